Source: an optimization exercise on an open RTL-to-GDS flow (aim: small area, a short achievable clock period and few clock cycles). Production flows keep margins and buffers that such runs may drop. The RTL was checked by simulation tests, not by an equivalence proof against the original design. The runs stand in the order in which they began. Some may have run side by side, so a run need not build on the results above it, and the first need not be the original design. Some runs may be left out. An edit can pass the tests and still lose a function that they never use. No activity file was given, so power comes from the tool's default toggle rates.

==> design/flow/design.v <==
module Top(
    Clk,
    Reset,
    Data_in,
    Wr_En,
    Outputs,
    Re
    );
    input wire Clk;
    input wire Reset;
    input wire Wr_En;
    input wire [3:0] Data_in;
    output wire Outputs;
    output wire Re;
    reg       wr_q;
    reg [3:0] din_q;
    always @(posedge Clk or negedge Reset)
        if (~Reset) wr_q <= 1'b0;
        else        wr_q <= Wr_En;
    always @(posedge Clk) din_q <= Data_in;
    localparam ST_WR = 2'd0, ST_HUF = 2'd1, ST_OUT = 2'd2;
    reg [1:0] st;
    reg [8:0] wc;         
    reg [1:0] ph;         
    reg       gdone;      
    reg [2:0] hs;         
    wire wactive = wr_q | (wc[8] & ~gdone);
    wire ins     = wactive & ph[1];
    wire first   = wr_q & (wc == 9'd0);
    wire [2:0] hin = wr_q ? din_q[3:1] : 3'd0;
    wire       lin = din_q[0];
    reg  [6:0] acc;
    reg  [1:0] lsb;
    wire [6:0] acc5 = {acc[4:0], 2'b00} + acc + {4'd0, hin};
    wire [9:0] grp  = {lsb[0], lsb[1], lin, acc5};
    always @(posedge Clk) begin
        if (wactive) begin
            if (ph == 2'd0) begin acc <= {4'd0, hin}; lsb[0] <= lin; end
            else            begin acc <= acc5;        lsb[1] <= lin; end
        end
    end
    localparam NG = 86;
    reg  [NG*10-1:0] ring;
    wire [9:0] slot0 = ring[9:0];
    always @(posedge Clk)
        ring <= {(ins ? grp : slot0), ring[NG*10-1:10]};
    reg [7:0] cnt  [0:9];
    reg [3:0] node [0:9];
    reg [5:0] code [0:9];
    wire [7:0] cur = cnt[din_q];
    wire [7:0] inc = cur + 8'd1;
    reg  [9:0] cand;
    reg  [3:0] vhi;
    reg  [9:0] m1, m2;
    reg  [7:0] v1, v2;
    wire [9:0] cand0 = (hs == 3'd0) ? 10'h3ff : ~m1;
    reg  [9:0] ch, cl;
    reg  [3:0] vh, vl;
    integer i, b;
    always @* begin
        ch = cand0;
        for (b = 7; b >= 4; b = b - 1) begin : eh
            reg [9:0] z;
            for (i = 0; i < 10; i = i + 1) z[i] = ch[i] & ~cnt[i][b];
            vh[b-4] = ~|z;
            if (|z) ch = z;
        end
        cl = cand;
        for (b = 3; b >= 0; b = b - 1) begin : el
            reg [9:0] z;
            for (i = 0; i < 10; i = i + 1) z[i] = cl[i] & ~cnt[i][b];
            vl[b] = ~|z;
            if (|z) cl = z;
        end
    end
    wire [9:0] pick = cl & ~(cl - 10'd1);
    function [3:0] enc;
        input [9:0] oh;
        begin
            enc[0] = oh[1] | oh[3] | oh[5] | oh[7] | oh[9];
            enc[1] = oh[2] | oh[3] | oh[6] | oh[7];
            enc[2] = oh[4] | oh[5] | oh[6] | oh[7];
            enc[3] = oh[8] | oh[9];
        end
    endfunction
    wire [3:0] m1b = enc(m1);
    wire [3:0] m2b = enc(m2);
    wire [7:0] s   = v1 + v2;
    wire       upd = (st == ST_HUF) && (hs == 3'd4) && (v2 != 8'hff);
    always @(posedge Clk) begin
        for (i = 0; i < 10; i = i + 1) begin
            if (first) begin
                cnt[i]  <= 8'd0;
                node[i] <= i;
                code[i] <= 6'd1;
            end else if (st == ST_WR && wr_q && din_q == i) begin
                cnt[i] <= inc;
            end else if (upd) begin
                if (m1[i]) cnt[i] <= 8'hff;
                else if (m2[i]) cnt[i] <= s;
                if (node[i] == m1b) begin
                    node[i] <= m2b;
                    code[i] <= {code[i][4:0], 1'b0};
                end else if (node[i] == m2b) begin
                    code[i] <= {code[i][4:0], 1'b1};
                end
            end
        end
    end
    always @(posedge Clk) begin
        if (st == ST_HUF) begin
            case (hs)
                3'd0, 3'd2: begin cand <= ch; vhi <= vh; end
                3'd1: begin m1 <= pick; v1 <= {vhi, vl}; end
                3'd3: begin m2 <= pick; v2 <= {vhi, vl}; end
                default: ;
            endcase
        end
    end
    reg [6:0] P;         
    reg [6:0] ng;        
    reg [9:0] qh, qx;    
    reg       hv, xv, h85, x85;
    reg [1:0] hidx;
    wire       attap = (P[3:0] == 4'd0);
    reg  [9:0] tap;
    always @* begin
        case (P[6:4])
            3'd0: tap = ring[  0*10 +: 10];
            3'd1: tap = ring[ 16*10 +: 10];
            3'd2: tap = ring[ 32*10 +: 10];
            3'd3: tap = ring[ 48*10 +: 10];
            3'd4: tap = ring[ 64*10 +: 10];
            default: tap = ring[ 80*10 +: 10];
        endcase
    end
    reg [8:0] hdec;
    always @* begin
        case (qh[6:0])
            7'd0: hdec = 9'b000000000;
            7'd1: hdec = 9'b000000001;
            7'd2: hdec = 9'b000000010;
            7'd3: hdec = 9'b000000011;
            7'd4: hdec = 9'b000000100;
            7'd5: hdec = 9'b000001000;
            7'd6: hdec = 9'b000001001;
            7'd7: hdec = 9'b000001010;
            7'd8: hdec = 9'b000001011;
            7'd9: hdec = 9'b000001100;
            7'd10: hdec = 9'b000010000;
            7'd11: hdec = 9'b000010001;
            7'd12: hdec = 9'b000010010;
            7'd13: hdec = 9'b000010011;
            7'd14: hdec = 9'b000010100;
            7'd15: hdec = 9'b000011000;
            7'd16: hdec = 9'b000011001;
            7'd17: hdec = 9'b000011010;
            7'd18: hdec = 9'b000011011;
            7'd19: hdec = 9'b000011100;
            7'd20: hdec = 9'b000100000;
            7'd21: hdec = 9'b000100001;
            7'd22: hdec = 9'b000100010;
            7'd23: hdec = 9'b000100011;
            7'd24: hdec = 9'b000100100;
            7'd25: hdec = 9'b001000000;
            7'd26: hdec = 9'b001000001;
            7'd27: hdec = 9'b001000010;
            7'd28: hdec = 9'b001000011;
            7'd29: hdec = 9'b001000100;
            7'd30: hdec = 9'b001001000;
            7'd31: hdec = 9'b001001001;
            7'd32: hdec = 9'b001001010;
            7'd33: hdec = 9'b001001011;
            7'd34: hdec = 9'b001001100;
            7'd35: hdec = 9'b001010000;
            7'd36: hdec = 9'b001010001;
            7'd37: hdec = 9'b001010010;
            7'd38: hdec = 9'b001010011;
            7'd39: hdec = 9'b001010100;
            7'd40: hdec = 9'b001011000;
            7'd41: hdec = 9'b001011001;
            7'd42: hdec = 9'b001011010;
            7'd43: hdec = 9'b001011011;
            7'd44: hdec = 9'b001011100;
            7'd45: hdec = 9'b001100000;
            7'd46: hdec = 9'b001100001;
            7'd47: hdec = 9'b001100010;
            7'd48: hdec = 9'b001100011;
            7'd49: hdec = 9'b001100100;
            7'd50: hdec = 9'b010000000;
            7'd51: hdec = 9'b010000001;
            7'd52: hdec = 9'b010000010;
            7'd53: hdec = 9'b010000011;
            7'd54: hdec = 9'b010000100;
            7'd55: hdec = 9'b010001000;
            7'd56: hdec = 9'b010001001;
            7'd57: hdec = 9'b010001010;
            7'd58: hdec = 9'b010001011;
            7'd59: hdec = 9'b010001100;
            7'd60: hdec = 9'b010010000;
            7'd61: hdec = 9'b010010001;
            7'd62: hdec = 9'b010010010;
            7'd63: hdec = 9'b010010011;
            7'd64: hdec = 9'b010010100;
            7'd65: hdec = 9'b010011000;
            7'd66: hdec = 9'b010011001;
            7'd67: hdec = 9'b010011010;
            7'd68: hdec = 9'b010011011;
            7'd69: hdec = 9'b010011100;
            7'd70: hdec = 9'b010100000;
            7'd71: hdec = 9'b010100001;
            7'd72: hdec = 9'b010100010;
            7'd73: hdec = 9'b010100011;
            7'd74: hdec = 9'b010100100;
            7'd75: hdec = 9'b011000000;
            7'd76: hdec = 9'b011000001;
            7'd77: hdec = 9'b011000010;
            7'd78: hdec = 9'b011000011;
            7'd79: hdec = 9'b011000100;
            7'd80: hdec = 9'b011001000;
            7'd81: hdec = 9'b011001001;
            7'd82: hdec = 9'b011001010;
            7'd83: hdec = 9'b011001011;
            7'd84: hdec = 9'b011001100;
            7'd85: hdec = 9'b011010000;
            7'd86: hdec = 9'b011010001;
            7'd87: hdec = 9'b011010010;
            7'd88: hdec = 9'b011010011;
            7'd89: hdec = 9'b011010100;
            7'd90: hdec = 9'b011011000;
            7'd91: hdec = 9'b011011001;
            7'd92: hdec = 9'b011011010;
            7'd93: hdec = 9'b011011011;
            7'd94: hdec = 9'b011011100;
            7'd95: hdec = 9'b011100000;
            7'd96: hdec = 9'b011100001;
            7'd97: hdec = 9'b011100010;
            7'd98: hdec = 9'b011100011;
            7'd99: hdec = 9'b011100100;
            7'd100: hdec = 9'b100000000;
            7'd101: hdec = 9'b100000001;
            7'd102: hdec = 9'b100000010;
            7'd103: hdec = 9'b100000011;
            7'd104: hdec = 9'b100000100;
            7'd105: hdec = 9'b100001000;
            7'd106: hdec = 9'b100001001;
            7'd107: hdec = 9'b100001010;
            7'd108: hdec = 9'b100001011;
            7'd109: hdec = 9'b100001100;
            7'd110: hdec = 9'b100010000;
            7'd111: hdec = 9'b100010001;
            7'd112: hdec = 9'b100010010;
            7'd113: hdec = 9'b100010011;
            7'd114: hdec = 9'b100010100;
            7'd115: hdec = 9'b100011000;
            7'd116: hdec = 9'b100011001;
            7'd117: hdec = 9'b100011010;
            7'd118: hdec = 9'b100011011;
            7'd119: hdec = 9'b100011100;
            7'd120: hdec = 9'b100100000;
            7'd121: hdec = 9'b100100001;
            7'd122: hdec = 9'b100100010;
            7'd123: hdec = 9'b100100011;
            7'd124: hdec = 9'b100100100;
            default: hdec = 9'b000000000;
        endcase
    end
    wire [2:0] h0 = hdec[8:6];
    wire [2:0] h1 = hdec[5:3];
    wire [2:0] h2 = hdec[2:0];
    reg [3:0] hdig;
    always @* begin
        case (hidx)
            2'd0: hdig = {h0, qh[9]};
            2'd1: hdig = {h1, qh[8]};
            default: hdig = {h2, qh[7]};
        endcase
    end
    reg [3:0] nd;
    reg       ndv, nd8;
    reg [3:0] sc;        
    reg [5:0] S;
    reg       rep;
    reg       out_r, re_r;
    assign Outputs = out_r;
    assign Re      = re_r;
    wire       sempty = (S == 6'b100000);
    wire       take   = (st == ST_OUT) && sempty && !rep && ndv;
    wire       hpop   = hv && (!ndv || take) && (sc == 4'd9) && (hidx == 2'd2 || h85);
    wire       fetch  = gdone && attap && (!xv || hpop || !hv);
    wire [5:0] c  = code[nd];
    reg  [5:0] tf;
    always @* begin
        if      (c[5]) tf = {c[4:0], 1'b1};
        else if (c[4]) tf = {c[3:0], 2'b10};
        else if (c[3]) tf = {c[2:0], 3'b100};
        else if (c[2]) tf = {c[1:0], 4'b1000};
        else if (c[1]) tf = {c[0],   5'b10000};
        else           tf = 6'b100000;
    end
    always @(posedge Clk or negedge Reset) begin
        if (~Reset) begin
            st <= ST_WR; wc <= 9'd0; ph <= 2'd0; gdone <= 1'b0; hs <= 3'd0;
            P <= 7'd0; ng <= 7'd0; hv <= 1'b0; xv <= 1'b0; h85 <= 1'b0; x85 <= 1'b0;
            hidx <= 2'd0; ndv <= 1'b0; nd8 <= 1'b0; sc <= 4'd0;
            S <= 6'b100000; rep <= 1'b0; out_r <= 1'b0; re_r <= 1'b0;
        end else begin
            if (wr_q) wc <= wc + 9'd1;
            if (wactive) ph <= ph[1] ? 2'd0 : ph + 2'd1;
            if (ins && !wr_q) begin
                gdone <= 1'b1;
                P  <= 7'd11;
                ng <= 7'd3;
            end
            if (wr_q && wc == 9'd255) st <= ST_HUF;
            if (st == ST_HUF) begin
                if (hs == 3'd4) begin
                    hs <= 3'd0;
                    if (v2 == 8'hff) st <= ST_OUT;
                end else hs <= hs + 3'd1;
            end
            if (gdone) begin
                if (fetch) begin
                    P  <= (P >= 7'd84) ? P - 7'd84 : P + 7'd2;
                    ng <= (ng == 7'd85) ? 7'd0 : ng + 7'd1;
                end else
                    P  <= (P == 7'd0) ? 7'd85 : P - 7'd1;
            end
            if (hpop || !hv) begin
                if (xv) begin
                    hv <= 1'b1; h85 <= x85; hidx <= 2'd0;
                    xv <= fetch; x85 <= (ng == 7'd85);
                end else begin
                    hv <= fetch; h85 <= (ng == 7'd85); hidx <= 2'd0;
                end
            end else if (fetch) begin
                xv <= 1'b1; x85 <= (ng == 7'd85);
            end
            if (!ndv || take) begin
                if (sc != 4'd9) begin
                    ndv <= 1'b1; nd8 <= (sc == 4'd8); sc <= sc + 4'd1;
                end else if (hv) begin
                    ndv <= 1'b1; nd8 <= 1'b0;
                    if (!hpop) hidx <= hidx + 2'd1;
                end else
                    ndv <= 1'b0;
            end
            if (!sempty) begin
                out_r <= S[5]; re_r <= 1'b1; S <= {S[4:0], 1'b0};
            end else if (rep) begin
                re_r <= 1'b1; rep <= 1'b0;
            end else begin
                re_r <= 1'b0;
                if (take) begin
                    S   <= tf;
                    rep <= nd8 && (tf != 6'b100000);
                end
            end
        end
    end
    always @(posedge Clk) begin
        if (hpop || !hv) begin
            if (xv) qh <= qx; else qh <= tap;
            if (xv) qx <= tap;
        end else if (fetch) qx <= tap;
        if (!ndv || take) begin
            if (sc != 4'd9) nd <= sc;
            else            nd <= hdig;
        end
    end
endmodule
==> design/flow/run.sh <==
#!/bin/bash
# synth_recipe.tcl (not shown) runs the flow's synth.tcl, then flattens the netlist and writes it again
# the make line also repeats each setting of config.mk as NAME=value (left out here)
make -C /OpenROAD-flow-scripts/flow DESIGN_CONFIG=/design/flow/config.mk WORK_HOME=/design/flow/orfs CLKGATE_MAP_FILE= SYNTH_SCRIPT=/design/flow/synth_recipe.tcl finish
==> design/flow/config.mk <==
export PLATFORM = sky130hd
export DESIGN_NAME = Top
export DESIGN_NICKNAME = Top
export VERILOG_FILES = /design/flow/design.v
export SDC_FILE = /design/flow/constraint.sdc
export NUM_CORES = 4
export LEC_CHECK = 0
export CAP_MARGIN = 20
export CORE_MARGIN = 2
export CORE_UTILIZATION = 40
export SETUP_SLACK_MARGIN = 0.5
export SLEW_MARGIN = 20
==> design/flow/constraint.sdc <==
create_clock -name core_clock -period 7.0 [get_ports {Clk}]
set_input_delay 1.4000 -clock core_clock [delete_from_list [all_inputs] [get_ports {Clk}]]
set_output_delay 1.4000 -clock core_clock [all_outputs]
set_load 0.01 [all_outputs]
==> results_dict.tcl, run 1 <==
set metrics [dict create \
    whs_endpoint "ring[33]$_DFF_P_" \
    initial_core_util_pct 40.4 \
    synth.distinct_cells 93 \
    nNetsFinal 3263 \
    wire_per_inst_microns 17.8 \
    crit_path_end_kind "register" \
    antenna_cells 0 \
    ys_ff_latch 1189 \
    dr.pass1.iters 5 \
    syn_area_sq_um 37000 \
    clkTransAtPathRegs_ns 0.06 \
    synth_xor_area_share_pct 2.65 \
    antenna_found_initial 0 \
    r2r-start "hs[0]$_DFFE_PN0P_" \
    cts_resized 0 \
    cts_buffer_depth 3 \
    avgSynthCellArea_sq_um 11.7 \
    syn_inst 3170 \
    rows 111 \
    grt_max_degree 94 \
    wl_microns 80000 \
    async_reset_ff_share_pct 4.46 \
    clk_latency_ns 0.69 \
    io_pins 9 \
    area.growth.synth_to_final_pct 14.1 \
    drt_iter0_drc 1993 \
    skew_ns 0.0784 \
    start_kind "register" \
    yosys_warnings 4 \
    whs_ns 0.282 \
    core_area_sq_um 91700 \
    via_per_inst 5.15 \
    synth_fa_ha_area_share_pct 1.78 \
    die_y_microns 308 \
    cp.arrival_ns 5.71 \
    peakVddDrop_uv 296 \
    setup_tns_ns 0 \
    r2r_cells 14 \
    max_cap_violations 0 \
    hp-start "ring[43]$_DFF_P_" \
    synthTopCellsByArea "dfxtp_1 57%, edfxtp_1 6.7%, dfrtp_1 3.5%" \
    synth-main-ff-cell "dfxtp_1" \
    die_width_microns 308 \
    grt_pass1_wl_microns 126000 \
    post-route-period-util_pct 75.3 \
    clock-sinks 1189 \
    netlist_top_cells_count "1053 x dfxtp_1, 317 x nor2_1, 228 x nand2_1, 162 x a21oi_1, 137 x o21ai_0" \
    numCtsBuffers 109 \
    p_leak_nw 16.5 \
    synth_edf_count 83 \
    yosysMostFrequentCell "dfxtp_1" \
    post_cts_buffers 0 \
    cts_tree "done" \
    fmax_mhz 190 \
    synth_compound_area_share_pct 12.2 \
    cts.hold.buffers_added 0 \
    tightest_slew_ns 1.19 \
    gp_congestion 0.929 \
    synth_nets 3227 \
    htree_levels 3 \
    gr-total-overflow 0 \
    drive_gt1_share_pct 8.71 \
    power.density_nw_per_um2 387 \
    clockRootBuffer "clkbuf_16" \
    final-setup-viol-count 0 \
    fin_crit_ns 5.27 \
    synth_top_area_share_pct 57.0 \
    slew_violations 0 \
    worstPathMaxFanout 31 \
    io_buffer_count 8 \
    dr_total_vias 23100 \
    drc 0 \
    min_delay_path_depth 0 \
    rrSetupSlack_ns 1.73 \
    muxShareOfSynthArea_pct 4.10 \
    synth_top_family_by_area "compound AO/OA/AOI/OAI gates" \
    slew_headroom_pct 20.5 \
    dp_hpwl_microns 52100 \
    die_area_sq_um 94900 \
    ys_seq_area_share_pct 67.3 \
    synth_top_cell_by_area "dfxtp_1" \
    hp-class "reg2reg" \
    rsz0062_at_grt "no" \
    grt_pass1_vias 21900 \
    hold_viol 0 \
    grt_use_total_pct 16.8 \
    path_class "reg2reg" \
    dp_slack_ns 1.49 \
    postRouteAntennaNets 0 \
    outcome "finished clean" \
    r2r_end "cand[0]$_DFFE_PP_" \
    setup_ws_ns 1.73 \
    synthSimpleGateAreaFrac_pct 9.78 \
    finalPower_mw 16.3 \
    crit_required_ns 7.43 \
]
## layout make-up
class	count	area (sq um)
Sequential cell	1189	24900
Clock inverter	29	429
Clock buffer	172	3350
Multi-Input combinational cell	1781	11400
Tap cell	1186	1480
Timing Repair Buffer	46	360
Inverter	79	298
Fill cell	8382	49500
## logic make-up (layout without fill, tap and decap cells)
kind of cell | after synthesis | in the layout
DFF | 1189 | 1189
and+or+nand+nor | 806 | 806
AOI/OAI and AO/OA | 677 | 677
buffers and inverters | 200 | 326
muxes | 135 | 135
xor gates and xnor gates | 112 | 112
adders and majority gates | 51 | 51
## state kept, by name (all words and copies together) (netlist names), 9 cells and up
name and count:
qx 10, code 60, cand 10, hdec 9
qh 10, node 40, wc 9, cnt 80
ring 860, m2 10, m1 10
## worst max-delay path by stage
stage | start | end | slack (ns) | cells past startpoint
2_1_floorplan | S[0]$_DFFE_PN0P_ | hdec[1]$_DFF_P_ | 2.92 | 16
3_3_place_gp | hs[0]$_DFFE_PN0P_ | cand[0]$_DFFE_PP_ | 1.48 | 14
3_5_place_dp | hs[0]$_DFFE_PN0P_ | cand[0]$_DFFE_PP_ | 1.49 | 14
4_1_cts | hs[0]$_DFFE_PN0P_ | cand[0]$_DFFE_PP_ | 1.38 | 14
5_1_grt | hs[0]$_DFFE_PN0P_ | cand[0]$_DFFE_PP_ | 1.25 | 14
6_report | hs[0]$_DFFE_PN0P_ | cand[0]$_DFFE_PP_ | 1.73 | 14
## power by group
group	total [mW]	switching [mW]	internal (mW)	leakage, nW
Clock	6.02	2.50	3.53	1.84
Combinational	1.67	0.929	0.740	4.72
Sequential	8.65	0.685	7.97	9.98
Total	16.3	4.11	12.2	16.5
## worst max-delay path, cell delays in order, from the launching register on
cell and delay [ns]:
dfrtp_1 0.41, inv_1 0.08, ha_1 0.26, nand2b_2 0.45, a21oi_1 0.18, or4_1 0.56
nor4_1 0.31, o21a_1 0.19, o221ai_2 0.26, o21ai_2 0.55, inv_2 0.14, o211a_1 0.23
or4b_1 0.52, nand4b_1 0.50, a221oi_1 0.37
## stage by stage
| stage | util [%] | instance area, sq um | instances |
|---|---|---|---|
| after CTS | 46.0 | 42200 | 4482 |
| after floorplan | - | 37000 | 3170 |
| after detailed placement | 41.9 | 38400 | 4281 |
| after global routing | 46.0 | 42200 | 4482 |
| final | 46.0 | 42200 | 4482 |
| after global placement | 41.9 | 38400 | 4281 |
## layout by cell type (no fill, tap or decap), drive strengths merged, types with 11 or more instances in the layout
cell,netlist,routed
a2111oi,14,14
a211oi,37,37
a21boi,11,11
a21o,23,23
a21oi,163,163
a221oi,16,16
a22o,11,11
a22oi,14,14
a31oi,47,47
and2,12,12
and3,12,12
buf,31,39
clkbuf,90,172
clkinv,4,23
dfrtp,52,52
dfxtp,1053,1053
edfxtp,83,83
ha,47,47
inv,75,76
mux2,31,31
mux2i,94,94
nand2,230,230
nand2b,28,28
nand3,45,45
nor2,317,317
nor2b,30,30
nor3,55,55
nor4,20,20
o211ai,31,31
o21ai,143,143
o221ai,28,28
o22ai,26,26
o31ai,11,11
or3,12,12
xnor2,88,88
xor2,24,24
## per-layer routing
layer	up-vias	track usage, %	share of wire, %
met2	771	25.4	43
met5	-	0	0
met1	11000	24.2	47
met3	184	2.65	6.3
li1	11200	-	-
met4	0	6.23	3.2
Testbench counts, summed over its fixed seeds: cycles 11,177.
==> run 2, diff against run 1 <==
--- a/design/flow/design.v
+++ b/design/flow/design.v
@@ -52,7 +52,9 @@
     reg  [9:0] cand;
     reg  [3:0] vhi;
-    reg  [9:0] m1, m2;
-    reg  [7:0] v1, v2;
-    wire [9:0] cand0 = (hs == 3'd0) ? 10'h3ff : ~m1;
+    reg  [9:0] C1, C2;    
+    reg  [7:0] v1, v2;    
+    reg  [9:0] m1r, m2r;  
+    reg        multi;     
+    wire [9:0] cand0 = (hs == 3'd0) ? 10'h3ff : ~C1;
     reg  [9:0] ch, cl;
     reg  [3:0] vh, vl;
@@ -74,5 +76,16 @@
         end
     end
-    wire [9:0] pick = cl & ~(cl - 10'd1);
+    function [9:0] lowest;
+        input [9:0] x;
+        integer k;
+        reg seen;
+        begin
+            seen = 1'b0;
+            for (k = 0; k < 10; k = k + 1) begin
+                lowest[k] = x[k] & ~seen;
+                seen = seen | x[k];
+            end
+        end
+    endfunction
     function [3:0] enc;
         input [9:0] oh;
@@ -84,8 +97,14 @@
         end
     endfunction
+    wire [9:0] c1lo  = lowest(C1);
+    wire [9:0] c1rest = C1 & ~c1lo;
+    wire [9:0] m1  = m1r;
+    wire [9:0] m2  = multi ? m2r : lowest(C2);
+    wire [7:0] v2e = multi ? v1 : v2;
     wire [3:0] m1b = enc(m1);
     wire [3:0] m2b = enc(m2);
-    wire [7:0] s   = v1 + v2;
-    wire       upd = (st == ST_HUF) && (hs == 3'd4) && (v2 != 8'hff);
+    wire [7:0] s   = v1 + v2e;
+    wire       hufu = (st == ST_HUF) && (hs == 3'd4);
+    wire       upd  = hufu && (v2e != 8'hff);
     always @(posedge Clk) begin
         for (i = 0; i < 10; i = i + 1) begin
@@ -112,8 +131,13 @@
             case (hs)
                 3'd0, 3'd2: begin cand <= ch; vhi <= vh; end
-                3'd1: begin m1 <= pick; v1 <= {vhi, vl}; end
-                3'd3: begin m2 <= pick; v2 <= {vhi, vl}; end
+                3'd1: begin C1 <= cl; v1 <= {vhi, vl}; end
+                3'd3: begin C2 <= cl; v2 <= {vhi, vl}; end
                 default: ;
             endcase
+            if (hs == 3'd2) begin
+                m1r   <= c1lo;
+                m2r   <= lowest(c1rest);
+                multi <= |c1rest;
+            end
         end
     end
@@ -317,6 +341,8 @@
                 if (hs == 3'd4) begin
                     hs <= 3'd0;
-                    if (v2 == 8'hff) st <= ST_OUT;
-                end else hs <= hs + 3'd1;
+                    if (v2e == 8'hff) st <= ST_OUT;
+                end else if (hs == 3'd2 && (|c1rest))
+                    hs <= 3'd4;
+                else hs <= hs + 3'd1;
             end
             if (gdone) begin
--- a/design/flow/config.mk
+++ b/design/flow/config.mk
@@ -6,7 +6,8 @@
 export NUM_CORES = 4
 export LEC_CHECK = 0
+export ABC_CLOCK_PERIOD_IN_PS = 3000
 export CAP_MARGIN = 20
 export CORE_MARGIN = 2
 export CORE_UTILIZATION = 40
-export SETUP_SLACK_MARGIN = 0.5
+export SETUP_SLACK_MARGIN = 4.0
 export SLEW_MARGIN = 20
==> results_dict.tcl, run 2 <==
set metrics [dict create \
    io_pins 9 \
    rrSetupSlack_ns 2.90 \
    async_reset_ff_share_pct 4.38 \
    clockRootBuffer "clkbuf_16" \
    antenna_cells 0 \
    syn_area_sq_um 38100 \
    hp-class "reg2reg" \
    crit_path_end_kind "register" \
    r2r-start "C1[9]$_DFFE_PP_" \
    netlist_top_cells_count "1053 x dfxtp_1, 308 x nor2_1, 234 x nand2_1, 154 x o21ai_0, 142 x a21oi_1" \
    final_util_pct 50.6 \
    path_common_cell "or4_4" \
    worstPathMaxFanout 8 \
    clock-sinks 1209 \
    r2r_end "cand[9]$_DFFE_PP_" \
    final_cell_mix "1045 x dfxtp_1, 260 x nor2_1, 225 x nand2_1, 195 x buf_4, 126 x o21ai_0" \
    finalPower_mw 16.8 \
    setup_tns_ns 0 \
    syn_inst 3253 \
    clkTransAtPathRegs_ns 0.07 \
    postRouteAntennaNets 0 \
    cp.depth 11 \
    yosysMostFrequentCell "dfxtp_1" \
    path_class "reg2reg" \
    gr-total-overflow 0 \
    cp_cell_sequence "a21oi_1 > or4_4 > or3_4 > a221o_1 > o211ai_4 > a311oi_4 > o211ai_1 > o32ai_2 > or4_4 > buf_4 > o22ai_4" \
    ys_ff_latch 1209 \
    nNetsFinal 3563 \
    fmax_mhz 244 \
    die_area_sq_um 97700 \
    avgSynthCellArea_sq_um 11.7 \
    synthTopCellsByArea "dfxtp_1 55%, edfxtp_1 8.1%, dfrtp_1 3.4%" \
    dp_hpwl_microns 56700 \
    wl_microns 96700 \
    slowest_stage "edfxtp_1" \
    reg_top3 "ring x860, cnt x80, code x60" \
    cts_tree "done" \
    power.density_nw_per_um2 351 \
    skew_ns 0.0646 \
    die_width_microns 313 \
    io_buffer_count 8 \
    antenna_found_initial 3 \
    synth_nets 3310 \
    top_register "ring" \
    clk_latency_ns 0.72 \
    rows 113 \
    slew_headroom_pct 25.9 \
    max_cap_violations 0 \
    dp_cells 4429 \
    final_area_sq_um 47900 \
    start_kind "register" \
    wire_per_inst_microns 19.9 \
    fin_crit_ns 4.10 \
    crit_end "cand[9]$_DFFE_PP_" \
    crit_start "C1[9]$_DFFE_PP_" \
    tightest_slew_ns 1.11 \
    p_leak_nw 19.3 \
    synth-main-ff-cell "dfxtp_1" \
    r2r_cells 11 \
    drc 0 \
    crit_buf_inv 1 \
    initial_core_util_pct 40.2 \
    final-setup-viol-count 0 \
    gp_congestion 0.942 \
    cts_buffer_depth 3 \
    critPathMaxStageDelay_ns 0.66 \
    core_area_sq_um 94700 \
    numCtsBuffers 111 \
    ys_seq_area_share_pct 67.0 \
    synth_top_area_share_pct 55.4 \
    nFillCells 8214 \
    crit_required_ns 7.55 \
    largest_reg_flops 860 \
    cp_top_family "simple AND/OR/NAND/NOR gates" \
    placed_area_sq_um 39900 \
    die_y_microns 313 \
    dr_total_vias 25800 \
    final_common_cell "dfxtp_1" \
    outcome "finished clean" \
    grt_use_total_pct 19.1 \
    yosys_warnings 4 \
    rsz0062_at_grt "yes" \
    synth_top_cell_by_area "dfxtp_1" \
    drive_gt1_share_pct 23.2 \
    hold_viol 0 \
    peakVddDrop_uv 287 \
    slew_violations 0 \
    post-route-period-util_pct 58.6 \
    area.growth.synth_to_final_pct 25.8 \
    grt_pass1_wl_microns 146000 \
    stdcell_count 4868 \
    synth_edf_count 103 \
    via_per_inst 5.30 \
    htree_levels 3 \
    drt_iter0_drc 2282 \
    dr.pass1.iters 6 \
    cp.arrival_ns 4.66 \
    grt_max_degree 83 \
    synth.distinct_cells 91 \
    grt_pass1_vias 24800 \
]
run 2: kinds of logic (layout without fill, tap and decap cells):
| group | count (synthesis) | in the layout | share of synthesized area (%) |
|---|---|---|---|
| AOI/OAI and AO/OA | 682 | 684 | 11.9 |
| muxes | 167 | 170 | 4.78 |
| and+or+nand+nor | 834 | 840 | 10.1 |
| buffers and inverters | 202 | 541 | 2.05 |
| DFF | 1209 | 1209 | 67.0 |
| xor gates and xnor gates | 108 | 108 | 2.48 |
| adders and majority gates | 51 | 51 | 1.73 |
run 2: cell type report:
class                   count  area, sq um  share of cell area (%)
multi-input cells        1853        14100                    29.5
clock inverters            55          682                    1.42
clock buffers             155         3270                    6.82
inverters                  71          298                   0.622
well taps                1265         1580                    3.30
repair buffers            260         2400                    5.00
flip-flops and latches   1209        25500                    53.3
run 2: layer usage:
metal / part of all wire [%] / track usage, % / vias up
li1: - / - / 12100
met3: 7.5 / 3.75 / 332
met4: 4.5 / 8.56 / 4
met5: 0.028 / 0 / -
met2: 44 / 28.9 / 1002
met1: 44 / 26.6 / 12400
run 2: where the power goes:
group	internal [mW]	switching, mW	total [mW]
Clock	3.66	2.65	6.32
Combinational	0.873	1.12	2.00
Sequential	7.90	0.591	8.49
Total	12.4	4.37	16.8
run 2: worst min-delay path by stage:
stage,from,endpoint,slack (ns),cells after the start
3_5_place_dp,ring[143]$_DFF_P_,ring[133]$_DFF_P_,0.31,0
2_1_floorplan,ring[10]$_DFF_P_,ring[0]$_DFF_P_,0.31,0
5_1_grt,ring[187]$_DFF_P_,ring[177]$_DFF_P_,0.30,0
6_report,ring[820]$_DFF_P_,ring[810]$_DFF_P_,0.30,0
4_1_cts,ring[820]$_DFF_P_,ring[810]$_DFF_P_,0.29,0
3_3_place_gp,ring[653]$_DFF_P_,ring[643]$_DFF_P_,0.31,0
run 2: timing repair:
action / in CTS / in global routing
cloned: 11 / 7
endpoints found under the setup margin: 264 / 191
setup buffers: 130 / 81
pin swaps: 95 / 104
hold buffers: 0 / 0
gates resized for setup: 267 / 182
run 2: stage by stage:
stage          worst slack (ns)  hold WS [ns]
2_1_floorplan              3.08         0.310
3_3_place_gp               2.13         0.310
3_5_place_dp               2.10         0.312
4_1_cts                    2.89         0.293
5_1_grt                    2.81         0.303
6_report                   2.90         0.301
Testbench counts for the RTL of run 2, summed over its fixed seeds: cycles 11,169.
==> run 3, diff against run 2 <==
--- a/design/flow/config.mk
+++ b/design/flow/config.mk
@@ -6,8 +6,7 @@
 export NUM_CORES = 4
 export LEC_CHECK = 0
-export ABC_CLOCK_PERIOD_IN_PS = 3000
 export CAP_MARGIN = 20
 export CORE_MARGIN = 2
 export CORE_UTILIZATION = 40
-export SETUP_SLACK_MARGIN = 4.0
+export SETUP_SLACK_MARGIN = 3.5
 export SLEW_MARGIN = 20
==> results_dict.tcl, run 3 <==
set metrics [dict create \
    post-route-period-util_pct 60.4 \
    final_common_cell "dfxtp_1" \
    core_area_sq_um 94700 \
    postRouteAntennaNets 0 \
    p_switching_mw 4.24 \
    rrSetupSlack_ns 2.77 \
    dr.pass1.iters 6 \
    grt_max_degree 92 \
    rows 113 \
    synth_top_area_share_pct 55.4 \
    drc 0 \
    ys_ff_latch 1209 \
    clkPwrFrac_pct 37.4 \
    cts.hold.buffers_added 0 \
    tightest_slew_ns 1.17 \
    gp_congestion 0.976 \
    area.growth.synth_to_final_pct 19.6 \
    hold_viol 0 \
    grtUsageMet3_pct 3.90 \
    crit_buf_inv 3 \
    avgSynthCellArea_sq_um 11.7 \
    setup_tns_ns 0 \
    p_leak_nw 18.3 \
    grt_pass1_vias 23800 \
    gr-total-overflow 0 \
    yosysMostFrequentCell "dfxtp_1" \
    clkTransAtPathRegs_ns 0.07 \
    path_common_cell "or4_4" \
    clk_latency_ns 0.70 \
    drive_gt1_share_pct 16.1 \
    die_y_microns 313 \
    clock-sinks 1209 \
    yosys_warnings 4 \
    die_area_sq_um 97700 \
    dr_total_vias 25100 \
    io_buffer_count 8 \
    grt_use_total_pct 18.4 \
    initial_core_util_pct 40.2 \
    reg_top3 "ring x860, cnt x80, code x60" \
    dp_hpwl_microns 57400 \
    crit_required_ns 7.50 \
    netlist_top_cells_count "1053 x dfxtp_1, 308 x nor2_1, 234 x nand2_1, 154 x o21ai_0, 142 x a21oi_1" \
    start_kind "register" \
    numCtsBuffers 108 \
    largest_reg_flops 860 \
    via_per_inst 5.28 \
    cts_buffer_depth 3 \
    synth-main-ff-cell "dfxtp_1" \
    met1_usage_pct 25.9 \
    nFillCells 8534 \
    skew_ns 0.0475 \
    combPwrFrac_pct 11.3 \
    outcome "finished clean" \
    io_pins 9 \
    grtUsageMet2_pct 27.5 \
    slowest_stage "or4_4" \
    synth_top_cell_by_area "dfxtp_1" \
    nNetsFinal 3460 \
    swShare_pct 25.6 \
    cts_tree "done" \
    cp_cell_sequence "inv_2 > ha_4 > nand2b_4 > a21oi_2 > or4_4 > or3_4 > a221o_1 > o211ai_2 > a311oi_4 > buf_6 > o211ai_1 > o32ai_2 > or4_4 > buf_4 > o22ai_4" \
    slew_headroom_pct 22.1 \
    critPathMaxStageDelay_ns 0.64 \
    fin_crit_ns 4.23 \
    internal-power_mw 12.3 \
    sequentialPowerShare_pct 51.3 \
    synthTopCellsByArea "dfxtp_1 55%, edfxtp_1 8.1%, dfrtp_1 3.4%" \
    crit_path_end_kind "register" \
    cp.depth 15 \
    path_class "reg2reg" \
    cp.arrival_ns 4.73 \
    die_width_microns 313 \
    min_delay_path_depth 0 \
    rsz0062_at_grt "yes" \
    grt_pass1_wl_microns 141000 \
    cp_top_family "simple AND/OR/NAND/NOR gates" \
    r2r_cells 15 \
    synth_nets 3310 \
    setup_ws_ns 2.77 \
    drt_iter0_drc 2265 \
    ys_seq_area_share_pct 67.0 \
    grt_busiest_layer "met2" \
    slew_violations 0 \
    final_cell_mix "1044 x dfxtp_1, 289 x nor2_1, 231 x nand2_1, 147 x o21ai_0, 140 x buf_4" \
    syn_area_sq_um 38100 \
    wire_per_inst_microns 19.4 \
    wl_microns 92600 \
    worstPathMaxFanout 6 \
    peakVddDrop_uv 297 \
    async_reset_ff_share_pct 4.38 \
    hp-class "reg2reg" \
    fmax_mhz 236 \
    syn_inst 3253 \
    max_cap_violations 0 \
    final-setup-viol-count 0 \
    synth.distinct_cells 91 \
    top_register "ring" \
    synth_edf_count 103 \
    htree_levels 3 \
    dp_slack_ns 2.02 \
    clockRootBuffer "clkbuf_16" \
    antenna_found_initial 1 \
    power.density_nw_per_um2 363 \
]
==> run 3: cell counts after synthesis <==
No cell type changed its count.
==> run 3: what timing repair did <==
item	4_1_cts	5_1_grt
pin swaps	33	36
resized for setup	109	105
setup buffers	46	69
gates cloned	8	1
endpoints found under the setup margin	181	145
==> run 3: routing by layer <==
| metal | up-vias | wire, microns |
|---|---|---|
| met1 | 12000 | 41600 |
| met2 | 1034 | 39600 |
| met3 | 307 | 7160 |
| met4 | 0 | 4210 |
| met5 | - | 0 |
| li1 | 11800 | - |
==> run 3: worst paths after layout <==
path | from | to
worst min register to register | ring[811]$_DFF_P_ | ring[801]$_DFF_P_
worst max-delay path | hs[0]$_DFFE_PN0P_ | cand[5]$_DFFE_PP_
worst min-delay path | ring[811]$_DFF_P_ | ring[801]$_DFF_P_
worst max register to register | hs[0]$_DFFE_PN0P_ | cand[5]$_DFFE_PP_
max in group asynchronous | Reset | P[5]$_DFFE_PN0P_
min in group asynchronous | Reset | ph[1]$_DFFE_PN0N_
==> run 3: cell type report <==
class	instances	area, sq um	share of cell area, %
inverter	71	282	0.618
clock buffer	167	3350	7.36
multi-input combinational	1849	12900	28.4
tap	1265	1580	3.47
antenna	1	2.50	0.00549
timing repair buffer	164	1370	3.01
sequential	1209	25500	56.0
clock inverter	34	497	1.09
==> run 3: kinds of logic (layout without fill, tap and decap cells) <==
kind of cell | count (synthesis) | after routing | share of synthesized area (%)
AOI/OAI and AO/OA | 682 | 683 | 11.9
xor gates and xnor gates | 108 | 108 | 2.48
adders and majority gates | 51 | 51 | 1.73
buffers and inverters | 202 | 436 | 2.05
DFF | 1209 | 1209 | 67.0
muxes | 167 | 168 | 4.78
other | 0 | 1 | 0
and+or+nand+nor | 834 | 839 | 10.1
==> run 3: metrics by stage <==
step	instances	utilization, %	power [mW]	cell area (sq um)	hold WS (ns)
2_1_floorplan	3253	-	9.51	38200	0.310
4_1_cts	4689	46.9	16.5	44500	0.309
6_report	4760	48.1	16.5	45600	0.307
3_5_place_dp	4434	41.9	10.2	39700	0.312
3_3_place_gp	4434	41.9	10.2	39700	0.310
5_1_grt	4759	48.1	17.2	45600	0.324
==> run 3: power by group through the flow <==
stage / Clock (mW) / Combinational, mW / Sequential [mW]
global route: 6.60 / 2.04 / 8.56
global placement: 0 / 1.57 / 8.60
floorplan: 0 / 1.19 / 8.32
CTS: 6.33 / 1.71 / 8.48
detailed placement: 0 / 1.58 / 8.60
finish: 6.19 / 1.86 / 8.49
==> run 4, diff against run 3 <==
--- a/design/flow/design.v
+++ b/design/flow/design.v
@@ -24,5 +24,5 @@
     reg [1:0] ph;         
     reg       gdone;      
-    reg [2:0] hs;         
+    reg [3:0] hs;         
     wire wactive = wr_q | (wc[8] & ~gdone);
     wire ins     = wactive & ph[1];
@@ -51,29 +51,33 @@
     wire [7:0] inc = cur + 8'd1;
     reg  [9:0] cand;
-    reg  [3:0] vhi;
     reg  [9:0] C1, C2;    
     reg  [7:0] v1, v2;    
     reg  [9:0] m1r, m2r;  
     reg        multi;     
-    wire [9:0] cand0 = (hs == 3'd0) ? 10'h3ff : ~C1;
-    reg  [9:0] ch, cl;
-    reg  [3:0] vh, vl;
-    integer i, b;
+    wire [9:0] cand0 = hs[2] ? ~C1 : 10'h3ff;
+    wire [9:0] cin   = (hs[1:0] == 2'd0) ? cand0 : cand;
+    reg  [9:0] ce;
+    reg  [1:0] ve;
+    reg  [5:0] vacc;
+    reg  [9:0] bh, bl;    
+    integer i;
     always @* begin
-        ch = cand0;
-        for (b = 7; b >= 4; b = b - 1) begin : eh
-            reg [9:0] z;
-            for (i = 0; i < 10; i = i + 1) z[i] = ch[i] & ~cnt[i][b];
-            vh[b-4] = ~|z;
-            if (|z) ch = z;
-        end
-        cl = cand;
-        for (b = 3; b >= 0; b = b - 1) begin : el
-            reg [9:0] z;
-            for (i = 0; i < 10; i = i + 1) z[i] = cl[i] & ~cnt[i][b];
-            vl[b] = ~|z;
-            if (|z) cl = z;
+        for (i = 0; i < 10; i = i + 1) begin
+            case (hs[1:0])
+                2'd0: begin bh[i] = cnt[i][7]; bl[i] = cnt[i][6]; end
+                2'd1: begin bh[i] = cnt[i][5]; bl[i] = cnt[i][4]; end
+                2'd2: begin bh[i] = cnt[i][3]; bl[i] = cnt[i][2]; end
+                default: begin bh[i] = cnt[i][1]; bl[i] = cnt[i][0]; end
+            endcase
         end
     end
+    wire [9:0] zh  = cin & ~bh;
+    wire [9:0] c1s = (|zh) ? zh : cin;
+    wire [9:0] zl  = c1s & ~bl;
+    always @* begin
+        ve[1] = ~|zh;
+        ve[0] = ~|zl;
+        ce    = (|zl) ? zl : c1s;
+    end
     function [9:0] lowest;
         input [9:0] x;
@@ -105,5 +109,5 @@
     wire [3:0] m2b = enc(m2);
     wire [7:0] s   = v1 + v2e;
-    wire       hufu = (st == ST_HUF) && (hs == 3'd4);
+    wire       hufu = (st == ST_HUF) && (hs == 4'd8);
     wire       upd  = hufu && (v2e != 8'hff);
     always @(posedge Clk) begin
@@ -129,11 +133,9 @@
     always @(posedge Clk) begin
         if (st == ST_HUF) begin
-            case (hs)
-                3'd0, 3'd2: begin cand <= ch; vhi <= vh; end
-                3'd1: begin C1 <= cl; v1 <= {vhi, vl}; end
-                3'd3: begin C2 <= cl; v2 <= {vhi, vl}; end
-                default: ;
-            endcase
-            if (hs == 3'd2) begin
+            cand <= ce;
+            vacc <= {vacc[3:0], ve};
+            if (hs == 4'd3) begin C1 <= ce; v1 <= {vacc, ve}; end
+            if (hs == 4'd7) begin C2 <= ce; v2 <= {vacc, ve}; end
+            if (hs == 4'd4) begin
                 m1r   <= c1lo;
                 m2r   <= lowest(c1rest);
@@ -325,5 +327,5 @@
     always @(posedge Clk or negedge Reset) begin
         if (~Reset) begin
-            st <= ST_WR; wc <= 9'd0; ph <= 2'd0; gdone <= 1'b0; hs <= 3'd0;
+            st <= ST_WR; wc <= 9'd0; ph <= 2'd0; gdone <= 1'b0; hs <= 4'd0;
             P <= 7'd0; ng <= 7'd0; hv <= 1'b0; xv <= 1'b0; h85 <= 1'b0; x85 <= 1'b0;
             hidx <= 2'd0; ndv <= 1'b0; nd8 <= 1'b0; sc <= 4'd0;
@@ -339,10 +341,10 @@
             if (wr_q && wc == 9'd255) st <= ST_HUF;
             if (st == ST_HUF) begin
-                if (hs == 3'd4) begin
-                    hs <= 3'd0;
+                if (hs == 4'd8) begin
+                    hs <= 4'd0;
                     if (v2e == 8'hff) st <= ST_OUT;
-                end else if (hs == 3'd2 && (|c1rest))
-                    hs <= 3'd4;
-                else hs <= hs + 3'd1;
+                end else if (hs == 4'd4 && (|c1rest))
+                    hs <= 4'd8;
+                else hs <= hs + 4'd1;
             end
             if (gdone) begin
--- a/design/flow/config.mk
+++ b/design/flow/config.mk
@@ -6,7 +6,8 @@
 export NUM_CORES = 4
 export LEC_CHECK = 0
+export ABC_CLOCK_PERIOD_IN_PS = 3000
 export CAP_MARGIN = 20
 export CORE_MARGIN = 2
 export CORE_UTILIZATION = 40
-export SETUP_SLACK_MARGIN = 3.5
+export SETUP_SLACK_MARGIN = 4.0
 export SLEW_MARGIN = 20
==> results_dict.tcl, run 4 <==
set metrics [dict create \
    outcome "finished clean" \
    io_pins 9 \
    synth_nets 3298 \
    postRouteAntennaNets 0 \
    synth_top_area_share_pct 55.2 \
    rrSetupSlack_ns 3.63 \
    synth.distinct_cells 91 \
    yosys_warnings 4 \
    gp_congestion 0.910 \
    setup_ws_ns 3.63 \
    stdcell_count 4806 \
    grt_busiest_layer "met2" \
    gr-total-overflow 0 \
    synth_top_cell_by_area "dfxtp_1" \
    clock-sinks 1212 \
    r2r_end "C2[0]$_DFFE_PP_" \
    area.growth.synth_to_final_pct 22.2 \
    numCtsBuffers 108 \
    avgSynthCellArea_sq_um 11.8 \
    min_delay_path_depth 0 \
    cp_cell_sequence "buf_4 > ha_4 > a222oi_1 > nand2b_1 > o311ai_0 > or4_4 > a311o_1 > nand4_4 > a221oi_4" \
    multiInputGateArea_sq_um 13000 \
    grt_max_degree 85 \
    post-route-period-util_pct 48.2 \
    htree_levels 3 \
    synth_edf_count 105 \
    crit_path_end_kind "register" \
    fin_crit_ns 3.37 \
    clockRootBuffer "clkbuf_16" \
    top_register "ring" \
    async_reset_ff_share_pct 4.46 \
    peakVddDrop_uv 322 \
    largest_reg_flops 860 \
    netlist_top_cells_count "1053 x dfxtp_1, 297 x nand2_1, 176 x nor2_1, 155 x o21ai_0, 130 x a21oi_1" \
    grt_pass1_wl_microns 135000 \
    grt_pass1_vias 23400 \
    cts.hold.buffers_added 0 \
    drt_iter0_drc 2599 \
    power.density_nw_per_um2 359 \
    clkTransAtPathRegs_ns 0.07 \
    ys_ff_latch 1212 \
    die_width_microns 313 \
    setup_tns_ns 0 \
    r2r_cells 9 \
    r2r-start "hs[1]$_DFFE_PN0P_" \
    hp-start "ring[141]$_DFF_P_" \
    rsz0062_at_grt "yes" \
    dp_hpwl_microns 52000 \
    synthTopCellsByArea "dfxtp_1 55%, edfxtp_1 8.3%, dfrtp_1 3.5%" \
    final_cell_mix "1049 x dfxtp_1, 290 x nand2_1, 180 x buf_4, 160 x nor2_1, 130 x o21ai_0" \
    cts_buffer_depth 3 \
    nFillCells 8217 \
    hp-class "reg2reg" \
    slowest_stage "a222oi_1" \
    start_kind "register" \
    dp_slack_ns 2.36 \
    crit_required_ns 7.49 \
    synth-main-ff-cell "dfxtp_1" \
    cp_top_family "compound AO/OA/AOI/OAI gates" \
    tightest_slew_ns 1.00 \
    wire_per_inst_microns 18.4 \
    hold_viol 0 \
    reg_top3 "ring x860, cnt x80, code x60" \
    initial_core_util_pct 40.3 \
    dr_total_vias 24900 \
    fmax_mhz 296 \
    syn_area_sq_um 38200 \
    synth_xor_area_share_pct 2.59 \
    die_area_sq_um 98000 \
    whs_ns 0.314 \
    dr.pass1.iters 9 \
    antenna_cells 0 \
    rows 113 \
    muxShareOfSynthArea_pct 4.72 \
    p_leak_nw 18.4 \
    die_y_microns 313 \
    drive_gt1_share_pct 20.0 \
    synth_compound_area_share_pct 11.8 \
    syn_inst 3241 \
    path_class "reg2reg" \
    synthSimpleGateAreaFrac_pct 9.46 \
    antenna_found_initial 1 \
    synth_fa_ha_area_share_pct 1.80 \
    worstPathMaxFanout 20 \
    ys_seq_area_share_pct 67.0 \
    met1_usage_pct 24.3 \
    io_buffer_count 8 \
    dp_cells 4392 \
    synth_top_family_by_area "compound AO/OA/AOI/OAI gates" \
    drc 0 \
    cp.arrival_ns 3.86 \
    yosysMostFrequentCell "dfxtp_1" \
    register_area_sq_um 25600 \
    slew_headroom_pct 33.0 \
    final-setup-viol-count 0 \
    skew_ns 0.0513 \
    critPathMaxStageDelay_ns 0.72 \
    crit_buf_inv 1 \
    grtUsageMet3_pct 2.97 \
    whs_endpoint "ring[131]$_DFF_P_" \
    core_area_sq_um 94900 \
    nNetsFinal 3503 \
    final_common_cell "dfxtp_1" \
    clk_latency_ns 0.69 \
    grt_use_total_pct 17.2 \
    final_util_pct 49.2 \
    wl_microns 88400 \
    grtUsageMet2_pct 26.4 \
    max_cap_violations 0 \
    via_per_inst 5.17 \
    slew_violations 0 \
    cts_tree "done" \
]
## run 4: cells by family after synthesis
| logic type | Yosys count |
|---|---|
| DFF | 1212 |
| AOI/OAI and AO/OA | 681 |
| buffers and inverters | 243 |
| muxes | 165 |
| adders and majority gates | 54 |
| and+or+nand+nor | 773 |
| xor gates and xnor gates | 113 |
## run 4: repair_timing
item,CTS,global route
pin swaps,38,75
setup endpoints to repair,255,188
resized for setup,160,190
buffers inserted,106,87
cloned,7,9
## run 4: report_power, final
part           switching (mW)  internal (mW)  leakage (nW)  total (mW)
Combinational            1.11          0.895          6.38        2.00
Sequential              0.606           8.18          10.2        8.79
Clock                    2.59           3.39          1.83        5.98
Total                    4.31           12.5          18.4        16.8
## run 4: per-layer routing
layer  vias to the layer above  routed length [microns]
li1                      11800                        -
met4                         0                     3320
met5                         -                        0
met3                       246                     5570
met1                     11900                    40700
met2                       917                    38800
## run 4: worst max path at each step
stage / from / endpoint / slack, ns / depth (start not counted)
floorplan: P[4]$_DFFE_PN0P_ / hdec[2]$_DFF_P_ / 4.00 / 16
global placement: P[4]$_DFFE_PN0P_ / hdec[0]$_DFF_P_ / 2.39 / 10
detailed placement: P[4]$_DFFE_PN0P_ / hdec[1]$_DFF_P_ / 2.36 / 9
CTS: hs[0]$_DFFE_PN0P_ / C2[6]$_DFFE_PP_ / 3.70 / 12
global route: hs[1]$_DFFE_PN0P_ / C1[0]$_DFFE_PP_ / 3.62 / 9
finish: hs[1]$_DFFE_PN0P_ / C2[0]$_DFFE_PP_ / 3.63 / 9
## run 4: area by class of cell
cell class,instances,area share (%)
Sequential cell,1212,54.8
Clock buffer,158,6.76
Tap cell,1265,3.39
Timing Repair Buffer,254,5.21
Multi-Input combinational cell,1789,27.9
Inverter,78,0.713
Timing Repair inverter,3,0.0456
Clock inverter,47,1.15
## run 4: metrics by stage
stage	cell area [sq um]	power, mW
2_1_floorplan	38400	9.94
3_3_place_gp	39600	10.5
3_5_place_dp	39600	10.6
4_1_cts	45100	16.8
5_1_grt	46700	17.5
6_report	46700	16.8
Testbench counts for the RTL of run 4, summed over its fixed seeds: cycles 11,455.
==> run 5, diff against run 4 <==
--- a/design/flow/design.v
+++ b/design/flow/design.v
@@ -24,5 +24,5 @@
     reg [1:0] ph;         
     reg       gdone;      
-    reg [3:0] hs;         
+    reg [2:0] hs;         
     wire wactive = wr_q | (wc[8] & ~gdone);
     wire ins     = wactive & ph[1];
@@ -46,18 +46,8 @@
         ring <= {(ins ? grp : slot0), ring[NG*10-1:10]};
     reg [7:0] cnt  [0:9];
-    reg [3:0] node [0:9];
-    reg [5:0] code [0:9];
     wire [7:0] cur = cnt[din_q];
     wire [7:0] inc = cur + 8'd1;
-    reg  [9:0] cand;
-    reg  [9:0] C1, C2;    
+    reg  [9:0] A, W, B;
     reg  [7:0] v1, v2;    
-    reg  [9:0] m1r, m2r;  
-    reg        multi;     
-    wire [9:0] cand0 = hs[2] ? ~C1 : 10'h3ff;
-    wire [9:0] cin   = (hs[1:0] == 2'd0) ? cand0 : cand;
-    reg  [9:0] ce;
-    reg  [1:0] ve;
-    reg  [5:0] vacc;
     reg  [9:0] bh, bl;    
     integer i;
@@ -72,11 +62,49 @@
         end
     end
-    wire [9:0] zh  = cin & ~bh;
-    wire [9:0] c1s = (|zh) ? zh : cin;
-    wire [9:0] zl  = c1s & ~bl;
-    always @* begin
-        ve[1] = ~|zh;
-        ve[0] = ~|zl;
-        ce    = (|zl) ? zl : c1s;
+    function two;    
+        input [9:0] x;
+        integer k;
+        reg seen;
+        begin
+            two = 1'b0; seen = 1'b0;
+            for (k = 0; k < 10; k = k + 1) begin
+                two = two | (x[k] & seen);
+                seen = seen | x[k];
+            end
+        end
+    endfunction
+    function [31:0] step;
+        input [9:0] a, w, bb, x;
+        reg [9:0] z, zb, an, wn, bn;
+        reg b1, b2;
+        begin
+            an = a; wn = w; bn = bb;
+            if (w == 10'd0) begin
+                z = a & ~x;
+                if (two(z)) begin an = z; b1 = 1'b0; b2 = 1'b0; end
+                else if (|z) begin wn = z; bn = a & x; b1 = 1'b0; b2 = 1'b1; end
+                else begin b1 = 1'b1; b2 = 1'b1; end
+            end else begin
+                zb = bb & ~x;
+                if (|zb) bn = zb;
+                b1 = |(w & x);
+                b2 = ~|zb;
+            end
+            step = {an, wn, bn, b1, b2};
+        end
+    endfunction
+    wire        s0   = (hs[1:0] == 2'd0);
+    wire [9:0]  Ai   = s0 ? 10'h3ff : A;
+    wire [9:0]  Wi   = s0 ? 10'h000 : W;
+    wire [31:0] r1   = step(Ai, Wi, B, bh);
+    wire [31:0] r2   = step(r1[31:22], r1[21:12], r1[11:2], bl);
+    always @(posedge Clk) begin
+        if (st == ST_HUF && !hs[2]) begin
+            A  <= r2[31:22];
+            W  <= r2[21:12];
+            B  <= r2[11:2];
+            v1 <= {v1[5:0], r1[1], r2[1]};
+            v2 <= {v2[5:0], r1[0], r2[0]};
+        end
     end
     function [9:0] lowest;
@@ -101,20 +129,16 @@
         end
     endfunction
-    wire [9:0] c1lo  = lowest(C1);
-    wire [9:0] c1rest = C1 & ~c1lo;
-    wire [9:0] m1  = m1r;
-    wire [9:0] m2  = multi ? m2r : lowest(C2);
-    wire [7:0] v2e = multi ? v1 : v2;
-    wire [3:0] m1b = enc(m1);
+    wire       wz  = (W == 10'd0);
+    wire [9:0] alo = lowest(A);
+    wire [9:0] m1  = wz ? alo : W;
+    wire [9:0] m2  = lowest(wz ? (A & ~alo) : B);
     wire [3:0] m2b = enc(m2);
-    wire [7:0] s   = v1 + v2e;
-    wire       hufu = (st == ST_HUF) && (hs == 4'd8);
-    wire       upd  = hufu && (v2e != 8'hff);
+    wire [7:0] s   = v1 + v2;
+    wire       hufu = (st == ST_HUF) && hs[2];
+    wire       upd  = hufu && (v2 != 8'hff);
     always @(posedge Clk) begin
         for (i = 0; i < 10; i = i + 1) begin
             if (first) begin
                 cnt[i]  <= 8'd0;
-                node[i] <= i;
-                code[i] <= 6'd1;
             end else if (st == ST_WR && wr_q && din_q == i) begin
                 cnt[i] <= inc;
@@ -122,26 +146,54 @@
                 if (m1[i]) cnt[i] <= 8'hff;
                 else if (m2[i]) cnt[i] <= s;
-                if (node[i] == m1b) begin
-                    node[i] <= m2b;
-                    code[i] <= {code[i][4:0], 1'b0};
-                end else if (node[i] == m2b) begin
-                    code[i] <= {code[i][4:0], 1'b1};
-                end
             end
         end
     end
-    always @(posedge Clk) begin
-        if (st == ST_HUF) begin
-            cand <= ce;
-            vacc <= {vacc[3:0], ve};
-            if (hs == 4'd3) begin C1 <= ce; v1 <= {vacc, ve}; end
-            if (hs == 4'd7) begin C2 <= ce; v2 <= {vacc, ve}; end
-            if (hs == 4'd4) begin
-                m1r   <= c1lo;
-                m2r   <= lowest(c1rest);
-                multi <= |c1rest;
+    reg  [99:0] ncr;
+    reg  [3:0]  rot;
+    reg         pa_v, pb_v;
+    reg  [3:0]  pa_n, pb_n, pa_1, pa_2, pb_1, pb_2;
+    wire [3:0]  m1b = enc(m1);
+    function [9:0] apply;
+        input [9:0] e;
+        input [3:0] a1, a2;
+        begin
+            if (e[9:6] == a1)      apply = {a2, e[4:0], 1'b0};
+            else if (e[9:6] == a2) apply = {e[9:6], e[4:0], 1'b1};
+            else                   apply = e;
+        end
+    endfunction
+    wire [9:0] ea = pa_v ? apply(ncr[9:0], pa_1, pa_2) : ncr[9:0];
+    wire [9:0] eb = pb_v ? apply(ea, pb_1, pb_2) : ea;
+    wire       ncinit = wr_q && (wc < 9'd10);
+    always @(posedge Clk)
+        ncr <= {(ncinit ? {rot, 6'd1} : eb), ncr[99:10]};
+    wire pa_last = pa_v && (pa_n == 4'd1);
+    wire pb_last = pb_v && (pb_n == 4'd1);
+    always @(posedge Clk or negedge Reset) begin
+        if (~Reset) begin
+            rot <= 4'd0;
+            pa_v <= 1'b0; pb_v <= 1'b0;
+            pa_n <= 4'd0; pb_n <= 4'd0;
+            pa_1 <= 4'd0; pa_2 <= 4'd0; pb_1 <= 4'd0; pb_2 <= 4'd0;
+        end else begin
+            rot <= (rot == 4'd9) ? 4'd0 : rot + 4'd1;
+            if (!pa_v || pa_last) begin
+                if (pb_v && !pb_last) begin
+                    pa_v <= 1'b1; pa_n <= pb_n - 4'd1; pa_1 <= pb_1; pa_2 <= pb_2;
+                    pb_v <= upd; pb_n <= 4'd10; pb_1 <= m1b; pb_2 <= m2b;
+                end else begin
+                    pa_v <= upd; pa_n <= 4'd10; pa_1 <= m1b; pa_2 <= m2b;
+                    pb_v <= 1'b0;
+                end
+            end else begin
+                pa_n <= pa_n - 4'd1;
+                if (pb_v && !pb_last) pb_n <= pb_n - 4'd1;
+                else begin
+                    pb_v <= upd; pb_n <= 4'd10; pb_1 <= m1b; pb_2 <= m2b;
+                end
             end
         end
     end
+    wire ncbusy = pa_v | pb_v;
     reg [6:0] P;         
     reg [6:0] ng;        
@@ -312,8 +364,14 @@
     assign Re      = re_r;
     wire       sempty = (S == 6'b100000);
-    wire       take   = (st == ST_OUT) && sempty && !rep && ndv;
+    wire       take   = (st == ST_OUT) && !ncbusy && sempty && !rep && ndv;
     wire       hpop   = hv && (!ndv || take) && (sc == 4'd9) && (hidx == 2'd2 || h85);
     wire       fetch  = gdone && attap && (!xv || hpop || !hv);
-    wire [5:0] c  = code[nd];
+    wire [4:0] pd = {1'b0, nd} + 5'd10 - {1'b0, rot};
+    wire [3:0] pos = (pd >= 5'd10) ? pd - 5'd10 : pd[3:0];
+    reg  [5:0] c;
+    always @* begin
+        c = 6'd0;
+        for (i = 0; i < 10; i = i + 1) if (pos == i) c = ncr[10*i +: 6];
+    end
     reg  [5:0] tf;
     always @* begin
@@ -327,5 +385,5 @@
     always @(posedge Clk or negedge Reset) begin
         if (~Reset) begin
-            st <= ST_WR; wc <= 9'd0; ph <= 2'd0; gdone <= 1'b0; hs <= 4'd0;
+            st <= ST_WR; wc <= 9'd0; ph <= 2'd0; gdone <= 1'b0; hs <= 3'd0;
             P <= 7'd0; ng <= 7'd0; hv <= 1'b0; xv <= 1'b0; h85 <= 1'b0; x85 <= 1'b0;
             hidx <= 2'd0; ndv <= 1'b0; nd8 <= 1'b0; sc <= 4'd0;
@@ -341,10 +399,8 @@
             if (wr_q && wc == 9'd255) st <= ST_HUF;
             if (st == ST_HUF) begin
-                if (hs == 4'd8) begin
-                    hs <= 4'd0;
-                    if (v2e == 8'hff) st <= ST_OUT;
-                end else if (hs == 4'd4 && (|c1rest))
-                    hs <= 4'd8;
-                else hs <= hs + 4'd1;
+                if (hs[2]) begin
+                    hs <= 3'd0;
+                    if (v2 == 8'hff) st <= ST_OUT;
+                end else hs <= hs + 3'd1;
             end
             if (gdone) begin
==> results_dict.tcl, run 5 <==
set metrics [dict create \
    max_cap_violations 0 \
    yosys_warnings 2 \
    io_pins 9 \
    final_util_pct 50.7 \
    cts_buffer_depth 3 \
    combPwrFrac_pct 10.6 \
    largest_reg_flops 860 \
    antenna_found_initial 0 \
    start_kind "register" \
    p_switching_mw 4.25 \
    grtUsageMet3_pct 4.50 \
    die_area_sq_um 97500 \
    whs_endpoint "ring[223]$_DFF_P_" \
    fmax_mhz 235 \
    top_register "ring" \
    hp-start "ring[233]$_DFF_P_" \
    drive_gt1_share_pct 24.3 \
    ys_seq_area_share_pct 67.2 \
    antenna_cells 0 \
    synth-main-ff-cell "dfxtp_1" \
    netlist_top_cells_count "1053 x dfxtp_1, 244 x nor2_1, 242 x nand2_1, 191 x a21oi_1, 161 x o21ai_0" \
    nNetsFinal 3594 \
    avgSynthCellArea_sq_um 11.8 \
    initial_core_util_pct 40.2 \
    io_buffer_count 8 \
    grt_busiest_layer "met2" \
    path_class "reg2reg" \
    yosysMostFrequentCell "dfxtp_1" \
    post-route-period-util_pct 60.8 \
    outcome "finished clean" \
    dr.pass1.iters 9 \
    sequentialPowerShare_pct 52.2 \
    power.density_nw_per_um2 351 \
    clkPwrFrac_pct 37.1 \
    setup_tns_ns 0 \
    ys_ff_latch 1215 \
    clockRootBuffer "clkbuf_16" \
    crit_required_ns 7.53 \
    numCtsBuffers 113 \
    syn_area_sq_um 38000 \
    p_leak_nw 19.1 \
    finalPower_mw 16.8 \
    clkTransAtPathRegs_ns 0.06 \
    reg_top3 "ring x860, ncr x100, cnt x80" \
    drc 0 \
    fin_crit_ns 4.26 \
    final-setup-viol-count 0 \
    cp.arrival_ns 4.79 \
    die_y_microns 312 \
    grt_pass1_vias 24700 \
    cts.hold.buffers_added 0 \
    r2r_cells 16 \
    rrSetupSlack_ns 2.74 \
    internal-power_mw 12.6 \
    via_per_inst 5.34 \
    clk_latency_ns 0.69 \
    nFillCells 8144 \
    synth_edf_count 79 \
    wl_microns 98800 \
    peakVddDrop_uv 255 \
    synth_top_area_share_pct 55.5 \
    swShare_pct 25.3 \
    postRouteAntennaNets 0 \
    final_common_cell "dfxtp_1" \
    setup_ws_ns 2.74 \
    cts_tree "done" \
    async_reset_ff_share_pct 6.83 \
    area.growth.synth_to_final_pct 26.3 \
    slew_headroom_pct 15.4 \
    r2r_end "A[5]$_DFFE_PP_" \
    synth.distinct_cells 99 \
    synth_nets 3291 \
    hold_viol 0 \
    clock-sinks 1215 \
    met1_usage_pct 27.5 \
    rows 113 \
    core_area_sq_um 94600 \
    syn_inst 3221 \
    dp_slack_ns 1.32 \
    die_width_microns 312 \
    grtUsageMet2_pct 28.3 \
    dr_total_vias 26100 \
    final_cell_mix "1049 x dfxtp_1, 218 x nand2_1, 218 x buf_4, 213 x nor2_1, 158 x a21oi_1" \
    gr-total-overflow 0 \
    r2r-start "hs[0]$_DFFE_PN0N_" \
    crit_path_end_kind "register" \
    wire_per_inst_microns 20.2 \
    synth_top_cell_by_area "dfxtp_1" \
    drt_iter0_drc 2540 \
    grt_pass1_wl_microns 149000 \
    synthTopCellsByArea "dfxtp_1 55%, edfxtp_1 6.2%, dfrtp_1 5.4%" \
    htree_levels 3 \
    hp-class "reg2reg" \
    grt_use_total_pct 19.5 \
    slew_violations 0 \
    dp_hpwl_microns 61100 \
    worstPathMaxFanout 11 \
    gp_congestion 0.994 \
    skew_ns 0.0230 \
    rsz0062_at_grt "yes" \
    grt_max_degree 43 \
    min_delay_path_depth 0 \
    tightest_slew_ns 1.27 \
]
## run 5: cell count changes after synthesis, sizes merged, moves of 29 or more
cell	change
mux2i	-60
xnor2	-40
nand2	-54
dfrtp	+29
a21oi	+63
o22ai	-31
nor2	+64
## run 5: layout make-up
| class | count | area (sq um) | share of cell area, % |
|---|---|---|---|
| flip-flops and latches | 1215 | 25600 | 53.2 |
| multi-input cells | 1791 | 13700 | 28.6 |
| clock buffers | 167 | 3430 | 7.14 |
| repair buffers | 303 | 2770 | 5.77 |
| well taps | 1265 | 1580 | 3.30 |
| clock inverters | 47 | 494 | 1.03 |
| inverters | 98 | 428 | 0.891 |
| repair inverters | 2 | 13.8 | 0.0287 |
## run 5: repair_timing
item | 4_1_cts | 5_1_grt
setup buffers | 154 | 97
gates cloned | 9 | 2
gates resized for setup | 258 | 195
pin swaps | 71 | 74
endpoints found under the setup margin | 168 | 151
## run 5: stage by stage
step | std cells | hold slack [ns] | instance area, sq um
after floorplan | 3221 | 0.310 | 38500
after global placement | 4411 | 0.310 | 39900
after detailed placement | 4411 | 0.312 | 39900
after CTS | 4788 | 0.312 | 46300
after global routing | 4888 | 0.316 | 48000
final | 4888 | 0.313 | 48000
## run 5: routing by layer
layer	up-vias	wire length, microns
li1	12100	-
met1	12600	44400
met4	0	4620
met2	1157	41800
met5	-	0
met3	312	8000
## run 5: power by group through the flow
stage	Combinational [mW]	Clock [mW]	Sequential [mW]
2_1_floorplan	1.12	0	8.61
3_3_place_gp	1.48	0	8.89
3_5_place_dp	1.50	0	8.89
4_1_cts	1.69	6.41	8.77
5_1_grt	1.94	6.68	8.90
6_report	1.79	6.25	8.79
## run 5: worst max-delay path, cell delays in order (launching register included)
cell	delay, ns
dfrtp_2	0.46
buf_4	0.16
ha_4	0.18
clkinvlp_2	0.37
nor2_1	0.15
a21oi_2	0.28
nor2_1	0.15
or4_4	0.54
a211oi_4	0.29
nand2_4	0.10
or3_4	0.43
buf_6	0.13
buf_6	0.10
o21ai_4	0.22
a31oi_4	0.13
buf_6	0.17
a211oi_2	0.21
## run 5: how the worst max path moves through the flow
stage	start	endpoint	depth (start not counted)
2_1_floorplan	rot[1]$_DFF_PN0_	rep$_DFFE_PN0P_	16
3_3_place_gp	hs[1]$_DFFE_PN0N_	B[5]$_DFFE_PP_	13
3_5_place_dp	hs[1]$_DFFE_PN0N_	B[5]$_DFFE_PP_	13
4_1_cts	hs[1]$_DFFE_PN0N_	B[1]$_DFFE_PP_	17
5_1_grt	hs[0]$_DFFE_PN0N_	B[2]$_DFFE_PP_	18
6_report	hs[0]$_DFFE_PN0N_	A[5]$_DFFE_PP_	16
## run 5: logic make-up after synthesis
kind of cell	Yosys count	share of synthesized area, %
multiplexers	129	4.11
AO/OA/AOI/OAI	758	13.2
buffers and inverters	220	2.30
AND/OR/NAND/NOR	762	9.29
XOR/XNOR	67	1.56
adder cells (fa/ha/maj)	70	2.34
flip-flops	1215	67.2
Testbench counts for the RTL of run 5, summed over its fixed seeds: cycles 11,224.
==> run 6, diff against run 5 <==
--- a/design/flow/config.mk
+++ b/design/flow/config.mk
@@ -10,4 +10,7 @@
 export CORE_MARGIN = 2
 export CORE_UTILIZATION = 40
+export CTS_BUF_LIST = sky130_fd_sc_hd__clkbuf_8 sky130_fd_sc_hd__clkbuf_16
+export CTS_CLUSTER_DIAMETER = 50
+export CTS_CLUSTER_SIZE = 18
 export SETUP_SLACK_MARGIN = 4.0
 export SLEW_MARGIN = 20
==> results_dict.tcl, run 6 <==
set metrics [dict create \
    outcome "finished clean" \
    synth-main-ff-cell "dfxtp_1" \
    path_common_cell "buf_4" \
    io_buffer_count 8 \
    yosys_warnings 2 \
    grt_pass1_wl_microns 150000 \
    numCtsBuffers 106 \
    clkTransAtPathRegs_ns 0.07 \
    fmax_mhz 231 \
    die_area_sq_um 97500 \
    cts_tree "done" \
    hold_viol 0 \
    io_pins 9 \
    antenna_cells 0 \
    syn_area_sq_um 38000 \
    drc 0 \
    cp.arrival_ns 4.85 \
    post-route-period-util_pct 61.8 \
    slew_headroom_pct 20.5 \
    max_cap_violations 0 \
    rows 113 \
    path_class "reg2reg" \
    core_area_sq_um 94600 \
    skew_ns 0.0497 \
    drt_iter0_drc 2664 \
    htree_levels 3 \
    fin_crit_ns 4.33 \
    final_cell_mix "1049 x dfxtp_1, 228 x buf_4, 222 x nand2_1, 214 x nor2_1, 161 x a21oi_1" \
    largest_reg_flops 860 \
    synthTopCellsByArea "dfxtp_1 55%, edfxtp_1 6.2%, dfrtp_1 5.4%" \
    via_per_inst 5.41 \
    synth_edf_count 79 \
    dr.pass1.iters 9 \
    crit_required_ns 7.52 \
    reg_top3 "ring x860, ncr x100, cnt x80" \
    final_common_cell "dfxtp_1" \
    placed_area_sq_um 39900 \
    crit_path_end_kind "register" \
    finalPower_mw 16.4 \
    power.density_nw_per_um2 343 \
    tightest_slew_ns 1.19 \
    dr_total_vias 26300 \
    peakVddDrop_uv 206 \
    wire_per_inst_microns 20.3 \
    grt_max_degree 81 \
    synth_top_cell_by_area "dfxtp_1" \
    slowest_stage "a222oi_1" \
    critPathMaxStageDelay_ns 0.49 \
    cts.hold.buffers_added 0 \
    grt_use_total_pct 19.6 \
    dp_hpwl_microns 61100 \
    worstPathMaxFanout 7 \
    final-setup-viol-count 0 \
    netlist_top_cells_count "1053 x dfxtp_1, 244 x nor2_1, 242 x nand2_1, 191 x a21oi_1, 161 x o21ai_0" \
    drive_gt1_share_pct 24.5 \
    yosysMostFrequentCell "dfxtp_1" \
    die_width_microns 312 \
    hp-class "reg2reg" \
    crit_start "hs[1]$_DFFE_PN0N_" \
    clk_latency_ns 0.70 \
    slew_violations 0 \
    top_register "ring" \
    async_reset_ff_share_pct 6.83 \
    ys_seq_area_share_pct 67.2 \
    cp_top_family "compound AO/OA/AOI/OAI gates" \
    r2r-start "hs[1]$_DFFE_PN0N_" \
    ys_ff_latch 1215 \
    crit_buf_inv 6 \
    final_area_sq_um 47900 \
    cts_buffer_depth 3 \
    synth_top_area_share_pct 55.5 \
    grt_pass1_vias 24800 \
    rsz0062_at_grt "yes" \
    p_leak_nw 19.0 \
    synth.distinct_cells 99 \
    area.growth.synth_to_final_pct 26.1 \
    clockRootBuffer "clkbuf_16" \
    initial_core_util_pct 40.2 \
    avgSynthCellArea_sq_um 11.8 \
    start_kind "register" \
    setup_tns_ns 0 \
    wl_microns 98800 \
    gr-total-overflow 0 \
    gp_congestion 0.994 \
    hp-start "ring[390]$_DFF_P_" \
    antenna_found_initial 0 \
    cp_cell_sequence "inv_4 > ha_4 > buf_12 > buf_6 > a222oi_1 > buf_4 > mux2i_1 > buf_4 > o22ai_1 > nor3b_1 > nand4_1 > buf_4 > nand2_1 > a211oi_1 > a21oi_1 > o31a_4 > a22oi_1 > mux2_2" \
    clock-sinks 1215 \
    syn_inst 3221 \
    die_y_microns 312 \
    nNetsFinal 3608 \
    synth_nets 3291 \
    postRouteAntennaNets 0 \
    nFillCells 8130 \
]
run 6: final cells by class:
type / instances / area [sq um] / area share [%]
Tap cell: 1265 / 1580 / 3.30
Timing Repair Buffer: 322 / 3080 / 6.43
Inverter: 98 / 434 / 0.906
Timing Repair inverter: 3 / 22.5 / 0.0470
Clock inverter: 61 / 649 / 1.35
Clock buffer: 116 / 2850 / 5.94
Multi-Input combinational cell: 1792 / 13800 / 28.7
Sequential cell: 1215 / 25600 / 53.3
run 6: worst paths after layout:
path / endpoint / slack [ns] / cells past startpoint
setup / recovery: B[9]$_DFFE_PP_ / 2.67 / 18
hold / removal: ring[380]$_DFF_P_ / 0.31 / 0
setup reg to reg: B[9]$_DFFE_PP_ / 2.67 / 18
hold reg to reg: ring[380]$_DFF_P_ / 0.31 / 0
max in group asynchronous: pa_v$_DFFE_PN0N_ / 5.23 / 2
min in group asynchronous: out_r$_DFFE_PN0N_ / 0.71 / 1
run 6: per-stage QoR:
stage          util, %  hold slack (ns)  worst slack, ns  instances
2_1_floorplan        -            0.310             2.87       3221
3_3_place_gp      42.2            0.310             1.52       4411
3_5_place_dp      42.2            0.312             1.32       4411
4_1_cts           49.0            0.315             2.73       4783
5_1_grt           50.7            0.319             2.60       4872
6_report          50.7            0.313             2.67       4872
run 6: worst register-to-register path, delay by kind of cell (launching register included):
kind,cells,cell delay [ns]
buffers and inverters,6,0.91
adder cells (fa/ha/maj),1,0.18
multiplexers,2,0.26
AO/OA/AOI/OAI,6,2.10
flip-flops,1,0.41
AND/OR/NAND/NOR,3,0.31
run 6: what timing repair did:
item,4_1_cts,5_1_grt
endpoints found under the setup margin,166,144
cloned,14,4
setup buffers,181,84
pin swaps,92,83
resized for setup,275,180
run 6: logic make-up (layout without fill, tap and decap cells):
kind of cell    Yosys count  count (layout)  share of synthesized area [%]
fa+ha+maj                70              70                           2.34
compound gates          758             760                           13.2
mux                     129             130                           4.11
simple gates            762             765                           9.29
buf+inv                 220             600                           2.30
xor+xnor                 67              67                           1.56
flops                  1215            1215                           67.2
run 6: routing by layer:
metal  vias up  global-route usage, %  share of wire, %
li1      12100                      -                 -
met1     12700                   28.0                44
met2      1245                   29.0                43
met3       316                   4.22               8.4
met4         0                   7.92               4.5
met5         -                      0                 0
run 6: report_power, final:
part,switching [mW],leakage [nW],internal [mW]
combinational,1.02,7.00,0.841
sequential,0.609,10.3,8.18
clock,2.70,1.75,3.07
==> run 7, diff against run 6 <==
==> design/flow/design.v (replaced) <==
module Top(
    Clk,
    Reset,
    Data_in,
    Wr_En,
    Outputs,
    Re
    );
    input wire Clk;
    input wire Reset;
    input wire Wr_En;
    input wire [3:0] Data_in;
    output wire Outputs;
    output wire Re;
    reg       wr_q;
    reg [3:0] din_q;
    always @(posedge Clk or negedge Reset)
        if (~Reset) wr_q <= 1'b0;
        else        wr_q <= Wr_En;
    always @(posedge Clk) din_q <= Data_in;
    reg [9:0] dsel;
    always @(posedge Clk) begin : dec
        integer k;
        for (k = 0; k < 10; k = k + 1) dsel[k] <= (Data_in == k);
    end
    localparam ST_WR = 2'd0, ST_HUF = 2'd1, ST_OUT = 2'd2;
    reg [1:0] st;
    reg [8:0] wc;         
    reg [1:0] ph;         
    reg       gdone;      
    reg [3:0] hs;         
    reg [3:0] hso;        
    wire wactive = wr_q | (wc[8] & ~gdone);
    wire ins     = wactive & ph[1];
    wire first   = wr_q & (wc == 9'd0);
    wire [2:0] hin = wr_q ? din_q[3:1] : 3'd0;
    wire       lin = din_q[0];
    reg  [6:0] acc;
    reg  [1:0] lsb;
    wire [6:0] acc5 = {acc[4:0], 2'b00} + acc + {4'd0, hin};
    wire [9:0] grp  = {lsb[0], lsb[1], lin, acc5};
    always @(posedge Clk) begin
        if (wactive) begin
            if (ph == 2'd0) begin acc <= {4'd0, hin}; lsb[0] <= lin; end
            else            begin acc <= acc5;        lsb[1] <= lin; end
        end
    end
    localparam NG = 86;
    reg  [NG*10-1:0] ring;
    wire [9:0] slot0 = ring[9:0];
    always @(posedge Clk)
        ring <= {(ins ? grp : slot0), ring[NG*10-1:10]};
    reg [7:0] cnt  [0:9];
    reg  [7:0] cur;
    always @* begin : rd
        integer k;
        cur = 8'd0;
        for (k = 0; k < 10; k = k + 1) cur = cur | (cnt[k] & {8{dsel[k]}});
    end
    wire [7:0] inc = cur + 8'd1;
    reg  [9:0] cand;
    reg  [9:0] C1, C2;    
    reg  [7:0] v1, v2;    
    reg  [5:0] vacc;
    reg  [9:0] m1r, m2r;  
    reg        multi;     
    reg  [9:0] bh, bl;    
    integer i;
    always @* begin
        for (i = 0; i < 10; i = i + 1) begin
            bh[i] = |({cnt[i][1], cnt[i][3], cnt[i][5], cnt[i][7]} & hso);
            bl[i] = |({cnt[i][0], cnt[i][2], cnt[i][4], cnt[i][6]} & hso);
        end
    end
    function two;    
        input [9:0] x;
        integer k;
        reg seen;
        begin
            two = 1'b0; seen = 1'b0;
            for (k = 0; k < 10; k = k + 1) begin
                two = two | (x[k] & seen);
                seen = seen | x[k];
            end
        end
    endfunction
    wire [9:0] cand0 = hs[2] ? ~C1 : 10'h3ff;
    wire [9:0] cin   = hso[0] ? cand0 : cand;
    wire [9:0] zh    = cin & ~bh;
    wire [9:0] c1s   = (|zh) ? zh : cin;
    wire [9:0] zl    = c1s & ~bl;
    wire [9:0] ce    = (|zl) ? zl : c1s;
    wire [1:0] ve    = {~|zh, ~|zl};
    always @(posedge Clk) begin
        if (st == ST_HUF) begin
            cand <= ce;
            vacc <= {vacc[3:0], ve};
            if (hs == 4'd3) begin C1 <= ce; v1 <= {vacc, ve}; end
            if (hs == 4'd7) begin C2 <= ce; v2 <= {vacc, ve}; end
            if (hs == 4'd4) begin
                m1r   <= c1lo;
                m2r   <= lowest(c1rest);
                multi <= |c1rest;
            end
        end
    end
    function [9:0] lowest;
        input [9:0] x;
        integer k;
        reg seen;
        begin
            seen = 1'b0;
            for (k = 0; k < 10; k = k + 1) begin
                lowest[k] = x[k] & ~seen;
                seen = seen | x[k];
            end
        end
    endfunction
    function [3:0] enc;
        input [9:0] oh;
        begin
            enc[0] = oh[1] | oh[3] | oh[5] | oh[7] | oh[9];
            enc[1] = oh[2] | oh[3] | oh[6] | oh[7];
            enc[2] = oh[4] | oh[5] | oh[6] | oh[7];
            enc[3] = oh[8] | oh[9];
        end
    endfunction
    wire [9:0] c1lo   = lowest(C1);
    wire [9:0] c1rest = C1 & ~c1lo;
    wire [9:0] m1  = m1r;
    wire [9:0] m2  = multi ? m2r : lowest(C2);
    wire       multi_n = |c1rest;
    wire [7:0] v2e = multi ? v1 : v2;
    wire [3:0] m2b = enc(m2);
    wire [7:0] s   = v1 + v2e;
    wire       hufu = (st == ST_HUF) && (hs == 4'd8);
    wire       upd  = hufu && (v2e != 8'hff);
    always @(posedge Clk) begin
        for (i = 0; i < 10; i = i + 1) begin
            if (first) begin
                cnt[i]  <= 8'd0;
            end else if (st == ST_WR && wr_q && dsel[i]) begin
                cnt[i] <= inc;
            end else if (upd) begin
                if (m1[i]) cnt[i] <= 8'hff;
                else if (m2[i]) cnt[i] <= s;
            end
        end
    end
    reg  [99:0] ncr;
    reg  [3:0]  rot;
    reg         pa_v, pb_v;
    reg  [3:0]  pa_n, pb_n, pa_1, pa_2, pb_1, pb_2;
    wire [3:0]  m1b = enc(m1);
    function [9:0] apply;
        input [9:0] e;
        input [3:0] a1, a2;
        begin
            if (e[9:6] == a1)      apply = {a2, e[4:0], 1'b0};
            else if (e[9:6] == a2) apply = {e[9:6], e[4:0], 1'b1};
            else                   apply = e;
        end
    endfunction
    wire [9:0] ea = pa_v ? apply(ncr[9:0], pa_1, pa_2) : ncr[9:0];
    wire [9:0] eb = pb_v ? apply(ea, pb_1, pb_2) : ea;
    wire       ncinit = wr_q && (wc < 9'd10);
    always @(posedge Clk)
        ncr <= {(ncinit ? {rot, 6'd1} : eb), ncr[99:10]};
    wire pa_last = pa_v && (pa_n == 4'd1);
    wire pb_last = pb_v && (pb_n == 4'd1);
    always @(posedge Clk or negedge Reset) begin
        if (~Reset) begin
            rot <= 4'd0;
            pa_v <= 1'b0; pb_v <= 1'b0;
            pa_n <= 4'd0; pb_n <= 4'd0;
            pa_1 <= 4'd0; pa_2 <= 4'd0; pb_1 <= 4'd0; pb_2 <= 4'd0;
        end else begin
            rot <= (rot == 4'd9) ? 4'd0 : rot + 4'd1;
            if (!pa_v || pa_last) begin
                if (pb_v && !pb_last) begin
                    pa_v <= 1'b1; pa_n <= pb_n - 4'd1; pa_1 <= pb_1; pa_2 <= pb_2;
                    pb_v <= upd; pb_n <= 4'd10; pb_1 <= m1b; pb_2 <= m2b;
                end else begin
                    pa_v <= upd; pa_n <= 4'd10; pa_1 <= m1b; pa_2 <= m2b;
                    pb_v <= 1'b0;
                end
            end else begin
                pa_n <= pa_n - 4'd1;
                if (pb_v && !pb_last) pb_n <= pb_n - 4'd1;
                else begin
                    pb_v <= upd; pb_n <= 4'd10; pb_1 <= m1b; pb_2 <= m2b;
                end
            end
        end
    end
    reg [9:0] nonff;
    always @* for (i = 0; i < 10; i = i + 1) nonff[i] = ~&cnt[i];
    wire fewer2 = ~two(nonff);
    reg [6:0] P;         
    reg [6:0] ng;        
    reg [9:0] qh, qx;    
    reg       hv, xv, h85, x85;
    reg [1:0] hidx;
    wire       attap = (P[3:0] == 4'd0);
    reg  [9:0] tap;
    always @* begin
        case (P[6:4])
            3'd0: tap = ring[  0*10 +: 10];
            3'd1: tap = ring[ 16*10 +: 10];
            3'd2: tap = ring[ 32*10 +: 10];
            3'd3: tap = ring[ 48*10 +: 10];
            3'd4: tap = ring[ 64*10 +: 10];
            default: tap = ring[ 80*10 +: 10];
        endcase
    end
    wire [6:0] hv7 = qh[6:0];
    wire [2:0] h0  = (hv7 >= 7'd100) ? 3'd4 : (hv7 >= 7'd75) ? 3'd3 :
                     (hv7 >= 7'd50)  ? 3'd2 : (hv7 >= 7'd25) ? 3'd1 : 3'd0;
    wire [6:0] r25 = hv7 - {h0, 4'd0} - {h0, 3'd0} - {4'd0, h0};
    wire [4:0] r5  = r25[4:0];
    wire [2:0] h1  = (r5 >= 5'd20) ? 3'd4 : (r5 >= 5'd15) ? 3'd3 :
                     (r5 >= 5'd10) ? 3'd2 : (r5 >= 5'd5)  ? 3'd1 : 3'd0;
    wire [4:0] rr1  = r5 - {h1, 2'd0} - {2'd0, h1};
    wire [2:0] h2  = rr1[2:0];
    reg [3:0] hdig;
    always @* begin
        case (hidx)
            2'd0: hdig = {h0, qh[9]};
            2'd1: hdig = {h1, qh[8]};
            default: hdig = {h2, qh[7]};
        endcase
    end
    reg [3:0] nd;
    reg       ndv, nd8;
    reg [3:0] sc;        
    reg [5:0] S;
    reg       rep;
    reg       out_r, re_r;
    assign Outputs = out_r;
    assign Re      = re_r;
    wire       sempty = (S == 6'b100000);
    reg  [3:0] ndpos;
    reg        pvalid;
    wire       nready = !(pa_v && ndpos < pa_n) && !(pb_v && ndpos < pb_n);
    wire       take   = (st == ST_OUT) && nready && sempty && !rep && pvalid;
    wire       hpop   = hv && (!ndv || take) && (sc == 4'd9) && (hidx == 2'd2 || h85);
    wire       fetch  = gdone && attap && (!xv || hpop || !hv);
    wire [4:0] pd = {1'b0, nd} + 5'd9 - {1'b0, rot};
    wire [3:0] pos = (pd >= 5'd10) ? pd - 5'd10 : pd[3:0];
    always @(posedge Clk) ndpos <= pos;
    reg  [5:0] c;
    always @* begin
        c = 6'd0;
        for (i = 0; i < 10; i = i + 1) if (ndpos == i) c = ncr[10*i +: 6];
    end
    reg  [5:0] tf;
    always @* begin
        if      (c[5]) tf = {c[4:0], 1'b1};
        else if (c[4]) tf = {c[3:0], 2'b10};
        else if (c[3]) tf = {c[2:0], 3'b100};
        else if (c[2]) tf = {c[1:0], 4'b1000};
        else if (c[1]) tf = {c[0],   5'b10000};
        else           tf = 6'b100000;
    end
    always @(posedge Clk or negedge Reset) begin
        if (~Reset) begin
            st <= ST_WR; wc <= 9'd0; ph <= 2'd0; gdone <= 1'b0; hs <= 4'd0; hso <= 4'b0001;
            P <= 7'd0; ng <= 7'd0; hv <= 1'b0; xv <= 1'b0; h85 <= 1'b0; x85 <= 1'b0;
            hidx <= 2'd0; ndv <= 1'b0; nd8 <= 1'b0; sc <= 4'd0; pvalid <= 1'b0;
            S <= 6'b100000; rep <= 1'b0; out_r <= 1'b0; re_r <= 1'b0;
        end else begin
            if (wr_q) wc <= wc + 9'd1;
            if (wactive) ph <= ph[1] ? 2'd0 : ph + 2'd1;
            if (ins && !wr_q) begin
                gdone <= 1'b1;
                P  <= 7'd11;
                ng <= 7'd3;
            end
            if (wr_q && wc == 9'd255) st <= ST_HUF;
            if (st == ST_HUF) begin
                if (hs == 4'd0 && fewer2) begin
                    st <= ST_OUT;
                end else if (hs == 4'd8) begin
                    hs <= 4'd0;
                    if (v2e == 8'hff) st <= ST_OUT;
                end else if (hs == 4'd4 && multi_n) begin
                    hs  <= 4'd8;
                    hso <= 4'b0001;
                end else begin
                    hs  <= hs + 4'd1;
                    hso <= {hso[2:0], hso[3]};
                end
            end
            if (gdone) begin
                if (fetch) begin
                    P  <= (P >= 7'd84) ? P - 7'd84 : P + 7'd2;
                    ng <= (ng == 7'd85) ? 7'd0 : ng + 7'd1;
                end else
                    P  <= (P == 7'd0) ? 7'd85 : P - 7'd1;
            end
            if (hpop || !hv) begin
                if (xv) begin
                    hv <= 1'b1; h85 <= x85; hidx <= 2'd0;
                    xv <= fetch; x85 <= (ng == 7'd85);
                end else begin
                    hv <= fetch; h85 <= (ng == 7'd85); hidx <= 2'd0;
                end
            end else if (fetch) begin
                xv <= 1'b1; x85 <= (ng == 7'd85);
            end
            pvalid <= ndv && !take;
            if (!ndv || take) begin
                if (sc != 4'd9) begin
                    ndv <= 1'b1; nd8 <= (sc == 4'd8); sc <= sc + 4'd1;
                end else if (hv) begin
                    ndv <= 1'b1; nd8 <= 1'b0;
                    if (!hpop) hidx <= hidx + 2'd1;
                end else
                    ndv <= 1'b0;
            end
            if (!sempty) begin
                out_r <= S[5]; re_r <= 1'b1; S <= {S[4:0], 1'b0};
            end else if (rep) begin
                re_r <= 1'b1; rep <= 1'b0;
            end else begin
                re_r <= 1'b0;
                if (take) begin
                    S   <= tf;
                    rep <= nd8 && (tf != 6'b100000);
                end
            end
        end
    end
    always @(posedge Clk) begin
        if (hpop || !hv) begin
            if (xv) qh <= qx; else qh <= tap;
            if (xv) qx <= tap;
        end else if (fetch) qx <= tap;
        if (!ndv || take) begin
            if (sc != 4'd9) nd <= sc;
            else            nd <= hdig;
        end
    end
endmodule
--- a/design/flow/config.mk
+++ b/design/flow/config.mk
@@ -10,7 +10,4 @@
 export CORE_MARGIN = 2
 export CORE_UTILIZATION = 40
-export CTS_BUF_LIST = sky130_fd_sc_hd__clkbuf_8 sky130_fd_sc_hd__clkbuf_16
-export CTS_CLUSTER_DIAMETER = 50
-export CTS_CLUSTER_SIZE = 18
 export SETUP_SLACK_MARGIN = 4.0
 export SLEW_MARGIN = 20
==> results_dict.tcl, run 7 <==
set metrics [dict create \
    core_area_sq_um 91400 \
    drc 0 \
    yosysMostFrequentCell "dfxtp_1" \
    antenna_found_initial 2 \
    dr.pass1.iters 8 \
    slowest_stage "fa_2" \
    grt_pass1_vias 21800 \
    die_area_sq_um 94400 \
    cts.hold.buffers_added 0 \
    power.density_nw_per_um2 379 \
    hp-class "reg2reg" \
    synth_edf_count 105 \
    netlist_top_cells_count "1058 x dfxtp_1, 218 x nand2_1, 148 x o21ai_0, 143 x nor2_1, 105 x edfxtp_1" \
    gp_congestion 0.895 \
    rsz0062_at_grt "yes" \
    r2r_cells 20 \
    fmax_mhz 232 \
    met1_usage_pct 22.4 \
    grt_busiest_layer "met2" \
    via_per_inst 5.06 \
    largest_reg_flops 860 \
    slew_violations 0 \
    setup_tns_ns 0 \
    dr_total_vias 21700 \
    syn_inst 2871 \
    skew_ns 0.0559 \
    gr-total-overflow 0 \
    final-setup-viol-count 0 \
    io_pins 9 \
    reg_top3 "ring x860, ncr x100, cnt x80" \
    async_reset_ff_share_pct 7.11 \
    cts_buffer_depth 3 \
    drt_iter0_drc 1697 \
    cp.depth 20 \
    synth_top_cell_by_area "dfxtp_1" \
    p_leak_nw 17.0 \
    r2r_end "nd[2]$_DFFE_PN_" \
    rows 111 \
    crit_path_end_kind "register" \
    rrSetupSlack_ns 2.69 \
    max_cap_violations 0 \
    stdcell_count 4286 \
    io_buffer_count 8 \
    synth_top_area_share_pct 57.6 \
    synth_nets 2946 \
    crit_buf_inv 3 \
    area.growth.synth_to_final_pct 19.4 \
    synth-main-ff-cell "dfxtp_1" \
    drive_gt1_share_pct 17.0 \
    finalPower_mw 16.7 \
    final_cell_mix "1054 x dfxtp_1, 200 x nand2_1, 134 x o21ai_0, 131 x nor2_1, 122 x clkbuf_16" \
    synth.distinct_cells 98 \
    cp_cell_sequence "buf_6 > a211oi_2 > a31oi_4 > buf_4 > a21oi_2 > a21oi_4 > fa_2 > nand2_2 > a21oi_4 > xnor2_2 > xnor2_2 > or3_1 > a21boi_2 > or3_4 > ha_4 > inv_2 > fa_2 > a221oi_2 > o21ai_1 > o21a_1" \
    peakVddDrop_uv 257 \
    fin_crit_ns 4.31 \
    grt_pass1_wl_microns 123000 \
    syn_area_sq_um 36800 \
    clkTransAtPathRegs_ns 0.06 \
    ys_seq_area_share_pct 72.2 \
    die_y_microns 307 \
    start_kind "register" \
    dp_hpwl_microns 47300 \
    wl_microns 77500 \
    cp_top_family "compound AO/OA/AOI/OAI gates" \
    crit_start "qh[2]$_DFFE_PN_" \
    cts_tree "done" \
    grt_max_degree 76 \
    clockRootBuffer "clkbuf_16" \
    tightest_slew_ns 1.11 \
    wire_per_inst_microns 18.1 \
    outcome "finished clean" \
    worstPathMaxFanout 4 \
    avgSynthCellArea_sq_um 12.8 \
    cp.arrival_ns 4.71 \
    numCtsBuffers 116 \
    slew_headroom_pct 25.5 \
    critPathMaxStageDelay_ns 0.44 \
    synthTopCellsByArea "dfxtp_1 58%, edfxtp_1 8.6%, dfrtp_1 5.9%" \
    postRouteAntennaNets 0 \
    antenna_cells 0 \
    grtUsageMet3_pct 3.21 \
    r2r-start "qh[2]$_DFFE_PN_" \
    grt_use_total_pct 16.4 \
    clk_latency_ns 0.70 \
    hold_viol 0 \
    grtUsageMet2_pct 25.9 \
    htree_levels 3 \
    yosys_warnings 2 \
    initial_core_util_pct 40.3 \
    post-route-period-util_pct 61.6 \
    top_register "ring" \
    die_width_microns 307 \
    path_class "reg2reg" \
    nNetsFinal 3077 \
    crit_end "nd[2]$_DFFE_PN_" \
    final_common_cell "dfxtp_1" \
    clock-sinks 1252 \
    ys_ff_latch 1252 \
    dp_cells 3980 \
    crit_required_ns 7.40 \
]
[run 7: metrics by stage]
step,utilization [%],worst slack (ns),cell area [sq um],hold WS [ns]
finish,48.1,2.69,43900,0.280
global route,48.1,2.52,43900,0.289
CTS,47.3,2.79,43200,0.281
detailed placement,41.9,2.60,38300,0.312
global placement,41.9,2.67,38300,0.310
floorplan,-,2.92,37000,0.310
[run 7: worst min path at each step]
stage	start	to	slack, ns	depth (start not counted)
2_1_floorplan	ncr[26]$_DFF_P_	ncr[16]$_DFF_P_	0.31	0
3_3_place_gp	ring[191]$_DFF_P_	ring[181]$_DFF_P_	0.31	0
3_5_place_dp	ring[246]$_DFF_P_	ring[236]$_DFF_P_	0.31	0
4_1_cts	ring[206]$_DFF_P_	ring[196]$_DFF_P_	0.28	0
5_1_grt	ring[46]$_DFF_P_	ring[36]$_DFF_P_	0.29	0
6_report	ring[206]$_DFF_P_	ring[196]$_DFF_P_	0.28	0
[run 7: logic make-up after synthesis]
| family | count (synthesis) | synth area share, % |
|---|---|---|
| flops | 1252 | 72.2 |
| mux | 88 | 2.97 |
| xor+xnor | 63 | 1.54 |
| fa+ha+maj | 73 | 2.57 |
| buf+inv | 184 | 2.08 |
| compound gates | 562 | 10.1 |
| simple gates | 649 | 8.52 |
[run 7: what timing repair did]
action	CTS	global route
cloned	3	1
buffers inserted	47	39
setup endpoints to repair	176	141
pin swaps	23	35
resized for setup	74	95
[run 7: power by group]
group	internal (mW)	leakage, nW	switching (mW)
logic	0.657	4.44	0.872
clock network	3.82	1.98	2.70
registers	8.19	10.6	0.436
[run 7: per-layer routing]
metal / vias to the layer above / part of all wire [%]
met5: - / 0.017
met4: 2 / 3.1
met3: 180 / 5.6
met2: 652 / 45
met1: 10600 / 46
li1: 10300 / -
[run 7: layout make-up]
cell class                 instances  area [sq um]
clock buffer                     163          3400
clock inverter                    53           701
fill                            7867         47400
inverter                          84           315
multi-input combinational       1435         10400
sequential                      1252         26600
tap                             1186          1480
timing repair buffer             113          1070
Testbench counts for the RTL of run 7, summed over its fixed seeds: cycles 11,446.
==> run 8, diff against run 7 <==
--- a/design/flow/config.mk
+++ b/design/flow/config.mk
@@ -10,4 +10,7 @@
 export CORE_MARGIN = 2
 export CORE_UTILIZATION = 40
+export CTS_BUF_LIST = sky130_fd_sc_hd__clkbuf_8
+export CTS_CLUSTER_DIAMETER = 40
+export CTS_CLUSTER_SIZE = 16
 export SETUP_SLACK_MARGIN = 4.0
 export SLEW_MARGIN = 20
==> results_dict.tcl, run 8 <==
set metrics [dict create \
    htree_levels 4 \
    gr-total-overflow 0 \
    reg_top3 "ring x860, ncr x100, cnt x80" \
    final_cell_mix "1054 x dfxtp_1, 200 x nand2_1, 146 x clkbuf_8, 131 x nor2_1, 130 x o21ai_0" \
    postRouteAntennaNets 0 \
    r2r-start "qh[2]$_DFFE_PN_" \
    clkTransAtPathRegs_ns 0.08 \
    critPathMaxStageDelay_ns 0.50 \
    r2r_cells 19 \
    cts_buffer_depth 3 \
    hp-start "ring[552]$_DFF_P_" \
    crit_required_ns 7.52 \
    syn_area_sq_um 36800 \
    die_width_microns 307 \
    crit_end "nd[2]$_DFFE_PN_" \
    cp.arrival_ns 4.77 \
    peakVddDrop_uv 227 \
    yosysMostFrequentCell "dfxtp_1" \
    multiInputGateArea_sq_um 10400 \
    antenna_found_initial 4 \
    hold_viol 0 \
    cp_top_family "compound AO/OA/AOI/OAI gates" \
    async_reset_ff_share_pct 7.11 \
    core_area_sq_um 91400 \
    die_y_microns 307 \
    fmax_mhz 236 \
    crit_start "qh[2]$_DFFE_PN_" \
    path_class "reg2reg" \
    grt_pass1_vias 21800 \
    drive_gt1_share_pct 17.8 \
    top_register "ring" \
    cts.hold.buffers_added 0 \
    cp_cell_sequence "o311a_1 > a31oi_2 > and2_4 > a21oi_4 > fa_2 > nand2_2 > a21oi_4 > xnor2_2 > xnor2_2 > buf_4 > nand2_2 > a21boi_2 > or3_4 > ha_4 > inv_2 > fa_2 > a221oi_2 > o21ai_1 > o21a_1" \
    start_kind "register" \
    synth_nets 2946 \
    rsz0062_at_grt "yes" \
    wl_microns 77000 \
    crit_buf_inv 2 \
    crit_path_end_kind "register" \
    grt_max_degree 76 \
    post-route-period-util_pct 60.6 \
    max_cap_violations 0 \
    cts_tree "done" \
    grt_use_total_pct 16.3 \
    worstPathMaxFanout 5 \
    initial_core_util_pct 40.3 \
    numCtsBuffers 133 \
    largest_reg_flops 860 \
    grt_pass1_wl_microns 122000 \
    ys_ff_latch 1252 \
    drt_iter0_drc 1732 \
    synthTopCellsByArea "dfxtp_1 58%, edfxtp_1 8.6%, dfrtp_1 5.9%" \
    rows 111 \
    via_per_inst 5.07 \
    skew_ns 0.0620 \
    cp.depth 19 \
    dr.pass1.iters 6 \
    drc 0 \
    final_common_cell "dfxtp_1" \
    tightest_slew_ns 1.08 \
    slew_violations 0 \
    clock-sinks 1252 \
    io_buffer_count 8 \
    wire_per_inst_microns 17.9 \
    outcome "finished clean" \
    hp-class "reg2reg" \
    gp_congestion 0.895 \
    ys_seq_area_share_pct 72.2 \
    p_leak_nw 16.6 \
    die_area_sq_um 94400 \
    synth_top_area_share_pct 57.6 \
    syn_inst 2871 \
    io_pins 9 \
    dr_total_vias 21800 \
    slew_headroom_pct 27.5 \
    dp_hpwl_microns 47300 \
    final-setup-viol-count 0 \
    synth_edf_count 105 \
    fin_crit_ns 4.24 \
    slowest_stage "edfxtp_1" \
    power.density_nw_per_um2 355 \
    clk_latency_ns 0.81 \
    netlist_top_cells_count "1058 x dfxtp_1, 218 x nand2_1, 148 x o21ai_0, 143 x nor2_1, 105 x edfxtp_1" \
    placed_area_sq_um 38300 \
    rrSetupSlack_ns 2.76 \
    area.growth.synth_to_final_pct 16.5 \
    synth-main-ff-cell "dfxtp_1" \
    register_area_sq_um 26600 \
    synth.distinct_cells 98 \
    synth_top_cell_by_area "dfxtp_1" \
    yosys_warnings 2 \
    setup_tns_ns 0 \
    avgSynthCellArea_sq_um 12.8 \
    r2r_end "nd[2]$_DFFE_PN_" \
    clockRootBuffer "clkbuf_8" \
    nFillCells 8003 \
    nNetsFinal 3093 \
    final_area_sq_um 42900 \
]
-- run 8: cell counts after synthesis --
No cell type changed its count.
-- run 8: how the worst min path moves through the flow --
stage	end	slack [ns]	cells past startpoint
floorplan	ncr[16]$_DFF_P_	0.31	0
global route	ring[236]$_DFF_P_	0.31	0
CTS	ring[542]$_DFF_P_	0.30	0
global placement	ring[181]$_DFF_P_	0.31	0
detailed placement	ring[236]$_DFF_P_	0.31	0
finish	ring[542]$_DFF_P_	0.30	0
-- run 8: per-stage QoR --
step | std cells | util [%] | power, mW | hold WS (ns) | setup WS (ns)
2_1_floorplan | 2871 | - | 9.61 | 0.310 | 2.92
3_3_place_gp | 3980 | 41.9 | 10.1 | 0.310 | 2.67
3_5_place_dp | 3980 | 41.9 | 10.1 | 0.312 | 2.60
4_1_cts | 4265 | 46.2 | 15.4 | 0.299 | 2.79
5_1_grt | 4298 | 46.9 | 16.0 | 0.305 | 2.55
6_report | 4298 | 46.9 | 15.2 | 0.296 | 2.76
-- run 8: routing by layer --
metal / global-route usage, % / vias to the layer above / routed length, microns
li1: - / 10300 / -
met1: 22.2 / 10500 / 34900
met2: 25.2 / 701 / 34500
met3: 3.50 / 216 / 4860
met4: 6.92 / 2 / 2720
met5: 0 / - / 13
-- run 8: final cells by class --
cell class | count | share of cell area [%]
sequential | 1252 | 62.0
tap | 1186 | 3.46
timing repair buffer | 112 | 2.56
clock inverter | 82 | 2.26
inverter | 84 | 0.736
antenna | 1 | 0.00584
clock buffer | 146 | 4.69
multi-input combinational | 1435 | 24.3
-- run 8: what timing repair did --
| item | CTS | global route |
|---|---|---|
| endpoints found under the hold margin | 0 | 0 |
| pin swaps | 28 | 32 |
| setup endpoints to repair | 180 | 142 |
| cloned | 3 | 0 |
| buffers inserted | 54 | 32 |
| gates resized for setup | 84 | 96 |
-- run 8: cells by family (layout without fill, tap and decap cells) --
kind of cell    count (synthesis)  in the layout  share of synthesized area [%]
compound gates                562            562                           10.1
fa+ha+maj                      73             73                           2.57
simple gates                  649            649                           8.52
buf+inv                       184            424                           2.08
flops                        1252           1252                           72.2
other cells                     0              1                              0
xor+xnor                       63             63                           1.54
mux                            88             88                           2.97
-- run 8: power by group --
group / switching (mW) / total, mW / leakage, nW / internal [mW]
Clock: 2.64 / 5.10 / 1.55 / 2.46
Combinational: 0.867 / 1.52 / 4.44 / 0.650
Sequential: 0.434 / 8.61 / 10.6 / 8.18
==> run 9, diff against run 8 <==
--- a/design/flow/design.v
+++ b/design/flow/design.v
@@ -63,5 +63,4 @@
     reg  [7:0] v1, v2;    
     reg  [5:0] vacc;
-    reg  [9:0] m1r, m2r;  
     reg        multi;     
     reg  [9:0] bh, bl;    
@@ -98,9 +97,5 @@
             if (hs == 4'd3) begin C1 <= ce; v1 <= {vacc, ve}; end
             if (hs == 4'd7) begin C2 <= ce; v2 <= {vacc, ve}; end
-            if (hs == 4'd4) begin
-                m1r   <= c1lo;
-                m2r   <= lowest(c1rest);
-                multi <= |c1rest;
-            end
+            if (hs == 4'd4) multi <= |c1rest;
         end
     end
@@ -128,6 +123,6 @@
     wire [9:0] c1lo   = lowest(C1);
     wire [9:0] c1rest = C1 & ~c1lo;
-    wire [9:0] m1  = m1r;
-    wire [9:0] m2  = multi ? m2r : lowest(C2);
+    wire [9:0] m1  = c1lo;
+    wire [9:0] m2  = lowest(multi ? c1rest : C2);
     wire       multi_n = |c1rest;
     wire [7:0] v2e = multi ? v1 : v2;
@@ -136,15 +131,10 @@
     wire       hufu = (st == ST_HUF) && (hs == 4'd8);
     wire       upd  = hufu && (v2e != 8'hff);
+    wire       cwr  = (st == ST_WR) && wr_q;
+    wire [7:0] cbus = (upd ? s : inc) & {8{~first}};
     always @(posedge Clk) begin
-        for (i = 0; i < 10; i = i + 1) begin
-            if (first) begin
-                cnt[i]  <= 8'd0;
-            end else if (st == ST_WR && wr_q && dsel[i]) begin
-                cnt[i] <= inc;
-            end else if (upd) begin
-                if (m1[i]) cnt[i] <= 8'hff;
-                else if (m2[i]) cnt[i] <= s;
-            end
-        end
+        for (i = 0; i < 10; i = i + 1)
+            if (first | (cwr & dsel[i]) | (upd & (m1[i] | m2[i])))
+                cnt[i] <= cbus | {8{upd & m1[i]}};
     end
     reg  [99:0] ncr;
@@ -199,5 +189,6 @@
     reg [6:0] P;         
     reg [6:0] ng;        
-    reg [9:0] qh, qx;    
+    reg [9:0] qx;        
+    reg [11:0] qh;       
     reg       hv, xv, h85, x85;
     reg [1:0] hidx;
@@ -214,19 +205,142 @@
         endcase
     end
-    wire [6:0] hv7 = qh[6:0];
-    wire [2:0] h0  = (hv7 >= 7'd100) ? 3'd4 : (hv7 >= 7'd75) ? 3'd3 :
-                     (hv7 >= 7'd50)  ? 3'd2 : (hv7 >= 7'd25) ? 3'd1 : 3'd0;
-    wire [6:0] r25 = hv7 - {h0, 4'd0} - {h0, 3'd0} - {4'd0, h0};
-    wire [4:0] r5  = r25[4:0];
-    wire [2:0] h1  = (r5 >= 5'd20) ? 3'd4 : (r5 >= 5'd15) ? 3'd3 :
-                     (r5 >= 5'd10) ? 3'd2 : (r5 >= 5'd5)  ? 3'd1 : 3'd0;
-    wire [4:0] rr1  = r5 - {h1, 2'd0} - {2'd0, h1};
-    wire [2:0] h2  = rr1[2:0];
+    reg [8:0] hdec;
+    always @* begin
+        case (qx[6:0])
+            7'd0: hdec = 9'b000000000;
+            7'd1: hdec = 9'b000000001;
+            7'd2: hdec = 9'b000000010;
+            7'd3: hdec = 9'b000000011;
+            7'd4: hdec = 9'b000000100;
+            7'd5: hdec = 9'b000001000;
+            7'd6: hdec = 9'b000001001;
+            7'd7: hdec = 9'b000001010;
+            7'd8: hdec = 9'b000001011;
+            7'd9: hdec = 9'b000001100;
+            7'd10: hdec = 9'b000010000;
+            7'd11: hdec = 9'b000010001;
+            7'd12: hdec = 9'b000010010;
+            7'd13: hdec = 9'b000010011;
+            7'd14: hdec = 9'b000010100;
+            7'd15: hdec = 9'b000011000;
+            7'd16: hdec = 9'b000011001;
+            7'd17: hdec = 9'b000011010;
+            7'd18: hdec = 9'b000011011;
+            7'd19: hdec = 9'b000011100;
+            7'd20: hdec = 9'b000100000;
+            7'd21: hdec = 9'b000100001;
+            7'd22: hdec = 9'b000100010;
+            7'd23: hdec = 9'b000100011;
+            7'd24: hdec = 9'b000100100;
+            7'd25: hdec = 9'b001000000;
+            7'd26: hdec = 9'b001000001;
+            7'd27: hdec = 9'b001000010;
+            7'd28: hdec = 9'b001000011;
+            7'd29: hdec = 9'b001000100;
+            7'd30: hdec = 9'b001001000;
+            7'd31: hdec = 9'b001001001;
+            7'd32: hdec = 9'b001001010;
+            7'd33: hdec = 9'b001001011;
+            7'd34: hdec = 9'b001001100;
+            7'd35: hdec = 9'b001010000;
+            7'd36: hdec = 9'b001010001;
+            7'd37: hdec = 9'b001010010;
+            7'd38: hdec = 9'b001010011;
+            7'd39: hdec = 9'b001010100;
+            7'd40: hdec = 9'b001011000;
+            7'd41: hdec = 9'b001011001;
+            7'd42: hdec = 9'b001011010;
+            7'd43: hdec = 9'b001011011;
+            7'd44: hdec = 9'b001011100;
+            7'd45: hdec = 9'b001100000;
+            7'd46: hdec = 9'b001100001;
+            7'd47: hdec = 9'b001100010;
+            7'd48: hdec = 9'b001100011;
+            7'd49: hdec = 9'b001100100;
+            7'd50: hdec = 9'b010000000;
+            7'd51: hdec = 9'b010000001;
+            7'd52: hdec = 9'b010000010;
+            7'd53: hdec = 9'b010000011;
+            7'd54: hdec = 9'b010000100;
+            7'd55: hdec = 9'b010001000;
+            7'd56: hdec = 9'b010001001;
+            7'd57: hdec = 9'b010001010;
+            7'd58: hdec = 9'b010001011;
+            7'd59: hdec = 9'b010001100;
+            7'd60: hdec = 9'b010010000;
+            7'd61: hdec = 9'b010010001;
+            7'd62: hdec = 9'b010010010;
+            7'd63: hdec = 9'b010010011;
+            7'd64: hdec = 9'b010010100;
+            7'd65: hdec = 9'b010011000;
+            7'd66: hdec = 9'b010011001;
+            7'd67: hdec = 9'b010011010;
+            7'd68: hdec = 9'b010011011;
+            7'd69: hdec = 9'b010011100;
+            7'd70: hdec = 9'b010100000;
+            7'd71: hdec = 9'b010100001;
+            7'd72: hdec = 9'b010100010;
+            7'd73: hdec = 9'b010100011;
+            7'd74: hdec = 9'b010100100;
+            7'd75: hdec = 9'b011000000;
+            7'd76: hdec = 9'b011000001;
+            7'd77: hdec = 9'b011000010;
+            7'd78: hdec = 9'b011000011;
+            7'd79: hdec = 9'b011000100;
+            7'd80: hdec = 9'b011001000;
+            7'd81: hdec = 9'b011001001;
+            7'd82: hdec = 9'b011001010;
+            7'd83: hdec = 9'b011001011;
+            7'd84: hdec = 9'b011001100;
+            7'd85: hdec = 9'b011010000;
+            7'd86: hdec = 9'b011010001;
+            7'd87: hdec = 9'b011010010;
+            7'd88: hdec = 9'b011010011;
+            7'd89: hdec = 9'b011010100;
+            7'd90: hdec = 9'b011011000;
+            7'd91: hdec = 9'b011011001;
+            7'd92: hdec = 9'b011011010;
+            7'd93: hdec = 9'b011011011;
+            7'd94: hdec = 9'b011011100;
+            7'd95: hdec = 9'b011100000;
+            7'd96: hdec = 9'b011100001;
+            7'd97: hdec = 9'b011100010;
+            7'd98: hdec = 9'b011100011;
+            7'd99: hdec = 9'b011100100;
+            7'd100: hdec = 9'b100000000;
+            7'd101: hdec = 9'b100000001;
+            7'd102: hdec = 9'b100000010;
+            7'd103: hdec = 9'b100000011;
+            7'd104: hdec = 9'b100000100;
+            7'd105: hdec = 9'b100001000;
+            7'd106: hdec = 9'b100001001;
+            7'd107: hdec = 9'b100001010;
+            7'd108: hdec = 9'b100001011;
+            7'd109: hdec = 9'b100001100;
+            7'd110: hdec = 9'b100010000;
+            7'd111: hdec = 9'b100010001;
+            7'd112: hdec = 9'b100010010;
+            7'd113: hdec = 9'b100010011;
+            7'd114: hdec = 9'b100010100;
+            7'd115: hdec = 9'b100011000;
+            7'd116: hdec = 9'b100011001;
+            7'd117: hdec = 9'b100011010;
+            7'd118: hdec = 9'b100011011;
+            7'd119: hdec = 9'b100011100;
+            7'd120: hdec = 9'b100100000;
+            7'd121: hdec = 9'b100100001;
+            7'd122: hdec = 9'b100100010;
+            7'd123: hdec = 9'b100100011;
+            7'd124: hdec = 9'b100100100;
+            default: hdec = 9'b000000000;
+        endcase
+    end
+    wire [11:0] qdec = {hdec[8:6], qx[9], hdec[5:3], qx[8], hdec[2:0], qx[7]};
     reg [3:0] hdig;
     always @* begin
         case (hidx)
-            2'd0: hdig = {h0, qh[9]};
-            2'd1: hdig = {h1, qh[8]};
-            default: hdig = {h2, qh[7]};
+            2'd0: hdig = qh[11:8];
+            2'd1: hdig = qh[7:4];
+            default: hdig = qh[3:0];
         endcase
     end
@@ -245,5 +359,6 @@
     wire       take   = (st == ST_OUT) && nready && sempty && !rep && pvalid;
     wire       hpop   = hv && (!ndv || take) && (sc == 4'd9) && (hidx == 2'd2 || h85);
-    wire       fetch  = gdone && attap && (!xv || hpop || !hv);
+    wire       move   = xv && (hpop || !hv);
+    wire       fetch  = gdone && attap && !xv;
     wire [4:0] pd = {1'b0, nd} + 5'd9 - {1'b0, rot};
     wire [3:0] pos = (pd >= 5'd10) ? pd - 5'd10 : pd[3:0];
@@ -300,13 +415,10 @@
             end
             if (hpop || !hv) begin
-                if (xv) begin
-                    hv <= 1'b1; h85 <= x85; hidx <= 2'd0;
-                    xv <= fetch; x85 <= (ng == 7'd85);
-                end else begin
-                    hv <= fetch; h85 <= (ng == 7'd85); hidx <= 2'd0;
-                end
-            end else if (fetch) begin
-                xv <= 1'b1; x85 <= (ng == 7'd85);
+                hv <= xv; h85 <= x85; hidx <= 2'd0;
             end
+            if (fetch) begin
+                xv <= 1'b1; x85 <= (ng == 7'd85);
+            end else if (move)
+                xv <= 1'b0;
             pvalid <= ndv && !take;
             if (!ndv || take) begin
@@ -333,8 +445,6 @@
     end
     always @(posedge Clk) begin
-        if (hpop || !hv) begin
-            if (xv) qh <= qx; else qh <= tap;
-            if (xv) qx <= tap;
-        end else if (fetch) qx <= tap;
+        if (move)  qh <= qdec;
+        if (fetch) qx <= tap;
         if (!ndv || take) begin
             if (sc != 4'd9) nd <= sc;
==> results_dict.tcl, run 9 <==
set metrics [dict create \
    final_util_pct 45.8 \
    critPathMaxStageDelay_ns 0.43 \
    cp.arrival_ns 3.60 \
    worstPathMaxFanout 9 \
    grt_pass1_wl_microns 116000 \
    cts_buffer_depth 3 \
    p_leak_nw 16.3 \
    nNetsFinal 2902 \
    avgSynthCellArea_sq_um 13.4 \
    clock-sinks 1235 \
    ys_ff_latch 1235 \
    area.growth.synth_to_final_pct 13.4 \
    synth_nets 2791 \
    slew_headroom_pct 34.4 \
    numCtsBuffers 119 \
    clockRootBuffer "clkbuf_8" \
    htree_levels 3 \
    synth_fa_ha_area_share_pct 2.40 \
    drive_gt1_share_pct 15.0 \
    cts_tree "done" \
    die_width_microns 305 \
    fin_crit_ns 3.02 \
    die_y_microns 305 \
    dp_hpwl_microns 47900 \
    hold_viol 0 \
    grt_use_total_pct 15.9 \
    wire_per_inst_microns 18.3 \
    postRouteAntennaNets 0 \
    slowest_stage "xor2_1" \
    final_cell_mix "973 x dfxtp_1, 188 x nand2_1, 168 x edfxtp_1, 140 x nor2_1, 131 x clkbuf_8" \
    clkTransAtPathRegs_ns 0.09 \
    io_pins 9 \
    whs_ns 0.304 \
    io_buffer_count 8 \
    clk_latency_ns 0.77 \
    synth_top_cell_by_area "dfxtp_1" \
    synth_compound_area_share_pct 9.11 \
    yosys_warnings 2 \
    rows 110 \
    async_reset_ff_share_pct 7.21 \
    placed_area_sq_um 37600 \
    final_area_sq_um 41200 \
    crit_path_end_kind "register" \
    synth_xor_area_share_pct 1.39 \
    wl_microns 74900 \
    drt_iter0_drc 1615 \
    gp_congestion 0.961 \
    tightest_slew_ns 0.975 \
    dr_total_vias 20700 \
    muxShareOfSynthArea_pct 3.20 \
    largest_reg_flops 860 \
    synth_top_family_by_area "compound AO/OA/AOI/OAI gates" \
    synth_top_area_share_pct 53.9 \
    slew_violations 0 \
    initial_core_util_pct 40.4 \
    hp-class "reg2reg" \
    core_area_sq_um 90000 \
    top_register "ring" \
    grt_max_degree 67 \
    antenna_found_initial 2 \
    grt_pass1_vias 20500 \
    yosysMostFrequentCell "dfxtp_1" \
    max_cap_violations 0 \
    cp_cell_sequence "a22o_1 > a221oi_1 > and4_1 > inv_1 > ha_1 > o31ai_1 > nor4_1 > xor2_1 > mux2i_4 > buf_6 > o21ai_0" \
    die_area_sq_um 93200 \
    outcome "finished clean" \
    start_kind "register" \
    path_class "reg2reg" \
    rsz0062_at_grt "yes" \
    synthSimpleGateAreaFrac_pct 8.06 \
    power.density_nw_per_um2 346 \
    via_per_inst 5.06 \
    skew_ns 0.0494 \
    ys_seq_area_share_pct 73.9 \
    post-route-period-util_pct 43.2 \
    fmax_mhz 331 \
    setup_tns_ns 0 \
    synth_edf_count 168 \
    dr.pass1.iters 6 \
    reg_top3 "ring x860, ncr x100, cnt x80" \
    gr-total-overflow 0 \
    netlist_top_cells_count "978 x dfxtp_1, 196 x nand2_1, 168 x edfxtp_1, 140 x nor2_1, 109 x o21ai_0" \
    finalPower_mw 14.2 \
    synth.distinct_cells 90 \
    synth-main-ff-cell "dfxtp_1" \
    syn_area_sq_um 36300 \
    final_common_cell "dfxtp_1" \
    cts.hold.buffers_added 0 \
    final-setup-viol-count 0 \
    drc 0 \
    peakVddDrop_uv 212 \
    syn_inst 2719 \
    synthTopCellsByArea "dfxtp_1 54%, edfxtp_1 14%, dfrtp_1 6.0%" \
    crit_required_ns 7.58 \
]
[run 9: layer usage]
layer	global-route usage (%)	vias up	wire, microns	share of wire (%)
li1	-	9805	-	-
met1	21.6	10100	34300	46
met2	24.8	622	33700	45
met3	3.40	176	4420	5.9
met4	6.01	0	2510	3.3
met5	0	-	0	0
[run 9: worst paths after layout]
| check | start | end | slack, ns | depth (start not counted) |
|---|---|---|---|---|
| max | dsel[6]$_DFF_P_ | cnt[4][6]$_DFFE_PP_ | 3.98 | 11 |
| min | ring[534]$_DFF_P_ | ring[524]$_DFF_P_ | 0.30 | 0 |
| min reg2reg | ring[534]$_DFF_P_ | ring[524]$_DFF_P_ | 0.30 | 0 |
| max reg2reg | dsel[6]$_DFF_P_ | cnt[4][6]$_DFFE_PP_ | 3.98 | 11 |
| min in group asynchronous | Reset | pb_2[2]$_DFFE_PN0P_ | 0.55 | 1 |
| max in group asynchronous | Reset | wr_q$_DFF_PN0_ | 5.20 | 2 |
[run 9: kinds of logic (layout without fill, tap and decap cells)]
family / count (synthesis) / count (layout)
mux: 93 / 93
fa+ha+maj: 68 / 68
buf+inv: 174 / 369
compound gates: 494 / 494
xor+xnor: 56 / 56
other cells: 0 / 1
simple gates: 599 / 599
flops: 1235 / 1235
[run 9: stage by stage]
step | std cells | setup WS, ns
6_report | 4091 | 3.98
5_1_grt | 4091 | 3.88
4_1_cts | 4058 | 3.97
3_5_place_dp | 3824 | 3.03
3_3_place_gp | 3824 | 3.17
2_1_floorplan | 2719 | 4.01
[run 9: what timing repair did]
item,4_1_cts,5_1_grt
cloned,1,3
pin swaps,8,17
setup buffers,28,29
setup endpoints to repair,245,181
endpoints found under the hold margin,0,0
resized for setup,48,63
[run 9: layout make-up]
class                      instances  area (sq um)
antenna                            1          2.50
clock buffer                     131          1800
clock inverter                    74           722
fill                            7978         48800
inverter                          76           293
multi-input combinational       1310          9200
sequential                      1235         26900
tap                             1176          1470
timing repair buffer              86           820
timing repair inverter             2          10.0
[run 9: critical path: cells and delay by family (launching register included)]
| kind | cells | cell delay [ns] |
|---|---|---|
| xor gates and xnor gates | 1 | 0.43 |
| DFF | 1 | 0.41 |
| and+or+nand+nor | 2 | 0.49 |
| muxes | 1 | 0.15 |
| AOI/OAI and AO/OA | 4 | 0.87 |
| buffers and inverters | 2 | 0.25 |
| adders and majority gates | 1 | 0.22 |
[run 9: where the power goes]
group,switching (mW),internal (mW)
clock network,2.44,2.07
logic,0.697,0.459
registers,0.369,8.20
Testbench counts for the RTL of run 9, summed over its fixed seeds: cycles 11,476.
==> run 10, diff against run 9 <==
--- a/design/flow/config.mk
+++ b/design/flow/config.mk
@@ -13,4 +13,4 @@
 export CTS_CLUSTER_DIAMETER = 40
 export CTS_CLUSTER_SIZE = 16
-export SETUP_SLACK_MARGIN = 4.0
+export SETUP_SLACK_MARGIN = 3.6
 export SLEW_MARGIN = 20
==> results_dict.tcl, run 10 <==
set metrics [dict create \
    outcome "finished clean" \
    slew_headroom_pct 31.5 \
    rsz0062_at_grt "no" \
    synth.distinct_cells 90 \
    clkPwrFrac_pct 33.4 \
    power.density_nw_per_um2 358 \
    yosys_warnings 2 \
    postRouteAntennaNets 0 \
    area.growth.synth_to_final_pct 11.7 \
    slew_violations 0 \
    start_kind "register" \
    die_y_microns 305 \
    whs_ns 0.309 \
    swShare_pct 24.6 \
    via_per_inst 5.02 \
    die_width_microns 305 \
    hp-class "reg2reg" \
    synth_top_area_share_pct 53.9 \
    p_leak_nw 16.0 \
    internal-power_mw 10.9 \
    synth-main-ff-cell "dfxtp_1" \
    yosysMostFrequentCell "dfxtp_1" \
    dp_cells 3823 \
    drive_gt1_share_pct 11.7 \
    nNetsFinal 2850 \
    post-route-period-util_pct 47.6 \
    top_register "ring" \
    synth_nets 2791 \
    whs_endpoint "ring[808]$_DFF_P_" \
    stdcell_count 4040 \
    fin_crit_ns 3.33 \
    gr-total-overflow 0 \
    ys_seq_area_share_pct 73.9 \
    core_area_sq_um 90000 \
    r2r_cells 8 \
    die_area_sq_um 93200 \
    clkTransAtPathRegs_ns 0.10 \
    r2r-start "hso[0]$_DFFE_PN1P_" \
    rrSetupSlack_ns 3.67 \
    crit_path_end_kind "register" \
    wl_microns 72600 \
    dr_total_vias 20300 \
    hold_viol 0 \
    tightest_slew_ns 1.02 \
    wire_per_inst_microns 18.0 \
    worstPathMaxFanout 25 \
    dp_hpwl_microns 47300 \
    avgSynthCellArea_sq_um 13.4 \
    clock-sinks 1235 \
    cts_tree "done" \
    hp-start "ring[818]$_DFF_P_" \
    crit_required_ns 7.48 \
    syn_area_sq_um 36300 \
    fmax_mhz 300 \
    grt_max_degree 82 \
    netlist_top_cells_count "978 x dfxtp_1, 196 x nand2_1, 168 x edfxtp_1, 140 x nor2_1, 109 x o21ai_0" \
    reg_top3 "ring x860, ncr x100, cnt x80" \
    skew_ns 0.0398 \
    dr.pass1.iters 6 \
    setup_tns_ns 0 \
    final_cell_mix "975 x dfxtp_1, 195 x nand2_1, 168 x edfxtp_1, 139 x nor2_1, 131 x clkbuf_8" \
    htree_levels 3 \
    max_cap_violations 0 \
    syn_inst 2719 \
    combPwrFrac_pct 7.6 \
    drt_iter0_drc 1607 \
    p_switching_mw 3.56 \
    async_reset_ff_share_pct 7.21 \
    cp.arrival_ns 3.81 \
    final_common_cell "dfxtp_1" \
    gp_congestion 0.923 \
    io_pins 9 \
    path_class "reg2reg" \
    grt_use_total_pct 15.5 \
    synth_top_cell_by_area "dfxtp_1" \
    numCtsBuffers 120 \
    clk_latency_ns 0.80 \
    synthTopCellsByArea "dfxtp_1 54%, edfxtp_1 14%, dfrtp_1 6.0%" \
    grt_pass1_vias 20300 \
    grt_pass1_wl_microns 114000 \
    synth_edf_count 168 \
    cts_buffer_depth 3 \
    io_buffer_count 8 \
    ys_ff_latch 1235 \
    cts.hold.buffers_added 0 \
    drc 0 \
    initial_core_util_pct 40.4 \
    clockRootBuffer "clkbuf_8" \
    min_delay_path_depth 0 \
    r2r_end "C2[5]$_DFFE_PP_" \
    largest_reg_flops 860 \
    rows 110 \
    sequentialPowerShare_pct 59.0 \
    antenna_found_initial 2 \
    nFillCells 8080 \
    final-setup-viol-count 0 \
    peakVddDrop_uv 242 \
]
-- run 10: power by group through the flow --
stage                     logic, mW  registers [mW]  clock network, mW
after floorplan               0.815            8.55                  0
after CTS                      1.12            8.59               5.00
after global routing           1.25            8.67               5.28
after detailed placement       1.11            8.72                  0
final                          1.11            8.56               4.84
after global placement         1.08            8.72                  0
-- run 10: stage by stage --
stage	cell area (sq um)	setup slack [ns]	utilization (%)	power, mW
after floorplan	36300	3.65	-	9.37
after global placement	37600	2.98	41.8	9.79
after detailed placement	37600	2.90	41.8	9.83
after CTS	40500	3.62	45.0	14.7
after global routing	40600	3.59	45.1	15.2
final	40600	3.67	45.1	14.5
-- run 10: layer usage --
layer	vias up	part of all wire, %	GRT usage, %
li1	9717	-	-
met2	579	45	24.0
met5	-	0	0
met4	0	3.3	5.93
met1	9820	47	21.3
met3	169	5.5	3.25
-- run 10: cells by family after synthesis --
group,share of synthesized area (%)
buf+inv,1.91
compound gates,9.11
flops,73.9
mux,3.20
xor+xnor,1.39
simple gates,8.06
fa+ha+maj,2.40
-- run 10: worst max path at each step --
stage	startpoint	endpoint	slack (ns)	cells after the start
after floorplan	multi$_DFFE_PP_	cnt[3][6]$_DFFE_PP_	3.65	12
after global placement	ndpos[0]$_DFF_P_	qh[7]$_DFFE_PP_	2.98	8
after detailed placement	ndpos[0]$_DFF_P_	qh[8]$_DFFE_PP_	2.90	8
after CTS	multi$_DFFE_PP_	cnt[7][7]$_DFFE_PP_	3.62	10
after global routing	C1[0]$_DFFE_PP_	cnt[9][0]$_DFFE_PP_	3.59	6
final	hso[0]$_DFFE_PN1P_	C2[5]$_DFFE_PP_	3.67	8
-- run 10: worst max-delay path, stage by stage, from the launching register on --
cell	delay (ns)
dfstp_4	0.83
clkbuf_16	0.27
a22oi_1	0.10
nand2_1	0.23
o22ai_1	0.13
nor4_1	0.40
o211ai_1	0.21
o21bai_4	0.29
a221oi_1	0.58
-- run 10: area by class of cell --
type / count / area (sq um) / area share (%)
Sequential cell: 1235 / 26900 / 66.2
Multi-Input combinational cell: 1310 / 8880 / 21.9
Clock buffer: 131 / 1800 / 4.44
Tap cell: 1176 / 1470 / 3.63
Clock inverter: 76 / 947 / 2.33
Timing Repair Buffer: 35 / 322 / 0.792
Inverter: 76 / 285 / 0.703
Antenna cell: 1 / 2.50 / 0.00617
-- run 10: repair_timing --
action / in CTS / in global routing
pin swaps: 3 / 2
buffers inserted: 6 / 3
resized for setup: 12 / 13
endpoints found under the setup margin: 158 / 102
==> run 11, diff against run 10 <==
--- a/design/flow/config.mk
+++ b/design/flow/config.mk
@@ -6,5 +6,5 @@
 export NUM_CORES = 4
 export LEC_CHECK = 0
-export ABC_CLOCK_PERIOD_IN_PS = 3000
+export ABC_CLOCK_PERIOD_IN_PS = 2600
 export CAP_MARGIN = 20
 export CORE_MARGIN = 2
@@ -13,4 +13,4 @@
 export CTS_CLUSTER_DIAMETER = 40
 export CTS_CLUSTER_SIZE = 16
-export SETUP_SLACK_MARGIN = 3.6
+export SETUP_SLACK_MARGIN = 4.4
 export SLEW_MARGIN = 20
==> results_dict.tcl, run 11 <==
set metrics [dict create \
    outcome "finished clean" \
    nNetsFinal 3018 \
    crit_buf_inv 3 \
    final_cell_mix "965 x dfxtp_1, 172 x nand2_1, 168 x edfxtp_1, 147 x clkbuf_8, 132 x nor2_1" \
    final_util_pct 48.5 \
    cts_buffer_depth 3 \
    synth_top_cell_by_area "dfxtp_1" \
    grt_pass1_vias 21500 \
    clk_latency_ns 0.81 \
    gr-total-overflow 0 \
    r2r-start "multi$_DFFE_PP_" \
    grt_pass1_wl_microns 125000 \
    cp_cell_sequence "buf_6 > mux2_4 > ha_4 > fa_2 > a21o_1 > a21oi_2 > o21bai_1 > a21oi_2 > xnor2_2 > mux2i_4 > buf_6 > buf_16 > o21ai_2" \
    ys_ff_latch 1235 \
    die_area_sq_um 93200 \
    r2r_cells 13 \
    slew_violations 0 \
    area.growth.synth_to_final_pct 20.2 \
    swShare_pct 25.2 \
    combPwrFrac_pct 9.1 \
    numCtsBuffers 135 \
    dr_total_vias 21500 \
    netlist_top_cells_count "978 x dfxtp_1, 196 x nand2_1, 168 x edfxtp_1, 140 x nor2_1, 109 x o21ai_0" \
    slew_headroom_pct 24.4 \
    skew_ns 0.0532 \
    syn_inst 2719 \
    htree_levels 4 \
    hold_viol 0 \
    largest_reg_flops 860 \
    grt_max_degree 81 \
    peakVddDrop_uv 203 \
    power.density_nw_per_um2 339 \
    clock-sinks 1235 \
    synth_top_area_share_pct 53.9 \
    initial_core_util_pct 40.4 \
    critPathMaxStageDelay_ns 0.42 \
    crit_start "multi$_DFFE_PP_" \
    nFillCells 7810 \
    p_switching_mw 3.73 \
    start_kind "register" \
    yosysMostFrequentCell "dfxtp_1" \
    rrSetupSlack_ns 4.08 \
    fin_crit_ns 2.92 \
    clkTransAtPathRegs_ns 0.09 \
    gp_congestion 0.979 \
    die_width_microns 305 \
    via_per_inst 5.10 \
    async_reset_ff_share_pct 7.21 \
    r2r_end "cnt[5][6]$_DFFE_PP_" \
    crit_end "cnt[5][6]$_DFFE_PP_" \
    drt_iter0_drc 1727 \
    setup_tns_ns 0 \
    crit_required_ns 7.55 \
    top_register "ring" \
    synth_edf_count 168 \
    final_common_cell "dfxtp_1" \
    synthTopCellsByArea "dfxtp_1 54%, edfxtp_1 14%, dfrtp_1 6.0%" \
    fmax_mhz 343 \
    min_delay_path_depth 0 \
    hp-class "reg2reg" \
    avgSynthCellArea_sq_um 13.4 \
    syn_area_sq_um 36300 \
    cp.depth 13 \
    clkPwrFrac_pct 33.0 \
    synth.distinct_cells 90 \
    postRouteAntennaNets 0 \
    dp_hpwl_microns 49300 \
    post-route-period-util_pct 41.7 \
    cp.arrival_ns 3.46 \
    io_buffer_count 8 \
    worstPathMaxFanout 5 \
    whs_ns 0.302 \
    sequentialPowerShare_pct 57.9 \
    antenna_found_initial 3 \
    core_area_sq_um 90000 \
    drive_gt1_share_pct 23.1 \
    synth_nets 2791 \
    internal-power_mw 11.1 \
    cts_tree "done" \
    finalPower_mw 14.8 \
    wire_per_inst_microns 19.3 \
    path_class "reg2reg" \
    p_leak_nw 17.4 \
    tightest_slew_ns 1.13 \
    die_y_microns 305 \
    io_pins 9 \
    grt_use_total_pct 17.2 \
    yosys_warnings 2 \
    final-setup-viol-count 0 \
    drc 0 \
    max_cap_violations 0 \
    slowest_stage "edfxtp_1" \
    synth-main-ff-cell "dfxtp_1" \
    reg_top3 "ring x860, ncr x100, cnt x80" \
    rows 110 \
    rsz0062_at_grt "yes" \
    crit_path_end_kind "register" \
    wl_microns 81300 \
    ys_seq_area_share_pct 73.9 \
    clockRootBuffer "clkbuf_8" \
    cp_top_family "compound AO/OA/AOI/OAI gates" \
    dr.pass1.iters 5 \
]
## run 11: cell counts after synthesis
Identical to the previous run, type by type.
## run 11: logic make-up after synthesis
| family | count (synthesis) | synth area share (%) |
|---|---|---|
| flops | 1235 | 73.9 |
| mux | 93 | 3.20 |
| compound gates | 494 | 9.11 |
| xor+xnor | 56 | 1.39 |
| fa+ha+maj | 68 | 2.40 |
| buf+inv | 174 | 1.91 |
| simple gates | 599 | 8.06 |
## run 11: layout make-up
class | instances | area (sq um) | share of cell area [%]
sequential | 1235 | 26900 | 61.6
multi-input combinational | 1313 | 10300 | 23.7
clock buffer | 147 | 2020 | 4.63
timing repair buffer | 183 | 1790 | 4.10
tap | 1176 | 1470 | 3.37
clock inverter | 81 | 825 | 1.89
inverter | 76 | 303 | 0.694
timing repair inverter | 2 | 10.0 | 0.0229
antenna | 2 | 5.00 | 0.0115
## run 11: power by group through the flow
stage / Clock, mW / Combinational, mW / Sequential, mW
2_1_floorplan: 0 / 0.823 / 8.55
3_3_place_gp: 0 / 1.10 / 8.71
3_5_place_dp: 0 / 1.14 / 8.72
4_1_cts: 5.05 / 1.28 / 8.59
5_1_grt: 5.35 / 1.49 / 8.68
6_report: 4.88 / 1.35 / 8.57
## run 11: through the flow
step           cell area (sq um)  std cells  worst slack, ns
5_1_grt                    43700       4214             4.02
6_report                   43700       4215             4.08
4_1_cts                    42700       4170             4.14
3_5_place_dp               37800       3822             2.96
3_3_place_gp               37800       3822             3.03
2_1_floorplan              36500       2719             4.16
## run 11: routing by layer
metal	wire length (microns)	GRT usage (%)
met5	0	0
met4	3550	8.39
met3	5360	3.74
met2	36300	26.2
met1	36100	23.3
## run 11: worst min path at each step
stage	startpoint	to
4_1_cts	ring[340]$_DFF_P_	ring[330]$_DFF_P_
3_3_place_gp	ring[657]$_DFF_P_	ring[647]$_DFF_P_
6_report	ring[340]$_DFF_P_	ring[330]$_DFF_P_
2_1_floorplan	ncr[26]$_DFF_P_	ncr[16]$_DFF_P_
5_1_grt	ring[340]$_DFF_P_	ring[330]$_DFF_P_
3_5_place_dp	ncr[16]$_DFF_P_	ncr[6]$_DFF_P_
## run 11: worst register-to-register path, cell delays in order (launching register included)
cell	delay (ns)
edfxtp_1	0.42
buf_6	0.16
mux2_4	0.31
ha_4	0.17
fa_2	0.35
a21o_1	0.18
a21oi_2	0.15
o21bai_1	0.09
a21oi_2	0.17
xnor2_2	0.15
mux2i_4	0.20
buf_6	0.15
buf_16	0.13
o21ai_2	0.07
## run 11: repair_timing
item | 4_1_cts | 5_1_grt
hold buffers | 0 | 0
pin swaps | 43 | 60
gates cloned | 9 | 4
setup endpoints to repair | 314 | 244
gates resized for setup | 223 | 123
buffers inserted | 111 | 39
hold endpoints to repair | 0 | 0
==> run 12, diff against run 11 <==
--- a/design/flow/design.v
+++ b/design/flow/design.v
@@ -29,5 +29,5 @@
     reg [1:0] ph;         
     reg       gdone;      
-    reg [3:0] hs;         
+    reg [1:0] hs;         
     reg [3:0] hso;        
     wire wactive = wr_q | (wc[8] & ~gdone);
@@ -59,15 +59,20 @@
     end
     wire [7:0] inc = cur + 8'd1;
+    localparam HS1 = 2'd0, HS2F = 2'd1, HS2 = 2'd2, HU = 2'd3;
     reg  [9:0] cand;
     reg  [9:0] C1, C2;    
     reg  [7:0] v1, v2;    
-    reg  [5:0] vacc;
+    reg  [7:0] vr;        
+    reg  [9:0] E;
+    reg  [3:0] Eg;
     reg        multi;     
     reg  [9:0] bh, bl;    
+    wire [3:0] gsel = hso;
+    reg        f2f, f1st;    
     integer i;
     always @* begin
         for (i = 0; i < 10; i = i + 1) begin
-            bh[i] = |({cnt[i][1], cnt[i][3], cnt[i][5], cnt[i][7]} & hso);
-            bl[i] = |({cnt[i][0], cnt[i][2], cnt[i][4], cnt[i][6]} & hso);
+            bh[i] = |({cnt[i][1], cnt[i][3], cnt[i][5], cnt[i][7]} & gsel);
+            bl[i] = |({cnt[i][0], cnt[i][2], cnt[i][4], cnt[i][6]} & gsel);
         end
     end
@@ -84,18 +89,26 @@
         end
     endfunction
-    wire [9:0] cand0 = hs[2] ? ~C1 : 10'h3ff;
-    wire [9:0] cin   = hso[0] ? cand0 : cand;
+    wire [9:0] cin   = f2f ? E : f1st ? 10'h3ff : cand;
+    wire       splitnow = ((|zl) && (|dl)) || ((|zh) && (|dh));
     wire [9:0] zh    = cin & ~bh;
+    wire [9:0] dh    = cin & bh;
     wire [9:0] c1s   = (|zh) ? zh : cin;
     wire [9:0] zl    = c1s & ~bl;
+    wire [9:0] dl    = c1s & bl;
     wire [9:0] ce    = (|zl) ? zl : c1s;
     wire [1:0] ve    = {~|zh, ~|zl};
+    wire [7:0] vnew  = {gsel[0] ? ve : vr[7:6], gsel[1] ? ve : vr[5:4],
+                        gsel[2] ? ve : vr[3:2], gsel[3] ? ve : vr[1:0]};
     always @(posedge Clk) begin
+        cand <= ce;
+        vr   <= vnew;
         if (st == ST_HUF) begin
-            cand <= ce;
-            vacc <= {vacc[3:0], ve};
-            if (hs == 4'd3) begin C1 <= ce; v1 <= {vacc, ve}; end
-            if (hs == 4'd7) begin C2 <= ce; v2 <= {vacc, ve}; end
-            if (hs == 4'd4) multi <= |c1rest;
+            if (hs == HS1) begin
+                if ((|zl) && (|dl))      begin E <= dl; Eg <= hso; end
+                else if ((|zh) && (|dh)) begin E <= dh; Eg <= hso; end
+                if (hso[3]) begin C1 <= ce; v1 <= vnew; end
+            end
+            if (hs == HS2F) multi <= multi_n;
+            if ((hs == HS2F || hs == HS2) && gsel[3]) begin C2 <= ce; v2 <= vnew; end
         end
     end
@@ -129,5 +142,5 @@
     wire [3:0] m2b = enc(m2);
     wire [7:0] s   = v1 + v2e;
-    wire       hufu = (st == ST_HUF) && (hs == 4'd8);
+    wire       hufu = (st == ST_HUF) && (hs == HU);
     wire       upd  = hufu && (v2e != 8'hff);
     wire       cwr  = (st == ST_WR) && wr_q;
@@ -140,6 +153,7 @@
     reg  [99:0] ncr;
     reg  [3:0]  rot;
-    reg         pa_v, pb_v;
-    reg  [3:0]  pa_n, pb_n, pa_1, pa_2, pb_1, pb_2;
+    reg         p_v;
+    reg  [2:0]  p_n;
+    reg  [3:0]  p_1, p_2;
     wire [3:0]  m1b = enc(m1);
     function [9:0] apply;
@@ -152,34 +166,24 @@
         end
     endfunction
-    wire [9:0] ea = pa_v ? apply(ncr[9:0], pa_1, pa_2) : ncr[9:0];
-    wire [9:0] eb = pb_v ? apply(ea, pb_1, pb_2) : ea;
+    wire [3:0] rot5   = (rot >= 4'd5) ? rot - 4'd5 : rot + 4'd5;
     wire       ncinit = wr_q && (wc < 9'd10);
+    wire [9:0] e0 = ncinit ? {rot,  6'd1} : p_v ? apply(ncr[9:0],   p_1, p_2) : ncr[9:0];
+    wire [9:0] e5 = ncinit ? {rot5, 6'd1} : p_v ? apply(ncr[59:50], p_1, p_2) : ncr[59:50];
     always @(posedge Clk)
-        ncr <= {(ncinit ? {rot, 6'd1} : eb), ncr[99:10]};
-    wire pa_last = pa_v && (pa_n == 4'd1);
-    wire pb_last = pb_v && (pb_n == 4'd1);
+        ncr <= {e0, ncr[99:60], e5, ncr[49:10]};
+    always @(posedge Clk) begin
+        if (upd) begin p_1 <= m1b; p_2 <= m2b; end
+    end
     always @(posedge Clk or negedge Reset) begin
         if (~Reset) begin
-            rot <= 4'd0;
-            pa_v <= 1'b0; pb_v <= 1'b0;
-            pa_n <= 4'd0; pb_n <= 4'd0;
-            pa_1 <= 4'd0; pa_2 <= 4'd0; pb_1 <= 4'd0; pb_2 <= 4'd0;
+            p_v <= 1'b0; p_n <= 3'd0; rot <= 4'd0;
         end else begin
-            rot <= (rot == 4'd9) ? 4'd0 : rot + 4'd1;
-            if (!pa_v || pa_last) begin
-                if (pb_v && !pb_last) begin
-                    pa_v <= 1'b1; pa_n <= pb_n - 4'd1; pa_1 <= pb_1; pa_2 <= pb_2;
-                    pb_v <= upd; pb_n <= 4'd10; pb_1 <= m1b; pb_2 <= m2b;
-                end else begin
-                    pa_v <= upd; pa_n <= 4'd10; pa_1 <= m1b; pa_2 <= m2b;
-                    pb_v <= 1'b0;
-                end
-            end else begin
-                pa_n <= pa_n - 4'd1;
-                if (pb_v && !pb_last) pb_n <= pb_n - 4'd1;
-                else begin
-                    pb_v <= upd; pb_n <= 4'd10; pb_1 <= m1b; pb_2 <= m2b;
-                end
-            end
+          rot <= (rot == 4'd9) ? 4'd0 : rot + 4'd1;
+          if (upd) begin
+            p_v <= 1'b1; p_n <= 3'd5;
+        end else if (p_v) begin
+            p_n <= p_n - 3'd1;
+            if (p_n == 3'd1) p_v <= 1'b0;
+          end
         end
     end
@@ -356,5 +360,6 @@
     reg  [3:0] ndpos;
     reg        pvalid;
-    wire       nready = !(pa_v && ndpos < pa_n) && !(pb_v && ndpos < pb_n);
+    wire [3:0] ndp5   = (ndpos >= 4'd5) ? ndpos - 4'd5 : ndpos;
+    wire       nready = !(p_v && ndp5 < {1'b0, p_n});
     wire       take   = (st == ST_OUT) && nready && sempty && !rep && pvalid;
     wire       hpop   = hv && (!ndv || take) && (sc == 4'd9) && (hidx == 2'd2 || h85);
@@ -380,5 +385,5 @@
     always @(posedge Clk or negedge Reset) begin
         if (~Reset) begin
-            st <= ST_WR; wc <= 9'd0; ph <= 2'd0; gdone <= 1'b0; hs <= 4'd0; hso <= 4'b0001;
+            st <= ST_WR; wc <= 9'd0; ph <= 2'd0; gdone <= 1'b0; hs <= 2'd0; hso <= 4'b0001; f2f <= 1'b0; f1st <= 1'b1;
             P <= 7'd0; ng <= 7'd0; hv <= 1'b0; xv <= 1'b0; h85 <= 1'b0; x85 <= 1'b0;
             hidx <= 2'd0; ndv <= 1'b0; nd8 <= 1'b0; sc <= 4'd0; pvalid <= 1'b0;
@@ -394,16 +399,28 @@
             if (wr_q && wc == 9'd255) st <= ST_HUF;
             if (st == ST_HUF) begin
-                if (hs == 4'd0 && fewer2) begin
-                    st <= ST_OUT;
-                end else if (hs == 4'd8) begin
-                    hs <= 4'd0;
-                    if (v2e == 8'hff) st <= ST_OUT;
-                end else if (hs == 4'd4 && multi_n) begin
-                    hs  <= 4'd8;
-                    hso <= 4'b0001;
-                end else begin
-                    hs  <= hs + 4'd1;
-                    hso <= {hso[2:0], hso[3]};
-                end
+                f2f  <= (hs == HS1) && hso[3] && !(hso[0] && fewer2);
+                f1st <= (hs == HU);
+                case (hs)
+                    HS1: begin
+                        if (hso[0] && fewer2) st <= ST_OUT;
+                        else if (hso[3]) begin
+                            hs  <= HS2F;
+                            hso <= splitnow ? 4'b1000 : Eg;
+                        end else
+                            hso <= {hso[2:0], hso[3]};
+                    end
+                    HS2F: begin
+                        if (multi_n || hso[3]) begin hs <= HU; hso <= 4'b0001; end
+                        else begin hs <= HS2; hso <= {hso[2:0], 1'b0}; end
+                    end
+                    HS2: begin
+                        hso <= {hso[2:0], hso[3]};
+                        if (hso[3]) hs <= HU;
+                    end
+                    default: begin
+                        hs <= HS1;
+                        if (v2e == 8'hff) st <= ST_OUT;
+                    end
+                endcase
             end
             if (gdone) begin
--- a/design/flow/config.mk
+++ b/design/flow/config.mk
@@ -6,5 +6,5 @@
 export NUM_CORES = 4
 export LEC_CHECK = 0
-export ABC_CLOCK_PERIOD_IN_PS = 2600
+export ABC_CLOCK_PERIOD_IN_PS = 3000
 export CAP_MARGIN = 20
 export CORE_MARGIN = 2
@@ -13,4 +13,4 @@
 export CTS_CLUSTER_DIAMETER = 40
 export CTS_CLUSTER_SIZE = 16
-export SETUP_SLACK_MARGIN = 4.4
+export SETUP_SLACK_MARGIN = 4.0
 export SLEW_MARGIN = 20
==> results_dict.tcl, run 12 <==
set metrics [dict create \
    synth_edf_count 174 \
    antenna_found_initial 1 \
    synth_top_area_share_pct 54.9 \
    path_class "reg2reg" \
    r2r-start "hso[0]$_DFFE_PN1P_" \
    hp-class "reg2reg" \
    via_per_inst 5.07 \
    outcome "finished clean" \
    postRouteAntennaNets 0 \
    hp-start "ring[557]$_DFF_P_" \
    critPathMaxStageDelay_ns 0.52 \
    nFillCells 7886 \
    cts_buffer_depth 3 \
    largest_reg_flops 860 \
    drive_gt1_share_pct 18.9 \
    dr.pass1.iters 5 \
    r2r_cells 11 \
    rrSetupSlack_ns 3.95 \
    core_area_sq_um 90000 \
    clockRootBuffer "clkbuf_8" \
    max_cap_violations 0 \
    final-setup-viol-count 0 \
    post-route-period-util_pct 43.5 \
    die_width_microns 305 \
    avgSynthCellArea_sq_um 13.2 \
    tightest_slew_ns 1.04 \
    synth.distinct_cells 89 \
    worstPathMaxFanout 13 \
    drt_iter0_drc 1685 \
    crit_required_ns 7.68 \
    rsz0062_at_grt "yes" \
    slowest_stage "dfstp_4" \
    clk_latency_ns 0.81 \
    skew_ns 0.0651 \
    slew_violations 0 \
    whs_ns 0.258 \
    dp_hpwl_microns 49200 \
    p_leak_nw 17.1 \
    initial_core_util_pct 40.3 \
    dr_total_vias 21500 \
    grt_use_total_pct 16.9 \
    ys_seq_area_share_pct 73.9 \
    final_common_cell "dfxtp_1" \
    synth_top_cell_by_area "dfxtp_1" \
    setup_tns_ns 0 \
    synthTopCellsByArea "dfxtp_1 55%, edfxtp_1 14%, dfrtp_1 4.4%" \
    gr-total-overflow 0 \
    fin_crit_ns 3.05 \
    clock-sinks 1237 \
    grt_pass1_vias 21400 \
    start_kind "register" \
    cts.hold.buffers_added 0 \
    ys_ff_latch 1237 \
    rows 110 \
    yosysMostFrequentCell "dfxtp_1" \
    slew_headroom_pct 30.1 \
    cp_cell_sequence "buf_8 > buf_12 > a22oi_2 > and2_4 > nor3_1 > a2111oi_2 > nand3_1 > a21oi_4 > buf_4 > o211ai_4 > o41a_1" \
    reg_top3 "ring x860, ncr x100, cnt x80" \
    synth_nets 2834 \
    final_cell_mix "986 x dfxtp_1, 204 x nand2_1, 174 x edfxtp_1, 147 x clkbuf_8, 144 x nor2_1" \
    cp.arrival_ns 3.73 \
    async_reset_ff_share_pct 5.42 \
    synth-main-ff-cell "dfxtp_1" \
    crit_buf_inv 3 \
    crit_path_end_kind "register" \
    yosys_warnings 2 \
    htree_levels 4 \
    peakVddDrop_uv 167 \
    nNetsFinal 3029 \
    netlist_top_cells_count "996 x dfxtp_1, 228 x nand2_1, 174 x edfxtp_1, 148 x nor2_1, 139 x a21oi_1" \
    hold_viol 0 \
    die_area_sq_um 93200 \
    r2r_end "hso[3]$_DFFE_PN0P_" \
    numCtsBuffers 136 \
    power.density_nw_per_um2 344 \
    die_y_microns 305 \
    fmax_mhz 328 \
    io_buffer_count 8 \
    syn_inst 2758 \
    wire_per_inst_microns 18.6 \
    top_register "ring" \
    clkTransAtPathRegs_ns 0.09 \
    gp_congestion 0.898 \
    syn_area_sq_um 36300 \
    grt_max_degree 68 \
    wl_microns 78900 \
    cp_top_family "compound AO/OA/AOI/OAI gates" \
    area.growth.synth_to_final_pct 17.7 \
    whs_endpoint "ring[547]$_DFF_P_" \
    cts_tree "done" \
    io_pins 9 \
    drc 0 \
    min_delay_path_depth 0 \
    grt_pass1_wl_microns 123000 \
]
-- run 12: kinds of logic (layout without fill, tap and decap cells) --
family | after synthesis | count (layout) | synth area share (%)
adders and majority gates | 71 | 71 | 2.52
muxes | 81 | 81 | 2.71
DFF | 1237 | 1237 | 73.9
xor gates and xnor gates | 54 | 54 | 1.30
buffers and inverters | 191 | 486 | 2.10
AOI/OAI and AO/OA | 523 | 524 | 9.59
and+or+nand+nor | 601 | 603 | 7.84
other | 0 | 2 | 0
-- run 12: how the worst max path moves through the flow --
stage                                   from                   to  cells after the start
final                     hso[0]$_DFFE_PN1P_   hso[3]$_DFFE_PN0P_                     11
after global routing      hso[0]$_DFFE_PN1P_   hso[3]$_DFFE_PN0P_                     10
after CTS                   ndpos[1]$_DFF_P_      qh[1]$_DFFE_PP_                     12
after detailed placement     multi$_DFFE_PP_  cnt[4][6]$_DFFE_PP_                      8
after global placement    hso[1]$_DFFE_PN0P_       E[4]$_DFFE_PP_                      8
after floorplan           hso[0]$_DFFE_PN1P_       E[0]$_DFFE_PP_                     11
-- run 12: area by class of cell --
type / instances / area (sq um) / share of cell area, %
tap: 1176 / 1470 / 3.44
clock buffer: 147 / 2020 / 4.73
inverter: 101 / 392 / 0.916
antenna: 2 / 5.00 / 0.0117
sequential: 1237 / 26900 / 62.9
multi-input combinational: 1333 / 9560 / 22.4
clock inverter: 94 / 1040 / 2.44
timing repair buffer: 144 / 1360 / 3.18
-- run 12: repair_timing --
action / CTS / global route
cloned: 4 / 3
setup endpoints to repair: 282 / 206
pin swaps: 24 / 34
gates resized for setup: 143 / 87
buffers inserted: 46 / 69
-- run 12: per-stage QoR --
step	power [mW]	setup WS, ns	util, %	std cells	cell area, sq um
after floorplan	9.20	4.00	-	2758	36300
after detailed placement	9.67	2.87	41.8	3869	37600
final	14.7	3.95	47.5	4234	42700
after CTS	14.9	3.93	46.4	4160	41700
after global placement	9.61	2.98	41.8	3869	37600
after global routing	15.4	3.91	47.5	4234	42700
-- run 12: layer usage --
metal	vias up	routed length, microns	GRT usage (%)
met5	-	0	0
met4	0	2930	7.26
met3	197	4800	3.71
met2	718	34900	25.6
met1	10500	36200	23.2
li1	10100	-	-
-- run 12: worst reg2reg max path, stage by stage, from the launching register on --
cell	delay, ns
dfstp_4	0.52
buf_8	0.16
buf_12	0.15
a22oi_2	0.34
and2_4	0.26
nor3_1	0.07
a2111oi_2	0.38
nand3_1	0.22
a21oi_4	0.17
buf_4	0.16
o211ai_4	0.11
o41a_1	0.40
-- run 12: where the power goes --
part / switching, mW / leakage [nW] / internal [mW]
registers: 0.358 / 10.4 / 8.08
logic: 0.704 / 5.08 / 0.429
clock network: 2.63 / 1.58 / 2.51
total: 3.69 / 17.1 / 11.0
Testbench counts for the RTL of run 12, summed over its fixed seeds: cycles 11,349.
==> run 13, diff against run 12 <==
--- a/design/flow/design.v
+++ b/design/flow/design.v
@@ -193,152 +193,62 @@
     reg [6:0] P;         
     reg [6:0] ng;        
-    reg [9:0] qx;        
+    reg [10:0] qx;       
     reg [11:0] qh;       
     reg       hv, xv, h85, x85;
     reg [1:0] hidx;
-    wire       attap = (P[3:0] == 4'd0);
+    wire       attap = (P[2:0] == 3'd0);
     reg  [9:0] tap;
     always @* begin
-        case (P[6:4])
-            3'd0: tap = ring[  0*10 +: 10];
-            3'd1: tap = ring[ 16*10 +: 10];
-            3'd2: tap = ring[ 32*10 +: 10];
-            3'd3: tap = ring[ 48*10 +: 10];
-            3'd4: tap = ring[ 64*10 +: 10];
+        case (P[6:3])
+            4'd0: tap = ring[  0*10 +: 10];
+            4'd1: tap = ring[  8*10 +: 10];
+            4'd2: tap = ring[ 16*10 +: 10];
+            4'd3: tap = ring[ 24*10 +: 10];
+            4'd4: tap = ring[ 32*10 +: 10];
+            4'd5: tap = ring[ 40*10 +: 10];
+            4'd6: tap = ring[ 48*10 +: 10];
+            4'd7: tap = ring[ 56*10 +: 10];
+            4'd8: tap = ring[ 64*10 +: 10];
+            4'd9: tap = ring[ 72*10 +: 10];
             default: tap = ring[ 80*10 +: 10];
         endcase
     end
-    reg [8:0] hdec;
+    wire [6:0] tv  = tap[6:0];
+    wire [2:0] th0 = (tv >= 7'd100) ? 3'd4 : (tv >= 7'd75) ? 3'd3 :
+                     (tv >= 7'd50)  ? 3'd2 : (tv >= 7'd25) ? 3'd1 : 3'd0;
+    wire [6:0] tr  = tv - {th0, 4'd0} - {th0, 3'd0} - {4'd0, th0};
+    wire [10:0] tapd = {tap[9:7], th0, tr[4:0]};
+    reg  [5:0] r5d;
     always @* begin
-        case (qx[6:0])
-            7'd0: hdec = 9'b000000000;
-            7'd1: hdec = 9'b000000001;
-            7'd2: hdec = 9'b000000010;
-            7'd3: hdec = 9'b000000011;
-            7'd4: hdec = 9'b000000100;
-            7'd5: hdec = 9'b000001000;
-            7'd6: hdec = 9'b000001001;
-            7'd7: hdec = 9'b000001010;
-            7'd8: hdec = 9'b000001011;
-            7'd9: hdec = 9'b000001100;
-            7'd10: hdec = 9'b000010000;
-            7'd11: hdec = 9'b000010001;
-            7'd12: hdec = 9'b000010010;
-            7'd13: hdec = 9'b000010011;
-            7'd14: hdec = 9'b000010100;
-            7'd15: hdec = 9'b000011000;
-            7'd16: hdec = 9'b000011001;
-            7'd17: hdec = 9'b000011010;
-            7'd18: hdec = 9'b000011011;
-            7'd19: hdec = 9'b000011100;
-            7'd20: hdec = 9'b000100000;
-            7'd21: hdec = 9'b000100001;
-            7'd22: hdec = 9'b000100010;
-            7'd23: hdec = 9'b000100011;
-            7'd24: hdec = 9'b000100100;
-            7'd25: hdec = 9'b001000000;
-            7'd26: hdec = 9'b001000001;
-            7'd27: hdec = 9'b001000010;
-            7'd28: hdec = 9'b001000011;
-            7'd29: hdec = 9'b001000100;
-            7'd30: hdec = 9'b001001000;
-            7'd31: hdec = 9'b001001001;
-            7'd32: hdec = 9'b001001010;
-            7'd33: hdec = 9'b001001011;
-            7'd34: hdec = 9'b001001100;
-            7'd35: hdec = 9'b001010000;
-            7'd36: hdec = 9'b001010001;
-            7'd37: hdec = 9'b001010010;
-            7'd38: hdec = 9'b001010011;
-            7'd39: hdec = 9'b001010100;
-            7'd40: hdec = 9'b001011000;
-            7'd41: hdec = 9'b001011001;
-            7'd42: hdec = 9'b001011010;
-            7'd43: hdec = 9'b001011011;
-            7'd44: hdec = 9'b001011100;
-            7'd45: hdec = 9'b001100000;
-            7'd46: hdec = 9'b001100001;
-            7'd47: hdec = 9'b001100010;
-            7'd48: hdec = 9'b001100011;
-            7'd49: hdec = 9'b001100100;
-            7'd50: hdec = 9'b010000000;
-            7'd51: hdec = 9'b010000001;
-            7'd52: hdec = 9'b010000010;
-            7'd53: hdec = 9'b010000011;
-            7'd54: hdec = 9'b010000100;
-            7'd55: hdec = 9'b010001000;
-            7'd56: hdec = 9'b010001001;
-            7'd57: hdec = 9'b010001010;
-            7'd58: hdec = 9'b010001011;
-            7'd59: hdec = 9'b010001100;
-            7'd60: hdec = 9'b010010000;
-            7'd61: hdec = 9'b010010001;
-            7'd62: hdec = 9'b010010010;
-            7'd63: hdec = 9'b010010011;
-            7'd64: hdec = 9'b010010100;
-            7'd65: hdec = 9'b010011000;
-            7'd66: hdec = 9'b010011001;
-            7'd67: hdec = 9'b010011010;
-            7'd68: hdec = 9'b010011011;
-            7'd69: hdec = 9'b010011100;
-            7'd70: hdec = 9'b010100000;
-            7'd71: hdec = 9'b010100001;
-            7'd72: hdec = 9'b010100010;
-            7'd73: hdec = 9'b010100011;
-            7'd74: hdec = 9'b010100100;
-            7'd75: hdec = 9'b011000000;
-            7'd76: hdec = 9'b011000001;
-            7'd77: hdec = 9'b011000010;
-            7'd78: hdec = 9'b011000011;
-            7'd79: hdec = 9'b011000100;
-            7'd80: hdec = 9'b011001000;
-            7'd81: hdec = 9'b011001001;
-            7'd82: hdec = 9'b011001010;
-            7'd83: hdec = 9'b011001011;
-            7'd84: hdec = 9'b011001100;
-            7'd85: hdec = 9'b011010000;
-            7'd86: hdec = 9'b011010001;
-            7'd87: hdec = 9'b011010010;
-            7'd88: hdec = 9'b011010011;
-            7'd89: hdec = 9'b011010100;
-            7'd90: hdec = 9'b011011000;
-            7'd91: hdec = 9'b011011001;
-            7'd92: hdec = 9'b011011010;
-            7'd93: hdec = 9'b011011011;
-            7'd94: hdec = 9'b011011100;
-            7'd95: hdec = 9'b011100000;
-            7'd96: hdec = 9'b011100001;
-            7'd97: hdec = 9'b011100010;
-            7'd98: hdec = 9'b011100011;
-            7'd99: hdec = 9'b011100100;
-            7'd100: hdec = 9'b100000000;
-            7'd101: hdec = 9'b100000001;
-            7'd102: hdec = 9'b100000010;
-            7'd103: hdec = 9'b100000011;
-            7'd104: hdec = 9'b100000100;
-            7'd105: hdec = 9'b100001000;
-            7'd106: hdec = 9'b100001001;
-            7'd107: hdec = 9'b100001010;
-            7'd108: hdec = 9'b100001011;
-            7'd109: hdec = 9'b100001100;
-            7'd110: hdec = 9'b100010000;
-            7'd111: hdec = 9'b100010001;
-            7'd112: hdec = 9'b100010010;
-            7'd113: hdec = 9'b100010011;
-            7'd114: hdec = 9'b100010100;
-            7'd115: hdec = 9'b100011000;
-            7'd116: hdec = 9'b100011001;
-            7'd117: hdec = 9'b100011010;
-            7'd118: hdec = 9'b100011011;
-            7'd119: hdec = 9'b100011100;
-            7'd120: hdec = 9'b100100000;
-            7'd121: hdec = 9'b100100001;
-            7'd122: hdec = 9'b100100010;
-            7'd123: hdec = 9'b100100011;
-            7'd124: hdec = 9'b100100100;
-            default: hdec = 9'b000000000;
+        case (qx[4:0])
+            5'd0: r5d = 6'b000000;
+            5'd1: r5d = 6'b000001;
+            5'd2: r5d = 6'b000010;
+            5'd3: r5d = 6'b000011;
+            5'd4: r5d = 6'b000100;
+            5'd5: r5d = 6'b001000;
+            5'd6: r5d = 6'b001001;
+            5'd7: r5d = 6'b001010;
+            5'd8: r5d = 6'b001011;
+            5'd9: r5d = 6'b001100;
+            5'd10: r5d = 6'b010000;
+            5'd11: r5d = 6'b010001;
+            5'd12: r5d = 6'b010010;
+            5'd13: r5d = 6'b010011;
+            5'd14: r5d = 6'b010100;
+            5'd15: r5d = 6'b011000;
+            5'd16: r5d = 6'b011001;
+            5'd17: r5d = 6'b011010;
+            5'd18: r5d = 6'b011011;
+            5'd19: r5d = 6'b011100;
+            5'd20: r5d = 6'b100000;
+            5'd21: r5d = 6'b100001;
+            5'd22: r5d = 6'b100010;
+            5'd23: r5d = 6'b100011;
+            5'd24: r5d = 6'b100100;
+            default: r5d = 6'b000000;
         endcase
     end
-    wire [11:0] qdec = {hdec[8:6], qx[9], hdec[5:3], qx[8], hdec[2:0], qx[7]};
+    wire [11:0] qdec = {qx[7:5], qx[10], r5d[5:3], qx[9], r5d[2:0], qx[8]};
     reg [3:0] hdig;
     always @* begin
@@ -463,5 +373,5 @@
     always @(posedge Clk) begin
         if (move)  qh <= qdec;
-        if (fetch) qx <= tap;
+        if (fetch) qx <= tapd;
         if (!ndv || take) begin
             if (sc != 4'd9) nd <= sc;
--- a/design/flow/config.mk
+++ b/design/flow/config.mk
@@ -9,8 +9,9 @@
 export CAP_MARGIN = 20
 export CORE_MARGIN = 2
-export CORE_UTILIZATION = 40
+export CORE_UTILIZATION = 65
 export CTS_BUF_LIST = sky130_fd_sc_hd__clkbuf_8
 export CTS_CLUSTER_DIAMETER = 40
 export CTS_CLUSTER_SIZE = 16
+export PLACE_DENSITY = 0.75
 export SETUP_SLACK_MARGIN = 4.0
 export SLEW_MARGIN = 20
==> results_dict.tcl, run 13 <==
set metrics [dict create \
    numCtsBuffers 111 \
    top_register "ring" \
    worstPathMaxFanout 5 \
    cts_tree "done" \
    nNetsFinal 3020 \
    final-setup-viol-count 0 \
    grt_pass1_wl_microns 128000 \
    crit_path_end_kind "register" \
    synth_edf_count 175 \
    drt-met1-wl_microns 35100 \
    peakVddDrop_uv 315 \
    finalPower_mw 15.4 \
    hold_viol 0 \
    ys_ff_latch 1238 \
    cp_cell_sequence "buf_6 > or4bb_1 > o2111ai_2 > o31ai_2 > or2_4 > a311o_1 > a21bo_2 > a21oi_4 > ha_4 > inv_2 > fa_2 > nand2b_4 > a21oi_2 > xnor2_1 > xnor2_1 > xnor2_1" \
    core_area_sq_um 56200 \
    cts_buffer_depth 3 \
    syn_area_sq_um 36700 \
    fmax_mhz 261 \
    clkTransAtPathRegs_ns 0.10 \
    synth_top_area_share_pct 54.3 \
    dr_total_vias 22100 \
    fin_crit_ns 3.84 \
    power.density_nw_per_um2 363 \
    tightest_slew_ns 1.07 \
    clk_latency_ns 0.77 \
    path_class "reg2reg" \
    rows 87 \
    syn_inst 2769 \
    slowest_stage "or4bb_1" \
    final_common_cell "dfxtp_1" \
    synthTopCellsByArea "dfxtp_1 54%, edfxtp_1 14%, dfrtp_1 4.4%" \
    yosys_warnings 2 \
    drive_gt1_share_pct 19.6 \
    ys_seq_area_share_pct 73.1 \
    gr-total-overflow 0 \
    reg_top3 "ring x860, ncr x100, cnt x80" \
    route.met3.wl_microns 6390 \
    rrSetupSlack_ns 3.16 \
    max_cap_violations 0 \
    critPathMaxStageDelay_ns 0.52 \
    clock-sinks 1238 \
    post-route-period-util_pct 54.8 \
    cp_top_family "compound AO/OA/AOI/OAI gates" \
    cp.arrival_ns 4.35 \
    avgSynthCellArea_sq_um 13.3 \
    path_common_cell "xnor2_1" \
    p_leak_nw 16.7 \
    crit_buf_inv 2 \
    setup_tns_ns 0 \
    synth-main-ff-cell "dfxtp_1" \
    slew_headroom_pct 28.3 \
    grt_max_degree 68 \
    io_pins 9 \
    htree_levels 3 \
    antenna_found_initial 4 \
    rsz0062_at_grt "yes" \
    wl_met2_microns 38800 \
    slew_violations 0 \
    drt_iter0_drc 2321 \
    wire_per_inst_microns 22.4 \
    hp-class "reg2reg" \
    initial_core_util_pct 65.4 \
    gp_congestion 0.974 \
    synth.distinct_cells 95 \
    final_area_sq_um 42300 \
    cts.hold.buffers_added 0 \
    outcome "finished clean" \
    netlist_top_cells_count "996 x dfxtp_1, 220 x nand2_1, 175 x edfxtp_1, 125 x nor2_1, 108 x o21ai_0" \
    grt_use_total_pct 28.5 \
    die_area_sq_um 58400 \
    die_width_microns 242 \
    postRouteAntennaNets 0 \
    clockRootBuffer "clkbuf_8" \
    placed_area_sq_um 37500 \
    die_y_microns 242 \
    crit_required_ns 7.51 \
    dp_hpwl_microns 53300 \
    synth_top_cell_by_area "dfxtp_1" \
    via_per_inst 5.88 \
    skew_ns 0.0461 \
    dr.pass1.iters 6 \
    synth_nets 2851 \
    area.growth.synth_to_final_pct 15.2 \
    grt_pass1_vias 21900 \
    async_reset_ff_share_pct 5.41 \
    largest_reg_flops 860 \
    top_layer_used "met5" \
    yosysMostFrequentCell "dfxtp_1" \
    wl_microns 84300 \
    start_kind "register" \
    final_cell_mix "994 x dfxtp_1, 191 x nand2_1, 175 x edfxtp_1, 122 x clkbuf_8, 113 x nor2_1" \
    drc 0 \
    io_buffer_count 8 \
]
==> run 13: repair_timing <==
action / CTS / global route
setup buffers: 105 / 29
pin swaps: 84 / 43
cloned: 5 / 2
endpoints found under the setup margin: 279 / 218
resized for setup: 213 / 101
==> run 13: kinds of logic after synthesis <==
group                    after synthesis  share of synthesized area, %
flip-flops                          1238                          73.1
AND/OR/NAND/NOR                      603                          8.01
AO/OA/AOI/OAI                        506                          9.61
buffers and inverters                183                          2.08
multiplexers                          98                          2.92
adder cells (fa/ha/maj)               77                          2.71
XOR/XNOR                              64                          1.53
==> run 13: final timing paths <==
check | start | endpoint | cells after the start
setup / recovery | P[4]$_DFFE_PN0P_ | qx[4]$_DFFE_PP_ | 16
min in group asynchronous | Reset | gdone$_DFFE_PN0P_ | 1
max in group asynchronous | Reset | P[6]$_DFFE_PN0P_ | 1
hold reg to reg | ring[475]$_DFF_P_ | ring[465]$_DFF_P_ | 0
setup reg to reg | P[4]$_DFFE_PN0P_ | qx[4]$_DFFE_PP_ | 16
hold / removal | ring[475]$_DFF_P_ | ring[465]$_DFF_P_ | 0
==> run 13: worst register-to-register path: cells and delay by family (launching register included) <==
family                     cells  cell delay (ns)
AOI/OAI and AO/OA              6             1.06
xor gates and xnor gates       3             0.37
adders and majority gates      2             0.53
and+or+nand+nor                3             0.94
buffers and inverters          2             0.18
DFF                            1             0.50
==> run 13: power breakdown <==
part	leakage (nW)	internal [mW]	switching, mW
registers	10.4	8.30	0.506
logic	5.08	0.990	1.22
clock network	1.24	1.94	2.41
==> run 13: final cells by class <==
cell class	count	area, sq um
Sequential cell	1238	26900
Timing Repair Buffer	154	1520
Multi-Input combinational cell	1351	10300
Tap cell	756	946
Inverter	81	335
Clock inverter	59	629
Fill cell	3501	13900
Timing Repair inverter	1	5.00
Clock buffer	122	1680
Antenna cell	1	2.50
==> run 13: per-layer routing <==
layer	global-route usage, %	vias to the layer above
met5	0	-
met4	12.3	2
met3	5.39	279
met1	38.6	10700
li1	-	10100
met2	45.5	1044
==> run 13: stage by stage <==
stage               utilization [%]  setup WS (ns)  instances  hold WS, ns
floorplan                         -           3.34       2769        0.310
global placement               66.8           2.42       3440        0.310
detailed placement             66.8           2.39       3440        0.312
CTS                            74.2           3.21       3731        0.313
global route                   75.3           2.98       3763        0.311
finish                         75.3           3.16       3763        0.323
Testbench counts for the RTL of run 13, summed over its fixed seeds: cycles 11,307.
==> run 14, diff against run 13 <==
--- a/design/flow/design.v
+++ b/design/flow/design.v
@@ -29,5 +29,5 @@
     reg [1:0] ph;         
     reg       gdone;      
-    reg [1:0] hs;         
+    reg       hs;         
     reg [3:0] hso;        
     wire wactive = wr_q | (wc[8] & ~gdone);
@@ -59,15 +59,12 @@
     end
     wire [7:0] inc = cur + 8'd1;
-    localparam HS1 = 2'd0, HS2F = 2'd1, HS2 = 2'd2, HU = 2'd3;
-    reg  [9:0] cand;
+    localparam HS = 1'b0, HU = 1'b1;
+    reg  [9:0] cand, F;
     reg  [9:0] C1, C2;    
     reg  [7:0] v1, v2;    
-    reg  [7:0] vr;        
-    reg  [9:0] E;
-    reg  [3:0] Eg;
-    reg        multi;     
+    reg  [7:0] vr1, vr2;  
+    reg        f1st;      
     reg  [9:0] bh, bl;    
     wire [3:0] gsel = hso;
-    reg        f2f, f1st;    
     integer i;
     always @* begin
@@ -80,47 +77,50 @@
         input [9:0] x;
         integer k;
-        reg seen;
         begin
-            two = 1'b0; seen = 1'b0;
-            for (k = 0; k < 10; k = k + 1) begin
-                two = two | (x[k] & seen);
-                seen = seen | x[k];
-            end
+            two = 1'b0;
+            for (k = 1; k < 10; k = k + 1) two = two | (x[k] & |(x & ((10'd1 << k) - 10'd1)));
         end
     endfunction
-    wire [9:0] cin   = f2f ? E : f1st ? 10'h3ff : cand;
-    wire       splitnow = ((|zl) && (|dl)) || ((|zh) && (|dh));
-    wire [9:0] zh    = cin & ~bh;
-    wire [9:0] dh    = cin & bh;
-    wire [9:0] c1s   = (|zh) ? zh : cin;
-    wire [9:0] zl    = c1s & ~bl;
-    wire [9:0] dl    = c1s & bl;
-    wire [9:0] ce    = (|zl) ? zl : c1s;
-    wire [1:0] ve    = {~|zh, ~|zl};
-    wire [7:0] vnew  = {gsel[0] ? ve : vr[7:6], gsel[1] ? ve : vr[5:4],
-                        gsel[2] ? ve : vr[3:2], gsel[3] ? ve : vr[1:0]};
+    wire [9:0] cin = f1st ? 10'h3ff : cand;
+    wire [9:0] fin = f1st ? 10'h000 : F;
+    wire [9:0] zh  = cin & ~bh;
+    wire [9:0] dh  = cin & bh;
+    wire       sh  = (|zh) & (|dh);
+    wire [9:0] c1s = (|zh) ? zh : cin;
+    wire [9:0] zfh = fin & ~bh;
+    wire [9:0] f1s = sh ? dh : (|zfh) ? zfh : fin;
+    wire [9:0] zl  = c1s & ~bl;
+    wire [9:0] dl  = c1s & bl;
+    wire       sl  = (|zl) & (|dl);
+    wire [9:0] ce  = (|zl) ? zl : c1s;
+    wire [9:0] zfl = f1s & ~bl;
+    wire [9:0] fe  = sl ? dl : (|zfl) ? zfl : f1s;
+    wire       a1h = ~|zh, a1l = ~|zl;
+    wire       a2h = sl ? a1h : sh ? 1'b1 : ~|zfh;
+    wire       a2l = sl ? 1'b1 : ~|zfl;
+    wire       cp  = sh | sl;    
+    reg  [7:0] vn1, vn2;
+    always @* begin
+        for (i = 0; i < 4; i = i + 1) begin
+            vn1[7-2*i -: 2] = gsel[i] ? {a1h, a1l} : vr1[7-2*i -: 2];
+            vn2[7-2*i -: 2] = gsel[i] ? {a2h, a2l} : cp ? vr1[7-2*i -: 2] : vr2[7-2*i -: 2];
+        end
+    end
     always @(posedge Clk) begin
         cand <= ce;
-        vr   <= vnew;
-        if (st == ST_HUF) begin
-            if (hs == HS1) begin
-                if ((|zl) && (|dl))      begin E <= dl; Eg <= hso; end
-                else if ((|zh) && (|dh)) begin E <= dh; Eg <= hso; end
-                if (hso[3]) begin C1 <= ce; v1 <= vnew; end
-            end
-            if (hs == HS2F) multi <= multi_n;
-            if ((hs == HS2F || hs == HS2) && gsel[3]) begin C2 <= ce; v2 <= vnew; end
+        F    <= fe;
+        vr1  <= vn1;
+        vr2  <= vn2;
+        if (st == ST_HUF && hs == HS && hso[3]) begin
+            C1 <= ce; v1 <= vn1;
+            C2 <= fe; v2 <= vn2;
         end
     end
-    function [9:0] lowest;
+    function [9:0] lowest;    
         input [9:0] x;
         integer k;
-        reg seen;
         begin
-            seen = 1'b0;
-            for (k = 0; k < 10; k = k + 1) begin
-                lowest[k] = x[k] & ~seen;
-                seen = seen | x[k];
-            end
+            lowest[0] = x[0];
+            for (k = 1; k < 10; k = k + 1) lowest[k] = x[k] & ~|(x & ((10'd1 << k) - 10'd1));
         end
     endfunction
@@ -137,11 +137,12 @@
     wire [9:0] c1rest = C1 & ~c1lo;
     wire [9:0] m1  = c1lo;
+    wire       multi = two(C1);
     wire [9:0] m2  = lowest(multi ? c1rest : C2);
-    wire       multi_n = |c1rest;
-    wire [7:0] v2e = multi ? v1 : v2;
+    wire       v2ff = multi ? (&v1) : (&v2);    
     wire [3:0] m2b = enc(m2);
-    wire [7:0] s   = v1 + v2e;
+    wire [7:0] sab = v1 + v2;
+    wire [7:0] s   = multi ? {v1[6:0], 1'b0} : sab;
     wire       hufu = (st == ST_HUF) && (hs == HU);
-    wire       upd  = hufu && (v2e != 8'hff);
+    wire       upd  = hufu && !v2ff;
     wire       cwr  = (st == ST_WR) && wr_q;
     wire [7:0] cbus = (upd ? s : inc) & {8{~first}};
@@ -217,9 +218,19 @@
     wire [2:0] th0 = (tv >= 7'd100) ? 3'd4 : (tv >= 7'd75) ? 3'd3 :
                      (tv >= 7'd50)  ? 3'd2 : (tv >= 7'd25) ? 3'd1 : 3'd0;
-    wire [6:0] tr  = tv - {th0, 4'd0} - {th0, 3'd0} - {4'd0, th0};
-    wire [10:0] tapd = {tap[9:7], th0, tr[4:0]};
+    wire [10:0] tapd = {tap[9:7], th0, tv[4:0]};
+    reg  [4:0] k25;
+    always @* begin
+        case (qx[7:5])
+            3'd1: k25 = 5'd25;
+            3'd2: k25 = 5'd18;
+            3'd3: k25 = 5'd11;
+            3'd4: k25 = 5'd4;
+            default: k25 = 5'd0;
+        endcase
+    end
+    wire [4:0] qr = qx[4:0] - k25;
     reg  [5:0] r5d;
     always @* begin
-        case (qx[4:0])
+        case (qr)
             5'd0: r5d = 6'b000000;
             5'd1: r5d = 6'b000001;
@@ -295,5 +306,5 @@
     always @(posedge Clk or negedge Reset) begin
         if (~Reset) begin
-            st <= ST_WR; wc <= 9'd0; ph <= 2'd0; gdone <= 1'b0; hs <= 2'd0; hso <= 4'b0001; f2f <= 1'b0; f1st <= 1'b1;
+            st <= ST_WR; wc <= 9'd0; ph <= 2'd0; gdone <= 1'b0; hs <= HS; hso <= 4'b0001; f1st <= 1'b1;
             P <= 7'd0; ng <= 7'd0; hv <= 1'b0; xv <= 1'b0; h85 <= 1'b0; x85 <= 1'b0;
             hidx <= 2'd0; ndv <= 1'b0; nd8 <= 1'b0; sc <= 4'd0; pvalid <= 1'b0;
@@ -309,28 +320,15 @@
             if (wr_q && wc == 9'd255) st <= ST_HUF;
             if (st == ST_HUF) begin
-                f2f  <= (hs == HS1) && hso[3] && !(hso[0] && fewer2);
                 f1st <= (hs == HU);
-                case (hs)
-                    HS1: begin
-                        if (hso[0] && fewer2) st <= ST_OUT;
-                        else if (hso[3]) begin
-                            hs  <= HS2F;
-                            hso <= splitnow ? 4'b1000 : Eg;
-                        end else
-                            hso <= {hso[2:0], hso[3]};
-                    end
-                    HS2F: begin
-                        if (multi_n || hso[3]) begin hs <= HU; hso <= 4'b0001; end
-                        else begin hs <= HS2; hso <= {hso[2:0], 1'b0}; end
-                    end
-                    HS2: begin
+                if (hs == HS) begin
+                    if (hso[0] && fewer2) st <= ST_OUT;
+                    else begin
                         hso <= {hso[2:0], hso[3]};
                         if (hso[3]) hs <= HU;
                     end
-                    default: begin
-                        hs <= HS1;
-                        if (v2e == 8'hff) st <= ST_OUT;
-                    end
-                endcase
+                end else begin
+                    hs <= HS;
+                    if (v2ff) st <= ST_OUT;
+                end
             end
             if (gdone) begin
==> results_dict.tcl, run 14 <==
set metrics [dict create \
    ys_ff_latch 1239 \
    largest_reg_flops 860 \
    grt_pass1_wl_microns 149000 \
    antenna_found_initial 3 \
    die_y_microns 242 \
    die_area_sq_um 58500 \
    cp_cell_sequence "or4_4 > nor3_4 > nand3_1 > maj3_1 > nor3b_2 > a21o_1 > o31ai_2 > nand3_1 > o211ai_1 > buf_4" \
    clock-sinks 1239 \
    p_leak_nw 17.5 \
    core_area_sq_um 56200 \
    netlist_top_cells_count "1014 x dfxtp_1, 239 x nand2_1, 160 x edfxtp_1, 142 x nor2_1, 115 x a21oi_1" \
    syn_inst 2828 \
    stdcell_count 3918 \
    nFillCells 3087 \
    gp_congestion 0.983 \
    dr.pass1.iters 7 \
    max_cap_violations 0 \
    dp_cells 3526 \
    critPathMaxStageDelay_ns 0.60 \
    postRouteAntennaNets 0 \
    grt_busiest_layer "met2" \
    hold_viol 0 \
    grt_pass1_vias 23900 \
    ys_seq_area_share_pct 72.7 \
    worstPathMaxFanout 8 \
    final_cell_mix "1008 x dfxtp_1, 204 x nand2_1, 160 x edfxtp_1, 159 x buf_4, 122 x clkbuf_8" \
    setup_tns_ns 0 \
    grt_max_degree 66 \
    cp.arrival_ns 3.85 \
    multiInputGateArea_sq_um 10900 \
    hp-class "reg2reg" \
    top_register "ring" \
    avgSynthCellArea_sq_um 13.0 \
    slew_violations 0 \
    fin_crit_ns 3.34 \
    io_pins 9 \
    cp_top_family "simple AND/OR/NAND/NOR gates" \
    rsz0062_at_grt "yes" \
    synth.distinct_cells 97 \
    wire_per_inst_microns 26.7 \
    outcome "finished clean" \
    cts_buffer_depth 3 \
    crit_buf_inv 1 \
    finalPower_mw 15.2 \
    met1_usage_pct 43.6 \
    final-setup-viol-count 0 \
    cts.hold.buffers_added 0 \
    clk_latency_ns 0.78 \
    syn_area_sq_um 36800 \
    yosysMostFrequentCell "dfxtp_1" \
    async_reset_ff_share_pct 5.25 \
    final_common_cell "dfxtp_1" \
    clockRootBuffer "clkbuf_8" \
    slew_headroom_pct 38.9 \
    gr-total-overflow 0 \
    synth_top_area_share_pct 55.2 \
    power.density_nw_per_um2 349 \
    drt_iter0_drc 2367 \
    dr_total_vias 24000 \
    die_width_microns 242 \
    peakVddDrop_uv 340 \
    post-route-period-util_pct 47.7 \
    synth_nets 2907 \
    initial_core_util_pct 65.4 \
    slowest_stage "or4_4" \
    synth_top_cell_by_area "dfxtp_1" \
    path_class "reg2reg" \
    register_area_sq_um 26800 \
    path_common_cell "nand3_1" \
    via_per_inst 6.13 \
    dp_hpwl_microns 62500 \
    start_kind "register" \
    htree_levels 3 \
    crit_required_ns 7.51 \
    skew_ns 0.0506 \
    grtUsageMet3_pct 7.28 \
    io_buffer_count 8 \
    synthTopCellsByArea "dfxtp_1 55%, edfxtp_1 13%, dfrtp_1 4.2%" \
    grt_use_total_pct 33.9 \
    cts_tree "done" \
    rows 87 \
    drive_gt1_share_pct 22.3 \
    crit_path_end_kind "register" \
    numCtsBuffers 115 \
    tightest_slew_ns 0.916 \
    wl_microns 105000 \
    nNetsFinal 3165 \
    area.growth.synth_to_final_pct 18.6 \
    clkTransAtPathRegs_ns 0.11 \
    fmax_mhz 299 \
    yosys_warnings 2 \
    drc 0 \
    reg_top3 "ring x860, ncr x100, cnt x80" \
    synth_edf_count 160 \
    grtUsageMet2_pct 55.1 \
    synth-main-ff-cell "dfxtp_1" \
]
## run 14: cell count changes in the layout (fill, tap and decap cells not counted), sizes merged, moves of 15 or more
cell    before   now
buf        146   216
dfxtp      996  1014
edfxtp     175   160
mux2i       60    36
nand2      220   241
nand3       30    60
nor2       126   144
o21ai      115    90
## run 14: cell families after synthesis
logic type / after synthesis / share of synthesized area, %
AOI/OAI and AO/OA: 561 / 10.8
xor gates and xnor gates: 61 / 1.45
adders and majority gates: 78 / 2.72
buffers and inverters: 161 / 1.82
DFF: 1239 / 72.7
muxes: 63 / 1.83
and+or+nand+nor: 665 / 8.67
## run 14: what timing repair did
action | in CTS | in global routing
pin swaps | 64 | 76
setup endpoints to repair | 306 | 273
gates cloned | 6 | 1
gates resized for setup | 275 | 143
setup buffers | 128 | 64
## run 14: per-stage QoR
stage	setup slack, ns	hold slack [ns]	util (%)	cell area [sq um]
after global placement	2.36	0.310	67.1	37700
after detailed placement	2.20	0.312	67.1	37700
after global routing	3.56	0.312	77.6	43600
after CTS	3.65	0.309	75.6	42500
after floorplan	3.80	0.310	-	36900
final	3.66	0.307	77.6	43600
## run 14: cell type report
class                      count  area share (%)
clock buffer                 122            3.85
sequential                  1239            61.4
antenna                        3          0.0172
timing repair buffer         223            4.86
clock inverter                68            1.82
multi-input combinational   1431            25.1
tap                          756            2.17
timing repair inverter         2          0.0574
inverter                      74           0.720
## run 14: layer usage
layer  wire (microns)  up-vias
li1                 -    10500
met1            39500    11700
met2            50100     1411
met3             8710      367
met4             6400        2
met5               12        -
## run 14: report_power, final
part	leakage [nW]	internal (mW)	switching, mW
combinational	5.80	0.610	1.16
clock	1.27	2.08	2.60
sequential	10.4	8.26	0.516
## run 14: final timing paths
| kind | start | to | slack (ns) | cells after the start |
|---|---|---|---|---|
| setup / recovery | C1[1]$_DFFE_PP_ | cnt[8][0]$_DFFE_PP_ | 3.66 | 10 |
| hold / removal | ring[268]$_DFF_P_ | ring[258]$_DFF_P_ | 0.31 | 0 |
| setup reg to reg | C1[1]$_DFFE_PP_ | cnt[8][0]$_DFFE_PP_ | 3.66 | 10 |
| hold reg to reg | ring[268]$_DFF_P_ | ring[258]$_DFF_P_ | 0.31 | 0 |
| max in group asynchronous | Reset | hso[2]$_DFFE_PN0P_ | 5.52 | 1 |
| min in group asynchronous | Reset | sc[0]$_DFFE_PN0P_ | 0.78 | 1 |
Testbench counts for the RTL of run 14, summed over its fixed seeds: cycles 11,152.
==> run 15, diff against run 14 <==
--- a/design/flow/config.mk
+++ b/design/flow/config.mk
@@ -9,9 +9,9 @@
 export CAP_MARGIN = 20
 export CORE_MARGIN = 2
-export CORE_UTILIZATION = 65
+export CORE_UTILIZATION = 60
 export CTS_BUF_LIST = sky130_fd_sc_hd__clkbuf_8
 export CTS_CLUSTER_DIAMETER = 40
 export CTS_CLUSTER_SIZE = 16
-export PLACE_DENSITY = 0.75
-export SETUP_SLACK_MARGIN = 4.0
+export PLACE_DENSITY = 0.72
+export SETUP_SLACK_MARGIN = 4.15
 export SLEW_MARGIN = 20
==> results_dict.tcl, run 15 <==
set metrics [dict create \
    reg_top3 "ring x860, ncr x100, cnt x80" \
    synth_edf_count 160 \
    dr.pass1.iters 6 \
    r2r-start "C1[0]$_DFFE_PP_" \
    hp-class "reg2reg" \
    power.density_nw_per_um2 335 \
    core_area_sq_um 60500 \
    synth_nets 2907 \
    start_kind "register" \
    post-route-period-util_pct 46.5 \
    setup_tns_ns 0 \
    rrSetupSlack_ns 3.74 \
    via_per_inst 5.87 \
    cts_tree "done" \
    die_y_microns 252 \
    cts_buffer_depth 3 \
    drive_gt1_share_pct 23.2 \
    slew_violations 0 \
    p_leak_nw 17.4 \
    top_layer_used "met4" \
    gr-total-overflow 0 \
    avgSynthCellArea_sq_um 13.0 \
    numCtsBuffers 115 \
    final_common_cell "dfxtp_1" \
    clockRootBuffer "clkbuf_8" \
    dr_total_vias 23100 \
    peakVddDrop_uv 301 \
    final_area_sq_um 43600 \
    wl_met2_microns 42600 \
    grt_use_total_pct 28.2 \
    drc 0 \
    hold_viol 0 \
    async_reset_ff_share_pct 5.25 \
    ys_ff_latch 1239 \
    r2r_end "cnt[9][0]$_DFFE_PP_" \
    synth_top_area_share_pct 55.2 \
    io_pins 9 \
    drt-met1-wl_microns 37800 \
    io_buffer_count 8 \
    clk_latency_ns 0.77 \
    crit_path_end_kind "register" \
    dp_hpwl_microns 59900 \
    skew_ns 0.0428 \
    synth_top_cell_by_area "dfxtp_1" \
    cts.hold.buffers_added 0 \
    die_width_microns 252 \
    largest_reg_flops 860 \
    synthTopCellsByArea "dfxtp_1 55%, edfxtp_1 13%, dfrtp_1 4.2%" \
    top_register "ring" \
    rows 90 \
    final-setup-viol-count 0 \
    cp.arrival_ns 3.75 \
    htree_levels 3 \
    placed_area_sq_um 37800 \
    crit_required_ns 7.49 \
    synth-main-ff-cell "dfxtp_1" \
    clkTransAtPathRegs_ns 0.09 \
    netlist_top_cells_count "1014 x dfxtp_1, 239 x nand2_1, 160 x edfxtp_1, 142 x nor2_1, 115 x a21oi_1" \
    min_delay_path_depth 0 \
    clock-sinks 1239 \
    yosysMostFrequentCell "dfxtp_1" \
    syn_area_sq_um 36800 \
    final_cell_mix "1010 x dfxtp_1, 207 x nand2_1, 160 x edfxtp_1, 159 x buf_4, 120 x nor2_1" \
    gp_congestion 0.945 \
    antenna_found_initial 0 \
    die_area_sq_um 63300 \
    worstPathMaxFanout 7 \
    syn_inst 2828 \
    outcome "finished clean" \
    whs_endpoint "ring[98]$_DFF_P_" \
    initial_core_util_pct 60.8 \
    fin_crit_ns 3.26 \
    drt_iter0_drc 1981 \
    tightest_slew_ns 1.01 \
    r2r_cells 14 \
    fmax_mhz 307 \
    max_cap_violations 0 \
    path_class "reg2reg" \
    area.growth.synth_to_final_pct 18.7 \
    grt_pass1_wl_microns 135000 \
    ys_seq_area_share_pct 72.7 \
    rsz0062_at_grt "yes" \
    route.met3.wl_microns 6660 \
    finalPower_mw 14.6 \
    wire_per_inst_microns 23.3 \
    yosys_warnings 2 \
    grt_pass1_vias 22600 \
    wl_microns 91800 \
    postRouteAntennaNets 0 \
    hp-start "ring[108]$_DFF_P_" \
    synth.distinct_cells 97 \
    nNetsFinal 3163 \
    slew_headroom_pct 32.8 \
    grt_max_degree 66 \
]
[run 15: cell counts after synthesis]
Identical to the previous run, type by type.
[run 15: kinds of logic after synthesis]
group           count (synthesis)  share of synthesized area, %
fa+ha+maj                      78                          2.72
compound gates                561                          10.8
simple gates                  665                          8.67
flops                        1239                          72.7
buf+inv                       161                          1.82
xor+xnor                       61                          1.45
mux                            63                          1.83
[run 15: what timing repair did]
item | in CTS | in global routing
setup endpoints to repair | 316 | 266
buffers inserted | 125 | 65
pin swaps | 88 | 58
gates resized for setup | 290 | 156
gates cloned | 5 | 2
[run 15: critical path: stages (launching register included)]
cell	delay [ns]
edfxtp_1	0.47
or4_4	0.59
nor3_4	0.26
nand3_2	0.15
o21ai_4	0.12
buf_4	0.16
o2bb2ai_4	0.16
a221oi_4	0.13
nand2_4	0.12
buf_12	0.17
inv_12	0.06
buf_4	0.14
a41oi_4	0.22
buf_12	0.17
nand2_1	0.06
[run 15: final cells by class]
| cell class | count | area, sq um |
|---|---|---|
| Sequential cell | 1239 | 26800 |
| Timing Repair Buffer | 223 | 2080 |
| Clock buffer | 118 | 1620 |
| Clock inverter | 66 | 646 |
| Tap cell | 782 | 978 |
| Multi-Input combinational cell | 1429 | 11200 |
| Fill cell | 3866 | 16800 |
| Antenna cell | 2 | 5.00 |
| Timing Repair inverter | 2 | 27.5 |
| Inverter | 74 | 330 |
[run 15: stage by stage]
stage	hold WS (ns)	util (%)	worst slack (ns)	instances
3_3_place_gp	0.309	62.5	2.87	3552
5_1_grt	0.305	72.2	3.65	3933
3_5_place_dp	0.312	62.5	2.75	3552
4_1_cts	0.293	70.1	3.81	3866
2_1_floorplan	0.310	-	3.80	2828
6_report	0.320	72.2	3.74	3935
[run 15: routing by layer]
layer	vias to the layer above	GRT usage [%]
met5	-	0
met3	268	4.98
met1	11300	37.7
met2	1032	45.2
met4	0	13.1
li1	10500	-
[run 15: report_power, final]
group          internal [mW]  total (mW)  leakage, nW  switching, mW
Sequential              8.26        8.70         10.4          0.443
Clock                   1.83        4.27         1.18           2.43
Combinational          0.636        1.64         5.81           1.01
Total                   10.7        14.6         17.4           3.88
[run 15: worst max-delay path by stage]
| stage | from | to | slack [ns] | depth (start not counted) |
|---|---|---|---|---|
| finish | C1[0]$_DFFE_PP_ | cnt[9][0]$_DFFE_PP_ | 3.74 | 14 |
| floorplan | C1[0]$_DFFE_PP_ | cnt[7][0]$_DFFE_PP_ | 3.80 | 11 |
| CTS | C1[2]$_DFFE_PP_ | cnt[5][1]$_DFFE_PP_ | 3.81 | 10 |
| global route | C1[0]$_DFFE_PP_ | cnt[5][0]$_DFFE_PP_ | 3.65 | 14 |
| global placement | hso[1]$_DFFE_PN0P_ | v2[5]$_DFFE_PP_ | 2.87 | 10 |
| detailed placement | C1[3]$_DFFE_PP_ | cnt[8][1]$_DFFE_PP_ | 2.75 | 10 |
==> run 16, diff against run 15 <==
--- a/design/flow/design.v
+++ b/design/flow/design.v
@@ -29,5 +29,5 @@
     reg [1:0] ph;         
     reg       gdone;      
-    reg       hs;         
+    reg [1:0] hs;         
     reg [3:0] hso;        
     wire wactive = wr_q | (wc[8] & ~gdone);
@@ -59,5 +59,5 @@
     end
     wire [7:0] inc = cur + 8'd1;
-    localparam HS = 1'b0, HU = 1'b1;
+    localparam HS = 2'd0, HP = 2'd1, HU = 2'd2;
     reg  [9:0] cand, F;
     reg  [9:0] C1, C2;    
@@ -136,11 +136,18 @@
     wire [9:0] c1lo   = lowest(C1);
     wire [9:0] c1rest = C1 & ~c1lo;
-    wire [9:0] m1  = c1lo;
     wire       multi = two(C1);
-    wire [9:0] m2  = lowest(multi ? c1rest : C2);
-    wire       v2ff = multi ? (&v1) : (&v2);    
-    wire [3:0] m2b = enc(m2);
+    wire [9:0] m2n = lowest(multi ? c1rest : C2);
     wire [7:0] sab = v1 + v2;
-    wire [7:0] s   = multi ? {v1[6:0], 1'b0} : sab;
+    reg  [9:0] m1, m2;
+    reg  [7:0] s;
+    reg        v2ff;      
+    always @(posedge Clk)
+        if (hs == HP) begin
+            m1   <= c1lo;
+            m2   <= m2n;
+            s    <= multi ? {v1[6:0], 1'b0} : sab;
+            v2ff <= multi ? (&v1) : (&v2);
+        end
+    wire [3:0] m2b = enc(m2);
     wire       hufu = (st == ST_HUF) && (hs == HU);
     wire       upd  = hufu && !v2ff;
@@ -325,6 +332,8 @@
                     else begin
                         hso <= {hso[2:0], hso[3]};
-                        if (hso[3]) hs <= HU;
+                        if (hso[3]) hs <= HP;
                     end
+                end else if (hs == HP) begin
+                    hs <= HU;
                 end else begin
                     hs <= HS;
--- a/design/flow/config.mk
+++ b/design/flow/config.mk
@@ -9,9 +9,9 @@
 export CAP_MARGIN = 20
 export CORE_MARGIN = 2
-export CORE_UTILIZATION = 60
+export CORE_UTILIZATION = 65
 export CTS_BUF_LIST = sky130_fd_sc_hd__clkbuf_8
 export CTS_CLUSTER_DIAMETER = 40
 export CTS_CLUSTER_SIZE = 16
-export PLACE_DENSITY = 0.72
-export SETUP_SLACK_MARGIN = 4.15
+export PLACE_DENSITY = 0.75
+export SETUP_SLACK_MARGIN = 4.0
 export SLEW_MARGIN = 20
==> results_dict.tcl, run 16 <==
set metrics [dict create \
    peakVddDrop_uv 337 \
    ys_seq_area_share_pct 73.5 \
    wire_per_inst_microns 25.1 \
    crit_required_ns 7.62 \
    reg_top3 "ring x860, ncr x100, cnt x80" \
    avgSynthCellArea_sq_um 13.0 \
    clock-sinks 1269 \
    worstPathMaxFanout 7 \
    netlist_top_cells_count "1014 x dfxtp_1, 279 x nand2_1, 189 x edfxtp_1, 149 x nor2_1, 122 x o21ai_0" \
    die_width_microns 244 \
    grt_pass1_wl_microns 143000 \
    top_register "ring" \
    postRouteAntennaNets 0 \
    wl_microns 98000 \
    nNetsFinal 3150 \
    area.growth.synth_to_final_pct 14.4 \
    async_reset_ff_share_pct 5.20 \
    setup_tns_ns 0 \
    skew_ns 0.0523 \
    rrSetupSlack_ns 3.65 \
    start_kind "register" \
    path_class "reg2reg" \
    grt_use_total_pct 32.0 \
    clkTransAtPathRegs_ns 0.10 \
    syn_area_sq_um 37600 \
    synth_top_area_share_pct 54.0 \
    die_y_microns 244 \
    cts_tree "done" \
    synth-main-ff-cell "dfxtp_1" \
    core_area_sq_um 57500 \
    synthTopCellsByArea "dfxtp_1 54%, edfxtp_1 15%, dfrtp_1 4.2%" \
    cts_buffer_depth 3 \
    p_leak_nw 17.4 \
    yosysMostFrequentCell "dfxtp_1" \
    post-route-period-util_pct 47.9 \
    final_cell_mix "1012 x dfxtp_1, 261 x nand2_1, 189 x edfxtp_1, 142 x nor2_1, 122 x clkbuf_8" \
    rows 88 \
    dp_hpwl_microns 60000 \
    tightest_slew_ns 1.07 \
    io_buffer_count 8 \
    drc 0 \
    synth_edf_count 189 \
    die_area_sq_um 59800 \
    outcome "finished clean" \
    drt_iter0_drc 2311 \
    initial_core_util_pct 65.4 \
    drive_gt1_share_pct 17.7 \
    final-setup-viol-count 0 \
    cp.arrival_ns 3.97 \
    ys_ff_latch 1269 \
    antenna_found_initial 2 \
    rsz0062_at_grt "yes" \
    yosys_warnings 2 \
    gp_congestion 0.977 \
    io_pins 9 \
    nFillCells 3389 \
    synth_top_cell_by_area "dfxtp_1" \
    crit_start "hso[0]$_DFFE_PN1P_" \
    numCtsBuffers 118 \
    final_common_cell "dfxtp_1" \
    clockRootBuffer "clkbuf_8" \
    syn_inst 2884 \
    finalPower_mw 15.4 \
    dr_total_vias 23500 \
    hp-class "reg2reg" \
    slew_headroom_pct 28.3 \
    dr.pass1.iters 7 \
    synth.distinct_cells 94 \
    r2r-start "hso[0]$_DFFE_PN1P_" \
    max_cap_violations 0 \
    synth_nets 2963 \
    clk_latency_ns 0.80 \
    fin_crit_ns 3.35 \
    largest_reg_flops 860 \
    hold_viol 0 \
    hp-start "ring[794]$_DFF_P_" \
    htree_levels 3 \
    gr-total-overflow 0 \
    grt_max_degree 67 \
    final_util_pct 74.8 \
    power.density_nw_per_um2 358 \
    grt_pass1_vias 23500 \
    via_per_inst 6.02 \
    fmax_mhz 298 \
    crit_path_end_kind "register" \
    slew_violations 0 \
]
## run 16: cell types whose count changed after synthesis, moves of 8 or more
cell / previous run / this run
a21boi_0: 10 / 2
a21oi_1: 115 / 95
a221oi_1: 29 / 20
a31oi_1: 19 / 29
buf_2: 20 / 12
clkbuf_1: 54 / 64
edfxtp_1: 160 / 189
mux2i_1: 34 / 47
nand2_1: 239 / 279
nand3_1: 59 / 50
nor3_1: 35 / 26
o21ai_0: 86 / 122
o31ai_1: 23 / 11
## run 16: per-stage QoR
step	hold slack [ns]	cell area, sq um	setup WS, ns	std cells
3_3_place_gp	0.310	38400	2.60	3588
5_1_grt	0.308	43000	3.61	3911
2_1_floorplan	0.310	37600	4.00	2884
3_5_place_dp	0.312	38500	2.61	3590
6_report	0.305	43000	3.65	3911
4_1_cts	0.287	42200	3.78	3871
## run 16: routing by layer
layer  wire (microns)  track usage, %  part of all wire, %
met5               13               0                0.013
met4             4700            14.3                  4.8
met3             6610            5.45                  6.7
met2            47600            53.2                   49
met1            39100            41.4                   40
## run 16: cell type report
| type | count | area, sq um | area share [%] |
|---|---|---|---|
| clock inverter | 72 | 704 | 1.64 |
| clock buffer | 122 | 1680 | 3.91 |
| tap | 765 | 957 | 2.23 |
| antenna | 1 | 2.50 | 0.00582 |
| timing repair buffer | 153 | 1420 | 3.31 |
| inverter | 71 | 293 | 0.681 |
| sequential | 1269 | 27700 | 64.3 |
| multi-input combinational | 1458 | 10300 | 23.9 |
## run 16: path summary, 6_finish.rpt
| kind | cells past startpoint | endpoint |
|---|---|---|
| setup / recovery | 11 | C2[0]$_DFFE_PP_ |
| min in group asynchronous | 1 | P[6]$_DFFE_PN0P_ |
| max in group asynchronous | 1 | hso[1]$_DFFE_PN0P_ |
| setup reg to reg | 11 | C2[0]$_DFFE_PP_ |
| hold / removal | 0 | ring[784]$_DFF_P_ |
| hold reg to reg | 0 | ring[784]$_DFF_P_ |
## run 16: cells by family (layout without fill, tap and decap cells)
family,Yosys count,after routing,share of synthesized area [%]
DFF,1269,1269,73.5
and+or+nand+nor,690,691,8.59
buffers and inverters,160,418,1.69
xor gates and xnor gates,65,66,1.51
other,0,1,0
adders and majority gates,77,77,2.63
AOI/OAI and AO/OA,551,552,10.0
muxes,72,72,2.03
## run 16: what timing repair did
action / CTS / global route
endpoints found under the setup margin: 275 / 194
pin swaps: 48 / 38
endpoints found under the hold margin: 0 / 0
gates resized for setup: 163 / 90
hold buffers: 0 / 0
buffers inserted: 83 / 34
gates cloned: 4 / 5
## run 16: report_power, final
| group | switching, mW | internal, mW |
|---|---|---|
| clock network | 2.67 | 1.91 |
| registers | 0.485 | 8.45 |
| logic | 1.20 | 0.681 |
| total | 4.35 | 11.0 |
## run 16: worst max-delay path, cell delays in order, from the launching register on
cell      delay, ns
dfstp_4        0.53
a22o_4         0.26
a221o_1        0.36
a222oi_1       0.38
buf_4          0.20
nand3_2        0.08
buf_6          0.15
o21a_4         0.21
mux2i_4        0.19
or4_4          0.45
a221o_1        0.32
o21ai_2        0.07
Testbench counts for the RTL of run 16, summed over its fixed seeds: cycles 11,234.
==> run 17, diff against run 16 <==
==> design/flow/design.v: back to that of run 9 <==
==> results_dict.tcl, run 17 <==
set metrics [dict create \
    cts.hold.buffers_added 0 \
    post-route-period-util_pct 42.2 \
    cp.arrival_ns 3.40 \
    slew_violations 0 \
    wl_microns 76100 \
    crit_required_ns 7.44 \
    cts_buffer_depth 3 \
    fmax_mhz 339 \
    grt_pass1_vias 20500 \
    synth-main-ff-cell "dfxtp_1" \
    skew_ns 0.0377 \
    synth_top_area_share_pct 53.9 \
    crit_start "hso[0]$_DFFE_PN1P_" \
    combPwrFrac_pct 8.7 \
    placed_area_sq_um 37100 \
    outcome "finished clean" \
    internal-power_mw 10.4 \
    min_delay_path_depth 0 \
    p_switching_mw 3.53 \
    final_area_sq_um 40200 \
    htree_levels 3 \
    setup_tns_ns 0 \
    slew_headroom_pct 22.6 \
    final-setup-viol-count 0 \
    netlist_top_cells_count "978 x dfxtp_1, 196 x nand2_1, 168 x edfxtp_1, 140 x nor2_1, 109 x o21ai_0" \
    synth.distinct_cells 90 \
    grt_max_degree 81 \
    swShare_pct 25.3 \
    power.density_nw_per_um2 348 \
    crit_path_end_kind "register" \
    drive_gt1_share_pct 13.6 \
    fin_crit_ns 2.95 \
    grt_pass1_wl_microns 116000 \
    gp_congestion 0.994 \
    via_per_inst 5.72 \
    syn_inst 2719 \
    rsz0062_at_grt "yes" \
    core_area_sq_um 55200 \
    ys_ff_latch 1235 \
    numCtsBuffers 109 \
    nNetsFinal 2891 \
    cts_tree "done" \
    async_reset_ff_share_pct 7.21 \
    wire_per_inst_microns 20.9 \
    reg_top3 "ring x860, ncr x100, cnt x80" \
    dp_hpwl_microns 47700 \
    rows 86 \
    ys_seq_area_share_pct 73.9 \
    drc 0 \
    p_leak_nw 16.1 \
    antenna_found_initial 1 \
    peakVddDrop_uv 293 \
    hp-start "ncr[57]$_DFF_P_" \
    hp-class "reg2reg" \
    r2r-start "hso[0]$_DFFE_PN1P_" \
    top_register "ring" \
    synth_top_cell_by_area "dfxtp_1" \
    io_buffer_count 8 \
    die_width_microns 240 \
    largest_reg_flops 860 \
    postRouteAntennaNets 0 \
    yosysMostFrequentCell "dfxtp_1" \
    clock-sinks 1235 \
    die_y_microns 240 \
    drt_iter0_drc 1867 \
    area.growth.synth_to_final_pct 10.6 \
    initial_core_util_pct 65.8 \
    dr.pass1.iters 6 \
    sequentialPowerShare_pct 61.5 \
    synthTopCellsByArea "dfxtp_1 54%, edfxtp_1 14%, dfrtp_1 6.0%" \
    start_kind "register" \
    hold_viol 0 \
    path_class "reg2reg" \
    dr_total_vias 20800 \
    final_cell_mix "971 x dfxtp_1, 195 x nand2_1, 168 x edfxtp_1, 138 x nor2_1, 117 x clkbuf_8" \
    synth_nets 2791 \
    worstPathMaxFanout 12 \
    yosys_warnings 2 \
    clkPwrFrac_pct 29.8 \
    tightest_slew_ns 1.16 \
    avgSynthCellArea_sq_um 13.4 \
    clockRootBuffer "clkbuf_8" \
    final_common_cell "dfxtp_1" \
    clkTransAtPathRegs_ns 0.09 \
    syn_area_sq_um 36300 \
    grt_use_total_pct 26.4 \
    synth_edf_count 168 \
    max_cap_violations 0 \
    r2r_cells 8 \
    gr-total-overflow 0 \
    die_area_sq_um 57800 \
    clk_latency_ns 0.75 \
    io_pins 9 \
]
## run 17: metrics by stage
stage                     setup WS [ns]  total power [mW]  cells  hold WS (ns)  utilization, %
final                              4.05              14.0   3634         0.299            72.8
after floorplan                    4.01              9.37   2719         0.310               -
after detailed placement           2.69              9.88   3391         0.312            67.2
after global routing               3.92              14.5   3634         0.289            72.8
after CTS                          3.87              14.0   3599         0.303            72.1
after global placement             2.63              9.79   3391         0.310            67.2
## run 17: repair_timing
action | 4_1_cts | 5_1_grt
gates resized for setup | 48 | 28
buffers inserted | 31 | 29
gates cloned | 0 | 5
pin swaps | 8 | 17
setup endpoints to repair | 248 | 178
## run 17: kinds of logic after synthesis
group	share of synthesized area [%]
compound gates	9.11
xor+xnor	1.39
fa+ha+maj	2.40
buf+inv	1.91
flops	73.9
mux	3.20
simple gates	8.06
## run 17: critical path, cell delays in order (launching register included)
cell and delay [ns]:
dfstp_4 0.66, buf_6 0.19, nand3_1 0.11, o21ai_0 0.18, o2111ai_1 0.21, or4_4 0.64, a21o_1 0.28, o21bai_4 0.26
a221oi_1 0.16
## run 17: metal layers
metal  up-vias  part of all wire, %  track usage [%]
met5         -                    0                0
met4         0                  3.7             10.1
met3       183                  6.1             4.45
met2       795                   47             42.9
met1     10000                   43             35.8
li1       9758                    -                -
## run 17: path summary, 6_finish.rpt
check	endpoint	slack, ns
worst max-delay path	C2[6]$_DFFE_PP_	4.05
worst max register to register	C2[6]$_DFFE_PP_	4.05
worst min register to register	ncr[47]$_DFF_P_	0.30
max in group asynchronous	hso[2]$_DFFE_PN0P_	5.55
min in group asynchronous	pa_1[3]$_DFFE_PN0N_	0.47
worst min-delay path	ncr[47]$_DFF_P_	0.30
## run 17: cell type report
| type | instances | area (sq um) |
|---|---|---|
| antenna | 1 | 2.50 |
| timing repair buffer | 83 | 724 |
| clock inverter | 60 | 598 |
| inverter | 76 | 293 |
| multi-input combinational | 1312 | 9130 |
| clock buffer | 117 | 1610 |
| timing repair inverter | 2 | 10.0 |
| sequential | 1235 | 26900 |
| tap | 748 | 936 |
| fill | 3426 | 15000 |
## run 17: power groups by stage
| stage | Sequential [mW] | Combinational, mW | Clock [mW] |
|---|---|---|---|
| 5_1_grt | 8.69 | 1.32 | 4.50 |
| 6_report | 8.60 | 1.21 | 4.17 |
| 3_5_place_dp | 8.75 | 1.13 | 0 |
| 2_1_floorplan | 8.55 | 0.815 | 0 |
| 3_3_place_gp | 8.71 | 1.09 | 0 |
| 4_1_cts | 8.62 | 1.17 | 4.26 |
Testbench counts for the RTL of run 17, summed over its fixed seeds: cycles 11,476.
==> run 18, diff against run 17 <==
==> design/flow/design.v (replaced) <==
module Top(
    Clk,
    Reset,
    Data_in,
    Wr_En,
    Outputs,
    Re
    );
    input wire Clk;
    input wire Reset;
    input wire Wr_En;
    input wire [3:0] Data_in;
    output wire Outputs;
    output wire Re;
    reg       wr_q;
    reg [3:0] din_q;
    always @(posedge Clk or negedge Reset)
        if (~Reset) wr_q <= 1'b0;
        else        wr_q <= Wr_En;
    always @(posedge Clk) din_q <= Data_in;
    reg [9:0] dsel;
    always @(posedge Clk) begin : dec
        integer k;
        for (k = 0; k < 10; k = k + 1) dsel[k] <= (Data_in == k);
    end
    localparam ST_WR = 2'd0, ST_HUF = 2'd1, ST_OUT = 2'd2;
    reg [1:0] st;
    reg [8:0] wc;         
    reg [1:0] ph;         
    reg       gdone;      
    reg [1:0] hs;         
    reg [3:0] hso;        
    wire wactive = wr_q | (wc[8] & ~gdone);
    wire ins     = wactive & ph[1];
    wire first   = wr_q & (wc == 9'd0);
    wire [2:0] hin = wr_q ? din_q[3:1] : 3'd0;
    wire       lin = din_q[0];
    reg  [6:0] acc;
    reg  [1:0] lsb;
    wire [6:0] acc5 = {acc[4:0], 2'b00} + acc + {4'd0, hin};
    wire [9:0] grp  = {lsb[0], lsb[1], lin, acc5};
    always @(posedge Clk) begin
        if (wactive) begin
            if (ph == 2'd0) begin acc <= {4'd0, hin}; lsb[0] <= lin; end
            else            begin acc <= acc5;        lsb[1] <= lin; end
        end
    end
    localparam NG = 86;
    reg  [NG*10-1:0] ring;
    wire [9:0] slot0 = ring[9:0];
    always @(posedge Clk)
        ring <= {(ins ? grp : slot0), ring[NG*10-1:10]};
    reg [7:0] cnt  [0:9];
    reg  [7:0] cur;
    always @* begin : rd
        integer k;
        cur = 8'd0;
        for (k = 0; k < 10; k = k + 1) cur = cur | (cnt[k] & {8{dsel[k]}});
    end
    wire [7:0] inc = cur + 8'd1;
    localparam HS = 2'd0, HP = 2'd1, HU = 2'd2;
    reg  [9:0] cand, F;
    reg  [9:0] C1, C2;    
    reg  [7:0] v1, v2;    
    reg  [7:0] vr1, vr2;  
    reg        f1st;      
    reg  [9:0] bh, bl;    
    wire [3:0] gsel = hso;
    integer i;
    function two;    
        input [9:0] x;
        integer k;
        begin
            two = 1'b0;
            for (k = 1; k < 10; k = k + 1) two = two | (x[k] & |(x & ((10'd1 << k) - 10'd1)));
        end
    endfunction
    wire [9:0] cin = f1st ? 10'h3ff : cand;
    wire [9:0] fin = f1st ? 10'h000 : F;
    wire [9:0] zh  = cin & ~bh;
    wire [9:0] dh  = cin & bh;
    wire       sh  = (|zh) & (|dh);
    wire [9:0] c1s = (|zh) ? zh : cin;
    wire [9:0] zfh = fin & ~bh;
    wire [9:0] f1s = sh ? dh : (|zfh) ? zfh : fin;
    wire [9:0] zl  = c1s & ~bl;
    wire [9:0] dl  = c1s & bl;
    wire       sl  = (|zl) & (|dl);
    wire [9:0] ce  = (|zl) ? zl : c1s;
    wire [9:0] zfl = f1s & ~bl;
    wire [9:0] fe  = sl ? dl : (|zfl) ? zfl : f1s;
    wire       a1h = ~|zh, a1l = ~|zl;
    wire       a2h = sl ? a1h : sh ? 1'b1 : ~|zfh;
    wire       a2l = sl ? 1'b1 : ~|zfl;
    wire       cp  = sh | sl;    
    reg  [7:0] vn1, vn2;
    always @* begin
        for (i = 0; i < 4; i = i + 1) begin
            vn1[7-2*i -: 2] = gsel[i] ? {a1h, a1l} : vr1[7-2*i -: 2];
            vn2[7-2*i -: 2] = gsel[i] ? {a2h, a2l} : cp ? vr1[7-2*i -: 2] : vr2[7-2*i -: 2];
        end
    end
    always @(posedge Clk) begin
        cand <= ce;
        F    <= fe;
        vr1  <= vn1;
        vr2  <= vn2;
        if (st == ST_HUF && hs == HS && hso[3]) begin
            C1 <= ce; v1 <= vn1;
            C2 <= fe; v2 <= vn2;
        end
    end
    function [9:0] lowest;    
        input [9:0] x;
        integer k;
        begin
            lowest[0] = x[0];
            for (k = 1; k < 10; k = k + 1) lowest[k] = x[k] & ~|(x & ((10'd1 << k) - 10'd1));
        end
    endfunction
    function [3:0] enc;
        input [9:0] oh;
        begin
            enc[0] = oh[1] | oh[3] | oh[5] | oh[7] | oh[9];
            enc[1] = oh[2] | oh[3] | oh[6] | oh[7];
            enc[2] = oh[4] | oh[5] | oh[6] | oh[7];
            enc[3] = oh[8] | oh[9];
        end
    endfunction
    wire [9:0] c1lo   = lowest(C1);
    wire [9:0] c1rest = C1 & ~c1lo;
    wire       multi = two(C1);
    wire [9:0] m2n = lowest(multi ? c1rest : C2);
    wire [7:0] sab = v1 + v2;
    reg  [3:0] m1b, m2b;
    reg  [7:0] s;
    reg        v2ff;      
    always @(posedge Clk)
        if (hs == HP) begin
            m1b  <= enc(c1lo);
            m2b  <= enc(m2n);
            s    <= multi ? {v1[6:0], 1'b0} : sab;
            v2ff <= multi ? (&v1) : (&v2);
        end
    reg  [9:0] m1, m2;    
    always @* for (i = 0; i < 10; i = i + 1) begin
        m1[i] = (m1b == i);
        m2[i] = (m2b == i);
    end
    wire       hufu = (st == ST_HUF) && (hs == HU);
    wire       upd  = hufu && !v2ff;
    reg        byp;
    reg  [9:0] nonff;
    always @* begin
        for (i = 0; i < 10; i = i + 1) begin
            bh[i] = |({cnt[i][1], cnt[i][3], cnt[i][5],
                       byp ? (m1[i] | (m2[i] ? s[7] : cnt[i][7])) : cnt[i][7]} & gsel);
            bl[i] = |({cnt[i][0], cnt[i][2], cnt[i][4],
                       byp ? (m1[i] | (m2[i] ? s[6] : cnt[i][6])) : cnt[i][6]} & gsel);
            nonff[i] = byp ? ~m1[i] & (m2[i] ? ~&s : ~&cnt[i]) : ~&cnt[i];
        end
    end
    wire       cwr  = (st == ST_WR) && wr_q;
    wire [7:0] cbus = (upd ? s : inc) & {8{~first}};
    always @(posedge Clk) begin
        for (i = 0; i < 10; i = i + 1)
            if (first | (cwr & dsel[i]) | (upd & (m1[i] | m2[i])))
                cnt[i] <= cbus | {8{upd & m1[i]}};
    end
    reg  [99:0] ncr;
    reg  [3:0]  rot;
    reg  [2:0]  pw;       
    function [9:0] apply;
        input [9:0] e;
        input [3:0] a1, a2;
        begin
            if (e[9:6] == a1)      apply = {a2, e[4:0], 1'b0};
            else if (e[9:6] == a2) apply = {e[9:6], e[4:0], 1'b1};
            else                   apply = e;
        end
    endfunction
    wire [3:0] rot5   = (rot >= 4'd5) ? rot - 4'd5 : rot + 4'd5;
    wire       ncinit = wr_q && (wc < 9'd10);
    wire       napp   = upd || (pw != 3'd0);
    wire [9:0] e0 = ncinit ? {rot,  6'd1} : napp ? apply(ncr[9:0],   m1b, m2b) : ncr[9:0];
    wire [9:0] e5 = ncinit ? {rot5, 6'd1} : napp ? apply(ncr[59:50], m1b, m2b) : ncr[59:50];
    always @(posedge Clk)
        ncr <= {e0, ncr[99:60], e5, ncr[49:10]};
    always @(posedge Clk or negedge Reset) begin
        if (~Reset) begin
            pw <= 3'd0; rot <= 4'd0;
        end else begin
            rot <= (rot == 4'd9) ? 4'd0 : rot + 4'd1;
            if (upd)              pw <= 3'd4;
            else if (pw != 3'd0)  pw <= pw - 3'd1;
        end
    end
    wire fewer2 = ~two(nonff);
    reg [6:0] P;         
    reg [6:0] ng;        
    reg [10:0] qx;       
    reg [11:0] qh;       
    reg       hv, xv, h85, x85;
    reg [1:0] hidx;
    wire       attap = (P[2:0] == 3'd0);
    reg  [9:0] tap;
    always @* begin
        case (P[6:3])
            4'd0: tap = ring[  0*10 +: 10];
            4'd1: tap = ring[  8*10 +: 10];
            4'd2: tap = ring[ 16*10 +: 10];
            4'd3: tap = ring[ 24*10 +: 10];
            4'd4: tap = ring[ 32*10 +: 10];
            4'd5: tap = ring[ 40*10 +: 10];
            4'd6: tap = ring[ 48*10 +: 10];
            4'd7: tap = ring[ 56*10 +: 10];
            4'd8: tap = ring[ 64*10 +: 10];
            4'd9: tap = ring[ 72*10 +: 10];
            default: tap = ring[ 80*10 +: 10];
        endcase
    end
    wire [6:0] tv  = tap[6:0];
    wire [2:0] th0 = (tv >= 7'd100) ? 3'd4 : (tv >= 7'd75) ? 3'd3 :
                     (tv >= 7'd50)  ? 3'd2 : (tv >= 7'd25) ? 3'd1 : 3'd0;
    wire [10:0] tapd = {tap[9:7], th0, tv[4:0]};
    reg  [4:0] k25;
    always @* begin
        case (qx[7:5])
            3'd1: k25 = 5'd25;
            3'd2: k25 = 5'd18;
            3'd3: k25 = 5'd11;
            3'd4: k25 = 5'd4;
            default: k25 = 5'd0;
        endcase
    end
    wire [4:0] qr = qx[4:0] - k25;
    reg  [5:0] r5d;
    always @* begin
        case (qr)
            5'd0: r5d = 6'b000000;
            5'd1: r5d = 6'b000001;
            5'd2: r5d = 6'b000010;
            5'd3: r5d = 6'b000011;
            5'd4: r5d = 6'b000100;
            5'd5: r5d = 6'b001000;
            5'd6: r5d = 6'b001001;
            5'd7: r5d = 6'b001010;
            5'd8: r5d = 6'b001011;
            5'd9: r5d = 6'b001100;
            5'd10: r5d = 6'b010000;
            5'd11: r5d = 6'b010001;
            5'd12: r5d = 6'b010010;
            5'd13: r5d = 6'b010011;
            5'd14: r5d = 6'b010100;
            5'd15: r5d = 6'b011000;
            5'd16: r5d = 6'b011001;
            5'd17: r5d = 6'b011010;
            5'd18: r5d = 6'b011011;
            5'd19: r5d = 6'b011100;
            5'd20: r5d = 6'b100000;
            5'd21: r5d = 6'b100001;
            5'd22: r5d = 6'b100010;
            5'd23: r5d = 6'b100011;
            5'd24: r5d = 6'b100100;
            default: r5d = 6'b000000;
        endcase
    end
    wire [11:0] qdec = {qx[7:5], qx[10], r5d[5:3], qx[9], r5d[2:0], qx[8]};
    reg [3:0] hdig;
    always @* begin
        case (hidx)
            2'd0: hdig = qh[11:8];
            2'd1: hdig = qh[7:4];
            default: hdig = qh[3:0];
        endcase
    end
    reg [3:0] nd;
    reg       ndv, nd8;
    reg [3:0] sc;        
    reg [5:0] S;
    reg       rep;
    reg       out_r, re_r;
    assign Outputs = out_r;
    assign Re      = re_r;
    wire       sempty = (S == 6'b100000);
    reg  [3:0] ndpos;
    reg        pvalid;
    wire [3:0] ndp5   = (ndpos >= 4'd5) ? ndpos - 4'd5 : ndpos;
    wire       nready = !(ndp5 < {1'b0, pw});
    wire       take   = (st == ST_OUT) && nready && sempty && !rep && pvalid;
    wire       hpop   = hv && (!ndv || take) && (sc == 4'd9) && (hidx == 2'd2 || h85);
    wire       move   = xv && (hpop || !hv);
    wire       fetch  = gdone && attap && !xv;
    wire [4:0] pd = {1'b0, nd} + 5'd9 - {1'b0, rot};
    wire [3:0] pos = (pd >= 5'd10) ? pd - 5'd10 : pd[3:0];
    always @(posedge Clk) ndpos <= pos;
    reg  [5:0] c;
    always @* begin
        c = 6'd0;
        for (i = 0; i < 10; i = i + 1) if (ndpos == i) c = ncr[10*i +: 6];
    end
    reg  [5:0] tf;
    always @* begin
        if      (c[5]) tf = {c[4:0], 1'b1};
        else if (c[4]) tf = {c[3:0], 2'b10};
        else if (c[3]) tf = {c[2:0], 3'b100};
        else if (c[2]) tf = {c[1:0], 4'b1000};
        else if (c[1]) tf = {c[0],   5'b10000};
        else           tf = 6'b100000;
    end
    always @(posedge Clk or negedge Reset) begin
        if (~Reset) begin
            st <= ST_WR; wc <= 9'd0; ph <= 2'd0; gdone <= 1'b0; hs <= HS; hso <= 4'b0001; f1st <= 1'b1; byp <= 1'b0;
            P <= 7'd0; ng <= 7'd0; hv <= 1'b0; xv <= 1'b0; h85 <= 1'b0; x85 <= 1'b0;
            hidx <= 2'd0; ndv <= 1'b0; nd8 <= 1'b0; sc <= 4'd0; pvalid <= 1'b0;
            S <= 6'b100000; rep <= 1'b0; out_r <= 1'b0; re_r <= 1'b0;
        end else begin
            if (wr_q) wc <= wc + 9'd1;
            if (wactive) ph <= ph[1] ? 2'd0 : ph + 2'd1;
            if (ins && !wr_q) begin
                gdone <= 1'b1;
                P  <= 7'd11;
                ng <= 7'd3;
            end
            if (wr_q && wc == 9'd255) st <= ST_HUF;
            if (st == ST_HUF) begin
                f1st <= (hs == HP);
                byp  <= (hs == HP);
                if (hs == HS) begin
                    if (hso[0] && fewer2) st <= ST_OUT;
                    else begin
                        hso <= {hso[2:0], hso[3]};
                        if (hso[3]) hs <= HP;
                    end
                end else if (hs == HP) begin
                    hs <= HU;
                end else begin
                    hs  <= HS;
                    hso <= 4'b0010;
                    if (v2ff || fewer2) st <= ST_OUT;
                end
            end
            if (gdone) begin
                if (fetch) begin
                    P  <= (P >= 7'd84) ? P - 7'd84 : P + 7'd2;
                    ng <= (ng == 7'd85) ? 7'd0 : ng + 7'd1;
                end else
                    P  <= (P == 7'd0) ? 7'd85 : P - 7'd1;
            end
            if (hpop || !hv) begin
                hv <= xv; h85 <= x85; hidx <= 2'd0;
            end
            if (fetch) begin
                xv <= 1'b1; x85 <= (ng == 7'd85);
            end else if (move)
                xv <= 1'b0;
            pvalid <= ndv && !take;
            if (!ndv || take) begin
                if (sc != 4'd9) begin
                    ndv <= 1'b1; nd8 <= (sc == 4'd8); sc <= sc + 4'd1;
                end else if (hv) begin
                    ndv <= 1'b1; nd8 <= 1'b0;
                    if (!hpop) hidx <= hidx + 2'd1;
                end else
                    ndv <= 1'b0;
            end
            if (!sempty) begin
                out_r <= S[5]; re_r <= 1'b1; S <= {S[4:0], 1'b0};
            end else if (rep) begin
                re_r <= 1'b1; rep <= 1'b0;
            end else begin
                re_r <= 1'b0;
                if (take) begin
                    S   <= tf;
                    rep <= nd8 && (tf != 6'b100000);
                end
            end
        end
    end
    always @(posedge Clk) begin
        if (move)  qh <= qdec;
        if (fetch) qx <= tapd;
        if (!ndv || take) begin
            if (sc != 4'd9) nd <= sc;
            else            nd <= hdig;
        end
    end
endmodule
==> results_dict.tcl, run 18 <==
set metrics [dict create \
    synthTopCellsByArea "dfxtp_1 54%, edfxtp_1 14%, dfrtp_1 4.2%" \
    critPathMaxStageDelay_ns 0.51 \
    final_cell_mix "1012 x dfxtp_1, 234 x nand2_1, 169 x edfxtp_1, 156 x buf_4, 140 x nor2_1" \
    clock-sinks 1249 \
    hp-start "ncr[68]$_DFF_P_" \
    worstPathMaxFanout 8 \
    peakVddDrop_uv 419 \
    dp_cells 3602 \
    hp-class "reg2reg" \
    synth_top_cell_by_area "dfxtp_1" \
    htree_levels 3 \
    post-route-period-util_pct 53.2 \
    cp_cell_sequence "buf_6 > nor4_4 > o21a_1 > o221ai_4 > a211oi_2 > o211ai_1 > buf_4 > o311ai_1 > o32ai_2 > a21oi_4 > nand3_4 > a32oi_2" \
    die_area_sq_um 59700 \
    drt_iter0_drc 2939 \
    wire_per_inst_microns 28.6 \
    internal-power_mw 10.8 \
    multiInputGateArea_sq_um 11400 \
    tightest_slew_ns 0.952 \
    netlist_top_cells_count "1014 x dfxtp_1, 254 x nand2_1, 169 x edfxtp_1, 150 x nor2_1, 120 x o21ai_0" \
    initial_core_util_pct 65.5 \
    cp.arrival_ns 4.30 \
    combPwrFrac_pct 12.5 \
    clkTransAtPathRegs_ns 0.09 \
    final-setup-viol-count 0 \
    skew_ns 0.0807 \
    slew_violations 0 \
    grt_max_degree 67 \
    min_delay_path_depth 0 \
    largest_reg_flops 860 \
    crit_path_end_kind "register" \
    whs_ns 0.290 \
    synth_top_area_share_pct 54.1 \
    r2r-start "m1b[3]$_DFFE_PP_" \
    area.growth.synth_to_final_pct 16.6 \
    antenna_found_initial 3 \
    grt_use_total_pct 35.8 \
    rrSetupSlack_ns 3.28 \
    finalPower_mw 15.3 \
    r2r_cells 12 \
    yosys_warnings 2 \
    sequentialPowerShare_pct 58.1 \
    swShare_pct 29.6 \
    max_cap_violations 0 \
    nFillCells 3086 \
    fin_crit_ns 3.72 \
    start_kind "register" \
    gr-total-overflow 0 \
    clk_latency_ns 0.80 \
    rows 88 \
    path_class "reg2reg" \
    stdcell_count 3972 \
    ys_ff_latch 1249 \
    postRouteAntennaNets 0 \
    hold_viol 0 \
    io_buffer_count 8 \
    nNetsFinal 3216 \
    syn_area_sq_um 37600 \
    fmax_mhz 269 \
    outcome "finished clean" \
    avgSynthCellArea_sq_um 12.9 \
    ys_seq_area_share_pct 72.0 \
    numCtsBuffers 115 \
    async_reset_ff_share_pct 5.28 \
    reg_top3 "ring x860, ncr x100, cnt x80" \
    syn_inst 2902 \
    clkPwrFrac_pct 29.4 \
    cts_buffer_depth 3 \
    gp_congestion 0.959 \
    final_common_cell "dfxtp_1" \
    core_area_sq_um 57400 \
    setup_tns_ns 0 \
    slew_headroom_pct 36.5 \
    crit_required_ns 7.58 \
    io_pins 9 \
    placed_area_sq_um 38700 \
    yosysMostFrequentCell "dfxtp_1" \
    cts_tree "done" \
    clockRootBuffer "clkbuf_8" \
    dp_hpwl_microns 66300 \
    via_per_inst 6.32 \
    final_util_pct 76.3 \
    setup_ws_ns 3.28 \
    die_width_microns 244 \
    synth_nets 2981 \
    p_leak_nw 17.3 \
    drc 0 \
    synth_edf_count 169 \
    grt_pass1_vias 25200 \
    top_register "ring" \
    grt_pass1_wl_microns 160000 \
    dr_total_vias 25100 \
    synth.distinct_cells 98 \
    p_switching_mw 4.53 \
    final_area_sq_um 43800 \
    dr.pass1.iters 9 \
    power.density_nw_per_um2 349 \
    dp_slack_ns 2.00 \
    whs_endpoint "ncr[58]$_DFF_P_" \
    synth-main-ff-cell "dfxtp_1" \
    rsz0062_at_grt "yes" \
    register_area_sq_um 27100 \
    drive_gt1_share_pct 20.3 \
    wl_microns 113000 \
    die_y_microns 244 \
    slowest_stage "o311ai_1" \
    r2r_end "v2[4]$_DFFE_PP_" \
]
-- run 18: changes by cell type after synthesis, sizes merged, moves of 16 or more --
| cell | before | now |
|---|---|---|
| dfxtp | 978 | 1014 |
| a222oi | 1 | 26 |
| a22oi | 72 | 42 |
| o21ai | 113 | 131 |
| dfrtp | 87 | 63 |
| xnor2 | 36 | 52 |
| a22o | 15 | 39 |
| o211ai | 23 | 6 |
| and2 | 8 | 30 |
| a221oi | 21 | 48 |
| nand2 | 196 | 255 |
-- run 18: area by class of cell --
cell class / count / share of cell area, %
timing repair buffer: 206 / 4.06
clock buffer: 119 / 3.74
timing repair inverter: 1 / 0.0114
antenna: 1 / 0.00572
inverter: 68 / 0.609
sequential: 1249 / 61.8
multi-input combinational: 1496 / 26.1
tap: 765 / 2.19
clock inverter: 67 / 1.43
-- run 18: power groups by stage --
| stage | combinational [mW] | clock (mW) | sequential [mW] |
|---|---|---|---|
| 2_1_floorplan | 0.813 | 0 | 8.65 |
| 3_5_place_dp | 1.27 | 0 | 8.94 |
| 3_3_place_gp | 1.13 | 0 | 8.85 |
| 4_1_cts | 1.46 | 4.40 | 8.83 |
| 5_1_grt | 1.93 | 4.73 | 8.92 |
| 6_report | 1.91 | 4.49 | 8.88 |
-- run 18: routing by layer --
layer | share of wire (%) | track usage [%] | wire (microns)
met1 | 37 | 44.7 | 42400
met2 | 48 | 59.5 | 54200
met3 | 7.9 | 6.37 | 8990
met4 | 6.9 | 19.8 | 7820
met5 | 0.020 | 0 | 23
-- run 18: critical path: cells and delay by family, from the launching register on --
kind,cells,cell delay [ns]
DFF,1,0.47
buffers and inverters,2,0.38
and+or+nand+nor,2,0.65
AOI/OAI and AO/OA,8,2.06
-- run 18: how the worst max path moves through the flow --
stage,cells past startpoint,start,slack (ns),to
finish,12,m1b[3]$_DFFE_PP_,3.28,v2[4]$_DFFE_PP_
global route,11,m1b[3]$_DFFE_PP_,3.21,v2[2]$_DFFE_PP_
CTS,13,m1b[1]$_DFFE_PP_,3.44,v2[6]$_DFFE_PP_
detailed placement,10,byp$_DFFE_PN0P_,2.00,v2[1]$_DFFE_PP_
global placement,10,byp$_DFFE_PN0P_,2.18,v2[5]$_DFFE_PP_
floorplan,12,m2b[3]$_DFFE_PP_,3.80,v2[0]$_DFFE_PP_
-- run 18: what timing repair did --
item	in CTS	in global routing
gates cloned	3	3
buffers inserted	126	51
pin swaps	59	48
resized for setup	196	108
endpoints found under the hold margin	0	0
setup endpoints to repair	144	130
hold buffers	0	0
-- run 18: cell families after synthesis --
family,Yosys count,share of synthesized area (%)
AO/OA/AOI/OAI,598,11.3
XOR/XNOR,64,1.49
adder cells (fa/ha/maj),76,2.61
buffers and inverters,160,1.72
flip-flops,1249,72.0
multiplexers,60,1.68
AND/OR/NAND/NOR,695,9.19
Testbench counts for the RTL of run 18, summed over its fixed seeds: cycles 11,152.
==> run 19, diff against run 18 <==
--- a/design/flow/design.v
+++ b/design/flow/design.v
@@ -29,5 +29,5 @@
     reg [1:0] ph;         
     reg       gdone;      
-    reg [1:0] hs;         
+    reg [3:0] hs;         
     reg [3:0] hso;        
     wire wactive = wr_q | (wc[8] & ~gdone);
@@ -59,62 +59,55 @@
     end
     wire [7:0] inc = cur + 8'd1;
-    localparam HS = 2'd0, HP = 2'd1, HU = 2'd2;
-    reg  [9:0] cand, F;
+    reg  [9:0] cand;
     reg  [9:0] C1, C2;    
     reg  [7:0] v1, v2;    
-    reg  [7:0] vr1, vr2;  
-    reg        f1st;      
+    reg  [5:0] vacc;
+    reg        multi;     
     reg  [9:0] bh, bl;    
-    wire [3:0] gsel = hso;
     integer i;
+    always @* begin
+        for (i = 0; i < 10; i = i + 1) begin
+            bh[i] = |({cnt[i][1], cnt[i][3], cnt[i][5], cnt[i][7]} & hso);
+            bl[i] = |({cnt[i][0], cnt[i][2], cnt[i][4], cnt[i][6]} & hso);
+        end
+    end
     function two;    
         input [9:0] x;
         integer k;
+        reg seen;
         begin
-            two = 1'b0;
-            for (k = 1; k < 10; k = k + 1) two = two | (x[k] & |(x & ((10'd1 << k) - 10'd1)));
+            two = 1'b0; seen = 1'b0;
+            for (k = 0; k < 10; k = k + 1) begin
+                two = two | (x[k] & seen);
+                seen = seen | x[k];
+            end
         end
     endfunction
-    wire [9:0] cin = f1st ? 10'h3ff : cand;
-    wire [9:0] fin = f1st ? 10'h000 : F;
-    wire [9:0] zh  = cin & ~bh;
-    wire [9:0] dh  = cin & bh;
-    wire       sh  = (|zh) & (|dh);
-    wire [9:0] c1s = (|zh) ? zh : cin;
-    wire [9:0] zfh = fin & ~bh;
-    wire [9:0] f1s = sh ? dh : (|zfh) ? zfh : fin;
-    wire [9:0] zl  = c1s & ~bl;
-    wire [9:0] dl  = c1s & bl;
-    wire       sl  = (|zl) & (|dl);
-    wire [9:0] ce  = (|zl) ? zl : c1s;
-    wire [9:0] zfl = f1s & ~bl;
-    wire [9:0] fe  = sl ? dl : (|zfl) ? zfl : f1s;
-    wire       a1h = ~|zh, a1l = ~|zl;
-    wire       a2h = sl ? a1h : sh ? 1'b1 : ~|zfh;
-    wire       a2l = sl ? 1'b1 : ~|zfl;
-    wire       cp  = sh | sl;    
-    reg  [7:0] vn1, vn2;
-    always @* begin
-        for (i = 0; i < 4; i = i + 1) begin
-            vn1[7-2*i -: 2] = gsel[i] ? {a1h, a1l} : vr1[7-2*i -: 2];
-            vn2[7-2*i -: 2] = gsel[i] ? {a2h, a2l} : cp ? vr1[7-2*i -: 2] : vr2[7-2*i -: 2];
-        end
-    end
+    wire [9:0] cand0 = hs[2] ? ~C1 : 10'h3ff;
+    wire [9:0] cin   = hso[0] ? cand0 : cand;
+    wire [9:0] zh    = cin & ~bh;
+    wire [9:0] c1s   = (|zh) ? zh : cin;
+    wire [9:0] zl    = c1s & ~bl;
+    wire [9:0] ce    = (|zl) ? zl : c1s;
+    wire [1:0] ve    = {~|zh, ~|zl};
     always @(posedge Clk) begin
-        cand <= ce;
-        F    <= fe;
-        vr1  <= vn1;
-        vr2  <= vn2;
-        if (st == ST_HUF && hs == HS && hso[3]) begin
-            C1 <= ce; v1 <= vn1;
-            C2 <= fe; v2 <= vn2;
+        if (st == ST_HUF) begin
+            cand <= ce;
+            vacc <= {vacc[3:0], ve};
+            if (hs == 4'd3) begin C1 <= ce; v1 <= {vacc, ve}; end
+            if (hs == 4'd7) begin C2 <= ce; v2 <= {vacc, ve}; end
+            if (hs == 4'd4) multi <= |c1rest;
         end
     end
-    function [9:0] lowest;    
+    function [9:0] lowest;
         input [9:0] x;
         integer k;
+        reg seen;
         begin
-            lowest[0] = x[0];
-            for (k = 1; k < 10; k = k + 1) lowest[k] = x[k] & ~|(x & ((10'd1 << k) - 10'd1));
+            seen = 1'b0;
+            for (k = 0; k < 10; k = k + 1) begin
+                lowest[k] = x[k] & ~seen;
+                seen = seen | x[k];
+            end
         end
     endfunction
@@ -130,35 +123,12 @@
     wire [9:0] c1lo   = lowest(C1);
     wire [9:0] c1rest = C1 & ~c1lo;
-    wire       multi = two(C1);
-    wire [9:0] m2n = lowest(multi ? c1rest : C2);
-    wire [7:0] sab = v1 + v2;
-    reg  [3:0] m1b, m2b;
-    reg  [7:0] s;
-    reg        v2ff;      
-    always @(posedge Clk)
-        if (hs == HP) begin
-            m1b  <= enc(c1lo);
-            m2b  <= enc(m2n);
-            s    <= multi ? {v1[6:0], 1'b0} : sab;
-            v2ff <= multi ? (&v1) : (&v2);
-        end
-    reg  [9:0] m1, m2;    
-    always @* for (i = 0; i < 10; i = i + 1) begin
-        m1[i] = (m1b == i);
-        m2[i] = (m2b == i);
-    end
-    wire       hufu = (st == ST_HUF) && (hs == HU);
-    wire       upd  = hufu && !v2ff;
-    reg        byp;
-    reg  [9:0] nonff;
-    always @* begin
-        for (i = 0; i < 10; i = i + 1) begin
-            bh[i] = |({cnt[i][1], cnt[i][3], cnt[i][5],
-                       byp ? (m1[i] | (m2[i] ? s[7] : cnt[i][7])) : cnt[i][7]} & gsel);
-            bl[i] = |({cnt[i][0], cnt[i][2], cnt[i][4],
-                       byp ? (m1[i] | (m2[i] ? s[6] : cnt[i][6])) : cnt[i][6]} & gsel);
-            nonff[i] = byp ? ~m1[i] & (m2[i] ? ~&s : ~&cnt[i]) : ~&cnt[i];
-        end
-    end
+    wire [9:0] m1  = c1lo;
+    wire [9:0] m2  = lowest(multi ? c1rest : C2);
+    wire       multi_n = |c1rest;
+    wire [7:0] v2e = multi ? v1 : v2;
+    wire [3:0] m2b = enc(m2);
+    wire [7:0] s   = v1 + v2e;
+    wire       hufu = (st == ST_HUF) && (hs == 4'd8);
+    wire       upd  = hufu && (v2e != 8'hff);
     wire       cwr  = (st == ST_WR) && wr_q;
     wire [7:0] cbus = (upd ? s : inc) & {8{~first}};
@@ -170,5 +140,7 @@
     reg  [99:0] ncr;
     reg  [3:0]  rot;
-    reg  [2:0]  pw;       
+    reg         pa_v, pb_v;
+    reg  [3:0]  pa_n, pb_n, pa_1, pa_2, pb_1, pb_2;
+    wire [3:0]  m1b = enc(m1);
     function [9:0] apply;
         input [9:0] e;
@@ -180,20 +152,38 @@
         end
     endfunction
-    wire [3:0] rot5   = (rot >= 4'd5) ? rot - 4'd5 : rot + 4'd5;
+    wire [9:0] ea = pa_v ? apply(ncr[9:0], pa_1, pa_2) : ncr[9:0];
+    wire [9:0] eb = pb_v ? apply(ea, pb_1, pb_2) : ea;
     wire       ncinit = wr_q && (wc < 9'd10);
-    wire       napp   = upd || (pw != 3'd0);
-    wire [9:0] e0 = ncinit ? {rot,  6'd1} : napp ? apply(ncr[9:0],   m1b, m2b) : ncr[9:0];
-    wire [9:0] e5 = ncinit ? {rot5, 6'd1} : napp ? apply(ncr[59:50], m1b, m2b) : ncr[59:50];
     always @(posedge Clk)
-        ncr <= {e0, ncr[99:60], e5, ncr[49:10]};
+        ncr <= {(ncinit ? {rot, 6'd1} : eb), ncr[99:10]};
+    wire pa_last = pa_v && (pa_n == 4'd1);
+    wire pb_last = pb_v && (pb_n == 4'd1);
     always @(posedge Clk or negedge Reset) begin
         if (~Reset) begin
-            pw <= 3'd0; rot <= 4'd0;
+            rot <= 4'd0;
+            pa_v <= 1'b0; pb_v <= 1'b0;
+            pa_n <= 4'd0; pb_n <= 4'd0;
+            pa_1 <= 4'd0; pa_2 <= 4'd0; pb_1 <= 4'd0; pb_2 <= 4'd0;
         end else begin
             rot <= (rot == 4'd9) ? 4'd0 : rot + 4'd1;
-            if (upd)              pw <= 3'd4;
-            else if (pw != 3'd0)  pw <= pw - 3'd1;
+            if (!pa_v || pa_last) begin
+                if (pb_v && !pb_last) begin
+                    pa_v <= 1'b1; pa_n <= pb_n - 4'd1; pa_1 <= pb_1; pa_2 <= pb_2;
+                    pb_v <= upd; pb_n <= 4'd10; pb_1 <= m1b; pb_2 <= m2b;
+                end else begin
+                    pa_v <= upd; pa_n <= 4'd10; pa_1 <= m1b; pa_2 <= m2b;
+                    pb_v <= 1'b0;
+                end
+            end else begin
+                pa_n <= pa_n - 4'd1;
+                if (pb_v && !pb_last) pb_n <= pb_n - 4'd1;
+                else begin
+                    pb_v <= upd; pb_n <= 4'd10; pb_1 <= m1b; pb_2 <= m2b;
+                end
+            end
         end
     end
+    reg [9:0] nonff;
+    always @* for (i = 0; i < 10; i = i + 1) nonff[i] = ~&cnt[i];
     wire fewer2 = ~two(nonff);
     reg [6:0] P;         
@@ -286,6 +276,5 @@
     reg  [3:0] ndpos;
     reg        pvalid;
-    wire [3:0] ndp5   = (ndpos >= 4'd5) ? ndpos - 4'd5 : ndpos;
-    wire       nready = !(ndp5 < {1'b0, pw});
+    wire       nready = !(pa_v && ndpos < pa_n) && !(pb_v && ndpos < pb_n);
     wire       take   = (st == ST_OUT) && nready && sempty && !rep && pvalid;
     wire       hpop   = hv && (!ndv || take) && (sc == 4'd9) && (hidx == 2'd2 || h85);
@@ -311,5 +300,5 @@
     always @(posedge Clk or negedge Reset) begin
         if (~Reset) begin
-            st <= ST_WR; wc <= 9'd0; ph <= 2'd0; gdone <= 1'b0; hs <= HS; hso <= 4'b0001; f1st <= 1'b1; byp <= 1'b0;
+            st <= ST_WR; wc <= 9'd0; ph <= 2'd0; gdone <= 1'b0; hs <= 4'd0; hso <= 4'b0001;
             P <= 7'd0; ng <= 7'd0; hv <= 1'b0; xv <= 1'b0; h85 <= 1'b0; x85 <= 1'b0;
             hidx <= 2'd0; ndv <= 1'b0; nd8 <= 1'b0; sc <= 4'd0; pvalid <= 1'b0;
@@ -325,18 +314,15 @@
             if (wr_q && wc == 9'd255) st <= ST_HUF;
             if (st == ST_HUF) begin
-                f1st <= (hs == HP);
-                byp  <= (hs == HP);
-                if (hs == HS) begin
-                    if (hso[0] && fewer2) st <= ST_OUT;
-                    else begin
-                        hso <= {hso[2:0], hso[3]};
-                        if (hso[3]) hs <= HP;
-                    end
-                end else if (hs == HP) begin
-                    hs <= HU;
+                if (hs == 4'd0 && fewer2) begin
+                    st <= ST_OUT;
+                end else if (hs == 4'd8) begin
+                    hs <= 4'd0;
+                    if (v2e == 8'hff) st <= ST_OUT;
+                end else if (hs == 4'd4 && multi_n) begin
+                    hs  <= 4'd8;
+                    hso <= 4'b0001;
                 end else begin
-                    hs  <= HS;
-                    hso <= 4'b0010;
-                    if (v2ff || fewer2) st <= ST_OUT;
+                    hs  <= hs + 4'd1;
+                    hso <= {hso[2:0], hso[3]};
                 end
             end
==> results_dict.tcl, run 19 <==
set metrics [dict create \
    async_reset_ff_share_pct 7.20 \
    swShare_pct 25.5 \
    top_register "ring" \
    core_area_sq_um 55000 \
    slew_violations 0 \
    drc 0 \
    rrSetupSlack_ns 4.06 \
    io_buffer_count 8 \
    dr_total_vias 20700 \
    max_cap_violations 0 \
    avgSynthCellArea_sq_um 13.5 \
    path_common_cell "inv_1" \
    combPwrFrac_pct 9.4 \
    min_delay_path_depth 0 \
    synthTopCellsByArea "dfxtp_1 54%, edfxtp_1 14%, dfrtp_1 6.0%" \
    p_leak_nw 16.3 \
    cts_tree "done" \
    drive_gt1_share_pct 14.3 \
    initial_core_util_pct 65.6 \
    nFillCells 3489 \
    reg_top3 "ring x860, ncr x100, cnt x80" \
    yosysMostFrequentCell "dfxtp_1" \
    gp_congestion 1.00 \
    synth_edf_count 169 \
    clock-sinks 1236 \
    worstPathMaxFanout 5 \
    cp_cell_sequence "a22o_1 > a221oi_2 > and3_1 > inv_1 > ha_1 > inv_1 > a41o_1 > nor4_2 > xnor2_1 > nand2_1 > o211ai_1 > buf_4 > buf_12 > nand2_2" \
    outcome "finished clean" \
    cp.arrival_ns 3.41 \
    r2r-start "cnt[0][0]$_DFFE_PP_" \
    syn_area_sq_um 36100 \
    crit_path_end_kind "register" \
    multiInputGateArea_sq_um 9040 \
    clk_latency_ns 0.77 \
    ys_seq_area_share_pct 74.5 \
    die_area_sq_um 57400 \
    drt_iter0_drc 1850 \
    final_common_cell "dfxtp_1" \
    sequentialPowerShare_pct 60.2 \
    synth_top_area_share_pct 54.2 \
    r2r_end "cnt[9][6]$_DFFE_PP_" \
    skew_ns 0.0515 \
    tightest_slew_ns 1.04 \
    clockRootBuffer "clkbuf_8" \
    finalPower_mw 14.5 \
    grt_max_degree 86 \
    grt_pass1_wl_microns 118000 \
    synth-main-ff-cell "dfxtp_1" \
    fmax_mhz 340 \
    largest_reg_flops 860 \
    final_area_sq_um 40300 \
    internal-power_mw 10.8 \
    start_kind "register" \
    final_util_pct 73.4 \
    postRouteAntennaNets 0 \
    cts.hold.buffers_added 0 \
    die_width_microns 240 \
    slowest_stage "edfxtp_1" \
    ys_ff_latch 1236 \
    synth_top_cell_by_area "dfxtp_1" \
    crit_required_ns 7.47 \
    r2r_cells 14 \
    clkPwrFrac_pct 30.4 \
    power.density_nw_per_um2 359 \
    hp-start "ring[521]$_DFF_P_" \
    setup_tns_ns 0 \
    peakVddDrop_uv 287 \
    wl_microns 76500 \
    antenna_found_initial 1 \
    dp_hpwl_microns 49200 \
    hp-class "reg2reg" \
    rows 86 \
    p_switching_mw 3.70 \
    hold_viol 0 \
    dr.pass1.iters 5 \
    final_cell_mix "964 x dfxtp_1, 205 x nand2_1, 169 x edfxtp_1, 119 x clkbuf_8, 116 x nor2_1" \
    htree_levels 3 \
    io_pins 9 \
    numCtsBuffers 110 \
    whs_endpoint "ring[511]$_DFF_P_" \
    synth_nets 2761 \
    clkTransAtPathRegs_ns 0.12 \
    die_y_microns 240 \
    post-route-period-util_pct 42.0 \
    critPathMaxStageDelay_ns 0.43 \
    grt_pass1_vias 20800 \
    nNetsFinal 2871 \
    register_area_sq_um 26900 \
    yosys_warnings 2 \
    syn_inst 2682 \
    gr-total-overflow 0 \
    final-setup-viol-count 0 \
    cts_buffer_depth 3 \
    whs_ns 0.317 \
    fin_crit_ns 2.94 \
    placed_area_sq_um 36900 \
    synth.distinct_cells 86 \
    via_per_inst 5.73 \
    netlist_top_cells_count "978 x dfxtp_1, 220 x nand2_1, 169 x edfxtp_1, 117 x nor2_1, 87 x dfrtp_1" \
    rsz0062_at_grt "yes" \
    slew_headroom_pct 30.1 \
    grt_use_total_pct 26.9 \
    wire_per_inst_microns 21.2 \
    area.growth.synth_to_final_pct 11.8 \
    path_class "reg2reg" \
]
-- run 19: power by group through the flow --
stage / clock network (mW) / logic, mW / registers [mW]
finish: 4.41 / 1.36 / 8.72
global route: 4.75 / 1.48 / 8.82
CTS: 4.49 / 1.24 / 8.74
detailed placement: 0 / 1.21 / 8.87
global placement: 0 / 1.17 / 8.82
floorplan: 0 / 0.887 / 8.62
-- run 19: layout make-up --
cell class / count / share of cell area [%]
timing repair buffer: 86 / 1.85
inverter: 80 / 0.769
sequential: 1236 / 66.8
antenna: 1 / 0.00620
multi-input combinational: 1278 / 22.4
tap: 748 / 2.32
clock buffer: 119 / 4.06
clock inverter: 63 / 1.83
-- run 19: kinds of logic (layout without fill, tap and decap cells) --
family	Yosys count	count (layout)	share of synthesized area [%]
buffers and inverters	170	348	1.87
AOI/OAI and AO/OA	470	472	9.27
DFF	1236	1236	74.5
xor gates and xnor gates	61	61	1.50
muxes	61	61	1.84
and+or+nand+nor	607	607	8.30
adders and majority gates	77	77	2.74
other	0	1	0
-- run 19: worst max path at each step --
stage / startpoint / depth (start not counted) / slack (ns) / to
global route: dsel[0]$_DFF_P_ / 14 / 3.94 / cnt[9][6]$_DFFE_PP_
detailed placement: hso[0]$_DFFE_PN1P_ / 7 / 3.18 / C1[3]$_DFFE_PP_
finish: cnt[0][0]$_DFFE_PP_ / 14 / 4.06 / cnt[9][6]$_DFFE_PP_
floorplan: multi$_DFFE_PP_ / 11 / 4.09 / cnt[3][7]$_DFFE_PP_
CTS: wr_q$_DFF_PN0_ / 6 / 3.98 / cnt[9][7]$_DFFE_PP_
global placement: hso[0]$_DFFE_PN1P_ / 7 / 3.13 / C2[0]$_DFFE_PP_
-- run 19: critical path, delay by kind of cell (launching register included) --
family,cells,cell delay (ns)
buffers and inverters,4,0.51
DFF,1,0.43
adders and majority gates,1,0.19
xor gates and xnor gates,1,0.16
and+or+nand+nor,4,0.54
AOI/OAI and AO/OA,4,0.83
-- run 19: timing repair --
action	4_1_cts	5_1_grt
setup endpoints to repair	228	211
buffers inserted	18	39
pin swaps	14	15
resized for setup	63	75
cloned	3	1
-- run 19: layer usage --
layer	part of all wire, %	global-route usage (%)	wire length [microns]	vias up
met5	0	0	0	-
met3	6.1	4.69	4680	211
met1	43	35.8	32500	10100
met4	4.1	11.4	3110	0
li1	-	-	-	9684
met2	47	43.9	36200	696
-- run 19: metrics by stage --
step,setup slack [ns],instances
after floorplan,4.09,2682
after global placement,3.13,3367
after detailed placement,3.18,3367
after CTS,3.98,3570
after global routing,3.94,3610
final,4.06,3611
Testbench counts for the RTL of run 19, summed over its fixed seeds: cycles 11,432.
==> run 20, diff against run 19 <==
--- a/design/flow/design.v
+++ b/design/flow/design.v
@@ -140,6 +140,7 @@
     reg  [99:0] ncr;
     reg  [3:0]  rot;
-    reg         pa_v, pb_v;
-    reg  [3:0]  pa_n, pb_n, pa_1, pa_2, pb_1, pb_2;
+    reg         p_v;
+    reg  [2:0]  p_n;
+    reg  [3:0]  p_1, p_2;
     wire [3:0]  m1b = enc(m1);
     function [9:0] apply;
@@ -152,34 +153,24 @@
         end
     endfunction
-    wire [9:0] ea = pa_v ? apply(ncr[9:0], pa_1, pa_2) : ncr[9:0];
-    wire [9:0] eb = pb_v ? apply(ea, pb_1, pb_2) : ea;
+    wire [3:0] rot5   = (rot >= 4'd5) ? rot - 4'd5 : rot + 4'd5;
     wire       ncinit = wr_q && (wc < 9'd10);
+    wire [9:0] e0 = ncinit ? {rot,  6'd1} : p_v ? apply(ncr[9:0],   p_1, p_2) : ncr[9:0];
+    wire [9:0] e5 = ncinit ? {rot5, 6'd1} : p_v ? apply(ncr[59:50], p_1, p_2) : ncr[59:50];
     always @(posedge Clk)
-        ncr <= {(ncinit ? {rot, 6'd1} : eb), ncr[99:10]};
-    wire pa_last = pa_v && (pa_n == 4'd1);
-    wire pb_last = pb_v && (pb_n == 4'd1);
+        ncr <= {e0, ncr[99:60], e5, ncr[49:10]};
+    always @(posedge Clk) begin
+        if (upd) begin p_1 <= m1b; p_2 <= m2b; end
+    end
     always @(posedge Clk or negedge Reset) begin
         if (~Reset) begin
-            rot <= 4'd0;
-            pa_v <= 1'b0; pb_v <= 1'b0;
-            pa_n <= 4'd0; pb_n <= 4'd0;
-            pa_1 <= 4'd0; pa_2 <= 4'd0; pb_1 <= 4'd0; pb_2 <= 4'd0;
+            p_v <= 1'b0; p_n <= 3'd0; rot <= 4'd0;
         end else begin
-            rot <= (rot == 4'd9) ? 4'd0 : rot + 4'd1;
-            if (!pa_v || pa_last) begin
-                if (pb_v && !pb_last) begin
-                    pa_v <= 1'b1; pa_n <= pb_n - 4'd1; pa_1 <= pb_1; pa_2 <= pb_2;
-                    pb_v <= upd; pb_n <= 4'd10; pb_1 <= m1b; pb_2 <= m2b;
-                end else begin
-                    pa_v <= upd; pa_n <= 4'd10; pa_1 <= m1b; pa_2 <= m2b;
-                    pb_v <= 1'b0;
-                end
-            end else begin
-                pa_n <= pa_n - 4'd1;
-                if (pb_v && !pb_last) pb_n <= pb_n - 4'd1;
-                else begin
-                    pb_v <= upd; pb_n <= 4'd10; pb_1 <= m1b; pb_2 <= m2b;
-                end
-            end
+          rot <= (rot == 4'd9) ? 4'd0 : rot + 4'd1;
+          if (upd) begin
+            p_v <= 1'b1; p_n <= 3'd5;
+        end else if (p_v) begin
+            p_n <= p_n - 3'd1;
+            if (p_n == 3'd1) p_v <= 1'b0;
+          end
         end
     end
@@ -276,5 +267,6 @@
     reg  [3:0] ndpos;
     reg        pvalid;
-    wire       nready = !(pa_v && ndpos < pa_n) && !(pb_v && ndpos < pb_n);
+    wire [3:0] ndp5   = (ndpos >= 4'd5) ? ndpos - 4'd5 : ndpos;
+    wire       nready = !(p_v && ndp5 < {1'b0, p_n});
     wire       take   = (st == ST_OUT) && nready && sempty && !rep && pvalid;
     wire       hpop   = hv && (!ndv || take) && (sc == 4'd9) && (hidx == 2'd2 || h85);
==> results_dict.tcl, run 20 <==
set metrics [dict create \
    outcome "finished clean" \
    antenna_found_initial 1 \
    async_reset_ff_share_pct 5.48 \
    clock-sinks 1222 \
    grt_pass1_wl_microns 114000 \
    clk_latency_ns 0.76 \
    r2r_cells 8 \
    nNetsFinal 2842 \
    hold_viol 0 \
    skew_ns 0.0404 \
    grt_max_degree 68 \
    cts.hold.buffers_added 0 \
    multiInputGateArea_sq_um 9060 \
    grt_pass1_vias 20100 \
    register_area_sq_um 26600 \
    cp.arrival_ns 3.50 \
    avgSynthCellArea_sq_um 13.4 \
    p_leak_nw 15.9 \
    hp-class "reg2reg" \
    drive_gt1_share_pct 13.7 \
    min_delay_path_depth 0 \
    whs_ns 0.302 \
    max_cap_violations 0 \
    gr-total-overflow 0 \
    dr_total_vias 20500 \
    syn_inst 2669 \
    die_width_microns 239 \
    fmax_mhz 327 \
    ys_ff_latch 1222 \
    die_area_sq_um 57000 \
    clockRootBuffer "clkbuf_8" \
    grtUsageMet3_pct 4.28 \
    dr.pass1.iters 6 \
    final-setup-viol-count 0 \
    synth.distinct_cells 102 \
    syn_area_sq_um 35800 \
    gp_congestion 0.948 \
    cts_tree "done" \
    final_area_sq_um 39800 \
    via_per_inst 5.80 \
    cts_buffer_depth 3 \
    nFillCells 3439 \
    synthTopCellsByArea "dfxtp_1 55%, edfxtp_1 15%, dfrtp_1 4.5%" \
    numCtsBuffers 114 \
    path_class "reg2reg" \
    synth-main-ff-cell "dfxtp_1" \
    synth_edf_count 177 \
    met1_usage_pct 35.6 \
    largest_reg_flops 860 \
    die_y_microns 239 \
    netlist_top_cells_count "978 x dfxtp_1, 187 x nand2_1, 177 x edfxtp_1, 127 x nor2_1, 88 x a21oi_1" \
    reg_top3 "ring x860, ncr x100, cnt x80" \
    slew_headroom_pct 30.1 \
    tightest_slew_ns 1.04 \
    grtUsageMet2_pct 41.6 \
    start_kind "register" \
    grt_busiest_layer "met2" \
    grt_use_total_pct 26.0 \
    core_area_sq_um 54800 \
    wl_microns 74400 \
    crit_required_ns 7.44 \
    postRouteAntennaNets 0 \
    wire_per_inst_microns 21.1 \
    peakVddDrop_uv 363 \
    crit_path_end_kind "register" \
    htree_levels 3 \
    placed_area_sq_um 36500 \
    post-route-period-util_pct 43.7 \
    ys_seq_area_share_pct 74.2 \
    yosysMostFrequentCell "dfxtp_1" \
    synth_top_area_share_pct 54.6 \
    power.density_nw_per_um2 356 \
    dp_hpwl_microns 48200 \
    finalPower_mw 14.2 \
    area.growth.synth_to_final_pct 11.0 \
    slew_violations 0 \
    final_cell_mix "974 x dfxtp_1, 177 x edfxtp_1, 173 x nand2_1, 126 x clkbuf_8, 124 x nor2_1" \
    fin_crit_ns 3.06 \
    rsz0062_at_grt "yes" \
    synth_top_cell_by_area "dfxtp_1" \
    setup_tns_ns 0 \
    worstPathMaxFanout 12 \
    drc 0 \
    rows 86 \
    initial_core_util_pct 65.4 \
    top_register "ring" \
    yosys_warnings 2 \
    setup_ws_ns 3.94 \
    dp_slack_ns 2.84 \
    drt_iter0_drc 2136 \
    io_pins 9 \
    synth_nets 2750 \
    io_buffer_count 8 \
    clkTransAtPathRegs_ns 0.09 \
    final_common_cell "dfxtp_1" \
]
## run 20: path summary, 6_finish.rpt
path	from	endpoint	slack, ns
max in group asynchronous	Reset	P[3]$_DFFE_PN0P_	5.45
max reg2reg	hso[0]$_DFFE_PN1P_	v1[0]$_DFFE_PP_	3.94
max	hso[0]$_DFFE_PN1P_	v1[0]$_DFFE_PP_	3.94
min reg2reg	ring[824]$_DFF_P_	ring[814]$_DFF_P_	0.30
min in group asynchronous	Reset	hs[2]$_DFFE_PN0P_	0.75
min	ring[824]$_DFF_P_	ring[814]$_DFF_P_	0.30
## run 20: cells by family (layout without fill, tap and decap cells)
family | Yosys count | count (layout) | synth area share (%)
AOI/OAI and AO/OA | 478 | 479 | 9.25
xor gates and xnor gates | 55 | 56 | 1.39
adders and majority gates | 77 | 77 | 2.77
buffers and inverters | 175 | 332 | 1.97
DFF | 1222 | 1222 | 74.2
muxes | 65 | 65 | 2.11
other | 0 | 1 | 0
and+or+nand+nor | 597 | 599 | 8.35
## run 20: power by group
part / leakage (nW) / switching [mW] / internal [mW]
Clock: 1.21 / 2.44 / 1.80
Sequential: 10.3 / 0.398 / 8.03
Combinational: 4.39 / 0.928 / 0.546
## run 20: through the flow
stage               util [%]  std cells
detailed placement      66.6       3296
global route            72.6       3535
global placement        66.6       3296
CTS                     71.4       3505
floorplan                  -       2669
finish                  72.6       3535
## run 20: worst max-delay path, stage by stage, from the launching register on
cell	delay [ns]
dfstp_4	0.67
buf_12	0.15
nand3_1	0.12
o21ai_0	0.22
o2111ai_1	0.18
or3_4	0.52
a21o_1	0.30
o21bai_4	0.36
inv_1	0.22
## run 20: what timing repair did
item                       4_1_cts  5_1_grt
hold endpoints to repair         0        0
setup buffers                   22       25
setup endpoints to repair      253      190
pin swaps                        9       23
gates cloned                     2        4
resized for setup               42       83
## run 20: area by class of cell
type                            count  area share (%)
Sequential cell                  1222            66.9
Multi-Input combinational cell   1276            22.8
Clock buffer                      126            4.36
Tap cell                          704            2.21
Timing Repair Buffer               65            1.50
Clock inverter                     59            1.45
Inverter                           81           0.815
Timing Repair inverter              1          0.0126
Antenna cell                        1         0.00629
## run 20: metal layers
metal / vias to the layer above / part of all wire, %
met2: 799 / 47
met5: - / 0
met1: 9926 / 43
li1: 9583 / -
met3: 198 / 6.5
met4: 0 / 3.6
Testbench counts for the RTL of run 20, summed over its fixed seeds: cycles 11,427.
==> run 21, diff against run 20 <==
--- a/design/flow/config.mk
+++ b/design/flow/config.mk
@@ -14,4 +14,4 @@
 export CTS_CLUSTER_SIZE = 16
 export PLACE_DENSITY = 0.75
-export SETUP_SLACK_MARGIN = 4.0
+export SETUP_SLACK_MARGIN = 4.15
 export SLEW_MARGIN = 20
==> results_dict.tcl, run 21 <==
set metrics [dict create \
    outcome "finished clean" \
    setup_tns_ns 0 \
    route.met3.wl_microns 4860 \
    drt-met1-wl_microns 31700 \
    path_class "reg2reg" \
    drt_iter0_drc 1815 \
    hp-class "reg2reg" \
    skew_ns 0.0364 \
    final_cell_mix "972 x dfxtp_1, 182 x nand2_1, 177 x edfxtp_1, 125 x nor2_1, 119 x clkbuf_8" \
    rows 86 \
    synth_edf_count 177 \
    top_register "ring" \
    postRouteAntennaNets 0 \
    grt_pass1_wl_microns 115000 \
    slew_violations 0 \
    largest_reg_flops 860 \
    die_y_microns 239 \
    cp_cell_sequence "nand2b_4 > inv_4 > ha_4 > inv_2 > fa_2 > a21o_1 > a21oi_2 > xor3_2 > and2_4 > o2bb2ai_4 > a21oi_2 > o22ai_2" \
    synth.distinct_cells 102 \
    drive_gt1_share_pct 14.5 \
    clkTransAtPathRegs_ns 0.08 \
    dr.pass1.iters 6 \
    cp.arrival_ns 3.32 \
    synth_nets 2750 \
    reg_top3 "ring x860, ncr x100, cnt x80" \
    dp_cells 3297 \
    power.density_nw_per_um2 359 \
    netlist_top_cells_count "978 x dfxtp_1, 187 x nand2_1, 177 x edfxtp_1, 127 x nor2_1, 88 x a21oi_1" \
    final_common_cell "dfxtp_1" \
    start_kind "register" \
    hp-start "ncr[37]$_DFF_P_" \
    antenna_found_initial 1 \
    dp_hpwl_microns 48000 \
    syn_area_sq_um 35800 \
    wl_microns 74500 \
    crit_start "qx[7]$_SDFFCE_PP1P_" \
    top_layer_used "met5" \
    synth_top_cell_by_area "dfxtp_1" \
    cts_tree "done" \
    rsz0062_at_grt "yes" \
    post-route-period-util_pct 41.0 \
    final_util_pct 72.9 \
    critPathMaxStageDelay_ns 0.53 \
    worstPathMaxFanout 6 \
    async_reset_ff_share_pct 5.48 \
    syn_inst 2669 \
    nNetsFinal 2854 \
    fmax_mhz 349 \
    cts_buffer_depth 3 \
    peakVddDrop_uv 272 \
    io_pins 9 \
    clockRootBuffer "clkbuf_8" \
    cts.hold.buffers_added 0 \
    synth-main-ff-cell "dfxtp_1" \
    r2r-start "qx[7]$_SDFFCE_PP1P_" \
    fin_crit_ns 2.87 \
    slew_headroom_pct 32.6 \
    wl_met2_microns 35100 \
    io_buffer_count 8 \
    slowest_stage "xor3_2" \
    crit_buf_inv 2 \
    area.growth.synth_to_final_pct 11.4 \
    grt_pass1_vias 20500 \
    die_width_microns 239 \
    yosysMostFrequentCell "dfxtp_1" \
    crit_path_end_kind "register" \
    initial_core_util_pct 65.4 \
    drc 0 \
    numCtsBuffers 112 \
    core_area_sq_um 54800 \
    antenna_cells 0 \
    htree_levels 3 \
    clock-sinks 1222 \
    cp_top_family "compound AO/OA/AOI/OAI gates" \
    gp_congestion 0.941 \
    wire_per_inst_microns 21.0 \
    max_cap_violations 0 \
    crit_required_ns 7.45 \
    yosys_warnings 2 \
    avgSynthCellArea_sq_um 13.4 \
    p_leak_nw 16.0 \
    die_area_sq_um 57000 \
    clk_latency_ns 0.73 \
    via_per_inst 5.77 \
    grt_use_total_pct 26.3 \
    gr-total-overflow 0 \
    synth_top_area_share_pct 54.6 \
    ys_ff_latch 1222 \
    final-setup-viol-count 0 \
    ys_seq_area_share_pct 74.2 \
    tightest_slew_ns 1.01 \
    stdcell_count 3545 \
    synthTopCellsByArea "dfxtp_1 55%, edfxtp_1 15%, dfrtp_1 4.5%" \
    dr_total_vias 20500 \
    hold_viol 0 \
    path_common_cell "a21oi_2" \
    grt_max_degree 68 \
]
==> run 21: path summary, 6_finish.rpt <==
path                                    endpoint  slack, ns  cells past startpoint
worst max-delay path             qh[1]$_DFFE_PP_       4.13                     12
worst min-delay path             ncr[27]$_DFF_P_       0.31                      0
worst max register to register   qh[1]$_DFFE_PP_       4.13                     12
worst min register to register   ncr[27]$_DFF_P_       0.31                      0
max in group asynchronous         wr_q$_DFF_PN0_       5.48                      1
min in group asynchronous       rot[1]$_DFF_PN0_       0.79                      1
==> run 21: final cells by class <==
| cell class | count | area (sq um) |
|---|---|---|
| Clock inverter | 64 | 733 |
| Timing Repair inverter | 1 | 5.00 |
| Clock buffer | 118 | 1620 |
| Multi-Input combinational cell | 1274 | 9030 |
| Tap cell | 704 | 881 |
| Fill cell | 3481 | 14900 |
| Inverter | 81 | 327 |
| Timing Repair Buffer | 81 | 703 |
| Sequential cell | 1222 | 26600 |
==> run 21: per-stage QoR <==
step	setup slack (ns)	total power, mW	instance area [sq um]	hold WS (ns)
global route	4.07	14.9	39900	0.311
floorplan	4.15	9.37	35900	0.310
global placement	2.96	9.88	36500	0.310
detailed placement	2.85	9.96	36500	0.312
finish	4.13	14.3	39900	0.315
CTS	4.10	14.3	39400	0.308
==> run 21: per-layer routing <==
| layer | global-route usage [%] | vias to the layer above |
|---|---|---|
| met2 | 42.5 | 789 |
| met5 | 0 | - |
| li1 | - | 9598 |
| met3 | 4.31 | 197 |
| met1 | 35.2 | 9870 |
| met4 | 11.8 | 2 |
==> run 21: kinds of logic after synthesis <==
| kind of cell | Yosys count | share of synthesized area [%] |
|---|---|---|
| compound gates | 478 | 9.25 |
| mux | 65 | 2.11 |
| xor+xnor | 55 | 1.39 |
| fa+ha+maj | 77 | 2.77 |
| flops | 1222 | 74.2 |
| buf+inv | 175 | 1.97 |
| simple gates | 597 | 8.35 |
==> run 21: report_power, final <==
| part | switching (mW) | leakage, nW | total, mW | internal, mW |
|---|---|---|---|---|
| Combinational | 0.976 | 4.45 | 1.54 | 0.565 |
| Clock | 2.39 | 1.25 | 4.36 | 1.97 |
| Sequential | 0.400 | 10.3 | 8.43 | 8.03 |
==> run 21: repair_timing <==
| item | 4_1_cts | 5_1_grt |
|---|---|---|
| buffers inserted | 37 | 26 |
| endpoints found under the hold margin | 0 | 0 |
| resized for setup | 60 | 74 |
| cloned | 3 | 0 |
| pin swaps | 13 | 21 |
| setup endpoints to repair | 263 | 195 |
==> run 22, diff against run 21 <==
--- a/design/flow/design.v
+++ b/design/flow/design.v
@@ -92,7 +92,7 @@
     wire [1:0] ve    = {~|zh, ~|zl};
     always @(posedge Clk) begin
+        cand <= ce;
+        vacc <= {vacc[3:0], ve};
         if (st == ST_HUF) begin
-            cand <= ce;
-            vacc <= {vacc[3:0], ve};
             if (hs == 4'd3) begin C1 <= ce; v1 <= {vacc, ve}; end
             if (hs == 4'd7) begin C2 <= ce; v2 <= {vacc, ve}; end
@@ -293,5 +293,5 @@
         if (~Reset) begin
             st <= ST_WR; wc <= 9'd0; ph <= 2'd0; gdone <= 1'b0; hs <= 4'd0; hso <= 4'b0001;
-            P <= 7'd0; ng <= 7'd0; hv <= 1'b0; xv <= 1'b0; h85 <= 1'b0; x85 <= 1'b0;
+            hv <= 1'b0; xv <= 1'b0; h85 <= 1'b0; x85 <= 1'b0;
             hidx <= 2'd0; ndv <= 1'b0; nd8 <= 1'b0; sc <= 4'd0; pvalid <= 1'b0;
             S <= 6'b100000; rep <= 1'b0; out_r <= 1'b0; re_r <= 1'b0;
@@ -301,6 +301,4 @@
             if (ins && !wr_q) begin
                 gdone <= 1'b1;
-                P  <= 7'd11;
-                ng <= 7'd3;
             end
             if (wr_q && wc == 9'd255) st <= ST_HUF;
@@ -319,11 +317,4 @@
                 end
             end
-            if (gdone) begin
-                if (fetch) begin
-                    P  <= (P >= 7'd84) ? P - 7'd84 : P + 7'd2;
-                    ng <= (ng == 7'd85) ? 7'd0 : ng + 7'd1;
-                end else
-                    P  <= (P == 7'd0) ? 7'd85 : P - 7'd1;
-            end
             if (hpop || !hv) begin
                 hv <= xv; h85 <= x85; hidx <= 2'd0;
@@ -357,4 +348,14 @@
     end
     always @(posedge Clk) begin
+        if (ins && !wr_q) begin
+            P  <= 7'd11;
+            ng <= 7'd3;
+        end else if (gdone) begin
+            if (fetch) begin
+                P  <= (P >= 7'd84) ? P - 7'd84 : P + 7'd2;
+                ng <= (ng == 7'd85) ? 7'd0 : ng + 7'd1;
+            end else
+                P  <= (P == 7'd0) ? 7'd85 : P - 7'd1;
+        end
         if (move)  qh <= qdec;
         if (fetch) qx <= tapd;
==> results_dict.tcl, run 22 <==
set metrics [dict create \
    outcome "finished clean" \
    dp_hpwl_microns 51500 \
    die_area_sq_um 56700 \
    path_class "reg2reg" \
    slew_headroom_pct 42.6 \
    largest_reg_flops 860 \
    syn_area_sq_um 35700 \
    max_cap_violations 0 \
    grt_max_degree 54 \
    area.growth.synth_to_final_pct 13.7 \
    nFillCells 3204 \
    clkTransAtPathRegs_ns 0.09 \
    fin_crit_ns 2.91 \
    cts_tree "done" \
    grt_pass1_vias 21100 \
    drc 0 \
    post-route-period-util_pct 41.5 \
    cts_buffer_depth 3 \
    multiInputGateArea_sq_um 9330 \
    clk_latency_ns 0.76 \
    yosys_warnings 2 \
    ys_ff_latch 1222 \
    crit_path_end_kind "register" \
    synth-main-ff-cell "dfxtp_1" \
    clock-sinks 1222 \
    drive_gt1_share_pct 16.7 \
    clockRootBuffer "clkbuf_8" \
    fmax_mhz 344 \
    netlist_top_cells_count "1008 x dfxtp_1, 199 x nand2_1, 161 x edfxtp_1, 116 x nor2_1, 91 x a21oi_1" \
    skew_ns 0.0343 \
    final_common_cell "dfxtp_1" \
    antenna_found_initial 4 \
    grt_pass1_wl_microns 121000 \
    power.density_nw_per_um2 365 \
    synth_top_area_share_pct 56.6 \
    die_y_microns 238 \
    dp_cells 3302 \
    io_buffer_count 8 \
    setup_tns_ns 0 \
    dr_total_vias 21200 \
    synthTopCellsByArea "dfxtp_1 57%, edfxtp_1 14%, dfrtp_1 3.6%" \
    slowest_stage "or4b_4" \
    synth_top_cell_by_area "dfxtp_1" \
    rsz0062_at_grt "yes" \
    final-setup-viol-count 0 \
    via_per_inst 5.89 \
    die_width_microns 238 \
    tightest_slew_ns 0.862 \
    initial_core_util_pct 66.0 \
    dr.pass1.iters 7 \
    gr-total-overflow 0 \
    synth_edf_count 161 \
    start_kind "register" \
    p_leak_nw 16.2 \
    avgSynthCellArea_sq_um 13.3 \
    async_reset_ff_share_pct 4.34 \
    synth.distinct_cells 97 \
    io_pins 9 \
    yosysMostFrequentCell "dfxtp_1" \
    htree_levels 3 \
    wl_microns 80600 \
    cp_cell_sequence "buf_6 > nor4_4 > a2bb2oi_2 > or4b_4 > or3_4 > nor2_4 > nand2_2 > o211ai_1 > buf_4" \
    register_area_sq_um 26400 \
    rows 85 \
    worstPathMaxFanout 8 \
    peakVddDrop_uv 332 \
    crit_required_ns 7.45 \
    critPathMaxStageDelay_ns 0.48 \
    top_register "ring" \
    grt_use_total_pct 28.0 \
    hold_viol 0 \
    syn_inst 2682 \
    reg_top3 "ring x860, ncr x100, cnt x80" \
    gp_congestion 0.958 \
    drt_iter0_drc 2090 \
    hp-class "reg2reg" \
    postRouteAntennaNets 0 \
    ys_seq_area_share_pct 73.9 \
    final_util_pct 75.0 \
    final_cell_mix "1000 x dfxtp_1, 185 x nand2_1, 161 x edfxtp_1, 124 x clkbuf_8, 112 x nor2_1" \
    stdcell_count 3596 \
    core_area_sq_um 54000 \
    cp.arrival_ns 3.35 \
    nNetsFinal 2906 \
    numCtsBuffers 114 \
    synth_nets 2763 \
    wire_per_inst_microns 22.4 \
    slew_violations 0 \
]
==> run 22: cell types whose count changed in the layout (fill, tap and decap cells not counted), moves of 7 or more <==
cell / change
buf_12: +7
buf_4: +21
buf_6: +7
dfrtp_1: -12
dfxtp_1: +28
edfxtp_1: -16
inv_6: -12
nand2_2: +8
nor2_1: -13
o21ai_0: -15
o22ai_1: +7
==> run 22: area by class of cell <==
class	instances	area share (%)
sequential	1222	65.0
multi-input combinational	1285	23.0
clock buffer	124	4.21
timing repair buffer	121	2.95
tap	696	2.15
clock inverter	66	1.84
inverter	80	0.768
timing repair inverter	1	0.0123
antenna	1	0.00617
==> run 22: kinds of logic (layout without fill, tap and decap cells) <==
logic type | count (synthesis) | count (layout) | share of synthesized area (%)
flip-flops | 1222 | 1222 | 73.9
AND/OR/NAND/NOR | 606 | 607 | 8.39
AO/OA/AOI/OAI | 474 | 474 | 9.35
buffers and inverters | 177 | 392 | 2.14
adder cells (fa/ha/maj) | 76 | 76 | 2.76
multiplexers | 65 | 65 | 1.90
XOR/XNOR | 62 | 63 | 1.57
other | 0 | 1 | 0
==> run 22: worst max-delay path: cells and delay by family (launching register included) <==
family,cells,cell delay (ns)
compound gates,2,0.38
buf+inv,2,0.36
flops,1,0.40
simple gates,5,1.47
==> run 22: metal layers <==
metal	part of all wire [%]	vias up	track usage, %
met1	41	10300	36.5
li1	-	9703	-
met5	0.051	-	0
met4	4.5	6	12.5
met2	48	962	46.1
met3	6.4	264	5.21
==> run 22: path summary, 6_finish.rpt <==
| path | start | slack, ns | end | depth (start not counted) |
|---|---|---|---|---|
| min in group asynchronous | Reset | 0.82 | re_r$_DFF_PN0_ | 2 |
| max in group asynchronous | Reset | 5.58 | wr_q$_DFF_PN0_ | 2 |
| worst min-delay path | ncr[97]$_DFF_P_ | 0.32 | ncr[87]$_DFF_P_ | 0 |
| worst min register to register | ncr[97]$_DFF_P_ | 0.32 | ncr[87]$_DFF_P_ | 0 |
| worst max-delay path | C1[0]$_DFFE_PP_ | 4.09 | cnt[8][1]$_DFFE_PP_ | 9 |
| worst max register to register | C1[0]$_DFFE_PP_ | 4.09 | cnt[8][1]$_DFFE_PP_ | 9 |
==> run 22: per-stage QoR <==
step,hold slack (ns),area [sq um],power [mW],setup WS [ns]
floorplan,0.310,35700,9.55,4.16
global placement,0.310,36300,10.1,3.24
detailed placement,0.312,36300,10.2,3.17
CTS,0.316,39400,14.7,3.96
global route,0.330,40500,15.3,4.03
finish,0.319,40500,14.8,4.09
==> run 22: where the power goes <==
part / switching (mW) / internal, mW
sequential: 0.450 / 8.16
clock: 2.42 / 2.05
combinational: 1.05 / 0.669
==> run 22: what timing repair did <==
action | in CTS | in global routing
cloned | 5 | 3
setup buffers | 40 | 54
setup endpoints to repair | 249 | 213
gates resized for setup | 71 | 149
hold buffers | 0 | 0
pin swaps | 23 | 38
Testbench counts for the RTL of run 22, summed over its fixed seeds: cycles 11,427.
==> run 23, diff against run 22 <==
--- a/design/flow/config.mk
+++ b/design/flow/config.mk
@@ -14,4 +14,4 @@
 export CTS_CLUSTER_SIZE = 16
 export PLACE_DENSITY = 0.75
-export SETUP_SLACK_MARGIN = 4.15
+export SETUP_SLACK_MARGIN = 4.3
 export SLEW_MARGIN = 20
==> results_dict.tcl, run 23 <==
set metrics [dict create \
    grt_pass1_wl_microns 122000 \
    combPwrFrac_pct 11.6 \
    setup_tns_ns 0 \
    worstPathMaxFanout 5 \
    final-setup-viol-count 0 \
    final_common_cell "dfxtp_1" \
    synth-main-ff-cell "dfxtp_1" \
    multiInputGateArea_sq_um 9440 \
    cts_buffer_depth 3 \
    p_leak_nw 16.3 \
    dp_slack_ns 3.29 \
    syn_inst 2682 \
    die_y_microns 238 \
    setup_ws_ns 4.13 \
    synth_top_cell_by_area "dfxtp_1" \
    die_area_sq_um 56700 \
    initial_core_util_pct 66.0 \
    r2r_cells 12 \
    slew_headroom_pct 32.7 \
    hp-start "ring[24]$_DFF_P_" \
    clk_latency_ns 0.75 \
    htree_levels 3 \
    io_buffer_count 8 \
    clkTransAtPathRegs_ns 0.08 \
    max_cap_violations 0 \
    dr.pass1.iters 6 \
    post-route-period-util_pct 40.9 \
    largest_reg_flops 860 \
    gr-total-overflow 0 \
    numCtsBuffers 109 \
    reg_top3 "ring x860, ncr x100, cnt x80" \
    drive_gt1_share_pct 18.0 \
    avgSynthCellArea_sq_um 13.3 \
    p_switching_mw 3.89 \
    fmax_mhz 349 \
    outcome "finished clean" \
    dr_total_vias 21200 \
    swShare_pct 26.5 \
    yosysMostFrequentCell "dfxtp_1" \
    sequentialPowerShare_pct 58.7 \
    synth_nets 2763 \
    nFillCells 3254 \
    fin_crit_ns 2.87 \
    io_pins 9 \
    start_kind "register" \
    clockRootBuffer "clkbuf_8" \
    synth_top_area_share_pct 56.6 \
    min_delay_path_depth 0 \
    yosys_warnings 2 \
    internal-power_mw 10.8 \
    r2r_end "cnt[7][6]$_DFFE_PP_" \
    grt_use_total_pct 28.2 \
    r2r-start "multi$_DFFE_PP_" \
    skew_ns 0.0331 \
    postRouteAntennaNets 0 \
    synthTopCellsByArea "dfxtp_1 57%, edfxtp_1 14%, dfrtp_1 3.6%" \
    clkPwrFrac_pct 29.7 \
    rows 85 \
    synth.distinct_cells 97 \
    hold_viol 0 \
    crit_path_end_kind "register" \
    crit_required_ns 7.47 \
    cts_tree "done" \
    power.density_nw_per_um2 360 \
    drc 0 \
    grt_pass1_vias 21000 \
    die_width_microns 238 \
    core_area_sq_um 54000 \
    wire_per_inst_microns 22.7 \
    syn_area_sq_um 35700 \
    peakVddDrop_uv 286 \
    synth_edf_count 161 \
    hp-class "reg2reg" \
    area.growth.synth_to_final_pct 14.2 \
    via_per_inst 5.88 \
    slew_violations 0 \
    cp.arrival_ns 3.34 \
    final_cell_mix "997 x dfxtp_1, 174 x nand2_1, 161 x edfxtp_1, 121 x clkbuf_8, 111 x nor2_1" \
    top_register "ring" \
    wl_microns 81900 \
    clock-sinks 1222 \
    ys_ff_latch 1222 \
    antenna_found_initial 4 \
    grt_max_degree 54 \
    ys_seq_area_share_pct 73.9 \
    async_reset_ff_share_pct 4.34 \
    drt_iter0_drc 1823 \
    dp_hpwl_microns 51200 \
    whs_endpoint "ring[14]$_DFF_P_" \
    rsz0062_at_grt "yes" \
    nNetsFinal 2928 \
    tightest_slew_ns 1.01 \
    gp_congestion 0.994 \
    path_class "reg2reg" \
    rrSetupSlack_ns 4.13 \
    register_area_sq_um 26400 \
    netlist_top_cells_count "1008 x dfxtp_1, 199 x nand2_1, 161 x edfxtp_1, 116 x nor2_1, 91 x a21oi_1" \
]
==> run 23: cell counts after synthesis <==
No cell type changed its count.
==> run 23: power groups by stage <==
| stage | logic (mW) | clock network [mW] | registers [mW] |
|---|---|---|---|
| floorplan | 1.03 | 0 | 8.52 |
| global placement | 1.38 | 0 | 8.69 |
| detailed placement | 1.42 | 0 | 8.74 |
| CTS | 1.56 | 4.43 | 8.61 |
| global route | 1.82 | 4.69 | 8.70 |
| finish | 1.70 | 4.36 | 8.62 |
==> run 23: worst max-delay path by stage <==
stage / slack, ns / from / to / cells past startpoint
2_1_floorplan: 4.16 / C1[1]$_DFFE_PP_ / cnt[9][0]$_DFFE_PP_ / 7
3_3_place_gp: 3.30 / hso[0]$_DFFE_PN1P_ / C1[0]$_DFFE_PP_ / 8
3_5_place_dp: 3.29 / multi$_DFFE_PP_ / cnt[3][0]$_DFFE_PP_ / 6
4_1_cts: 4.19 / C1[1]$_DFFE_PP_ / cnt[7][6]$_DFFE_PP_ / 8
5_1_grt: 4.04 / multi$_DFFE_PP_ / cnt[7][6]$_DFFE_PP_ / 12
6_report: 4.13 / multi$_DFFE_PP_ / cnt[7][6]$_DFFE_PP_ / 12
==> run 23: repair_timing <==
action                     in CTS  in global routing
setup endpoints to repair     255                187
gates resized for setup       131                125
hold buffers                    0                  0
buffers inserted               70                 51
gates cloned                    2                  9
pin swaps                      37                 52
==> run 23: critical path, stage by stage, from the launching register on <==
cell	delay, ns
edfxtp_1	0.40
buf_6	0.15
mux2_4	0.31
ha_4	0.17
fa_2	0.34
a21o_1	0.18
a21oi_2	0.17
o21bai_1	0.11
a21oi_2	0.20
xnor2_2	0.12
a22oi_2	0.20
buf_6	0.18
nand2_1	0.07
==> run 23: area by class of cell <==
type	instances	share of cell area, %
repair inverters	1	0.0123
repair buffers	146	3.27
clock inverters	59	1.72
diodes	1	0.00615
inverters	80	0.774
well taps	696	2.14
flip-flops and latches	1222	64.8
multi-input cells	1287	23.2
clock buffers	121	4.09
==> run 23: routing by layer <==
metal / routed length [microns] / global-route usage [%]
met4: 3900 / 12.3
met5: 0 / 0
met3: 4940 / 5.59
met1: 34200 / 36.7
met2: 38900 / 46.2
==> run 23: logic make-up after synthesis <==
kind of cell | Yosys count | share of synthesized area [%]
compound gates | 474 | 9.35
xor+xnor | 62 | 1.57
fa+ha+maj | 76 | 2.76
buf+inv | 177 | 2.14
flops | 1222 | 73.9
mux | 65 | 1.90
simple gates | 606 | 8.39
==> run 23: per-stage QoR <==
step | power (mW) | utilization [%] | hold slack, ns | cells | cell area, sq um
after floorplan | 9.56 | - | 0.310 | 2682 | 35700
after global placement | 10.1 | 67.2 | 0.310 | 3300 | 36300
after detailed placement | 10.2 | 67.2 | 0.312 | 3300 | 36300
after CTS | 14.6 | 73.4 | 0.303 | 3552 | 39600
after global routing | 15.2 | 75.4 | 0.305 | 3613 | 40700
final | 14.7 | 75.4 | 0.321 | 3613 | 40700
==> run 24, diff against run 23 <==
--- a/design/flow/config.mk
+++ b/design/flow/config.mk
@@ -11,7 +11,7 @@
 export CORE_UTILIZATION = 65
 export CTS_BUF_LIST = sky130_fd_sc_hd__clkbuf_8
-export CTS_CLUSTER_DIAMETER = 40
-export CTS_CLUSTER_SIZE = 16
+export CTS_CLUSTER_DIAMETER = 50
+export CTS_CLUSTER_SIZE = 22
 export PLACE_DENSITY = 0.75
-export SETUP_SLACK_MARGIN = 4.3
+export SETUP_SLACK_MARGIN = 4.15
 export SLEW_MARGIN = 20
==> results_dict.tcl, run 24 <==
set metrics [dict create \
    outcome "finished clean" \
    skew_ns 0.0414 \
    placed_area_sq_um 36300 \
    postRouteAntennaNets 0 \
    crit_buf_inv 2 \
    dp_cells 3302 \
    setup_ws_ns 4.06 \
    synth_nets 2763 \
    final_util_pct 72.9 \
    cp_top_family "simple AND/OR/NAND/NOR gates" \
    clockRootBuffer "clkbuf_8" \
    fmax_mhz 340 \
    wl_microns 78100 \
    slew_violations 0 \
    top_register "ring" \
    reg_top3 "ring x860, ncr x100, cnt x80" \
    gp_congestion 0.958 \
    synth-main-ff-cell "dfxtp_1" \
    drive_gt1_share_pct 13.9 \
    nNetsFinal 2854 \
    hold_viol 0 \
    cp.arrival_ns 3.36 \
    antenna_found_initial 1 \
    cts_tree "done" \
    gr-total-overflow 0 \
    setup_tns_ns 0 \
    tightest_slew_ns 0.876 \
    grt_use_total_pct 27.4 \
    met1_usage_pct 36.7 \
    crit_required_ns 7.42 \
    crit_path_end_kind "register" \
    io_pins 9 \
    async_reset_ff_share_pct 4.34 \
    clkTransAtPathRegs_ns 0.12 \
    path_class "reg2reg" \
    critPathMaxStageDelay_ns 0.53 \
    via_per_inst 5.81 \
    final_area_sq_um 39400 \
    ys_ff_latch 1222 \
    final_common_cell "dfxtp_1" \
    syn_area_sq_um 35700 \
    cts_buffer_depth 3 \
    synth_top_area_share_pct 56.6 \
    stdcell_count 3523 \
    initial_core_util_pct 66.0 \
    core_area_sq_um 54000 \
    grt_pass1_wl_microns 118000 \
    cts.hold.buffers_added 0 \
    drc 0 \
    die_width_microns 238 \
    dp_hpwl_microns 51500 \
    drt_iter0_drc 1906 \
    p_leak_nw 15.7 \
    grt_busiest_layer "met2" \
    final_cell_mix "1000 x dfxtp_1, 191 x nand2_1, 161 x edfxtp_1, 113 x nor2_1, 87 x clkbuf_8" \
    synth_edf_count 161 \
    hp-class "reg2reg" \
    cp_cell_sequence "buf_6 > or4_4 > nor2_4 > o2bb2ai_1 > or3_4 > nor2_4 > nand2_2 > o211ai_1 > buf_4" \
    synth.distinct_cells 97 \
    synth_top_cell_by_area "dfxtp_1" \
    dr.pass1.iters 6 \
    fin_crit_ns 2.94 \
    rsz0062_at_grt "yes" \
    r2r-start "C1[2]$_DFFE_PP_" \
    die_y_microns 238 \
    die_area_sq_um 56700 \
    wire_per_inst_microns 22.2 \
    power.density_nw_per_um2 353 \
    dr_total_vias 20500 \
    htree_levels 3 \
    final-setup-viol-count 0 \
    peakVddDrop_uv 339 \
    grt_pass1_vias 20500 \
    max_cap_violations 0 \
    largest_reg_flops 860 \
    io_buffer_count 8 \
    path_common_cell "nor2_4" \
    area.growth.synth_to_final_pct 10.5 \
    start_kind "register" \
    finalPower_mw 13.9 \
    nFillCells 3388 \
    grtUsageMet2_pct 45.1 \
    rows 85 \
    whs_ns 0.309 \
    numCtsBuffers 83 \
    ys_seq_area_share_pct 73.9 \
    crit_start "C1[2]$_DFFE_PP_" \
    yosysMostFrequentCell "dfxtp_1" \
    grt_max_degree 54 \
    netlist_top_cells_count "1008 x dfxtp_1, 199 x nand2_1, 161 x edfxtp_1, 116 x nor2_1, 91 x a21oi_1" \
    slew_headroom_pct 41.6 \
    slowest_stage "edfxtp_1" \
    clk_latency_ns 0.74 \
    clock-sinks 1222 \
    avgSynthCellArea_sq_um 13.3 \
    worstPathMaxFanout 8 \
    post-route-period-util_pct 42.0 \
    syn_inst 2682 \
    dp_slack_ns 3.17 \
    hp-start "ring[261]$_DFF_P_" \
    grtUsageMet3_pct 4.70 \
    synthTopCellsByArea "dfxtp_1 57%, edfxtp_1 14%, dfrtp_1 3.6%" \
    yosys_warnings 2 \
]
[run 24: changes by cell type in the layout (fill, tap and decap cells not counted), sizes merged, moves of 2 or more]
| cell | before | now |
|---|---|---|
| buf | 137 | 90 |
| clkbuf | 125 | 88 |
| bufinv | 8 | 1 |
| bufbuf | 0 | 2 |
| clkinv | 21 | 18 |
[run 24: where the power goes]
group,switching (mW),total (mW),internal (mW)
Clock,2.34,3.68,1.33
Sequential,0.442,8.60,8.16
Combinational,1.02,1.64,0.626
Total,3.80,13.9,10.1
[run 24: final timing paths]
check / slack [ns] / to / cells after the start
worst max-delay path: 4.06 / cnt[8][3]$_DFFE_PP_ / 9
worst min-delay path: 0.31 / ring[251]$_DFF_P_ / 0
worst max register to register: 4.06 / cnt[8][3]$_DFFE_PP_ / 9
worst min register to register: 0.31 / ring[251]$_DFF_P_ / 0
max in group asynchronous: 5.59 / wr_q$_DFF_PN0_ / 2
min in group asynchronous: 0.81 / re_r$_DFF_PN0_ / 2
[run 24: worst reg2reg max path, stage by stage (launching register included)]
cell and delay [ns]:
edfxtp_1 0.53, buf_6 0.17, or4_4 0.52, nor2_4 0.23, o2bb2ai_1 0.13, or3_4 0.41
nor2_4 0.14, nand2_2 0.11, o211ai_1 0.20, buf_4 0.20
[run 24: per-layer routing]
metal | up-vias | share of wire, %
met1 | 9938 | 42
met5 | - | 0
met2 | 766 | 48
met3 | 198 | 6.3
li1 | 9576 | -
met4 | 0 | 3.7
[run 24: final cells by class]
cell class / instances / area (sq um) / area share, %
Inverter: 80 / 314 / 0.797
Antenna cell: 1 / 2.50 / 0.00635
Sequential cell: 1222 / 26400 / 66.9
Clock inverter: 51 / 558 / 1.42
Multi-Input combinational cell: 1285 / 9110 / 23.1
Tap cell: 696 / 871 / 2.21
Clock buffer: 87 / 1200 / 3.04
Timing Repair Buffer: 100 / 972 / 2.47
Timing Repair inverter: 1 / 5.00 / 0.0127
[run 24: logic make-up (layout without fill, tap and decap cells)]
group | Yosys count | in the layout | synth area share, %
compound gates | 474 | 475 | 9.35
flops | 1222 | 1222 | 73.9
mux | 65 | 65 | 1.90
buf+inv | 177 | 319 | 2.14
other cells | 0 | 1 | 0
simple gates | 606 | 607 | 8.39
xor+xnor | 62 | 62 | 1.57
fa+ha+maj | 76 | 76 | 2.76
[run 24: what timing repair did]
action / CTS / global route
cloned: 3 / 3
pin swaps: 21 / 27
gates resized for setup: 72 / 87
setup buffers: 46 / 29
setup endpoints to repair: 252 / 222
==> run 25, diff against run 24 <==
--- a/design/flow/config.mk
+++ b/design/flow/config.mk
@@ -11,6 +11,6 @@
 export CORE_UTILIZATION = 65
 export CTS_BUF_LIST = sky130_fd_sc_hd__clkbuf_8
-export CTS_CLUSTER_DIAMETER = 50
-export CTS_CLUSTER_SIZE = 22
+export CTS_CLUSTER_DIAMETER = 45
+export CTS_CLUSTER_SIZE = 20
 export PLACE_DENSITY = 0.75
 export SETUP_SLACK_MARGIN = 4.15
==> results_dict.tcl, run 25 <==
set metrics [dict create \
    outcome "finished clean" \
    async_reset_ff_share_pct 4.34 \
    wire_per_inst_microns 23.3 \
    netlist_top_cells_count "1008 x dfxtp_1, 199 x nand2_1, 161 x edfxtp_1, 116 x nor2_1, 91 x a21oi_1" \
    nNetsFinal 2892 \
    worstPathMaxFanout 19 \
    cts_buffer_depth 3 \
    final_common_cell "dfxtp_1" \
    numCtsBuffers 98 \
    io_pins 9 \
    dr_total_vias 21200 \
    gp_congestion 0.958 \
    dp_hpwl_microns 51500 \
    wl_microns 83400 \
    ys_seq_area_share_pct 73.9 \
    hp-class "reg2reg" \
    drt_iter0_drc 2029 \
    cp.arrival_ns 3.58 \
    htree_levels 3 \
    final_util_pct 74.6 \
    p_leak_nw 16.1 \
    synthTopCellsByArea "dfxtp_1 57%, edfxtp_1 14%, dfrtp_1 3.6%" \
    final-setup-viol-count 0 \
    antenna_found_initial 2 \
    max_cap_violations 0 \
    grt_pass1_wl_microns 125000 \
    clk_latency_ns 0.77 \
    drc 0 \
    crit_required_ns 7.64 \
    peakVddDrop_uv 398 \
    synth_edf_count 161 \
    slew_violations 0 \
    r2r-start "P[4]$_SDFFE_PP0P_" \
    slew_headroom_pct 43.2 \
    clock-sinks 1222 \
    die_y_microns 238 \
    cts.hold.buffers_added 0 \
    register_area_sq_um 26400 \
    cts_tree "done" \
    slowest_stage "nor2b_1" \
    start_kind "register" \
    path_class "reg2reg" \
    cp_cell_sequence "buf_12 > nor2b_1 > a222oi_1 > a31oi_2 > buf_4 > buf_4 > a21oi_1 > o2111ai_1 > o311a_4" \
    hold_viol 0 \
    yosys_warnings 2 \
    io_buffer_count 8 \
    syn_area_sq_um 35700 \
    crit_path_end_kind "register" \
    gr-total-overflow 0 \
    initial_core_util_pct 66.0 \
    die_width_microns 238 \
    largest_reg_flops 860 \
    die_area_sq_um 56700 \
    critPathMaxStageDelay_ns 0.65 \
    avgSynthCellArea_sq_um 13.3 \
    drive_gt1_share_pct 16.1 \
    grt_pass1_vias 21300 \
    rows 85 \
    setup_tns_ns 0 \
    rsz0062_at_grt "yes" \
    tightest_slew_ns 0.842 \
    postRouteAntennaNets 0 \
    synth_top_cell_by_area "dfxtp_1" \
    final_cell_mix "998 x dfxtp_1, 186 x nand2_1, 161 x edfxtp_1, 113 x nor2_1, 103 x clkbuf_8" \
    area.growth.synth_to_final_pct 13.0 \
    crit_buf_inv 3 \
    clockRootBuffer "clkbuf_8" \
    core_area_sq_um 54000 \
    syn_inst 2682 \
    via_per_inst 5.90 \
    synth_top_area_share_pct 56.6 \
    synth_nets 2763 \
    fmax_mhz 340 \
    path_common_cell "buf_4" \
    top_register "ring" \
    crit_start "P[4]$_SDFFE_PP0P_" \
    nFillCells 3177 \
    post-route-period-util_pct 42.1 \
    cp_top_family "compound AO/OA/AOI/OAI gates" \
    skew_ns 0.0495 \
    clkTransAtPathRegs_ns 0.11 \
    dr.pass1.iters 8 \
    fin_crit_ns 2.94 \
    ys_ff_latch 1222 \
    synth.distinct_cells 97 \
    multiInputGateArea_sq_um 9160 \
    power.density_nw_per_um2 369 \
    yosysMostFrequentCell "dfxtp_1" \
    synth-main-ff-cell "dfxtp_1" \
    hp-start "ring[464]$_DFF_P_" \
    grt_max_degree 54 \
    reg_top3 "ring x860, ncr x100, cnt x80" \
    grt_use_total_pct 28.9 \
]
run 25: changes by cell type in the layout (fill, tap and decap cells not counted), moves of 3 or more:
| cell | before | now |
|---|---|---|
| buf_4 | 71 | 91 |
| clkbuf_8 | 87 | 103 |
| bufinv_16 | 1 | 10 |
| inv_6 | 8 | 14 |
| nand2_1 | 191 | 186 |
| nand2_2 | 9 | 14 |
| a221oi_4 | 2 | 6 |
| a221oi_2 | 9 | 6 |
| buf_12 | 7 | 10 |
| inv_1 | 77 | 80 |
| o21ai_0 | 60 | 57 |
| o21ai_4 | 1 | 4 |
run 25: final cells by class:
| cell class | count | area share [%] |
|---|---|---|
| Sequential cell | 1222 | 65.5 |
| Clock inverter | 73 | 2.29 |
| Inverter | 80 | 0.782 |
| Antenna cell | 3 | 0.0186 |
| Multi-Input combinational cell | 1284 | 22.7 |
| Timing Repair Buffer | 124 | 3.04 |
| Tap cell | 696 | 2.16 |
| Timing Repair inverter | 1 | 0.0124 |
| Clock buffer | 103 | 3.52 |
run 25: final timing paths:
| path | endpoint | slack, ns | cells past startpoint |
|---|---|---|---|
| max in group asynchronous | wr_q$_DFF_PN0_ | 5.59 | 2 |
| setup reg to reg | qx[5]$_SDFFCE_PP0P_ | 4.06 | 9 |
| hold / removal | ring[454]$_DFF_P_ | 0.31 | 0 |
| min in group asynchronous | ph[0]$_DFFE_PN0N_ | 0.80 | 2 |
| hold reg to reg | ring[454]$_DFF_P_ | 0.31 | 0 |
| setup / recovery | qx[5]$_SDFFCE_PP0P_ | 4.06 | 9 |
run 25: metrics by stage:
stage          power (mW)  instances  setup WS [ns]  cell area [sq um]  hold WS [ns]
6_report             14.9       3586           4.06              40300         0.308
5_1_grt              15.4       3585           4.04              40300         0.321
4_1_cts              14.7       3529           4.09              39400         0.309
3_5_place_dp         10.2       3302           3.17              36300         0.312
3_3_place_gp         10.1       3302           3.24              36300         0.310
2_1_floorplan        9.55       2682           4.16              35700         0.310
run 25: metal layers:
| layer | share of wire, % | global-route usage [%] | up-vias | wire length, microns |
|---|---|---|---|---|
| li1 | - | - | 9684 | - |
| met1 | 41 | 37.6 | 10300 | 34300 |
| met2 | 48 | 47.9 | 901 | 40400 |
| met3 | 6.1 | 4.93 | 248 | 5090 |
| met4 | 4.4 | 12.9 | 2 | 3670 |
| met5 | 0.013 | 0 | - | 11 |
run 25: what timing repair did:
item | in CTS | in global routing
setup endpoints to repair | 254 | 215
cloned | 4 | 4
resized for setup | 79 | 108
endpoints found under the hold margin | 0 | 0
pin swaps | 25 | 34
buffers inserted | 47 | 49
run 25: cells by family (layout without fill, tap and decap cells):
kind of cell,Yosys count,after routing,synth area share (%)
buffers and inverters,177,381,2.14
other,0,3,0
AOI/OAI and AO/OA,474,474,9.35
DFF,1222,1222,73.9
and+or+nand+nor,606,607,8.39
adders and majority gates,76,76,2.76
xor gates and xnor gates,62,62,1.57
muxes,65,65,1.90
run 25: power by group:
group / switching (mW) / total (mW) / internal (mW)
Sequential: 0.468 / 8.63 / 8.16
Combinational: 1.12 / 1.83 / 0.709
Clock: 2.52 / 4.42 / 1.90
==> run 26, diff against run 25 <==
--- a/design/flow/config.mk
+++ b/design/flow/config.mk
@@ -6,5 +6,5 @@
 export NUM_CORES = 4
 export LEC_CHECK = 0
-export ABC_CLOCK_PERIOD_IN_PS = 3000
+export ABC_AREA = 1
 export CAP_MARGIN = 20
 export CORE_MARGIN = 2
==> results_dict.tcl, run 26 <==
set metrics [dict create \
    htree_levels 3 \
    yosys_warnings 2 \
    final_common_cell "dfxtp_1" \
    final-setup-viol-count 0 \
    io_pins 9 \
    dp_hpwl_microns 48500 \
    hold_viol 0 \
    fmax_mhz 345 \
    die_width_microns 238 \
    p_leak_nw 16.8 \
    cp_cell_sequence "buf_12 > clkinvlp_4 > nand2_2 > nand2_2 > ha_4 > a21oi_2 > nand2_2 > a21oi_2 > o21ai_2 > and2_4 > nor2_2 > nor2_1 > nor2_1 > xor2_1 > o211ai_4 > buf_6 > buf_12 > nand2_1" \
    synth.distinct_cells 72 \
    wire_per_inst_microns 18.9 \
    die_y_microns 238 \
    avgSynthCellArea_sq_um 11.7 \
    grt_max_degree 54 \
    netlist_top_cells_count "1008 x dfxtp_1, 567 x nand2_1, 255 x inv_1, 173 x nand3_1, 173 x nor2_1" \
    antenna_found_initial 2 \
    gr-total-overflow 0 \
    crit_required_ns 7.46 \
    slew_violations 0 \
    clk_latency_ns 0.75 \
    synth-main-ff-cell "dfxtp_1" \
    via_per_inst 5.42 \
    syn_area_sq_um 35600 \
    numCtsBuffers 96 \
    async_reset_ff_share_pct 4.34 \
    synth_top_area_share_pct 56.7 \
    outcome "finished clean" \
    max_cap_violations 0 \
    area.growth.synth_to_final_pct 11.7 \
    syn_inst 3053 \
    drive_gt1_share_pct 12.5 \
    path_class "reg2reg" \
    critPathMaxStageDelay_ns 0.41 \
    io_buffer_count 8 \
    yosysMostFrequentCell "dfxtp_1" \
    final_cell_mix "1002 x dfxtp_1, 533 x nand2_1, 254 x inv_1, 166 x nand3_1, 161 x edfxtp_1" \
    slowest_stage "edfxtp_1" \
    cts.hold.buffers_added 0 \
    cts_tree "done" \
    start_kind "register" \
    setup_tns_ns 0 \
    top_register "ring" \
    clkTransAtPathRegs_ns 0.11 \
    clock-sinks 1222 \
    grt_pass1_vias 20900 \
    skew_ns 0.0466 \
    dp_cells 3711 \
    die_area_sq_um 56600 \
    dr.pass1.iters 6 \
    core_area_sq_um 54000 \
    clockRootBuffer "clkbuf_8" \
    ys_ff_latch 1222 \
    cts_buffer_depth 3 \
    postRouteAntennaNets 0 \
    power.density_nw_per_um2 352 \
    reg_top3 "ring x860, ncr x100, cnt x80" \
    rows 85 \
    wl_microns 74600 \
    drc 0 \
    cp.arrival_ns 3.36 \
    synth_edf_count 161 \
    rsz0062_at_grt "yes" \
    nNetsFinal 3259 \
    grt_use_total_pct 26.5 \
    ys_seq_area_share_pct 74.0 \
    gp_congestion 0.997 \
    crit_path_end_kind "register" \
    grt_pass1_wl_microns 116000 \
    fin_crit_ns 2.90 \
    synthTopCellsByArea "dfxtp_1 57%, edfxtp_1 14%, nand2_1 6.0%" \
    stdcell_count 3950 \
    largest_reg_flops 860 \
    dr_total_vias 21400 \
    worstPathMaxFanout 6 \
    post-route-period-util_pct 41.4 \
    synth_nets 3134 \
    hp-class "reg2reg" \
    path_common_cell "nand2_2" \
    peakVddDrop_uv 301 \
    slew_headroom_pct 21.5 \
    tightest_slew_ns 1.17 \
    initial_core_util_pct 65.9 \
    drt_iter0_drc 1847 \
    synth_top_cell_by_area "dfxtp_1" \
]
run 26: kinds of logic (layout without fill, tap and decap cells):
kind of cell	after synthesis	in the layout	synth area share, %
flops	1222	1222	74.0
other cells	0	2	0
compound gates	342	342	5.93
fa+ha+maj	74	74	2.71
buf+inv	330	529	3.70
xor+xnor	37	37	0.911
simple gates	1047	1047	12.7
mux	1	1	0.0281
run 26: cell type report:
type / instances / area [sq um]
antenna: 2 / 5.00
clock buffer: 100 / 1380
clock inverter: 72 / 837
fill: 3523 / 14300
inverter: 266 / 1030
multi-input combinational: 1501 / 8400
sequential: 1222 / 26400
tap: 696 / 871
timing repair buffer: 88 / 870
timing repair inverter: 3 / 20.0
run 26: critical path, delay by kind of cell (launching register included):
family	cells	cell delay, ns
and+or+nand+nor	8	0.68
buffers and inverters	4	0.59
AOI/OAI and AO/OA	4	0.58
DFF	1	0.41
adders and majority gates	1	0.24
xor gates and xnor gates	1	0.11
run 26: final timing paths:
kind	slack, ns	start	endpoint	depth (start not counted)
setup / recovery	4.10	multi$_DFFE_PP_	cnt[8][7]$_DFFE_PP_	18
hold / removal	0.30	ring[763]$_DFF_P_	ring[753]$_DFF_P_	0
setup reg to reg	4.10	multi$_DFFE_PP_	cnt[8][7]$_DFFE_PP_	18
hold reg to reg	0.30	ring[763]$_DFF_P_	ring[753]$_DFF_P_	0
max in group asynchronous	5.62	Reset	hso[2]$_DFFE_PN0P_	2
min in group asynchronous	0.81	Reset	ph[0]$_DFFE_PN0N_	2
run 26: report_power, final:
group	internal, mW	leakage, nW	total [mW]	switching, mW
Clock	1.76	1.14	4.17	2.41
Combinational	0.470	5.41	1.45	0.976
Sequential	8.03	10.3	8.38	0.357
run 26: per-stage QoR:
step | utilization (%) | hold WS, ns | setup slack (ns) | cell area, sq um | power [mW]
2_1_floorplan | - | 0.310 | 4.25 | 35600 | 9.25
3_3_place_gp | 67.4 | 0.310 | 3.49 | 36400 | 9.78
3_5_place_dp | 67.4 | 0.312 | 3.39 | 36400 | 9.86
4_1_cts | 72.6 | 0.294 | 4.12 | 39200 | 14.0
5_1_grt | 73.6 | 0.314 | 3.93 | 39800 | 14.6
6_report | 73.6 | 0.296 | 4.10 | 39800 | 14.0
run 26: repair_timing:
action | CTS | global route
setup buffers | 31 | 27
setup endpoints to repair | 221 | 167
pin swaps | 14 | 17
gates resized for setup | 70 | 84
gates cloned | 4 | 3
run 26: metal layers:
| layer | GRT usage (%) | share of wire [%] | vias up |
|---|---|---|---|
| li1 | - | - | 10300 |
| met1 | 36.5 | 43 | 10200 |
| met2 | 42.5 | 46 | 780 |
| met3 | 4.11 | 6.5 | 177 |
| met4 | 11.1 | 3.6 | 0 |
| met5 | 0 | 0 | - |
==> run 27, diff against run 26 <==
--- a/design/flow/config.mk
+++ b/design/flow/config.mk
@@ -14,4 +14,4 @@
 export CTS_CLUSTER_SIZE = 20
 export PLACE_DENSITY = 0.75
-export SETUP_SLACK_MARGIN = 4.15
+export SETUP_SLACK_MARGIN = 4.3
 export SLEW_MARGIN = 20
==> results_dict.tcl, run 27 <==
set metrics [dict create \
    outcome "finished clean" \
    synth_nets 3134 \
    rrSetupSlack_ns 4.17 \
    power.density_nw_per_um2 351 \
    whs_ns 0.317 \
    dp_hpwl_microns 47700 \
    cts_buffer_depth 3 \
    nNetsFinal 3277 \
    ys_seq_area_share_pct 74.0 \
    cp.arrival_ns 3.31 \
    dr.pass1.iters 8 \
    area.growth.synth_to_final_pct 12.4 \
    setup_tns_ns 0 \
    synthTopCellsByArea "dfxtp_1 57%, edfxtp_1 14%, nand2_1 6.0%" \
    io_buffer_count 8 \
    peakVddDrop_uv 365 \
    via_per_inst 5.40 \
    crit_path_end_kind "register" \
    nFillCells 3570 \
    drive_gt1_share_pct 14.1 \
    path_class "reg2reg" \
    register_area_sq_um 26400 \
    final-setup-viol-count 0 \
    crit_required_ns 7.48 \
    dr_total_vias 21400 \
    min_delay_path_depth 0 \
    r2r_end "cnt[9][6]$_DFFE_PP_" \
    clk_latency_ns 0.74 \
    die_width_microns 238 \
    start_kind "register" \
    clock-sinks 1222 \
    netlist_top_cells_count "1008 x dfxtp_1, 567 x nand2_1, 255 x inv_1, 173 x nand3_1, 173 x nor2_1" \
    max_cap_violations 0 \
    yosys_warnings 2 \
    dp_cells 3712 \
    post-route-period-util_pct 40.5 \
    cts.hold.buffers_added 0 \
    multiInputGateArea_sq_um 8620 \
    htree_levels 3 \
    initial_core_util_pct 65.9 \
    synth.distinct_cells 72 \
    clockRootBuffer "clkbuf_8" \
    io_pins 9 \
    r2r_cells 17 \
    gr-total-overflow 0 \
    synth_top_cell_by_area "dfxtp_1" \
    hp-class "reg2reg" \
    p_leak_nw 16.9 \
    cts_tree "done" \
    syn_inst 3053 \
    largest_reg_flops 860 \
    numCtsBuffers 94 \
    syn_area_sq_um 35600 \
    skew_ns 0.0555 \
    top_register "ring" \
    stdcell_count 3964 \
    synth_top_area_share_pct 56.7 \
    grt_use_total_pct 26.5 \
    avgSynthCellArea_sq_um 11.7 \
    reg_top3 "ring x860, ncr x100, cnt x80" \
    synth_edf_count 161 \
    fmax_mhz 353 \
    rows 85 \
    fin_crit_ns 2.83 \
    r2r-start "multi$_DFFE_PP_" \
    ys_ff_latch 1222 \
    rsz0062_at_grt "yes" \
    grt_pass1_wl_microns 115000 \
    hold_viol 0 \
    die_y_microns 238 \
    wire_per_inst_microns 19.2 \
    final_area_sq_um 40000 \
    dp_slack_ns 3.43 \
    worstPathMaxFanout 5 \
    grt_max_degree 54 \
    async_reset_ff_share_pct 4.34 \
    tightest_slew_ns 1.02 \
    grt_pass1_vias 20800 \
    hp-start "ring[377]$_DFF_P_" \
    antenna_found_initial 2 \
    synth-main-ff-cell "dfxtp_1" \
    whs_endpoint "ring[367]$_DFF_P_" \
    drc 0 \
    final_cell_mix "999 x dfxtp_1, 522 x nand2_1, 251 x inv_1, 161 x edfxtp_1, 161 x nand3_1" \
    core_area_sq_um 54000 \
    slew_violations 0 \
    gp_congestion 0.975 \
    clkTransAtPathRegs_ns 0.10 \
    wl_microns 76000 \
    die_area_sq_um 56600 \
    drt_iter0_drc 1752 \
    slew_headroom_pct 32.0 \
    setup_ws_ns 4.17 \
    final_common_cell "dfxtp_1" \
    placed_area_sq_um 36400 \
    yosysMostFrequentCell "dfxtp_1" \
    postRouteAntennaNets 0 \
]
[run 27: cell count changes in the layout (fill, tap and decap cells not counted), moves of 5 or more]
| cell | delta |
|---|---|
| inv_8 | -6 |
| nand2_2 | +11 |
| buf_4 | +17 |
| clkinv_4 | -7 |
| nand2_1 | -11 |
| nor2_1 | -7 |
| nand3_1 | -5 |
| inv_12 | +7 |
| clkinv_8 | -7 |
| nor2_2 | +6 |
[run 27: area by class of cell]
type                    count  share of cell area, %
diodes                      2                 0.0125
clock buffers             100                   3.44
clock inverters            66                   1.79
inverters                 266                   2.59
multi-input cells        1504                   21.5
flip-flops and latches   1222                   65.9
well taps                 696                   2.18
repair buffers            107                   2.51
repair inverters            1                 0.0125
[run 27: per-layer routing]
metal	track usage [%]	vias to the layer above	part of all wire, %
met4	10.8	0	4.0
met3	4.30	180	5.4
met1	35.0	10300	43
met2	44.1	676	48
met5	0	-	0
li1	-	10300	-
[run 27: cells by family (layout without fill, tap and decap cells)]
kind of cell | Yosys count | after routing | share of synthesized area, %
AND/OR/NAND/NOR | 1047 | 1050 | 12.7
AO/OA/AOI/OAI | 342 | 342 | 5.93
buffers and inverters | 330 | 540 | 3.70
XOR/XNOR | 37 | 37 | 0.911
adder cells (fa/ha/maj) | 74 | 74 | 2.71
multiplexers | 1 | 1 | 0.0281
flip-flops | 1222 | 1222 | 74.0
other | 0 | 2 | 0
[run 27: how the worst max path moves through the flow]
stage                                  from                  end  slack (ns)  cells past startpoint
after detailed placement    multi$_DFFE_PP_  cnt[8][0]$_DFFE_PP_        3.43                     10
after CTS                 out_r$_DFFE_PN0N_              Outputs        4.20                      1
after floorplan             C1[0]$_DFFE_PP_  cnt[5][0]$_DFFE_PP_        4.30                      9
after global routing        multi$_DFFE_PP_  cnt[9][6]$_DFFE_PP_        4.05                     17
final                       multi$_DFFE_PP_  cnt[9][6]$_DFFE_PP_        4.17                     17
after global placement      multi$_DFFE_PP_  cnt[8][2]$_DFFE_PP_        3.57                     10
[run 27: where the power goes]
group,internal (mW),switching [mW],leakage [nW],total [mW]
Sequential,8.03,0.358,10.3,8.39
Clock,1.65,2.41,1.07,4.06
Combinational,0.540,1.04,5.50,1.58
Total,10.2,3.81,16.9,14.0
[run 27: repair_timing]
item / in CTS / in global routing
buffers inserted: 31 / 46
setup endpoints to repair: 236 / 225
pin swaps: 12 / 33
gates resized for setup: 92 / 125
gates cloned: 1 / 6
[run 27: worst max-delay path: stages (launching register included)]
cell and delay, ns:
edfxtp_1 0.44, buf_12 0.17, buf_4 0.13, nand2_1 0.08, nand2_2 0.08, ha_4 0.17, fa_2 0.39, a21oi_2 0.18
o21bai_2 0.09, nand2_1 0.07, nand2_1 0.07, a21oi_2 0.16, nand2_1 0.06, nand2_1 0.09, o21ai_2 0.09, nand2_4 0.14
buf_12 0.15, nand2_2 0.04
[run 27: metrics by stage]
step                      power [mW]  utilization (%)
after global placement          9.79             67.4
after detailed placement        9.86             67.4
final                           14.0             74.0
after floorplan                 9.25                -
after global routing            14.6             74.0
after CTS                       14.0             72.5
==> run 28, diff against run 27 <==
--- a/design/flow/config.mk
+++ b/design/flow/config.mk
@@ -14,4 +14,4 @@
 export CTS_CLUSTER_SIZE = 20
 export PLACE_DENSITY = 0.75
-export SETUP_SLACK_MARGIN = 4.3
+export SETUP_SLACK_MARGIN = 4.45
 export SLEW_MARGIN = 20
==> results_dict.tcl, run 28 <==
set metrics [dict create \
    outcome "finished clean" \
    htree_levels 3 \
    drive_gt1_share_pct 16.9 \
    largest_reg_flops 860 \
    antenna_found_initial 3 \
    core_area_sq_um 54000 \
    syn_area_sq_um 35600 \
    synth_nets 3134 \
    clock-sinks 1222 \
    final-setup-viol-count 0 \
    sequentialPowerShare_pct 59.6 \
    die_width_microns 238 \
    combPwrFrac_pct 11.4 \
    dp_cells 3708 \
    final_util_pct 75.7 \
    gr-total-overflow 0 \
    synth_top_area_share_pct 56.7 \
    via_per_inst 5.48 \
    grt_max_degree 54 \
    p_switching_mw 3.77 \
    drt_iter0_drc 1864 \
    nNetsFinal 3322 \
    setup_ws_ns 4.15 \
    wire_per_inst_microns 19.4 \
    whs_endpoint "ring[322]$_DFF_P_" \
    final_cell_mix "999 x dfxtp_1, 514 x nand2_1, 241 x inv_1, 161 x edfxtp_1, 152 x nand3_1" \
    crit_required_ns 7.43 \
    reg_top3 "ring x860, ncr x100, cnt x80" \
    hold_viol 0 \
    die_y_microns 238 \
    die_area_sq_um 56600 \
    final_area_sq_um 40900 \
    r2r_cells 13 \
    post-route-period-util_pct 40.7 \
    rsz0062_at_grt "yes" \
    grt_pass1_vias 21300 \
    clk_latency_ns 0.72 \
    numCtsBuffers 91 \
    postRouteAntennaNets 0 \
    whs_ns 0.321 \
    stdcell_count 4003 \
    gp_congestion 0.999 \
    max_cap_violations 0 \
    slew_violations 0 \
    finalPower_mw 14.1 \
    fin_crit_ns 2.85 \
    cts.hold.buffers_added 0 \
    ys_ff_latch 1222 \
    min_delay_path_depth 0 \
    initial_core_util_pct 65.9 \
    dr_total_vias 21900 \
    dp_slack_ns 3.03 \
    cts_tree "done" \
    rows 85 \
    setup_tns_ns 0 \
    grt_pass1_wl_microns 116000 \
    final_common_cell "dfxtp_1" \
    fmax_mhz 351 \
    path_class "reg2reg" \
    clkPwrFrac_pct 29.0 \
    slew_headroom_pct 30.6 \
    internal-power_mw 10.3 \
    hp-class "reg2reg" \
    avgSynthCellArea_sq_um 11.7 \
    ys_seq_area_share_pct 74.0 \
    grt_use_total_pct 26.8 \
    worstPathMaxFanout 8 \
    hp-start "ring[332]$_DFF_P_" \
    io_pins 9 \
    drc 0 \
    yosys_warnings 2 \
    io_buffer_count 8 \
    rrSetupSlack_ns 4.15 \
    top_register "ring" \
    r2r_end "cnt[9][1]$_DFFE_PP_" \
    peakVddDrop_uv 288 \
    netlist_top_cells_count "1008 x dfxtp_1, 567 x nand2_1, 255 x inv_1, 173 x nand3_1, 173 x nor2_1" \
    power.density_nw_per_um2 344 \
    crit_path_end_kind "register" \
    cp_cell_sequence "buf_6 > o21ai_4 > nand2_2 > o21ai_4 > inv_2 > nor2_2 > inv_2 > nor2_2 > nand2_2 > nor4_4 > o2111ai_2 > o211ai_1 > buf_4" \
    dr.pass1.iters 5 \
    cp.arrival_ns 3.28 \
    p_leak_nw 17.2 \
    critPathMaxStageDelay_ns 0.53 \
    skew_ns 0.0392 \
    clkTransAtPathRegs_ns 0.11 \
    yosysMostFrequentCell "dfxtp_1" \
    synth_top_cell_by_area "dfxtp_1" \
    swShare_pct 26.8 \
    wl_microns 77800 \
    synth_edf_count 161 \
    clockRootBuffer "clkbuf_8" \
    synth.distinct_cells 72 \
    area.growth.synth_to_final_pct 14.9 \
    dp_hpwl_microns 48200 \
    tightest_slew_ns 1.04 \
    synth-main-ff-cell "dfxtp_1" \
    placed_area_sq_um 36400 \
    cts_buffer_depth 3 \
    r2r-start "C1[1]$_DFFE_PP_" \
    async_reset_ff_share_pct 4.34 \
    slowest_stage "edfxtp_1" \
    start_kind "register" \
    synthTopCellsByArea "dfxtp_1 57%, edfxtp_1 14%, nand2_1 6.0%" \
    syn_inst 3053 \
]
-- run 28: cell counts after synthesis --
No cell type changed its count.
-- run 28: per-layer routing --
| layer | wire (microns) | vias to the layer above | global-route usage [%] |
|---|---|---|---|
| li1 | - | 10400 | - |
| met2 | 36100 | 884 | 43.9 |
| met1 | 32300 | 10400 | 35.6 |
| met3 | 5270 | 266 | 4.04 |
| met4 | 4080 | 0 | 12.2 |
| met5 | 0 | - | 0 |
-- run 28: critical path, delay by kind of cell (launching register included) --
kind | cells | cell delay (ns)
and+or+nand+nor | 5 | 0.84
AOI/OAI and AO/OA | 4 | 0.69
DFF | 1 | 0.53
buffers and inverters | 4 | 0.49
-- run 28: area by class of cell --
type	instances	area, sq um
Sequential cell	1222	26400
Fill cell	3336	13100
Multi-Input combinational cell	1504	9020
Timing Repair Buffer	152	1440
Clock buffer	100	1380
Inverter	266	1050
Tap cell	696	871
Clock inverter	56	719
Timing Repair inverter	4	30.0
Antenna cell	3	7.51
-- run 28: how the worst max path moves through the flow --
stage / startpoint / endpoint / slack (ns) / cells past startpoint
floorplan: C1[1]$_DFFE_PP_ / cnt[9][0]$_DFFE_PP_ / 4.43 / 11
global placement: multi$_DFFE_PP_ / cnt[8][0]$_DFFE_PP_ / 3.20 / 10
detailed placement: multi$_DFFE_PP_ / cnt[8][6]$_DFFE_PP_ / 3.03 / 10
CTS: multi$_DFFE_PP_ / cnt[4][7]$_DFFE_PP_ / 4.22 / 16
global route: multi$_DFFE_PP_ / cnt[4][7]$_DFFE_PP_ / 4.03 / 15
finish: C1[1]$_DFFE_PP_ / cnt[9][1]$_DFFE_PP_ / 4.15 / 13
-- run 28: power groups by stage --
stage | clock network, mW | logic, mW | registers, mW
after CTS | 4.16 | 1.49 | 8.39
after global placement | 0 | 1.28 | 8.50
after detailed placement | 0 | 1.33 | 8.53
final | 4.09 | 1.60 | 8.40
after floorplan | 0 | 0.893 | 8.36
after global routing | 4.41 | 1.74 | 8.47
-- run 28: kinds of logic (layout without fill, tap and decap cells) --
| kind of cell | Yosys count | after routing | share of synthesized area, % |
|---|---|---|---|
| buffers and inverters | 330 | 578 | 3.70 |
| AOI/OAI and AO/OA | 342 | 342 | 5.93 |
| muxes | 1 | 1 | 0.0281 |
| adders and majority gates | 74 | 74 | 2.71 |
| other | 0 | 3 | 0 |
| DFF | 1222 | 1222 | 74.0 |
| and+or+nand+nor | 1047 | 1050 | 12.7 |
| xor gates and xnor gates | 37 | 37 | 0.911 |
-- run 28: what timing repair did --
action | in CTS | in global routing
buffers inserted | 70 | 51
setup endpoints to repair | 282 | 247
resized for setup | 163 | 184
pin swaps | 28 | 62
gates cloned | 9 | 6
==> run 29, diff against run 28 <==
--- a/design/flow/config.mk
+++ b/design/flow/config.mk
@@ -11,7 +11,7 @@
 export CORE_UTILIZATION = 65
 export CTS_BUF_LIST = sky130_fd_sc_hd__clkbuf_8
-export CTS_CLUSTER_DIAMETER = 45
-export CTS_CLUSTER_SIZE = 20
+export CTS_CLUSTER_DIAMETER = 40
+export CTS_CLUSTER_SIZE = 16
 export PLACE_DENSITY = 0.75
-export SETUP_SLACK_MARGIN = 4.45
+export SETUP_SLACK_MARGIN = 4.3
 export SLEW_MARGIN = 20
==> results_dict.tcl, run 29 <==
set metrics [dict create \
    synth_nets 3134 \
    internal-power_mw 10.4 \
    final_area_sq_um 40100 \
    via_per_inst 5.38 \
    syn_inst 3053 \
    muxShareOfSynthArea_pct 0.0281 \
    clk_latency_ns 0.74 \
    wire_per_inst_microns 18.9 \
    rrSetupSlack_ns 4.07 \
    p_switching_mw 3.76 \
    post-route-period-util_pct 41.9 \
    avgSynthCellArea_sq_um 11.7 \
    whs_ns 0.311 \
    outcome "finished clean" \
    worstPathMaxFanout 5 \
    largest_reg_flops 860 \
    synth_xor_area_share_pct 0.911 \
    max_cap_violations 0 \
    synth_fa_ha_area_share_pct 2.71 \
    crit_end "cnt[1][7]$_DFFE_PP_" \
    slew_violations 0 \
    crit_start "multi$_DFFE_PP_" \
    synth.distinct_cells 72 \
    antenna_found_initial 1 \
    netlist_top_cells_count "1008 x dfxtp_1, 567 x nand2_1, 255 x inv_1, 173 x nand3_1, 173 x nor2_1" \
    syn_area_sq_um 35600 \
    synth_top_area_share_pct 56.7 \
    grt_use_total_pct 26.3 \
    htree_levels 3 \
    p_leak_nw 17.0 \
    grt_pass1_wl_microns 115000 \
    die_area_sq_um 56600 \
    power.density_nw_per_um2 353 \
    gr-total-overflow 0 \
    initial_core_util_pct 65.9 \
    async_reset_ff_share_pct 4.34 \
    synthTopCellsByArea "dfxtp_1 57%, edfxtp_1 14%, nand2_1 6.0%" \
    fmax_mhz 341 \
    reg_top3 "ring x860, ncr x100, cnt x80" \
    swShare_pct 26.5 \
    setup_tns_ns 0 \
    grt_max_degree 54 \
    core_area_sq_um 54000 \
    drive_gt1_share_pct 13.8 \
    ys_seq_area_share_pct 74.0 \
    crit_required_ns 7.49 \
    synth_top_family_by_area "simple AND/OR/NAND/NOR gates" \
    rsz0062_at_grt "yes" \
    fin_crit_ns 2.93 \
    cp.arrival_ns 3.42 \
    nNetsFinal 3290 \
    drc 0 \
    clkPwrFrac_pct 30.1 \
    cts_tree "done" \
    dp_hpwl_microns 47700 \
    final_cell_mix "1001 x dfxtp_1, 531 x nand2_1, 256 x inv_1, 164 x nand3_1, 161 x edfxtp_1" \
    dp_cells 3712 \
    die_width_microns 238 \
    hold_viol 0 \
    hp-class "reg2reg" \
    peakVddDrop_uv 300 \
    crit_path_end_kind "register" \
    drt_iter0_drc 1717 \
    dr.pass1.iters 6 \
    sequentialPowerShare_pct 59.1 \
    path_class "reg2reg" \
    top_register "ring" \
    ys_ff_latch 1222 \
    synth_edf_count 161 \
    final_common_cell "dfxtp_1" \
    synth-main-ff-cell "dfxtp_1" \
    slew_headroom_pct 32.3 \
    numCtsBuffers 107 \
    synth_top_cell_by_area "dfxtp_1" \
    r2r_cells 19 \
    nFillCells 3549 \
    rows 85 \
    r2r_end "cnt[1][7]$_DFFE_PP_" \
    tightest_slew_ns 1.01 \
    final-setup-viol-count 0 \
    yosys_warnings 2 \
    gp_congestion 0.975 \
    clockRootBuffer "clkbuf_8" \
    final_util_pct 74.3 \
    postRouteAntennaNets 0 \
    die_y_microns 238 \
    start_kind "register" \
    cts_buffer_depth 3 \
    io_buffer_count 8 \
    skew_ns 0.0370 \
    synth_compound_area_share_pct 5.93 \
    r2r-start "multi$_DFFE_PP_" \
    wl_microns 75200 \
    synthSimpleGateAreaFrac_pct 12.7 \
    antenna_cells 0 \
    placed_area_sq_um 36400 \
    stdcell_count 3977 \
    dr_total_vias 21400 \
    grt_pass1_vias 20800 \
    clkTransAtPathRegs_ns 0.10 \
    combPwrFrac_pct 10.8 \
    io_pins 9 \
    area.growth.synth_to_final_pct 12.8 \
    clock-sinks 1222 \
    yosysMostFrequentCell "dfxtp_1" \
]
## run 29: worst min path at each step
stage                           start                end  slack, ns  cells after the start
finish              ring[216]$_DFF_P_  ring[206]$_DFF_P_       0.31                      0
floorplan             ncr[26]$_DFF_P_    ncr[16]$_DFF_P_       0.31                      0
global placement    ring[799]$_DFF_P_  ring[789]$_DFF_P_       0.31                      0
global route        ring[795]$_DFF_P_  ring[785]$_DFF_P_       0.32                      0
detailed placement  ring[228]$_DFF_P_  ring[218]$_DFF_P_       0.31                      0
CTS                 ring[377]$_DFF_P_  ring[367]$_DFF_P_       0.31                      0
## run 29: logic make-up (layout without fill, tap and decap cells)
logic type / Yosys count / count (layout)
compound gates: 342 / 342
mux: 1 / 1
fa+ha+maj: 74 / 74
xor+xnor: 37 / 37
flops: 1222 / 1222
simple gates: 1047 / 1049
buf+inv: 330 / 556
## run 29: power groups by stage
stage / sequential (mW) / combinational (mW) / clock, mW
finish: 8.38 / 1.54 / 4.27
global placement: 8.50 / 1.29 / 0
CTS: 8.38 / 1.42 / 4.35
global route: 8.47 / 1.68 / 4.60
detailed placement: 8.52 / 1.34 / 0
floorplan: 8.36 / 0.893 / 0
## run 29: through the flow
stage                     total power, mW  setup WS (ns)
after floorplan                      9.25           4.30
after global placement               9.79           3.57
after detailed placement             9.86           3.43
after CTS                            14.2           4.15
after global routing                 14.7           3.93
final                                14.2           4.07
## run 29: cell type report
cell class                      instances  area, sq um  area share, %
Clock inverter                         65          702           1.75
Timing Repair inverter                  1         5.00         0.0125
Clock buffer                          116         1600           3.98
Inverter                              266         1030           2.57
Multi-Input combinational cell       1503         8540           21.3
Tap cell                              696          871           2.17
Timing Repair Buffer                  108         1040           2.59
Sequential cell                      1222        26400           65.7
## run 29: metal layers
metal	part of all wire, %	GRT usage [%]	vias up	wire, microns
li1	-	-	10300	-
met1	43	34.7	10200	32300
met2	47	43.3	686	35500
met3	5.6	4.52	209	4200
met4	4.3	11.3	0	3200
met5	0	0	-	0
## run 29: repair_timing
item | 4_1_cts | 5_1_grt
pin swaps | 15 | 35
endpoints found under the setup margin | 239 | 231
buffers inserted | 31 | 45
hold buffers | 0 | 0
cloned | 2 | 6
gates resized for setup | 89 | 111
## run 29: worst max-delay path, stage by stage, from the launching register on
cell	delay, ns
edfxtp_1	0.41
buf_12	0.15
clkinvlp_4	0.15
buf_6	0.16
nand2_4	0.05
nand2_4	0.07
ha_4	0.27
nand3_2	0.06
nand2_2	0.08
a21oi_2	0.06
o21ai_2	0.16
and2_4	0.17
nor2_2	0.04
nor2_1	0.10
nor2_1	0.06
xor2_1	0.17
o211ai_4	0.21
buf_6	0.14
buf_16	0.13
nand2_1	0.06
==> run 30, diff against run 29 <==
--- a/design/flow/config.mk
+++ b/design/flow/config.mk
@@ -9,9 +9,9 @@
 export CAP_MARGIN = 20
 export CORE_MARGIN = 2
-export CORE_UTILIZATION = 65
+export CORE_UTILIZATION = 62
 export CTS_BUF_LIST = sky130_fd_sc_hd__clkbuf_8
-export CTS_CLUSTER_DIAMETER = 40
-export CTS_CLUSTER_SIZE = 16
-export PLACE_DENSITY = 0.75
+export CTS_CLUSTER_DIAMETER = 45
+export CTS_CLUSTER_SIZE = 20
+export PLACE_DENSITY = 0.7
 export SETUP_SLACK_MARGIN = 4.3
 export SLEW_MARGIN = 20
==> results_dict.tcl, run 30 <==
set metrics [dict create \
    die_area_sq_um 59300 \
    skew_ns 0.0271 \
    die_y_microns 244 \
    outcome "finished clean" \
    tightest_slew_ns 0.782 \
    cp.arrival_ns 3.28 \
    rows 87 \
    rrSetupSlack_ns 4.21 \
    grt_pass1_wl_microns 118000 \
    cts_tree "done" \
    setup_tns_ns 0 \
    gr-total-overflow 0 \
    slowest_stage "edfxtp_1" \
    grt_pass1_vias 21000 \
    yosys_warnings 2 \
    nNetsFinal 3301 \
    wire_per_inst_microns 19.3 \
    avgSynthCellArea_sq_um 11.7 \
    ys_seq_area_share_pct 74.0 \
    io_buffer_count 8 \
    clock-sinks 1222 \
    post-route-period-util_pct 39.8 \
    rsz0062_at_grt "yes" \
    crit_path_end_kind "register" \
    final-setup-viol-count 0 \
    syn_area_sq_um 35600 \
    synth-main-ff-cell "dfxtp_1" \
    synth_edf_count 161 \
    fin_crit_ns 2.79 \
    dp_cells 3774 \
    via_per_inst 5.32 \
    core_area_sq_um 56600 \
    hp-class "reg2reg" \
    netlist_top_cells_count "1008 x dfxtp_1, 567 x nand2_1, 255 x inv_1, 173 x nand3_1, 173 x nor2_1" \
    crit_buf_inv 3 \
    yosysMostFrequentCell "dfxtp_1" \
    die_width_microns 244 \
    synth_top_area_share_pct 56.7 \
    cp_top_family "simple AND/OR/NAND/NOR gates" \
    wl_microns 78400 \
    clk_latency_ns 0.75 \
    finalPower_mw 14.3 \
    gp_congestion 0.984 \
    postRouteAntennaNets 0 \
    p_leak_nw 17.1 \
    fmax_mhz 359 \
    worstPathMaxFanout 5 \
    area.growth.synth_to_final_pct 14.2 \
    grt_max_degree 54 \
    drc 0 \
    max_cap_violations 0 \
    hold_viol 0 \
    synth_top_cell_by_area "dfxtp_1" \
    final_common_cell "dfxtp_1" \
    slew_violations 0 \
    final_cell_mix "999 x dfxtp_1, 523 x nand2_1, 253 x inv_1, 161 x edfxtp_1, 158 x nand3_1" \
    drive_gt1_share_pct 15.1 \
    start_kind "register" \
    async_reset_ff_share_pct 4.34 \
    numCtsBuffers 101 \
    clockRootBuffer "clkbuf_8" \
    whs_ns 0.309 \
    slew_headroom_pct 47.4 \
    dp_hpwl_microns 50300 \
    dr_total_vias 21600 \
    dr.pass1.iters 6 \
    reg_top3 "ring x860, ncr x100, cnt x80" \
    grt_use_total_pct 25.9 \
    syn_inst 3053 \
    io_pins 9 \
    clkTransAtPathRegs_ns 0.11 \
    initial_core_util_pct 62.9 \
    stdcell_count 4060 \
    cp_cell_sequence "buf_6 > clkinvlp_4 > nand2_2 > nand2_2 > ha_4 > a21oi_2 > nand2_2 > a21oi_2 > o21ai_1 > and2_1 > nor2_1 > nor2_1 > nor2_1 > xor2_1 > o211ai_4 > clkbuf_16 > nand2_1" \
    synth_nets 3134 \
    critPathMaxStageDelay_ns 0.43 \
    synthTopCellsByArea "dfxtp_1 57%, edfxtp_1 14%, nand2_1 6.0%" \
    largest_reg_flops 860 \
    peakVddDrop_uv 346 \
    path_class "reg2reg" \
    crit_required_ns 7.49 \
    top_register "ring" \
    drt_iter0_drc 1592 \
    synth.distinct_cells 72 \
    ys_ff_latch 1222 \
    cts_buffer_depth 3 \
    power.density_nw_per_um2 352 \
    antenna_found_initial 0 \
    htree_levels 3 \
]
run 30: cell counts after synthesis:
No cell type changed its count.
run 30: power breakdown:
part           internal [mW]  leakage, nW  switching [mW]  total (mW)
clock network           1.83         1.21            2.56        4.39
registers               8.03         10.3           0.367        8.39
logic                  0.528         5.59            1.02        1.55
total                   10.4         17.1            3.95        14.3
run 30: through the flow:
stage	utilization, %	cell area (sq um)	worst slack, ns
CTS	69.7	39500	4.20
detailed placement	64.5	36500	3.04
global route	71.8	40700	4.03
floorplan	-	35600	4.30
global placement	64.5	36500	3.15
finish	71.8	40700	4.21
run 30: cell type report:
class,instances,area [sq um]
clock inverters,79,903
clock buffers,107,1470
repair buffers,122,1180
multi-input cells,1503,8700
fillers,3861,15900
diodes,1,2.50
well taps,756,946
repair inverters,4,28.8
inverters,266,1050
flip-flops and latches,1222,26400
run 30: path summary, 6_finish.rpt:
path / from / end / cells after the start
max: multi$_DFFE_PP_ / cnt[1][7]$_DFFE_PP_ / 17
min: ring[27]$_DFF_P_ / ring[17]$_DFF_P_ / 0
max reg2reg: multi$_DFFE_PP_ / cnt[1][7]$_DFFE_PP_ / 17
min reg2reg: ring[27]$_DFF_P_ / ring[17]$_DFF_P_ / 0
max in group asynchronous: Reset / hso[2]$_DFFE_PN0P_ / 2
min in group asynchronous: Reset / hs[0]$_DFFE_PN0P_ / 2
run 30: cells by family (layout without fill, tap and decap cells):
family / count (synthesis) / after routing / share of synthesized area (%)
flops: 1222 / 1222 / 74.0
simple gates: 1047 / 1049 / 12.7
compound gates: 342 / 342 / 5.93
buf+inv: 330 / 578 / 3.70
fa+ha+maj: 74 / 74 / 2.71
xor+xnor: 37 / 37 / 0.911
mux: 1 / 1 / 0.0281
other cells: 0 / 1 / 0
run 30: layer usage:
metal,global-route usage (%),vias to the layer above,share of wire (%)
met5,0,-,0
met4,10.7,0,4.3
met3,4.16,212,5.2
met2,42.5,680,47
met1,34.6,10300,44
li1,-,10400,-
run 30: timing repair:
item                                    4_1_cts  5_1_grt
pin swaps                                    14       51
hold buffers                                  0        0
gates cloned                                  2        9
gates resized for setup                      90      169
buffers inserted                             24       64
endpoints found under the setup margin      259      243
==> run 31, diff against run 30 <==
--- a/design/flow/config.mk
+++ b/design/flow/config.mk
@@ -7,11 +7,11 @@
 export LEC_CHECK = 0
 export ABC_AREA = 1
-export CAP_MARGIN = 20
+export CAP_MARGIN = 10
 export CORE_MARGIN = 2
-export CORE_UTILIZATION = 62
+export CORE_UTILIZATION = 65
 export CTS_BUF_LIST = sky130_fd_sc_hd__clkbuf_8
 export CTS_CLUSTER_DIAMETER = 45
 export CTS_CLUSTER_SIZE = 20
-export PLACE_DENSITY = 0.7
+export PLACE_DENSITY = 0.75
 export SETUP_SLACK_MARGIN = 4.3
-export SLEW_MARGIN = 20
+export SLEW_MARGIN = 10
==> results_dict.tcl, run 31 <==
set metrics [dict create \
    outcome "finished clean" \
    dr.pass1.iters 8 \
    clock-sinks 1222 \
    cp.depth 17 \
    power.density_nw_per_um2 351 \
    nFillCells 3570 \
    hp-class "reg2reg" \
    crit_required_ns 7.48 \
    peakVddDrop_uv 365 \
    hold_viol 0 \
    yosys_warnings 2 \
    synth_top_family_by_area "simple AND/OR/NAND/NOR gates" \
    synth_compound_area_share_pct 5.93 \
    synth-main-ff-cell "dfxtp_1" \
    dr_total_vias 21400 \
    whs_ns 0.317 \
    numCtsBuffers 94 \
    rsz0062_at_grt "yes" \
    die_area_sq_um 56600 \
    max_cap_violations 0 \
    gp_congestion 0.975 \
    grt_pass1_vias 20800 \
    postRouteAntennaNets 0 \
    final-setup-viol-count 0 \
    path_class "reg2reg" \
    avgSynthCellArea_sq_um 11.7 \
    synth_top_area_share_pct 56.7 \
    internal-power_mw 10.2 \
    clockRootBuffer "clkbuf_8" \
    async_reset_ff_share_pct 4.34 \
    muxShareOfSynthArea_pct 0.0281 \
    crit_buf_inv 3 \
    drive_gt1_share_pct 14.1 \
    hp-start "ring[377]$_DFF_P_" \
    drc 0 \
    ys_seq_area_share_pct 74.0 \
    drt_iter0_drc 1752 \
    grt_max_degree 54 \
    stdcell_count 3964 \
    core_area_sq_um 54000 \
    rrSetupSlack_ns 4.17 \
    netlist_top_cells_count "1008 x dfxtp_1, 567 x nand2_1, 255 x inv_1, 173 x nand3_1, 173 x nor2_1" \
    syn_inst 3053 \
    top_register "ring" \
    clkTransAtPathRegs_ns 0.10 \
    r2r_cells 17 \
    crit_start "multi$_DFFE_PP_" \
    yosysMostFrequentCell "dfxtp_1" \
    grt_use_total_pct 26.5 \
    cp_cell_sequence "buf_12 > buf_4 > nand2_1 > nand2_2 > ha_4 > fa_2 > a21oi_2 > o21bai_2 > nand2_1 > nand2_1 > a21oi_2 > nand2_1 > nand2_1 > o21ai_2 > nand2_4 > buf_12 > nand2_2" \
    setup_tns_ns 0 \
    fin_crit_ns 2.83 \
    die_y_microns 238 \
    cp.arrival_ns 3.31 \
    final_cell_mix "999 x dfxtp_1, 522 x nand2_1, 251 x inv_1, 161 x edfxtp_1, 161 x nand3_1" \
    synthTopCellsByArea "dfxtp_1 57%, edfxtp_1 14%, nand2_1 6.0%" \
    combPwrFrac_pct 11.3 \
    wire_per_inst_microns 19.2 \
    start_kind "register" \
    clk_latency_ns 0.74 \
    io_buffer_count 8 \
    sequentialPowerShare_pct 59.8 \
    syn_area_sq_um 35600 \
    synth_xor_area_share_pct 0.911 \
    tightest_slew_ns 1.02 \
    final_area_sq_um 40000 \
    grt_pass1_wl_microns 115000 \
    antenna_found_initial 2 \
    r2r-start "multi$_DFFE_PP_" \
    multiInputGateArea_sq_um 8620 \
    cts_tree "done" \
    gr-total-overflow 0 \
    r2r_end "cnt[9][6]$_DFFE_PP_" \
    htree_levels 3 \
    cp_top_family "simple AND/OR/NAND/NOR gates" \
    synth_nets 3134 \
    critPathMaxStageDelay_ns 0.44 \
    io_pins 9 \
    register_area_sq_um 26400 \
    largest_reg_flops 860 \
    post-route-period-util_pct 40.5 \
    swShare_pct 27.1 \
    synth_fa_ha_area_share_pct 2.71 \
    slew_headroom_pct 32.0 \
    placed_area_sq_um 36400 \
    synthSimpleGateAreaFrac_pct 12.7 \
    skew_ns 0.0555 \
    crit_path_end_kind "register" \
    p_switching_mw 3.81 \
    nNetsFinal 3277 \
    dp_cells 3712 \
    fmax_mhz 353 \
    reg_top3 "ring x860, ncr x100, cnt x80" \
    dp_hpwl_microns 47700 \
    p_leak_nw 16.9 \
    path_common_cell "nand2_1" \
    wl_microns 76000 \
    rows 85 \
    final_common_cell "dfxtp_1" \
    synth_edf_count 161 \
    cts_buffer_depth 3 \
    worstPathMaxFanout 5 \
    via_per_inst 5.40 \
    slew_violations 0 \
    area.growth.synth_to_final_pct 12.4 \
    crit_end "cnt[9][6]$_DFFE_PP_" \
    die_width_microns 238 \
    synth.distinct_cells 72 \
    clkPwrFrac_pct 28.9 \
    slowest_stage "edfxtp_1" \
    initial_core_util_pct 65.9 \
    synth_top_cell_by_area "dfxtp_1" \
    ys_ff_latch 1222 \
]
==> run 31: cell types whose count changed in the layout (fill, tap and decap cells not counted), moves of 4 or more <==
| cell | change |
|---|---|
| buf_4 | -9 |
| inv_8 | -8 |
| clkbuf_8 | -7 |
| inv_2 | +6 |
| nor2_2 | +6 |
| o21ai_0 | +6 |
| clkinv_8 | -4 |
| clkinvlp_4 | -4 |
| nand3_4 | -4 |
==> run 31: power groups by stage <==
| stage | clock network, mW | logic (mW) | registers [mW] |
|---|---|---|---|
| finish | 4.06 | 1.58 | 8.39 |
| global route | 4.38 | 1.72 | 8.47 |
| CTS | 4.13 | 1.45 | 8.39 |
| detailed placement | 0 | 1.34 | 8.52 |
| global placement | 0 | 1.29 | 8.50 |
| floorplan | 0 | 0.893 | 8.36 |
==> run 31: worst min-delay path by stage <==
| stage | to | cells after the start |
|---|---|---|
| global placement | ring[789]$_DFF_P_ | 0 |
| detailed placement | ring[218]$_DFF_P_ | 0 |
| global route | ncr[28]$_DFF_P_ | 0 |
| floorplan | ncr[16]$_DFF_P_ | 0 |
| CTS | ring[367]$_DFF_P_ | 0 |
| finish | ring[367]$_DFF_P_ | 0 |
==> run 31: what timing repair did <==
action	CTS	global route
gates resized for setup	92	125
endpoints found under the setup margin	236	225
pin swaps	12	33
hold buffers	0	0
setup buffers	31	46
cloned	1	6
==> run 31: final cells by class <==
cell class,count,share of cell area [%]
repair inverters,1,0.0125
inverters,266,2.59
multi-input cells,1504,21.5
repair buffers,107,2.51
well taps,696,2.18
clock buffers,100,3.44
clock inverters,66,1.79
flip-flops and latches,1222,65.9
diodes,2,0.0125
==> run 31: kinds of logic after synthesis <==
kind of cell | count (synthesis)
AO/OA/AOI/OAI | 342
multiplexers | 1
buffers and inverters | 330
adder cells (fa/ha/maj) | 74
flip-flops | 1222
AND/OR/NAND/NOR | 1047
XOR/XNOR | 37
==> run 31: through the flow <==
stage	power, mW	worst slack, ns	util (%)
3_3_place_gp	9.79	3.57	67.4
4_1_cts	14.0	4.20	72.5
5_1_grt	14.6	4.05	74.0
6_report	14.0	4.17	74.0
2_1_floorplan	9.25	4.30	-
3_5_place_dp	9.86	3.43	67.4
==> run 31: routing by layer <==
layer	wire [microns]	vias to the layer above	GRT usage (%)
li1	-	10300	-
met1	32700	10300	35.0
met2	36200	676	44.1
met3	4080	180	4.30
met4	3030	0	10.8
met5	0	-	0

[separate check: timing with driven ports]
The results above use ideal ports. As a check the final layouts listed here were re-extracted and re-timed, cells and wires unchanged.
Step 1 assumes that a clkbuf_16 drives the clock port and a buf_2 every other input.
Step 2 moves the port delays by t, midway between the first and last clock arrival at a register: inputs arrive t later, outputs are due t later. That takes back most of the time a late clock gives input paths.
a / b / c = ideal ports / drivers / drivers and shift; a / b = the first two.
run	shift t [ns]	setup slack, ns	hold slack, ns	worst data-port slew with drivers (ns)	pins driven straight from the clock port
run 1	0.712	1.728 / 1.728 / 1.728	0.282 / 0.282 / 0.282	0.04	1
run 2	0.754	2.897 / 2.897 / 2.897	0.301 / 0.301 / 0.301	0.03	1
run 3	0.742	2.769 / 2.769 / 2.769	0.307 / 0.307 / 0.307	0.04	1
run 4	0.733	3.627 / 3.627 / 3.627	0.314 / 0.314 / 0.314	0.03	1
run 5	0.746	2.744 / 2.744 / 2.744	0.313 / 0.313 / 0.313	0.03	1
run 6	0.732	2.673 / 2.673 / 2.673	0.313 / 0.313 / 0.313	0.03	1
run 7	0.732	2.689 / 2.689 / 2.689	0.280 / 0.280 / 0.280	0.06	1
run 8	0.837	2.755 / 2.755 / 2.755	0.296 / 0.296 / 0.296	0.06	1
run 9	0.799	3.978 / 3.978 / 3.978	0.304 / 0.304 / 0.304	0.03	1
run 10	0.834	3.666 / 3.666 / 3.666	0.309 / 0.309 / 0.309	0.04	1
run 11	0.845	4.082 / 4.082 / 4.082	0.302 / 0.302 / 0.302	0.04	1
run 12	0.836	3.952 / 3.952 / 3.952	0.258 / 0.258 / 0.258	0.04	1
run 13	0.801	3.164 / 3.164 / 3.164	0.323 / 0.323 / 0.323	0.09	1
run 14	0.818	3.658 / 3.658 / 3.658	0.307 / 0.307 / 0.307	0.05	1
run 15	0.809	3.745 / 3.745 / 3.745	0.320 / 0.320 / 0.320	0.04	1
run 16	0.839	3.648 / 3.648 / 3.648	0.305 / 0.305 / 0.305	0.05	1
run 17	0.786	4.046 / 4.046 / 4.046	0.299 / 0.299 / 0.299	0.04	1
run 18	0.822	3.278 / 3.278 / 3.278	0.290 / 0.290 / 0.290	0.08	1
run 19	0.805	4.058 / 4.058 / 4.058	0.317 / 0.317 / 0.317	0.09	1
run 20	0.786	3.938 / 3.938 / 3.938	0.302 / 0.302 / 0.302	0.04	1
run 21	0.766	4.131 / 4.131 / 4.131	0.315 / 0.315 / 0.315	0.05	1
run 22	0.799	4.092 / 4.092 / 4.092	0.319 / 0.319 / 0.319	0.04	1
run 23	0.800	4.134 / 4.134 / 3.867	0.321 / 0.321 / 0.321	0.04	1
run 24	0.768	4.062 / 4.062 / 4.062	0.309 / 0.309 / 0.309	0.04	1
run 25	0.799	4.055 / 4.055 / 4.055	0.308 / 0.308 / 0.308	0.04	1
run 26	0.777	4.102 / 4.102 / 4.102	0.296 / 0.296 / 0.296	0.03	1
run 27	0.774	4.168 / 4.168 / 4.168	0.317 / 0.317 / 0.317	0.03	1
run 28	0.763	4.154 / 4.154 / 4.154	0.321 / 0.321 / 0.321	0.04	1
run 29	0.786	4.068 / 4.068 / 4.068	0.311 / 0.311 / 0.311	0.03	1
run 30	0.794	4.214 / 4.204 / 4.214	0.309 / 0.309 / 0.309	0.04	1
run 31	0.774	4.168 / 4.168 / 4.168	0.317 / 0.317 / 0.317	0.03	1
After both steps setup and hold are still met in every run listed. The setup slack of run 23, which loses most, moves by 0.000 ns with the drivers and by -0.267 ns with both steps.
